This design comes from an exercise in tuning for small area and a short achievable clock period on the open sky130 flow, not from production work.
At most, simulation tests tie the RTL to the original design; equivalence was not proved.
The runs stand in the order in which they began. Some may have run side by side, so a run need not build on the results above it, and the first need not be the original design.
The series may have gaps, and a smaller design here may also do less where the tests do not look.
Function not checked in runs 2, 8 to 18, 24 to 26, 28 to 32, 36 and 37: the RTL went through the layout flow alone.
No driver is modelled on the clock port, so clock power and skew are understated where the tree is cut down; a real chip needs a root buffer or a tree.
Power is estimated from default activity; no workload was simulated.

### design/flow/run.sh
#!/bin/bash
# synth_recipe.tcl (not shown) runs the flow's synth.tcl, then flattens the netlist and writes it again
# the make line also repeats each setting of config.mk as NAME=value (left out here)
make -C /OpenROAD-flow-scripts/flow DESIGN_CONFIG=/design/flow/config.mk WORK_HOME=/design/flow/orfs CLKGATE_MAP_FILE= SYNTH_SCRIPT=/design/flow/synth_recipe.tcl finish
### design/flow/config.mk
export PLATFORM = sky130hd
export DESIGN_NAME = uart_circle_area
export DESIGN_NICKNAME = uart_circle_area
export VERILOG_FILES = /design/flow/design.v
export SDC_FILE = /design/flow/constraint.sdc
export NUM_CORES = 4
export LEC_CHECK = 0
export CAP_MARGIN = 20
export CORE_MARGIN = 2
export CORE_UTILIZATION = 40
export SLEW_MARGIN = 20
### design/flow/constraint.sdc
create_clock -name core_clock -period 24.0 [get_ports {clock}]
set_input_delay 4.8000 -clock core_clock [delete_from_list [all_inputs] [get_ports {clock}]]
set_output_delay 4.8000 -clock core_clock [all_outputs]
set_load 0.01 [all_outputs]
### design/flow/design.v
`timescale 1ns/1ns
module uart_circle_area (
clock         ,  
reset         ,  
rx_i          ,  
rx_data       ,  
area_o        ,  
rx_data_valid ,  
rx_error         
);
input  clock;
input  reset;
input  rx_i;
output [7:0] rx_data;
output reg   rx_data_valid;
output reg   rx_error;
output [31:0] area_o;
parameter IDLE = 2'b00, DATA = 2'b01, CHECK_STOP = 2'b10, ERROR = 2'b11;   
parameter PI = 16'd31416;  
reg [1:0] state      ;  
reg [1:0] next_state ;  
reg [2:0] counter    ;  
reg [7:0] shift	     ;  
reg [31:0] area;
always @ (*) begin
  case(state)
    IDLE : if (rx_i == 1'b1) begin  
             next_state = IDLE;
           end else begin
             next_state = DATA;
           end
    DATA : if (counter < 7) begin	 
             next_state = DATA;
           end else begin
             next_state = CHECK_STOP;
           end
    CHECK_STOP : if (rx_i == 1'b1) begin
                   next_state = IDLE;
                 end else begin
                   next_state = ERROR;
                 end
    ERROR : if (rx_i == 1'b1) begin
	      next_state = IDLE;
            end else begin
	      next_state = ERROR;
            end
    default : next_state = IDLE;
  endcase
end
always @ (posedge clock) begin   
  if (reset == 1'b1) begin
    state <= IDLE;
  end else begin
    state <= next_state;
  end
end
always @ (posedge clock) begin   
  if (reset == 1'b1) begin
    counter       <= 1'b0;
    shift         <= 8'b0;
    rx_error      <= 1'b0;
    rx_data_valid <= 1'b0;
    area          <= 16'b0;
  end else begin
    case(state)
      IDLE : begin
               counter       <= 1'b0;
               shift         <= shift;
	       rx_error      <= 1'b0;
               rx_data_valid <= rx_data_valid;
               area          <= area;
             end
      DATA : begin
               counter       <= counter + 1;	    
	       shift[7]      <= rx_i;
               shift[6:0]    <= shift[7:1];
               rx_error      <= 1'b0;
               rx_data_valid <= 1'b0;
	       area          <= 16'b0;
             end
      CHECK_STOP : begin
                     counter  <= 1'b0;
		     shift    <= shift;
                     rx_error <= 1'b0;
		     if (rx_i == 1'b1) begin
		       rx_data_valid <= 1'b1;
		       area <= (PI * (shift * shift)) / 10_000;  
                     end else begin
		       rx_data_valid <= 1'b0;
		     end
                   end
      ERROR : begin
                counter       <= 1'b0;
		shift         <= shift;
		rx_error      <= 1'b1;
                rx_data_valid <= 1'b0;
                area          <= 16'b0;
	      end
      default : begin
                  counter       <= 1'b0;
		  shift         <= 8'b0;
		  rx_error      <= 1'b0;
		  rx_data_valid <= 1'b0;
                  area          <= 16'b0;
                end
    endcase
  end
end
assign rx_data = shift;
assign area_o = area;
endmodule  
==> metrics.yaml, run 1 <==
hold_path:
  min_path_type: "flop to flop"
  whs_path_depth: 1
logic_synthesis:
  synth_edf_count: 0
  yosysSeqAreaShare_pct: 4.56
  yosys_most_used_dff: "dfxtp_1"
  synthDistinctLibCells: 125
  ys_ff_latch: 33
  yosysWarnings: 1
  synthesis.area_sq_um: 14500
  synth.avg_cell_area_sq_um: 7.60
  syn-instance-count: 1905
  synthArstFlopShare_pct: 0
final_layout:
  syn2layout_area_growth_pct: 24.4
  nFillCells: 3377
  multi_input_area_sq_um: 14000
  drive_above_1_share_pct: 24.4
  num_antenna_cells: 0
  final_nets: 2299
  seq_area_sq_um: 678
  final_core_util_pct: 50.5
timing:
  slew_viol_final: 0
  relSlewSlack_pct: 23.3
  hold_violations: 0
  min_period_over_period_pct: 95.4
  setup_violations: 0
  setup_ws_ns: 1.09
  tightestPinTransition_ns: 1.15
  fin_crit_ns: 22.91
  fin_setup_tns_ns: 0
  fmax_mhz: 43.7
  clock_skew_ns: 0.00601
worst_setup_path:
  cp_max_fo: 12
  worstPathArrival_ns: 23.10
  cp-end-kind: "flop"
  critPathSlowestCell: "fa_1"
  critPathMostFrequentCell: "inv_1"
  rr_worst_depth: 89
  path_class: "flop to flop"
  critPathMaxStageDelay_ns: 0.55
  reg2reg_slack_ns: 1.09
  start_kind: "flop"
  cp.required_ns: 24.19
clock_network:
  cts_inserted_buffers: 5
  root_buffer: "clkbuf_16"
  h-tree-depth: 2
  cts_tree: "yes"
  cts.sink_count: 33
  cts.reportedPaths.clkPinSlew_ns: 0.06
  postCtsHoldBufs: 0
  cts_buffer_depth: 2
  clock_latency_ns: 0.30
route:
  post_drt_wl_per_cell_microns: 17.3
  drc: 0
  drt_iter0_markers: 1035
  vias: 15100
  routed_wl_mm: 44.0
  ant_nets: 0
  firstDrtPassIters: 22
  routed_via_density: 5.93
global_routing:
  grt_pass1_wl_mm: 70.3
  first_global_vias: 14200
  grt_max_degree: 34
  globalRouteOverflowTotal: 0
  grt_use_total_pct: 21.8
  antenna_found_initial: 0
job:
  maxCapViolCount: 0
die:
  start_util_pct: 40.6
  die_height_microns: 194
  io_pins: 45
  die_w_microns: 194
  row_count: 69
  fp.coreArea_sq_um: 35700
  die_area_sq_um: 37700
run_status:
  status: "no timing/DRC/antenna violations"
placed_design:
  portBuffers: 30
  hpwl_mm: 34.1
  dp_slack_ns: -0.608
  routabilityCongestion: 0.912
repair_timing:
action | in CTS | in global routing
cloned | 0 | 2
setup buffers | 3 | 62
setup endpoints to repair | 1 | 2
resized for setup | 20 | 226
pin swaps | 4 | 65
layout by cell type (no fill, tap or decap), types with 12 or more instances in the layout:
cell | netlist | final
nand3_1 | 49 | 44
a21oi_2 | 6 | 28
ha_1 | 118 | 109
nand2_1 | 133 | 129
nor3_2 | 4 | 12
inv_1 | 192 | 191
buf_4 | 16 | 199
o21ai_0 | 61 | 55
or3_1 | 19 | 18
a31oi_1 | 28 | 26
nand4_1 | 18 | 18
and2_1 | 51 | 43
a21o_1 | 27 | 26
conb_1 | 2 | 18
clkdlybuf4s50_1 | 0 | 30
o21a_1 | 27 | 24
a22oi_1 | 19 | 16
xnor2_1 | 89 | 76
nor3_1 | 54 | 44
a211oi_1 | 21 | 18
a21oi_1 | 138 | 113
nor2_1 | 146 | 137
nand2b_1 | 19 | 19
o211ai_1 | 29 | 29
fa_1 | 93 | 93
o21ai_1 | 31 | 27
dfxtp_1 | 33 | 27
or2_2 | 16 | 16
xor2_1 | 34 | 28
xnor2_2 | 9 | 15
and3_1 | 19 | 16
per-layer routing:
layer | track usage [%] | wire (microns)
met1 | 30.3 | 20300
met2 | 37.7 | 21400
met3 | 1.51 | 1710
met4 | 3.45 | 545
met5 | 0 | 0
worst max-delay path: cells and delay by family, from the launching register on:
family                   cells  cell delay, ns
AO/OA/AOI/OAI               41            9.88
XOR/XNOR                     4            0.64
adder cells (fa/ha/maj)     11            4.94
buffers and inverters       14            1.58
flip-flops                   1            0.40
multiplexers                 1            0.35
AND/OR/NAND/NOR             18            4.95
logic make-up after synthesis:
family,Yosys count,share of synthesized area [%]
AOI/OAI and AO/OA,629,32.5
xor gates and xnor gates,134,8.67
adders and majority gates,222,23.8
buffers and inverters,271,7.74
DFF,33,4.56
muxes,25,1.87
other,2,0.0519
and+or+nand+nor,589,20.8
sequential cells by signal, summed over array words and instances, names as in the netlist:
| name | count |
|---|---|
| rx_data_valid | 1 |
| rx_error | 1 |
| shift | 8 |
| counter | 3 |
| area | 18 |
| state | 2 |
layout make-up:
| cell class | instances | share of cell area [%] |
|---|---|---|
| clock inverters | 3 | 0.0972 |
| multi-input cells | 1619 | 77.9 |
| flip-flops and latches | 33 | 3.76 |
| clock buffers | 5 | 0.694 |
| inverters | 192 | 4.00 |
| repair buffers | 234 | 10.4 |
| well taps | 461 | 3.20 |
Yosys cell counts (12+ instances only):
cell type / count / area share (%)
nor2_1: 146 / 3.8
dfxtp_1: 33 / 4.6
a21oi_1: 138 / 4.8
buf_2: 23 / 0.79
mux2i_1: 15 / 1.0
or2_2: 16 / 0.69
a31oi_1: 28 / 1.2
inv_1: 192 / 5.0
a21o_1: 27 / 1.4
o21ai_0: 61 / 2.1
o22ai_1: 14 / 0.60
or3_1: 19 / 0.82
a211oi_1: 21 / 1.1
clkbuf_1: 32 / 0.83
xor2_1: 34 / 2.1
xnor2_1: 89 / 5.4
and3_1: 19 / 0.82
o211ai_1: 29 / 1.5
o21a_1: 27 / 1.4
nand4_1: 18 / 0.78
buf_4: 16 / 0.83
o21bai_1: 12 / 0.62
o21ai_1: 31 / 1.1
ha_1: 118 / 10
nor3_1: 54 / 1.9
o31ai_1: 12 / 0.62
and2_1: 51 / 2.2
nand2_1: 133 / 3.4
fa_1: 93 / 13
a22oi_1: 19 / 0.98
nand3_1: 49 / 1.7
nand2b_1: 19 / 0.82
path summary, 6_finish.rpt:
check | from | end
max | shift[3] | area[0]
min | counter[0] | counter[0]
max reg2reg | shift[3] | area[0]
min reg2reg | counter[0] | counter[0]
per-stage QoR:
stage	cells	instance area [sq um]	hold slack (ns)
global route	2547	18000	0.479
floorplan	1921	14500	0.428
CTS	2483	16300	0.460
global placement	2472	16100	0.437
finish	2547	18000	0.460
detailed placement	2472	16100	0.450
Power of run 1 is left out: the tool's default activity adds up to more than one toggle a clock period on the data nets, which glitch-free logic cannot reach.
==> run 2, diff against run 1 <==
==> design/flow/design.v (replaced) <==
module uart_circle_area (
  input         clock,
  input         reset,
  input         rx_i,
  output [7:0]  rx_data,
  output [31:0] area_o,
  output reg    rx_data_valid,
  output reg    rx_error
);
  localparam IDLE = 4'd0, CHECK_STOP = 4'd9, ERROR = 4'd10;
  reg [3:0]  state;
  reg [7:0]  shift;
  reg [17:0] area_q;
  wire       in_data = (state >= 4'd1) && (state <= 4'd8);
  wire [17:0] f;
  always @(posedge clock) begin
    if (reset) begin
      state <= IDLE;
      shift <= 8'd0;
      rx_data_valid <= 1'b0;
      rx_error <= 1'b0;
    end else begin
      rx_error <= (state == ERROR);
      case (state)
        IDLE:       if (!rx_i) state <= 4'd1;
        CHECK_STOP: begin state <= rx_i ? IDLE : ERROR; rx_data_valid <= rx_i; end
        ERROR:      begin if (rx_i) state <= IDLE; rx_data_valid <= 1'b0; end
        default:    begin state <= state + 4'd1; shift <= {rx_i, shift[7:1]}; rx_data_valid <= 1'b0; end
      endcase
    end
  end
  always @(posedge clock) area_q <= f;
  assign rx_data = shift;
  assign area_o  = {14'd0, area_q & {18{rx_data_valid}}};
  fcomb u_f(.r(shift), .a(f));
endmodule
module fcomb(r, a);
  input [7:0] r;
  wire [7:0] r;
  output [17:0] a;
  wire [17:0] a;
  wire _0_;
  wire _100_;
  wire _101_;
  wire _102_;
  wire _103_;
  wire _104_;
  wire _105_;
  wire _106_;
  wire _107_;
  wire _108_;
  wire _109_;
  wire _10_;
  wire _110_;
  wire _111_;
  wire _112_;
  wire _113_;
  wire _114_;
  wire _115_;
  wire _116_;
  wire _117_;
  wire _118_;
  wire _119_;
  wire _11_;
  wire _120_;
  wire _121_;
  wire _122_;
  wire _123_;
  wire _124_;
  wire _125_;
  wire _126_;
  wire _127_;
  wire _128_;
  wire _129_;
  wire _12_;
  wire _130_;
  wire _131_;
  wire _132_;
  wire _133_;
  wire _134_;
  wire _135_;
  wire _136_;
  wire _137_;
  wire _138_;
  wire _139_;
  wire _13_;
  wire _140_;
  wire _141_;
  wire _142_;
  wire _143_;
  wire _144_;
  wire _145_;
  wire _146_;
  wire _147_;
  wire _148_;
  wire _149_;
  wire _14_;
  wire _150_;
  wire _151_;
  wire _152_;
  wire _153_;
  wire _154_;
  wire _155_;
  wire _156_;
  wire _157_;
  wire _158_;
  wire _159_;
  wire _15_;
  wire _160_;
  wire _161_;
  wire _162_;
  wire _163_;
  wire _164_;
  wire _165_;
  wire _166_;
  wire _167_;
  wire _168_;
  wire _169_;
  wire _16_;
  wire _170_;
  wire _171_;
  wire _172_;
  wire _173_;
  wire _174_;
  wire _175_;
  wire _176_;
  wire _177_;
  wire _178_;
  wire _179_;
  wire _17_;
  wire _180_;
  wire _181_;
  wire _182_;
  wire _183_;
  wire _184_;
  wire _185_;
  wire _186_;
  wire _187_;
  wire _188_;
  wire _189_;
  wire _18_;
  wire _190_;
  wire _191_;
  wire _192_;
  wire _193_;
  wire _194_;
  wire _195_;
  wire _196_;
  wire _197_;
  wire _198_;
  wire _199_;
  wire _19_;
  wire _1_;
  wire _200_;
  wire _201_;
  wire _202_;
  wire _203_;
  wire _204_;
  wire _205_;
  wire _206_;
  wire _207_;
  wire _208_;
  wire _209_;
  wire _20_;
  wire _210_;
  wire _211_;
  wire _212_;
  wire _213_;
  wire _214_;
  wire _215_;
  wire _216_;
  wire _217_;
  wire _218_;
  wire _219_;
  wire _21_;
  wire _220_;
  wire _221_;
  wire _222_;
  wire _223_;
  wire _224_;
  wire _225_;
  wire _226_;
  wire _227_;
  wire _228_;
  wire _229_;
  wire _22_;
  wire _230_;
  wire _231_;
  wire _232_;
  wire _233_;
  wire _234_;
  wire _235_;
  wire _236_;
  wire _237_;
  wire _238_;
  wire _239_;
  wire _23_;
  wire _240_;
  wire _241_;
  wire _242_;
  wire _243_;
  wire _244_;
  wire _245_;
  wire _246_;
  wire _247_;
  wire _248_;
  wire _249_;
  wire _24_;
  wire _250_;
  wire _251_;
  wire _252_;
  wire _253_;
  wire _254_;
  wire _255_;
  wire _256_;
  wire _257_;
  wire _258_;
  wire _259_;
  wire _25_;
  wire _260_;
  wire _261_;
  wire _262_;
  wire _263_;
  wire _264_;
  wire _265_;
  wire _266_;
  wire _267_;
  wire _268_;
  wire _269_;
  wire _26_;
  wire _270_;
  wire _271_;
  wire _272_;
  wire _273_;
  wire _274_;
  wire _275_;
  wire _276_;
  wire _277_;
  wire _278_;
  wire _279_;
  wire _27_;
  wire _280_;
  wire _281_;
  wire _282_;
  wire _283_;
  wire _284_;
  wire _285_;
  wire _286_;
  wire _287_;
  wire _288_;
  wire _289_;
  wire _28_;
  wire _290_;
  wire _291_;
  wire _292_;
  wire _293_;
  wire _294_;
  wire _295_;
  wire _296_;
  wire _297_;
  wire _298_;
  wire _299_;
  wire _29_;
  wire _2_;
  wire _300_;
  wire _301_;
  wire _302_;
  wire _303_;
  wire _304_;
  wire _305_;
  wire _306_;
  wire _307_;
  wire _308_;
  wire _309_;
  wire _30_;
  wire _310_;
  wire _311_;
  wire _312_;
  wire _313_;
  wire _314_;
  wire _315_;
  wire _316_;
  wire _317_;
  wire _318_;
  wire _319_;
  wire _31_;
  wire _320_;
  wire _321_;
  wire _322_;
  wire _323_;
  wire _324_;
  wire _325_;
  wire _326_;
  wire _327_;
  wire _328_;
  wire _329_;
  wire _32_;
  wire _330_;
  wire _331_;
  wire _332_;
  wire _333_;
  wire _334_;
  wire _335_;
  wire _336_;
  wire _337_;
  wire _338_;
  wire _339_;
  wire _33_;
  wire _340_;
  wire _341_;
  wire _342_;
  wire _343_;
  wire _344_;
  wire _345_;
  wire _346_;
  wire _347_;
  wire _348_;
  wire _349_;
  wire _34_;
  wire _350_;
  wire _351_;
  wire _352_;
  wire _353_;
  wire _354_;
  wire _355_;
  wire _356_;
  wire _357_;
  wire _358_;
  wire _359_;
  wire _35_;
  wire _360_;
  wire _361_;
  wire _362_;
  wire _363_;
  wire _364_;
  wire _365_;
  wire _366_;
  wire _367_;
  wire _368_;
  wire _369_;
  wire _36_;
  wire _370_;
  wire _371_;
  wire _372_;
  wire _373_;
  wire _374_;
  wire _375_;
  wire _376_;
  wire _377_;
  wire _378_;
  wire _379_;
  wire _37_;
  wire _380_;
  wire _381_;
  wire _382_;
  wire _383_;
  wire _384_;
  wire _385_;
  wire _386_;
  wire _387_;
  wire _388_;
  wire _389_;
  wire _38_;
  wire _390_;
  wire _391_;
  wire _392_;
  wire _393_;
  wire _394_;
  wire _395_;
  wire _396_;
  wire _397_;
  wire _398_;
  wire _399_;
  wire _39_;
  wire _3_;
  wire _400_;
  wire _401_;
  wire _402_;
  wire _403_;
  wire _404_;
  wire _405_;
  wire _406_;
  wire _407_;
  wire _408_;
  wire _409_;
  wire _40_;
  wire _410_;
  wire _411_;
  wire _412_;
  wire _413_;
  wire _414_;
  wire _415_;
  wire _416_;
  wire _417_;
  wire _418_;
  wire _419_;
  wire _41_;
  wire _420_;
  wire _421_;
  wire _422_;
  wire _423_;
  wire _424_;
  wire _425_;
  wire _426_;
  wire _427_;
  wire _428_;
  wire _429_;
  wire _42_;
  wire _430_;
  wire _431_;
  wire _432_;
  wire _433_;
  wire _434_;
  wire _435_;
  wire _436_;
  wire _437_;
  wire _438_;
  wire _439_;
  wire _43_;
  wire _440_;
  wire _441_;
  wire _442_;
  wire _443_;
  wire _444_;
  wire _445_;
  wire _446_;
  wire _447_;
  wire _448_;
  wire _449_;
  wire _44_;
  wire _450_;
  wire _451_;
  wire _452_;
  wire _453_;
  wire _454_;
  wire _455_;
  wire _456_;
  wire _457_;
  wire _458_;
  wire _459_;
  wire _45_;
  wire _460_;
  wire _461_;
  wire _462_;
  wire _463_;
  wire _464_;
  wire _465_;
  wire _466_;
  wire _467_;
  wire _468_;
  wire _469_;
  wire _46_;
  wire _470_;
  wire _471_;
  wire _472_;
  wire _473_;
  wire _474_;
  wire _475_;
  wire _476_;
  wire _477_;
  wire _478_;
  wire _479_;
  wire _47_;
  wire _480_;
  wire _481_;
  wire _482_;
  wire _483_;
  wire _484_;
  wire _485_;
  wire _486_;
  wire _487_;
  wire _488_;
  wire _489_;
  wire _48_;
  wire _490_;
  wire _491_;
  wire _492_;
  wire _493_;
  wire _494_;
  wire _495_;
  wire _496_;
  wire _497_;
  wire _498_;
  wire _499_;
  wire _49_;
  wire _4_;
  wire _500_;
  wire _501_;
  wire _502_;
  wire _503_;
  wire _504_;
  wire _505_;
  wire _506_;
  wire _507_;
  wire _508_;
  wire _509_;
  wire _50_;
  wire _510_;
  wire _511_;
  wire _512_;
  wire _513_;
  wire _514_;
  wire _515_;
  wire _516_;
  wire _517_;
  wire _518_;
  wire _519_;
  wire _51_;
  wire _520_;
  wire _521_;
  wire _522_;
  wire _523_;
  wire _524_;
  wire _525_;
  wire _526_;
  wire _527_;
  wire _528_;
  wire _529_;
  wire _52_;
  wire _530_;
  wire _531_;
  wire _532_;
  wire _533_;
  wire _534_;
  wire _535_;
  wire _536_;
  wire _537_;
  wire _538_;
  wire _539_;
  wire _53_;
  wire _540_;
  wire _541_;
  wire _542_;
  wire _543_;
  wire _544_;
  wire _545_;
  wire _546_;
  wire _547_;
  wire _548_;
  wire _549_;
  wire _54_;
  wire _550_;
  wire _551_;
  wire _552_;
  wire _553_;
  wire _554_;
  wire _555_;
  wire _556_;
  wire _557_;
  wire _558_;
  wire _559_;
  wire _55_;
  wire _560_;
  wire _561_;
  wire _562_;
  wire _563_;
  wire _564_;
  wire _565_;
  wire _566_;
  wire _567_;
  wire _568_;
  wire _569_;
  wire _56_;
  wire _570_;
  wire _571_;
  wire _572_;
  wire _573_;
  wire _574_;
  wire _575_;
  wire _576_;
  wire _577_;
  wire _578_;
  wire _579_;
  wire _57_;
  wire _580_;
  wire _581_;
  wire _582_;
  wire _583_;
  wire _584_;
  wire _585_;
  wire _586_;
  wire _587_;
  wire _588_;
  wire _589_;
  wire _58_;
  wire _590_;
  wire _591_;
  wire _592_;
  wire _593_;
  wire _594_;
  wire _595_;
  wire _596_;
  wire _597_;
  wire _598_;
  wire _599_;
  wire _59_;
  wire _5_;
  wire _600_;
  wire _601_;
  wire _602_;
  wire _603_;
  wire _604_;
  wire _605_;
  wire _606_;
  wire _607_;
  wire _608_;
  wire _609_;
  wire _60_;
  wire _610_;
  wire _611_;
  wire _612_;
  wire _613_;
  wire _614_;
  wire _615_;
  wire _616_;
  wire _617_;
  wire _618_;
  wire _619_;
  wire _61_;
  wire _620_;
  wire _621_;
  wire _622_;
  wire _623_;
  wire _624_;
  wire _625_;
  wire _626_;
  wire _627_;
  wire _628_;
  wire _629_;
  wire _62_;
  wire _630_;
  wire _631_;
  wire _632_;
  wire _633_;
  wire _634_;
  wire _635_;
  wire _636_;
  wire _637_;
  wire _638_;
  wire _639_;
  wire _63_;
  wire _640_;
  wire _641_;
  wire _642_;
  wire _643_;
  wire _644_;
  wire _645_;
  wire _646_;
  wire _647_;
  wire _648_;
  wire _649_;
  wire _64_;
  wire _650_;
  wire _651_;
  wire _652_;
  wire _653_;
  wire _65_;
  wire _66_;
  wire _67_;
  wire _68_;
  wire _69_;
  wire _6_;
  wire _70_;
  wire _71_;
  wire _72_;
  wire _73_;
  wire _74_;
  wire _75_;
  wire _76_;
  wire _77_;
  wire _78_;
  wire _79_;
  wire _7_;
  wire _80_;
  wire _81_;
  wire _82_;
  wire _83_;
  wire _84_;
  wire _85_;
  wire _86_;
  wire _87_;
  wire _88_;
  wire _89_;
  wire _8_;
  wire _90_;
  wire _91_;
  wire _92_;
  wire _93_;
  wire _94_;
  wire _95_;
  wire _96_;
  wire _97_;
  wire _98_;
  wire _99_;
  wire _9_;
  assign _289_ = ~((_292_ & _291_) | _290_);
  assign _288_ = ~((_623_ | _342_) & _409_);
  assign _287_ = _562_ & ~(_604_);
  assign _286_ = _299_ | ~(_287_);
  assign _285_ = ~(_488_ & _445_);
  assign _284_ = _603_ & _285_;
  assign _283_ = ~((_617_ | _581_) & _621_);
  assign _282_ = ~((_497_ & _284_) | _283_);
  assign _281_ = _288_ & _282_;
  assign _280_ = ~((_295_ & _289_) | (_286_ & _281_));
  assign a[8] = r[7] ? _280_ : _300_;
  assign _279_ = _570_ & _502_;
  assign _278_ = _390_ & ~(_307_);
  assign _277_ = ~(_606_ | _581_);
  assign _276_ = ~((_602_ | _294_) & (_279_ | _561_));
  assign _275_ = ~((_292_ & _276_) | _277_);
  assign _274_ = ~((_619_ | _278_) & _275_);
  assign _273_ = _621_ & ~(_274_);
  assign _272_ = ~(_586_ & _517_);
  assign _271_ = ~((_372_ & _272_) | _561_);
  assign _270_ = ~((_607_ & _531_) | _581_);
  assign _269_ = _270_ & ~(_411_);
  assign _268_ = ~((_619_ | _299_) & r[6]);
  assign _267_ = _269_ | _268_;
  assign _266_ = _271_ | _267_;
  assign _265_ = ~((_495_ | _266_) & r[7]);
  assign _264_ = ~(_493_ & _435_);
  assign _263_ = ~((_493_ & _435_) | _399_);
  assign _262_ = ~(_517_ & _407_);
  assign _261_ = ~((_530_ & _262_) | _581_);
  assign _260_ = _586_ | _493_;
  assign _259_ = _585_ & ~(_493_);
  assign _258_ = ~((_605_ & _418_) | _619_);
  assign _257_ = ~((_624_ | _623_) & (_614_ | _507_));
  assign _256_ = ~((_259_ & _258_) | (_257_ & _603_));
  assign _255_ = ~((_561_ | _263_) & _256_);
  assign _254_ = ~((_261_ | _255_) & _328_);
  assign _253_ = r[2] ? _444_ : r[0];
  assign _252_ = ~(_607_ & _406_);
  assign _251_ = ~((_515_ & _252_) | _619_);
  assign _250_ = _608_ | ~(_600_);
  assign _249_ = ~((_624_ & _492_) | (_336_ & r[3]));
  assign _248_ = r[0] | _521_;
  assign _247_ = ~(_531_ & _248_);
  assign _246_ = ~((_603_ & _491_) | (_247_ & _562_));
  assign _245_ = ~((_581_ | _249_) & _246_);
  assign _244_ = ~((_251_ | _245_) & _593_);
  assign _243_ = _254_ & _244_;
  assign a[7] = ~((_273_ | _265_) & _243_);
  assign _242_ = ~(_582_ & _259_);
  assign _241_ = ~(_516_ & _408_);
  assign _240_ = ~((_618_ & _493_) | _561_);
  assign _239_ = ~((_241_ & _240_) | r[6]);
  assign _238_ = ~((_386_ | _242_) & _239_);
  assign _237_ = _482_ & _250_;
  assign _236_ = _584_ & _431_;
  assign _235_ = ~(r[3] & _512_);
  assign _234_ = ~(_603_ & _235_);
  assign _233_ = ~((_619_ | _237_) & (_236_ | _234_));
  assign _232_ = _562_ & _447_;
  assign _231_ = _604_ & _418_;
  assign _230_ = _602_ | _492_;
  assign _229_ = r[4] & _507_;
  assign _228_ = ~((_519_ & _317_) | _619_);
  assign _227_ = ~((_535_ | _444_) & _582_);
  assign _226_ = r[6] & ~(_228_);
  assign _225_ = ~((_231_ | _230_) & (_227_ | _371_));
  assign _224_ = ~((_264_ & _232_) | _225_);
  assign _223_ = ~((_238_ | _233_) & r[7]);
  assign _222_ = ~((_226_ & _224_) | _223_);
  assign _221_ = _607_ & _586_;
  assign _220_ = ~(_613_ & _221_);
  assign _219_ = ~((_376_ & _262_) | (_220_ & _474_));
  assign _218_ = ~((_623_ & _614_) | (_607_ & _550_));
  assign _217_ = ~((_553_ & _218_) | _619_);
  assign _216_ = _615_ & ~(_386_);
  assign _215_ = ~((_622_ | _219_) & (_216_ | _561_));
  assign _214_ = _217_ | _215_;
  assign _213_ = ~((_535_ | _444_) & _627_);
  assign _212_ = r[5] | _608_;
  assign _211_ = ~((r[3] & _490_) | _212_);
  assign _210_ = ~((_423_ | _213_) & (_211_ | _620_));
  assign _209_ = ~(_623_ & _293_);
  assign _208_ = r[2] & _531_;
  assign _207_ = _221_ | _208_;
  assign _206_ = ~((_579_ & _209_) | (_207_ & _582_));
  assign _205_ = ~(_210_ & _206_);
  assign _204_ = ~((_593_ & _214_) | (_205_ & _328_));
  assign a[6] = _222_ | ~(_204_);
  assign _203_ = ~((r[3] | _393_) & _562_);
  assign _202_ = r[1] ? _489_ : _607_;
  assign _201_ = ~(_623_ & _202_);
  assign _200_ = ~(_617_ & _376_);
  assign _199_ = r[5] & ~(_200_);
  assign _198_ = ~((_607_ & _533_) | (_431_ & _260_));
  assign _197_ = ~((_623_ | _445_) & _397_);
  assign _196_ = ~((_620_ & _198_) | r[6]);
  assign _195_ = ~((_201_ & _199_) | (_197_ & _603_));
  assign _194_ = ~((_373_ | _203_) & _195_);
  assign _193_ = _196_ & ~(_194_);
  assign _192_ = ~(_607_ & _523_);
  assign _191_ = r[3] & _192_;
  assign _190_ = r[3] ? _192_ : _444_;
  assign _189_ = _620_ & _190_;
  assign _188_ = _623_ ? _490_ : _512_;
  assign _187_ = _624_ & _562_;
  assign _186_ = _535_ & _187_;
  assign _185_ = ~((_582_ & _188_) | (_186_ & _519_));
  assign _184_ = ~(_404_ & _185_);
  assign _183_ = ~((_189_ | _184_) & r[7]);
  assign _182_ = ~((_609_ & _492_) | r[4]);
  assign _181_ = _353_ & _182_;
  assign _180_ = r[3] ? _445_ : _614_;
  assign _179_ = r[0] ? _508_ : _616_;
  assign _178_ = ~((_627_ | _179_) & r[5]);
  assign _177_ = ~((_561_ | _180_) & _178_);
  assign _176_ = _607_ & _582_;
  assign _175_ = ~((_582_ & _309_) | (_176_ & _407_));
  assign _174_ = ~((_181_ | _177_) & _175_);
  assign _173_ = ~((_584_ & _569_) | (_431_ & r[3]));
  assign _172_ = ~((_373_ | _333_) & _582_);
  assign _171_ = r[3] ? _433_ : _489_;
  assign _170_ = ~(_402_ & _171_);
  assign _169_ = ~(_586_ & _518_);
  assign _168_ = _562_ & ~(_516_);
  assign _167_ = r[4] & ~(_516_);
  assign _166_ = ~((_620_ & _170_) | (_169_ & _168_));
  assign _165_ = _172_ & _166_;
  assign _164_ = ~((_602_ | _173_) & _165_);
  assign _163_ = ~((_593_ & _174_) | (_164_ & _328_));
  assign a[5] = ~((_193_ | _183_) & _163_);
  assign _162_ = _515_ | ~(_418_);
  assign _161_ = _582_ & ~(_319_);
  assign _160_ = ~(r[3] & _393_);
  assign _159_ = _603_ & ~(_411_);
  assign _158_ = ~((_520_ & _480_) | _236_);
  assign _157_ = ~((_607_ & _550_) | _522_);
  assign _156_ = ~((_561_ | _157_) & r[6]);
  assign _155_ = ~((_160_ & _159_) | _156_);
  assign _154_ = ~((_162_ & _161_) | (_158_ & _620_));
  assign _153_ = _155_ & _154_;
  assign _152_ = ~((_418_ & _352_) | (_248_ & _604_));
  assign _151_ = _607_ & _260_;
  assign _150_ = ~((r[3] & _248_) | _151_);
  assign _149_ = _627_ ? _150_ : _152_;
  assign _148_ = ~((_584_ & _435_) | (_433_ & _520_));
  assign _147_ = _507_ & ~(_451_);
  assign _146_ = ~((_623_ & _512_) | (_433_ & _516_));
  assign _145_ = ~((_581_ | _148_) & (_146_ | _602_));
  assign _144_ = _621_ & ~(_145_);
  assign _143_ = ~((r[5] | _149_) & _144_);
  assign _142_ = ~(r[7] & _143_);
  assign _141_ = ~((_522_ | _253_) & _623_);
  assign _140_ = ~((_513_ & _448_) | r[4]);
  assign _139_ = _402_ & _248_;
  assign _138_ = ~((_141_ & _140_) | (_139_ & r[4]));
  assign _137_ = _622_ & _138_;
  assign _136_ = ~(_536_ & _444_);
  assign _135_ = ~(_553_ & _136_);
  assign _134_ = ~((_523_ & _448_) | _135_);
  assign _133_ = ~((_516_ & _480_) | _319_);
  assign _132_ = ~((_581_ | _134_) & (_133_ | _602_));
  assign _131_ = _137_ | _132_;
  assign _130_ = ~(_549_ & _431_);
  assign _129_ = ~((_517_ & _508_) | _627_);
  assign _128_ = ~((_618_ & _549_) | r[4]);
  assign _127_ = r[0] ? _507_ : _535_;
  assign _126_ = ~((_130_ & _129_) | (_128_ & _127_));
  assign _125_ = _622_ & _126_;
  assign _124_ = ~((_521_ & _299_) | (_248_ & _604_));
  assign _123_ = ~((_520_ & _433_) | _407_);
  assign _122_ = _602_ | _600_;
  assign _121_ = ~((_581_ | _124_) & (_123_ | _122_));
  assign _120_ = _125_ | _121_;
  assign _119_ = ~((_593_ & _131_) | (_120_ & _328_));
  assign a[4] = ~((_153_ | _142_) & _119_);
  assign _118_ = ~((_488_ & _445_) | (_392_ & _623_));
  assign _117_ = ~((r[5] | _118_) & _627_);
  assign _116_ = ~(_452_ & _248_);
  assign _115_ = ~((_493_ & _433_) | _561_);
  assign _114_ = ~((_520_ & _435_) | _622_);
  assign _113_ = ~((_116_ & _115_) | (_114_ & _272_));
  assign _112_ = _613_ & _446_;
  assign _111_ = _581_ | _406_;
  assign _110_ = ~((_112_ | _111_) & r[6]);
  assign _109_ = ~((_117_ & _113_) | _110_);
  assign _108_ = r[3] ? _392_ : _430_;
  assign _107_ = _623_ ? _294_ : _609_;
  assign _106_ = _582_ & _107_;
  assign _105_ = _440_ & ~(_571_);
  assign _104_ = ~((_534_ & _433_) | _561_);
  assign _103_ = ~((_607_ & _520_) | _555_);
  assign _102_ = ~((_426_ & _104_) | (_103_ & r[5]));
  assign _101_ = _102_ & ~(_106_);
  assign _100_ = ~((_619_ | _108_) & _101_);
  assign _99_ = ~((r[6] | _100_) & r[7]);
  assign _98_ = ~((_488_ & _435_) | _203_);
  assign _97_ = _623_ & ~(_521_);
  assign _96_ = ~((_452_ & _248_) | _600_);
  assign _95_ = _96_ & ~(_97_);
  assign _94_ = _498_ & ~(_221_);
  assign _93_ = ~((r[0] | _519_) & _94_);
  assign _92_ = ~((r[0] | _508_) & _603_);
  assign _91_ = ~((_558_ | _92_) & r[6]);
  assign _90_ = ~((_620_ & _93_) | _91_);
  assign _89_ = ~((_581_ | _95_) & _90_);
  assign _88_ = ~(_600_ & _523_);
  assign _87_ = ~((_160_ & _88_) | _627_);
  assign _86_ = ~((_492_ & _489_) | _315_);
  assign _85_ = r[5] | _86_;
  assign _84_ = ~((_531_ | _492_) & _603_);
  assign _83_ = ~((_624_ & _507_) | _581_);
  assign _82_ = _83_ & ~(_551_);
  assign _81_ = _621_ & _84_;
  assign _80_ = ~((_87_ | _85_) & _81_);
  assign _79_ = ~((_98_ | _89_) & (_82_ | _80_));
  assign a[3] = ~((_109_ | _99_) & (_79_ | r[7]));
  assign _78_ = ~((r[0] | _521_) & (_444_ | r[2]));
  assign _77_ = ~((_502_ & _464_) | (_78_ & r[3]));
  assign _76_ = ~((_524_ & _516_) | _411_);
  assign _75_ = ~((_627_ | _76_) & r[5]);
  assign _74_ = ~((_147_ & _105_) | (_77_ & _627_));
  assign _73_ = ~(_75_ & _74_);
  assign _72_ = r[1] ? r[0] : r[3];
  assign _71_ = _582_ & _72_;
  assign _70_ = ~((_613_ & _71_) | r[6]);
  assign _69_ = _623_ & _78_;
  assign _68_ = ~(_608_ | _424_);
  assign _67_ = ~((_69_ | _68_) & _620_);
  assign _66_ = ~((_626_ & _531_) | (_431_ & _260_));
  assign _65_ = ~((_602_ | _66_) & r[6]);
  assign _64_ = ~((r[3] & _502_) | _406_);
  assign _63_ = ~((_618_ & _352_) | (_192_ & r[3]));
  assign _62_ = ~((_561_ | _64_) & (_63_ | _581_));
  assign _61_ = ~(_65_ | _62_);
  assign _60_ = ~((_73_ & _70_) | (_67_ & _61_));
  assign _59_ = r[7] & ~(_60_);
  assign _58_ = _569_ & _534_;
  assign _57_ = _69_ | _58_;
  assign _56_ = ~((_520_ & _433_) | (_432_ & _492_));
  assign _55_ = ~_56_;
  assign _54_ = _627_ ? _55_ : _57_;
  assign _53_ = ~(_486_ & _367_);
  assign _52_ = ~(_603_ & _53_);
  assign _51_ = ~((_599_ | _445_) & _176_);
  assign _50_ = ~(_593_ & _51_);
  assign _49_ = ~((_622_ & _54_) | _50_);
  assign _48_ = ~((_584_ & _435_) | (_434_ & r[3]));
  assign _47_ = ~(_423_ | _135_);
  assign _46_ = ~((r[1] | _613_) & _407_);
  assign _45_ = ~(_620_ & _46_);
  assign _44_ = ~(_562_ & _444_);
  assign _43_ = _520_ | _44_;
  assign _42_ = ~((_487_ | _45_) & (_43_ | _97_));
  assign _41_ = ~((_581_ | _48_) & (_47_ | _602_));
  assign _40_ = ~(_42_ | _41_);
  assign _39_ = ~((_52_ & _49_) | (_40_ & _328_));
  assign a[2] = _39_ & ~(_59_);
  assign _38_ = r[3] & _293_;
  assign _37_ = ~((r[0] & _520_) | (_431_ & _623_));
  assign _36_ = ~((_570_ | _221_) & _603_);
  assign _35_ = ~((_582_ & _399_) | (_176_ & _501_));
  assign _34_ = ~((_203_ | _38_) & _36_);
  assign _33_ = r[6] & _35_;
  assign _32_ = ~((_619_ | _37_) & _33_);
  assign _31_ = ~(_34_ | _32_);
  assign _30_ = _600_ | _558_;
  assign _29_ = ~((_112_ | _30_) & _603_);
  assign _28_ = _520_ & _517_;
  assign _27_ = ~(_498_ & _229_);
  assign _26_ = ~((_407_ | _200_) & (_28_ | _27_));
  assign _25_ = ~(_520_ & _176_);
  assign _24_ = ~((_383_ & _97_) | r[6]);
  assign _23_ = _25_ & _24_;
  assign _22_ = ~((r[5] | _26_) & _23_);
  assign _21_ = _22_ | ~(_29_);
  assign _20_ = ~(r[7] & _21_);
  assign _19_ = ~((_487_ | _411_) & _603_);
  assign _18_ = ~((_618_ & _584_) | (_516_ & _408_));
  assign _17_ = ~((_581_ | _18_) & _19_);
  assign _16_ = ~((_623_ & _431_) | _458_);
  assign _15_ = ~((r[1] | _517_) & _488_);
  assign _14_ = _441_ & _15_;
  assign _13_ = ~((_561_ | _16_) & (_14_ | _619_));
  assign _12_ = _17_ | _13_;
  assign _11_ = ~((_408_ & _167_) | (_128_ & _292_));
  assign _10_ = ~((_279_ | _221_) & _620_);
  assign _9_ = ~((_605_ | _518_) & _562_);
  assign _8_ = _10_ & _9_;
  assign _7_ = ~((_622_ | _11_) & _8_);
  assign _6_ = ~((_593_ & _12_) | (_7_ & _328_));
  assign a[1] = ~((_31_ | _20_) & _6_);
  assign _5_ = ~(r[4] & _94_);
  assign _4_ = ~((_618_ & _452_) | _5_);
  assign _3_ = ~((_410_ | _401_) & r[5]);
  assign _2_ = r[3] ? r[0] : r[1];
  assign _1_ = ~((_522_ | _2_) & _627_);
  assign _0_ = ~(r[4] & _136_);
  assign _653_ = ~((_351_ | _1_) & (_0_ | _550_));
  assign _628_ = ~((_4_ | _3_) & (_653_ | r[5]));
  assign _629_ = ~((_606_ | _513_) & (_192_ | r[3]));
  assign _630_ = _493_ | ~(_285_);
  assign _631_ = ~((_623_ & _518_) | (_513_ & _448_));
  assign _632_ = _561_ | _388_;
  assign _633_ = ~((_581_ | _631_) & (_632_ | _523_));
  assign _634_ = ~((_603_ & _629_) | (_630_ & _620_));
  assign _635_ = _633_ | ~(_634_);
  assign _636_ = r[6] & ~(_635_);
  assign _637_ = ~((r[6] | _628_) & r[7]);
  assign _638_ = r[4] | _58_;
  assign _639_ = ~((_428_ | _231_) & (_638_ | _325_));
  assign _640_ = _191_ | _151_;
  assign _641_ = _582_ & _402_;
  assign _642_ = ~((_603_ & _640_) | (_641_ & _441_));
  assign _643_ = ~((r[5] | _639_) & _642_);
  assign _644_ = ~((_279_ | _69_) & _582_);
  assign _645_ = ~((r[0] | _519_) & (_192_ | r[3]));
  assign _646_ = ~(_585_ & _400_);
  assign _647_ = ~(_571_ & _524_);
  assign _648_ = ~((_493_ & _431_) | _561_);
  assign _649_ = ~((_620_ & _645_) | (_647_ & _648_));
  assign _650_ = _644_ & _649_;
  assign _651_ = ~((_602_ | _646_) & _650_);
  assign _652_ = ~((_593_ & _643_) | (_651_ & _328_));
  assign a[0] = ~((_636_ | _637_) & _652_);
  assign a[17] = r[7] & _610_;
  assign _627_ = ~r[4];
  assign _626_ = ~r[2];
  assign _625_ = ~r[1];
  assign _624_ = ~r[0];
  assign _623_ = ~r[3];
  assign _622_ = ~r[5];
  assign _621_ = ~r[6];
  assign _620_ = ~(r[4] | r[5]);
  assign _619_ = r[4] | r[5];
  assign _618_ = r[1] | r[0];
  assign _617_ = ~(r[2] & r[3]);
  assign _616_ = r[2] & r[1];
  assign _615_ = ~_616_;
  assign _614_ = r[2] & r[0];
  assign _613_ = ~(r[2] & r[0]);
  assign _612_ = _618_ & ~(_617_);
  assign _611_ = _619_ | _612_;
  assign _610_ = r[6] & _611_;
  assign _609_ = ~(r[1] & r[0]);
  assign _608_ = ~(r[2] | r[1]);
  assign _607_ = r[2] | r[0];
  assign _606_ = ~(r[1] & r[3]);
  assign _605_ = r[3] & ~(_608_);
  assign _604_ = ~((_626_ & _609_) | _623_);
  assign _603_ = r[4] & r[5];
  assign _602_ = ~(r[4] & r[5]);
  assign _601_ = ~(_604_ & _603_);
  assign _600_ = ~(r[0] | r[3]);
  assign _599_ = ~(r[2] | r[3]);
  assign _598_ = r[2] | r[3];
  assign _597_ = ~(_608_ & _600_);
  assign _596_ = ~(r[4] & _597_);
  assign _595_ = ~(_622_ & _596_);
  assign _594_ = ~((r[6] | _595_) & r[7]);
  assign a[16] = ~((_610_ & _601_) | _594_);
  assign _593_ = r[6] & ~(r[7]);
  assign _592_ = r[4] | r[3];
  assign _591_ = ~(r[5] & _592_);
  assign _590_ = ~(r[0] & _616_);
  assign _589_ = _590_ & ~(_592_);
  assign _588_ = _622_ | _589_;
  assign _587_ = _588_ | ~(_593_);
  assign _586_ = ~(r[1] | r[3]);
  assign _585_ = r[1] | r[3];
  assign _584_ = ~((r[2] & r[1]) | r[3]);
  assign _583_ = ~(_613_ & _584_);
  assign _582_ = r[5] & ~(r[4]);
  assign _581_ = r[4] | ~(r[5]);
  assign _580_ = ~(_627_ & _583_);
  assign _579_ = _603_ & ~(_604_);
  assign _578_ = _579_ | ~(_610_);
  assign _577_ = ~((_583_ & _582_) | _578_);
  assign _576_ = ~((_603_ & _597_) | r[6]);
  assign _575_ = ~(_595_ & _576_);
  assign _574_ = ~(r[7] & _575_);
  assign a[15] = ~((_577_ | _574_) & _587_);
  assign _573_ = r[1] & ~(_617_);
  assign _572_ = r[4] & _573_;
  assign _571_ = r[0] & r[3];
  assign _570_ = r[3] & _618_;
  assign _569_ = r[1] | _607_;
  assign _568_ = r[3] & _569_;
  assign _567_ = _627_ & ~(_568_);
  assign _566_ = _622_ & _567_;
  assign _565_ = ~((_588_ | _572_) & _593_);
  assign _564_ = r[5] & ~(_604_);
  assign _563_ = ~(_580_ & _564_);
  assign _562_ = r[4] & ~(r[5]);
  assign _561_ = r[5] | ~(r[4]);
  assign _560_ = ~(_610_ & _563_);
  assign _559_ = ~((_568_ & _562_) | _560_);
  assign _558_ = _623_ & _608_;
  assign _557_ = ~((r[4] & _597_) | (_582_ & _558_));
  assign _556_ = ~((r[6] | _557_) & r[7]);
  assign a[14] = ~((_566_ | _565_) & (_559_ | _556_));
  assign _555_ = ~(r[4] & _598_);
  assign _554_ = r[6] | ~(r[5]);
  assign _553_ = ~(_609_ & _599_);
  assign _552_ = ~(r[4] & _553_);
  assign _551_ = r[3] & ~(r[2]);
  assign _550_ = r[3] & ~(r[1]);
  assign _549_ = r[3] & ~(_616_);
  assign _548_ = ~(_573_ | _552_);
  assign _547_ = r[5] | _567_;
  assign _546_ = ~((r[4] & _568_) | _547_);
  assign _545_ = ~((_588_ | _548_) & r[6]);
  assign _544_ = ~((_555_ | _554_) & (_546_ | _545_));
  assign _543_ = ~(_605_ | _596_);
  assign _542_ = _543_ & ~(_571_);
  assign _541_ = ~((_605_ | _558_) & r[5]);
  assign _540_ = _602_ & _541_;
  assign _539_ = ~(_622_ & _592_);
  assign _538_ = ~((_542_ | _540_) & (_539_ | _543_));
  assign _537_ = ~((_613_ & _584_) | _604_);
  assign _536_ = r[2] & ~(r[3]);
  assign _535_ = r[3] | ~(r[2]);
  assign _534_ = r[3] & _613_;
  assign _533_ = _613_ & _549_;
  assign _532_ = ~((_611_ | _584_) & (_581_ | _537_));
  assign _531_ = r[3] & _609_;
  assign _530_ = ~(r[3] & _590_);
  assign _529_ = ~(_590_ & _568_);
  assign _528_ = _562_ & _553_;
  assign _527_ = ~((_583_ & _579_) | (_529_ & _528_));
  assign _526_ = _532_ | ~(_527_);
  assign _525_ = r[6] ? _526_ : _538_;
  assign a[13] = r[7] ? _525_ : _544_;
  assign _524_ = ~(_616_ | _608_);
  assign _523_ = ~(r[2] ^ r[1]);
  assign _522_ = r[1] & ~(r[2]);
  assign _521_ = r[1] | ~(r[2]);
  assign _520_ = r[3] & _521_;
  assign _519_ = ~(r[3] & _523_);
  assign _518_ = r[0] & ~(r[2]);
  assign _517_ = r[2] | ~(r[0]);
  assign _516_ = r[3] & _517_;
  assign _515_ = _522_ | ~(_516_);
  assign _514_ = r[5] ? _515_ : _519_;
  assign _513_ = ~(r[2] ^ r[0]);
  assign _512_ = ~(_625_ & _513_);
  assign _511_ = _625_ ? _513_ : r[2];
  assign _510_ = ~(_623_ & _511_);
  assign _509_ = ~(_514_ & _510_);
  assign _508_ = r[1] & ~(r[3]);
  assign _507_ = r[3] | ~(r[1]);
  assign _506_ = r[3] | _609_;
  assign _505_ = ~(r[2] | r[5]);
  assign _504_ = ~((r[5] & _524_) | (_506_ & _505_));
  assign _503_ = _627_ ? _504_ : _509_;
  assign _502_ = ~(r[0] & _522_);
  assign _501_ = _623_ & _521_;
  assign _500_ = ~((r[0] & _522_) | (_507_ & _598_));
  assign _499_ = ~(_502_ & _501_);
  assign _498_ = ~(_623_ & _614_);
  assign _497_ = _499_ & _498_;
  assign _496_ = _615_ & _604_;
  assign _495_ = ~((_613_ & _496_) | _602_);
  assign _494_ = _497_ & _495_;
  assign _493_ = ~((r[2] & r[0]) | r[3]);
  assign _492_ = _623_ & ~(_608_);
  assign _491_ = _523_ | ~(_493_);
  assign _490_ = r[2] & ~(r[0]);
  assign _489_ = r[0] | ~(r[2]);
  assign _488_ = r[3] & _489_;
  assign _487_ = r[3] & _513_;
  assign _486_ = _519_ & ~(_487_);
  assign _485_ = ~((_491_ & _486_) | _581_);
  assign _484_ = r[0] & ~(r[1]);
  assign _483_ = r[1] | ~(r[0]);
  assign _482_ = ~((_523_ | _484_) & r[3]);
  assign _481_ = _620_ & _482_;
  assign _480_ = ~(r[1] & _489_);
  assign _479_ = ~((_516_ & _480_) | _500_);
  assign _478_ = ~((_561_ | _479_) & r[6]);
  assign _477_ = ~((_499_ & _481_) | _478_);
  assign _476_ = _485_ | ~(_477_);
  assign _475_ = ~((r[6] | _503_) & (_494_ | _476_));
  assign _474_ = r[4] & ~(_549_);
  assign _473_ = ~((r[4] | _612_) & (_552_ | _549_));
  assign _472_ = _588_ | ~(_473_);
  assign _471_ = ~((_547_ | _542_) & r[6]);
  assign _470_ = _471_ | ~(_472_);
  assign _469_ = r[4] & _535_;
  assign _468_ = ~(_530_ & _469_);
  assign _467_ = ~((_580_ & _468_) | _554_);
  assign _466_ = ~(r[7] | _467_);
  assign a[12] = ~((r[7] & _475_) | (_470_ & _466_));
  assign _465_ = _592_ ? _511_ : r[2];
  assign _464_ = ~((r[2] & _609_) | r[3]);
  assign _463_ = ~(_502_ & _464_);
  assign _462_ = ~(_482_ & _463_);
  assign _461_ = ~((_500_ | _496_) & _603_);
  assign _460_ = ~((_581_ | _462_) & _461_);
  assign _459_ = ~((_622_ & _465_) | _460_);
  assign _458_ = _605_ & _590_;
  assign _457_ = _555_ | _458_;
  assign _456_ = _612_ | _580_;
  assign _455_ = r[5] & _457_;
  assign _454_ = ~((_605_ & _562_) | (_456_ & _455_));
  assign _453_ = _621_ ? _454_ : _459_;
  assign _452_ = r[3] & _480_;
  assign _451_ = _623_ & ~(_513_);
  assign _450_ = ~((_524_ & _451_) | _452_);
  assign _449_ = _627_ & ~(_450_);
  assign _448_ = r[3] & _483_;
  assign _447_ = ~(_551_ & _483_);
  assign _446_ = ~(_606_ & _447_);
  assign _445_ = r[1] ^ r[0];
  assign _444_ = ~(r[1] ^ r[0]);
  assign _443_ = ~(_623_ & _444_);
  assign _442_ = ~(r[5] & _443_);
  assign _441_ = ~(_493_ & _444_);
  assign _440_ = _562_ & ~(_550_);
  assign _439_ = ~((_441_ & _440_) | _582_);
  assign _438_ = ~((_446_ | _442_) & _439_);
  assign _437_ = ~((_625_ & _582_) | r[6]);
  assign _436_ = ~((_449_ | _438_) & _437_);
  assign _435_ = ~(_626_ & _444_);
  assign _434_ = r[1] & ~(r[0]);
  assign _433_ = r[0] | ~(r[1]);
  assign _432_ = ~(r[2] & _434_);
  assign _431_ = ~(_626_ & _445_);
  assign _430_ = r[2] ? _433_ : _445_;
  assign _429_ = r[3] & _430_;
  assign _428_ = ~((r[0] | _535_) & r[4]);
  assign _427_ = _428_ | ~(_443_);
  assign _426_ = ~(_584_ & _445_);
  assign _425_ = ~(_626_ & _434_);
  assign _424_ = ~((r[1] | _613_) & r[3]);
  assign _423_ = _425_ & ~(_424_);
  assign _422_ = _426_ & ~(_423_);
  assign _421_ = ~((_429_ | _427_) & (_422_ | r[4]));
  assign _420_ = ~((_615_ & _513_) | r[3]);
  assign _419_ = _582_ & _420_;
  assign _418_ = ~(r[2] & _444_);
  assign _417_ = _431_ & _418_;
  assign _416_ = ~((_591_ | _417_) & r[6]);
  assign _415_ = _419_ | _416_;
  assign _414_ = ~((_622_ & _421_) | _415_);
  assign _413_ = ~(r[7] & _436_);
  assign a[11] = ~((r[7] | _453_) & (_414_ | _413_));
  assign _412_ = ~(r[3] & _417_);
  assign _411_ = ~((_598_ & _507_) | _513_);
  assign _410_ = r[4] | _411_;
  assign _409_ = _620_ & ~(_411_);
  assign _408_ = ~(r[2] & _445_);
  assign _407_ = _623_ & ~(_522_);
  assign _406_ = ~((_585_ & _535_) | (_445_ & r[2]));
  assign _405_ = ~((_446_ | _406_) & _582_);
  assign _404_ = ~((r[1] & _603_) | _621_);
  assign _403_ = ~(_405_ & _404_);
  assign _402_ = ~(_626_ & _571_);
  assign _401_ = _607_ & ~(_424_);
  assign _400_ = ~(_624_ & _521_);
  assign _399_ = _400_ & ~(_424_);
  assign _398_ = _399_ & ~(_522_);
  assign _397_ = ~(_501_ & _425_);
  assign _396_ = ~((_614_ | _397_) & _562_);
  assign _395_ = _398_ | _396_;
  assign _394_ = ~((_412_ & _409_) | _403_);
  assign _393_ = _626_ ? _444_ : _484_;
  assign _392_ = _626_ ? _445_ : _483_;
  assign _391_ = ~(_623_ & _393_);
  assign _390_ = ~(_516_ & _432_);
  assign _389_ = _620_ & _390_;
  assign _388_ = _600_ | _571_;
  assign _387_ = ~((_623_ & _616_) | _388_);
  assign _386_ = _624_ & _605_;
  assign _385_ = ~((_624_ | r[3]) & _603_);
  assign _384_ = _386_ | _385_;
  assign _383_ = r[0] & _582_;
  assign _382_ = _621_ & ~(_383_);
  assign _381_ = ~((_561_ | _387_) & _382_);
  assign _380_ = ~((_391_ & _389_) | _381_);
  assign _379_ = ~((_395_ & _394_) | (_384_ & _380_));
  assign _378_ = ~((_448_ & _425_) | _627_);
  assign _377_ = ~(_443_ & _378_);
  assign _376_ = ~((r[3] & _444_) | r[4]);
  assign _375_ = ~((_507_ & _376_) | r[5]);
  assign _374_ = ~(_377_ & _375_);
  assign _373_ = ~((r[2] & _433_) | _623_);
  assign _372_ = ~(_534_ & _425_);
  assign _371_ = _425_ & _373_;
  assign _370_ = ~((r[3] | _430_) & _603_);
  assign _369_ = ~((_371_ | _370_) & r[6]);
  assign _368_ = _492_ & _445_;
  assign _367_ = ~(_492_ & _445_);
  assign _366_ = ~((_423_ | _368_) & _582_);
  assign _365_ = _366_ & ~(_369_);
  assign _364_ = ~(_583_ & _511_);
  assign _363_ = _582_ & _364_;
  assign _362_ = _528_ & ~(_605_);
  assign _361_ = ~((_464_ | _452_) & _603_);
  assign _360_ = _363_ | _362_;
  assign _359_ = _361_ & ~(_360_);
  assign _358_ = ~((_374_ & _365_) | (_359_ & _621_));
  assign a[10] = r[7] ? _379_ : _358_;
  assign _357_ = ~((r[3] | _480_) & _481_);
  assign _356_ = _590_ & _562_;
  assign _355_ = ~((_603_ & _364_) | (_356_ & _492_));
  assign _354_ = ~((_357_ & _355_) | r[6]);
  assign _353_ = ~(_534_ & _435_);
  assign _352_ = _623_ & _517_;
  assign _351_ = _623_ & _513_;
  assign _350_ = ~(_623_ & _513_);
  assign _349_ = ~((_353_ & _350_) | _581_);
  assign _348_ = ~((_524_ & _451_) | _550_);
  assign _347_ = _562_ & _372_;
  assign _346_ = ~((r[0] | _602_) & r[6]);
  assign _345_ = ~((_426_ & _347_) | _346_);
  assign _344_ = ~((_619_ | _348_) & _345_);
  assign _343_ = ~((_349_ | _344_) & r[7]);
  assign _342_ = r[2] ? _445_ : r[1];
  assign _341_ = _492_ & _418_;
  assign _340_ = _618_ & _531_;
  assign _339_ = ~(_618_ & _531_);
  assign _338_ = ~((_341_ | _340_) & _603_);
  assign _337_ = _600_ | ~(_390_);
  assign _336_ = ~(r[2] ^ _484_);
  assign _335_ = ~((_617_ | _433_) & _582_);
  assign _334_ = _517_ & _483_;
  assign _333_ = _492_ & _334_;
  assign _332_ = _619_ | _571_;
  assign _331_ = ~((_336_ | _335_) & (_333_ | _332_));
  assign _330_ = ~((_562_ & _337_) | _331_);
  assign _329_ = ~(_338_ & _330_);
  assign _328_ = ~(r[6] | r[7]);
  assign _327_ = ~(_562_ & _462_);
  assign _326_ = ~((_371_ | _341_) & _603_);
  assign _325_ = _418_ & _407_;
  assign _324_ = ~((_418_ & _407_) | _581_);
  assign _323_ = ~((_620_ & _612_) | (_339_ & _324_));
  assign _322_ = _326_ & _323_;
  assign _321_ = ~(_327_ & _322_);
  assign _320_ = ~((_593_ & _329_) | (_328_ & _321_));
  assign a[9] = ~((_354_ | _343_) & _320_);
  assign _319_ = ~((_483_ & _400_) | r[3]);
  assign _318_ = ~((_429_ | _319_) & _582_);
  assign _317_ = ~(_432_ & _352_);
  assign _316_ = _571_ | ~(_317_);
  assign _315_ = r[4] | _551_;
  assign _314_ = ~((_517_ & _480_) | r[3]);
  assign _313_ = ~((_627_ | _533_) & (_315_ | _314_));
  assign _312_ = ~((r[5] | _313_) & r[6]);
  assign _311_ = ~((_603_ & _316_) | _312_);
  assign _310_ = ~((_420_ | _340_) & _603_);
  assign _309_ = _516_ & _483_;
  assign _308_ = ~((_451_ | _309_) & _582_);
  assign _307_ = _492_ & _444_;
  assign _306_ = ~(_570_ & _524_);
  assign _305_ = ~(_562_ & _306_);
  assign _304_ = _620_ & ~(_523_);
  assign _303_ = ~((_448_ & _304_) | r[6]);
  assign _302_ = ~((_307_ | _305_) & _303_);
  assign _301_ = _308_ & ~(_302_);
  assign _300_ = ~((_318_ & _311_) | (_310_ & _301_));
  assign _299_ = _623_ & _480_;
  assign _298_ = _458_ | _299_;
  assign _297_ = _623_ ? _392_ : r[0];
  assign _296_ = _622_ ? _297_ : _298_;
  assign _295_ = ~(_627_ & _296_);
  assign _294_ = _626_ ? _433_ : _445_;
  assign _293_ = _626_ ? _434_ : _444_;
  assign _292_ = ~(_623_ & _294_);
  assign _291_ = ~((_520_ & _431_) | _561_);
  assign _290_ = ~(r[6] & _601_);
endmodule
--- a/design/flow/config.mk
+++ b/design/flow/config.mk
@@ -7,2 +7,3 @@
 export LEC_CHECK = 0
+export ABC_AREA = 1
 export CAP_MARGIN = 20
==> metrics.yaml, run 2 <==
run_status:
  status: "no timing/DRC/antenna violations"
global_routing:
  antenna_found_initial: 0
  first_global_vias: 6578
  globalRouteOverflowTotal: 0
  grt_use_total_pct: 43.1
  grt_max_degree: 57
  grt_pass1_wl_mm: 42.4
worst_setup_path:
  rr_worst_depth: 10
  crit_cells: 1
  path_class: "flop to primary output"
  crit_buf_inv: 1
  worstPathArrival_ns: 2.11
  path_cells: "clkdlybuf4s50_1"
  cp_top_family: "flip-flops"
  cp.required_ns: 19.20
  cp_max_fo: 24
  critPathMaxStageDelay_ns: 1.10
  start_kind: "flop"
  critPathSlowestCell: "dfxtp_1"
  cp-end-kind: "primary output"
placed_design:
  place_area_sq_um: 5390
  hpwl_mm: 20.4
  routabilityCongestion: 1.08
  portBuffers: 30
  dp.cells: 1124
route:
  drc: 0
  vias: 7383
  ant_nets: 0
  routed_wl_mm: 29.2
  post_drt_wl_per_cell_microns: 25.8
  drt_iter0_markers: 1688
  firstDrtPassIters: 9
  routed_via_density: 6.52
die:
  die_area_sq_um: 13600
  die_w_microns: 117
  io_pins: 45
  row_count: 41
  fp.coreArea_sq_um: 12500
  start_util_pct: 40.7
  die_height_microns: 117
hold_path:
  whs_path_depth: 2
  min_path_type: "flop to flop"
power:
  total_leakage_power_nw: 2.77
  ir_worst_vdd_uv: 75.1
  total_power_uw: 671
  p_per_area_nw_per_um2: 121
timing:
  fin_setup_tns_ns: 0
  fin_crit_ns: 6.91
  relSlewSlack_pct: 21.8
  tightestPinTransition_ns: 1.17
  fmax_mhz: 145
  rsz0062_at_grt: "false"
  min_period_over_period_pct: 28.8
  slew_viol_final: 0
  clock_skew_ns: 0.0126
  hold_violations: 0
  setup_violations: 0
clock_network:
  postCtsSetupBuffers: 0
  cts_buffer_depth: 2
  clock_latency_ns: 0.31
  h-tree-depth: 2
  cts.reportedPaths.clkPinSlew_ns: 0.06
  cts.sink_count: 32
  post_cts_resized: 0
  postCtsHoldBufs: 0
  root_buffer: "clkbuf_16"
  cts_tree: "yes"
  cts_inserted_buffers: 5
logic_synthesis:
  synth_area_leaders: "nand2_1 22%, dfxtp_1 13%, nand3_1 12%"
  yosysTopAreaCell: "nand2_1"
  yosys_most_used_dff: "dfxtp_1"
  synth.avg_cell_area_sq_um: 5.29
  synthTopCellsByCount: "296 x nand2_1, 120 x nand3_1, 91 x nor2_1, 85 x inv_1, 67 x o21ai_0"
  yosysSeqAreaShare_pct: 12.6
  synth-compound-area-share_pct: 20.4
  synth_top_family_by_area: "simple AND/OR/NAND/NOR gates"
  synthMuxAreaShare_pct: 0
  ys_ff_latch: 32
  synth.most_common_cell: "nand2_1"
  synth_edf_count: 0
  synth_fa_ha_area_share_pct: 8.50
  synthesis.area_sq_um: 5090
  synthDistinctLibCells: 33
  syn-instance-count: 962
  yosysWarnings: 1
  synthArstFlopShare_pct: 0
  synthXorXnorAreaFrac_pct: 0.344
  synthSimpleGateAreaFrac_pct: 44.2
  synth_top_cell_area_share_pct: 21.8
final_layout:
  top_register: "area_q"
  num_antenna_cells: 0
  syn2layout_area_growth_pct: 8.85
  layout.cells.non_filler: 1132
  final_cell_mix: "296 x nand2_1, 120 x nand3_1, 91 x nor2_1"
  final_core_util_pct: 44.3
  top_regs: "area_q: 18 flops, shift: 8 flops, state: 4 flops"
  largest_register_ffs: 18
  final_nets: 996
  postLayoutCellArea_sq_um: 5540
  drive_above_1_share_pct: 3.65
  mostFrequentLayoutCell: "nand2_1"
job:
  maxCapViolCount: 0
==> run 2: changes by cell type after synthesis, moves of 25 or more <==
| cell | change |
|---|---|
| nand2_1 | +163 |
| xnor2_1 | -89 |
| ha_1 | -85 |
| inv_1 | -107 |
| a21o_1 | -27 |
| o21a_1 | -25 |
| xor2_1 | -32 |
| fa_1 | -92 |
| nor2_1 | -55 |
| a21oi_1 | -76 |
| nand3_1 | +71 |
| and2_1 | -51 |
| nor3_1 | -43 |
==> run 2: kinds of logic (layout without fill, tap and decap cells) <==
family,after synthesis,in the layout
compound gates,193,193
other cells,1,14
flops,32,32
buf+inv,160,145
simple gates,540,540
fa+ha+maj,34,34
xor+xnor,2,2
==> run 2: routing by layer <==
metal / up-vias / track usage, % / routed length [microns]
met4: 0 / 30.0 / 2810
met2: 774 / 60.5 / 11400
met3: 209 / 16.9 / 4700
met1: 3277 / 53.8 / 10300
li1: 3123 / - / -
met5: - / 0 / 0
==> run 2: worst paths after layout <==
kind,endpoint,start,slack [ns]
max,rx_data[4],shift[4],17.09
min,state[2],state[2],0.57
max reg2reg,area_q[9],shift[2],19.74
min reg2reg,state[2],state[2],0.57
==> run 2: worst reg2reg max path, delay by kind of cell, from the launching register on <==
family                     cells  cell delay [ns]
AOI/OAI and AO/OA              2             0.57
buffers and inverters          4             1.29
DFF                            1             1.04
adders and majority gates      2             0.57
and+or+nand+nor                2             0.62
==> run 2: final cells by class <==
class	instances	area (sq um)
Tap cell	172	215
Timing Repair Buffer	39	368
Sequential cell	32	642
Inverter	98	368
Clock inverter	3	23.8
Clock buffer	5	125
Multi-Input combinational cell	783	3800
Fill cell	1441	6970
==> run 2: where the power goes <==
part / switching (mW) / internal, mW / total [mW]
clock network: 0.0310 / 0.0387 / 0.0697
registers: 0.0198 / 0.0707 / 0.0905
logic: 0.383 / 0.128 / 0.511
==> run 2: per-stage QoR <==
stage / setup WS (ns) / hold slack, ns
2_1_floorplan: 18.12 / 0.513
3_3_place_gp: 17.55 / 0.538
3_5_place_dp: 17.53 / 0.548
4_1_cts: 17.21 / 0.559
5_1_grt: 17.12 / 0.608
6_report: 17.09 / 0.570
==> run 3, diff against run 2 <==
==> design/flow/design.v (replaced) <==
module uart_circle_area (
  input         clock,
  input         reset,
  input         rx_i,
  output [7:0]  rx_data,
  output [31:0] area_o,
  output reg    rx_data_valid,
  output reg    rx_error
);
  localparam IDLE = 2'd0, DATA = 2'd1, CHECK_STOP = 2'd2, ERROR = 2'd3;
  reg [1:0]  state;
  reg [2:0]  cnt;
  reg [7:0]  shift;
  reg [17:0] acc;
  always @(posedge clock) begin
    if (reset) begin
      state <= IDLE;
      cnt <= 3'd0;
      shift <= 8'd0;
      rx_data_valid <= 1'b0;
      rx_error <= 1'b0;
    end else begin
      rx_error <= (state == ERROR);
      case (state)
        IDLE: begin
          cnt <= 3'd0;
          if (!rx_i) state <= DATA;
        end
        DATA: begin
          cnt <= cnt + 3'd1;
          shift <= {rx_i, shift[7:1]};
          rx_data_valid <= 1'b0;
          if (cnt == 3'd7) state <= CHECK_STOP;
        end
        CHECK_STOP: begin
          rx_data_valid <= rx_i;
          state <= rx_i ? IDLE : ERROR;
        end
        default: begin
          rx_data_valid <= 1'b0;
          if (rx_i) state <= IDLE;
        end
      endcase
    end
  end
  wire [7:0] mask = {cnt != 3'd0, cnt > 3'd1, cnt > 3'd2, cnt > 3'd3,
                     cnt > 3'd4, cnt > 3'd5, cnt > 3'd6, 1'b0};
  wire [7:0] sp   = shift & mask;
  wire [6:0] ahi  = (cnt == 3'd0) ? 7'd0 : acc[17:11];
  wire [8:0] sum  = {2'b00, ahi} + {1'b0, sp} + 9'd128;
  wire [17:0] area;
  kmul u_kmul (.s(acc[17:2]), .a(area));
  wire        in_data = (state == DATA);
  wire [17:0] keep = (state == CHECK_STOP) ? area : acc;
  wire [8:0]  hi0  = in_data ? {2'b00, ahi} : keep[17:9];
  wire [8:0]  lo   = in_data ? acc[10:2] : keep[8:0];
  wire        take = in_data & rx_i;
  always @(posedge clock)
    acc <= {take ? sum : hi0, lo};
  assign rx_data = shift;
  assign area_o  = {14'd0, acc & {18{rx_data_valid}}};
endmodule
module kmul(input [15:0] s, output [17:0] a);
  wire n1 = ~s[8];
  wire n2 = ~s[9];
  wire n3 = ~s[10];
  wire n4 = ~s[11];
  wire n5 = ~s[12];
  wire n6 = ~s[13];
  wire n7 = ~s[14];
  wire n8 = ~s[15];
  wire n9 = ~s[0];
  wire n10 = ~s[2];
  wire n11 = ~s[3];
  wire n12 = ~s[4];
  wire n13 = ~s[5];
  wire n14 = ~s[6];
  wire n15 = ~s[7];
  wire s16 = s[12] ^ s[8];
  wire c17 = s[12] & s[8];
  wire s18 = s[13] ^ s[9];
  wire c19 = s[13] & s[9];
  wire s20 = s[14] ^ s[10] ^ s[7];
  wire c21 = (s[14] & s[10]) | (s[14] & s[7]) | (s[10] & s[7]);
  wire s22 = s[15] ^ s[11] ^ s[8];
  wire c23 = (s[15] & s[11]) | (s[15] & s[8]) | (s[11] & s[8]);
  wire s24 = s[12] ^ s[9];
  wire c25 = s[12] & s[9];
  wire s26 = s[13] ^ s[10];
  wire c27 = s[13] & s[10];
  wire s28 = s[14] ^ s[11];
  wire c29 = s[14] & s[11];
  wire s30 = s[15] ^ s[12];
  wire c31 = s[15] & s[12];
  wire s32 = s[15] ^ n6;
  wire c33 = s[15] & n6;
  wire s34 = s[7] ^ s[3];
  wire c35 = s[7] & s[3];
  wire s36 = s[8] ^ s[4];
  wire c37 = s[8] & s[4];
  wire s38 = s[9] ^ s[5] ^ s[2];
  wire c39 = (s[9] & s[5]) | (s[9] & s[2]) | (s[5] & s[2]);
  wire s40 = s[10] ^ s[6] ^ s[3];
  wire c41 = (s[10] & s[6]) | (s[10] & s[3]) | (s[6] & s[3]);
  wire s42 = s[11] ^ s[7] ^ s[4];
  wire c43 = (s[11] & s[7]) | (s[11] & s[4]) | (s[7] & s[4]);
  wire s44 = s[5] ^ n10 ^ s[0];
  wire c45 = (s[5] & n10) | (s[5] & s[0]) | (n10 & s[0]);
  wire s46 = s[6] ^ n11 ^ s18;
  wire c47 = (s[6] & n11) | (s[6] & s18) | (n11 & s18);
  wire s48 = n12 ^ s[2] ^ s20;
  wire c49 = (n12 & s[2]) | (n12 & s20) | (s[2] & s20);
  wire s50 = n13 ^ s[3] ^ s22;
  wire c51 = (n13 & s[3]) | (n13 & s22) | (s[3] & s22);
  wire s52 = n14 ^ s[4] ^ s24;
  wire c53 = (n14 & s[4]) | (n14 & s24) | (s[4] & s24);
  wire s54 = n15 ^ s[5] ^ s26;
  wire c55 = (n15 & s[5]) | (n15 & s26) | (s[5] & s26);
  wire s56 = n1 ^ s[6] ^ s28;
  wire c57 = (n1 & s[6]) | (n1 & s28) | (s[6] & s28);
  wire s58 = n2 ^ s[7] ^ s30;
  wire c59 = (n2 & s[7]) | (n2 & s30) | (s[7] & s30);
  wire s60 = s[13] ^ n3 ^ s[8];
  wire c61 = (s[13] & n3) | (s[13] & s[8]) | (n3 & s[8]);
  wire s62 = s[14] ^ n4;
  wire c63 = s[14] & n4;
  wire s64 = s[15] ^ n5;
  wire c65 = s[15] & n5;
  wire s66 = s[10] ^ n1;
  wire c67 = s[10] & n1;
  wire s68 = s[11] ^ n2 ^ s[0];
  wire c69 = (s[11] & n2) | (s[11] & s[0]) | (n2 & s[0]);
  wire s70 = s[12] ^ n3;
  wire c71 = s[12] & n3;
  wire s72 = s[13] ^ n4 ^ s[2];
  wire c73 = (s[13] & n4) | (s[13] & s[2]) | (n4 & s[2]);
  wire s74 = s[14] ^ n5 ^ s[3];
  wire c75 = (s[14] & n5) | (s[14] & s[3]) | (n5 & s[3]);
  wire s76 = s[4] ^ s[0] ^ s32;
  wire c77 = (s[4] & s[0]) | (s[4] & s32) | (s[0] & s32);
  wire s78 = n7 ^ s[5] ^ c33;
  wire c79 = (n7 & s[5]) | (n7 & c33) | (s[5] & c33);
  wire s80 = n8 ^ s[6] ^ s[2];
  wire c81 = (n8 & s[6]) | (n8 & s[2]) | (s[6] & s[2]);
  wire s82 = s[0] ^ 1'b1 ^ s34;
  wire c83 = (s[0] & 1'b1) | (s[0] & s34) | (1'b1 & s34);
  wire s84 = 1'b1 ^ s36 ^ c35;
  wire c85 = (1'b1 & s36) | (1'b1 & c35) | (s36 & c35);
  wire s86 = 1'b1 ^ s38 ^ c37;
  wire c87 = (1'b1 & s38) | (1'b1 & c37) | (s38 & c37);
  wire s88 = n9 ^ s40 ^ c39;
  wire c89 = (n9 & s40) | (n9 & c39) | (s40 & c39);
  wire s90 = 1'b1 ^ s42 ^ c41;
  wire c91 = (1'b1 & s42) | (1'b1 & c41) | (s42 & c41);
  wire s92 = s16 ^ s44 ^ c43;
  wire c93 = (s16 & s44) | (s16 & c43) | (s44 & c43);
  wire s94 = c17 ^ s46 ^ c45;
  wire c95 = (c17 & s46) | (c17 & c45) | (s46 & c45);
  wire s96 = c19 ^ s48 ^ c47;
  wire c97 = (c19 & s48) | (c19 & c47) | (s48 & c47);
  wire s98 = c21 ^ s50 ^ c49;
  wire c99 = (c21 & s50) | (c21 & c49) | (s50 & c49);
  wire s100 = c23 ^ s52 ^ c51;
  wire c101 = (c23 & s52) | (c23 & c51) | (s52 & c51);
  wire s102 = c25 ^ s54 ^ c53;
  wire c103 = (c25 & s54) | (c25 & c53) | (s54 & c53);
  wire s104 = c27 ^ s56 ^ c55;
  wire c105 = (c27 & s56) | (c27 & c55) | (s56 & c55);
  wire s106 = c29 ^ s58 ^ c57;
  wire c107 = (c29 & s58) | (c29 & c57) | (s58 & c57);
  wire s108 = c31 ^ s60 ^ c59;
  wire c109 = (c31 & s60) | (c31 & c59) | (s60 & c59);
  wire s110 = s[9] ^ s62 ^ c61;
  wire c111 = (s[9] & s62) | (s[9] & c61) | (s62 & c61);
  wire s112 = s[10] ^ s64 ^ c63;
  wire c113 = (s[10] & s64) | (s[10] & c63) | (s64 & c63);
  wire s114 = n6 ^ s[11] ^ c65;
  wire c115 = (n6 & s[11]) | (n6 & c65) | (s[11] & c65);
  wire s116 = n7 ^ s[12];
  wire c117 = n7 & s[12];
  wire s118 = n8 ^ s[13];
  wire c119 = n8 & s[13];
  wire s120 = s[14] ^ 1'b1;
  wire c121 = s[14] & 1'b1;
  wire s122 = s[15] ^ 1'b1;
  wire c123 = s[15] & 1'b1;
  wire s124 = 1'b1 ^ s66;
  wire c125 = 1'b1 & s66;
  wire s126 = s68 ^ c67 ^ c125;
  wire c127 = (s68 & c67) | (s68 & c125) | (c67 & c125);
  wire s128 = s70 ^ c69 ^ c127;
  wire c129 = (s70 & c69) | (s70 & c127) | (c69 & c127);
  wire s130 = s72 ^ c71 ^ c129;
  wire c131 = (s72 & c71) | (s72 & c129) | (c71 & c129);
  wire s132 = s74 ^ c73 ^ c131;
  wire c133 = (s74 & c73) | (s74 & c131) | (c73 & c131);
  wire s134 = s76 ^ c75 ^ c133;
  wire c135 = (s76 & c75) | (s76 & c133) | (c75 & c133);
  wire s136 = s78 ^ c77 ^ c135;
  wire c137 = (s78 & c77) | (s78 & c135) | (c77 & c135);
  wire s138 = s80 ^ c79 ^ c137;
  wire c139 = (s80 & c79) | (s80 & c137) | (c79 & c137);
  wire s140 = s82 ^ c81 ^ c139;
  wire c141 = (s82 & c81) | (s82 & c139) | (c81 & c139);
  wire s142 = s84 ^ c83 ^ c141;
  wire c143 = (s84 & c83) | (s84 & c141) | (c83 & c141);
  wire s144 = s86 ^ c85 ^ c143;
  wire c145 = (s86 & c85) | (s86 & c143) | (c85 & c143);
  wire s146 = s88 ^ c87 ^ c145;
  wire c147 = (s88 & c87) | (s88 & c145) | (c87 & c145);
  wire s148 = s90 ^ c89 ^ c147;
  wire c149 = (s90 & c89) | (s90 & c147) | (c89 & c147);
  wire s150 = s92 ^ c91 ^ c149;
  wire c151 = (s92 & c91) | (s92 & c149) | (c91 & c149);
  wire s152 = s94 ^ c93 ^ c151;
  wire c153 = (s94 & c93) | (s94 & c151) | (c93 & c151);
  wire s154 = s96 ^ c95 ^ c153;
  wire c155 = (s96 & c95) | (s96 & c153) | (c95 & c153);
  wire s156 = s98 ^ c97 ^ c155;
  wire c157 = (s98 & c97) | (s98 & c155) | (c97 & c155);
  wire s158 = s100 ^ c99 ^ c157;
  wire c159 = (s100 & c99) | (s100 & c157) | (c99 & c157);
  wire s160 = s102 ^ c101 ^ c159;
  wire c161 = (s102 & c101) | (s102 & c159) | (c101 & c159);
  wire s162 = s104 ^ c103 ^ c161;
  wire c163 = (s104 & c103) | (s104 & c161) | (c103 & c161);
  wire s164 = s106 ^ c105 ^ c163;
  wire c165 = (s106 & c105) | (s106 & c163) | (c105 & c163);
  wire s166 = s108 ^ c107 ^ c165;
  wire c167 = (s108 & c107) | (s108 & c165) | (c107 & c165);
  wire s168 = s110 ^ c109 ^ c167;
  wire c169 = (s110 & c109) | (s110 & c167) | (c109 & c167);
  wire s170 = s112 ^ c111 ^ c169;
  wire c171 = (s112 & c111) | (s112 & c169) | (c111 & c169);
  wire s172 = s114 ^ c113 ^ c171;
  wire c173 = (s114 & c113) | (s114 & c171) | (c113 & c171);
  wire s174 = s116 ^ c115 ^ c173;
  wire c175 = (s116 & c115) | (s116 & c173) | (c115 & c173);
  wire s176 = s118 ^ c117 ^ c175;
  wire c177 = (s118 & c117) | (s118 & c175) | (c117 & c175);
  wire s178 = s120 ^ c119 ^ c177;
  wire c179 = (s120 & c119) | (s120 & c177) | (c119 & c177);
  wire s180 = s122 ^ c121 ^ c179;
  wire c181 = (s122 & c121) | (s122 & c179) | (c121 & c179);
  assign a = {s180, s178, s176, s174, s172, s170, s168, s166, s164, s162, s160, s158, s156, s154, s152, s150, s148, s146};
endmodule
==> metrics.yaml, run 3 <==
run_status:
  status: "no timing/DRC/antenna violations"
worst_setup_path:
  r2r_end: "acc[17]"
  reg2reg_slack_ns: 14.75
  r2r_start: "acc[15]"
  rr_worst_depth: 35
  critPathMostFrequentCell: "fa_1"
  worstPathArrival_ns: 9.30
  critPathSlowestCell: "edfxtp_1"
  path_class: "flop to flop"
  crit_start: "acc[15]"
  cp_max_fo: 7
  cp-endpoint: "acc[17]"
  start_kind: "flop"
  critPathMaxStageDelay_ns: 0.51
  cp-end-kind: "flop"
  cp.required_ns: 24.05
die:
  fp.coreArea_sq_um: 9150
  die_w_microns: 101
  die_area_sq_um: 10100
  row_count: 35
  start_util_pct: 40.8
  io_pins: 45
  die_height_microns: 101
timing:
  fmax_mhz: 108
  slew_viol_final: 0
  fin_setup_tns_ns: 0
  hold_violations: 0
  setup_violations: 0
  fin_crit_ns: 9.25
  relSlewSlack_pct: 44.5
  clock_skew_ns: 0.00302
  min_period_over_period_pct: 38.6
  rsz0062_at_grt: "false"
  tightestPinTransition_ns: 0.833
final_layout:
  final_nets: 566
  drive_above_1_share_pct: 2.53
  syn2layout_area_growth_pct: 11.9
  nFillCells: 893
  top_regs: "acc: 18 flops, shift: 8 flops, cnt: 3 flops"
  postLayoutCellArea_sq_um: 4180
  largest_register_ffs: 18
  final_cell_mix: "116 x inv_1, 88 x nand2_1, 51 x fa_1"
  num_antenna_cells: 0
  mostFrequentLayoutCell: "inv_1"
  top_register: "acc"
logic_synthesis:
  yosys_most_used_dff: "edfxtp_1"
  synthSimpleGateAreaFrac_pct: 13.8
  ys_ff_latch: 33
  synthTopCellsByCount: "116 x inv_1, 88 x nand2_1, 51 x fa_1, 38 x ha_1, 28 x nor2_1"
  synthMuxAreaShare_pct: 0
  synth_area_leaders: "fa_1 27%, edfxtp_1 14%, ha_1 13%"
  yosysSeqAreaShare_pct: 22.5
  synth-compound-area-share_pct: 7.80
  synth_edf_count: 18
  yosysWarnings: 1
  synth.most_common_cell: "inv_1"
  synth_fa_ha_area_share_pct: 40.1
  synthDistinctLibCells: 27
  syn-instance-count: 444
  synth_top_cell_area_share_pct: 27.3
  synth.avg_cell_area_sq_um: 8.41
  yosysTopAreaCell: "fa_1"
  synthesis.area_sq_um: 3740
  synthArstFlopShare_pct: 0
  synth_top_family_by_area: "adder cells"
  synthXorXnorAreaFrac_pct: 0.234
clock_network:
  postCtsSetupBuffers: 0
  cts.sink_count: 33
  cts.reportedPaths.clkPinSlew_ns: 0.07
  root_buffer: "clkbuf_8"
  clock_latency_ns: 0.28
  postCtsHoldBufs: 0
  post_cts_resized: 0
  h-tree-depth: 2
  cts_tree: "yes"
  cts_inserted_buffers: 5
  cts_buffer_depth: 2
job:
  maxCapViolCount: 0
global_routing:
  first_global_vias: 2780
  grt_pass1_wl_mm: 13.8
  grt_use_total_pct: 17.5
  antenna_found_initial: 0
  globalRouteOverflowTotal: 0
  grt_max_degree: 38
route:
  firstDrtPassIters: 4
  ant_nets: 0
  vias: 2724
  routed_wl_mm: 8.04
  routed_via_density: 4.65
  post_drt_wl_per_cell_microns: 13.7
  drt_iter0_markers: 135
  drc: 0
hold_path:
  worstHoldStart: "shift[5]"
  min_path_type: "flop to flop"
placed_design:
  place_area_sq_um: 4090
  routabilityCongestion: 0.896
  hpwl_mm: 6.66
  portBuffers: 30
[run 3: cell types whose count changed in the layout (fill, tap and decap cells not counted), moves of 48 or more]
cell | before | now
o21ai_0 | 67 | 19
nor2_1 | 91 | 28
nand2_1 | 296 | 88
fa_1 | 1 | 51
nand3_1 | 120 | 10
a21oi_1 | 62 | 14
[run 3: worst min path at each step]
| stage | depth (start not counted) | slack [ns] | endpoint |
|---|---|---|---|
| finish | 2 | 0.51 | shift[5] |
| global route | 2 | 0.55 | shift[6] |
| CTS | 2 | 0.51 | shift[5] |
| detailed placement | 2 | 0.50 | shift[5] |
| global placement | 2 | 0.49 | shift[4] |
| floorplan | 2 | 0.49 | cnt[2] |
[run 3: metrics by stage]
stage	worst slack (ns)	std cells	hold WS, ns	utilization (%)
2_1_floorplan	15.19	457	0.491	-
3_3_place_gp	14.92	578	0.491	44.7
3_5_place_dp	14.69	578	0.498	44.7
4_1_cts	14.72	586	0.507	45.7
5_1_grt	14.29	586	0.551	45.7
6_report	14.75	586	0.509	45.7
[run 3: final cells by class]
class / count / area (sq um) / area share (%)
Tap cell: 111 / 139 / 3.32
Multi-Input combinational cell: 286 / 2370 / 56.6
Timing Repair Buffer: 30 / 300 / 7.19
Clock buffer: 8 / 90.1 / 2.16
Sequential cell: 33 / 841 / 20.1
Inverter: 118 / 443 / 10.6
[run 3: worst max-delay path: cells and delay by family, from the launching register on]
family	cells	cell delay, ns
fa+ha+maj	19	7.12
buf+inv	5	0.44
compound gates	1	0.13
flops	1	0.51
simple gates	10	0.81
[run 3: routing by layer]
layer  share of wire, %  wire (microns)  GRT usage (%)
met5                  0               0              0
met4                1.9             155           4.74
met3                3.1             252           2.64
met2                 51            4090           30.8
met1                 44            3540           22.6
[run 3: cell families after synthesis]
group | Yosys count
buffers and inverters | 138
flip-flops | 33
other | 1
AND/OR/NAND/NOR | 131
adder cells (fa/ha/maj) | 89
AO/OA/AOI/OAI | 51
XOR/XNOR | 1
Power of run 3 is left out: the tool's default activity adds up to more than one toggle a clock period on the data nets, which glitch-free logic cannot reach.
==> run 4, diff against run 3 <==
--- a/design/flow/design.v
+++ b/design/flow/design.v
@@ -186,61 +186,149 @@
   wire c123 = s[15] & 1'b1;
-  wire s124 = 1'b1 ^ s66;
-  wire c125 = 1'b1 & s66;
-  wire s126 = s68 ^ c67 ^ c125;
-  wire c127 = (s68 & c67) | (s68 & c125) | (c67 & c125);
-  wire s128 = s70 ^ c69 ^ c127;
-  wire c129 = (s70 & c69) | (s70 & c127) | (c69 & c127);
-  wire s130 = s72 ^ c71 ^ c129;
-  wire c131 = (s72 & c71) | (s72 & c129) | (c71 & c129);
-  wire s132 = s74 ^ c73 ^ c131;
-  wire c133 = (s74 & c73) | (s74 & c131) | (c73 & c131);
-  wire s134 = s76 ^ c75 ^ c133;
-  wire c135 = (s76 & c75) | (s76 & c133) | (c75 & c133);
-  wire s136 = s78 ^ c77 ^ c135;
-  wire c137 = (s78 & c77) | (s78 & c135) | (c77 & c135);
-  wire s138 = s80 ^ c79 ^ c137;
-  wire c139 = (s80 & c79) | (s80 & c137) | (c79 & c137);
-  wire s140 = s82 ^ c81 ^ c139;
-  wire c141 = (s82 & c81) | (s82 & c139) | (c81 & c139);
-  wire s142 = s84 ^ c83 ^ c141;
-  wire c143 = (s84 & c83) | (s84 & c141) | (c83 & c141);
-  wire s144 = s86 ^ c85 ^ c143;
-  wire c145 = (s86 & c85) | (s86 & c143) | (c85 & c143);
-  wire s146 = s88 ^ c87 ^ c145;
-  wire c147 = (s88 & c87) | (s88 & c145) | (c87 & c145);
-  wire s148 = s90 ^ c89 ^ c147;
-  wire c149 = (s90 & c89) | (s90 & c147) | (c89 & c147);
-  wire s150 = s92 ^ c91 ^ c149;
-  wire c151 = (s92 & c91) | (s92 & c149) | (c91 & c149);
-  wire s152 = s94 ^ c93 ^ c151;
-  wire c153 = (s94 & c93) | (s94 & c151) | (c93 & c151);
-  wire s154 = s96 ^ c95 ^ c153;
-  wire c155 = (s96 & c95) | (s96 & c153) | (c95 & c153);
-  wire s156 = s98 ^ c97 ^ c155;
-  wire c157 = (s98 & c97) | (s98 & c155) | (c97 & c155);
-  wire s158 = s100 ^ c99 ^ c157;
-  wire c159 = (s100 & c99) | (s100 & c157) | (c99 & c157);
-  wire s160 = s102 ^ c101 ^ c159;
-  wire c161 = (s102 & c101) | (s102 & c159) | (c101 & c159);
-  wire s162 = s104 ^ c103 ^ c161;
-  wire c163 = (s104 & c103) | (s104 & c161) | (c103 & c161);
-  wire s164 = s106 ^ c105 ^ c163;
-  wire c165 = (s106 & c105) | (s106 & c163) | (c105 & c163);
-  wire s166 = s108 ^ c107 ^ c165;
-  wire c167 = (s108 & c107) | (s108 & c165) | (c107 & c165);
-  wire s168 = s110 ^ c109 ^ c167;
-  wire c169 = (s110 & c109) | (s110 & c167) | (c109 & c167);
-  wire s170 = s112 ^ c111 ^ c169;
-  wire c171 = (s112 & c111) | (s112 & c169) | (c111 & c169);
-  wire s172 = s114 ^ c113 ^ c171;
-  wire c173 = (s114 & c113) | (s114 & c171) | (c113 & c171);
-  wire s174 = s116 ^ c115 ^ c173;
-  wire c175 = (s116 & c115) | (s116 & c173) | (c115 & c173);
-  wire s176 = s118 ^ c117 ^ c175;
-  wire c177 = (s118 & c117) | (s118 & c175) | (c117 & c175);
-  wire s178 = s120 ^ c119 ^ c177;
-  wire c179 = (s120 & c119) | (s120 & c177) | (c119 & c177);
-  wire s180 = s122 ^ c121 ^ c179;
-  wire c181 = (s122 & c121) | (s122 & c179) | (c121 & c179);
-  assign a = {s180, s178, s176, s174, s172, s170, s168, s166, s164, s162, s160, s158, s156, s154, s152, s150, s148, s146};
+  wire g124 = 1'b1 & s66;
+  wire p125 = 1'b1 ^ s66;
+  wire g126 = s68 & c67;
+  wire p127 = s68 ^ c67;
+  wire g128 = s70 & c69;
+  wire p129 = s70 ^ c69;
+  wire g130 = s72 & c71;
+  wire p131 = s72 ^ c71;
+  wire g132 = s74 & c73;
+  wire p133 = s74 ^ c73;
+  wire g134 = s76 & c75;
+  wire p135 = s76 ^ c75;
+  wire g136 = s78 & c77;
+  wire p137 = s78 ^ c77;
+  wire g138 = s80 & c79;
+  wire p139 = s80 ^ c79;
+  wire g140 = s82 & c81;
+  wire p141 = s82 ^ c81;
+  wire g142 = s84 & c83;
+  wire p143 = s84 ^ c83;
+  wire g144 = s86 & c85;
+  wire p145 = s86 ^ c85;
+  wire g146 = s88 & c87;
+  wire p147 = s88 ^ c87;
+  wire g148 = s90 & c89;
+  wire p149 = s90 ^ c89;
+  wire g150 = s92 & c91;
+  wire p151 = s92 ^ c91;
+  wire g152 = s94 & c93;
+  wire p153 = s94 ^ c93;
+  wire g154 = s96 & c95;
+  wire p155 = s96 ^ c95;
+  wire g156 = s98 & c97;
+  wire p157 = s98 ^ c97;
+  wire g158 = s100 & c99;
+  wire p159 = s100 ^ c99;
+  wire g160 = s102 & c101;
+  wire p161 = s102 ^ c101;
+  wire g162 = s104 & c103;
+  wire p163 = s104 ^ c103;
+  wire g164 = s106 & c105;
+  wire p165 = s106 ^ c105;
+  wire g166 = s108 & c107;
+  wire p167 = s108 ^ c107;
+  wire g168 = s110 & c109;
+  wire p169 = s110 ^ c109;
+  wire g170 = s112 & c111;
+  wire p171 = s112 ^ c111;
+  wire g172 = s114 & c113;
+  wire p173 = s114 ^ c113;
+  wire g174 = s116 & c115;
+  wire p175 = s116 ^ c115;
+  wire g176 = s118 & c117;
+  wire p177 = s118 ^ c117;
+  wire g178 = s120 & c119;
+  wire p179 = s120 ^ c119;
+  wire g180 = s122 & c121;
+  wire p181 = s122 ^ c121;
+  wire G182 = g126 | (p127 & g124);
+  wire G183 = g130 | (p131 & g128);
+  wire P184 = p131 & p129;
+  wire G185 = g134 | (p135 & g132);
+  wire P186 = p135 & p133;
+  wire G187 = g138 | (p139 & g136);
+  wire P188 = p139 & p137;
+  wire G189 = g142 | (p143 & g140);
+  wire P190 = p143 & p141;
+  wire G191 = g146 | (p147 & g144);
+  wire P192 = p147 & p145;
+  wire G193 = g150 | (p151 & g148);
+  wire P194 = p151 & p149;
+  wire G195 = g154 | (p155 & g152);
+  wire P196 = p155 & p153;
+  wire G197 = g158 | (p159 & g156);
+  wire P198 = p159 & p157;
+  wire G199 = g162 | (p163 & g160);
+  wire P200 = p163 & p161;
+  wire G201 = g166 | (p167 & g164);
+  wire P202 = p167 & p165;
+  wire G203 = g170 | (p171 & g168);
+  wire P204 = p171 & p169;
+  wire G205 = g174 | (p175 & g172);
+  wire P206 = p175 & p173;
+  wire G207 = g178 | (p179 & g176);
+  wire P208 = p179 & p177;
+  wire G209 = G183 | (P184 & G182);
+  wire G210 = G187 | (P188 & G185);
+  wire P211 = P188 & P186;
+  wire G212 = G191 | (P192 & G189);
+  wire P213 = P192 & P190;
+  wire G214 = G195 | (P196 & G193);
+  wire P215 = P196 & P194;
+  wire G216 = G199 | (P200 & G197);
+  wire P217 = P200 & P198;
+  wire G218 = G203 | (P204 & G201);
+  wire P219 = P204 & P202;
+  wire G220 = G207 | (P208 & G205);
+  wire P221 = P208 & P206;
+  wire G222 = G210 | (P211 & G209);
+  wire G223 = G214 | (P215 & G212);
+  wire P224 = P215 & P213;
+  wire G225 = G218 | (P219 & G216);
+  wire P226 = P219 & P217;
+  wire G227 = G223 | (P224 & G222);
+  wire G228 = G225 | (P226 & G227);
+  wire G229 = G212 | (P213 & G222);
+  wire G230 = G216 | (P217 & G227);
+  wire G231 = G220 | (P221 & G228);
+  wire G232 = G185 | (P186 & G209);
+  wire G233 = G189 | (P190 & G222);
+  wire G234 = G193 | (P194 & G229);
+  wire G235 = G197 | (P198 & G227);
+  wire G236 = G201 | (P202 & G230);
+  wire G237 = G205 | (P206 & G228);
+  wire G238 = g128 | (p129 & G182);
+  wire G239 = g132 | (p133 & G209);
+  wire G240 = g136 | (p137 & G232);
+  wire G241 = g140 | (p141 & G222);
+  wire G242 = g144 | (p145 & G233);
+  wire G243 = g148 | (p149 & G229);
+  wire G244 = g152 | (p153 & G234);
+  wire G245 = g156 | (p157 & G227);
+  wire G246 = g160 | (p161 & G235);
+  wire G247 = g164 | (p165 & G230);
+  wire G248 = g168 | (p169 & G236);
+  wire G249 = g172 | (p173 & G228);
+  wire G250 = g176 | (p177 & G237);
+  wire G251 = g180 | (p181 & G231);
+  wire x252 = p147 ^ G242;
+  wire x253 = p149 ^ G229;
+  wire x254 = p151 ^ G243;
+  wire x255 = p153 ^ G234;
+  wire x256 = p155 ^ G244;
+  wire x257 = p157 ^ G227;
+  wire x258 = p159 ^ G245;
+  wire x259 = p161 ^ G235;
+  wire x260 = p163 ^ G246;
+  wire x261 = p165 ^ G230;
+  wire x262 = p167 ^ G247;
+  wire x263 = p169 ^ G236;
+  wire x264 = p171 ^ G248;
+  wire x265 = p173 ^ G228;
+  wire x266 = p175 ^ G249;
+  wire x267 = p177 ^ G237;
+  wire x268 = p179 ^ G250;
+  wire x269 = p181 ^ G231;
+  assign a = {x269, x268, x267, x266, x265, x264, x263, x262, x261, x260, x259, x258, x257, x256, x255, x254, x253, x252};
 endmodule
==> metrics.yaml, run 4 <==
clock_network:
  cts.reportedPaths.clkPinSlew_ns: 0.07
  cts.sink_count: 33
  postCtsHoldBufs: 0
  clock_latency_ns: 0.30
  h-tree-depth: 2
  root_buffer: "clkbuf_8"
  postCtsSetupBuffers: 0
  post_cts_resized: 0
  cts_buffer_depth: 2
  cts_inserted_buffers: 5
  cts_tree: "yes"
logic_synthesis:
  synth_top_cell_area_share_pct: 20.1
  synthArstFlopShare_pct: 0
  yosysSeqAreaShare_pct: 20.1
  synthDistinctLibCells: 35
  yosysTopAreaCell: "fa_1"
  yosys_most_used_dff: "edfxtp_1"
  yosysWarnings: 1
  synthesis.area_sq_um: 4170
  ys_ff_latch: 33
  syn-instance-count: 504
  synth_area_leaders: "fa_1 20%, ha_1 19%, edfxtp_1 13%"
  synth.avg_cell_area_sq_um: 8.28
  synth.most_common_cell: "inv_1"
  synth_edf_count: 18
  synthTopCellsByCount: "116 x inv_1, 81 x nand2_1, 65 x ha_1, 42 x fa_1, 34 x nor2_1"
global_routing:
  grt_use_total_pct: 17.9
  grt_max_degree: 34
  antenna_found_initial: 0
  grt_pass1_wl_mm: 15.9
  globalRouteOverflowTotal: 0
  first_global_vias: 3370
final_layout:
  largest_register_ffs: 18
  mostFrequentLayoutCell: "inv_1"
  syn2layout_area_growth_pct: 11.5
  final_nets: 645
  nFillCells: 1011
  top_register: "acc"
  top_regs: "acc: 18 flops, shift: 8 flops, cnt: 3 flops"
  num_antenna_cells: 0
  drive_above_1_share_pct: 4.10
  final_cell_mix: "116 x inv_1, 81 x nand2_1, 65 x ha_1"
timing:
  clock_skew_ns: 0.0113
  rsz0062_at_grt: "false"
  whs_ns: 0.518
  setup_ws_ns: 17.35
  relSlewSlack_pct: 42.7
  setup_violations: 0
  fin_crit_ns: 6.65
  min_period_over_period_pct: 27.7
  fin_setup_tns_ns: 0
  slew_viol_final: 0
  tightestPinTransition_ns: 0.859
  fmax_mhz: 150
  hold_violations: 0
worst_setup_path:
  r2r_end: "acc[10]"
  r2r_start: "acc[16]"
  cp_max_fo: 20
  worstPathArrival_ns: 1.85
  path_cells: "nand2_1 > inv_1 > clkdlybuf4s50_1"
  cp-endpoint: "area_o[13]"
  crit_start: "rx_data_valid"
  start_kind: "flop"
  cp-end-kind: "primary output"
  reg2reg_slack_ns: 19.44
  critPathMaxStageDelay_ns: 0.84
  cp.required_ns: 19.20
  rr_worst_depth: 16
  path_class: "flop to primary output"
  critPathSlowestCell: "dfxtp_1"
  cp_top_family: "flip-flops"
  crit_cells: 3
  crit_buf_inv: 2
die:
  row_count: 37
  io_pins: 45
  die_w_microns: 106
  fp.coreArea_sq_um: 10200
  die_area_sq_um: 11300
  start_util_pct: 40.8
  die_height_microns: 106
route:
  drt_iter0_markers: 107
  post_drt_wl_per_cell_microns: 13.3
  vias: 3175
  routed_wl_mm: 8.92
  drc: 0
  firstDrtPassIters: 4
  ant_nets: 0
  routed_via_density: 4.72
run_status:
  status: "no timing/DRC/antenna violations"
placed_design:
  portBuffers: 30
  dp_slack_ns: 17.64
  routabilityCongestion: 0.861
  hpwl_mm: 7.25
job:
  maxCapViolCount: 0
hold_path:
  min_path_type: "flop to flop"
## run 4: cell count changes after synthesis, sizes merged, moves of 4 or more
| cell | before | now |
|---|---|---|
| clkbuf | 0 | 5 |
| xnor2 | 1 | 6 |
| xor2 | 0 | 4 |
| fa | 51 | 42 |
| nor2 | 29 | 36 |
| a21oi | 14 | 26 |
| o21ai | 23 | 27 |
| buf | 20 | 15 |
| ha | 38 | 65 |
## run 4: final cells by class
class                   count  area, sq um  share of cell area [%]
multi-input cells         345         2800                    60.1
flip-flops and latches     33          841                    18.1
inverters                 119          447                    9.60
repair buffers             31          308                    6.61
well taps                 136          170                    3.66
clock buffers               7         86.3                    1.85
clock inverters             1         6.26                   0.134
## run 4: logic make-up after synthesis
| logic type | count (synthesis) | share of synthesized area, % |
|---|---|---|
| buffers and inverters | 139 | 14.0 |
| XOR/XNOR | 10 | 2.10 |
| AO/OA/AOI/OAI | 72 | 9.71 |
| flip-flops | 33 | 20.1 |
| other | 1 | 0.0898 |
| adder cells (fa/ha/maj) | 107 | 39.6 |
| multiplexers | 1 | 0.270 |
| AND/OR/NAND/NOR | 141 | 14.0 |
## run 4: tightest hold or removal path: cells and delay by family, from the launching register on
family | cells | cell delay [ns]
AOI/OAI and AO/OA | 1 | 0.07
buffers and inverters | 1 | 0.09
DFF | 1 | 0.32
## run 4: through the flow
| stage | cells | area (sq um) | utilization (%) |
|---|---|---|---|
| 3_5_place_dp | 664 | 4560 | 44.6 |
| 6_report | 672 | 4650 | 45.5 |
| 3_3_place_gp | 664 | 4560 | 44.6 |
| 2_1_floorplan | 517 | 4220 | - |
| 4_1_cts | 672 | 4650 | 45.5 |
| 5_1_grt | 672 | 4650 | 45.5 |
## run 4: worst min path at each step
| stage | start | to | depth (start not counted) | slack, ns |
|---|---|---|---|---|
| final | shift[3] | shift[3] | 2 | 0.52 |
| after global routing | shift[3] | shift[2] | 2 | 0.54 |
| after CTS | shift[3] | shift[2] | 2 | 0.52 |
| after detailed placement | shift[0] | shift[0] | 2 | 0.50 |
| after global placement | shift[0] | shift[0] | 2 | 0.49 |
| after floorplan | cnt[1] | cnt[1] | 2 | 0.49 |
## run 4: metal layers
layer | up-vias | track usage (%) | routed length [microns]
met5 | - | 0 | 0
met4 | 0 | 5.83 | 180
met3 | 15 | 2.82 | 289
met2 | 59 | 32.2 | 4590
met1 | 1492 | 21.8 | 3860
li1 | 1609 | - | -
Power of run 4 is left out for the same reason.
==> run 5, diff against run 4 <==
--- a/design/flow/design.v
+++ b/design/flow/design.v
@@ -9,7 +9,11 @@
 );
-  localparam IDLE = 2'd0, DATA = 2'd1, CHECK_STOP = 2'd2, ERROR = 2'd3;
-  reg [1:0]  state;
-  reg [2:0]  cnt;
+  localparam IDLE = 4'b0000, CHECK_STOP = 4'b0001, ERROR = 4'b0010;
+  reg [3:0]  state;
   reg [7:0]  shift;
   reg [17:0] acc;
+  reg [2:0]  vg;
+  wire       in_data = state[3];
+  wire [2:0] cnt     = state[2:0];
+  wire       in_cs   = (state == CHECK_STOP);
+  wire       in_idle = (state == IDLE);
   always @(posedge clock) begin
@@ -17,5 +21,5 @@
       state <= IDLE;
-      cnt <= 3'd0;
       shift <= 8'd0;
       rx_data_valid <= 1'b0;
+      vg <= 3'b000;
       rx_error <= 1'b0;
@@ -23,22 +27,16 @@
       rx_error <= (state == ERROR);
-      case (state)
-        IDLE: begin
-          cnt <= 3'd0;
-          if (!rx_i) state <= DATA;
-        end
-        DATA: begin
-          cnt <= cnt + 3'd1;
-          shift <= {rx_i, shift[7:1]};
-          rx_data_valid <= 1'b0;
-          if (cnt == 3'd7) state <= CHECK_STOP;
-        end
-        CHECK_STOP: begin
-          rx_data_valid <= rx_i;
-          state <= rx_i ? IDLE : ERROR;
-        end
-        default: begin
-          rx_data_valid <= 1'b0;
-          if (rx_i) state <= IDLE;
-        end
-      endcase
+      rx_data_valid <= in_cs ? rx_i : (in_idle & rx_data_valid);
+      vg[0] <= in_cs ? rx_i : (in_idle & vg[0]);
+      vg[1] <= in_cs ? rx_i : (in_idle & vg[1]);
+      vg[2] <= in_cs ? rx_i : (in_idle & vg[2]);
+      if (in_data) begin
+        shift <= {rx_i, shift[7:1]};
+        state <= (cnt == 3'd7) ? CHECK_STOP : state + 4'd1;
+      end else if (in_cs) begin
+        state <= rx_i ? IDLE : ERROR;
+      end else if (in_idle) begin
+        if (!rx_i) state <= 4'b1000;
+      end else begin
+        if (rx_i) state <= IDLE;
+      end
     end
@@ -52,4 +50,3 @@
   kmul u_kmul (.s(acc[17:2]), .a(area));
-  wire        in_data = (state == DATA);
-  wire [17:0] keep = (state == CHECK_STOP) ? area : acc;
+  wire [17:0] keep = in_cs ? area : acc;
   wire [8:0]  hi0  = in_data ? {2'b00, ahi} : keep[17:9];
@@ -60,3 +57,3 @@
   assign rx_data = shift;
-  assign area_o  = {14'd0, acc & {18{rx_data_valid}}};
+  assign area_o  = {14'd0, acc & {{6{vg[2]}}, {6{vg[1]}}, {6{vg[0]}}}};
 endmodule
@@ -245,90 +242,76 @@
   wire G182 = g126 | (p127 & g124);
-  wire G183 = g130 | (p131 & g128);
-  wire P184 = p131 & p129;
-  wire G185 = g134 | (p135 & g132);
-  wire P186 = p135 & p133;
-  wire G187 = g138 | (p139 & g136);
-  wire P188 = p139 & p137;
-  wire G189 = g142 | (p143 & g140);
-  wire P190 = p143 & p141;
-  wire G191 = g146 | (p147 & g144);
-  wire P192 = p147 & p145;
-  wire G193 = g150 | (p151 & g148);
-  wire P194 = p151 & p149;
-  wire G195 = g154 | (p155 & g152);
-  wire P196 = p155 & p153;
-  wire G197 = g158 | (p159 & g156);
-  wire P198 = p159 & p157;
-  wire G199 = g162 | (p163 & g160);
-  wire P200 = p163 & p161;
-  wire G201 = g166 | (p167 & g164);
-  wire P202 = p167 & p165;
-  wire G203 = g170 | (p171 & g168);
-  wire P204 = p171 & p169;
-  wire G205 = g174 | (p175 & g172);
-  wire P206 = p175 & p173;
-  wire G207 = g178 | (p179 & g176);
-  wire P208 = p179 & p177;
-  wire G209 = G183 | (P184 & G182);
-  wire G210 = G187 | (P188 & G185);
-  wire P211 = P188 & P186;
-  wire G212 = G191 | (P192 & G189);
-  wire P213 = P192 & P190;
-  wire G214 = G195 | (P196 & G193);
-  wire P215 = P196 & P194;
-  wire G216 = G199 | (P200 & G197);
-  wire P217 = P200 & P198;
-  wire G218 = G203 | (P204 & G201);
-  wire P219 = P204 & P202;
-  wire G220 = G207 | (P208 & G205);
-  wire P221 = P208 & P206;
-  wire G222 = G210 | (P211 & G209);
-  wire G223 = G214 | (P215 & G212);
-  wire P224 = P215 & P213;
-  wire G225 = G218 | (P219 & G216);
-  wire P226 = P219 & P217;
-  wire G227 = G223 | (P224 & G222);
-  wire G228 = G225 | (P226 & G227);
-  wire G229 = G212 | (P213 & G222);
-  wire G230 = G216 | (P217 & G227);
-  wire G231 = G220 | (P221 & G228);
-  wire G232 = G185 | (P186 & G209);
-  wire G233 = G189 | (P190 & G222);
-  wire G234 = G193 | (P194 & G229);
-  wire G235 = G197 | (P198 & G227);
-  wire G236 = G201 | (P202 & G230);
-  wire G237 = G205 | (P206 & G228);
-  wire G238 = g128 | (p129 & G182);
-  wire G239 = g132 | (p133 & G209);
-  wire G240 = g136 | (p137 & G232);
-  wire G241 = g140 | (p141 & G222);
-  wire G242 = g144 | (p145 & G233);
-  wire G243 = g148 | (p149 & G229);
-  wire G244 = g152 | (p153 & G234);
-  wire G245 = g156 | (p157 & G227);
-  wire G246 = g160 | (p161 & G235);
-  wire G247 = g164 | (p165 & G230);
-  wire G248 = g168 | (p169 & G236);
-  wire G249 = g172 | (p173 & G228);
-  wire G250 = g176 | (p177 & G237);
-  wire G251 = g180 | (p181 & G231);
-  wire x252 = p147 ^ G242;
-  wire x253 = p149 ^ G229;
-  wire x254 = p151 ^ G243;
-  wire x255 = p153 ^ G234;
-  wire x256 = p155 ^ G244;
-  wire x257 = p157 ^ G227;
-  wire x258 = p159 ^ G245;
-  wire x259 = p161 ^ G235;
-  wire x260 = p163 ^ G246;
-  wire x261 = p165 ^ G230;
-  wire x262 = p167 ^ G247;
-  wire x263 = p169 ^ G236;
-  wire x264 = p171 ^ G248;
-  wire x265 = p173 ^ G228;
-  wire x266 = p175 ^ G249;
-  wire x267 = p177 ^ G237;
-  wire x268 = p179 ^ G250;
-  wire x269 = p181 ^ G231;
-  assign a = {x269, x268, x267, x266, x265, x264, x263, x262, x261, x260, x259, x258, x257, x256, x255, x254, x253, x252};
+  wire G183 = g128 | (p129 & G182);
+  wire G184 = g130 | (p131 & G183);
+  wire G185 = g132 | (p133 & G184);
+  wire G186 = g134 | (p135 & G185);
+  wire G187 = g136 | (p137 & G186);
+  wire G188 = g138 | (p139 & G187);
+  wire G189 = g140 | (p141 & G188);
+  wire G190 = g142 | (p143 & G189);
+  wire G191 = g144 | (p145 & G190);
+  wire G192 = g148 | (p149 & g146);
+  wire P193 = p149 & p147;
+  wire G194 = g152 | (p153 & g150);
+  wire P195 = p153 & p151;
+  wire G196 = g156 | (p157 & g154);
+  wire P197 = p157 & p155;
+  wire G198 = g160 | (p161 & g158);
+  wire P199 = p161 & p159;
+  wire G200 = g164 | (p165 & g162);
+  wire P201 = p165 & p163;
+  wire G202 = g168 | (p169 & g166);
+  wire P203 = p169 & p167;
+  wire G204 = g172 | (p173 & g170);
+  wire P205 = p173 & p171;
+  wire G206 = g176 | (p177 & g174);
+  wire P207 = p177 & p175;
+  wire G208 = g180 | (p181 & g178);
+  wire P209 = p181 & p179;
+  wire G210 = G192 | (P193 & G191);
+  wire G211 = G196 | (P197 & G194);
+  wire P212 = P197 & P195;
+  wire G213 = G200 | (P201 & G198);
+  wire P214 = P201 & P199;
+  wire G215 = G204 | (P205 & G202);
+  wire P216 = P205 & P203;
+  wire G217 = G208 | (P209 & G206);
+  wire P218 = P209 & P207;
+  wire G219 = G211 | (P212 & G210);
+  wire G220 = G215 | (P216 & G213);
+  wire P221 = P216 & P214;
+  wire G222 = G220 | (P221 & G219);
+  wire G223 = G213 | (P214 & G219);
+  wire G224 = G217 | (P218 & G222);
+  wire G225 = G194 | (P195 & G210);
+  wire G226 = G198 | (P199 & G219);
+  wire G227 = G202 | (P203 & G223);
+  wire G228 = G206 | (P207 & G222);
+  wire G229 = g146 | (p147 & G191);
+  wire G230 = g150 | (p151 & G210);
+  wire G231 = g154 | (p155 & G225);
+  wire G232 = g158 | (p159 & G219);
+  wire G233 = g162 | (p163 & G226);
+  wire G234 = g166 | (p167 & G223);
+  wire G235 = g170 | (p171 & G227);
+  wire G236 = g174 | (p175 & G222);
+  wire G237 = g178 | (p179 & G228);
+  wire x238 = p147 ^ G191;
+  wire x239 = p149 ^ G229;
+  wire x240 = p151 ^ G210;
+  wire x241 = p153 ^ G230;
+  wire x242 = p155 ^ G225;
+  wire x243 = p157 ^ G231;
+  wire x244 = p159 ^ G219;
+  wire x245 = p161 ^ G232;
+  wire x246 = p163 ^ G226;
+  wire x247 = p165 ^ G233;
+  wire x248 = p167 ^ G223;
+  wire x249 = p169 ^ G234;
+  wire x250 = p171 ^ G227;
+  wire x251 = p173 ^ G235;
+  wire x252 = p175 ^ G222;
+  wire x253 = p177 ^ G236;
+  wire x254 = p179 ^ G228;
+  wire x255 = p181 ^ G237;
+  assign a = {x255, x254, x253, x252, x251, x250, x249, x248, x247, x246, x245, x244, x243, x242, x241, x240, x239, x238};
 endmodule
==> metrics.yaml, run 5 <==
clock_network:
  cts_tree: "yes"
  h-tree-depth: 2
  clock_latency_ns: 0.29
  postCtsSetupBuffers: 0
  cts.reportedPaths.clkPinSlew_ns: 0.08
  cts_inserted_buffers: 5
  post_cts_resized: 0
  cts.sink_count: 35
  postCtsHoldBufs: 0
  root_buffer: "clkbuf_8"
  cts_buffer_depth: 2
placed_design:
  hpwl_mm: 7.44
  portBuffers: 30
  routabilityCongestion: 0.894
job:
  maxCapViolCount: 0
final_layout:
  largest_register_ffs: 18
  drive_above_1_share_pct: 6.04
  final_nets: 634
  nFillCells: 1043
  top_regs: "acc: 18 flops, shift: 8 flops, state: 4 flops"
  top_register: "acc"
  syn2layout_area_growth_pct: 11.9
  num_antenna_cells: 0
  final_cell_mix: "109 x inv_1, 84 x nand2_1, 59 x ha_1"
  mostFrequentLayoutCell: "inv_1"
logic_synthesis:
  synth.most_common_cell: "inv_1"
  yosys_most_used_dff: "edfxtp_1"
  synthTopCellsByCount: "109 x inv_1, 84 x nand2_1, 59 x ha_1, 43 x fa_1, 32 x nor2_1"
  yosysWarnings: 1
  ys_ff_latch: 35
  syn-instance-count: 500
  yosysTopAreaCell: "fa_1"
  synth.avg_cell_area_sq_um: 8.32
  synth_edf_count: 18
  synth_area_leaders: "fa_1 21%, ha_1 18%, edfxtp_1 13%"
  synthArstFlopShare_pct: 0
  yosysSeqAreaShare_pct: 21.2
  synthDistinctLibCells: 32
  synth_top_cell_area_share_pct: 20.7
  synthesis.area_sq_um: 4160
die:
  fp.coreArea_sq_um: 10200
  io_pins: 45
  die_area_sq_um: 11200
  die_height_microns: 106
  die_w_microns: 106
  start_util_pct: 40.8
  row_count: 37
timing:
  min_period_over_period_pct: 26.7
  rsz0062_at_grt: "false"
  slew_viol_final: 0
  tightestPinTransition_ns: 0.993
  fmax_mhz: 156
  clock_skew_ns: 0.00889
  fin_setup_tns_ns: 0
  relSlewSlack_pct: 33.7
  setup_violations: 0
  hold_violations: 0
  fin_crit_ns: 6.42
worst_setup_path:
  crit_buf_inv: 2
  cp_max_fo: 8
  start_kind: "flop"
  critPathMaxStageDelay_ns: 0.61
  rr_worst_depth: 19
  worstPathArrival_ns: 1.62
  reg2reg_slack_ns: 19.47
  path_cells: "nand2_1 > inv_1 > clkdlybuf4s50_1"
  critPathSlowestCell: "edfxtp_1"
  cp-end-kind: "primary output"
  cp.required_ns: 19.20
  cp_top_family: "flip-flops"
  r2r_start: "acc[17]"
  path_class: "flop to primary output"
  r2r_end: "acc[13]"
route:
  routed_wl_mm: 9.12
  routed_via_density: 4.66
  ant_nets: 0
  wl_met3_microns: 244
  post_drt_wl_per_cell_microns: 13.7
  vias: 3102
  drc: 0
  dr_wl_met2_mm: 4.48
  highest_layer: "met4"
  drt_iter0_markers: 114
  firstDrtPassIters: 4
  m1WireLength_mm: 4.21
hold_path:
  min_path_type: "flop to flop"
  worstHoldStart: "rx_data_valid"
  min_to: "rx_data_valid"
  whs_path_depth: 2
run_status:
  status: "no timing/DRC/antenna violations"
global_routing:
  first_global_vias: 3273
  grt_pass1_wl_mm: 15.8
  globalRouteOverflowTotal: 0
  antenna_found_initial: 0
  grt_max_degree: 30
  grt_use_total_pct: 17.8
-- run 5: changes by cell type after synthesis, sizes merged, moves of 3 or more --
cell / delta
xnor2: +5
a211oi: -3
xor2: -3
nor2: -4
nand2: +9
ha: -6
nand3: -3
o21ai: +3
a31oi: -3
nor4: +3
a21o: -3
-- run 5: layout make-up --
type	instances	area [sq um]	area share, %
multi-input cells	337	2740	59.0
flip-flops and latches	35	881	18.9
inverters	120	450	9.68
repair buffers	30	300	6.45
well taps	136	170	3.66
clock buffers	5	68.8	1.48
clock inverters	3	38.8	0.834
-- run 5: cell families after synthesis --
group                      share of synthesized area (%)
xor gates and xnor gates                            2.53
AOI/OAI and AO/OA                                   8.43
other                                             0.0902
and+or+nand+nor                                     15.0
DFF                                                 21.2
adders and majority gates                           38.5
muxes                                              0.271
buffers and inverters                               14.0
-- run 5: routing by layer --
metal | up-vias | track usage (%)
met5 | - | 0
met4 | 0 | 5.36
met3 | 17 | 2.70
met2 | 49 | 30.4
met1 | 1463 | 23.4
li1 | 1573 | -
-- run 5: per-stage QoR --
step / instances / utilization (%) / setup WS, ns / instance area (sq um) / hold slack [ns]
after floorplan: 513 / - / 18.38 / 4210 / 0.483
after global placement: 658 / 44.6 / 17.63 / 4550 / 0.457
after detailed placement: 658 / 44.6 / 17.61 / 4550 / 0.462
after CTS: 666 / 45.7 / 17.56 / 4650 / 0.474
after global routing: 666 / 45.7 / 17.46 / 4650 / 0.505
final: 666 / 45.7 / 17.58 / 4650 / 0.469
-- run 5: tightest hold or removal path: stages, from the launching register on --
cell and delay [ns]:
dfxtp_1 0.31, nand2_1 0.06, a21oi_1 0.05
-- run 5: worst max-delay path by stage --
| stage | endpoint | from | depth (start not counted) | slack [ns] |
|---|---|---|---|---|
| final | area_o[14] | acc[14] | 3 | 17.58 |
| after global routing | area_o[14] | acc[14] | 3 | 17.46 |
| after CTS | area_o[4] | acc[4] | 3 | 17.56 |
| after detailed placement | acc[11] | rx_i | 4 | 17.61 |
| after global placement | acc[11] | rx_i | 4 | 17.63 |
| after floorplan | acc[11] | rx_i | 3 | 18.38 |
Power of run 5 is left out for the same reason.
==> run 6, diff against run 5 <==
==> design/flow/flow/run.sh (new file) <==
#!/bin/bash
# The standard layout (standard.sh, unchanged synthesis and steps).
# Only difference: the port buffers that global placement inserts on every
# input and output use sky130_fd_sc_hd__buf_2 instead of the resizer's pick.
cp standard.sh standard.sh.txt
export BUFFER_PORTS_ARGS="-buffer_cell sky130_fd_sc_hd__buf_2"
bash standard.sh > standard.log 2>&1
==> design/flow/standard.sh (new file) <==
#!/bin/bash
# synth_recipe.tcl (not shown) runs the flow's synth.tcl, then flattens the netlist and writes it again
# the make line also repeats each setting of config.mk as NAME=value (left out here)
make -C /OpenROAD-flow-scripts/flow DESIGN_CONFIG=/design/flow/config.mk WORK_HOME=/design/flow/orfs CLKGATE_MAP_FILE= SYNTH_SCRIPT=/design/flow/synth_recipe.tcl "${@:-finish}"
removed: design/flow/run.sh
==> metrics.yaml, run 6 <==
run_status:
  status: "no timing/DRC/antenna violations"
logic_synthesis:
  synthArstFlopShare_pct: 0
  yosysSeqAreaShare_pct: 21.2
  synth_edf_count: 18
  ys_ff_latch: 35
  synth_top_cell_area_share_pct: 20.7
  synthTopCellsByCount: "109 x inv_1, 84 x nand2_1, 59 x ha_1, 43 x fa_1, 32 x nor2_1"
  yosys_most_used_dff: "edfxtp_1"
  yosysTopAreaCell: "fa_1"
  synth_area_leaders: "fa_1 21%, ha_1 18%, edfxtp_1 13%"
  synth.most_common_cell: "inv_1"
  syn-instance-count: 500
  synth.avg_cell_area_sq_um: 8.32
  yosysWarnings: 1
  synthDistinctLibCells: 32
  synthesis.area_sq_um: 4160
clock_network:
  cts.reportedPaths.clkPinSlew_ns: 0.08
  post_cts_resized: 0
  cts.sink_count: 35
  cts_tree: "yes"
  postCtsHoldBufs: 0
  cts_buffer_depth: 2
  h-tree-depth: 2
  postCtsSetupBuffers: 0
  clock_latency_ns: 0.29
  cts_inserted_buffers: 5
  root_buffer: "clkbuf_8"
route:
  firstDrtPassIters: 4
  drt_iter0_markers: 84
  vias: 3113
  routed_via_density: 4.67
  routed_wl_mm: 8.93
  ant_nets: 0
  post_drt_wl_per_cell_microns: 13.4
  drc: 0
worst_setup_path:
  cp-end-kind: "primary output"
  path_cells: "nand2_1 > inv_1 > buf_2"
  start_kind: "flop"
  critPathMaxStageDelay_ns: 0.59
  cp_max_fo: 8
  worstPathArrival_ns: 1.20
  critPathSlowestCell: "edfxtp_1"
  path_class: "flop to primary output"
  cp.required_ns: 19.20
global_routing:
  antenna_found_initial: 0
  grt_util_met2_pct: 31.4
  grt_use_total_pct: 17.7
  grt_max_degree: 30
  first_global_vias: 3245
  grt_use_met3_pct: 2.21
  grt_pass1_wl_mm: 15.8
  top_usage_layer: "met2"
  grtUsageMet1_pct: 23.0
  globalRouteOverflowTotal: 0
timing:
  fin_setup_tns_ns: 0
  relSlewSlack_pct: 62.6
  hold_violations: 0
  min_period_over_period_pct: 25.0
  slew_viol_final: 0
  rsz0062_at_grt: "false"
  fin_crit_ns: 6.00
  setup_violations: 0
  clock_skew_ns: 0.00985
  tightestPinTransition_ns: 0.560
  fmax_mhz: 167
final_layout:
  seq_area_sq_um: 882
  multi_input_area_sq_um: 2740
  top_register: "acc"
  final_nets: 634
  final_core_util_pct: 44.0
  largest_register_ffs: 18
  top_regs: "acc: 18 flops, shift: 8 flops, state: 4 flops"
  syn2layout_area_growth_pct: 7.88
  mostFrequentLayoutCell: "inv_1"
  nFillCells: 1052
  num_antenna_cells: 0
  drive_above_1_share_pct: 11.9
  final_cell_mix: "109 x inv_1, 84 x nand2_1, 59 x ha_1"
die:
  die_w_microns: 106
  die_area_sq_um: 11200
  start_util_pct: 40.8
  fp.coreArea_sq_um: 10200
  io_pins: 45
  row_count: 37
  die_height_microns: 106
placed_design:
  routabilityCongestion: 0.895
  portBuffers: 30
  hpwl_mm: 7.33
hold_path:
  min_path_type: "flop to flop"
job:
  maxCapViolCount: 0
## run 6: logic make-up (layout without fill, tap and decap cells)
logic type / count (synthesis) / count (layout) / synth area share [%]
flops: 35 / 35 / 21.2
fa+ha+maj: 102 / 102 / 38.5
mux: 1 / 1 / 0.271
compound gates: 62 / 62 / 8.43
other cells: 1 / 14 / 0.0902
xor+xnor: 12 / 12 / 2.53
simple gates: 146 / 146 / 15.0
buf+inv: 141 / 158 / 14.0
## run 6: area by class of cell
| cell class | count | area share, % |
|---|---|---|
| flip-flops and latches | 35 | 19.7 |
| repair buffers | 30 | 3.35 |
| well taps | 136 | 3.79 |
| inverters | 120 | 10.0 |
| clock inverters | 3 | 0.446 |
| clock buffers | 5 | 1.53 |
| multi-input cells | 337 | 61.2 |
## run 6: path summary, 6_finish.rpt
check                 from             to  slack (ns)  cells past startpoint
max                acc[14]     area_o[14]       18.00                      3
min          rx_data_valid  rx_data_valid        0.47                      2
max reg2reg        acc[13]        acc[13]       19.51                     19
min reg2reg  rx_data_valid  rx_data_valid        0.47                      2
## run 6: worst max-delay path: cells and delay by family, from the launching register on
family / cells / cell delay [ns]
buf+inv: 2 / 0.18
simple gates: 1 / 0.14
flops: 1 / 0.59
## run 6: through the flow
stage          hold slack [ns]  std cells  instance area, sq um  setup WS [ns]
5_1_grt                  0.515        666                  4490          17.88
3_5_place_dp             0.456        658                  4400          18.07
6_report                 0.466        666                  4490          18.00
2_1_floorplan            0.483        513                  4210          18.38
4_1_cts                  0.468        666                  4480          17.98
3_3_place_gp             0.451        658                  4400          18.08
## run 6: layer usage
layer  vias up  part of all wire, %
li1       1567                    -
met1      1487                   45
met2        50                   50
met3         9                  3.4
met4         0                  1.4
met5         -                    0
Power of run 6 is left out for the same reason.
==> run 7, diff against run 6 <==
==> design/flow/design.v (replaced) <==
module uart_circle_area (
  input         clock,
  input         reset,
  input         rx_i,
  output [7:0]  rx_data,
  output [31:0] area_o,
  output reg    rx_data_valid,
  output reg    rx_error
);
  localparam IDLE = 4'b0000, CHECK_STOP = 4'b0001, ERROR = 4'b0010;
  reg [3:0]  state;
  reg [7:0]  shift;
  reg [17:0] acc;
  reg [2:0]  vg;
  wire       in_data = state[3];
  wire [2:0] cnt     = state[2:0];
  wire       in_cs   = (state == CHECK_STOP);
  wire       in_idle = (state == IDLE);
  always @(posedge clock) begin
    if (reset) begin
      state <= IDLE;
      shift <= 8'd0;
      rx_data_valid <= 1'b0;
      vg <= 3'b000;
      rx_error <= 1'b0;
    end else begin
      rx_error <= (state == ERROR);
      rx_data_valid <= in_cs ? rx_i : (in_idle & rx_data_valid);
      vg[0] <= in_cs ? rx_i : (in_idle & vg[0]);
      vg[1] <= in_cs ? rx_i : (in_idle & vg[1]);
      vg[2] <= in_cs ? rx_i : (in_idle & vg[2]);
      if (in_data) begin
        shift <= {rx_i, shift[7:1]};
        state <= (cnt == 3'd7) ? CHECK_STOP : state + 4'd1;
      end else if (in_cs) begin
        state <= rx_i ? IDLE : ERROR;
      end else if (in_idle) begin
        if (!rx_i) state <= 4'b1000;
      end else begin
        if (rx_i) state <= IDLE;
      end
    end
  end
  wire [7:0] mask = {cnt != 3'd0, cnt > 3'd1, cnt > 3'd2, cnt > 3'd3,
                     cnt > 3'd4, cnt > 3'd5, cnt > 3'd6, 1'b0};
  wire [7:0] sp   = shift & mask;
  wire [6:0] ahi  = (cnt == 3'd0) ? 7'd0 : acc[17:11];
  wire [8:0] sum  = {2'b00, ahi} + {1'b0, sp} + 9'd128;
  wire [17:0] area;
  wire [15:0] s = acc[17:2];
  wire s1 = s[12] ^ s[8];
  wire c2 = s[12] & s[8];
  wire s3 = s[13] ^ s[9];
  wire c4 = s[13] & s[9];
  wire s5, c6;
  kmul_fa u_s5 (.a(s[14]), .b(s[10]), .ci(s[7]), .s(s5), .co(c6));
  wire s7, c8;
  kmul_fa u_s7 (.a(s[15]), .b(s[11]), .ci(s[8]), .s(s7), .co(c8));
  wire s9 = s[12] ^ s[9];
  wire c10 = s[12] & s[9];
  wire s11 = s[13] ^ s[10];
  wire c12 = s[13] & s[10];
  wire s13 = s[14] ^ s[11];
  wire c14 = s[14] & s[11];
  wire s15 = s[15] ^ s[12];
  wire c16 = s[15] & s[12];
  wire s17 = s[15] ^ s[4];
  wire c18 = s[15] & s[4];
  wire s19 = s[7] ^ s[3];
  wire c20 = s[7] & s[3];
  wire s21 = s[8] ^ s[4];
  wire c22 = s[8] & s[4];
  wire s23, c24;
  kmul_fa u_s23 (.a(s[9]), .b(s[5]), .ci(s[2]), .s(s23), .co(c24));
  wire s25, c26;
  kmul_fa u_s25 (.a(s[10]), .b(s[6]), .ci(s[3]), .s(s25), .co(c26));
  wire s27, c28;
  kmul_fa u_s27 (.a(s[11]), .b(s[7]), .ci(s[4]), .s(s27), .co(c28));
  wire s29, c30;
  kmul_fa u_s29 (.a(s[5]), .b(s[0]), .ci(s1), .s(s29), .co(c30));
  wire s31, c32;
  kmul_fa u_s31 (.a(s[6]), .b(s3), .ci(c2), .s(s31), .co(c32));
  wire s33, c34;
  kmul_fa u_s33 (.a(s[2]), .b(s5), .ci(c4), .s(s33), .co(c34));
  wire s35, c36;
  kmul_fa u_s35 (.a(s[3]), .b(s7), .ci(c6), .s(s35), .co(c36));
  wire s37, c38;
  kmul_fa u_s37 (.a(s[4]), .b(s9), .ci(c8), .s(s37), .co(c38));
  wire s39, c40;
  kmul_fa u_s39 (.a(s[5]), .b(s11), .ci(c10), .s(s39), .co(c40));
  wire s41, c42;
  kmul_fa u_s41 (.a(s[6]), .b(s13), .ci(c12), .s(s41), .co(c42));
  wire s43, c44;
  kmul_fa u_s43 (.a(s[7]), .b(s15), .ci(c14), .s(s43), .co(c44));
  wire s45, c46;
  kmul_fa u_s45 (.a(s[13]), .b(s[8]), .ci(c16), .s(s45), .co(c46));
  wire s47 = s[14] ^ s[9];
  wire c48 = s[14] & s[9];
  wire s49 = s[15] ^ s[10];
  wire c50 = s[15] & s[10];
  wire s51, c52;
  kmul_fa u_s51 (.a(~s[9]), .b(s[11]), .ci(s[0]), .s(s51), .co(c52));
  wire s53 = s[10] ^ s[12];
  wire c54 = ~s[10] & s[12];
  wire s55, c56;
  kmul_fa u_s55 (.a(~s[11]), .b(s[13]), .ci(s[2]), .s(s55), .co(c56));
  wire s57, c58;
  kmul_fa u_s57 (.a(~s[12]), .b(s[14]), .ci(s[3]), .s(s57), .co(c58));
  wire s59, c60;
  kmul_fa u_s59 (.a(~s[13]), .b(s[0]), .ci(s17), .s(s59), .co(c60));
  wire s61, c62;
  kmul_fa u_s61 (.a(~s[14]), .b(s[5]), .ci(c18), .s(s61), .co(c62));
  wire s63, c64;
  kmul_fa u_s63 (.a(~s[15]), .b(s[6]), .ci(s[2]), .s(s63), .co(c64));
  wire s65, c66;
  kmul_fa u_s65 (.a(1'b1), .b(s[0]), .ci(s19), .s(s65), .co(c66));
  wire s67, c68;
  kmul_fa u_s67 (.a(1'b1), .b(s21), .ci(c20), .s(s67), .co(c68));
  wire s69, c70;
  kmul_fa u_s69 (.a(1'b1), .b(s23), .ci(c22), .s(s69), .co(c70));
  wire s71, c72;
  kmul_fa u_s71 (.a(~s[0]), .b(s25), .ci(c24), .s(s71), .co(c72));
  wire s73, c74;
  kmul_fa u_s73 (.a(1'b1), .b(s27), .ci(c26), .s(s73), .co(c74));
  wire s75, c76;
  kmul_fa u_s75 (.a(~s[2]), .b(s29), .ci(c28), .s(s75), .co(c76));
  wire s77, c78;
  kmul_fa u_s77 (.a(~s[3]), .b(s31), .ci(c30), .s(s77), .co(c78));
  wire s79, c80;
  kmul_fa u_s79 (.a(~s[4]), .b(s33), .ci(c32), .s(s79), .co(c80));
  wire s81, c82;
  kmul_fa u_s81 (.a(~s[5]), .b(s35), .ci(c34), .s(s81), .co(c82));
  wire s83, c84;
  kmul_fa u_s83 (.a(~s[6]), .b(s37), .ci(c36), .s(s83), .co(c84));
  wire s85, c86;
  kmul_fa u_s85 (.a(~s[7]), .b(s39), .ci(c38), .s(s85), .co(c86));
  wire s87, c88;
  kmul_fa u_s87 (.a(~s[8]), .b(s41), .ci(c40), .s(s87), .co(c88));
  wire s89, c90;
  kmul_fa u_s89 (.a(~s[9]), .b(s43), .ci(c42), .s(s89), .co(c90));
  wire s91, c92;
  kmul_fa u_s91 (.a(~s[10]), .b(s45), .ci(c44), .s(s91), .co(c92));
  wire s93, c94;
  kmul_fa u_s93 (.a(~s[11]), .b(s47), .ci(c46), .s(s93), .co(c94));
  wire s95, c96;
  kmul_fa u_s95 (.a(~s[12]), .b(s49), .ci(c48), .s(s95), .co(c96));
  wire s97, c98;
  kmul_fa u_s97 (.a(~s[13]), .b(s[11]), .ci(c50), .s(s97), .co(c98));
  wire s99 = s[14] ^ s[12];
  wire c100 = ~s[14] & s[12];
  wire s101 = s[15] ^ s[13];
  wire c102 = ~s[15] & s[13];
  wire p103 = s[10] ^ s[8];
  wire g104 = s[10] & s[8];
  wire p105 = s51 ^ s[8];
  wire g106 = s51 & ~s[8];
  wire p107 = s53 ^ c52;
  wire g108 = ~s53 & c52;
  wire p109 = s55 ^ c54;
  wire g110 = s55 & c54;
  wire p111 = s57 ^ c56;
  wire g112 = s57 & c56;
  wire p113 = s59 ^ c58;
  wire g114 = s59 & c58;
  wire p115 = s61 ^ c60;
  wire g116 = s61 & c60;
  wire p117 = s63 ^ c62;
  wire g118 = s63 & c62;
  wire p119 = s65 ^ c64;
  wire g120 = s65 & c64;
  wire p121 = s67 ^ c66;
  wire g122 = s67 & c66;
  wire p123 = s69 ^ c68;
  wire g124 = s69 & c68;
  wire p125 = s71 ^ c70;
  wire g126 = s71 & c70;
  wire p127 = s73 ^ c72;
  wire g128 = s73 & c72;
  wire p129 = s75 ^ c74;
  wire g130 = s75 & c74;
  wire p131 = s77 ^ c76;
  wire g132 = s77 & c76;
  wire p133 = s79 ^ c78;
  wire g134 = s79 & c78;
  wire p135 = s81 ^ c80;
  wire g136 = s81 & c80;
  wire p137 = s83 ^ c82;
  wire g138 = s83 & c82;
  wire p139 = s85 ^ c84;
  wire g140 = s85 & c84;
  wire p141 = s87 ^ c86;
  wire g142 = s87 & c86;
  wire p143 = s89 ^ c88;
  wire g144 = s89 & c88;
  wire p145 = s91 ^ c90;
  wire g146 = s91 & c90;
  wire p147 = s93 ^ c92;
  wire g148 = s93 & c92;
  wire p149 = s95 ^ c94;
  wire g150 = s95 & c94;
  wire p151 = s97 ^ c96;
  wire g152 = s97 & c96;
  wire p153 = s99 ^ c98;
  wire g154 = ~s99 & c98;
  wire p155 = s101 ^ c100;
  wire g156 = ~s101 & c100;
  wire p157 = s[14] ^ c102;
  wire g158 = ~s[14] & c102;
  wire p159 = s[15] ^ s[14];
  wire g160 = ~s[15] & s[14];
  wire G161 = g106 | (~p105 & g104);
  wire P162 = ~p105 & p103;
  wire G163 = g108 | (~p107 & G161);
  wire P164 = ~p107 & P162;
  wire G165 = g110 | (p109 & G163);
  wire P166 = p109 & P164;
  wire G167 = g112 | (p111 & G165);
  wire P168 = p111 & P166;
  wire G169 = g114 | (p113 & G167);
  wire P170 = p113 & P168;
  wire G171 = g116 | (p115 & G169);
  wire P172 = p115 & P170;
  wire G173 = g118 | (p117 & G171);
  wire P174 = p117 & P172;
  wire G175 = g120 | (p119 & G173);
  wire P176 = p119 & P174;
  wire G177 = g122 | (p121 & G175);
  wire P178 = p121 & P176;
  wire G179 = g124 | (p123 & G177);
  wire P180 = p123 & P178;
  wire G181 = g126 | (p125 & G179);
  wire P182 = p125 & P180;
  wire G183 = g128 | (p127 & G181);
  wire P184 = p127 & P182;
  wire G185 = g132 | (p131 & g130);
  wire P186 = p131 & p129;
  wire G187 = g136 | (p135 & g134);
  wire P188 = p135 & p133;
  wire G189 = g140 | (p139 & g138);
  wire P190 = p139 & p137;
  wire G191 = g144 | (p143 & g142);
  wire P192 = p143 & p141;
  wire G193 = g148 | (p147 & g146);
  wire P194 = p147 & p145;
  wire G195 = g152 | (p151 & g150);
  wire P196 = p151 & p149;
  wire G197 = g156 | (~p155 & g154);
  wire P198 = ~p155 & ~p153;
  wire G199 = g160 | (~p159 & g158);
  wire P200 = ~p159 & ~p157;
  wire G201 = G185 | (P186 & G183);
  wire P202 = P186 & P184;
  wire G203 = G189 | (P190 & G187);
  wire P204 = P190 & P188;
  wire G205 = G193 | (P194 & G191);
  wire P206 = P194 & P192;
  wire G207 = G197 | (P198 & G195);
  wire P208 = P198 & P196;
  wire G209 = G203 | (P204 & G201);
  wire P210 = P204 & P202;
  wire G211 = G207 | (P208 & G205);
  wire P212 = P208 & P206;
  wire G213 = G211 | (P212 & G209);
  wire P214 = P212 & P210;
  wire G215 = G205 | (P206 & G209);
  wire P216 = P206 & P210;
  wire G217 = G187 | (P188 & G201);
  wire P218 = P188 & P202;
  wire G219 = G191 | (P192 & G209);
  wire P220 = P192 & P210;
  wire G221 = G195 | (P196 & G215);
  wire P222 = P196 & P216;
  wire G223 = G199 | (P200 & G213);
  wire P224 = P200 & P214;
  wire G225 = g130 | (p129 & G183);
  wire P226 = p129 & P184;
  wire G227 = g134 | (p133 & G201);
  wire P228 = p133 & P202;
  wire G229 = g138 | (p137 & G217);
  wire P230 = p137 & P218;
  wire G231 = g142 | (p141 & G209);
  wire P232 = p141 & P210;
  wire G233 = g146 | (p145 & G219);
  wire P234 = p145 & P220;
  wire G235 = g150 | (p149 & G215);
  wire P236 = p149 & P216;
  wire G237 = g154 | (~p153 & G221);
  wire P238 = ~p153 & P222;
  wire G239 = g158 | (~p157 & G213);
  wire P240 = ~p157 & P214;
  wire x241 = p125 ^ G179;
  wire x242 = p127 ^ G181;
  wire x243 = p129 ^ G183;
  wire x244 = p131 ^ G225;
  wire x245 = p133 ^ G201;
  wire x246 = p135 ^ G227;
  wire x247 = p137 ^ G217;
  wire x248 = p139 ^ G229;
  wire x249 = p141 ^ G209;
  wire x250 = p143 ^ G231;
  wire x251 = p145 ^ G219;
  wire x252 = p147 ^ G233;
  wire x253 = p149 ^ G215;
  wire x254 = p151 ^ G235;
  wire x255 = ~p153 ^ G221;
  wire x256 = ~p155 ^ G237;
  wire x257 = ~p157 ^ G213;
  wire x258 = ~p159 ^ G239;
  assign area = {x258, x257, x256, x255, x254, x253, x252, x251, x250, x249, x248, x247, x246, x245, x244, x243, x242, x241};
  wire [17:0] keep = in_cs ? area : acc;
  wire [8:0]  hi0  = in_data ? {2'b00, ahi} : keep[17:9];
  wire [8:0]  lo   = in_data ? acc[10:2] : keep[8:0];
  wire        take = in_data & rx_i;
  always @(posedge clock)
    acc <= {take ? sum : hi0, lo};
  assign rx_data = shift;
  assign area_o  = {14'd0, acc & {{6{vg[2]}}, {6{vg[1]}}, {6{vg[0]}}}};
endmodule
module kmul_fa(input a, input b, input ci, output s, output co);
  assign s  = a ^ b ^ ci;
  assign co = (a & b) | (a & ci) | (b & ci);
endmodule
--- a/design/flow/config.mk
+++ b/design/flow/config.mk
@@ -12 +12,2 @@
 export SLEW_MARGIN = 20
+export SYNTH_HIERARCHICAL = 1
==> metrics.yaml, run 7 <==
worst_setup_path:
  cp.required_ns: 19.20
  r2r_start: "acc[11]"
  cp-end-kind: "primary output"
  reg2reg_slack_ns: 18.75
  path_class: "flop to primary output"
  start_kind: "flop"
  r2r_end: "acc[16]"
  rr_worst_depth: 39
  cp_max_fo: 7
  worstPathArrival_ns: 1.23
logic_synthesis:
  ys_ff_latch: 35
  yosysTopAreaCell: "fa_1"
  synth_fa_ha_area_share_pct: 41.2
  synth_edf_count: 18
  synth-compound-area-share_pct: 9.64
  synth_top_cell_area_share_pct: 24.9
  synth_area_leaders: "fa_1 25%, ha_1 16%, edfxtp_1 14%"
  synthMuxAreaShare_pct: 0.292
  syn-instance-count: 422
  synthTopCellsByCount: "83 x nand2_1, 64 x inv_1, 50 x ha_1, 48 x fa_1"
  synth.avg_cell_area_sq_um: 9.13
  synthDistinctLibCells: 36
  yosysSeqAreaShare_pct: 22.8
  synthSimpleGateAreaFrac_pct: 14.1
  synthesis.area_sq_um: 3850
  synth_top_family_by_area: "adder cells"
  synthArstFlopShare_pct: 0
  yosysWarnings: 7
  synthXorXnorAreaFrac_pct: 2.04
  yosys_most_used_dff: "edfxtp_1"
  synth.most_common_cell: "nand2_1"
hold_path:
  min_path_type: "flop to flop"
  worstHoldStart: "shift[0]"
  min_to: "shift[0]"
  whs_path_depth: 2
route:
  drc: 0
  drt_iter0_markers: 101
  routed_via_density: 4.76
  routed_wl_mm: 8.26
  firstDrtPassIters: 6
  ant_nets: 0
  post_drt_wl_per_cell_microns: 14.1
  vias: 2796
clock_network:
  cts_inserted_buffers: 5
  cts_tree: "yes"
  post_cts_resized: 0
  clock_latency_ns: 0.29
  cts.sink_count: 35
  cts.reportedPaths.clkPinSlew_ns: 0.08
  h-tree-depth: 2
  postCtsHoldBufs: 0
  postCtsSetupBuffers: 0
  root_buffer: "clkbuf_8"
  cts_buffer_depth: 2
global_routing:
  grt_max_degree: 31
  grt_use_total_pct: 17.2
  first_global_vias: 2849
  globalRouteOverflowTotal: 0
  antenna_found_initial: 0
  grt_pass1_wl_mm: 14.0
die:
  fp.coreArea_sq_um: 9280
  die_area_sq_um: 10400
  io_pins: 45
  row_count: 35
  start_util_pct: 41.5
  die_height_microns: 102
  die_w_microns: 102
final_layout:
  num_antenna_cells: 0
  final_cell_mix: "83 x nand2_1, 64 x inv_1, 50 x ha_1"
  mostFrequentLayoutCell: "nand2_1"
  largest_register_ffs: 18
  syn2layout_area_growth_pct: 8.89
  final_nets: 558
  top_register: "acc"
  top_regs: "acc: 18 flops, shift: 8 flops, state: 4 flops"
  drive_above_1_share_pct: 11.6
timing:
  clock_skew_ns: 0.00822
  fin_crit_ns: 6.03
  fmax_mhz: 166
  slew_viol_final: 0
  setup_violations: 0
  rsz0062_at_grt: "false"
  relSlewSlack_pct: 49.4
  tightestPinTransition_ns: 0.755
  min_period_over_period_pct: 25.1
  hold_violations: 0
  fin_setup_tns_ns: 0
placed_design:
  hpwl_mm: 6.66
  routabilityCongestion: 0.855
  portBuffers: 30
job:
  maxCapViolCount: 0
run_status:
  status: "no timing/DRC/antenna violations"
run 7: critical path, stage by stage, from the launching register on:
cell and delay, ns:
edfxtp_1 0.64, nand2_1 0.11, inv_1 0.06, buf_2 0.12
run 7: Yosys stat by module, one instance, submodules excluded:
module	cells inside	copies in the design
kmul_fa	1	37
uart_circle_area	385	1
run 7: area by class of cell:
cell class / count / area (sq um)
clock inverters: 2 / 8.76
clock buffers: 6 / 72.6
well taps: 129 / 161
inverters: 65 / 244
fillers: 923 / 5090
flip-flops and latches: 35 / 881
multi-input cells: 317 / 2660
repair buffers: 33 / 173
run 7: stage by stage:
stage	setup WS [ns]	util (%)	hold slack [ns]	area, sq um	cells
2_1_floorplan	18.40	-	0.484	3920	438
3_3_place_gp	18.16	44.3	0.447	4120	579
3_5_place_dp	18.13	44.3	0.456	4120	579
4_1_cts	17.94	45.2	0.466	4200	587
5_1_grt	17.80	45.2	0.503	4200	587
6_report	17.97	45.2	0.463	4200	587
run 7: logic make-up (layout without fill, tap and decap cells):
family                     Yosys count  in the layout
buffers and inverters               86            106
muxes                                1              1
other                                2             18
xor gates and xnor gates             9              9
AOI/OAI and AO/OA                   63             63
and+or+nand+nor                    128            128
adders and majority gates           98             98
DFF                                 35             35
run 7: metal layers:
| metal | part of all wire, % | track usage [%] |
|---|---|---|
| met2 | 48 | 28.9 |
| met3 | 3.2 | 2.67 |
| met1 | 48 | 23.9 |
| met4 | 0.76 | 3.08 |
| met5 | 0 | 0 |
run 7: worst max-delay path by stage:
stage | from | cells after the start | slack [ns] | to
after floorplan | rx_i | 3 | 18.40 | acc[11]
after global placement | rx_i | 4 | 18.16 | acc[11]
after detailed placement | rx_i | 4 | 18.13 | acc[11]
after CTS | acc[13] | 3 | 17.94 | area_o[13]
after global routing | acc[13] | 3 | 17.80 | area_o[13]
final | acc[13] | 3 | 17.97 | area_o[13]
Power of run 7 is left out for the same reason.
==> run 8, diff against run 7 <==
==> design/flow/design.v (replaced) <==
module uart_circle_area (
  input         clock,
  input         reset,
  input         rx_i,
  output [7:0]  rx_data,
  output [31:0] area_o,
  output reg    rx_data_valid,
  output reg    rx_error
);
  localparam IDLE = 4'b0000, CHECK_STOP = 4'b0001, ERROR = 4'b0010;
  reg [3:0]  state;
  reg [7:0]  shift;
  reg [17:0] acc;
  reg [2:0]  vg;
  wire       in_data = state[3];
  wire [2:0] cnt     = state[2:0];
  wire       in_cs   = (state == CHECK_STOP);
  wire       in_idle = (state == IDLE);
  always @(posedge clock) begin
    if (reset) begin
      state <= IDLE;
      shift <= 8'd0;
      rx_data_valid <= 1'b0;
      vg <= 3'b000;
      rx_error <= 1'b0;
    end else begin
      rx_error <= (state == ERROR);
      rx_data_valid <= in_cs ? rx_i : (in_idle & rx_data_valid);
      vg[0] <= in_cs ? rx_i : (in_idle & vg[0]);
      vg[1] <= in_cs ? rx_i : (in_idle & vg[1]);
      vg[2] <= in_cs ? rx_i : (in_idle & vg[2]);
      if (in_data) begin
        shift <= {rx_i, shift[7:1]};
        state <= (cnt == 3'd7) ? CHECK_STOP : state + 4'd1;
      end else if (in_cs) begin
        state <= rx_i ? IDLE : ERROR;
      end else if (in_idle) begin
        if (!rx_i) state <= 4'b1000;
      end else begin
        if (rx_i) state <= IDLE;
      end
    end
  end
  wire [7:0] mask = {cnt != 3'd0, cnt > 3'd1, cnt > 3'd2, cnt > 3'd3,
                     cnt > 3'd4, cnt > 3'd5, cnt > 3'd6, 1'b0};
  wire [7:0] sp   = shift & mask;
  wire [6:0] ahi  = (cnt == 3'd0) ? 7'd0 : acc[17:11];
  wire [8:0] sum;
  wire [8:2] sc;
  assign sum[0] = ahi[0];
  assign sum[1] = ahi[1] ^ sp[1];
  assign sc[2]  = ahi[1] & sp[1];
  genvar gi;
  generate
    for (gi = 2; gi < 7; gi = gi + 1) begin : g_sadd
      kmul_fa u_fa (.a(ahi[gi]), .b(sp[gi]), .ci(sc[gi]), .s(sum[gi]), .co(sc[gi+1]));
    end
  endgenerate
  assign sum[7] = ~(sp[7] ^ sc[7]);
  assign sum[8] = sp[7] | sc[7];
  wire [17:0] area;
  wire [15:0] s = acc[17:2];
  wire s1 = s[12] ^ s[8];
  wire c2 = s[12] & s[8];
  wire s3 = s[13] ^ s[9];
  wire c4 = s[13] & s[9];
  wire s5, c6;
  kmul_fa u_s5 (.a(s[14]), .b(s[10]), .ci(s[7]), .s(s5), .co(c6));
  wire s7, c8;
  kmul_fa u_s7 (.a(s[15]), .b(s[11]), .ci(s[8]), .s(s7), .co(c8));
  wire s9 = s[12] ^ s[9];
  wire c10 = s[12] & s[9];
  wire s11 = s[13] ^ s[10];
  wire c12 = s[13] & s[10];
  wire s13 = s[14] ^ s[11];
  wire c14 = s[14] & s[11];
  wire s15 = s[15] ^ s[12];
  wire c16 = s[15] & s[12];
  wire s17 = s[15] ^ s[4];
  wire c18 = s[15] & s[4];
  wire s19 = s[7] ^ s[3];
  wire c20 = s[7] & s[3];
  wire s21 = s[8] ^ s[4];
  wire c22 = s[8] & s[4];
  wire s23, c24;
  kmul_fa u_s23 (.a(s[9]), .b(s[5]), .ci(s[2]), .s(s23), .co(c24));
  wire s25, c26;
  kmul_fa u_s25 (.a(s[10]), .b(s[6]), .ci(s[3]), .s(s25), .co(c26));
  wire s27, c28;
  kmul_fa u_s27 (.a(s[11]), .b(s[7]), .ci(s[4]), .s(s27), .co(c28));
  wire s29, c30;
  kmul_fa u_s29 (.a(s[5]), .b(s[0]), .ci(s1), .s(s29), .co(c30));
  wire s31, c32;
  kmul_fa u_s31 (.a(s[6]), .b(s3), .ci(c2), .s(s31), .co(c32));
  wire s33, c34;
  kmul_fa u_s33 (.a(s[2]), .b(s5), .ci(c4), .s(s33), .co(c34));
  wire s35, c36;
  kmul_fa u_s35 (.a(s[3]), .b(s7), .ci(c6), .s(s35), .co(c36));
  wire s37, c38;
  kmul_fa u_s37 (.a(s[4]), .b(s9), .ci(c8), .s(s37), .co(c38));
  wire s39, c40;
  kmul_fa u_s39 (.a(s[5]), .b(s11), .ci(c10), .s(s39), .co(c40));
  wire s41, c42;
  kmul_fa u_s41 (.a(s[6]), .b(s13), .ci(c12), .s(s41), .co(c42));
  wire s43, c44;
  kmul_fa u_s43 (.a(s[7]), .b(s15), .ci(c14), .s(s43), .co(c44));
  wire s45, c46;
  kmul_fa u_s45 (.a(s[13]), .b(s[8]), .ci(c16), .s(s45), .co(c46));
  wire s47 = s[14] ^ s[9];
  wire c48 = s[14] & s[9];
  wire s49 = s[15] ^ s[10];
  wire c50 = s[15] & s[10];
  wire s51 = s[13] ^ s[2];
  wire c52 = s[13] & s[2];
  wire s53 = s[12] ^ s[14];
  wire c54 = ~s[12] & s[14];
  wire s55, c56;
  kmul_fa u_s55 (.a(~s[13]), .b(s[0]), .ci(s17), .s(s55), .co(c56));
  wire s57, c58;
  kmul_fa u_s57 (.a(~s[14]), .b(s[5]), .ci(c18), .s(s57), .co(c58));
  wire s59, c60;
  kmul_fa u_s59 (.a(~s[15]), .b(s[6]), .ci(s[2]), .s(s59), .co(c60));
  wire s61, c62;
  kmul_fa u_s61 (.a(1'b1), .b(s[0]), .ci(s19), .s(s61), .co(c62));
  wire s63, c64;
  kmul_fa u_s63 (.a(1'b1), .b(s21), .ci(c20), .s(s63), .co(c64));
  wire s65, c66;
  kmul_fa u_s65 (.a(1'b1), .b(s23), .ci(c22), .s(s65), .co(c66));
  wire s67, c68;
  kmul_fa u_s67 (.a(~s[0]), .b(s25), .ci(c24), .s(s67), .co(c68));
  wire s69, c70;
  kmul_fa u_s69 (.a(1'b1), .b(s27), .ci(c26), .s(s69), .co(c70));
  wire s71, c72;
  kmul_fa u_s71 (.a(~s[2]), .b(s29), .ci(c28), .s(s71), .co(c72));
  wire s73, c74;
  kmul_fa u_s73 (.a(~s[3]), .b(s31), .ci(c30), .s(s73), .co(c74));
  wire s75, c76;
  kmul_fa u_s75 (.a(~s[4]), .b(s33), .ci(c32), .s(s75), .co(c76));
  wire s77, c78;
  kmul_fa u_s77 (.a(~s[5]), .b(s35), .ci(c34), .s(s77), .co(c78));
  wire s79, c80;
  kmul_fa u_s79 (.a(~s[6]), .b(s37), .ci(c36), .s(s79), .co(c80));
  wire s81, c82;
  kmul_fa u_s81 (.a(~s[7]), .b(s39), .ci(c38), .s(s81), .co(c82));
  wire s83, c84;
  kmul_fa u_s83 (.a(~s[8]), .b(s41), .ci(c40), .s(s83), .co(c84));
  wire s85, c86;
  kmul_fa u_s85 (.a(~s[9]), .b(s43), .ci(c42), .s(s85), .co(c86));
  wire s87, c88;
  kmul_fa u_s87 (.a(~s[10]), .b(s45), .ci(c44), .s(s87), .co(c88));
  wire s89, c90;
  kmul_fa u_s89 (.a(~s[11]), .b(s47), .ci(c46), .s(s89), .co(c90));
  wire s91, c92;
  kmul_fa u_s91 (.a(~s[12]), .b(s49), .ci(c48), .s(s91), .co(c92));
  wire s93, c94;
  kmul_fa u_s93 (.a(~s[13]), .b(s[11]), .ci(c50), .s(s93), .co(c94));
  wire s95 = s[14] ^ s[12];
  wire c96 = ~s[14] & s[12];
  wire s97 = s[15] ^ s[13];
  wire c98 = ~s[15] & s[13];
  wire p99 = s[9] ^ s[11];
  wire g100 = ~s[9] & s[11];
  wire p101 = s53 ^ c52;
  wire g102 = ~s53 & c52;
  wire p103 = s55 ^ c54;
  wire g104 = s55 & c54;
  wire p105 = s57 ^ c56;
  wire g106 = s57 & c56;
  wire p107 = s59 ^ c58;
  wire g108 = s59 & c58;
  wire p109 = s61 ^ c60;
  wire g110 = s61 & c60;
  wire p111 = s63 ^ c62;
  wire g112 = s63 & c62;
  wire p113 = s65 ^ c64;
  wire g114 = s65 & c64;
  wire p115 = s67 ^ c66;
  wire g116 = s67 & c66;
  wire p117 = s69 ^ c68;
  wire g118 = s69 & c68;
  wire p119 = s71 ^ c70;
  wire g120 = s71 & c70;
  wire p121 = s73 ^ c72;
  wire g122 = s73 & c72;
  wire p123 = s75 ^ c74;
  wire g124 = s75 & c74;
  wire p125 = s77 ^ c76;
  wire g126 = s77 & c76;
  wire p127 = s79 ^ c78;
  wire g128 = s79 & c78;
  wire p129 = s81 ^ c80;
  wire g130 = s81 & c80;
  wire p131 = s83 ^ c82;
  wire g132 = s83 & c82;
  wire p133 = s85 ^ c84;
  wire g134 = s85 & c84;
  wire p135 = s87 ^ c86;
  wire g136 = s87 & c86;
  wire p137 = s89 ^ c88;
  wire g138 = s89 & c88;
  wire p139 = s91 ^ c90;
  wire g140 = s91 & c90;
  wire p141 = s93 ^ c92;
  wire g142 = s93 & c92;
  wire p143 = s95 ^ c94;
  wire g144 = ~s95 & c94;
  wire p145 = s97 ^ c96;
  wire g146 = ~s97 & c96;
  wire p147 = s[14] ^ c98;
  wire g148 = ~s[14] & c98;
  wire p149 = s[15] ^ s[14];
  wire g150 = ~s[15] & s[14];
  wire G151 = g100 | (~p99 & ~s[8]);
  wire P152 = ~p99 & s[8];
  wire G153 = ~s[10] & G151;
  wire P154 = ~s[10] & P152;
  wire G155 = s51 | (~s51 & G153);
  wire P156 = ~s51 & P154;
  wire G157 = g102 | (~p101 & G155);
  wire P158 = ~p101 & P156;
  wire G159 = g104 | (p103 & G157);
  wire P160 = p103 & P158;
  wire G161 = g106 | (p105 & G159);
  wire P162 = p105 & P160;
  wire G163 = g108 | (p107 & G161);
  wire P164 = p107 & P162;
  wire G165 = g110 | (p109 & G163);
  wire P166 = p109 & P164;
  wire G167 = g112 | (p111 & G165);
  wire P168 = p111 & P166;
  wire G169 = g114 | (p113 & G167);
  wire P170 = p113 & P168;
  wire G171 = g116 | (p115 & G169);
  wire P172 = p115 & P170;
  wire G173 = g118 | (p117 & G171);
  wire P174 = p117 & P172;
  wire G175 = g122 | (p121 & g120);
  wire P176 = p121 & p119;
  wire G177 = g126 | (p125 & g124);
  wire P178 = p125 & p123;
  wire G179 = g130 | (p129 & g128);
  wire P180 = p129 & p127;
  wire G181 = g134 | (p133 & g132);
  wire P182 = p133 & p131;
  wire G183 = g138 | (p137 & g136);
  wire P184 = p137 & p135;
  wire G185 = g142 | (p141 & g140);
  wire P186 = p141 & p139;
  wire G187 = g146 | (~p145 & g144);
  wire P188 = ~p145 & ~p143;
  wire G189 = g150 | (~p149 & g148);
  wire P190 = ~p149 & ~p147;
  wire G191 = G175 | (P176 & G173);
  wire P192 = P176 & P174;
  wire G193 = G179 | (P180 & G177);
  wire P194 = P180 & P178;
  wire G195 = G183 | (P184 & G181);
  wire P196 = P184 & P182;
  wire G197 = G187 | (P188 & G185);
  wire P198 = P188 & P186;
  wire G199 = G193 | (P194 & G191);
  wire P200 = P194 & P192;
  wire G201 = G197 | (P198 & G195);
  wire P202 = P198 & P196;
  wire G203 = G201 | (P202 & G199);
  wire P204 = P202 & P200;
  wire G205 = G195 | (P196 & G199);
  wire P206 = P196 & P200;
  wire G207 = G177 | (P178 & G191);
  wire P208 = P178 & P192;
  wire G209 = G181 | (P182 & G199);
  wire P210 = P182 & P200;
  wire G211 = G185 | (P186 & G205);
  wire P212 = P186 & P206;
  wire G213 = G189 | (P190 & G203);
  wire P214 = P190 & P204;
  wire G215 = g120 | (p119 & G173);
  wire P216 = p119 & P174;
  wire G217 = g124 | (p123 & G191);
  wire P218 = p123 & P192;
  wire G219 = g128 | (p127 & G207);
  wire P220 = p127 & P208;
  wire G221 = g132 | (p131 & G199);
  wire P222 = p131 & P200;
  wire G223 = g136 | (p135 & G209);
  wire P224 = p135 & P210;
  wire G225 = g140 | (p139 & G205);
  wire P226 = p139 & P206;
  wire G227 = g144 | (~p143 & G211);
  wire P228 = ~p143 & P212;
  wire G229 = g148 | (~p147 & G203);
  wire P230 = ~p147 & P204;
  wire x231 = p115 ^ G169;
  wire x232 = p117 ^ G171;
  wire x233 = p119 ^ G173;
  wire x234 = p121 ^ G215;
  wire x235 = p123 ^ G191;
  wire x236 = p125 ^ G217;
  wire x237 = p127 ^ G207;
  wire x238 = p129 ^ G219;
  wire x239 = p131 ^ G199;
  wire x240 = p133 ^ G221;
  wire x241 = p135 ^ G209;
  wire x242 = p137 ^ G223;
  wire x243 = p139 ^ G205;
  wire x244 = p141 ^ G225;
  wire x245 = ~p143 ^ G211;
  wire x246 = ~p145 ^ G227;
  wire x247 = ~p147 ^ G203;
  wire x248 = ~p149 ^ G229;
  assign area = {x248, x247, x246, x245, x244, x243, x242, x241, x240, x239, x238, x237, x236, x235, x234, x233, x232, x231};
  wire [17:0] keep = in_cs ? area : acc;
  wire [8:0]  hi0  = in_data ? {2'b00, ahi} : keep[17:9];
  wire [8:0]  lo   = in_data ? acc[10:2] : keep[8:0];
  wire        take = in_data & rx_i;
  always @(posedge clock)
    acc <= {take ? sum : hi0, lo};
  assign rx_data = shift;
  assign area_o  = {14'd0, acc & {{6{vg[2]}}, {6{vg[1]}}, {6{vg[0]}}}};
endmodule
module kmul_fa(input a, input b, input ci, output s, output co);
  assign s  = a ^ b ^ ci;
  assign co = (a & b) | (a & ci) | (b & ci);
endmodule
--- a/design/flow/config.mk
+++ b/design/flow/config.mk
@@ -11,2 +11,4 @@
 export CORE_UTILIZATION = 40
+export CTS_CLUSTER_DIAMETER = 150
+export CTS_CLUSTER_SIZE = 40
 export SLEW_MARGIN = 20
==> metrics.yaml, run 8 <==
worst_setup_path:
  critPathMaxStageDelay_ns: 0.59
  crit_buf_inv: 2
  path_class: "flop to primary output"
  crit_cells: 3
  r2r_end: "acc[17]"
  cp-endpoint: "area_o[7]"
  start_kind: "flop"
  crit_start: "acc[7]"
  cp_top_family: "flip-flops"
  worstPathArrival_ns: 1.19
  path_cells: "nand2_1 > inv_1 > buf_2"
  reg2reg_slack_ns: 19.08
  rr_worst_depth: 31
  cp_max_fo: 7
  critPathSlowestCell: "edfxtp_1"
  cp-end-kind: "primary output"
  r2r_start: "acc[6]"
  cp.required_ns: 19.20
clock_network:
  root_buffer: "clkbuf_8"
  h-tree-depth: 2
  cts_buffer_depth: 2
  post_cts_resized: 0
  cts_tree: "yes"
  postCtsSetupBuffers: 0
  clock_latency_ns: 0.29
  cts_inserted_buffers: 5
  cts.reportedPaths.clkPinSlew_ns: 0.08
  postCtsHoldBufs: 0
  cts.sink_count: 35
run_status:
  status: "no timing/DRC/antenna violations"
final_layout:
  syn2layout_area_growth_pct: 9.03
  top_regs: "acc: 18 flops, shift: 8 flops, state: 4 flops"
  final_cell_mix: "87 x nand2_1, 49 x inv_1, 49 x fa_1"
  num_antenna_cells: 0
  drive_above_1_share_pct: 14.5
  mostFrequentLayoutCell: "nand2_1"
  largest_register_ffs: 18
  top_register: "acc"
  final_nets: 529
  layout.cells.non_filler: 544
logic_synthesis:
  synthTopCellsByCount: "87 x nand2_1, 49 x fa_1, 49 x inv_1, 45 x ha_1, 25 x nor2_1"
  syn-instance-count: 399
  synthesis.area_sq_um: 3710
  yosysTopAreaCell: "fa_1"
  synthArstFlopShare_pct: 0
  synthDistinctLibCells: 37
  synth.most_common_cell: "nand2_1"
  synth_edf_count: 18
  yosys_most_used_dff: "edfxtp_1"
  yosysSeqAreaShare_pct: 23.7
  synth_top_cell_area_share_pct: 26.4
  synth_area_leaders: "fa_1 26%, ha_1 15%, edfxtp_1 15%"
  yosysWarnings: 7
  ys_ff_latch: 35
  synth.avg_cell_area_sq_um: 9.30
timing:
  clock_skew_ns: 0.00757
  tightestPinTransition_ns: 0.524
  whs_ns: 0.459
  fin_setup_tns_ns: 0
  relSlewSlack_pct: 65.0
  hold_violations: 0
  fmax_mhz: 167
  setup_violations: 0
  fin_crit_ns: 5.99
  rsz0062_at_grt: "false"
  slew_viol_final: 0
  min_period_over_period_pct: 25.0
die:
  die_w_microns: 100
  die_height_microns: 100
  io_pins: 45
  start_util_pct: 40.8
  fp.coreArea_sq_um: 9110
  row_count: 35
  die_area_sq_um: 10100
placed_design:
  portBuffers: 30
  routabilityCongestion: 0.890
  dp.cells: 536
  hpwl_mm: 6.31
route:
  routed_wl_mm: 7.78
  post_drt_wl_per_cell_microns: 14.3
  firstDrtPassIters: 4
  ant_nets: 0
  drc: 0
  vias: 2660
  routed_via_density: 4.89
  drt_iter0_markers: 97
global_routing:
  grt_max_degree: 29
  antenna_found_initial: 0
  first_global_vias: 2769
  grt_pass1_wl_mm: 13.7
  grt_use_total_pct: 17.1
  globalRouteOverflowTotal: 0
job:
  maxCapViolCount: 0
hold_path:
  min_path_type: "flop to flop"
-- run 8: cell count changes in the layout (fill, tap and decap cells not counted), moves of 3 or more --
| cell | change |
|---|---|
| o21ai_0 | -18 |
| inv_1 | -15 |
| o21ai_1 | +12 |
| inv_2 | +10 |
| a21oi_1 | -7 |
| ha_1 | -5 |
| nand2_1 | +4 |
| nor2_1 | +3 |
| nor3_1 | -3 |
-- run 8: metrics by stage --
step	instance area, sq um	setup WS [ns]	utilization, %
detailed placement	3940	18.18	43.2
global route	4050	17.93	44.4
CTS	4050	17.99	44.4
global placement	3940	18.22	43.2
finish	4050	18.01	44.4
floorplan	3770	18.42	-
-- run 8: per-module statistics from Yosys, one instance, submodules excluded --
module / copies in the design / cells / cell area (sq um)
uart_circle_area: 1 / 360 / 2930
kmul_fa: 39 / 1 / 20.0
-- run 8: cell type report --
cell class              count  area, sq um
inverters                  59          221
flip-flops and latches     35          881
fillers                   896         5060
clock inverters             2         17.5
multi-input cells         300         2540
clock buffers               6         93.8
repair buffers             31          158
well taps                 111          139
-- run 8: worst min-delay path, delay by kind of cell, from the launching register on --
kind,cells,cell delay [ns]
compound gates,1,0.05
flops,1,0.31
simple gates,1,0.06
-- run 8: worst min-delay path by stage --
stage	start	end	slack (ns)	depth (start not counted)
floorplan	rx_data_valid	rx_data_valid	0.48	2
global placement	shift[0]	shift[0]	0.45	2
detailed placement	shift[0]	shift[0]	0.45	2
CTS	shift[0]	shift[0]	0.46	2
global route	rx_data_valid	rx_data_valid	0.51	2
finish	shift[0]	shift[0]	0.46	2
-- run 8: layer usage --
metal,up-vias,part of all wire [%],track usage [%]
li1,1309,-,-
met1,1300,44,22.0
met2,44,52,30.6
met3,7,2.8,2.86
met4,0,0.63,2.85
met5,-,0,0
-- run 8: logic make-up after synthesis --
| kind of cell | after synthesis | share of synthesized area [%] |
|---|---|---|
| simple gates | 135 | 15.7 |
| flops | 35 | 23.7 |
| buf+inv | 80 | 9.54 |
| mux | 1 | 0.303 |
| other cells | 2 | 0.202 |
| compound gates | 44 | 7.08 |
| xor+xnor | 8 | 1.89 |
| fa+ha+maj | 94 | 41.6 |
Power of run 8 is left out for the same reason.
==> run 9, diff against run 8 <==
--- a/design/flow/config.mk
+++ b/design/flow/config.mk
@@ -11,4 +11,2 @@
 export CORE_UTILIZATION = 40
-export CTS_CLUSTER_DIAMETER = 150
-export CTS_CLUSTER_SIZE = 40
 export SLEW_MARGIN = 20
==> metrics.yaml, run 9 <==
run_status:
  status: "no timing/DRC/antenna violations"
die:
  row_count: 35
  die_area_sq_um: 10100
  die_w_microns: 100
  fp.coreArea_sq_um: 9110
  io_pins: 45
  die_height_microns: 100
  start_util_pct: 40.8
logic_synthesis:
  synthDistinctLibCells: 37
  synth.avg_cell_area_sq_um: 9.30
  synth_edf_count: 18
  yosysSeqAreaShare_pct: 23.7
  ys_ff_latch: 35
  yosysTopAreaCell: "fa_1"
  synth.most_common_cell: "nand2_1"
  synthArstFlopShare_pct: 0
  synthesis.area_sq_um: 3710
  yosys_most_used_dff: "edfxtp_1"
  syn-instance-count: 399
  synth_area_leaders: "fa_1 26%, ha_1 15%, edfxtp_1 15%"
  yosysWarnings: 7
  synthTopCellsByCount: "87 x nand2_1, 49 x fa_1, 49 x inv_1, 45 x ha_1, 25 x nor2_1"
  synth_top_cell_area_share_pct: 26.4
clock_network:
  cts_inserted_buffers: 5
  post_cts_resized: 0
  cts.reportedPaths.clkPinSlew_ns: 0.08
  clock_latency_ns: 0.29
  cts.sink_count: 35
  h-tree-depth: 2
  postCtsSetupBuffers: 0
  root_buffer: "clkbuf_8"
  cts_buffer_depth: 2
  postCtsHoldBufs: 0
  cts_tree: "yes"
worst_setup_path:
  cp_max_fo: 7
  cp-end-kind: "primary output"
  cp.required_ns: 19.20
  worstPathArrival_ns: 1.19
  path_cells: "nand2_1 > inv_1 > buf_2"
  critPathMaxStageDelay_ns: 0.59
  start_kind: "flop"
  critPathSlowestCell: "edfxtp_1"
  path_class: "flop to primary output"
  crit_buf_inv: 2
  cp_top_family: "flip-flops"
final_layout:
  largest_register_ffs: 18
  nFillCells: 896
  final_nets: 529
  drive_above_1_share_pct: 14.5
  multi_input_area_sq_um: 2540
  mostFrequentLayoutCell: "nand2_1"
  num_antenna_cells: 0
  seq_area_sq_um: 881
  top_regs: "acc: 18 flops, shift: 8 flops, state: 4 flops"
  syn2layout_area_growth_pct: 9.03
  top_register: "acc"
  final_cell_mix: "87 x nand2_1, 49 x inv_1, 49 x fa_1"
  layout.cells.non_filler: 544
  final_core_util_pct: 44.4
timing:
  min_period_over_period_pct: 25.0
  rsz0062_at_grt: "false"
  whs_ns: 0.459
  tightestPinTransition_ns: 0.524
  fmax_mhz: 167
  slew_viol_final: 0
  clock_skew_ns: 0.00757
  hold_violations: 0
  fin_crit_ns: 5.99
  fin_setup_tns_ns: 0
  setup_violations: 0
  relSlewSlack_pct: 65.0
placed_design:
  portBuffers: 30
  hpwl_mm: 6.31
  routabilityCongestion: 0.890
  dp.cells: 536
route:
  drc: 0
  routed_wl_mm: 7.78
  post_drt_wl_per_cell_microns: 14.3
  routed_via_density: 4.89
  ant_nets: 0
  vias: 2660
  drt_iter0_markers: 97
  firstDrtPassIters: 4
global_routing:
  grt_pass1_wl_mm: 13.7
  globalRouteOverflowTotal: 0
  grt_max_degree: 29
  first_global_vias: 2769
  antenna_found_initial: 0
  grt_use_total_pct: 17.1
hold_path:
  min_path_type: "flop to flop"
job:
  maxCapViolCount: 0
==> run 9: cell counts after synthesis <==
Identical to the previous run, type by type.
==> run 9: per-module statistics from Yosys, one instance, submodules excluded <==
module | cells | copies in the design | flip-flops and latches
kmul_fa | 1 | 39 | 0
uart_circle_area | 360 | 1 | 35
==> run 9: worst paths after layout <==
kind                               start  slack (ns)         to  depth (start not counted)
worst max-delay path              acc[7]       18.01  area_o[7]                          3
worst max register to register    acc[6]       19.08    acc[17]                         31
worst min-delay path            shift[0]        0.46   shift[0]                          2
worst min register to register  shift[0]        0.46   shift[0]                          2
==> run 9: worst register-to-register path, delay by kind of cell (launching register included) <==
kind,cells,cell delay [ns]
flip-flops,1,0.55
AO/OA/AOI/OAI,1,0.08
AND/OR/NAND/NOR,24,1.76
adder cells (fa/ha/maj),6,2.31
==> run 9: cell families after synthesis <==
group	count (synthesis)	share of synthesized area, %
adder cells (fa/ha/maj)	94	41.6
AO/OA/AOI/OAI	44	7.08
AND/OR/NAND/NOR	135	15.7
XOR/XNOR	8	1.89
flip-flops	35	23.7
multiplexers	1	0.303
buffers and inverters	80	9.54
other	2	0.202
==> run 9: layout make-up <==
type | count | area share [%]
repair buffers | 31 | 3.89
inverters | 59 | 5.47
clock inverters | 2 | 0.433
clock buffers | 6 | 2.32
well taps | 111 | 3.43
flip-flops and latches | 35 | 21.8
multi-input cells | 300 | 62.7
==> run 9: routing by layer <==
layer  global-route usage [%]  wire (microns)  vias to the layer above
li1                         -               -                     1309
met1                     22.0            3460                     1300
met2                     30.6            4060                       44
met3                     2.86             217                        7
met4                     2.85              49                        0
met5                        0               0                        -
==> run 9: stage by stage <==
stage	setup slack, ns	cell area [sq um]
2_1_floorplan	18.42	3770
3_3_place_gp	18.22	3940
3_5_place_dp	18.18	3940
4_1_cts	17.99	4050
5_1_grt	17.93	4050
6_report	18.01	4050
Power of run 9 is left out for the same reason.
==> run 10, diff against run 9 <==
==> design/flow/flow/run.sh (replaced) <==
#!/bin/bash
# The standard layout (standard.sh: unchanged synthesis and steps) with
# two differences:
# - the port buffers that global placement puts on every input and output are
#   sky130_fd_sc_hd__buf_2 instead of the resizer's pick;
# - the resizer's setup repair (floorplan, CTS, global route) aims for 18 ns of
#   slack at the design's 24 ns clock, so it also shortens paths that already
#   meet 24 ns. The SDC and the clock period are the standard flow's, unchanged.
cp standard.sh standard.sh.txt
export BUFFER_PORTS_ARGS="-buffer_cell sky130_fd_sc_hd__buf_2"
export SETUP_SLACK_MARGIN=18
bash standard.sh > standard.log 2>&1
==> metrics.yaml, run 10 <==
run_status:
  status: "no timing/DRC/antenna violations"
worst_setup_path:
  cp_max_fo: 6
  path_class: "flop to primary output"
  start_kind: "flop"
  cp-end-kind: "primary output"
  worstPathArrival_ns: 1.14
  cp.required_ns: 19.20
final_layout:
  mostFrequentLayoutCell: "nand2_1"
  top_register: "acc"
  final_cell_mix: "87 x nand2_1, 49 x inv_1, 49 x fa_1"
  syn2layout_area_growth_pct: 13.9
  largest_register_ffs: 18
  layout.cells.non_filler: 568
  postLayoutCellArea_sq_um: 4230
  top_regs: "acc: 18 flops, shift: 8 flops, state: 4 flops"
  num_antenna_cells: 0
  final_nets: 553
  drive_above_1_share_pct: 19.0
timing:
  tightestPinTransition_ns: 0.525
  fmax_mhz: 168
  hold_violations: 0
  clock_skew_ns: 0.00768
  fin_crit_ns: 5.94
  rsz0062_at_grt: "false"
  slew_viol_final: 0
  fin_setup_tns_ns: 0
  setup_violations: 0
  whs_ns: 0.459
  min_period_over_period_pct: 24.8
  relSlewSlack_pct: 65.0
logic_synthesis:
  yosysWarnings: 7
  synth_top_cell_area_share_pct: 26.4
  ys_ff_latch: 35
  yosys_most_used_dff: "edfxtp_1"
  synth_edf_count: 18
  yosysSeqAreaShare_pct: 23.7
  synthArstFlopShare_pct: 0
  synthesis.area_sq_um: 3710
  synthDistinctLibCells: 37
  synth_area_leaders: "fa_1 26%, ha_1 15%, edfxtp_1 15%"
  synth.avg_cell_area_sq_um: 9.30
  synth.most_common_cell: "nand2_1"
  syn-instance-count: 399
  yosysTopAreaCell: "fa_1"
  synthTopCellsByCount: "87 x nand2_1, 49 x fa_1, 49 x inv_1, 45 x ha_1, 25 x nor2_1"
route:
  routed_via_density: 4.83
  ant_nets: 0
  post_drt_wl_per_cell_microns: 14.0
  vias: 2743
  firstDrtPassIters: 4
  drt_iter0_markers: 118
  drc: 0
  routed_wl_mm: 7.96
global_routing:
  grt_pass1_wl_mm: 13.7
  first_global_vias: 2771
  globalRouteOverflowTotal: 0
  antenna_found_initial: 0
  grt_use_total_pct: 17.1
  grt_max_degree: 29
clock_network:
  h-tree-depth: 2
  postCtsHoldBufs: 0
  clock_latency_ns: 0.30
  cts.sink_count: 35
  root_buffer: "clkbuf_8"
  post_cts_resized: 0
  cts_inserted_buffers: 5
  cts_tree: "yes"
  cts.reportedPaths.clkPinSlew_ns: 0.08
  postCtsSetupBuffers: 1
  cts_buffer_depth: 2
job:
  maxCapViolCount: 0
hold_path:
  min_path_type: "flop to flop"
die:
  fp.coreArea_sq_um: 9110
  io_pins: 45
  die_height_microns: 100
  die_w_microns: 100
  start_util_pct: 40.8
  row_count: 35
  die_area_sq_um: 10100
placed_design:
  place_area_sq_um: 3940
  portBuffers: 30
  routabilityCongestion: 0.890
  hpwl_mm: 6.31
  dp.cells: 536
## run 10: cell count changes in the layout (fill, tap and decap cells not counted), sizes merged
cell	delta
buf	+24
## run 10: final cells by class
| class | count | area, sq um |
|---|---|---|
| tap | 111 | 139 |
| sequential | 35 | 881 |
| timing repair buffer | 55 | 338 |
| fill | 887 | 4880 |
| clock buffer | 6 | 93.8 |
| inverter | 59 | 221 |
| clock inverter | 2 | 17.5 |
| multi-input combinational | 300 | 2540 |
## run 10: final timing paths
| path | from | to | slack (ns) | cells after the start |
|---|---|---|---|---|
| worst min-delay path | shift[0] | shift[0] | 0.46 | 2 |
| worst max-delay path | acc[10] | area_o[10] | 18.06 | 3 |
| worst max register to register | acc[17] | acc[17] | 19.00 | 32 |
| worst min register to register | shift[0] | shift[0] | 0.46 | 2 |
## run 10: layer usage
layer  global-route usage (%)  up-vias  routed length [microns]
li1                         -     1355                        -
met3                     2.86        5                      243
met1                     22.0     1344                     3480
met4                     2.85        0                       36
met5                        0        -                        0
met2                     30.6       39                     4200
## run 10: cells by family (layout without fill, tap and decap cells)
| family | Yosys count | count (layout) | share of synthesized area, % |
|---|---|---|---|
| and+or+nand+nor | 135 | 135 | 15.7 |
| adders and majority gates | 94 | 94 | 41.6 |
| muxes | 1 | 1 | 0.303 |
| other | 2 | 18 | 0.202 |
| buffers and inverters | 80 | 122 | 9.54 |
| xor gates and xnor gates | 8 | 8 | 1.89 |
| AOI/OAI and AO/OA | 44 | 44 | 7.08 |
| DFF | 35 | 35 | 23.7 |
## run 10: modules after synthesis, one instance, submodules excluded
module / times used / cells
uart_circle_area: 1 / 360
kmul_fa: 39 / 1
## run 10: stage by stage
step | util, % | setup WS, ns
after floorplan | - | 18.42
after global placement | 43.2 | 18.22
after detailed placement | 43.2 | 18.18
after CTS | 44.5 | 18.00
after global routing | 46.4 | 18.00
final | 46.4 | 18.06
## run 10: critical path: stages (launching register included)
cell and delay [ns]:
edfxtp_1 0.56, nand2_1 0.13, inv_1 0.04, buf_2 0.13
Power of run 10 is left out for the same reason.
==> run 11, diff against run 10 <==
--- a/design/flow/flow/run.sh
+++ b/design/flow/flow/run.sh
@@ -5,3 +5,3 @@
 #   sky130_fd_sc_hd__buf_2 instead of the resizer's pick;
-# - the resizer's setup repair (floorplan, CTS, global route) aims for 18 ns of
+# - the resizer's setup repair (floorplan, CTS, global route) aims for 18.4 ns of
 #   slack at the design's 24 ns clock, so it also shortens paths that already
@@ -10,3 +10,3 @@
 export BUFFER_PORTS_ARGS="-buffer_cell sky130_fd_sc_hd__buf_2"
-export SETUP_SLACK_MARGIN=18
+export SETUP_SLACK_MARGIN=18.4
 bash standard.sh > standard.log 2>&1
==> metrics.yaml, run 11 <==
timing:
  relSlewSlack_pct: 64.7
  tightestPinTransition_ns: 0.529
  setup_violations: 0
  hold_violations: 0
  fin_crit_ns: 5.81
  min_period_over_period_pct: 24.2
  slew_viol_final: 0
  fmax_mhz: 172
  clock_skew_ns: 0.00828
  rsz0062_at_grt: "true"
  fin_setup_tns_ns: 0
logic_synthesis:
  yosys_most_used_dff: "edfxtp_1"
  syn-instance-count: 399
  synthTopCellsByCount: "87 x nand2_1, 49 x fa_1, 49 x inv_1, 45 x ha_1, 25 x nor2_1"
  yosysTopAreaCell: "fa_1"
  synth_edf_count: 18
  synthDistinctLibCells: 37
  synth_area_leaders: "fa_1 26%, ha_1 15%, edfxtp_1 15%"
  synthesis.area_sq_um: 3710
  synth.avg_cell_area_sq_um: 9.30
  synth.most_common_cell: "nand2_1"
  synthArstFlopShare_pct: 0
  yosysSeqAreaShare_pct: 23.7
  synth_top_cell_area_share_pct: 26.4
  yosysWarnings: 7
  ys_ff_latch: 35
placed_design:
  routabilityCongestion: 0.890
  hpwl_mm: 6.31
  portBuffers: 30
global_routing:
  grt_pass1_wl_mm: 14.1
  grt_use_total_pct: 17.8
  globalRouteOverflowTotal: 0
  first_global_vias: 2869
  antenna_found_initial: 0
  grt_max_degree: 29
route:
  vias: 2751
  post_drt_wl_per_cell_microns: 14.4
  routed_wl_mm: 8.19
  routed_via_density: 4.85
  drt_iter0_markers: 140
  ant_nets: 0
  firstDrtPassIters: 5
  drc: 0
final_layout:
  largest_register_ffs: 18
  drive_above_1_share_pct: 20.6
  top_regs: "acc: 18 flops, shift: 8 flops, state: 4 flops"
  top_register: "acc"
  syn2layout_area_growth_pct: 14.4
  final_cell_mix: "87 x nand2_1, 49 x inv_1, 49 x fa_1"
  num_antenna_cells: 0
  mostFrequentLayoutCell: "nand2_1"
  final_nets: 552
worst_setup_path:
  cp-end-kind: "primary output"
  r2r_end: "acc[17]"
  path_class: "flop to primary output"
  rr_worst_depth: 33
  critPathMaxStageDelay_ns: 0.46
  path_cells: "nand2_1 > inv_1 > buf_2"
  reg2reg_slack_ns: 18.94
  worstPathArrival_ns: 1.01
  cp.required_ns: 19.20
  start_kind: "flop"
  cp_max_fo: 2
  critPathSlowestCell: "edfxtp_1"
  r2r_start: "acc[17]"
die:
  die_height_microns: 100
  fp.coreArea_sq_um: 9110
  start_util_pct: 40.8
  die_w_microns: 100
  die_area_sq_um: 10100
  row_count: 35
  io_pins: 45
hold_path:
  min_to: "shift[0]"
  worstHoldStart: "shift[0]"
  whs_path_depth: 2
  min_path_type: "flop to flop"
clock_network:
  cts_tree: "yes"
  cts.reportedPaths.clkPinSlew_ns: 0.09
  cts_inserted_buffers: 5
  root_buffer: "clkbuf_8"
  h-tree-depth: 2
  cts_buffer_depth: 2
  cts.sink_count: 35
  clock_latency_ns: 0.29
job:
  maxCapViolCount: 0
run_status:
  status: "no timing/DRC/antenna violations"
## run 11: cell counts after synthesis
Identical to the previous run, type by type.
## run 11: kinds of logic (layout without fill, tap and decap cells)
| family | after synthesis | after routing | share of synthesized area [%] |
|---|---|---|---|
| DFF | 35 | 35 | 23.7 |
| other | 2 | 18 | 0.202 |
| xor gates and xnor gates | 8 | 8 | 1.89 |
| buffers and inverters | 80 | 121 | 9.54 |
| and+or+nand+nor | 135 | 135 | 15.7 |
| adders and majority gates | 94 | 94 | 41.6 |
| muxes | 1 | 1 | 0.303 |
| AOI/OAI and AO/OA | 44 | 44 | 7.08 |
## run 11: cell type report
cell class / instances / area, sq um
Tap cell: 111 / 139
Clock inverter: 2 / 17.5
Fill cell: 886 / 4860
Timing Repair Buffer: 54 / 343
Multi-Input combinational cell: 300 / 2540
Clock buffer: 6 / 93.8
Inverter: 59 / 221
Sequential cell: 35 / 896
## run 11: routing by layer
metal  track usage, %  vias to the layer above  wire [microns]
li1                 -                     1352               -
met1             22.1                     1337            3560
met2             32.3                       51            4280
met3             2.92                       11             216
met4             4.00                        0             129
met5                0                        -               0
## run 11: worst max path at each step
stage / from / endpoint / slack, ns / cells past startpoint
2_1_floorplan: rx_i / acc[11] / 18.42 / 3
3_3_place_gp: rx_i / acc[11] / 18.22 / 4
3_5_place_dp: rx_i / acc[11] / 18.18 / 4
4_1_cts: acc[14] / area_o[14] / 18.18 / 3
5_1_grt: acc[14] / area_o[14] / 18.13 / 3
6_report: acc[14] / area_o[14] / 18.19 / 3
## run 11: worst max-delay path: cells and delay by family, from the launching register on
family,cells,cell delay (ns)
flip-flops,1,0.46
AND/OR/NAND/NOR,1,0.10
buffers and inverters,2,0.17
## run 11: timing repair
| action | in CTS | in global routing |
|---|---|---|
| setup endpoints to repair | 23 | 23 |
| pin swaps | 17 | 4 |
| hold buffers | 0 | 0 |
| gates cloned | 0 | 0 |
| gates resized for setup | 10 | 2 |
| buffers inserted | 18 | 5 |
## run 11: stage by stage
step                      instance area, sq um  instances  hold WS, ns  worst slack, ns  util, %
after global routing                      4250        567        0.509            18.13     46.6
final                                     4250        567        0.459            18.19     46.6
after detailed placement                  3940        536        0.450            18.18     43.2
after global placement                    3940        536        0.450            18.22     43.2
after CTS                                 4200        562        0.462            18.18     46.1
after floorplan                           3770        415        0.483            18.42        -
## run 11: modules after synthesis (local to each module, per instance)
| module | flip-flops and latches | cell area, sq um | cells |
|---|---|---|---|
| kmul_fa | 0 | 20.0 | 1 |
| uart_circle_area | 35 | 2930 | 360 |
Power of run 11 is left out for the same reason.
==> run 12, diff against run 11 <==
==> design/flow/flow/run.sh (replaced) <==
#!/bin/bash
# The standard layout (standard.sh, unchanged synthesis and steps).
# Only difference: the port buffers that global placement inserts on every
# input and output use sky130_fd_sc_hd__buf_2 instead of the resizer's pick.
cp standard.sh standard.sh.txt
export BUFFER_PORTS_ARGS="-buffer_cell sky130_fd_sc_hd__buf_2"
bash standard.sh > standard.log 2>&1
--- a/design/flow/config.mk
+++ b/design/flow/config.mk
@@ -10,3 +10,4 @@
 export CORE_MARGIN = 2
-export CORE_UTILIZATION = 40
+export CORE_UTILIZATION = 80
+export PLACE_DENSITY = 0.9
 export SLEW_MARGIN = 20
==> metrics.yaml, run 12 <==
die:
  row_count: 24
  start_util_pct: 84.1
  fp.coreArea_sq_um: 4410
  die_area_sq_um: 5200
  die_w_microns: 72.1
  io_pins: 45
  die_height_microns: 72.1
clock_network:
  cts.reportedPaths.clkPinSlew_ns: 0.08
  cts_buffer_depth: 2
  cts_inserted_buffers: 5
  postCtsHoldBufs: 0
  root_buffer: "clkbuf_8"
  post_cts_resized: 0
  postCtsSetupBuffers: 0
  h-tree-depth: 2
  cts_tree: "yes"
  cts.sink_count: 35
  clock_latency_ns: 0.30
final_layout:
  mostFrequentLayoutCell: "nand2_1"
  final_nets: 528
  postLayoutCellArea_sq_um: 3960
  final_cell_mix: "87 x nand2_1, 49 x inv_1, 49 x fa_1"
  top_regs: "acc: 18 flops, shift: 8 flops, state: 4 flops"
  drive_above_1_share_pct: 14.4
  top_register: "acc"
  num_antenna_cells: 0
  largest_register_ffs: 18
  syn2layout_area_growth_pct: 6.74
  nFillCells: 205
logic_synthesis:
  synth.avg_cell_area_sq_um: 9.30
  yosys_most_used_dff: "edfxtp_1"
  synthTopCellsByCount: "87 x nand2_1, 49 x fa_1, 49 x inv_1, 45 x ha_1, 25 x nor2_1"
  syn-instance-count: 399
  synthArstFlopShare_pct: 0
  synth_top_cell_area_share_pct: 26.4
  synthesis.area_sq_um: 3710
  synthMuxAreaShare_pct: 0.303
  ys_ff_latch: 35
  yosysWarnings: 7
  synthSimpleGateAreaFrac_pct: 15.7
  synthDistinctLibCells: 37
  synth_fa_ha_area_share_pct: 41.6
  synth_area_leaders: "fa_1 26%, ha_1 15%, edfxtp_1 15%"
  yosysTopAreaCell: "fa_1"
  synth_edf_count: 18
  synthXorXnorAreaFrac_pct: 1.89
  synth-compound-area-share_pct: 7.08
  synth_top_family_by_area: "adder cells"
  synth.most_common_cell: "nand2_1"
  yosysSeqAreaShare_pct: 23.7
job:
  maxCapViolCount: 0
route:
  routed_via_density: 6.05
  ant_nets: 0
  routed_wl_mm: 8.65
  vias: 2928
  drt_iter0_markers: 293
  post_drt_wl_per_cell_microns: 17.9
  firstDrtPassIters: 6
  drc: 0
hold_path:
  min_to: "shift[0]"
  worstHoldStart: "shift[0]"
  whs_path_depth: 2
  min_path_type: "flop to flop"
timing:
  rsz0062_at_grt: "false"
  min_period_over_period_pct: 25.0
  tightestPinTransition_ns: 1.05
  setup_violations: 0
  fin_setup_tns_ns: 0
  fmax_mhz: 167
  fin_crit_ns: 5.99
  clock_skew_ns: 0.00846
  slew_viol_final: 0
  relSlewSlack_pct: 29.8
  hold_violations: 0
global_routing:
  grt_pass1_wl_mm: 14.4
  grt_use_total_pct: 37.0
  grt_max_degree: 29
  globalRouteOverflowTotal: 0
  first_global_vias: 3111
  antenna_found_initial: 0
placed_design:
  routabilityCongestion: 0.890
  hpwl_mm: 6.41
  place_area_sq_um: 3850
  portBuffers: 30
worst_setup_path:
  worstPathArrival_ns: 1.19
  cp.required_ns: 19.20
  r2r_end: "acc[17]"
  r2r_start: "acc[6]"
  path_class: "flop to primary output"
  start_kind: "flop"
  rr_worst_depth: 31
  path_cells: "nand2_1 > inv_1 > buf_2"
  reg2reg_slack_ns: 18.83
  critPathSlowestCell: "edfxtp_1"
  critPathMaxStageDelay_ns: 0.59
  crit_start: "acc[7]"
  cp_max_fo: 7
  cp-end-kind: "primary output"
run_status:
  status: "no timing/DRC/antenna violations"
## run 12: changes by cell type in the layout (fill, tap and decap cells not counted)
cell and delta:
buf_6 -2, dfxtp_1 +8, buf_2 +2, inv_6 -1
dfxtp_2 -6, buf_4 -24, clkinv_2 +1, dfxtp_4 -2
## run 12: logic make-up after synthesis
kind of cell,after synthesis
flip-flops,35
multiplexers,1
adder cells (fa/ha/maj),94
other,2
buffers and inverters,80
AO/OA/AOI/OAI,44
XOR/XNOR,8
AND/OR/NAND/NOR,135
## run 12: worst max path at each step
stage	end	slack, ns	depth (start not counted)
detailed placement	acc[11]	18.12	4
global route	area_o[7]	17.93	3
finish	area_o[7]	18.01	3
global placement	acc[11]	18.18	4
floorplan	acc[11]	18.42	3
CTS	area_o[7]	18.00	3
## run 12: through the flow
| stage | hold slack [ns] | cells | setup slack, ns | utilization [%] |
|---|---|---|---|---|
| after detailed placement | 0.455 | 476 | 18.12 | 87.3 |
| after floorplan | 0.483 | 415 | 18.42 | - |
| final | 0.460 | 484 | 18.01 | 89.8 |
| after global routing | 0.494 | 484 | 17.93 | 89.8 |
| after global placement | 0.445 | 476 | 18.18 | 87.3 |
| after CTS | 0.467 | 484 | 18.00 | 89.8 |
## run 12: per-layer routing
metal  routed length (microns)  vias up  track usage (%)
met3                       742       42             7.36
li1                          -     1300                -
met5                         0        -                0
met2                      4320      182             61.5
met1                      3290     1404             46.9
met4                       301        0             17.6
## run 12: per-module statistics from Yosys (local to each module, per instance)
module	flip-flops and latches	cells inside	copies in the design
uart_circle_area	35	360	1
kmul_fa	0	1	39
## run 12: layout make-up
cell class,count,area (sq um),area share (%)
multi-input combinational,300,2540,64.0
sequential,35,881,22.2
inverter,59,221,5.59
timing repair buffer,30,150,3.79
clock buffer,6,93.8,2.37
tap,52,65.1,1.64
clock inverter,2,13.8,0.347
## run 12: worst max-delay path, delay by kind of cell (launching register included)
family	cells	cell delay, ns
and+or+nand+nor	1	0.14
DFF	1	0.59
buffers and inverters	2	0.17
Power of run 12 is left out for the same reason.
==> run 13, diff against run 12 <==
--- a/design/flow/config.mk
+++ b/design/flow/config.mk
@@ -10,4 +10,4 @@
 export CORE_MARGIN = 2
-export CORE_UTILIZATION = 80
-export PLACE_DENSITY = 0.9
+export CORE_UTILIZATION = 65
+export PLACE_DENSITY = 0.75
 export SLEW_MARGIN = 20
==> metrics.yaml, run 13 <==
global_routing:
  first_global_vias: 2765
  antenna_found_initial: 0
  grt_use_total_pct: 27.8
  grt_max_degree: 29
  globalRouteOverflowTotal: 0
  grt_pass1_wl_mm: 13.1
clock_network:
  h-tree-depth: 2
  cts_buffer_depth: 2
  cts_inserted_buffers: 5
  postCtsSetupBuffers: 0
  clock_latency_ns: 0.30
  postCtsHoldBufs: 0
  root_buffer: "clkbuf_8"
  cts.sink_count: 35
  cts_tree: "yes"
  cts.reportedPaths.clkPinSlew_ns: 0.07
  post_cts_resized: 0
final_layout:
  largest_register_ffs: 18
  drive_above_1_share_pct: 14.5
  syn2layout_area_growth_pct: 7.75
  top_register: "acc"
  mostFrequentLayoutCell: "nand2_1"
  top_regs: "acc: 18 flops, shift: 8 flops, state: 4 flops"
  final_nets: 529
  final_cell_mix: "87 x nand2_1, 49 x inv_1, 49 x fa_1"
  num_antenna_cells: 0
  final_core_util_pct: 72.6
  seq_area_sq_um: 881
  multi_input_area_sq_um: 2540
  nFillCells: 434
timing:
  setup_violations: 0
  clock_skew_ns: 0.00377
  fin_crit_ns: 6.00
  fmax_mhz: 167
  tightestPinTransition_ns: 0.517
  min_period_over_period_pct: 25.0
  relSlewSlack_pct: 65.5
  hold_violations: 0
  fin_setup_tns_ns: 0
  slew_viol_final: 0
  rsz0062_at_grt: "false"
worst_setup_path:
  worstPathArrival_ns: 1.20
  path_class: "flop to primary output"
  cp-end-kind: "primary output"
  start_kind: "flop"
  cp_max_fo: 7
  cp.required_ns: 19.20
die:
  io_pins: 45
  row_count: 27
  fp.coreArea_sq_um: 5510
  die_w_microns: 79.6
  die_height_microns: 79.6
  die_area_sq_um: 6330
  start_util_pct: 67.4
logic_synthesis:
  synth_fa_ha_area_share_pct: 41.6
  synth_edf_count: 18
  synthArstFlopShare_pct: 0
  yosysSeqAreaShare_pct: 23.7
  synth-compound-area-share_pct: 7.08
  synth_area_leaders: "fa_1 26%, ha_1 15%, edfxtp_1 15%"
  synth_top_cell_area_share_pct: 26.4
  ys_ff_latch: 35
  synthSimpleGateAreaFrac_pct: 15.7
  yosysTopAreaCell: "fa_1"
  synthTopCellsByCount: "87 x nand2_1, 49 x fa_1, 49 x inv_1, 45 x ha_1, 25 x nor2_1"
  synthXorXnorAreaFrac_pct: 1.89
  yosys_most_used_dff: "edfxtp_1"
  synthesis.area_sq_um: 3710
  syn-instance-count: 399
  synth_top_family_by_area: "adder cells"
  synth.most_common_cell: "nand2_1"
  yosysWarnings: 7
  synthDistinctLibCells: 37
  synthMuxAreaShare_pct: 0.303
  synth.avg_cell_area_sq_um: 9.30
job:
  maxCapViolCount: 0
route:
  drc: 0
  firstDrtPassIters: 4
  m1WireLength_mm: 3.35
  ant_nets: 0
  highest_layer: "met4"
  drt_iter0_markers: 122
  routed_via_density: 5.34
  wl_met3_microns: 334
  routed_wl_mm: 7.66
  post_drt_wl_per_cell_microns: 15.2
  dr_wl_met2_mm: 3.81
  vias: 2699
placed_design:
  routabilityCongestion: 0.838
  portBuffers: 30
  hpwl_mm: 6.13
run_status:
  status: "no timing/DRC/antenna violations"
hold_path:
  min_path_type: "flop to flop"
-- run 13: cell counts after synthesis --
Identical to the previous run, type by type.
-- run 13: metal layers --
metal  global-route usage [%]  vias to the layer above
met5                        0                        -
met4                     11.0                        0
met3                     4.86                       15
met2                     46.8                       68
met1                     35.7                     1312
li1                         -                     1304
-- run 13: cell families (layout without fill, tap and decap cells) --
| kind of cell | after synthesis | after routing |
|---|---|---|
| AO/OA/AOI/OAI | 44 | 44 |
| XOR/XNOR | 8 | 8 |
| flip-flops | 35 | 35 |
| buffers and inverters | 80 | 98 |
| multiplexers | 1 | 1 |
| adder cells (fa/ha/maj) | 94 | 94 |
| AND/OR/NAND/NOR | 135 | 135 |
| other | 2 | 18 |
-- run 13: Yosys stat by module (local to each module, per instance) --
module / times used / cell area (sq um) / cells
kmul_fa: 39 / 20.0 / 1
uart_circle_area: 1 / 2930 / 360
-- run 13: critical path, stage by stage, from the launching register on --
cell	delay (ns)
edfxtp_1	0.59
nand2_1	0.14
inv_1	0.04
buf_2	0.13
-- run 13: path summary, 6_finish.rpt --
kind,startpoint,endpoint,slack [ns],cells after the start
min,shift[0],shift[0],0.47,2
max,acc[13],area_o[13],18.00,3
max reg2reg,acc[17],acc[17],19.01,31
min reg2reg,shift[0],shift[0],0.47,2
-- run 13: layout make-up --
class,instances,share of cell area [%]
Timing Repair Buffer,31,3.94
Sequential cell,35,22.0
Inverter,59,5.54
Clock inverter,1,0.125
Tap cell,72,2.25
Clock buffer,7,2.69
Multi-Input combinational cell,300,63.4
-- run 13: stage by stage --
| stage | hold slack [ns] | cell area (sq um) | cells | setup slack, ns |
|---|---|---|---|---|
| 2_1_floorplan | 0.483 | 3770 | 415 | 18.42 |
| 3_3_place_gp | 0.447 | 3890 | 497 | 18.21 |
| 3_5_place_dp | 0.457 | 3890 | 497 | 18.15 |
| 4_1_cts | 0.466 | 4000 | 505 | 17.99 |
| 5_1_grt | 0.481 | 4000 | 505 | 17.91 |
| 6_report | 0.472 | 4000 | 505 | 18.00 |
Power of run 13 is left out for the same reason.
==> run 14, diff against run 13 <==
==> design/flow/flow/run.sh (replaced) <==
#!/bin/bash
# The standard layout (standard.sh: unchanged synthesis and steps) with
# two differences:
# - the port buffers that global placement puts on every input and output are
#   sky130_fd_sc_hd__buf_2 instead of the resizer's pick;
# - clock tree synthesis may put all 35 flip-flops in one sink cluster, uses
#   clkbuf_16 buffers and no dummy loads, so the tree is shallow.
cp standard.sh standard.sh.txt
export BUFFER_PORTS_ARGS="-buffer_cell sky130_fd_sc_hd__buf_2"
export CTS_ARGS="-sink_clustering_enable -repair_clock_nets -sink_clustering_size 64 -sink_clustering_max_diameter 400 -buf_list sky130_fd_sc_hd__clkbuf_16 -root_buf sky130_fd_sc_hd__clkbuf_16 -dont_use_dummy_load"
bash standard.sh > standard.log 2>&1
--- a/design/flow/config.mk
+++ b/design/flow/config.mk
@@ -10,4 +10,3 @@
 export CORE_MARGIN = 2
-export CORE_UTILIZATION = 65
-export PLACE_DENSITY = 0.75
+export CORE_UTILIZATION = 40
 export SLEW_MARGIN = 20
==> metrics.yaml, run 14 <==
final_layout:
  num_antenna_cells: 0
  largest_register_ffs: 18
  top_register: "acc"
  drive_above_1_share_pct: 14.0
  final_nets: 529
  syn2layout_area_growth_pct: 9.40
  top_regs: "acc: 18 flops, shift: 8 flops, state: 4 flops"
  mostFrequentLayoutCell: "nand2_1"
  nFillCells: 897
  final_cell_mix: "87 x nand2_1, 49 x inv_1, 49 x fa_1"
global_routing:
  antenna_found_initial: 0
  grt_use_total_pct: 17.2
  grt_pass1_wl_mm: 13.7
  globalRouteOverflowTotal: 0
  grt_max_degree: 29
  first_global_vias: 2751
logic_synthesis:
  yosys_most_used_dff: "edfxtp_1"
  synth_area_leaders: "fa_1 26%, ha_1 15%, edfxtp_1 15%"
  syn-instance-count: 399
  synth_edf_count: 18
  yosysWarnings: 7
  yosysSeqAreaShare_pct: 23.7
  synthTopCellsByCount: "87 x nand2_1, 49 x fa_1, 49 x inv_1, 45 x ha_1, 25 x nor2_1"
  yosysTopAreaCell: "fa_1"
  synthArstFlopShare_pct: 0
  ys_ff_latch: 35
  synth.avg_cell_area_sq_um: 9.30
  synthesis.area_sq_um: 3710
  synth_top_cell_area_share_pct: 26.4
  synth.most_common_cell: "nand2_1"
  synthDistinctLibCells: 37
route:
  drt_iter0_markers: 95
  routed_wl_mm: 7.82
  post_drt_wl_per_cell_microns: 14.5
  routed_via_density: 4.87
  vias: 2636
  drc: 0
  firstDrtPassIters: 4
  ant_nets: 0
worst_setup_path:
  cp-end-kind: "primary output"
  cp_max_fo: 7
  cp_top_family: "flip-flops"
  path_class: "flop to primary output"
  worstPathArrival_ns: 1.15
  path_cells: "nand2_1 > inv_1 > buf_2"
  cp.required_ns: 19.20
  start_kind: "flop"
  crit_start: "acc[7]"
  crit_buf_inv: 2
  r2r_start: "acc[6]"
  critPathMaxStageDelay_ns: 0.58
  critPathSlowestCell: "edfxtp_1"
die:
  fp.coreArea_sq_um: 9110
  die_area_sq_um: 10100
  io_pins: 45
  die_height_microns: 100
  row_count: 35
  start_util_pct: 40.8
  die_w_microns: 100
clock_network:
  postCtsHoldBufs: 0
  cts.sink_count: 35
  root_buffer: "clkbuf_16"
  h-tree-depth: 2
  cts_buffer_depth: 2
  cts.reportedPaths.clkPinSlew_ns: 0.06
  cts_inserted_buffers: 5
  postCtsSetupBuffers: 0
  post_cts_resized: 0
  cts_tree: "yes"
  clock_latency_ns: 0.28
hold_path:
  min_path_type: "flop to flop"
  worstHoldStart: "shift[0]"
timing:
  fmax_mhz: 168
  relSlewSlack_pct: 64.4
  setup_violations: 0
  tightestPinTransition_ns: 0.533
  rsz0062_at_grt: "false"
  fin_crit_ns: 5.95
  fin_setup_tns_ns: 0
  min_period_over_period_pct: 24.8
  clock_skew_ns: 0.0106
  slew_viol_final: 0
  hold_violations: 0
job:
  maxCapViolCount: 0
placed_design:
  routabilityCongestion: 0.890
  portBuffers: 30
  hpwl_mm: 6.31
run_status:
  status: "no timing/DRC/antenna violations"
==> run 14: cell counts after synthesis <==
Identical to the previous run, type by type.
==> run 14: final cells by class <==
type,instances,area [sq um],area share (%)
flip-flops and latches,35,881,21.7
inverters,59,221,5.45
multi-input cells,300,2540,62.5
well taps,111,139,3.42
clock buffers,5,125,3.08
repair buffers,31,158,3.88
==> run 14: through the flow <==
stage | cell area [sq um] | hold WS [ns] | setup WS (ns) | util, % | cells
6_report | 4060 | 0.456 | 18.05 | 44.6 | 541
5_1_grt | 4060 | 0.505 | 17.97 | 44.6 | 541
4_1_cts | 4060 | 0.459 | 18.02 | 44.6 | 541
3_5_place_dp | 3940 | 0.450 | 18.18 | 43.2 | 536
3_3_place_gp | 3940 | 0.450 | 18.22 | 43.2 | 536
2_1_floorplan | 3770 | 0.483 | 18.42 | - | 415
==> run 14: worst paths after layout <==
check | to | slack (ns) | cells after the start
setup / recovery | area_o[7] | 18.05 | 3
hold reg to reg | shift[0] | 0.46 | 2
hold / removal | shift[0] | 0.46 | 2
setup reg to reg | acc[17] | 19.05 | 31
==> run 14: per-layer routing <==
metal	vias up	global-route usage, %	wire, microns
li1	1306	-	-
met1	1293	22.2	3470
met2	33	30.6	4090
met3	4	3.06	231
met4	0	2.85	36
met5	-	0	0
==> run 14: per-module statistics from Yosys (local to each module, per instance) <==
| module | flops+latches | area, sq um | copies in the design | cells |
|---|---|---|---|---|
| kmul_fa | 0 | 20.0 | 39 | 1 |
| uart_circle_area | 35 | 2930 | 1 | 360 |
==> run 14: kinds of logic after synthesis <==
| logic type | Yosys count | synth area share, % |
|---|---|---|
| and+or+nand+nor | 135 | 15.7 |
| adders and majority gates | 94 | 41.6 |
| buffers and inverters | 80 | 9.54 |
| AOI/OAI and AO/OA | 44 | 7.08 |
| DFF | 35 | 23.7 |
| xor gates and xnor gates | 8 | 1.89 |
| other | 2 | 0.202 |
| muxes | 1 | 0.303 |
==> run 14: worst register-to-register path: cells and delay by family (launching register included) <==
kind | cells | cell delay, ns
adders and majority gates | 6 | 2.33
DFF | 1 | 0.56
and+or+nand+nor | 24 | 1.76
AOI/OAI and AO/OA | 1 | 0.08
Power of run 14 is left out for the same reason.
==> run 15, diff against run 14 <==
==> design/flow/flow/run.sh (replaced) <==
#!/bin/bash
# The standard layout (standard.sh: unchanged synthesis and steps) with
# two differences:
# - the port buffers that global placement puts on every input and output are
#   sky130_fd_sc_hd__buf_2 instead of the resizer's pick;
# - clock tree synthesis may put all 35 flip-flops in one sink cluster, uses
#   clkbuf_8 buffers and no dummy loads, so the tree is shallow.
cp standard.sh standard.sh.txt
export BUFFER_PORTS_ARGS="-buffer_cell sky130_fd_sc_hd__buf_2"
export CTS_ARGS="-sink_clustering_enable -repair_clock_nets -sink_clustering_size 64 -sink_clustering_max_diameter 400 -buf_list sky130_fd_sc_hd__clkbuf_8 -root_buf sky130_fd_sc_hd__clkbuf_8 -dont_use_dummy_load"
bash standard.sh > standard.log 2>&1
==> metrics.yaml, run 15 <==
logic_synthesis:
  synthesis.area_sq_um: 3710
  synth_edf_count: 18
  synth.most_common_cell: "nand2_1"
  synth_top_cell_area_share_pct: 26.4
  yosysTopAreaCell: "fa_1"
  yosysSeqAreaShare_pct: 23.7
  yosysWarnings: 7
  synth.avg_cell_area_sq_um: 9.30
  synthTopCellsByCount: "87 x nand2_1, 49 x fa_1, 49 x inv_1, 45 x ha_1, 25 x nor2_1"
  synthArstFlopShare_pct: 0
  syn-instance-count: 399
  yosys_most_used_dff: "edfxtp_1"
  synth_area_leaders: "fa_1 26%, ha_1 15%, edfxtp_1 15%"
  synthDistinctLibCells: 37
  ys_ff_latch: 35
hold_path:
  worstHoldStart: "shift[0]"
  min_path_type: "flop to flop"
  whs_path_depth: 2
  min_to: "shift[0]"
worst_setup_path:
  cp.required_ns: 19.20
  start_kind: "flop"
  path_class: "flop to primary output"
  critPathMaxStageDelay_ns: 0.58
  worstPathArrival_ns: 1.17
  path_cells: "nand2_1 > inv_1 > buf_2"
  r2r_end: "acc[17]"
  critPathSlowestCell: "edfxtp_1"
  cp_max_fo: 7
  reg2reg_slack_ns: 19.07
  crit_start: "acc[9]"
  cp-end-kind: "primary output"
  r2r_start: "acc[6]"
  rr_worst_depth: 31
final_layout:
  top_register: "acc"
  mostFrequentLayoutCell: "nand2_1"
  top_regs: "acc: 18 flops, shift: 8 flops, state: 4 flops"
  postLayoutCellArea_sq_um: 4010
  num_antenna_cells: 0
  drive_above_1_share_pct: 14.0
  nFillCells: 902
  final_cell_mix: "87 x nand2_1, 49 x inv_1, 49 x fa_1"
  syn2layout_area_growth_pct: 7.89
  largest_register_ffs: 18
  final_nets: 529
timing:
  fmax_mhz: 168
  min_period_over_period_pct: 24.9
  clock_skew_ns: 0.0175
  relSlewSlack_pct: 64.9
  fin_crit_ns: 5.97
  tightestPinTransition_ns: 0.526
  rsz0062_at_grt: "false"
  hold_violations: 0
  setup_violations: 0
  slew_viol_final: 0
  fin_setup_tns_ns: 0
global_routing:
  grt_pass1_wl_mm: 13.6
  globalRouteOverflowTotal: 0
  grt_max_degree: 29
  grt_use_total_pct: 17.0
  first_global_vias: 2744
  antenna_found_initial: 0
die:
  start_util_pct: 40.8
  die_area_sq_um: 10100
  die_height_microns: 100
  fp.coreArea_sq_um: 9110
  die_w_microns: 100
  row_count: 35
  io_pins: 45
placed_design:
  routabilityCongestion: 0.890
  portBuffers: 30
  hpwl_mm: 6.31
  place_area_sq_um: 3940
clock_network:
  postCtsSetupBuffers: 0
  h-tree-depth: 2
  post_cts_resized: 0
  cts.reportedPaths.clkPinSlew_ns: 0.08
  cts_tree: "yes"
  root_buffer: "clkbuf_8"
  cts.sink_count: 35
  cts_inserted_buffers: 5
  cts_buffer_depth: 2
  postCtsHoldBufs: 0
  clock_latency_ns: 0.29
route:
  post_drt_wl_per_cell_microns: 14.4
  firstDrtPassIters: 4
  drt_iter0_markers: 99
  routed_wl_mm: 7.80
  routed_via_density: 4.90
  ant_nets: 0
  drc: 0
  vias: 2649
run_status:
  status: "no timing/DRC/antenna violations"
job:
  maxCapViolCount: 0
run 15: cell families after synthesis:
group	after synthesis	share of synthesized area, %
DFF	35	23.7
muxes	1	0.303
xor gates and xnor gates	8	1.89
adders and majority gates	94	41.6
and+or+nand+nor	135	15.7
other	2	0.202
buffers and inverters	80	9.54
AOI/OAI and AO/OA	44	7.08
run 15: worst max-delay path by stage:
stage	cells after the start	slack (ns)	endpoint
2_1_floorplan	3	18.42	acc[11]
3_5_place_dp	4	18.18	acc[11]
3_3_place_gp	4	18.22	acc[11]
4_1_cts	3	18.01	area_o[7]
5_1_grt	3	17.95	area_o[7]
6_report	3	18.03	area_o[9]
run 15: cell type report:
type	count	area (sq um)	share of cell area [%]
flip-flops and latches	35	881	22.0
well taps	111	139	3.47
clock buffers	5	68.8	1.72
multi-input cells	300	2540	63.4
repair buffers	31	158	3.94
inverters	59	221	5.53
run 15: critical path: cells and delay by family, from the launching register on:
kind	cells	cell delay, ns
flops	1	0.58
buf+inv	2	0.17
simple gates	1	0.13
run 15: layer usage:
metal	global-route usage, %	part of all wire (%)	vias up
met3	2.86	3.0	7
met2	30.4	52	43
li1	-	-	1301
met4	2.53	0.44	0
met5	0	0	-
met1	22.0	44	1298
run 15: per-stage QoR:
step                cells  setup WS, ns  utilization, %  hold WS, ns
floorplan             415         18.42               -        0.483
global placement      536         18.22            43.2        0.450
detailed placement    536         18.18            43.2        0.450
CTS                   541         18.01            44.0        0.463
global route          541         17.95            44.0        0.509
finish                541         18.03            44.0        0.459
run 15: Yosys stat by module, one instance, submodules excluded:
module	cells	copies in the design	flip-flops and latches	area (sq um)
kmul_fa	1	39	0	20.0
uart_circle_area	360	1	35	2930
Power of run 15 is left out for the same reason.
==> run 16, diff against run 15 <==
--- a/design/flow/config.mk
+++ b/design/flow/config.mk
@@ -7,3 +7,3 @@
 export LEC_CHECK = 0
-export ABC_AREA = 1
+export ABC_AREA = 0
 export CAP_MARGIN = 20
==> metrics.yaml, run 16 <==
run_status:
  status: "no timing/DRC/antenna violations"
final_layout:
  final_cell_mix: "49 x fa_1, 45 x ha_1, 30 x buf_2"
  final_nets: 475
  nFillCells: 892
  largest_register_ffs: 18
  num_antenna_cells: 0
  mostFrequentLayoutCell: "fa_1"
  syn2layout_area_growth_pct: 6.91
  drive_above_1_share_pct: 13.0
  top_register: "acc"
  top_regs: "acc: 18 flops, shift: 8 flops, state: 4 flops"
global_routing:
  globalRouteOverflowTotal: 0
  first_global_vias: 2605
  antenna_found_initial: 0
  grt_pass1_wl_mm: 13.5
  grt_use_total_pct: 16.9
  grt_max_degree: 50
logic_synthesis:
  synth_edf_count: 18
  synth_top_cell_area_share_pct: 26.1
  ys_ff_latch: 35
  yosysTopAreaCell: "fa_1"
  synth.most_common_cell: "fa_1"
  synth.avg_cell_area_sq_um: 10.7
  synthTopCellsByCount: "49 x fa_1, 45 x ha_1, 25 x a21oi_1, 23 x nor2_1, 21 x inv_1"
  synthArstFlopShare_pct: 0
  yosysWarnings: 7
  synthDistinctLibCells: 44
  yosys_most_used_dff: "edfxtp_1"
  synthesis.area_sq_um: 3760
  syn-instance-count: 351
  yosysSeqAreaShare_pct: 23.4
  synth_area_leaders: "fa_1 26%, ha_1 15%, edfxtp_1 14%"
route:
  firstDrtPassIters: 4
  drc: 0
  drt_iter0_markers: 140
  ant_nets: 0
  routed_via_density: 5.17
  vias: 2517
  routed_wl_mm: 7.84
  post_drt_wl_per_cell_microns: 16.1
die:
  start_util_pct: 40.9
  die_w_microns: 101
  die_height_microns: 101
  row_count: 35
  die_area_sq_um: 10200
  fp.coreArea_sq_um: 9200
  io_pins: 45
clock_network:
  postCtsHoldBufs: 0
  postCtsSetupBuffers: 0
  cts_tree: "yes"
  post_cts_resized: 0
  cts_inserted_buffers: 5
  root_buffer: "clkbuf_8"
  clock_latency_ns: 0.29
  cts.sink_count: 35
  cts_buffer_depth: 2
  h-tree-depth: 2
  cts.reportedPaths.clkPinSlew_ns: 0.08
hold_path:
  min_path_type: "flop to flop"
worst_setup_path:
  critPathSlowestCell: "edfxtp_1"
  path_class: "flop to primary output"
  critPathMaxStageDelay_ns: 0.60
  worstPathArrival_ns: 1.28
  start_kind: "flop"
  path_cells: "and2_1 > buf_2"
  cp-end-kind: "primary output"
  cp_max_fo: 7
  cp.required_ns: 19.20
timing:
  whs_ns: 0.497
  fin_setup_tns_ns: 0
  fin_crit_ns: 6.08
  slew_viol_final: 0
  relSlewSlack_pct: 29.2
  setup_violations: 0
  tightestPinTransition_ns: 1.06
  clock_skew_ns: 0.00743
  rsz0062_at_grt: "false"
  min_period_over_period_pct: 25.3
  fmax_mhz: 164
  hold_violations: 0
placed_design:
  portBuffers: 30
  routabilityCongestion: 0.812
  hpwl_mm: 6.05
job:
  maxCapViolCount: 0
==> run 16: cell types whose count changed after synthesis, moves of 6 or more <==
cell / before / now
a21o_1: 1 / 8
mux2i_1: 0 / 10
inv_1: 49 / 21
inv_2: 10 / 1
buf_2: 1 / 7
a21oi_1: 15 / 25
o21ai_1: 12 / 2
mux2_2: 1 / 9
o21ai_0: 4 / 12
and2_1: 0 / 18
nand2_1: 87 / 17
==> run 16: cell families after synthesis <==
| group | Yosys count | share of synthesized area, % |
|---|---|---|
| adders and majority gates | 94 | 41.0 |
| muxes | 19 | 5.35 |
| AOI/OAI and AO/OA | 63 | 10.2 |
| DFF | 35 | 23.4 |
| and+or+nand+nor | 81 | 11.3 |
| other | 2 | 0.200 |
| buffers and inverters | 48 | 6.42 |
| xor gates and xnor gates | 9 | 2.09 |
==> run 16: per-module statistics from Yosys (local to each module, per instance) <==
module	cells inside	flops+latches	times used
kmul_fa	1	0	39
uart_circle_area	312	35	1
==> run 16: layout make-up <==
cell class                      count  area (sq um)  area share [%]
Tap cell                          111           139            3.45
Timing Repair Buffer               30           150            3.73
Inverter                           22          82.6            2.05
Multi-Input combinational cell    284          2700            67.1
Sequential cell                    35           882            21.9
Clock buffer                        5          68.8            1.71
==> run 16: per-layer routing <==
layer  global-route usage [%]  routed length (microns)  vias to the layer above
met5                        0                        0                        -
met4                     4.37                       76                        0
met3                     2.15                      210                        4
met2                     26.4                     3610                       50
met1                     24.9                     3940                     1237
li1                         -                        -                     1226
==> run 16: per-stage QoR <==
| stage | instance area [sq um] | util [%] | setup slack [ns] | std cells |
|---|---|---|---|---|
| floorplan | 3820 | - | 18.30 | 367 |
| global placement | 3960 | 43.0 | 18.12 | 482 |
| detailed placement | 3960 | 43.0 | 18.09 | 482 |
| CTS | 4020 | 43.8 | 17.91 | 487 |
| global route | 4020 | 43.8 | 17.83 | 487 |
| finish | 4020 | 43.8 | 17.92 | 487 |
==> run 16: path summary, 6_finish.rpt <==
path | start | to | slack [ns] | cells after the start
worst max-delay path | acc[8] | area_o[8] | 17.92 | 2
worst min-delay path | shift[0] | shift[0] | 0.50 | 2
worst max register to register | acc[9] | acc[17] | 18.32 | 18
worst min register to register | shift[0] | shift[0] | 0.50 | 2
==> run 16: critical path: cells and delay by family (launching register included) <==
kind,cells,cell delay (ns)
buf+inv,1,0.13
flops,1,0.60
simple gates,1,0.26
Power of run 16 is left out for the same reason.
==> run 17, diff against run 16 <==
==> design/flow/flow/run.sh (replaced) <==
#!/bin/bash
# The standard layout (standard.sh: unchanged synthesis and steps) with
# these differences:
# - the port buffers that global placement puts on every input and output are
#   sky130_fd_sc_hd__buf_2 instead of the resizer's pick;
# - clock tree synthesis uses clkbuf_8 buffers and no dummy loads;
# - the tie-low cell that synthesis makes is not split into one cell per load
#   (SKIP_REPAIR_TIE_FANOUT), so the constant outputs share it.
cp standard.sh standard.sh.txt
export BUFFER_PORTS_ARGS="-buffer_cell sky130_fd_sc_hd__buf_2"
export CTS_ARGS="-sink_clustering_enable -repair_clock_nets -sink_clustering_size 64 -sink_clustering_max_diameter 400 -buf_list sky130_fd_sc_hd__clkbuf_8 -root_buf sky130_fd_sc_hd__clkbuf_8 -dont_use_dummy_load"
export SKIP_REPAIR_TIE_FANOUT=1
bash standard.sh > standard.log 2>&1
--- a/design/flow/config.mk
+++ b/design/flow/config.mk
@@ -7,3 +7,3 @@
 export LEC_CHECK = 0
-export ABC_AREA = 0
+export ABC_AREA = 1
 export CAP_MARGIN = 20
==> metrics.yaml, run 17 <==
run_status:
  status: "no timing/DRC/antenna violations"
job:
  maxCapViolCount: 0
timing:
  rsz0062_at_grt: "false"
  slew_viol_final: 0
  relSlewSlack_pct: 63.5
  clock_skew_ns: 0.0167
  fmax_mhz: 167
  fin_crit_ns: 5.99
  hold_violations: 0
  whs_ns: 0.464
  tightestPinTransition_ns: 0.547
  min_period_over_period_pct: 25.0
  setup_violations: 0
  fin_setup_tns_ns: 0
clock_network:
  cts_tree: "yes"
  cts.sink_count: 35
  clock_latency_ns: 0.30
  postCtsSetupBuffers: 0
  root_buffer: "clkbuf_8"
  postCtsHoldBufs: 0
  post_cts_resized: 0
  cts_inserted_buffers: 5
  cts.reportedPaths.clkPinSlew_ns: 0.08
  h-tree-depth: 2
  cts_buffer_depth: 2
logic_synthesis:
  synth_top_family_by_area: "adder cells"
  synthSimpleGateAreaFrac_pct: 15.7
  yosysSeqAreaShare_pct: 23.7
  synthTopCellsByCount: "87 x nand2_1, 49 x fa_1, 49 x inv_1, 45 x ha_1, 25 x nor2_1"
  synth_edf_count: 18
  synthMuxAreaShare_pct: 0.303
  synth_area_leaders: "fa_1 26%, ha_1 15%, edfxtp_1 15%"
  yosysWarnings: 7
  synth_top_cell_area_share_pct: 26.4
  synthDistinctLibCells: 37
  ys_ff_latch: 35
  synthArstFlopShare_pct: 0
  synth_fa_ha_area_share_pct: 41.6
  yosys_most_used_dff: "edfxtp_1"
  synth.avg_cell_area_sq_um: 9.30
  synthXorXnorAreaFrac_pct: 1.89
  synth.most_common_cell: "nand2_1"
  synthesis.area_sq_um: 3710
  yosysTopAreaCell: "fa_1"
  syn-instance-count: 399
  synth-compound-area-share_pct: 7.08
die:
  row_count: 35
  fp.coreArea_sq_um: 9110
  start_util_pct: 40.8
  die_w_microns: 100
  io_pins: 45
  die_area_sq_um: 10100
  die_height_microns: 100
worst_setup_path:
  start_kind: "flop"
  rr_worst_depth: 31
  crit_buf_inv: 2
  path_class: "flop to primary output"
  reg2reg_slack_ns: 19.02
  worstPathArrival_ns: 1.19
  cp_max_fo: 7
  critPathSlowestCell: "edfxtp_1"
  critPathMaxStageDelay_ns: 0.58
  path_cells: "nand2_1 > inv_1 > buf_2"
  cp.required_ns: 19.20
  cp_top_family: "flip-flops"
  cp-end-kind: "primary output"
  r2r_end: "acc[17]"
  r2r_start: "acc[6]"
placed_design:
  place_area_sq_um: 3880
  routabilityCongestion: 0.897
  portBuffers: 30
  hpwl_mm: 6.29
final_layout:
  mostFrequentLayoutCell: "nand2_1"
  final_cell_mix: "87 x nand2_1, 49 x inv_1, 49 x fa_1"
  final_core_util_pct: 43.3
  final_nets: 513
  postLayoutCellArea_sq_um: 3950
  syn2layout_area_growth_pct: 6.27
  num_antenna_cells: 0
  top_register: "acc"
  largest_register_ffs: 18
  nFillCells: 907
  top_regs: "acc: 18 flops, shift: 8 flops, state: 4 flops"
  drive_above_1_share_pct: 14.5
global_routing:
  antenna_found_initial: 0
  grt_pass1_wl_mm: 13.1
  grt_max_degree: 29
  globalRouteOverflowTotal: 0
  grt_use_total_pct: 16.9
  first_global_vias: 2677
hold_path:
  min_path_type: "flop to flop"
  whs_path_depth: 2
  worstHoldStart: "shift[0]"
  min_to: "shift[0]"
route:
  post_drt_wl_per_cell_microns: 14.7
  drc: 0
  routed_wl_mm: 7.71
  ant_nets: 0
  routed_via_density: 4.93
  firstDrtPassIters: 4
  vias: 2588
  drt_iter0_markers: 105
run 17: cell types whose count changed in the layout (fill, tap and decap cells not counted), sizes merged, moves of 8 or more:
cell | before | now
a21oi | 25 | 15
and2 | 18 | 0
conb | 18 | 2
inv | 22 | 59
mux2 | 9 | 1
mux2i | 10 | 0
nand2 | 17 | 92
nand3 | 2 | 10
run 17: modules after synthesis, one instance, submodules excluded:
module            cells  area [sq um]
uart_circle_area    360          2930
kmul_fa               1          20.0
run 17: cell type report:
type | count | area, sq um | share of cell area (%)
multi-input combinational | 284 | 2480 | 62.8
sequential | 35 | 881 | 22.3
timing repair buffer | 31 | 158 | 4.00
clock buffer | 5 | 68.8 | 1.74
inverter | 59 | 221 | 5.61
tap | 111 | 139 | 3.52
run 17: cell families (layout without fill, tap and decap cells):
logic type      Yosys count  count (layout)
compound gates           44              44
xor+xnor                  8               8
fa+ha+maj                94              94
buf+inv                  80              95
flops                    35              35
mux                       1               1
other cells               2               2
simple gates            135             135
run 17: how the worst max path moves through the flow:
stage,start,end,slack (ns),depth (start not counted)
2_1_floorplan,rx_i,acc[11],18.42,3
4_1_cts,acc[13],area_o[13],17.98,3
3_3_place_gp,rx_i,acc[11],18.21,4
3_5_place_dp,rx_i,acc[11],18.20,4
5_1_grt,acc[13],area_o[13],17.91,3
6_report,acc[13],area_o[13],18.01,3
run 17: metrics by stage:
stage	setup WS [ns]	cells
after floorplan	18.42	399
after global placement	18.21	520
after detailed placement	18.20	520
after CTS	17.98	525
after global routing	17.91	525
final	18.01	525
run 17: per-layer routing:
layer	wire length (microns)	global-route usage (%)	up-vias
met1	3490	22.0	1256
met5	0	0	-
met4	89	3.58	0
met2	3940	29.7	42
li1	-	-	1281
met3	189	2.58	9
run 17: worst register-to-register path, delay by kind of cell, from the launching register on:
family          cells  cell delay, ns
compound gates      1            0.08
fa+ha+maj           6            2.28
flops               1            0.55
simple gates       24            1.83
Power of run 17 is left out for the same reason.
==> run 18, diff against run 17 <==
--- a/design/flow/design.v
+++ b/design/flow/design.v
@@ -13,3 +13,3 @@
   reg [17:0] acc;
-  reg [2:0]  vg;
+  reg [1:0]  vg;
   wire       in_data = state[3];
@@ -23,3 +23,3 @@
       rx_data_valid <= 1'b0;
-      vg <= 3'b000;
+      vg <= 2'b00;
       rx_error <= 1'b0;
@@ -30,3 +30,2 @@
       vg[1] <= in_cs ? rx_i : (in_idle & vg[1]);
-      vg[2] <= in_cs ? rx_i : (in_idle & vg[2]);
       if (in_data) begin
@@ -236,26 +235,26 @@
   wire P174 = p117 & P172;
-  wire G175 = g122 | (p121 & g120);
-  wire P176 = p121 & p119;
-  wire G177 = g126 | (p125 & g124);
-  wire P178 = p125 & p123;
-  wire G179 = g130 | (p129 & g128);
-  wire P180 = p129 & p127;
-  wire G181 = g134 | (p133 & g132);
-  wire P182 = p133 & p131;
-  wire G183 = g138 | (p137 & g136);
-  wire P184 = p137 & p135;
-  wire G185 = g142 | (p141 & g140);
-  wire P186 = p141 & p139;
-  wire G187 = g146 | (~p145 & g144);
-  wire P188 = ~p145 & ~p143;
-  wire G189 = g150 | (~p149 & g148);
-  wire P190 = ~p149 & ~p147;
-  wire G191 = G175 | (P176 & G173);
-  wire P192 = P176 & P174;
-  wire G193 = G179 | (P180 & G177);
-  wire P194 = P180 & P178;
-  wire G195 = G183 | (P184 & G181);
-  wire P196 = P184 & P182;
-  wire G197 = G187 | (P188 & G185);
-  wire P198 = P188 & P186;
+  wire G175 = g120 | (p119 & G173);
+  wire P176 = p119 & P174;
+  wire G177 = g124 | (p123 & g122);
+  wire P178 = p123 & p121;
+  wire G179 = g128 | (p127 & g126);
+  wire P180 = p127 & p125;
+  wire G181 = g132 | (p131 & g130);
+  wire P182 = p131 & p129;
+  wire G183 = g136 | (p135 & g134);
+  wire P184 = p135 & p133;
+  wire G185 = g140 | (p139 & g138);
+  wire P186 = p139 & p137;
+  wire G187 = g144 | (~p143 & g142);
+  wire P188 = ~p143 & p141;
+  wire G189 = g148 | (~p147 & g146);
+  wire P190 = ~p147 & ~p145;
+  wire G191 = G177 | (P178 & G175);
+  wire P192 = P178 & P176;
+  wire G193 = G181 | (P182 & G179);
+  wire P194 = P182 & P180;
+  wire G195 = G185 | (P186 & G183);
+  wire P196 = P186 & P184;
+  wire G197 = G189 | (P190 & G187);
+  wire P198 = P190 & P188;
   wire G199 = G193 | (P194 & G191);
@@ -268,45 +267,43 @@
   wire P206 = P196 & P200;
-  wire G207 = G177 | (P178 & G191);
-  wire P208 = P178 & P192;
-  wire G209 = G181 | (P182 & G199);
-  wire P210 = P182 & P200;
-  wire G211 = G185 | (P186 & G205);
-  wire P212 = P186 & P206;
-  wire G213 = G189 | (P190 & G203);
-  wire P214 = P190 & P204;
-  wire G215 = g120 | (p119 & G173);
-  wire P216 = p119 & P174;
-  wire G217 = g124 | (p123 & G191);
-  wire P218 = p123 & P192;
-  wire G219 = g128 | (p127 & G207);
-  wire P220 = p127 & P208;
-  wire G221 = g132 | (p131 & G199);
-  wire P222 = p131 & P200;
-  wire G223 = g136 | (p135 & G209);
-  wire P224 = p135 & P210;
-  wire G225 = g140 | (p139 & G205);
-  wire P226 = p139 & P206;
-  wire G227 = g144 | (~p143 & G211);
-  wire P228 = ~p143 & P212;
-  wire G229 = g148 | (~p147 & G203);
-  wire P230 = ~p147 & P204;
-  wire x231 = p115 ^ G169;
-  wire x232 = p117 ^ G171;
-  wire x233 = p119 ^ G173;
-  wire x234 = p121 ^ G215;
-  wire x235 = p123 ^ G191;
-  wire x236 = p125 ^ G217;
-  wire x237 = p127 ^ G207;
-  wire x238 = p129 ^ G219;
-  wire x239 = p131 ^ G199;
-  wire x240 = p133 ^ G221;
-  wire x241 = p135 ^ G209;
-  wire x242 = p137 ^ G223;
-  wire x243 = p139 ^ G205;
-  wire x244 = p141 ^ G225;
-  wire x245 = ~p143 ^ G211;
-  wire x246 = ~p145 ^ G227;
-  wire x247 = ~p147 ^ G203;
-  wire x248 = ~p149 ^ G229;
-  assign area = {x248, x247, x246, x245, x244, x243, x242, x241, x240, x239, x238, x237, x236, x235, x234, x233, x232, x231};
+  wire G207 = G179 | (P180 & G191);
+  wire P208 = P180 & P192;
+  wire G209 = G183 | (P184 & G199);
+  wire P210 = P184 & P200;
+  wire G211 = G187 | (P188 & G205);
+  wire P212 = P188 & P206;
+  wire G213 = g122 | (p121 & G175);
+  wire P214 = p121 & P176;
+  wire G215 = g126 | (p125 & G191);
+  wire P216 = p125 & P192;
+  wire G217 = g130 | (p129 & G207);
+  wire P218 = p129 & P208;
+  wire G219 = g134 | (p133 & G199);
+  wire P220 = p133 & P200;
+  wire G221 = g138 | (p137 & G209);
+  wire P222 = p137 & P210;
+  wire G223 = g142 | (p141 & G205);
+  wire P224 = p141 & P206;
+  wire G225 = g146 | (~p145 & G211);
+  wire P226 = ~p145 & P212;
+  wire G227 = g150 | (~p149 & G203);
+  wire P228 = ~p149 & P204;
+  wire x229 = p115 ^ G169;
+  wire x230 = p117 ^ G171;
+  wire x231 = p119 ^ G173;
+  wire x232 = p121 ^ G175;
+  wire x233 = p123 ^ G213;
+  wire x234 = p125 ^ G191;
+  wire x235 = p127 ^ G215;
+  wire x236 = p129 ^ G207;
+  wire x237 = p131 ^ G217;
+  wire x238 = p133 ^ G199;
+  wire x239 = p135 ^ G219;
+  wire x240 = p137 ^ G209;
+  wire x241 = p139 ^ G221;
+  wire x242 = p141 ^ G205;
+  wire x243 = ~p143 ^ G223;
+  wire x244 = ~p145 ^ G211;
+  wire x245 = ~p147 ^ G225;
+  wire x246 = ~p149 ^ G203;
+  assign area = {x246, x245, x244, x243, x242, x241, x240, x239, x238, x237, x236, x235, x234, x233, x232, x231, x230, x229};
   wire [17:0] keep = in_cs ? area : acc;
@@ -318,3 +315,3 @@
   assign rx_data = shift;
-  assign area_o  = {14'd0, acc & {{6{vg[2]}}, {6{vg[1]}}, {6{vg[0]}}}};
+  assign area_o  = {14'd0, acc & {{6{rx_data_valid}}, {6{vg[1]}}, {6{vg[0]}}}};
 endmodule
==> metrics.yaml, run 18 <==
run_status:
  status: "no timing/DRC/antenna violations"
route:
  routed_wl_mm: 7.49
  drt_iter0_markers: 70
  firstDrtPassIters: 4
  vias: 2610
  post_drt_wl_per_cell_microns: 14.1
  ant_nets: 0
  drc: 0
  routed_via_density: 4.92
logic_synthesis:
  synth_top_family_by_area: "adder cells"
  synthSimpleGateAreaFrac_pct: 15.2
  synthMuxAreaShare_pct: 0
  yosysSeqAreaShare_pct: 23.2
  synth_area_leaders: "fa_1 26%, ha_1 15%, edfxtp_1 15%"
  synth_fa_ha_area_share_pct: 41.5
  syn-instance-count: 407
  synth.most_common_cell: "nand2_1"
  synth_top_cell_area_share_pct: 26.4
  yosysTopAreaCell: "fa_1"
  synthTopCellsByCount: "89 x nand2_1, 65 x inv_1, 49 x fa_1, 45 x ha_1, 26 x nor2_1"
  synthArstFlopShare_pct: 0
  yosys_most_used_dff: "edfxtp_1"
  synthXorXnorAreaFrac_pct: 1.41
  synthesis.area_sq_um: 3720
  synthDistinctLibCells: 39
  ys_ff_latch: 34
  yosysWarnings: 7
  synth.avg_cell_area_sq_um: 9.13
  synth_edf_count: 18
  synth-compound-area-share_pct: 7.91
clock_network:
  cts.reportedPaths.clkPinSlew_ns: 0.08
  postCtsSetupBuffers: 0
  root_buffer: "clkbuf_8"
  cts_tree: "yes"
  clock_latency_ns: 0.29
  postCtsHoldBufs: 0
  cts_inserted_buffers: 5
  h-tree-depth: 2
  cts_buffer_depth: 2
  cts.sink_count: 34
  post_cts_resized: 0
worst_setup_path:
  path_class: "flop to primary output"
  cp-end-kind: "primary output"
  path_cells: "nand2_1 > inv_1 > buf_2"
  r2r_start: "acc[17]"
  cp.required_ns: 19.20
  cp_max_fo: 7
  r2r_end: "acc[16]"
  cp-endpoint: "area_o[15]"
  crit_cells: 3
  start_kind: "flop"
  reg2reg_slack_ns: 18.78
  critPathMaxStageDelay_ns: 0.58
  worstPathArrival_ns: 1.17
  cp_top_family: "flip-flops"
  crit_start: "acc[15]"
  crit_buf_inv: 2
  critPathSlowestCell: "edfxtp_1"
  rr_worst_depth: 29
timing:
  tightestPinTransition_ns: 0.910
  relSlewSlack_pct: 39.3
  slew_viol_final: 0
  setup_violations: 0
  fin_crit_ns: 5.97
  min_period_over_period_pct: 24.9
  fin_setup_tns_ns: 0
  clock_skew_ns: 0.0148
  hold_violations: 0
  fmax_mhz: 168
  rsz0062_at_grt: "false"
hold_path:
  min_path_type: "flop to flop"
  whs_path_depth: 2
final_layout:
  final_nets: 518
  top_regs: "acc: 18 flops, shift: 8 flops, state: 4 flops"
  mostFrequentLayoutCell: "nand2_1"
  largest_register_ffs: 18
  syn2layout_area_growth_pct: 5.59
  top_register: "acc"
  drive_above_1_share_pct: 11.5
  final_cell_mix: "89 x nand2_1, 65 x inv_1, 49 x fa_1"
  num_antenna_cells: 0
  nFillCells: 933
global_routing:
  first_global_vias: 2687
  globalRouteOverflowTotal: 0
  grt_max_degree: 30
  grt_pass1_wl_mm: 12.8
  antenna_found_initial: 0
  grt_use_total_pct: 16.3
job:
  maxCapViolCount: 0
die:
  die_area_sq_um: 10100
  die_w_microns: 100
  die_height_microns: 100
  start_util_pct: 40.8
  io_pins: 45
  row_count: 35
  fp.coreArea_sq_um: 9110
placed_design:
  routabilityCongestion: 0.892
  portBuffers: 30
  hpwl_mm: 6.18
run 18: stage by stage:
step,instances,util (%),worst slack (ns),hold slack [ns],area (sq um)
after floorplan,407,-,18.50,0.484,3720
after global placement,525,42.3,18.28,0.449,3860
after detailed placement,525,42.3,18.26,0.464,3860
after CTS,530,43.1,18.00,0.477,3930
after global routing,530,43.1,17.92,0.507,3930
final,530,43.1,18.03,0.476,3930
run 18: cell families (layout without fill, tap and decap cells):
group                    after synthesis  count (layout)
AO/OA/AOI/OAI                         50              50
other                                  2               2
AND/OR/NAND/NOR                      133             133
flip-flops                            34              34
XOR/XNOR                               6               6
adder cells (fa/ha/maj)               94              94
buffers and inverters                 88             100
run 18: per-layer routing:
layer	GRT usage, %	vias to the layer above	routed length (microns)
met2	29.2	44	3870
met4	3.90	0	140
li1	-	1299	-
met1	20.3	1257	3270
met5	0	-	0
met3	2.92	10	208
run 18: worst min path at each step:
stage                     to  slack [ns]      from
CTS                 shift[0]        0.48  shift[0]
global route        shift[0]        0.51  shift[0]
detailed placement  shift[0]        0.46  shift[0]
finish              shift[0]        0.48  shift[0]
global placement    shift[0]        0.45  shift[0]
floorplan           shift[0]        0.48  shift[0]
run 18: tightest hold or removal path, delay by kind of cell, from the launching register on:
family / cells / cell delay [ns]
flip-flops: 1 / 0.32
AND/OR/NAND/NOR: 1 / 0.06
AO/OA/AOI/OAI: 1 / 0.05
run 18: layout make-up:
| class | instances | area [sq um] | area share (%) |
|---|---|---|---|
| timing repair buffer | 30 | 150 | 3.83 |
| sequential | 34 | 861 | 21.9 |
| clock buffer | 5 | 68.8 | 1.75 |
| tap | 111 | 139 | 3.54 |
| multi-input combinational | 285 | 2460 | 62.7 |
| inverter | 65 | 244 | 6.22 |
run 18: per-module statistics from Yosys (local to each module, per instance):
module	cell area [sq um]	copies in the design	cells inside	flip-flops and latches
kmul_fa	20.0	39	1	0
uart_circle_area	2940	1	368	34
Power of run 18 is left out for the same reason.
==> run 19, diff against run 18 <==
--- a/design/flow/design.v
+++ b/design/flow/design.v
@@ -237,54 +237,54 @@
   wire P176 = p119 & P174;
-  wire G177 = g124 | (p123 & g122);
-  wire P178 = p123 & p121;
-  wire G179 = g128 | (p127 & g126);
-  wire P180 = p127 & p125;
-  wire G181 = g132 | (p131 & g130);
-  wire P182 = p131 & p129;
-  wire G183 = g136 | (p135 & g134);
-  wire P184 = p135 & p133;
-  wire G185 = g140 | (p139 & g138);
-  wire P186 = p139 & p137;
-  wire G187 = g144 | (~p143 & g142);
-  wire P188 = ~p143 & p141;
-  wire G189 = g148 | (~p147 & g146);
-  wire P190 = ~p147 & ~p145;
-  wire G191 = G177 | (P178 & G175);
-  wire P192 = P178 & P176;
-  wire G193 = G181 | (P182 & G179);
-  wire P194 = P182 & P180;
-  wire G195 = G185 | (P186 & G183);
-  wire P196 = P186 & P184;
-  wire G197 = G189 | (P190 & G187);
-  wire P198 = P190 & P188;
-  wire G199 = G193 | (P194 & G191);
-  wire P200 = P194 & P192;
-  wire G201 = G197 | (P198 & G195);
-  wire P202 = P198 & P196;
-  wire G203 = G201 | (P202 & G199);
-  wire P204 = P202 & P200;
-  wire G205 = G195 | (P196 & G199);
-  wire P206 = P196 & P200;
-  wire G207 = G179 | (P180 & G191);
-  wire P208 = P180 & P192;
-  wire G209 = G183 | (P184 & G199);
-  wire P210 = P184 & P200;
-  wire G211 = G187 | (P188 & G205);
-  wire P212 = P188 & P206;
-  wire G213 = g122 | (p121 & G175);
-  wire P214 = p121 & P176;
-  wire G215 = g126 | (p125 & G191);
-  wire P216 = p125 & P192;
-  wire G217 = g130 | (p129 & G207);
-  wire P218 = p129 & P208;
-  wire G219 = g134 | (p133 & G199);
-  wire P220 = p133 & P200;
-  wire G221 = g138 | (p137 & G209);
-  wire P222 = p137 & P210;
-  wire G223 = g142 | (p141 & G205);
-  wire P224 = p141 & P206;
-  wire G225 = g146 | (~p145 & G211);
-  wire P226 = ~p145 & P212;
-  wire G227 = g150 | (~p149 & G203);
-  wire P228 = ~p149 & P204;
+  wire G177 = g122 | (p121 & G175);
+  wire P178 = p121 & P176;
+  wire G179 = g126 | (p125 & g124);
+  wire P180 = p125 & p123;
+  wire G181 = g130 | (p129 & g128);
+  wire P182 = p129 & p127;
+  wire G183 = g134 | (p133 & g132);
+  wire P184 = p133 & p131;
+  wire G185 = g138 | (p137 & g136);
+  wire P186 = p137 & p135;
+  wire G187 = g142 | (p141 & g140);
+  wire P188 = p141 & p139;
+  wire G189 = g146 | (~p145 & g144);
+  wire P190 = ~p145 & ~p143;
+  wire G191 = g150 | (~p149 & g148);
+  wire P192 = ~p149 & ~p147;
+  wire G193 = G179 | (P180 & G177);
+  wire P194 = P180 & P178;
+  wire G195 = G183 | (P184 & G181);
+  wire P196 = P184 & P182;
+  wire G197 = G187 | (P188 & G185);
+  wire P198 = P188 & P186;
+  wire G199 = G191 | (P192 & G189);
+  wire P200 = P192 & P190;
+  wire G201 = G195 | (P196 & G193);
+  wire P202 = P196 & P194;
+  wire G203 = G199 | (P200 & G197);
+  wire P204 = P200 & P198;
+  wire G205 = G203 | (P204 & G201);
+  wire P206 = P204 & P202;
+  wire G207 = G197 | (P198 & G201);
+  wire P208 = P198 & P202;
+  wire G209 = G181 | (P182 & G193);
+  wire P210 = P182 & P194;
+  wire G211 = G185 | (P186 & G201);
+  wire P212 = P186 & P202;
+  wire G213 = G189 | (P190 & G207);
+  wire P214 = P190 & P208;
+  wire G215 = g124 | (p123 & G177);
+  wire P216 = p123 & P178;
+  wire G217 = g128 | (p127 & G193);
+  wire P218 = p127 & P194;
+  wire G219 = g132 | (p131 & G209);
+  wire P220 = p131 & P210;
+  wire G221 = g136 | (p135 & G201);
+  wire P222 = p135 & P202;
+  wire G223 = g140 | (p139 & G211);
+  wire P224 = p139 & P212;
+  wire G225 = g144 | (~p143 & G207);
+  wire P226 = ~p143 & P208;
+  wire G227 = g148 | (~p147 & G213);
+  wire P228 = ~p147 & P214;
   wire x229 = p115 ^ G169;
@@ -293,16 +293,16 @@
   wire x232 = p121 ^ G175;
-  wire x233 = p123 ^ G213;
-  wire x234 = p125 ^ G191;
-  wire x235 = p127 ^ G215;
-  wire x236 = p129 ^ G207;
-  wire x237 = p131 ^ G217;
-  wire x238 = p133 ^ G199;
-  wire x239 = p135 ^ G219;
-  wire x240 = p137 ^ G209;
-  wire x241 = p139 ^ G221;
-  wire x242 = p141 ^ G205;
-  wire x243 = ~p143 ^ G223;
-  wire x244 = ~p145 ^ G211;
-  wire x245 = ~p147 ^ G225;
-  wire x246 = ~p149 ^ G203;
+  wire x233 = p123 ^ G177;
+  wire x234 = p125 ^ G215;
+  wire x235 = p127 ^ G193;
+  wire x236 = p129 ^ G217;
+  wire x237 = p131 ^ G209;
+  wire x238 = p133 ^ G219;
+  wire x239 = p135 ^ G201;
+  wire x240 = p137 ^ G221;
+  wire x241 = p139 ^ G211;
+  wire x242 = p141 ^ G223;
+  wire x243 = ~p143 ^ G207;
+  wire x244 = ~p145 ^ G225;
+  wire x245 = ~p147 ^ G213;
+  wire x246 = ~p149 ^ G227;
   assign area = {x246, x245, x244, x243, x242, x241, x240, x239, x238, x237, x236, x235, x234, x233, x232, x231, x230, x229};
==> metrics.yaml, run 19 <==
run_status:
  status: "no timing/DRC/antenna violations"
global_routing:
  grt_max_degree: 32
  grt_pass1_wl_mm: 13.4
  grt_use_total_pct: 17.2
  first_global_vias: 2667
  globalRouteOverflowTotal: 0
  antenna_found_initial: 0
clock_network:
  clock_latency_ns: 0.30
  cts.sink_count: 34
  cts.reportedPaths.clkPinSlew_ns: 0.07
  cts_buffer_depth: 2
  postCtsHoldBufs: 0
  post_cts_resized: 0
  h-tree-depth: 2
  cts_inserted_buffers: 5
  cts_tree: "yes"
  postCtsSetupBuffers: 0
  root_buffer: "clkbuf_8"
worst_setup_path:
  path_class: "flop to primary output"
  cp.required_ns: 19.20
  cp-end-kind: "primary output"
  start_kind: "flop"
  cp_max_fo: 7
  worstPathArrival_ns: 1.22
timing:
  fmax_mhz: 166
  hold_violations: 0
  whs_ns: 0.461
  clock_skew_ns: 0.0161
  rsz0062_at_grt: "false"
  relSlewSlack_pct: 63.3
  tightestPinTransition_ns: 0.550
  slew_viol_final: 0
  setup_violations: 0
  min_period_over_period_pct: 25.1
  fin_setup_tns_ns: 0
  fin_crit_ns: 6.02
placed_design:
  dp.cells: 507
  portBuffers: 30
  routabilityCongestion: 0.934
  hpwl_mm: 6.18
final_layout:
  num_antenna_cells: 0
  drive_above_1_share_pct: 12.6
  final_nets: 502
  syn2layout_area_growth_pct: 6.50
  layout.cells.non_filler: 512
  largest_register_ffs: 18
  top_register: "acc"
  nFillCells: 856
  mostFrequentLayoutCell: "nand2_1"
  top_regs: "acc: 18 flops, shift: 8 flops, state: 4 flops"
  final_cell_mix: "87 x nand2_1, 57 x inv_1, 50 x fa_1"
die:
  start_util_pct: 41.3
  row_count: 34
  die_height_microns: 99.1
  die_area_sq_um: 9830
  die_w_microns: 99.1
  io_pins: 45
  fp.coreArea_sq_um: 8760
route:
  drc: 0
  post_drt_wl_per_cell_microns: 15.2
  ant_nets: 0
  drt_iter0_markers: 98
  routed_via_density: 4.97
  firstDrtPassIters: 4
  vias: 2543
  routed_wl_mm: 7.80
logic_synthesis:
  yosysSeqAreaShare_pct: 23.8
  yosysWarnings: 7
  synthTopCellsByCount: "87 x nand2_1, 57 x inv_1, 50 x fa_1, 43 x ha_1, 24 x nor2_1"
  synth_area_leaders: "fa_1 28%, edfxtp_1 15%, ha_1 15%"
  syn-instance-count: 388
  synthArstFlopShare_pct: 0
  synth.most_common_cell: "nand2_1"
  synth_top_cell_area_share_pct: 27.7
  synth.avg_cell_area_sq_um: 9.33
  synthDistinctLibCells: 31
  synthesis.area_sq_um: 3620
  ys_ff_latch: 34
  yosys_most_used_dff: "edfxtp_1"
  yosysTopAreaCell: "fa_1"
  synth_edf_count: 18
hold_path:
  min_path_type: "flop to flop"
job:
  maxCapViolCount: 0
## run 19: cell count changes in the layout (fill, tap and decap cells not counted), sizes merged, moves of 3 or more
cell | before | now
o22ai | 3 | 0
o21ai | 11 | 15
o31ai | 3 | 0
a21oi | 24 | 15
inv | 65 | 58
## run 19: worst paths after layout
check	slack [ns]	startpoint	end	cells after the start
min reg2reg	0.46	shift[0]	shift[0]	2
min	0.46	shift[0]	shift[0]	2
max	17.98	acc[13]	area_o[13]	3
max reg2reg	18.30	acc[17]	acc[17]	33
## run 19: logic make-up after synthesis
family                   synth area share, %
AND/OR/NAND/NOR                         15.2
adder cells (fa/ha/maj)                 42.5
buffers and inverters                   9.71
AO/OA/AOI/OAI                           6.91
flip-flops                              23.8
XOR/XNOR                                1.69
other                                  0.207
## run 19: through the flow
stage,util (%),worst slack [ns],cell area (sq um)
2_1_floorplan,-,18.51,3620
3_3_place_gp,43.2,18.28,3790
3_5_place_dp,43.2,18.29,3790
4_1_cts,44.0,17.98,3850
5_1_grt,44.0,17.88,3850
6_report,44.0,17.98,3850
## run 19: layout make-up
class | count | area, sq um | share of cell area (%)
Tap cell | 108 | 135 | 3.51
Clock buffer | 5 | 68.8 | 1.79
Inverter | 58 | 218 | 5.65
Multi-Input combinational cell | 275 | 2410 | 62.4
Sequential cell | 34 | 861 | 22.3
Timing Repair Buffer | 32 | 165 | 4.28
## run 19: layer usage
layer  share of wire (%)  track usage, %
met2                  46            28.4
met4                 1.4            4.21
met1                  48            23.9
met3                 4.2            2.67
met5                   0               0
## run 19: per-module statistics from Yosys (local to each module, per instance)
| module | flip-flops and latches | cells inside | copies in the design |
|---|---|---|---|
| kmul_fa | 0 | 1 | 39 |
| uart_circle_area | 34 | 349 | 1 |
## run 19: critical path: stages, from the launching register on
cell and delay, ns:
edfxtp_1 0.64, nand2_1 0.10, inv_1 0.06, buf_2 0.13
Power of run 19 is left out for the same reason.
==> run 20, diff against run 19 <==
--- a/design/flow/flow/run.sh
+++ b/design/flow/flow/run.sh
@@ -4,3 +4,3 @@
 # - the port buffers that global placement puts on every input and output are
-#   sky130_fd_sc_hd__buf_2 instead of the resizer's pick;
+#   sky130_fd_sc_hd__buf_1 instead of the resizer's pick;
 # - clock tree synthesis uses clkbuf_8 buffers and no dummy loads;
@@ -9,3 +9,3 @@
 cp standard.sh standard.sh.txt
-export BUFFER_PORTS_ARGS="-buffer_cell sky130_fd_sc_hd__buf_2"
+export BUFFER_PORTS_ARGS="-buffer_cell sky130_fd_sc_hd__buf_1"
 export CTS_ARGS="-sink_clustering_enable -repair_clock_nets -sink_clustering_size 64 -sink_clustering_max_diameter 400 -buf_list sky130_fd_sc_hd__clkbuf_8 -root_buf sky130_fd_sc_hd__clkbuf_8 -dont_use_dummy_load"
==> metrics.yaml, run 20 <==
timing:
  rsz0062_at_grt: "false"
  fin_crit_ns: 6.07
  setup_violations: 0
  min_period_over_period_pct: 25.3
  whs_ns: 0.464
  clock_skew_ns: 0.0102
  fin_setup_tns_ns: 0
  hold_violations: 0
  fmax_mhz: 165
  slew_viol_final: 0
  relSlewSlack_pct: 32.2
  tightestPinTransition_ns: 1.02
logic_synthesis:
  synthDistinctLibCells: 31
  synth.most_common_cell: "nand2_1"
  syn-instance-count: 388
  yosysSeqAreaShare_pct: 23.8
  synth_edf_count: 18
  yosysTopAreaCell: "fa_1"
  synth_top_cell_area_share_pct: 27.7
  yosysWarnings: 7
  synthesis.area_sq_um: 3620
  synth_area_leaders: "fa_1 28%, edfxtp_1 15%, ha_1 15%"
  ys_ff_latch: 34
  synth.avg_cell_area_sq_um: 9.33
  synthArstFlopShare_pct: 0
  synthTopCellsByCount: "87 x nand2_1, 57 x inv_1, 50 x fa_1, 43 x ha_1, 24 x nor2_1"
  yosys_most_used_dff: "edfxtp_1"
die:
  die_w_microns: 99.1
  fp.coreArea_sq_um: 8760
  row_count: 34
  die_area_sq_um: 9830
  start_util_pct: 41.3
  io_pins: 45
  die_height_microns: 99.1
global_routing:
  first_global_vias: 2709
  grt_use_total_pct: 17.8
  grt_max_degree: 32
  grt_pass1_wl_mm: 13.7
  globalRouteOverflowTotal: 0
  antenna_found_initial: 0
placed_design:
  place_area_sq_um: 3730
  portBuffers: 30
  hpwl_mm: 6.32
  routabilityCongestion: 0.848
  dp.cells: 505
clock_network:
  h-tree-depth: 2
  cts_buffer_depth: 2
  cts.sink_count: 34
  post_cts_resized: 0
  clock_latency_ns: 0.29
  cts.reportedPaths.clkPinSlew_ns: 0.06
  postCtsSetupBuffers: 0
  cts_tree: "yes"
  root_buffer: "clkbuf_8"
  cts_inserted_buffers: 5
  postCtsHoldBufs: 0
route:
  ant_nets: 0
  firstDrtPassIters: 4
  drt_iter0_markers: 101
  routed_via_density: 4.97
  routed_wl_mm: 7.97
  post_drt_wl_per_cell_microns: 15.6
  drc: 0
  vias: 2533
final_layout:
  mostFrequentLayoutCell: "nand2_1"
  top_regs: "acc: 18 flops, shift: 8 flops, state: 4 flops"
  layout.cells.non_filler: 510
  postLayoutCellArea_sq_um: 3800
  num_antenna_cells: 0
  final_cell_mix: "87 x nand2_1, 57 x inv_1, 50 x fa_1"
  final_nets: 500
  drive_above_1_share_pct: 4.73
  syn2layout_area_growth_pct: 5.05
  largest_register_ffs: 18
  top_register: "acc"
hold_path:
  worstHoldStart: "shift[0]"
  min_path_type: "flop to flop"
  whs_path_depth: 2
  min_to: "shift[0]"
worst_setup_path:
  cp.required_ns: 19.20
  path_class: "flop to primary output"
  cp-end-kind: "primary output"
  reg2reg_slack_ns: 18.29
  start_kind: "flop"
  crit_start: "acc[13]"
  rr_worst_depth: 33
  r2r_start: "acc[17]"
  worstPathArrival_ns: 1.27
  cp_max_fo: 7
  r2r_end: "acc[17]"
run_status:
  status: "no timing/DRC/antenna violations"
job:
  maxCapViolCount: 0
==> run 20: cell counts after synthesis <==
No cell type changed its count.
==> run 20: how the worst max path moves through the flow <==
stage	depth (start not counted)	to
floorplan	2	area_o[7]
global route	3	area_o[13]
CTS	3	area_o[13]
finish	3	area_o[13]
global placement	5	acc[11]
detailed placement	6	state[1]
==> run 20: critical path: stages (launching register included) <==
cell,delay [ns]
edfxtp_1,0.67
nand2_1,0.11
inv_1,0.07
buf_1,0.14
==> run 20: layout make-up <==
class | instances | area (sq um)
clock buffer | 5 | 68.8
fill | 875 | 4960
timing repair buffer | 30 | 113
sequential | 34 | 861
multi-input combinational | 275 | 2410
tap | 108 | 135
inverter | 58 | 218
==> run 20: cell families (layout without fill, tap and decap cells) <==
group | Yosys count | after routing | share of synthesized area, %
and+or+nand+nor | 131 | 131 | 15.2
DFF | 34 | 34 | 23.8
other | 2 | 2 | 0.207
buffers and inverters | 79 | 93 | 9.71
AOI/OAI and AO/OA | 42 | 42 | 6.91
xor gates and xnor gates | 7 | 7 | 1.69
adders and majority gates | 93 | 93 | 42.5
==> run 20: metal layers <==
metal	vias to the layer above	track usage, %	wire [microns]
met4	0	5.90	214
li1	1241	-	-
met5	-	0	0
met1	1199	24.1	3580
met3	16	2.88	409
met2	77	29.3	3760
==> run 20: through the flow <==
stage / util, % / setup WS [ns]
2_1_floorplan: - / 18.51
3_3_place_gp: 42.6 / 18.25
3_5_place_dp: 42.6 / 18.19
4_1_cts: 43.4 / 17.92
5_1_grt: 43.4 / 17.84
6_report: 43.4 / 17.93
==> run 20: Yosys stat by module, one instance, submodules excluded <==
module,flip-flops and latches,cell area (sq um),cells inside
kmul_fa,0,20.0,1
uart_circle_area,34,2840,349
Power of run 20 is left out for the same reason.
==> run 21, diff against run 20 <==
--- a/design/flow/design.v
+++ b/design/flow/design.v
@@ -159,151 +159,120 @@
   wire c98 = ~s[15] & s[13];
-  wire p99 = s[9] ^ s[11];
-  wire g100 = ~s[9] & s[11];
-  wire p101 = s53 ^ c52;
-  wire g102 = ~s53 & c52;
-  wire p103 = s55 ^ c54;
-  wire g104 = s55 & c54;
-  wire p105 = s57 ^ c56;
-  wire g106 = s57 & c56;
-  wire p107 = s59 ^ c58;
-  wire g108 = s59 & c58;
-  wire p109 = s61 ^ c60;
-  wire g110 = s61 & c60;
-  wire p111 = s63 ^ c62;
-  wire g112 = s63 & c62;
-  wire p113 = s65 ^ c64;
-  wire g114 = s65 & c64;
-  wire p115 = s67 ^ c66;
-  wire g116 = s67 & c66;
-  wire p117 = s69 ^ c68;
-  wire g118 = s69 & c68;
-  wire p119 = s71 ^ c70;
-  wire g120 = s71 & c70;
-  wire p121 = s73 ^ c72;
-  wire g122 = s73 & c72;
-  wire p123 = s75 ^ c74;
-  wire g124 = s75 & c74;
-  wire p125 = s77 ^ c76;
-  wire g126 = s77 & c76;
-  wire p127 = s79 ^ c78;
-  wire g128 = s79 & c78;
-  wire p129 = s81 ^ c80;
-  wire g130 = s81 & c80;
-  wire p131 = s83 ^ c82;
-  wire g132 = s83 & c82;
-  wire p133 = s85 ^ c84;
-  wire g134 = s85 & c84;
-  wire p135 = s87 ^ c86;
-  wire g136 = s87 & c86;
-  wire p137 = s89 ^ c88;
-  wire g138 = s89 & c88;
-  wire p139 = s91 ^ c90;
-  wire g140 = s91 & c90;
-  wire p141 = s93 ^ c92;
-  wire g142 = s93 & c92;
-  wire p143 = s95 ^ c94;
-  wire g144 = ~s95 & c94;
-  wire p145 = s97 ^ c96;
-  wire g146 = ~s97 & c96;
-  wire p147 = s[14] ^ c98;
-  wire g148 = ~s[14] & c98;
-  wire p149 = s[15] ^ s[14];
-  wire g150 = ~s[15] & s[14];
-  wire G151 = g100 | (~p99 & ~s[8]);
-  wire P152 = ~p99 & s[8];
-  wire G153 = ~s[10] & G151;
-  wire P154 = ~s[10] & P152;
-  wire G155 = s51 | (~s51 & G153);
-  wire P156 = ~s51 & P154;
-  wire G157 = g102 | (~p101 & G155);
-  wire P158 = ~p101 & P156;
-  wire G159 = g104 | (p103 & G157);
-  wire P160 = p103 & P158;
-  wire G161 = g106 | (p105 & G159);
-  wire P162 = p105 & P160;
-  wire G163 = g108 | (p107 & G161);
-  wire P164 = p107 & P162;
-  wire G165 = g110 | (p109 & G163);
-  wire P166 = p109 & P164;
-  wire G167 = g112 | (p111 & G165);
-  wire P168 = p111 & P166;
-  wire G169 = g114 | (p113 & G167);
-  wire P170 = p113 & P168;
-  wire G171 = g116 | (p115 & G169);
-  wire P172 = p115 & P170;
-  wire G173 = g118 | (p117 & G171);
-  wire P174 = p117 & P172;
-  wire G175 = g120 | (p119 & G173);
-  wire P176 = p119 & P174;
-  wire G177 = g122 | (p121 & G175);
-  wire P178 = p121 & P176;
-  wire G179 = g126 | (p125 & g124);
-  wire P180 = p125 & p123;
-  wire G181 = g130 | (p129 & g128);
-  wire P182 = p129 & p127;
-  wire G183 = g134 | (p133 & g132);
-  wire P184 = p133 & p131;
-  wire G185 = g138 | (p137 & g136);
-  wire P186 = p137 & p135;
-  wire G187 = g142 | (p141 & g140);
-  wire P188 = p141 & p139;
-  wire G189 = g146 | (~p145 & g144);
-  wire P190 = ~p145 & ~p143;
-  wire G191 = g150 | (~p149 & g148);
-  wire P192 = ~p149 & ~p147;
-  wire G193 = G179 | (P180 & G177);
-  wire P194 = P180 & P178;
-  wire G195 = G183 | (P184 & G181);
-  wire P196 = P184 & P182;
-  wire G197 = G187 | (P188 & G185);
-  wire P198 = P188 & P186;
-  wire G199 = G191 | (P192 & G189);
-  wire P200 = P192 & P190;
-  wire G201 = G195 | (P196 & G193);
-  wire P202 = P196 & P194;
-  wire G203 = G199 | (P200 & G197);
-  wire P204 = P200 & P198;
-  wire G205 = G203 | (P204 & G201);
-  wire P206 = P204 & P202;
-  wire G207 = G197 | (P198 & G201);
-  wire P208 = P198 & P202;
-  wire G209 = G181 | (P182 & G193);
-  wire P210 = P182 & P194;
-  wire G211 = G185 | (P186 & G201);
-  wire P212 = P186 & P202;
-  wire G213 = G189 | (P190 & G207);
-  wire P214 = P190 & P208;
-  wire G215 = g124 | (p123 & G177);
-  wire P216 = p123 & P178;
-  wire G217 = g128 | (p127 & G193);
-  wire P218 = p127 & P194;
-  wire G219 = g132 | (p131 & G209);
-  wire P220 = p131 & P210;
-  wire G221 = g136 | (p135 & G201);
-  wire P222 = p135 & P202;
-  wire G223 = g140 | (p139 & G211);
-  wire P224 = p139 & P212;
-  wire G225 = g144 | (~p143 & G207);
-  wire P226 = ~p143 & P208;
-  wire G227 = g148 | (~p147 & G213);
-  wire P228 = ~p147 & P214;
-  wire x229 = p115 ^ G169;
-  wire x230 = p117 ^ G171;
-  wire x231 = p119 ^ G173;
-  wire x232 = p121 ^ G175;
-  wire x233 = p123 ^ G177;
-  wire x234 = p125 ^ G215;
-  wire x235 = p127 ^ G193;
-  wire x236 = p129 ^ G217;
-  wire x237 = p131 ^ G209;
-  wire x238 = p133 ^ G219;
-  wire x239 = p135 ^ G201;
-  wire x240 = p137 ^ G221;
-  wire x241 = p139 ^ G211;
-  wire x242 = p141 ^ G223;
-  wire x243 = ~p143 ^ G207;
-  wire x244 = ~p145 ^ G225;
-  wire x245 = ~p147 ^ G213;
-  wire x246 = ~p149 ^ G227;
-  assign area = {x246, x245, x244, x243, x242, x241, x240, x239, x238, x237, x236, x235, x234, x233, x232, x231, x230, x229};
+  wire p99 = s53 ^ c52;
+  wire g100 = ~s53 & c52;
+  wire p101 = s55 ^ c54;
+  wire g102 = s55 & c54;
+  wire p103 = s57 ^ c56;
+  wire g104 = s57 & c56;
+  wire p105 = s59 ^ c58;
+  wire g106 = s59 & c58;
+  wire p107 = s61 ^ c60;
+  wire g108 = s61 & c60;
+  wire p109 = s63 ^ c62;
+  wire g110 = s63 & c62;
+  wire p111 = s65 ^ c64;
+  wire g112 = s65 & c64;
+  wire p113 = s67 ^ c66;
+  wire g114 = s67 & c66;
+  wire p115 = s69 ^ c68;
+  wire g116 = s69 & c68;
+  wire p117 = s71 ^ c70;
+  wire g118 = s71 & c70;
+  wire p119 = s73 ^ c72;
+  wire g120 = s73 & c72;
+  wire p121 = s75 ^ c74;
+  wire g122 = s75 & c74;
+  wire p123 = s77 ^ c76;
+  wire g124 = s77 & c76;
+  wire p125 = s79 ^ c78;
+  wire g126 = s79 & c78;
+  wire p127 = s81 ^ c80;
+  wire g128 = s81 & c80;
+  wire p129 = s83 ^ c82;
+  wire g130 = s83 & c82;
+  wire p131 = s85 ^ c84;
+  wire g132 = s85 & c84;
+  wire p133 = s87 ^ c86;
+  wire g134 = s87 & c86;
+  wire p135 = s89 ^ c88;
+  wire g136 = s89 & c88;
+  wire p137 = s91 ^ c90;
+  wire g138 = s91 & c90;
+  wire p139 = s93 ^ c92;
+  wire g140 = s93 & c92;
+  wire p141 = s95 ^ c94;
+  wire g142 = ~s95 & c94;
+  wire p143 = s97 ^ c96;
+  wire g144 = ~s97 & c96;
+  wire p145 = s[14] ^ c98;
+  wire g146 = ~s[14] & c98;
+  wire p147 = s[15] ^ s[14];
+  wire g148 = ~s[15] & s[14];
+  wire G149 = ~s[10] & ~s[9];
+  wire G150 = s51 | (~s51 & G149);
+  wire G151 = g100 | (~p99 & G150);
+  wire G152 = g102 | (p101 & G151);
+  wire G153 = g104 | (p103 & G152);
+  wire G154 = g106 | (p105 & G153);
+  wire G155 = g108 | (p107 & G154);
+  wire G156 = g110 | (p109 & G155);
+  wire G157 = g112 | (p111 & G156);
+  wire G158 = g114 | (p113 & G157);
+  wire G159 = g116 | (p115 & G158);
+  wire G160 = g118 | (p117 & G159);
+  wire G161 = g120 | (p119 & G160);
+  wire G162 = g124 | (p123 & g122);
+  wire P163 = p123 & p121;
+  wire G164 = g128 | (p127 & g126);
+  wire P165 = p127 & p125;
+  wire G166 = g132 | (p131 & g130);
+  wire P167 = p131 & p129;
+  wire G168 = g136 | (p135 & g134);
+  wire P169 = p135 & p133;
+  wire G170 = g140 | (p139 & g138);
+  wire P171 = p139 & p137;
+  wire G172 = g144 | (~p143 & g142);
+  wire P173 = ~p143 & ~p141;
+  wire G174 = g148 | (~p147 & g146);
+  wire P175 = ~p147 & ~p145;
+  wire G176 = G162 | (P163 & G161);
+  wire G177 = G166 | (P167 & G164);
+  wire P178 = P167 & P165;
+  wire G179 = G170 | (P171 & G168);
+  wire P180 = P171 & P169;
+  wire G181 = G174 | (P175 & G172);
+  wire P182 = P175 & P173;
+  wire G183 = G177 | (P178 & G176);
+  wire G184 = G181 | (P182 & G179);
+  wire P185 = P182 & P180;
+  wire G186 = G184 | (P185 & G183);
+  wire G187 = G179 | (P180 & G183);
+  wire G188 = G164 | (P165 & G176);
+  wire G189 = G168 | (P169 & G183);
+  wire G190 = G172 | (P173 & G187);
+  wire G191 = g122 | (p121 & G161);
+  wire G192 = g126 | (p125 & G176);
+  wire G193 = g130 | (p129 & G188);
+  wire G194 = g134 | (p133 & G183);
+  wire G195 = g138 | (p137 & G189);
+  wire G196 = g142 | (~p141 & G187);
+  wire G197 = g146 | (~p145 & G190);
+  wire x198 = p113 ^ G157;
+  wire x199 = p115 ^ G158;
+  wire x200 = p117 ^ G159;
+  wire x201 = p119 ^ G160;
+  wire x202 = p121 ^ G161;
+  wire x203 = p123 ^ G191;
+  wire x204 = p125 ^ G176;
+  wire x205 = p127 ^ G192;
+  wire x206 = p129 ^ G188;
+  wire x207 = p131 ^ G193;
+  wire x208 = p133 ^ G183;
+  wire x209 = p135 ^ G194;
+  wire x210 = p137 ^ G189;
+  wire x211 = p139 ^ G195;
+  wire x212 = ~p141 ^ G187;
+  wire x213 = ~p143 ^ G196;
+  wire x214 = ~p145 ^ G190;
+  wire x215 = ~p147 ^ G197;
+  assign area = {x215, x214, x213, x212, x211, x210, x209, x208, x207, x206, x205, x204, x203, x202, x201, x200, x199, x198};
   wire [17:0] keep = in_cs ? area : acc;
==> design/flow/flow/run.sh (replaced) <==
#!/bin/bash
# The standard layout (standard.sh: unchanged synthesis and steps) with
# these differences:
# - the port buffers that global placement puts on every input and output are
#   sky130_fd_sc_hd__buf_1 instead of the resizer's pick;
# - the tie-low cell that synthesis makes is not split into one cell per load
#   (SKIP_REPAIR_TIE_FANOUT), so the constant outputs share it;
# - after CTS, nbuf.tcl replaces the clock tree by 2 clkbuf_16 buffers, each fed
#   by the clock port and driving one placement cluster of the 34 flip-flops;
#   then the standard steps go on from global routing. The buffers are alike
#   and so are their loads, so all flip-flops see about the same clock arrival.
cp standard.sh standard.sh.txt
export BUFFER_PORTS_ARGS="-buffer_cell sky130_fd_sc_hd__buf_1"
export CTS_ARGS="-sink_clustering_enable -repair_clock_nets -buf_list sky130_fd_sc_hd__clkbuf_8 -root_buf sky130_fd_sc_hd__clkbuf_8 -dont_use_dummy_load"
export SKIP_REPAIR_TIE_FANOUT=1
bash standard.sh cts > standard_cts.log 2>&1
RES_DIR=orfs/results/sky130hd/uart_circle_area/base CLK_NET=clock NBUF=2 CLKBUF=sky130_fd_sc_hd__clkbuf_16 \
  openroad -no_init -exit flow/nbuf.tcl > nbuf.log 2>&1
bash standard.sh > standard.log 2>&1
==> design/flow/flow/nbuf.tcl (new file) <==
# Replace the clock tree that CTS built by NBUF clock buffers (CLKBUF), each
# driven straight from the clock port and driving one cluster of flip-flop
# clock pins (k-means on the pin positions). Reads and rewrites the CTS result.
set res $::env(RES_DIR)
set nbuf $::env(NBUF)
read_db $res/4_1_cts.odb
set db [ord::get_db]
set block [ord::get_db_block]
set clk [$block findNet $::env(CLK_NET)]
set bufs {}
set nets {}
set sinks {}
proc walk {net} {
  global bufs nets sinks
  foreach it [$net getITerms] {
    if {[$it getIoType] != "INPUT"} { continue }
    set inst [$it getInst]
    set m [[$inst getMaster] getName]
    if {[string match "sky130_fd_sc_hd__clkbuf_*" $m]} {
      lappend bufs $inst
      set on [[$inst findITerm X] getNet]
      if {$on ne "NULL"} { lappend nets $on; walk $on }
    } else {
      lappend sinks $it
    }
  }
}
walk $clk
puts "nbuf: [llength $bufs] tree buffers, [llength $sinks] sinks"
set px {}; set py {}
foreach it $sinks {
  set b [[$it getInst] getBBox]
  lappend px [expr {([$b xMin] + [$b xMax]) / 2}]
  lappend py [expr {([$b yMin] + [$b yMax]) / 2}]
}
set n [llength $sinks]
# k-means, seeded by sinks spread along x
set order [lsort -integer -indices $px]
set cx {}; set cy {}
for {set k 0} {$k < $nbuf} {incr k} {
  set i [lindex $order [expr {int(($k + 0.5) * $n / $nbuf)}]]
  lappend cx [lindex $px $i]; lappend cy [lindex $py $i]
}
for {set iter 0} {$iter < 20} {incr iter} {
  set asg {}
  for {set i 0} {$i < $n} {incr i} {
    set best 0; set bd -1
    for {set k 0} {$k < $nbuf} {incr k} {
      set d [expr {abs([lindex $px $i] - [lindex $cx $k]) + abs([lindex $py $i] - [lindex $cy $k])}]
      if {$bd < 0 || $d < $bd} { set bd $d; set best $k }
    }
    lappend asg $best
  }
  for {set k 0} {$k < $nbuf} {incr k} {
    set sx 0; set sy 0; set c 0
    for {set i 0} {$i < $n} {incr i} {
      if {[lindex $asg $i] == $k} { incr sx [lindex $px $i]; incr sy [lindex $py $i]; incr c }
    }
    if {$c > 0} { lset cx $k [expr {$sx / $c}]; lset cy $k [expr {$sy / $c}] }
  }
}
foreach it $sinks { $it disconnect }
foreach b $bufs {
  foreach it [$b getITerms] { $it disconnect }
  odb::dbInst_destroy $b
}
foreach nn $nets { odb::dbNet_destroy $nn }
set master [$db findMaster $::env(CLKBUF)]
for {set k 0} {$k < $nbuf} {incr k} {
  set inst [odb::dbInst_create $block $master clkbuf_${k}_clock]
  set onet [odb::dbNet_create $block clknet_${k}_clock]
  $onet setSigType CLOCK
  [$inst findITerm A] connect $clk
  [$inst findITerm X] connect $onet
  set c 0
  for {set i 0} {$i < $n} {incr i} {
    if {[lindex $asg $i] == $k} { [lindex $sinks $i] connect $onet; incr c }
  }
  $inst setLocation [lindex $cx $k] [lindex $cy $k]
  $inst setPlacementStatus PLACED
  $inst setSourceType TIMING
  puts "nbuf: buffer $k at [lindex $cx $k] [lindex $cy $k] drives $c flip-flops"
}
detailed_placement
check_placement
write_db $res/4_1_cts.odb
write_db $res/4_cts.odb
==> metrics.yaml, run 21 <==
logic_synthesis:
  synthTopCellsByCount: "76 x nand2_1, 61 x inv_1, 50 x fa_1, 42 x ha_1, 24 x nor2_1"
  yosysWarnings: 7
  synth_top_cell_area_share_pct: 27.8
  synth_top_family_by_area: "adder cells"
  synthesis.area_sq_um: 3600
  synth-compound-area-share_pct: 7.19
  synth_area_leaders: "fa_1 28%, edfxtp_1 15%, ha_1 15%"
  synth.avg_cell_area_sq_um: 9.33
  synth.most_common_cell: "nand2_1"
  synth_edf_count: 18
  synthMuxAreaShare_pct: 0
  yosys_most_used_dff: "edfxtp_1"
  syn-instance-count: 386
  ys_ff_latch: 34
  synthDistinctLibCells: 29
  synth_fa_ha_area_share_pct: 42.4
  yosysTopAreaCell: "fa_1"
  synthArstFlopShare_pct: 0
  synthXorXnorAreaFrac_pct: 1.22
  yosysSeqAreaShare_pct: 23.9
  synthSimpleGateAreaFrac_pct: 14.8
route:
  drc: 0
  drt_iter0_markers: 100
  routed_via_density: 4.90
  vias: 2472
  ant_nets: 0
  firstDrtPassIters: 4
  post_drt_wl_per_cell_microns: 14.3
  routed_wl_mm: 7.25
clock_network:
  postCtsSetupBuffers: 0
  post_cts_resized: 0
  postCtsHoldBufs: 0
  clock_latency_ns: 0.16
  cts.sink_count: 34
  cts.reportedPaths.clkPinSlew_ns: 0.10
final_layout:
  final_cell_mix: "76 x nand2_1, 61 x inv_1, 50 x fa_1"
  drive_above_1_share_pct: 4.28
  top_register: "acc"
  final_nets: 494
  nFillCells: 851
  final_core_util_pct: 43.1
  syn2layout_area_growth_pct: 4.41
  mostFrequentLayoutCell: "nand2_1"
  top_regs: "acc: 18 flops, shift: 8 flops, state: 4 flops"
  largest_register_ffs: 18
  num_antenna_cells: 0
die:
  die_area_sq_um: 9780
  die_height_microns: 98.9
  io_pins: 45
  fp.coreArea_sq_um: 8720
  die_w_microns: 98.9
  row_count: 34
  start_util_pct: 41.3
placed_design:
  routabilityCongestion: 0.830
  dp_slack_ns: 18.10
  portBuffers: 30
  hpwl_mm: 5.97
timing:
  fin_setup_tns_ns: 0
  setup_ws_ns: 18.09
  setup_violations: 0
  min_period_over_period_pct: 24.6
  slew_viol_final: 0
  fin_crit_ns: 5.91
  relSlewSlack_pct: 33.6
  fmax_mhz: 169
  rsz0062_at_grt: "false"
  tightestPinTransition_ns: 0.995
  hold_violations: 0
  clock_skew_ns: 0.0371
worst_setup_path:
  cp-end-kind: "primary output"
  reg2reg_slack_ns: 18.18
  cp_max_fo: 8
  worstPathArrival_ns: 1.11
  start_kind: "flop"
  path_class: "flop to primary output"
  cp.required_ns: 19.20
job:
  maxCapViolCount: 0
global_routing:
  first_global_vias: 2505
  grt_pass1_wl_mm: 12.4
  grt_use_total_pct: 15.8
  antenna_found_initial: 0
  grt_max_degree: 30
  globalRouteOverflowTotal: 0
hold_path:
  min_path_type: "flop to flop"
run_status:
  status: "no timing/DRC/antenna violations"
[run 21: changes by cell type in the layout (fill, tap and decap cells not counted), moves of 2 or more]
cell       before  now
a211oi_1        4    6
clkbuf_8        5    0
xnor2_1         7    5
clkbuf_16       0    2
a21oi_1        15   18
o22ai_1         0    2
nand2_1        87   76
inv_1          57   61
[run 21: final timing paths]
kind                            startpoint    endpoint  cells past startpoint
worst max register to register     acc[17]     acc[17]                     35
worst max-delay path               acc[11]  area_o[11]                      3
worst min register to register    shift[0]    shift[0]                      2
worst min-delay path              shift[0]    shift[0]                      2
[run 21: stage by stage]
| stage | hold slack [ns] | cell area, sq um | cells |
|---|---|---|---|
| final | 0.473 | 3760 | 505 |
| after global routing | 0.508 | 3760 | 505 |
| after CTS | 0.471 | 3780 | 508 |
| after detailed placement | 0.459 | 3710 | 503 |
| after global placement | 0.452 | 3710 | 503 |
| after floorplan | 0.484 | 3600 | 386 |
[run 21: final cells by class]
| class | count | area [sq um] | area share (%) |
|---|---|---|---|
| Inverter | 62 | 233 | 6.19 |
| Timing Repair Buffer | 30 | 113 | 3.00 |
| Sequential cell | 34 | 861 | 22.9 |
| Tap cell | 108 | 135 | 3.59 |
| Multi-Input combinational cell | 269 | 2370 | 63.0 |
| Clock buffer | 2 | 50.0 | 1.33 |
[run 21: layer usage]
metal	up-vias	track usage, %	part of all wire, %
met5	-	0	0
met3	4	2.20	3.9
met1	1205	21.7	45
met4	0	2.74	0.70
met2	33	27.1	50
li1	1230	-	-
[run 21: per-module statistics from Yosys (local to each module, per instance)]
module	flops+latches	times used
kmul_fa	0	39
uart_circle_area	34	1
[run 21: critical path: stages (launching register included)]
cell and delay, ns:
edfxtp_1 0.60, nand2_1 0.12, inv_1 0.08, buf_1 0.15
[run 21: logic make-up after synthesis]
logic type      Yosys count
other cells               2
fa+ha+maj                92
buf+inv                  83
compound gates           46
simple gates            124
xor+xnor                  5
flops                    34
Power of run 21 is left out for the same reason.
==> run 22, diff against run 21 <==
--- a/design/flow/flow/run.sh
+++ b/design/flow/flow/run.sh
@@ -7,3 +7,3 @@
 #   (SKIP_REPAIR_TIE_FANOUT), so the constant outputs share it;
-# - after CTS, nbuf.tcl replaces the clock tree by 2 clkbuf_16 buffers, each fed
+# - after CTS, nbuf.tcl replaces the clock tree by 4 clkbuf_4 buffers, each fed
 #   by the clock port and driving one placement cluster of the 34 flip-flops;
@@ -16,3 +16,3 @@
 bash standard.sh cts > standard_cts.log 2>&1
-RES_DIR=orfs/results/sky130hd/uart_circle_area/base CLK_NET=clock NBUF=2 CLKBUF=sky130_fd_sc_hd__clkbuf_16 \
+RES_DIR=orfs/results/sky130hd/uart_circle_area/base CLK_NET=clock NBUF=4 CLKBUF=sky130_fd_sc_hd__clkbuf_4 \
   openroad -no_init -exit flow/nbuf.tcl > nbuf.log 2>&1
==> metrics.yaml, run 22 <==
run_status:
  status: "no timing/DRC/antenna violations"
clock_network:
  postCtsHoldBufs: 0
  postCtsSetupBuffers: 0
  post_cts_resized: 0
  clock_latency_ns: 0.18
  cts.sink_count: 34
  cts.reportedPaths.clkPinSlew_ns: 0.12
timing:
  rsz0062_at_grt: "false"
  tightestPinTransition_ns: 0.988
  setup_violations: 0
  clock_skew_ns: 0.0333
  fmax_mhz: 168
  min_period_over_period_pct: 24.8
  fin_crit_ns: 5.95
  fin_setup_tns_ns: 0
  hold_violations: 0
  setup_ws_ns: 18.05
  relSlewSlack_pct: 34.0
  slew_viol_final: 0
final_layout:
  top_register: "acc"
  top_regs: "acc: 18 flops, shift: 8 flops, state: 4 flops"
  final_nets: 496
  mostFrequentLayoutCell: "nand2_1"
  seq_area_sq_um: 861
  multi_input_area_sq_um: 2370
  largest_register_ffs: 18
  nFillCells: 859
  final_cell_mix: "76 x nand2_1, 61 x inv_1, 50 x fa_1"
  postLayoutCellArea_sq_um: 3740
  syn2layout_area_growth_pct: 3.93
  drive_above_1_share_pct: 4.76
logic_synthesis:
  yosysWarnings: 7
  synth_top_cell_area_share_pct: 27.8
  synth_edf_count: 18
  synthTopCellsByCount: "76 x nand2_1, 61 x inv_1, 50 x fa_1, 42 x ha_1, 24 x nor2_1"
  yosysTopAreaCell: "fa_1"
  synth.avg_cell_area_sq_um: 9.33
  ys_ff_latch: 34
  synthesis.area_sq_um: 3600
  yosys_most_used_dff: "edfxtp_1"
  synth.most_common_cell: "nand2_1"
  synthArstFlopShare_pct: 0
  yosysSeqAreaShare_pct: 23.9
  synth_area_leaders: "fa_1 28%, edfxtp_1 15%, ha_1 15%"
  synthDistinctLibCells: 29
  syn-instance-count: 386
placed_design:
  place_area_sq_um: 3710
  portBuffers: 30
  routabilityCongestion: 0.830
  dp_slack_ns: 18.10
  hpwl_mm: 5.97
route:
  ant_nets: 0
  drt_iter0_markers: 84
  routed_wl_mm: 7.26
  post_drt_wl_per_cell_microns: 14.3
  firstDrtPassIters: 4
  drc: 0
  routed_via_density: 4.91
  vias: 2496
die:
  die_w_microns: 98.9
  fp.coreArea_sq_um: 8720
  io_pins: 45
  start_util_pct: 41.3
  row_count: 34
  die_area_sq_um: 9780
  die_height_microns: 98.9
job:
  maxCapViolCount: 0
global_routing:
  antenna_found_initial: 1
  first_global_vias: 2524
  grt_use_total_pct: 16.0
  grt_max_degree: 30
  grt_pass1_wl_mm: 12.4
  globalRouteOverflowTotal: 0
worst_setup_path:
  cp-endpoint: "area_o[7]"
  path_cells: "nand2_1 > inv_1 > buf_1"
  cp.required_ns: 19.20
  cp-end-kind: "primary output"
  r2r_end: "acc[17]"
  rr_worst_depth: 35
  crit_buf_inv: 2
  r2r_start: "acc[6]"
  cp_top_family: "flip-flops"
  start_kind: "flop"
  crit_start: "acc[7]"
  reg2reg_slack_ns: 18.16
  critPathSlowestCell: "edfxtp_1"
  crit_cells: 3
  path_class: "flop to primary output"
  cp_max_fo: 7
  critPathMaxStageDelay_ns: 0.64
  worstPathArrival_ns: 1.15
hold_path:
  min_path_type: "flop to flop"
run 22: cell counts after synthesis:
No cell type changed its count.
run 22: per-stage QoR:
step / cells / utilization, % / hold slack, ns
6_report: 508 / 42.9 / 0.472
5_1_grt: 508 / 42.9 / 0.507
4_1_cts: 508 / 43.3 / 0.471
3_5_place_dp: 503 / 42.5 / 0.459
3_3_place_gp: 503 / 42.5 / 0.452
2_1_floorplan: 386 / - / 0.484
run 22: per-module statistics from Yosys, one instance, submodules excluded:
module	cells inside	flops+latches	area, sq um	times used
kmul_fa	1	0	20.0	39
uart_circle_area	347	34	2820	1
run 22: worst register-to-register path: cells and delay by family, from the launching register on:
family / cells / cell delay (ns)
AO/OA/AOI/OAI: 1 / 0.10
AND/OR/NAND/NOR: 26 / 1.82
flip-flops: 1 / 0.57
adder cells (fa/ha/maj): 8 / 3.09
run 22: worst min path at each step:
| stage | from | end | slack, ns | depth (start not counted) |
|---|---|---|---|---|
| after floorplan | shift[0] | shift[0] | 0.48 | 2 |
| after global placement | shift[0] | shift[0] | 0.45 | 2 |
| after detailed placement | shift[0] | shift[0] | 0.46 | 2 |
| after CTS | shift[0] | shift[0] | 0.47 | 2 |
| after global routing | shift[0] | shift[0] | 0.51 | 2 |
| final | shift[0] | shift[0] | 0.47 | 2 |
run 22: cells by family (layout without fill, tap and decap cells):
logic type | count (synthesis) | count (layout) | share of synthesized area [%]
compound gates | 46 | 46 | 7.19
xor+xnor | 5 | 5 | 1.22
fa+ha+maj | 92 | 92 | 42.4
buf+inv | 83 | 96 | 10.3
flops | 34 | 34 | 23.9
other cells | 2 | 3 | 0.209
simple gates | 124 | 124 | 14.8
run 22: layout make-up:
class / instances / area share (%)
Multi-Input combinational cell: 269 / 63.3
Inverter: 62 / 6.22
Sequential cell: 34 / 23.0
Antenna cell: 1 / 0.0669
Timing Repair Buffer: 30 / 3.01
Clock buffer: 4 / 0.802
Tap cell: 108 / 3.61
run 22: layer usage:
metal  global-route usage, %  share of wire, %  wire length (microns)  vias up
li1                        -                 -                      -     1234
met2                    27.2                50                   3630       32
met3                    3.05               3.2                    230        5
met1                    21.4                46                   3330     1225
met4                    3.69              0.98                     71        0
met5                       0                 0                      0        -
Power of run 22 is left out for the same reason.
==> run 23, diff against run 22 <==
--- a/design/flow/flow/run.sh
+++ b/design/flow/flow/run.sh
@@ -7,3 +7,3 @@
 #   (SKIP_REPAIR_TIE_FANOUT), so the constant outputs share it;
-# - after CTS, nbuf.tcl replaces the clock tree by 4 clkbuf_4 buffers, each fed
+# - after CTS, nbuf.tcl replaces the clock tree by 3 clkbuf_8 buffers, each fed
 #   by the clock port and driving one placement cluster of the 34 flip-flops;
@@ -16,3 +16,3 @@
 bash standard.sh cts > standard_cts.log 2>&1
-RES_DIR=orfs/results/sky130hd/uart_circle_area/base CLK_NET=clock NBUF=4 CLKBUF=sky130_fd_sc_hd__clkbuf_4 \
+RES_DIR=orfs/results/sky130hd/uart_circle_area/base CLK_NET=clock NBUF=3 CLKBUF=sky130_fd_sc_hd__clkbuf_8 \
   openroad -no_init -exit flow/nbuf.tcl > nbuf.log 2>&1
==> metrics.yaml, run 23 <==
run_status:
  status: "no timing/DRC/antenna violations"
die:
  io_pins: 45
  die_area_sq_um: 9780
  row_count: 34
  die_w_microns: 98.9
  die_height_microns: 98.9
  start_util_pct: 41.3
  fp.coreArea_sq_um: 8720
timing:
  tightestPinTransition_ns: 0.984
  clock_skew_ns: 0.0376
  relSlewSlack_pct: 34.3
  rsz0062_at_grt: "false"
  fin_crit_ns: 5.91
  slew_viol_final: 0
  setup_ws_ns: 18.09
  setup_violations: 0
  hold_violations: 0
  fin_setup_tns_ns: 0
  min_period_over_period_pct: 24.6
  fmax_mhz: 169
worst_setup_path:
  cp-end-kind: "primary output"
  path_class: "flop to primary output"
  r2r_end: "acc[17]"
  reg2reg_slack_ns: 18.18
  rr_worst_depth: 35
  start_kind: "flop"
  critPathMaxStageDelay_ns: 0.61
  cp.required_ns: 19.20
  r2r_start: "acc[17]"
  cp_max_fo: 8
  path_cells: "nand2_1 > inv_1 > buf_1"
  critPathSlowestCell: "edfxtp_1"
  worstPathArrival_ns: 1.11
clock_network:
  clock_latency_ns: 0.16
  cts.reportedPaths.clkPinSlew_ns: 0.10
  postCtsSetupBuffers: 0
  cts.sink_count: 34
  post_cts_resized: 0
  postCtsHoldBufs: 0
placed_design:
  routabilityCongestion: 0.830
  portBuffers: 30
  dp_slack_ns: 18.10
  hpwl_mm: 5.97
global_routing:
  top_usage_layer: "met2"
  first_global_vias: 2510
  grt_util_met2_pct: 27.2
  globalRouteOverflowTotal: 0
  grtUsageMet1_pct: 21.3
  grt_use_met3_pct: 2.62
  grt_use_total_pct: 15.8
  antenna_found_initial: 0
  grt_pass1_wl_mm: 12.3
  grt_max_degree: 30
logic_synthesis:
  synthesis.area_sq_um: 3600
  synthArstFlopShare_pct: 0
  yosysSeqAreaShare_pct: 23.9
  synthTopCellsByCount: "76 x nand2_1, 61 x inv_1, 50 x fa_1, 42 x ha_1, 24 x nor2_1"
  synth_edf_count: 18
  ys_ff_latch: 34
  syn-instance-count: 386
  synth_top_cell_area_share_pct: 27.8
  synth.avg_cell_area_sq_um: 9.33
  yosys_most_used_dff: "edfxtp_1"
  synth.most_common_cell: "nand2_1"
  synth_area_leaders: "fa_1 28%, edfxtp_1 15%, ha_1 15%"
  yosysWarnings: 7
  synthDistinctLibCells: 29
  yosysTopAreaCell: "fa_1"
route:
  ant_nets: 0
  firstDrtPassIters: 4
  drc: 0
  routed_wl_mm: 7.21
  drt_iter0_markers: 72
  routed_via_density: 4.93
  post_drt_wl_per_cell_microns: 14.3
  vias: 2493
final_layout:
  top_register: "acc"
  final_core_util_pct: 43.0
  num_antenna_cells: 0
  final_nets: 495
  final_cell_mix: "76 x nand2_1, 61 x inv_1, 50 x fa_1"
  nFillCells: 854
  top_regs: "acc: 18 flops, shift: 8 flops, state: 4 flops"
  mostFrequentLayoutCell: "nand2_1"
  largest_register_ffs: 18
  syn2layout_area_growth_pct: 4.17
  drive_above_1_share_pct: 4.52
job:
  maxCapViolCount: 0
hold_path:
  whs_path_depth: 2
  worstHoldStart: "shift[0]"
  min_to: "shift[0]"
  min_path_type: "flop to flop"
==> run 23: cell count changes in the layout (fill, tap and decap cells not counted) <==
cell,before,now
clkbuf_4,4,0
clkbuf_8,0,3
diode_2,1,0
==> run 23: worst max path at each step <==
stage,end,startpoint,cells after the start
finish,area_o[11],acc[11],3
global route,acc[17],acc[17],35
CTS,area_o[7],acc[7],3
detailed placement,acc[15],rx_i,5
global placement,acc[15],rx_i,5
floorplan,state[1],rx_i,4
==> run 23: cells by family after synthesis <==
family / share of synthesized area (%)
buffers and inverters: 10.3
DFF: 23.9
other: 0.209
and+or+nand+nor: 14.8
adders and majority gates: 42.4
AOI/OAI and AO/OA: 7.19
xor gates and xnor gates: 1.22
==> run 23: metal layers <==
layer / routed length, microns / vias up
li1: - / 1230
met1: 3340 / 1223
met2: 3600 / 36
met3: 218 / 4
met4: 56 / 0
met5: 0 / -
==> run 23: critical path: cells and delay by family, from the launching register on <==
kind,cells,cell delay (ns)
flip-flops,1,0.61
buffers and inverters,2,0.23
AND/OR/NAND/NOR,1,0.12
==> run 23: per-stage QoR <==
| step | hold WS [ns] | cell area, sq um | instances |
|---|---|---|---|
| 2_1_floorplan | 0.484 | 3600 | 386 |
| 3_3_place_gp | 0.452 | 3710 | 503 |
| 3_5_place_dp | 0.459 | 3710 | 503 |
| 4_1_cts | 0.471 | 3780 | 508 |
| 5_1_grt | 0.507 | 3750 | 506 |
| 6_report | 0.473 | 3750 | 506 |
==> run 23: modules after synthesis, one instance, submodules excluded <==
module	cells inside	area [sq um]	copies in the design
uart_circle_area	347	2820	1
kmul_fa	1	20.0	39
==> run 23: area by class of cell <==
cell class | instances | area [sq um] | share of cell area (%)
Clock buffer | 3 | 41.3 | 1.10
Inverter | 62 | 233 | 6.20
Multi-Input combinational cell | 269 | 2370 | 63.1
Sequential cell | 34 | 861 | 22.9
Tap cell | 108 | 135 | 3.60
Timing Repair Buffer | 30 | 113 | 3.00
Power of run 23 is left out for the same reason.
==> run 24, diff against run 23 <==
--- a/design/flow/design.v
+++ b/design/flow/design.v
@@ -13,3 +13,3 @@
   reg [17:0] acc;
-  reg [1:0]  vg;
+  reg [1:0]  vgn;
   wire       in_data = state[3];
@@ -23,3 +23,3 @@
       rx_data_valid <= 1'b0;
-      vg <= 2'b00;
+      vgn <= 2'b11;
       rx_error <= 1'b0;
@@ -28,4 +28,4 @@
       rx_data_valid <= in_cs ? rx_i : (in_idle & rx_data_valid);
-      vg[0] <= in_cs ? rx_i : (in_idle & vg[0]);
-      vg[1] <= in_cs ? rx_i : (in_idle & vg[1]);
+      vgn[0] <= in_cs ? ~rx_i : (~in_idle | vgn[0]);
+      vgn[1] <= in_cs ? ~rx_i : (~in_idle | vgn[1]);
       if (in_data) begin
@@ -159,15 +159,15 @@
   wire c98 = ~s[15] & s[13];
-  wire p99 = s53 ^ c52;
+  wire p99 = ~s53 | c52;
   wire g100 = ~s53 & c52;
-  wire p101 = s55 ^ c54;
+  wire p101 = s55 | c54;
   wire g102 = s55 & c54;
-  wire p103 = s57 ^ c56;
+  wire p103 = s57 | c56;
   wire g104 = s57 & c56;
-  wire p105 = s59 ^ c58;
+  wire p105 = s59 | c58;
   wire g106 = s59 & c58;
-  wire p107 = s61 ^ c60;
+  wire p107 = s61 | c60;
   wire g108 = s61 & c60;
-  wire p109 = s63 ^ c62;
+  wire p109 = s63 | c62;
   wire g110 = s63 & c62;
-  wire p111 = s65 ^ c64;
+  wire p111 = s65 | c64;
   wire g112 = s65 & c64;
@@ -211,3 +211,3 @@
   wire G150 = s51 | (~s51 & G149);
-  wire G151 = g100 | (~p99 & G150);
+  wire G151 = g100 | (p99 & G150);
   wire G152 = g102 | (p101 & G151);
@@ -277,3 +277,3 @@
   assign area = {x215, x214, x213, x212, x211, x210, x209, x208, x207, x206, x205, x204, x203, x202, x201, x200, x199, x198};
-  wire [17:0] keep = in_cs ? area : acc;
+  wire [17:0] keep = in_cs ? ~area : acc;
   wire [8:0]  hi0  = in_data ? {2'b00, ahi} : keep[17:9];
@@ -284,3 +284,3 @@
   assign rx_data = shift;
-  assign area_o  = {14'd0, acc & {{6{rx_data_valid}}, {6{vg[1]}}, {6{vg[0]}}}};
+  assign area_o  = {14'd0, ~(acc | {{6{~rx_data_valid}}, {6{vgn[1]}}, {6{vgn[0]}}})};
 endmodule
==> metrics.yaml, run 24 <==
timing:
  clock_skew_ns: 0.0588
  min_period_over_period_pct: 24.7
  fin_crit_ns: 5.93
  slew_viol_final: 0
  fmax_mhz: 169
  hold_violations: 0
  rsz0062_at_grt: "false"
  setup_violations: 0
  fin_setup_tns_ns: 0
logic_synthesis:
  synthArstFlopShare_pct: 0
  synth_area_leaders: "fa_1 28%, edfxtp_1 15%, ha_1 12%"
  yosysTopAreaCell: "fa_1"
  synthDistinctLibCells: 35
  yosys_most_used_dff: "edfxtp_1"
  yosysSeqAreaShare_pct: 24.2
  yosysWarnings: 7
  synth.most_common_cell: "inv_1"
  ys_ff_latch: 34
  synthesis.area_sq_um: 3560
  synthTopCellsByCount: "60 x inv_1, 58 x nand2_1, 50 x fa_1, 41 x nor2_1, 35 x ha_1"
  synth.avg_cell_area_sq_um: 9.14
  synth_top_cell_area_share_pct: 28.1
  syn-instance-count: 389
  synth_edf_count: 18
global_routing:
  grt_max_degree: 31
  antenna_found_initial: 0
  globalRouteOverflowTotal: 0
  first_global_vias: 2741
  grt_use_total_pct: 17.2
  grt_pass1_wl_mm: 13.3
worst_setup_path:
  crit_start: "acc[16]"
  start_kind: "flop"
  cp_top_family: "flip-flops"
  cp-end-kind: "primary output"
  path_cells: "nor2_1 > buf_1"
  worstPathArrival_ns: 1.13
  critPathMaxStageDelay_ns: 0.59
  crit_buf_inv: 1
  cp.required_ns: 19.20
  critPathSlowestCell: "edfxtp_1"
  r2r_start: "acc[11]"
  cp_max_fo: 8
  path_class: "flop to primary output"
final_layout:
  nFillCells: 887
  drive_above_1_share_pct: 3.23
  syn2layout_area_growth_pct: 4.68
  final_cell_mix: "60 x inv_1, 58 x nand2_1, 50 x fa_1"
  multi_input_area_sq_um: 2330
  mostFrequentLayoutCell: "inv_1"
  top_register: "acc"
  top_regs: "acc: 18 flops, shift: 8 flops, state: 4 flops"
  final_nets: 493
  largest_register_ffs: 18
  layout.cells.non_filler: 511
  num_antenna_cells: 0
  seq_area_sq_um: 861
placed_design:
  hpwl_mm: 6.36
  portBuffers: 30
  dp.cells: 508
  routabilityCongestion: 0.851
clock_network:
  post_cts_resized: 0
  postCtsSetupBuffers: 0
  cts.sink_count: 34
  clock_latency_ns: 0.17
  cts.reportedPaths.clkPinSlew_ns: 0.12
  postCtsHoldBufs: 0
hold_path:
  min_path_type: "flop to flop"
  worstHoldStart: "shift[0]"
die:
  start_util_pct: 41.0
  die_height_microns: 98.3
  die_w_microns: 98.3
  io_pins: 45
  die_area_sq_um: 9660
  row_count: 34
  fp.coreArea_sq_um: 8680
job:
  maxCapViolCount: 0
route:
  post_drt_wl_per_cell_microns: 15.2
  routed_via_density: 5.12
  firstDrtPassIters: 5
  drt_iter0_markers: 66
  vias: 2617
  ant_nets: 0
  routed_wl_mm: 7.78
  drc: 0
run_status:
  status: "no timing/DRC/antenna violations"
==> run 24: changes by cell type in the layout (fill, tap and decap cells not counted), moves of 5 or more <==
cell,delta
o21ai_0,+7
ha_1,-7
nor2_1,+17
a211oi_1,-5
nand2_2,-6
nand2_1,-18
==> run 24: modules after synthesis, one instance, submodules excluded <==
| module | cells | flip-flops and latches | cell area (sq um) | copies in the design |
|---|---|---|---|---|
| uart_circle_area | 350 | 34 | 2780 | 1 |
| kmul_fa | 1 | 0 | 20.0 | 39 |
==> run 24: worst min-delay path, cell delays in order, from the launching register on <==
cell	delay, ns
dfxtp_1	0.33
o21ai_0	0.07
nor2_1	0.08
==> run 24: through the flow <==
stage | util (%) | cell area, sq um | setup slack (ns) | hold slack [ns]
finish | 42.9 | 3720 | 18.07 | 0.520
global route | 42.9 | 3720 | 18.00 | 0.539
CTS | 43.2 | 3750 | 17.94 | 0.514
detailed placement | 42.4 | 3680 | 18.13 | 0.502
global placement | 42.4 | 3680 | 18.17 | 0.482
floorplan | - | 3560 | 18.46 | 0.501
==> run 24: cell type report <==
class	instances	area share, %
Sequential cell	34	23.1
Clock buffer	3	1.11
Tap cell	108	3.63
Multi-Input combinational cell	272	62.6
Inverter	63	6.35
Timing Repair Buffer	31	3.23
==> run 24: final timing paths <==
check,endpoint,slack (ns),cells after the start
setup / recovery,area_o[16],18.07,2
hold / removal,shift[0],0.52,2
setup reg to reg,acc[17],18.69,22
hold reg to reg,shift[0],0.52,2
==> run 24: cells by family (layout without fill, tap and decap cells) <==
| family | Yosys count | in the layout | share of synthesized area (%) |
|---|---|---|---|
| simple gates | 119 | 119 | 13.8 |
| fa+ha+maj | 85 | 85 | 40.5 |
| buf+inv | 83 | 97 | 10.3 |
| compound gates | 60 | 60 | 9.39 |
| flops | 34 | 34 | 24.2 |
| xor+xnor | 6 | 6 | 1.69 |
| other cells | 2 | 2 | 0.211 |
==> run 24: routing by layer <==
layer / part of all wire [%] / vias to the layer above / wire length (microns) / GRT usage (%)
li1: - / 1248 / - / -
met1: 45 / 1293 / 3540 / 23.0
met2: 49 / 67 / 3800 / 29.6
met3: 4.2 / 9 / 324 / 2.22
met4: 1.4 / 0 / 112 / 4.53
met5: 0 / - / 0 / 0
Power of run 24 is left out for the same reason.
==> run 25, diff against run 24 <==
--- a/design/flow/design.v
+++ b/design/flow/design.v
@@ -13,3 +13,2 @@
   reg [17:0] acc;
-  reg [1:0]  vgn;
   wire       in_data = state[3];
@@ -23,3 +22,2 @@
       rx_data_valid <= 1'b0;
-      vgn <= 2'b11;
       rx_error <= 1'b0;
@@ -28,4 +26,2 @@
       rx_data_valid <= in_cs ? rx_i : (in_idle & rx_data_valid);
-      vgn[0] <= in_cs ? ~rx_i : (~in_idle | vgn[0]);
-      vgn[1] <= in_cs ? ~rx_i : (~in_idle | vgn[1]);
       if (in_data) begin
@@ -284,3 +280,3 @@
   assign rx_data = shift;
-  assign area_o  = {14'd0, ~(acc | {{6{~rx_data_valid}}, {6{vgn[1]}}, {6{vgn[0]}}})};
+  assign area_o  = {14'd0, ~(acc | {18{~rx_data_valid}})};
 endmodule
==> metrics.yaml, run 25 <==
run_status:
  status: "no timing/DRC/antenna violations"
worst_setup_path:
  path_class: "flop to primary output"
  worstPathArrival_ns: 1.28
  cp_max_fo: 19
  crit_start: "rx_data_valid"
  cp.required_ns: 19.20
  start_kind: "flop"
  r2r_start: "acc[11]"
  cp-end-kind: "primary output"
logic_synthesis:
  yosysSeqAreaShare_pct: 23.3
  synthTopCellsByCount: "56 x inv_1, 55 x nand2_1, 50 x fa_1, 44 x nor2_1, 35 x ha_1"
  synth_top_cell_area_share_pct: 28.4
  ys_ff_latch: 32
  synthesis.area_sq_um: 3520
  yosysWarnings: 7
  yosys_most_used_dff: "edfxtp_1"
  synthDistinctLibCells: 36
  synthArstFlopShare_pct: 0
  syn-instance-count: 381
  synth_area_leaders: "fa_1 28%, edfxtp_1 15%, ha_1 12%"
  synth.avg_cell_area_sq_um: 9.25
  yosysTopAreaCell: "fa_1"
  synth_edf_count: 18
  synth.most_common_cell: "inv_1"
final_layout:
  postLayoutCellArea_sq_um: 3660
  top_regs: "acc: 18 flops, shift: 8 flops, state: 4 flops"
  syn2layout_area_growth_pct: 3.87
  num_antenna_cells: 0
  drive_above_1_share_pct: 3.32
  seq_area_sq_um: 821
  top_register: "acc"
  mostFrequentLayoutCell: "inv_1"
  final_nets: 482
  nFillCells: 875
  final_cell_mix: "56 x inv_1, 55 x nand2_1, 50 x fa_1"
  multi_input_area_sq_um: 2320
  largest_register_ffs: 18
timing:
  rsz0062_at_grt: "false"
  fin_setup_tns_ns: 0
  slew_viol_final: 0
  relSlewSlack_pct: 33.6
  fmax_mhz: 165
  clock_skew_ns: 0.0172
  hold_violations: 0
  min_period_over_period_pct: 25.3
  setup_violations: 0
  whs_ns: 0.512
  tightestPinTransition_ns: 0.995
  fin_crit_ns: 6.08
hold_path:
  min_path_type: "flop to flop"
  worstHoldStart: "shift[7]"
global_routing:
  antenna_found_initial: 0
  first_global_vias: 2612
  grt_use_total_pct: 17.5
  grt_pass1_wl_mm: 13.3
  grt_max_degree: 31
  globalRouteOverflowTotal: 0
route:
  drc: 0
  routed_wl_mm: 7.61
  drt_iter0_markers: 106
  vias: 2507
  post_drt_wl_per_cell_microns: 15.2
  ant_nets: 0
  firstDrtPassIters: 4
  routed_via_density: 5.01
job:
  maxCapViolCount: 0
placed_design:
  routabilityCongestion: 0.811
  portBuffers: 30
  hpwl_mm: 6.21
  place_area_sq_um: 3620
die:
  io_pins: 45
  die_height_microns: 97.9
  row_count: 34
  die_w_microns: 97.9
  start_util_pct: 40.8
  fp.coreArea_sq_um: 8640
  die_area_sq_um: 9580
clock_network:
  postCtsSetupBuffers: 0
  clock_latency_ns: 0.15
  cts.reportedPaths.clkPinSlew_ns: 0.08
  post_cts_resized: 0
  cts.sink_count: 32
  postCtsHoldBufs: 0
[run 25: changes by cell type after synthesis, sizes merged, moves of 2 or more]
cell    previous run  this run
dfxtp             16        14
o211ai             2         4
nand2             59        57
clkbuf             4         1
o22ai              6         3
and3               0         2
o21ai             23        21
a21oi             20        16
inv               63        57
buf               16        21
clkinv             0         2
nand4              1         3
[run 25: through the flow]
step | std cells | setup slack, ns | util, %
4_1_cts | 502 | 17.77 | 42.7
6_report | 500 | 17.92 | 42.4
2_1_floorplan | 381 | 18.23 | -
3_5_place_dp | 497 | 18.09 | 41.9
3_3_place_gp | 497 | 18.22 | 41.9
5_1_grt | 500 | 17.77 | 42.4
[run 25: cell type report]
cell class,instances,share of cell area (%)
multi-input combinational,268,63.3
sequential,32,22.4
inverter,59,6.39
tap,108,3.69
timing repair buffer,30,3.08
clock buffer,3,1.13
[run 25: per-layer routing]
layer  part of all wire (%)  global-route usage (%)  vias up  wire length [microns]
met4                    1.5                    3.53        0                    117
met2                     47                    29.2       68                   3590
met5                      0                       0        -                      0
met1                     46                    24.3     1213                   3530
li1                       -                       -     1218                      -
met3                    5.0                    2.65        8                    380
[run 25: final timing paths]
| kind | cells after the start | slack, ns | to |
|---|---|---|---|
| setup / recovery | 3 | 17.92 | area_o[11] |
| hold / removal | 2 | 0.51 | shift[7] |
| setup reg to reg | 22 | 18.57 | acc[17] |
| hold reg to reg | 2 | 0.51 | shift[7] |
[run 25: modules after synthesis, one instance, submodules excluded]
module	cells	copies in the design	area, sq um	flops+latches
uart_circle_area	342	1	2740	32
kmul_fa	1	39	20.0	0
[run 25: kinds of logic (layout without fill, tap and decap cells)]
kind of cell / Yosys count / in the layout / share of synthesized area (%)
buffers and inverters: 81 / 92 / 11.0
xor gates and xnor gates: 7 / 7 / 1.74
DFF: 32 / 32 / 23.3
adders and majority gates: 85 / 85 / 40.8
other: 2 / 2 / 0.213
and+or+nand+nor: 122 / 122 / 14.6
AOI/OAI and AO/OA: 52 / 52 / 8.38
[run 25: critical path, cell delays in order (launching register included)]
cell and delay, ns:
dfxtp_1 0.34, clkinv_1 0.37, nor2_1 0.25, buf_1 0.17
Power of run 25 is left out for the same reason.
==> run 26, diff against run 25 <==
--- a/design/flow/design.v
+++ b/design/flow/design.v
@@ -13,2 +13,3 @@
   reg [17:0] acc;
+  reg        vgn;
   wire       in_data = state[3];
@@ -22,2 +23,3 @@
       rx_data_valid <= 1'b0;
+      vgn <= 1'b1;
       rx_error <= 1'b0;
@@ -26,2 +28,3 @@
       rx_data_valid <= in_cs ? rx_i : (in_idle & rx_data_valid);
+      vgn <= in_cs ? ~rx_i : (~in_idle | vgn);
       if (in_data) begin
@@ -280,3 +283,3 @@
   assign rx_data = shift;
-  assign area_o  = {14'd0, ~(acc | {18{~rx_data_valid}})};
+  assign area_o  = {14'd0, ~(acc | {18{vgn}})};
 endmodule
==> metrics.yaml, run 26 <==
run_status:
  status: "no timing/DRC/antenna violations"
global_routing:
  antenna_found_initial: 0
  first_global_vias: 2739
  globalRouteOverflowTotal: 0
  grt_pass1_wl_mm: 13.6
  grt_use_total_pct: 17.5
  grt_max_degree: 33
clock_network:
  postCtsHoldBufs: 0
  post_cts_resized: 0
  cts.sink_count: 33
  cts.reportedPaths.clkPinSlew_ns: 0.10
  clock_latency_ns: 0.15
  postCtsSetupBuffers: 0
worst_setup_path:
  start_kind: "flop"
  r2r_start: "acc[11]"
  reg2reg_slack_ns: 18.69
  cp-endpoint: "area_o[13]"
  cp.required_ns: 19.20
  path_class: "flop to primary output"
  rr_worst_depth: 22
  worstPathArrival_ns: 1.21
  r2r_end: "acc[17]"
  cp-end-kind: "primary output"
  cp_max_fo: 19
  crit_start: "vgn"
route:
  drt_iter0_markers: 122
  routed_via_density: 5.09
  vias: 2603
  firstDrtPassIters: 4
  ant_nets: 0
  drc: 0
  post_drt_wl_per_cell_microns: 15.5
  routed_wl_mm: 7.90
final_layout:
  final_core_util_pct: 42.8
  mostFrequentLayoutCell: "nand2_1"
  top_regs: "acc: 18 flops, shift: 8 flops, state: 4 flops"
  syn2layout_area_growth_pct: 3.53
  top_register: "acc"
  final_nets: 493
  largest_register_ffs: 18
  drive_above_1_share_pct: 5.21
  final_cell_mix: "64 x nand2_1, 57 x inv_1, 50 x fa_1"
  num_antenna_cells: 0
logic_synthesis:
  synthesis.area_sq_um: 3620
  synth.avg_cell_area_sq_um: 9.23
  synthTopCellsByCount: "64 x nand2_1, 57 x inv_1, 50 x fa_1, 44 x nor2_1, 35 x ha_1"
  yosys_most_used_dff: "edfxtp_1"
  yosysTopAreaCell: "fa_1"
  synth_edf_count: 18
  synth.most_common_cell: "nand2_1"
  synthDistinctLibCells: 39
  synth_area_leaders: "fa_1 28%, edfxtp_1 15%, ha_1 12%"
  yosysSeqAreaShare_pct: 23.2
  synthArstFlopShare_pct: 0
  ys_ff_latch: 33
  synth_top_cell_area_share_pct: 27.7
  yosysWarnings: 7
  syn-instance-count: 392
hold_path:
  worstHoldStart: "rx_data_valid"
  min_path_type: "flop to flop"
  whs_path_depth: 2
die:
  start_util_pct: 41.3
  die_w_microns: 99.1
  row_count: 34
  io_pins: 45
  die_area_sq_um: 9830
  fp.coreArea_sq_um: 8760
  die_height_microns: 99.1
job:
  maxCapViolCount: 0
timing:
  fmax_mhz: 166
  fin_crit_ns: 6.01
  setup_ws_ns: 17.99
  hold_violations: 0
  clock_skew_ns: 0.0262
  min_period_over_period_pct: 25.1
  rsz0062_at_grt: "false"
  setup_violations: 0
  fin_setup_tns_ns: 0
  tightestPinTransition_ns: 0.683
  relSlewSlack_pct: 54.4
  slew_viol_final: 0
placed_design:
  hpwl_mm: 6.32
  routabilityCongestion: 0.803
  portBuffers: 30
  dp_slack_ns: 18.14
run 26: logic make-up after synthesis:
family                     count (synthesis)  synth area share, %
other                                      2                0.207
AOI/OAI and AO/OA                         51                 8.30
xor gates and xnor gates                   8                 2.14
DFF                                       33                 23.2
adders and majority gates                 85                 39.8
and+or+nand+nor                          128                 15.1
buffers and inverters                     85                 11.2
run 26: critical path, stage by stage, from the launching register on:
cell and delay (ns):
dfxtp_1 0.77, nor2_1 0.13, buf_1 0.16
run 26: per-stage QoR:
stage	instance area [sq um]	instances	hold slack (ns)
floorplan	3620	392	0.483
finish	3750	511	0.466
detailed placement	3710	508	0.455
global placement	3710	508	0.449
CTS	3770	513	0.464
global route	3750	511	0.512
run 26: area by class of cell:
| class | instances | area, sq um |
|---|---|---|
| inverter | 62 | 238 |
| fill | 870 | 5020 |
| sequential | 33 | 841 |
| clock buffer | 3 | 41.3 |
| multi-input combinational | 274 | 2370 |
| timing repair buffer | 31 | 120 |
| tap | 108 | 135 |
run 26: how the worst min path moves through the flow:
stage / end
2_1_floorplan: rx_data_valid
3_3_place_gp: rx_data_valid
3_5_place_dp: rx_data_valid
4_1_cts: rx_data_valid
5_1_grt: rx_data_valid
6_report: rx_data_valid
run 26: metal layers:
metal  up-vias  part of all wire [%]  global-route usage (%)
met5         -                     0                       0
met4         0                   1.4                    4.21
met3        10                   4.4                    2.67
met2        68                    49                    30.2
met1      1278                    45                    23.3
li1       1247                     -                       -
run 26: modules after synthesis (local to each module, per instance):
module	copies in the design	area (sq um)	flip-flops and latches
kmul_fa	39	20.0	0
uart_circle_area	1	2840	33
Power of run 26 is left out for the same reason.
==> run 27, diff against run 26 <==
--- a/design/flow/design.v
+++ b/design/flow/design.v
@@ -13,3 +13,3 @@
   reg [17:0] acc;
-  reg        vgn;
+  reg [1:0]  vgn;
   wire       in_data = state[3];
@@ -23,3 +23,3 @@
       rx_data_valid <= 1'b0;
-      vgn <= 1'b1;
+      vgn <= 2'b11;
       rx_error <= 1'b0;
@@ -28,3 +28,4 @@
       rx_data_valid <= in_cs ? rx_i : (in_idle & rx_data_valid);
-      vgn <= in_cs ? ~rx_i : (~in_idle | vgn);
+      vgn[0] <= in_cs ? ~rx_i : (~in_idle | vgn[0]);
+      vgn[1] <= in_cs ? ~rx_i : (~in_idle | vgn[1]);
       if (in_data) begin
@@ -158,15 +159,15 @@
   wire c98 = ~s[15] & s[13];
-  wire p99 = ~s53 | c52;
+  wire p99 = s53 ^ c52;
   wire g100 = ~s53 & c52;
-  wire p101 = s55 | c54;
+  wire p101 = s55 ^ c54;
   wire g102 = s55 & c54;
-  wire p103 = s57 | c56;
+  wire p103 = s57 ^ c56;
   wire g104 = s57 & c56;
-  wire p105 = s59 | c58;
+  wire p105 = s59 ^ c58;
   wire g106 = s59 & c58;
-  wire p107 = s61 | c60;
+  wire p107 = s61 ^ c60;
   wire g108 = s61 & c60;
-  wire p109 = s63 | c62;
+  wire p109 = s63 ^ c62;
   wire g110 = s63 & c62;
-  wire p111 = s65 | c64;
+  wire p111 = s65 ^ c64;
   wire g112 = s65 & c64;
@@ -210,3 +211,3 @@
   wire G150 = s51 | (~s51 & G149);
-  wire G151 = g100 | (p99 & G150);
+  wire G151 = g100 | (~p99 & G150);
   wire G152 = g102 | (p101 & G151);
@@ -283,3 +284,3 @@
   assign rx_data = shift;
-  assign area_o  = {14'd0, ~(acc | {18{vgn}})};
+  assign area_o  = {14'd0, ~(acc | {{6{~rx_data_valid}}, {6{vgn[1]}}, {6{vgn[0]}}})};
 endmodule
==> metrics.yaml, run 27 <==
run_status:
  status: "no timing/DRC/antenna violations"
clock_network:
  post_cts_resized: 0
  cts.sink_count: 34
  postCtsHoldBufs: 0
  cts.reportedPaths.clkPinSlew_ns: 0.09
  clock_latency_ns: 0.15
  postCtsSetupBuffers: 0
timing:
  rsz0062_at_grt: "false"
  slew_viol_final: 0
  fin_setup_tns_ns: 0
  setup_violations: 0
  fmax_mhz: 170
  clock_skew_ns: 0.0193
  relSlewSlack_pct: 50.4
  fin_crit_ns: 5.89
  tightestPinTransition_ns: 0.743
  hold_violations: 0
  min_period_over_period_pct: 24.5
final_layout:
  final_nets: 493
  mostFrequentLayoutCell: "inv_1"
  top_regs: "acc: 18 flops, shift: 8 flops, state: 4 flops"
  num_antenna_cells: 0
  largest_register_ffs: 18
  final_cell_mix: "64 x inv_1, 57 x nand2_1, 50 x fa_1"
  top_register: "acc"
  layout.cells.non_filler: 504
  syn2layout_area_growth_pct: 4.69
  drive_above_1_share_pct: 3.28
logic_synthesis:
  yosysSeqAreaShare_pct: 24.1
  synthDistinctLibCells: 31
  synthesis.area_sq_um: 3580
  synthTopCellsByCount: "64 x inv_1, 57 x nand2_1, 50 x fa_1, 42 x ha_1, 38 x nor2_1"
  synthArstFlopShare_pct: 0
  yosysWarnings: 7
  synth_top_cell_area_share_pct: 28.0
  ys_ff_latch: 34
  synth.most_common_cell: "inv_1"
  syn-instance-count: 382
  synth.avg_cell_area_sq_um: 9.36
  yosysTopAreaCell: "fa_1"
  synth_edf_count: 18
  yosys_most_used_dff: "edfxtp_1"
  synth_area_leaders: "fa_1 28%, edfxtp_1 15%, ha_1 15%"
die:
  die_height_microns: 98.6
  start_util_pct: 41.2
  die_w_microns: 98.6
  row_count: 34
  io_pins: 45
  fp.coreArea_sq_um: 8680
  die_area_sq_um: 9720
route:
  drt_iter0_markers: 91
  post_drt_wl_per_cell_microns: 15.2
  routed_via_density: 4.96
  ant_nets: 0
  drc: 0
  firstDrtPassIters: 4
  routed_wl_mm: 7.67
  vias: 2499
global_routing:
  first_global_vias: 2735
  globalRouteOverflowTotal: 0
  antenna_found_initial: 0
  grt_use_total_pct: 17.1
  grt_max_degree: 32
  grt_pass1_wl_mm: 13.3
hold_path:
  min_path_type: "flop to flop"
  whs_path_depth: 2
  worstHoldStart: "rx_data_valid"
  min_to: "rx_data_valid"
placed_design:
  dp.cells: 501
  portBuffers: 30
  hpwl_mm: 6.19
  routabilityCongestion: 0.843
job:
  maxCapViolCount: 0
worst_setup_path:
  cp_max_fo: 8
  start_kind: "flop"
  path_class: "flop to primary output"
  reg2reg_slack_ns: 18.26
  r2r_start: "acc[17]"
  r2r_end: "acc[17]"
  worstPathArrival_ns: 1.09
  cp-end-kind: "primary output"
  rr_worst_depth: 29
  cp.required_ns: 19.20
-- run 27: worst max-delay path, stage by stage (launching register included) --
cell	delay, ns
edfxtp_1	0.60
nor2_1	0.17
buf_1	0.17
-- run 27: per-layer routing --
| metal | up-vias | wire length (microns) | track usage [%] |
|---|---|---|---|
| li1 | 1221 | - | - |
| met1 | 1219 | 3390 | 22.5 |
| met2 | 54 | 3910 | 30.8 |
| met3 | 5 | 312 | 2.77 |
| met4 | 0 | 60 | 2.32 |
| met5 | - | 0 | 0 |
-- run 27: how the worst max path moves through the flow --
stage	from	to	cells past startpoint
global placement	rx_i	acc[11]	5
global route	acc[6]	acc[17]	29
finish	acc[16]	area_o[16]	2
floorplan	rx_i	acc[11]	4
detailed placement	rx_i	acc[13]	5
CTS	acc[16]	area_o[16]	2
-- run 27: layout make-up --
type,instances,area [sq um]
well taps,108,135
multi-input cells,264,2350
fillers,882,4930
flip-flops and latches,34,861
inverters,64,240
repair buffers,31,120
clock buffers,3,41.3
-- run 27: logic make-up after synthesis --
group	count (synthesis)	synth area share [%]
adder cells (fa/ha/maj)	92	42.7
buffers and inverters	84	10.3
other	2	0.210
flip-flops	34	24.1
AND/OR/NAND/NOR	106	11.7
AO/OA/AOI/OAI	57	9.34
XOR/XNOR	7	1.71
-- run 27: per-module statistics from Yosys (local to each module, per instance) --
module | copies in the design | cells inside | area (sq um)
uart_circle_area | 1 | 343 | 2800
kmul_fa | 39 | 1 | 20.0
-- run 27: metrics by stage --
step / util (%) / hold WS (ns) / setup slack (ns) / instance area, sq um
after floorplan: - / 0.495 / 18.46 / 3580
after global placement: 42.7 / 0.471 / 18.18 / 3700
after detailed placement: 42.7 / 0.476 / 18.12 / 3700
after CTS: 43.5 / 0.486 / 17.92 / 3770
after global routing: 43.2 / 0.517 / 17.91 / 3740
final: 43.2 / 0.495 / 18.11 / 3740
Power of run 27 is left out for the same reason.
==> run 28, diff against run 27 <==
--- a/design/flow/design.v
+++ b/design/flow/design.v
@@ -159,15 +159,15 @@
   wire c98 = ~s[15] & s[13];
-  wire p99 = s53 ^ c52;
+  wire p99 = ~s53 | c52;
   wire g100 = ~s53 & c52;
-  wire p101 = s55 ^ c54;
+  wire p101 = s55 | c54;
   wire g102 = s55 & c54;
-  wire p103 = s57 ^ c56;
+  wire p103 = s57 | c56;
   wire g104 = s57 & c56;
-  wire p105 = s59 ^ c58;
+  wire p105 = s59 | c58;
   wire g106 = s59 & c58;
-  wire p107 = s61 ^ c60;
+  wire p107 = s61 | c60;
   wire g108 = s61 & c60;
-  wire p109 = s63 ^ c62;
+  wire p109 = s63 | c62;
   wire g110 = s63 & c62;
-  wire p111 = s65 ^ c64;
+  wire p111 = s65 | c64;
   wire g112 = s65 & c64;
@@ -211,3 +211,3 @@
   wire G150 = s51 | (~s51 & G149);
-  wire G151 = g100 | (~p99 & G150);
+  wire G151 = g100 | (p99 & G150);
   wire G152 = g102 | (p101 & G151);
--- a/design/flow/config.mk
+++ b/design/flow/config.mk
@@ -8,6 +8,6 @@
 export ABC_AREA = 1
-export CAP_MARGIN = 20
+export CAP_MARGIN = 0
 export CORE_MARGIN = 2
 export CORE_UTILIZATION = 40
-export SLEW_MARGIN = 20
+export SLEW_MARGIN = 0
 export SYNTH_HIERARCHICAL = 1
==> metrics.yaml, run 28 <==
global_routing:
  first_global_vias: 2741
  grt_use_met3_pct: 2.22
  grt_util_met2_pct: 29.6
  grt_use_total_pct: 17.2
  top_usage_layer: "met2"
  globalRouteOverflowTotal: 0
  grt_pass1_wl_mm: 13.3
  grt_max_degree: 31
  grtUsageMet1_pct: 23.0
  antenna_found_initial: 0
logic_synthesis:
  synth.most_common_cell: "inv_1"
  synth_top_cell_area_share_pct: 28.1
  ys_ff_latch: 34
  syn-instance-count: 389
  synthXorXnorAreaFrac_pct: 1.69
  synthSimpleGateAreaFrac_pct: 13.8
  synth.avg_cell_area_sq_um: 9.14
  synth_fa_ha_area_share_pct: 40.5
  yosysSeqAreaShare_pct: 24.2
  synth_top_family_by_area: "adder cells"
  yosys_most_used_dff: "edfxtp_1"
  synthMuxAreaShare_pct: 0
  synthTopCellsByCount: "60 x inv_1, 58 x nand2_1, 50 x fa_1, 41 x nor2_1, 35 x ha_1"
  synth_edf_count: 18
  synthArstFlopShare_pct: 0
  yosysWarnings: 7
  synthDistinctLibCells: 35
  synthesis.area_sq_um: 3560
  synth_area_leaders: "fa_1 28%, edfxtp_1 15%, ha_1 12%"
  synth-compound-area-share_pct: 9.39
  yosysTopAreaCell: "fa_1"
clock_network:
  postCtsHoldBufs: 0
  post_cts_resized: 0
  cts.sink_count: 34
  clock_latency_ns: 0.17
  postCtsSetupBuffers: 0
  cts.reportedPaths.clkPinSlew_ns: 0.12
route:
  post_drt_wl_per_cell_microns: 15.2
  routed_wl_mm: 7.78
  drc: 0
  ant_nets: 0
  routed_via_density: 5.12
  firstDrtPassIters: 5
  vias: 2617
  drt_iter0_markers: 66
final_layout:
  multi_input_area_sq_um: 2330
  largest_register_ffs: 18
  final_nets: 493
  mostFrequentLayoutCell: "inv_1"
  final_cell_mix: "60 x inv_1, 58 x nand2_1, 50 x fa_1"
  syn2layout_area_growth_pct: 4.68
  seq_area_sq_um: 861
  drive_above_1_share_pct: 3.23
  final_core_util_pct: 42.9
  nFillCells: 887
  num_antenna_cells: 0
  top_regs: "acc: 18 flops, shift: 8 flops, state: 4 flops"
  top_register: "acc"
timing:
  fin_crit_ns: 5.93
  clock_skew_ns: 0.0588
  fmax_mhz: 169
  setup_violations: 0
  rsz0062_at_grt: "false"
  fin_setup_tns_ns: 0
  min_period_over_period_pct: 24.7
  slew_viol_final: 0
  hold_violations: 0
die:
  die_height_microns: 98.3
  die_area_sq_um: 9660
  start_util_pct: 41.0
  row_count: 34
  fp.coreArea_sq_um: 8680
  io_pins: 45
  die_w_microns: 98.3
hold_path:
  min_path_type: "flop to flop"
worst_setup_path:
  start_kind: "flop"
  path_class: "flop to primary output"
  crit_buf_inv: 1
  cp.required_ns: 19.20
  critPathMaxStageDelay_ns: 0.59
  worstPathArrival_ns: 1.13
  cp_max_fo: 8
  cp_top_family: "flip-flops"
  path_cells: "nor2_1 > buf_1"
  cp-end-kind: "primary output"
  critPathSlowestCell: "edfxtp_1"
placed_design:
  hpwl_mm: 6.36
  routabilityCongestion: 0.851
  portBuffers: 30
run_status:
  status: "no timing/DRC/antenna violations"
job:
  maxCapViolCount: 0
[run 28: changes by cell type after synthesis, moves of 3 or more]
| cell | delta |
|---|---|
| inv_1 | -4 |
| inv_2 | +3 |
| nor2_1 | +3 |
| ha_1 | -7 |
| nand3_1 | +4 |
| o22ai_1 | +3 |
[run 28: cell families (layout without fill, tap and decap cells)]
logic type,after synthesis,count (layout)
XOR/XNOR,6,6
buffers and inverters,83,97
AND/OR/NAND/NOR,119,119
adder cells (fa/ha/maj),85,85
other,2,2
AO/OA/AOI/OAI,60,60
flip-flops,34,34
[run 28: per-stage QoR]
stage	area (sq um)	setup slack (ns)	cells	hold slack [ns]
after global placement	3680	18.17	508	0.482
after global routing	3720	18.00	511	0.539
after CTS	3750	17.94	513	0.514
final	3720	18.07	511	0.520
after detailed placement	3680	18.13	508	0.502
after floorplan	3560	18.46	389	0.501
[run 28: worst min-delay path, cell delays in order (launching register included)]
cell     delay, ns
dfxtp_1       0.33
o21ai_0       0.07
nor2_1        0.08
[run 28: final timing paths]
check	start	endpoint	slack, ns	cells past startpoint
min	shift[0]	shift[0]	0.52	2
max reg2reg	acc[11]	acc[17]	18.69	22
min reg2reg	shift[0]	shift[0]	0.52	2
max	acc[16]	area_o[16]	18.07	2
[run 28: Yosys stat by module, one instance, submodules excluded]
| module | cells inside | flip-flops and latches | copies in the design | cell area, sq um |
|---|---|---|---|---|
| kmul_fa | 1 | 0 | 39 | 20.0 |
| uart_circle_area | 350 | 34 | 1 | 2780 |
[run 28: final cells by class]
type / instances / area share (%)
Tap cell: 108 / 3.63
Clock buffer: 3 / 1.11
Multi-Input combinational cell: 272 / 62.6
Sequential cell: 34 / 23.1
Timing Repair Buffer: 31 / 3.23
Inverter: 63 / 6.35
[run 28: metal layers]
| layer | share of wire [%] | wire length, microns |
|---|---|---|
| met2 | 49 | 3800 |
| met4 | 1.4 | 112 |
| met3 | 4.2 | 324 |
| met1 | 45 | 3540 |
| met5 | 0 | 0 |
Power of run 28 is left out for the same reason.
==> run 29, diff against run 28 <==
--- a/design/flow/design.v
+++ b/design/flow/design.v
@@ -7,5 +7,6 @@
   output reg    rx_data_valid,
-  output reg    rx_error
+  output        rx_error
 );
-  localparam IDLE = 4'b0000, CHECK_STOP = 4'b0001, ERROR = 4'b0010;
+  localparam IDLE = 4'b0000, IDLE_E = 4'b0100, CHECK_STOP = 4'b0001,
+             ERROR = 4'b0010, ERROR_E = 4'b0011;
   reg [3:0]  state;
@@ -13,3 +14,3 @@
   reg [17:0] acc;
-  reg [1:0]  vgn;
+  reg        vgn;
   wire       in_data = state[3];
@@ -17,3 +18,3 @@
   wire       in_cs   = (state == CHECK_STOP);
-  wire       in_idle = (state == IDLE);
+  wire       in_idle = (state == IDLE) | (state == IDLE_E);
   always @(posedge clock) begin
@@ -23,9 +24,6 @@
       rx_data_valid <= 1'b0;
-      vgn <= 2'b11;
-      rx_error <= 1'b0;
+      vgn <= 1'b1;
     end else begin
-      rx_error <= (state == ERROR);
       rx_data_valid <= in_cs ? rx_i : (in_idle & rx_data_valid);
-      vgn[0] <= in_cs ? ~rx_i : (~in_idle | vgn[0]);
-      vgn[1] <= in_cs ? ~rx_i : (~in_idle | vgn[1]);
+      vgn <= in_cs ? ~rx_i : (~in_idle | vgn);
       if (in_data) begin
@@ -36,5 +34,5 @@
       end else if (in_idle) begin
-        if (!rx_i) state <= 4'b1000;
+        state <= rx_i ? IDLE : 4'b1000;
       end else begin
-        if (rx_i) state <= IDLE;
+        state <= rx_i ? IDLE_E : ERROR_E;
       end
@@ -284,3 +282,4 @@
   assign rx_data = shift;
-  assign area_o  = {14'd0, ~(acc | {{6{~rx_data_valid}}, {6{vgn[1]}}, {6{vgn[0]}}})};
+  assign rx_error = (state == ERROR_E) | (state == IDLE_E);
+  assign area_o  = {14'd0, ~(acc | {18{vgn}})};
 endmodule
--- a/design/flow/config.mk
+++ b/design/flow/config.mk
@@ -8,6 +8,6 @@
 export ABC_AREA = 1
-export CAP_MARGIN = 0
+export CAP_MARGIN = 20
 export CORE_MARGIN = 2
 export CORE_UTILIZATION = 40
-export SLEW_MARGIN = 0
+export SLEW_MARGIN = 20
 export SYNTH_HIERARCHICAL = 1
==> metrics.yaml, run 29 <==
run_status:
  status: "no timing/DRC/antenna violations"
route:
  drt_iter0_markers: 109
  wl_met3_microns: 286
  highest_layer: "met4"
  ant_nets: 0
  vias: 2517
  routed_via_density: 4.94
  firstDrtPassIters: 4
  post_drt_wl_per_cell_microns: 15.0
  m1WireLength_mm: 3.54
  routed_wl_mm: 7.65
  dr_wl_met2_mm: 3.80
  drc: 0
global_routing:
  first_global_vias: 2567
  grt_pass1_wl_mm: 13.1
  globalRouteOverflowTotal: 0
  grt_use_total_pct: 17.0
  grt_max_degree: 29
  antenna_found_initial: 0
die:
  fp.coreArea_sq_um: 8680
  start_util_pct: 40.9
  io_pins: 45
  die_w_microns: 98.2
  die_area_sq_um: 9640
  row_count: 34
  die_height_microns: 98.2
timing:
  setup_violations: 0
  rsz0062_at_grt: "false"
  fin_crit_ns: 6.58
  clock_skew_ns: 0.00824
  slew_viol_final: 0
  min_period_over_period_pct: 27.4
  relSlewSlack_pct: 32.4
  tightestPinTransition_ns: 1.01
  fmax_mhz: 152
  hold_violations: 0
  fin_setup_tns_ns: 0
logic_synthesis:
  synthTopCellsByCount: "68 x inv_1, 50 x fa_1, 49 x nand2_1, 45 x nor2_1, 35 x ha_1"
  ys_ff_latch: 32
  yosysSeqAreaShare_pct: 23.1
  synth_top_cell_area_share_pct: 28.2
  synthesis.area_sq_um: 3550
  synth.most_common_cell: "inv_1"
  synth.avg_cell_area_sq_um: 9.12
  synthDistinctLibCells: 36
  synth_area_leaders: "fa_1 28%, edfxtp_1 15%, ha_1 12%"
  yosys_most_used_dff: "edfxtp_1"
  yosysWarnings: 7
  syn-instance-count: 389
  synth_edf_count: 18
  yosysTopAreaCell: "fa_1"
  synthArstFlopShare_pct: 0
clock_network:
  cts.sink_count: 32
  post_cts_resized: 0
  postCtsHoldBufs: 0
  postCtsSetupBuffers: 0
  cts.reportedPaths.clkPinSlew_ns: 0.08
  clock_latency_ns: 0.14
final_layout:
  syn2layout_area_growth_pct: 4.09
  num_antenna_cells: 0
  seq_area_sq_um: 821
  final_nets: 491
  top_register: "acc"
  final_cell_mix: "68 x inv_1, 50 x fa_1, 49 x nand2_1"
  largest_register_ffs: 18
  mostFrequentLayoutCell: "inv_1"
  drive_above_1_share_pct: 3.74
  top_regs: "acc: 18 flops, shift: 8 flops, state: 4 flops"
  nFillCells: 880
  multi_input_area_sq_um: 2320
worst_setup_path:
  rr_worst_depth: 21
  path_cells: "inv_4 > nand3_1 > o21ai_0 > buf_1"
  start_kind: "flop"
  r2r_start: "acc[7]"
  crit_buf_inv: 2
  reg2reg_slack_ns: 18.59
  critPathSlowestCell: "dfxtp_1"
  cp_top_family: "flip-flops"
  r2r_end: "acc[17]"
  cp-end-kind: "primary output"
  critPathMaxStageDelay_ns: 0.99
  worstPathArrival_ns: 1.78
  cp_max_fo: 28
  cp.required_ns: 19.20
  path_class: "flop to primary output"
hold_path:
  worstHoldStart: "rx_data_valid"
  min_path_type: "flop to flop"
  min_to: "rx_data_valid"
  whs_path_depth: 2
placed_design:
  portBuffers: 30
  hpwl_mm: 6.26
  routabilityCongestion: 0.866
job:
  maxCapViolCount: 0
run 29: cell count changes after synthesis, moves of 3 or more:
cell / delta
or2_2: +3
inv_1: +8
a21oi_1: -3
nor2_1: +4
clkbuf_1: -3
nand2_1: -9
run 29: Yosys stat by module, one instance, submodules excluded:
module | times used | flip-flops and latches | cells inside | area (sq um)
kmul_fa | 39 | 0 | 1 | 20.0
uart_circle_area | 1 | 32 | 350 | 2770
run 29: tightest hold or removal path, delay by kind of cell, from the launching register on:
kind	cells	cell delay (ns)
flops	1	0.32
simple gates	1	0.06
compound gates	1	0.06
run 29: worst max-delay path by stage:
stage | from | end | slack, ns | depth (start not counted)
CTS | state[3] | rx_error | 17.27 | 4
finish | state[3] | rx_error | 17.42 | 4
global route | state[3] | rx_error | 17.17 | 4
floorplan | state[0] | rx_error | 18.09 | 6
detailed placement | state[3] | rx_error | 17.57 | 4
global placement | state[3] | rx_error | 17.63 | 4
run 29: layer usage:
layer,up-vias,global-route usage [%]
li1,1238,-
met1,1228,24.5
met2,48,28.8
met3,3,2.15
met4,0,1.90
met5,-,0
run 29: cells by family (layout without fill, tap and decap cells):
logic type               after synthesis  in the layout  synth area share, %
AO/OA/AOI/OAI                         56             56                 8.89
AND/OR/NAND/NOR                      118            118                 14.5
XOR/XNOR                               5              5                 1.23
other                                  2              2                0.212
adder cells (fa/ha/maj)               85             85                 40.6
buffers and inverters                 91            103                 11.5
flip-flops                            32             32                 23.1
run 29: area by class of cell:
type                            count  share of cell area (%)
Clock buffer                        3                    1.12
Inverter                           70                    7.18
Multi-Input combinational cell    266                    62.8
Sequential cell                    32                    22.2
Tap cell                          108                    3.66
Timing Repair Buffer               30                    3.05
run 29: through the flow:
stage | setup slack (ns) | area, sq um | hold slack (ns) | util [%] | instances
after global routing | 17.17 | 3690 | 0.497 | 42.6 | 509
after floorplan | 18.09 | 3550 | 0.483 | - | 389
final | 17.42 | 3690 | 0.472 | 42.6 | 509
after CTS | 17.27 | 3720 | 0.475 | 42.9 | 511
after global placement | 17.63 | 3650 | 0.463 | 42.1 | 506
after detailed placement | 17.57 | 3650 | 0.464 | 42.1 | 506
Power of run 29 is left out for the same reason.
==> run 30, diff against run 29 <==
--- a/design/flow/design.v
+++ b/design/flow/design.v
@@ -14,3 +14,3 @@
   reg [17:0] acc;
-  reg        vgn;
+  reg [1:0]  vgn;
   wire       in_data = state[3];
@@ -24,6 +24,7 @@
       rx_data_valid <= 1'b0;
-      vgn <= 1'b1;
+      vgn <= 2'b11;
     end else begin
       rx_data_valid <= in_cs ? rx_i : (in_idle & rx_data_valid);
-      vgn <= in_cs ? ~rx_i : (~in_idle | vgn);
+      vgn[0] <= in_cs ? ~rx_i : (~in_idle | vgn[0]);
+      vgn[1] <= in_cs ? ~rx_i : (~in_idle | vgn[1]);
       if (in_data) begin
@@ -283,3 +284,3 @@
   assign rx_error = (state == ERROR_E) | (state == IDLE_E);
-  assign area_o  = {14'd0, ~(acc | {18{vgn}})};
+  assign area_o  = {14'd0, ~(acc | {{6{~rx_data_valid}}, {6{vgn[1]}}, {6{vgn[0]}}})};
 endmodule
==> metrics.yaml, run 30 <==
logic_synthesis:
  syn-instance-count: 390
  yosysTopAreaCell: "fa_1"
  yosysWarnings: 7
  synthDistinctLibCells: 38
  synth.most_common_cell: "inv_1"
  synth_area_leaders: "fa_1 28%, edfxtp_1 15%, ha_1 12%"
  ys_ff_latch: 33
  synthesis.area_sq_um: 3570
  yosys_most_used_dff: "edfxtp_1"
  synth_edf_count: 18
  yosysSeqAreaShare_pct: 23.6
  synth_top_cell_area_share_pct: 28.1
  synthTopCellsByCount: "65 x inv_1, 53 x nand2_1, 50 x fa_1, 50 x nor2_1, 35 x ha_1"
  synthArstFlopShare_pct: 0
  synth.avg_cell_area_sq_um: 9.14
final_layout:
  multi_input_area_sq_um: 2320
  postLayoutCellArea_sq_um: 3730
  nFillCells: 861
  syn2layout_area_growth_pct: 4.53
  top_register: "acc"
  largest_register_ffs: 18
  top_regs: "acc: 18 flops, shift: 8 flops, state: 4 flops"
  num_antenna_cells: 0
  mostFrequentLayoutCell: "inv_1"
  drive_above_1_share_pct: 3.95
  final_cell_mix: "65 x inv_1, 53 x nand2_1, 50 x nor2_1, 50 x fa_1, 35 x ha_1"
  final_nets: 495
  seq_area_sq_um: 841
  layout.cells.non_filler: 513
clock_network:
  cts.sink_count: 33
  postCtsHoldBufs: 0
  postCtsSetupBuffers: 0
  clock_latency_ns: 0.14
  cts.reportedPaths.clkPinSlew_ns: 0.08
  post_cts_resized: 0
global_routing:
  grtUsageMet1_pct: 22.1
  top_usage_layer: "met2"
  antenna_found_initial: 0
  first_global_vias: 2567
  globalRouteOverflowTotal: 0
  grt_pass1_wl_mm: 12.7
  grt_use_total_pct: 16.4
  grt_max_degree: 29
  grt_use_met3_pct: 2.62
  grt_util_met2_pct: 28.2
die:
  io_pins: 45
  start_util_pct: 41.1
  die_w_microns: 98.4
  row_count: 34
  die_area_sq_um: 9690
  fp.coreArea_sq_um: 8680
  die_height_microns: 98.4
worst_setup_path:
  cp_max_fo: 6
  cp.required_ns: 19.20
  crit_start: "state[0]"
  r2r_start: "acc[7]"
  cp-end-kind: "primary output"
  worstPathArrival_ns: 1.49
  start_kind: "flop"
  path_class: "flop to primary output"
timing:
  hold_violations: 0
  fmax_mhz: 159
  fin_setup_tns_ns: 0
  fin_crit_ns: 6.29
  setup_violations: 0
  setup_ws_ns: 17.71
  rsz0062_at_grt: "false"
  clock_skew_ns: 0.0208
  min_period_over_period_pct: 26.2
  slew_viol_final: 0
route:
  routed_wl_mm: 7.45
  drc: 0
  routed_via_density: 4.90
  ant_nets: 0
  drt_iter0_markers: 88
  firstDrtPassIters: 4
  vias: 2512
  post_drt_wl_per_cell_microns: 14.5
run_status:
  status: "no timing/DRC/antenna violations"
placed_design:
  dp.cells: 510
  hpwl_mm: 6.11
  dp_slack_ns: 17.90
  place_area_sq_um: 3690
  portBuffers: 30
  routabilityCongestion: 0.866
job:
  maxCapViolCount: 0
hold_path:
  min_path_type: "flop to flop"
  worstHoldStart: "rx_data_valid"
run 30: logic make-up (layout without fill, tap and decap cells):
family,after synthesis,in the layout,synth area share [%]
simple gates,119,119,13.8
buf+inv,87,102,11.2
compound gates,58,58,9.33
flops,33,33,23.6
fa+ha+maj,85,85,40.4
other cells,2,2,0.211
xor+xnor,6,6,1.47
run 30: through the flow:
| stage | utilization [%] | hold WS, ns |
|---|---|---|
| after floorplan | - | 0.496 |
| after global placement | 42.5 | 0.478 |
| after detailed placement | 42.5 | 0.476 |
| after CTS | 43.3 | 0.487 |
| after global routing | 42.9 | 0.503 |
| final | 42.9 | 0.490 |
run 30: critical path, cell delays in order (launching register included):
cell and delay (ns):
dfxtp_1 0.37, inv_1 0.12, ha_1 0.19, inv_1 0.06, nor2_1 0.18, inv_1 0.11, o21ai_0 0.15, buf_1 0.16
run 30: path summary, 6_finish.rpt:
path                    to  slack, ns  depth (start not counted)
max               rx_error      17.71                          7
min reg2reg  rx_data_valid       0.49                          2
max reg2reg        acc[14]      18.81                         19
min          rx_data_valid       0.49                          2
run 30: layout make-up:
| type | instances | share of cell area, % |
|---|---|---|
| clock buffers | 3 | 1.11 |
| well taps | 108 | 3.63 |
| repair buffers | 31 | 3.22 |
| multi-input cells | 270 | 62.4 |
| flip-flops and latches | 33 | 22.6 |
| inverters | 68 | 7.12 |
run 30: modules after synthesis (local to each module, per instance):
module            flip-flops and latches  copies in the design  cells
kmul_fa                                0                    39      1
uart_circle_area                      33                     1    351
run 30: routing by layer:
metal,part of all wire [%],up-vias
li1,-,1244
met3,3.0,8
met4,1.2,0
met5,0,-
met2,50,37
met1,46,1223
Power of run 30 is left out for the same reason.
==> run 31, diff against run 30 <==
--- a/design/flow/design.v
+++ b/design/flow/design.v
@@ -7,6 +7,5 @@
   output reg    rx_data_valid,
-  output        rx_error
+  output reg    rx_error
 );
-  localparam IDLE = 4'b0000, IDLE_E = 4'b0100, CHECK_STOP = 4'b0001,
-             ERROR = 4'b0010, ERROR_E = 4'b0011;
+  localparam IDLE = 4'b0000, CHECK_STOP = 4'b0001, ERROR = 4'b0010;
   reg [3:0]  state;
@@ -18,3 +17,3 @@
   wire       in_cs   = (state == CHECK_STOP);
-  wire       in_idle = (state == IDLE) | (state == IDLE_E);
+  wire       in_idle = (state == IDLE);
   always @(posedge clock) begin
@@ -25,3 +24,5 @@
       vgn <= 2'b11;
+      rx_error <= 1'b0;
     end else begin
+      rx_error <= (state == ERROR);
       rx_data_valid <= in_cs ? rx_i : (in_idle & rx_data_valid);
@@ -35,5 +36,5 @@
       end else if (in_idle) begin
-        state <= rx_i ? IDLE : 4'b1000;
+        if (!rx_i) state <= 4'b1000;
       end else begin
-        state <= rx_i ? IDLE_E : ERROR_E;
+        if (rx_i) state <= IDLE;
       end
@@ -283,3 +284,2 @@
   assign rx_data = shift;
-  assign rx_error = (state == ERROR_E) | (state == IDLE_E);
   assign area_o  = {14'd0, ~(acc | {{6{~rx_data_valid}}, {6{vgn[1]}}, {6{vgn[0]}}})};
--- a/design/flow/config.mk
+++ b/design/flow/config.mk
@@ -10,3 +10,4 @@
 export CORE_MARGIN = 2
-export CORE_UTILIZATION = 40
+export CORE_UTILIZATION = 70
+export PLACE_DENSITY = 0.85
 export SLEW_MARGIN = 20
==> metrics.yaml, run 31 <==
run_status:
  status: "no timing/DRC/antenna violations"
route:
  routed_via_density: 5.69
  routed_wl_mm: 7.70
  drc: 0
  firstDrtPassIters: 5
  ant_nets: 0
  post_drt_wl_per_cell_microns: 16.4
  drt_iter0_markers: 226
  vias: 2675
worst_setup_path:
  start_kind: "flop"
  critPathSlowestCell: "edfxtp_1"
  rr_worst_depth: 26
  cp.required_ns: 19.20
  r2r_start: "acc[17]"
  path_class: "flop to primary output"
  cp_max_fo: 6
  critPathMaxStageDelay_ns: 0.56
  cp-end-kind: "primary output"
  crit_start: "acc[13]"
  reg2reg_slack_ns: 18.64
  worstPathArrival_ns: 1.11
  path_cells: "nor2_1 > buf_1"
timing:
  clock_skew_ns: 0.0446
  slew_viol_final: 0
  min_period_over_period_pct: 24.6
  fmax_mhz: 169
  setup_violations: 0
  hold_violations: 0
  fin_setup_tns_ns: 0
  setup_ws_ns: 18.09
  rsz0062_at_grt: "false"
  fin_crit_ns: 5.91
final_layout:
  final_core_util_pct: 76.2
  mostFrequentLayoutCell: "inv_1"
  final_nets: 493
  final_cell_mix: "60 x inv_1, 58 x nand2_1, 50 x fa_1"
  drive_above_1_share_pct: 3.23
  layout.cells.non_filler: 470
  syn2layout_area_growth_pct: 3.24
  num_antenna_cells: 0
  top_regs: "acc: 18 flops, shift: 8 flops, state: 4 flops"
  top_register: "acc"
  nFillCells: 327
  largest_register_ffs: 18
die:
  die_height_microns: 75.3
  fp.coreArea_sq_um: 4820
  die_w_microns: 75.3
  io_pins: 45
  start_util_pct: 73.8
  die_area_sq_um: 5670
  row_count: 25
logic_synthesis:
  synthesis.area_sq_um: 3560
  yosysTopAreaCell: "fa_1"
  syn-instance-count: 389
  synthDistinctLibCells: 35
  synth_area_leaders: "fa_1 28%, edfxtp_1 15%, ha_1 12%"
  synth.most_common_cell: "inv_1"
  synth.avg_cell_area_sq_um: 9.14
  synthTopCellsByCount: "60 x inv_1, 58 x nand2_1, 50 x fa_1, 41 x nor2_1, 35 x ha_1"
  synth_edf_count: 18
  yosysWarnings: 7
  yosysSeqAreaShare_pct: 24.2
  yosys_most_used_dff: "edfxtp_1"
  synthArstFlopShare_pct: 0
  synth_top_cell_area_share_pct: 28.1
  ys_ff_latch: 34
clock_network:
  clock_latency_ns: 0.16
  cts.sink_count: 34
  cts.reportedPaths.clkPinSlew_ns: 0.11
  postCtsSetupBuffers: 0
  post_cts_resized: 0
  postCtsHoldBufs: 0
hold_path:
  worstHoldStart: "shift[0]"
  min_path_type: "flop to flop"
  whs_path_depth: 2
placed_design:
  dp.cells: 467
  routabilityCongestion: 0.940
  portBuffers: 30
  dp_slack_ns: 18.10
  hpwl_mm: 5.95
global_routing:
  globalRouteOverflowTotal: 0
  first_global_vias: 2684
  grt_pass1_wl_mm: 12.7
  antenna_found_initial: 0
  grt_use_total_pct: 30.4
  grt_max_degree: 31
job:
  maxCapViolCount: 0
[run 31: cell types whose count changed after synthesis, sizes merged, moves of 3 or more]
| cell | change |
|---|---|
| inv | -5 |
| nor2 | -8 |
| nand2 | +4 |
| nand3 | +4 |
| a21oi | +3 |
| clkbuf | +3 |
[run 31: area by class of cell]
cell class	count	area [sq um]	share of cell area, %
Clock buffer	3	41.3	1.12
Multi-Input combinational cell	272	2330	63.4
Inverter	63	236	6.44
Timing Repair Buffer	31	120	3.27
Sequential cell	34	861	23.4
Tap cell	67	83.8	2.28
[run 31: modules after synthesis, one instance, submodules excluded]
module            copies in the design  cell area, sq um
uart_circle_area                     1              2780
kmul_fa                             39              20.0
[run 31: final timing paths]
| kind | endpoint |
|---|---|
| setup reg to reg | acc[15] |
| hold reg to reg | shift[0] |
| setup / recovery | area_o[13] |
| hold / removal | shift[0] |
[run 31: worst max-delay path: cells and delay by family, from the launching register on]
| family | cells | cell delay (ns) |
|---|---|---|
| and+or+nand+nor | 1 | 0.22 |
| buffers and inverters | 1 | 0.17 |
| DFF | 1 | 0.56 |
[run 31: cells by family after synthesis]
group	Yosys count	share of synthesized area (%)
AO/OA/AOI/OAI	60	9.39
XOR/XNOR	6	1.69
adder cells (fa/ha/maj)	85	40.5
buffers and inverters	83	10.3
flip-flops	34	24.2
other	2	0.211
AND/OR/NAND/NOR	119	13.8
[run 31: stage by stage]
stage | hold WS (ns) | area, sq um
2_1_floorplan | 0.501 | 3560
3_3_place_gp | 0.478 | 3630
3_5_place_dp | 0.483 | 3630
4_1_cts | 0.498 | 3700
5_1_grt | 0.537 | 3670
6_report | 0.504 | 3670
[run 31: per-layer routing]
metal	routed length (microns)	global-route usage, %
met3	515	5.35
met4	221	10.9
met1	3080	39.3
met2	3880	51.8
met5	0	0
Power of run 31 is left out for the same reason.
==> run 32, diff against run 31 <==
--- a/design/flow/config.mk
+++ b/design/flow/config.mk
@@ -10,4 +10,4 @@
 export CORE_MARGIN = 2
-export CORE_UTILIZATION = 70
-export PLACE_DENSITY = 0.85
+export CORE_UTILIZATION = 85
+export PLACE_DENSITY = 0.92
 export SLEW_MARGIN = 20
==> metrics.yaml, run 32 <==
die:
  die_area_sq_um: 4720
  row_count: 23
  start_util_pct: 88.9
  die_height_microns: 68.7
  die_w_microns: 68.7
  fp.coreArea_sq_um: 4000
  io_pins: 45
timing:
  setup_violations: 0
  hold_violations: 0
  slew_viol_final: 0
  fin_setup_tns_ns: 0
  fmax_mhz: 169
  rsz0062_at_grt: "false"
  min_period_over_period_pct: 24.7
  clock_skew_ns: 0.0208
  fin_crit_ns: 5.93
clock_network:
  cts.sink_count: 34
  clock_latency_ns: 0.15
  postCtsHoldBufs: 0
  cts.reportedPaths.clkPinSlew_ns: 0.09
  postCtsSetupBuffers: 0
  post_cts_resized: 0
worst_setup_path:
  worstPathArrival_ns: 1.13
  critPathSlowestCell: "edfxtp_1"
  cp_top_family: "flip-flops"
  cp-end-kind: "primary output"
  cp.required_ns: 19.20
  start_kind: "flop"
  path_class: "flop to primary output"
  critPathMaxStageDelay_ns: 0.59
  cp_max_fo: 6
  path_cells: "nor2_1 > buf_1"
  crit_buf_inv: 1
placed_design:
  routabilityCongestion: 0.908
  dp.cells: 450
  hpwl_mm: 6.44
  portBuffers: 30
final_layout:
  nFillCells: 168
  top_register: "acc"
  final_cell_mix: "60 x inv_1, 58 x nand2_1, 50 x fa_1"
  mostFrequentLayoutCell: "inv_1"
  final_core_util_pct: 91.3
  largest_register_ffs: 18
  top_regs: "acc: 18 flops, shift: 8 flops, state: 4 flops"
  num_antenna_cells: 0
  layout.cells.non_filler: 453
  syn2layout_area_growth_pct: 2.64
  final_nets: 493
  drive_above_1_share_pct: 3.23
job:
  maxCapViolCount: 0
run_status:
  status: "no timing/DRC/antenna violations"
logic_synthesis:
  synthSimpleGateAreaFrac_pct: 13.8
  synth-compound-area-share_pct: 9.39
  yosysTopAreaCell: "fa_1"
  synthMuxAreaShare_pct: 0
  ys_ff_latch: 34
  yosys_most_used_dff: "edfxtp_1"
  synth_edf_count: 18
  synthesis.area_sq_um: 3560
  synth_area_leaders: "fa_1 28%, edfxtp_1 15%, ha_1 12%"
  synth.most_common_cell: "inv_1"
  synthTopCellsByCount: "60 x inv_1, 58 x nand2_1, 50 x fa_1, 41 x nor2_1, 35 x ha_1"
  synth.avg_cell_area_sq_um: 9.14
  synthDistinctLibCells: 35
  syn-instance-count: 389
  synth_fa_ha_area_share_pct: 40.5
  synth_top_cell_area_share_pct: 28.1
  synth_top_family_by_area: "adder cells"
  synthArstFlopShare_pct: 0
  synthXorXnorAreaFrac_pct: 1.69
  yosysSeqAreaShare_pct: 24.2
  yosysWarnings: 7
global_routing:
  grt_use_total_pct: 42.0
  first_global_vias: 2961
  antenna_found_initial: 0
  grt_pass1_wl_mm: 13.9
  grt_max_degree: 31
  globalRouteOverflowTotal: 0
route:
  ant_nets: 0
  routed_via_density: 6.42
  post_drt_wl_per_cell_microns: 19.8
  firstDrtPassIters: 5
  wl_met3_microns: 997
  highest_layer: "met4"
  dr_wl_met2_mm: 4.38
  drt_iter0_markers: 357
  routed_wl_mm: 8.98
  m1WireLength_mm: 3.19
  drc: 0
  vias: 2906
hold_path:
  min_path_type: "flop to flop"
## run 32: cell counts in the layout (fill, tap and decap cells not counted)
No cell type changed its count.
## run 32: worst paths after layout
check	startpoint	endpoint	slack (ns)	depth (start not counted)
setup / recovery	acc[13]	area_o[13]	18.07	2
hold / removal	shift[5]	shift[4]	0.52	2
setup reg to reg	acc[11]	acc[17]	18.53	22
hold reg to reg	shift[5]	shift[4]	0.52	2
## run 32: cells by family (layout without fill, tap and decap cells)
family,after synthesis,after routing
and+or+nand+nor,119,119
adders and majority gates,85,85
DFF,34,34
xor gates and xnor gates,6,6
AOI/OAI and AO/OA,60,60
buffers and inverters,83,97
other,2,2
## run 32: final cells by class
type,instances,area (sq um),area share (%)
repair buffers,31,120,3.29
inverters,63,236,6.48
multi-input cells,272,2330,63.8
clock buffers,3,41.3,1.13
well taps,50,62.6,1.71
flip-flops and latches,34,861,23.6
## run 32: stage by stage
step | setup slack, ns | hold slack (ns) | instance area [sq um]
after global routing | 18.04 | 0.554 | 3650
after detailed placement | 18.13 | 0.494 | 3610
final | 18.07 | 0.516 | 3650
after CTS | 17.97 | 0.510 | 3680
after floorplan | 18.46 | 0.501 | 3560
after global placement | 18.18 | 0.476 | 3610
## run 32: per-module statistics from Yosys, one instance, submodules excluded
module | flops+latches | copies in the design | cells | cell area (sq um)
kmul_fa | 0 | 39 | 1 | 20.0
uart_circle_area | 34 | 1 | 350 | 2780
## run 32: tightest hold or removal path: cells and delay by family, from the launching register on
kind,cells,cell delay [ns]
buffers and inverters,1,0.09
flip-flops,1,0.32
AO/OA/AOI/OAI,1,0.07
## run 32: routing by layer
metal	vias to the layer above	track usage (%)
met3	43	11.0
li1	1247	-
met1	1386	50.3
met2	230	70.0
met5	-	0
met4	0	21.8
Power of run 32 is left out for the same reason.
==> run 33, diff against run 32 <==
--- a/design/flow/design.v
+++ b/design/flow/design.v
@@ -159,15 +159,15 @@
   wire c98 = ~s[15] & s[13];
-  wire p99 = ~s53 | c52;
+  wire p99 = s53 ^ c52;
   wire g100 = ~s53 & c52;
-  wire p101 = s55 | c54;
+  wire p101 = s55 ^ c54;
   wire g102 = s55 & c54;
-  wire p103 = s57 | c56;
+  wire p103 = s57 ^ c56;
   wire g104 = s57 & c56;
-  wire p105 = s59 | c58;
+  wire p105 = s59 ^ c58;
   wire g106 = s59 & c58;
-  wire p107 = s61 | c60;
+  wire p107 = s61 ^ c60;
   wire g108 = s61 & c60;
-  wire p109 = s63 | c62;
+  wire p109 = s63 ^ c62;
   wire g110 = s63 & c62;
-  wire p111 = s65 | c64;
+  wire p111 = s65 ^ c64;
   wire g112 = s65 & c64;
@@ -211,3 +211,3 @@
   wire G150 = s51 | (~s51 & G149);
-  wire G151 = g100 | (p99 & G150);
+  wire G151 = g100 | (~p99 & G150);
   wire G152 = g102 | (p101 & G151);
--- a/design/flow/config.mk
+++ b/design/flow/config.mk
@@ -10,4 +10,4 @@
 export CORE_MARGIN = 2
-export CORE_UTILIZATION = 85
-export PLACE_DENSITY = 0.92
+export CORE_UTILIZATION = 70
+export PLACE_DENSITY = 0.85
 export SLEW_MARGIN = 20
==> metrics.yaml, run 33 <==
timing:
  setup_violations: 0
  clock_skew_ns: 0.0181
  min_period_over_period_pct: 24.4
  fmax_mhz: 171
  rsz0062_at_grt: "false"
  fin_crit_ns: 5.86
  slew_viol_final: 0
  hold_violations: 0
  fin_setup_tns_ns: 0
  setup_ws_ns: 18.14
  tightestPinTransition_ns: 0.717
  relSlewSlack_pct: 52.1
global_routing:
  antenna_found_initial: 0
  globalRouteOverflowTotal: 0
  first_global_vias: 2629
  grt_use_total_pct: 28.4
  grt_pass1_wl_mm: 12.0
  grt_max_degree: 31
logic_synthesis:
  yosysSeqAreaShare_pct: 24.1
  synth_edf_count: 18
  synth.most_common_cell: "inv_1"
  yosysTopAreaCell: "fa_1"
  synth_area_leaders: "fa_1 28%, edfxtp_1 15%, ha_1 15%"
  synth_top_cell_area_share_pct: 28.0
  yosys_most_used_dff: "edfxtp_1"
  synthesis.area_sq_um: 3580
  synthArstFlopShare_pct: 0
  synthTopCellsByCount: "64 x inv_1, 57 x nand2_1, 50 x fa_1, 42 x ha_1, 38 x nor2_1"
  ys_ff_latch: 34
  yosysWarnings: 7
  syn-instance-count: 382
  synth.avg_cell_area_sq_um: 9.36
  synthDistinctLibCells: 31
die:
  fp.coreArea_sq_um: 5010
  start_util_pct: 71.4
  die_w_microns: 75.5
  die_height_microns: 75.5
  die_area_sq_um: 5700
  row_count: 26
  io_pins: 45
final_layout:
  top_regs: "acc: 18 flops, shift: 8 flops, state: 4 flops"
  final_cell_mix: "64 x inv_1, 57 x nand2_1, 50 x fa_1"
  seq_area_sq_um: 861
  largest_register_ffs: 18
  mostFrequentLayoutCell: "inv_1"
  multi_input_area_sq_um: 2350
  drive_above_1_share_pct: 3.28
  syn2layout_area_growth_pct: 3.36
  num_antenna_cells: 0
  final_nets: 493
  top_register: "acc"
  final_core_util_pct: 73.8
  nFillCells: 372
worst_setup_path:
  cp_max_fo: 8
  cp.required_ns: 19.20
  critPathSlowestCell: "edfxtp_1"
  critPathMaxStageDelay_ns: 0.59
  path_class: "flop to primary output"
  path_cells: "nor2_1 > buf_1"
  worstPathArrival_ns: 1.06
  start_kind: "flop"
  cp-end-kind: "primary output"
clock_network:
  cts.reportedPaths.clkPinSlew_ns: 0.09
  cts.sink_count: 34
  postCtsHoldBufs: 0
  postCtsSetupBuffers: 0
  clock_latency_ns: 0.15
  post_cts_resized: 0
hold_path:
  min_path_type: "flop to flop"
route:
  firstDrtPassIters: 4
  vias: 2603
  post_drt_wl_per_cell_microns: 16.2
  routed_via_density: 5.59
  drc: 0
  drt_iter0_markers: 155
  routed_wl_mm: 7.55
  ant_nets: 0
placed_design:
  routabilityCongestion: 0.854
  hpwl_mm: 6.07
  portBuffers: 30
  dp_slack_ns: 18.17
run_status:
  status: "no timing/DRC/antenna violations"
job:
  maxCapViolCount: 0
run 33: cell types whose count changed in the layout (fill, tap and decap cells not counted), moves of 2 or more:
| cell | change |
|---|---|
| o21ai_2 | +2 |
| nor2_2 | -2 |
| a21oi_2 | +2 |
| inv_2 | -3 |
| nand3_1 | -4 |
| inv_1 | +4 |
| o22ai_1 | -3 |
| nor2_1 | -3 |
| a21oi_1 | -2 |
| ha_1 | +7 |
run 33: stage by stage:
| stage | area [sq um] | std cells | hold slack (ns) |
|---|---|---|---|
| after floorplan | 3580 | 382 | 0.495 |
| after global placement | 3660 | 463 | 0.475 |
| after detailed placement | 3660 | 463 | 0.476 |
| after CTS | 3720 | 468 | 0.485 |
| after global routing | 3700 | 466 | 0.517 |
| final | 3700 | 466 | 0.496 |
run 33: cell families after synthesis:
group | share of synthesized area, %
adders and majority gates | 42.7
other | 0.210
buffers and inverters | 10.3
DFF | 24.1
and+or+nand+nor | 11.7
xor gates and xnor gates | 1.71
AOI/OAI and AO/OA | 9.34
run 33: layout make-up:
class	instances	share of cell area, %
multi-input combinational	264	63.5
inverter	64	6.50
tap	70	2.37
clock buffer	3	1.12
sequential	34	23.3
timing repair buffer	31	3.25
run 33: worst paths after layout:
path / to / depth (start not counted) / startpoint / slack, ns
hold / removal: rx_data_valid / 2 / rx_data_valid / 0.50
hold reg to reg: rx_data_valid / 2 / rx_data_valid / 0.50
setup / recovery: area_o[16] / 2 / acc[16] / 18.14
setup reg to reg: acc[15] / 29 / acc[17] / 18.32
run 33: worst max-delay path, delay by kind of cell (launching register included):
family	cells	cell delay, ns
buf+inv	1	0.16
flops	1	0.59
simple gates	1	0.17
run 33: Yosys stat by module (local to each module, per instance):
module	flops+latches	area (sq um)	copies in the design	cells inside
uart_circle_area	34	2800	1	343
kmul_fa	0	20.0	39	1
run 33: layer usage:
metal,part of all wire [%],global-route usage [%],vias to the layer above
li1,-,-,1223
met1,39,34.7,1278
met2,54,51.5,87
met3,5.3,4.89,15
met4,1.6,8.38,0
met5,0,0,-
Power of run 33 is left out for the same reason.
==> run 34, diff against run 33 <==
--- a/design/flow/flow/run.sh
+++ b/design/flow/flow/run.sh
@@ -7,3 +7,3 @@
 #   (SKIP_REPAIR_TIE_FANOUT), so the constant outputs share it;
-# - after CTS, nbuf.tcl replaces the clock tree by 3 clkbuf_8 buffers, each fed
+# - after CTS, nbuf.tcl replaces the clock tree by 2 clkbuf_8 buffers, each fed
 #   by the clock port and driving one placement cluster of the 34 flip-flops;
@@ -16,3 +16,3 @@
 bash standard.sh cts > standard_cts.log 2>&1
-RES_DIR=orfs/results/sky130hd/uart_circle_area/base CLK_NET=clock NBUF=3 CLKBUF=sky130_fd_sc_hd__clkbuf_8 \
+RES_DIR=orfs/results/sky130hd/uart_circle_area/base CLK_NET=clock NBUF=2 CLKBUF=sky130_fd_sc_hd__clkbuf_8 \
   openroad -no_init -exit flow/nbuf.tcl > nbuf.log 2>&1
--- a/design/flow/flow/nbuf.tcl
+++ b/design/flow/flow/nbuf.tcl
@@ -2,3 +2,3 @@
 # driven straight from the clock port and driving one cluster of flip-flop
-# clock pins (k-means on the pin positions). Reads and rewrites the CTS result.
+# clock pins (k-means on the pin positions, clusters of equal size). Reads and rewrites the CTS result.
 set res $::env(RES_DIR)
@@ -43,11 +43,20 @@
 }
+# balanced k-means: each buffer gets at most ceil(n / nbuf) flip-flops
+set cap [expr {($n + $nbuf - 1) / $nbuf}]
 for {set iter 0} {$iter < 20} {incr iter} {
-  set asg {}
+  set pairs {}
   for {set i 0} {$i < $n} {incr i} {
-    set best 0; set bd -1
     for {set k 0} {$k < $nbuf} {incr k} {
       set d [expr {abs([lindex $px $i] - [lindex $cx $k]) + abs([lindex $py $i] - [lindex $cy $k])}]
-      if {$bd < 0 || $d < $bd} { set bd $d; set best $k }
+      lappend pairs [list $d $i $k]
     }
-    lappend asg $best
+  }
+  set pairs [lsort -integer -index 0 $pairs]
+  set asg [lrepeat $n -1]
+  set fill [lrepeat $nbuf 0]
+  foreach p $pairs {
+    lassign $p d i k
+    if {[lindex $asg $i] >= 0 || [lindex $fill $k] >= $cap} { continue }
+    lset asg $i $k
+    lset fill $k [expr {[lindex $fill $k] + 1}]
   }
==> metrics.yaml, run 34 <==
run_status:
  status: "no timing/DRC/antenna violations"
timing:
  fin_setup_tns_ns: 0
  min_period_over_period_pct: 24.5
  fin_crit_ns: 5.89
  tightestPinTransition_ns: 0.732
  relSlewSlack_pct: 51.1
  rsz0062_at_grt: "false"
  fmax_mhz: 170
  clock_skew_ns: 0.00484
  hold_violations: 0
  setup_violations: 0
  slew_viol_final: 0
die:
  die_area_sq_um: 5700
  row_count: 26
  fp.coreArea_sq_um: 5010
  die_height_microns: 75.5
  start_util_pct: 71.4
  io_pins: 45
  die_w_microns: 75.5
worst_setup_path:
  cp-end-kind: "primary output"
  critPathMaxStageDelay_ns: 0.60
  critPathSlowestCell: "edfxtp_1"
  cp_max_fo: 8
  cp.required_ns: 19.20
  worstPathArrival_ns: 1.09
  path_class: "flop to primary output"
  path_cells: "nor2_1 > buf_1"
  start_kind: "flop"
logic_synthesis:
  yosysSeqAreaShare_pct: 24.1
  ys_ff_latch: 34
  synth_edf_count: 18
  yosys_most_used_dff: "edfxtp_1"
  synthDistinctLibCells: 31
  syn-instance-count: 382
  yosysTopAreaCell: "fa_1"
  synthArstFlopShare_pct: 0
  synthesis.area_sq_um: 3580
  synth_area_leaders: "fa_1 28%, edfxtp_1 15%, ha_1 15%"
  yosysWarnings: 7
  synth.most_common_cell: "inv_1"
  synth_top_cell_area_share_pct: 28.0
  synthTopCellsByCount: "64 x inv_1, 57 x nand2_1, 50 x fa_1, 42 x ha_1, 38 x nor2_1"
  synth.avg_cell_area_sq_um: 9.36
final_layout:
  top_register: "acc"
  final_nets: 492
  mostFrequentLayoutCell: "inv_1"
  final_cell_mix: "64 x inv_1, 57 x nand2_1, 50 x fa_1"
  top_regs: "acc: 18 flops, shift: 8 flops, state: 4 flops"
  num_antenna_cells: 0
  syn2layout_area_growth_pct: 2.97
  drive_above_1_share_pct: 3.04
  largest_register_ffs: 18
route:
  firstDrtPassIters: 4
  ant_nets: 0
  routed_via_density: 5.50
  drt_iter0_markers: 194
  post_drt_wl_per_cell_microns: 16.2
  routed_wl_mm: 7.51
  drc: 0
  vias: 2558
clock_network:
  clock_latency_ns: 0.16
  cts.reportedPaths.clkPinSlew_ns: 0.11
  postCtsSetupBuffers: 0
  postCtsHoldBufs: 0
  post_cts_resized: 0
  cts.sink_count: 34
global_routing:
  grt_max_degree: 31
  globalRouteOverflowTotal: 0
  first_global_vias: 2596
  antenna_found_initial: 0
  grt_use_total_pct: 28.2
  grt_pass1_wl_mm: 12.0
placed_design:
  hpwl_mm: 6.07
  routabilityCongestion: 0.854
  portBuffers: 30
job:
  maxCapViolCount: 0
hold_path:
  min_path_type: "flop to flop"
-- run 34: cell counts after synthesis --
No cell type changed its count.
-- run 34: worst max-delay path, delay by kind of cell, from the launching register on --
kind	cells	cell delay, ns
buf+inv	1	0.16
flops	1	0.60
simple gates	1	0.17
-- run 34: worst paths after layout --
| path | to | slack [ns] | from | cells past startpoint |
|---|---|---|---|---|
| max reg2reg | acc[15] | 18.30 | acc[6] | 29 |
| min | rx_data_valid | 0.50 | rx_data_valid | 2 |
| min reg2reg | rx_data_valid | 0.50 | rx_data_valid | 2 |
| max | area_o[16] | 18.11 | acc[16] | 2 |
-- run 34: cells by family (layout without fill, tap and decap cells) --
kind of cell / Yosys count / in the layout / synth area share, %
AND/OR/NAND/NOR: 106 / 106 / 11.7
adder cells (fa/ha/maj): 92 / 92 / 42.7
buffers and inverters: 84 / 97 / 10.3
AO/OA/AOI/OAI: 57 / 57 / 9.34
flip-flops: 34 / 34 / 24.1
XOR/XNOR: 7 / 7 / 1.71
other: 2 / 2 / 0.210
-- run 34: layer usage --
layer / track usage, % / share of wire, % / vias up
met3: 3.57 / 5.0 / 13
li1: - / - / 1216
met1: 35.6 / 39 / 1256
met5: 0 / 0 / -
met4: 6.43 / 1.6 / 0
met2: 51.7 / 54 / 73
-- run 34: through the flow --
stage	utilization (%)	area (sq um)	hold WS, ns	setup slack, ns	std cells
after floorplan	-	3580	0.495	18.46	382
after global placement	73.0	3660	0.475	18.21	463
after detailed placement	73.0	3660	0.476	18.17	463
after CTS	74.4	3720	0.485	17.98	468
after global routing	73.5	3680	0.522	17.98	465
final	73.5	3680	0.496	18.11	465
-- run 34: modules after synthesis, one instance, submodules excluded --
module,flops+latches,cells inside,times used,area [sq um]
uart_circle_area,34,343,1,2800
kmul_fa,0,1,39,20.0
-- run 34: final cells by class --
| class | instances | area (sq um) |
|---|---|---|
| sequential | 34 | 861 |
| timing repair buffer | 31 | 120 |
| multi-input combinational | 264 | 2350 |
| tap | 70 | 87.6 |
| clock buffer | 2 | 27.5 |
| inverter | 64 | 240 |
| fill | 376 | 1330 |
Power of run 34 is left out for the same reason.
==> run 35, diff against run 34 <==
--- a/design/flow/flow/run.sh
+++ b/design/flow/flow/run.sh
@@ -7,3 +7,3 @@
 #   (SKIP_REPAIR_TIE_FANOUT), so the constant outputs share it;
-# - after CTS, nbuf.tcl replaces the clock tree by 2 clkbuf_8 buffers, each fed
+# - after CTS, nbuf.tcl replaces the clock tree by 3 clkbuf_8 buffers, each fed
 #   by the clock port and driving one placement cluster of the 34 flip-flops;
@@ -16,3 +16,3 @@
 bash standard.sh cts > standard_cts.log 2>&1
-RES_DIR=orfs/results/sky130hd/uart_circle_area/base CLK_NET=clock NBUF=2 CLKBUF=sky130_fd_sc_hd__clkbuf_8 \
+RES_DIR=orfs/results/sky130hd/uart_circle_area/base CLK_NET=clock NBUF=3 CLKBUF=sky130_fd_sc_hd__clkbuf_8 \
   openroad -no_init -exit flow/nbuf.tcl > nbuf.log 2>&1
==> metrics.yaml, run 35 <==
timing:
  whs_ns: 0.492
  fmax_mhz: 171
  setup_violations: 0
  min_period_over_period_pct: 24.4
  fin_setup_tns_ns: 0
  slew_viol_final: 0
  fin_crit_ns: 5.86
  relSlewSlack_pct: 51.8
  hold_violations: 0
  clock_skew_ns: 0.00383
  tightestPinTransition_ns: 0.723
  rsz0062_at_grt: "false"
route:
  drt_iter0_markers: 175
  routed_wl_mm: 7.58
  post_drt_wl_per_cell_microns: 16.3
  routed_via_density: 5.59
  vias: 2607
  drc: 0
  ant_nets: 0
  firstDrtPassIters: 5
die:
  io_pins: 45
  die_w_microns: 75.5
  fp.coreArea_sq_um: 5010
  row_count: 26
  start_util_pct: 71.4
  die_height_microns: 75.5
  die_area_sq_um: 5700
logic_synthesis:
  synth_edf_count: 18
  synthDistinctLibCells: 31
  synth.most_common_cell: "inv_1"
  synthTopCellsByCount: "64 x inv_1, 57 x nand2_1, 50 x fa_1, 42 x ha_1, 38 x nor2_1"
  ys_ff_latch: 34
  synth_top_cell_area_share_pct: 28.0
  yosysWarnings: 7
  synth_area_leaders: "fa_1 28%, edfxtp_1 15%, ha_1 15%"
  syn-instance-count: 382
  yosysTopAreaCell: "fa_1"
  synthArstFlopShare_pct: 0
  synth.avg_cell_area_sq_um: 9.36
  yosys_most_used_dff: "edfxtp_1"
  synthesis.area_sq_um: 3580
  yosysSeqAreaShare_pct: 24.1
clock_network:
  postCtsSetupBuffers: 0
  post_cts_resized: 0
  clock_latency_ns: 0.14
  cts.sink_count: 34
  postCtsHoldBufs: 0
  cts.reportedPaths.clkPinSlew_ns: 0.08
worst_setup_path:
  reg2reg_slack_ns: 18.31
  critPathSlowestCell: "edfxtp_1"
  worstPathArrival_ns: 1.06
  rr_worst_depth: 29
  r2r_end: "acc[15]"
  critPathMaxStageDelay_ns: 0.59
  cp-end-kind: "primary output"
  r2r_start: "acc[6]"
  cp.required_ns: 19.20
  path_cells: "nor2_1 > buf_1"
  cp_max_fo: 8
  path_class: "flop to primary output"
  start_kind: "flop"
hold_path:
  min_path_type: "flop to flop"
  min_to: "rx_data_valid"
  whs_path_depth: 2
  worstHoldStart: "rx_data_valid"
global_routing:
  globalRouteOverflowTotal: 0
  antenna_found_initial: 0
  grt_pass1_wl_mm: 12.0
  first_global_vias: 2636
  grt_use_total_pct: 28.3
  grt_max_degree: 31
final_layout:
  largest_register_ffs: 18
  nFillCells: 373
  final_nets: 493
  final_core_util_pct: 73.8
  num_antenna_cells: 0
  drive_above_1_share_pct: 3.28
  top_register: "acc"
  final_cell_mix: "64 x inv_1, 57 x nand2_1, 50 x fa_1"
  top_regs: "acc: 18 flops, shift: 8 flops, state: 4 flops"
  syn2layout_area_growth_pct: 3.36
  mostFrequentLayoutCell: "inv_1"
  postLayoutCellArea_sq_um: 3700
run_status:
  status: "no timing/DRC/antenna violations"
placed_design:
  routabilityCongestion: 0.854
  hpwl_mm: 6.07
  portBuffers: 30
  place_area_sq_um: 3660
job:
  maxCapViolCount: 0
[run 35: stage by stage]
stage	setup WS (ns)	instances
global placement	18.21	463
finish	18.14	466
floorplan	18.46	382
global route	17.99	466
detailed placement	18.17	463
CTS	17.98	468
[run 35: modules after synthesis, one instance, submodules excluded]
module / flops+latches / cell area [sq um]
uart_circle_area: 34 / 2800
kmul_fa: 0 / 20.0
[run 35: per-layer routing]
layer | vias up | global-route usage (%) | wire, microns
li1 | 1224 | - | -
met1 | 1272 | 35.2 | 3010
met2 | 92 | 51.5 | 4020
met3 | 19 | 3.97 | 378
met4 | 0 | 7.80 | 160
met5 | - | 0 | 0
[run 35: worst max-delay path, delay by kind of cell, from the launching register on]
| kind | cells | cell delay [ns] |
|---|---|---|
| DFF | 1 | 0.59 |
| and+or+nand+nor | 1 | 0.17 |
| buffers and inverters | 1 | 0.16 |
[run 35: worst max path at each step]
stage | from | to | slack, ns | cells after the start
2_1_floorplan | rx_i | acc[11] | 18.46 | 4
3_3_place_gp | rx_i | acc[11] | 18.21 | 5
3_5_place_dp | rx_i | acc[13] | 18.17 | 5
4_1_cts | acc[16] | area_o[16] | 17.98 | 2
5_1_grt | acc[15] | acc[17] | 17.99 | 29
6_report | acc[16] | area_o[16] | 18.14 | 2
[run 35: cell type report]
type                            instances  area [sq um]  share of cell area, %
Multi-Input combinational cell        264          2350                   63.5
Inverter                               64           240                   6.50
Clock buffer                            3          41.3                   1.12
Timing Repair Buffer                   31           120                   3.25
Sequential cell                        34           861                   23.3
Tap cell                               70          87.6                   2.37
[run 35: kinds of logic (layout without fill, tap and decap cells)]
kind of cell | Yosys count | after routing | synth area share, %
flip-flops | 34 | 34 | 24.1
buffers and inverters | 84 | 98 | 10.3
AO/OA/AOI/OAI | 57 | 57 | 9.34
AND/OR/NAND/NOR | 106 | 106 | 11.7
XOR/XNOR | 7 | 7 | 1.71
other | 2 | 2 | 0.210
adder cells (fa/ha/maj) | 92 | 92 | 42.7
Power of run 35 is left out for the same reason.
==> run 36, diff against run 35 <==
--- a/design/flow/design.v
+++ b/design/flow/design.v
@@ -222,4 +222,4 @@
   wire G161 = g120 | (p119 & G160);
-  wire G162 = g124 | (p123 & g122);
-  wire P163 = p123 & p121;
+  wire G162 = g122 | (p121 & G161);
+  wire G163 = g124 | (p123 & G162);
   wire G164 = g128 | (p127 & g126);
@@ -236,43 +236,37 @@
   wire P175 = ~p147 & ~p145;
-  wire G176 = G162 | (P163 & G161);
-  wire G177 = G166 | (P167 & G164);
-  wire P178 = P167 & P165;
-  wire G179 = G170 | (P171 & G168);
-  wire P180 = P171 & P169;
-  wire G181 = G174 | (P175 & G172);
-  wire P182 = P175 & P173;
-  wire G183 = G177 | (P178 & G176);
-  wire G184 = G181 | (P182 & G179);
-  wire P185 = P182 & P180;
-  wire G186 = G184 | (P185 & G183);
-  wire G187 = G179 | (P180 & G183);
-  wire G188 = G164 | (P165 & G176);
-  wire G189 = G168 | (P169 & G183);
-  wire G190 = G172 | (P173 & G187);
-  wire G191 = g122 | (p121 & G161);
-  wire G192 = g126 | (p125 & G176);
-  wire G193 = g130 | (p129 & G188);
-  wire G194 = g134 | (p133 & G183);
-  wire G195 = g138 | (p137 & G189);
-  wire G196 = g142 | (~p141 & G187);
-  wire G197 = g146 | (~p145 & G190);
-  wire x198 = p113 ^ G157;
-  wire x199 = p115 ^ G158;
-  wire x200 = p117 ^ G159;
-  wire x201 = p119 ^ G160;
-  wire x202 = p121 ^ G161;
-  wire x203 = p123 ^ G191;
-  wire x204 = p125 ^ G176;
-  wire x205 = p127 ^ G192;
-  wire x206 = p129 ^ G188;
-  wire x207 = p131 ^ G193;
-  wire x208 = p133 ^ G183;
-  wire x209 = p135 ^ G194;
-  wire x210 = p137 ^ G189;
-  wire x211 = p139 ^ G195;
-  wire x212 = ~p141 ^ G187;
-  wire x213 = ~p143 ^ G196;
-  wire x214 = ~p145 ^ G190;
-  wire x215 = ~p147 ^ G197;
-  assign area = {x215, x214, x213, x212, x211, x210, x209, x208, x207, x206, x205, x204, x203, x202, x201, x200, x199, x198};
+  wire G176 = G164 | (P165 & G163);
+  wire G177 = G168 | (P169 & G166);
+  wire P178 = P169 & P167;
+  wire G179 = G172 | (P173 & G170);
+  wire P180 = P173 & P171;
+  wire G181 = G177 | (P178 & G176);
+  wire G182 = G179 | (P180 & G181);
+  wire G183 = G166 | (P167 & G176);
+  wire G184 = G170 | (P171 & G181);
+  wire G185 = G174 | (P175 & G182);
+  wire G186 = g126 | (p125 & G163);
+  wire G187 = g130 | (p129 & G176);
+  wire G188 = g134 | (p133 & G183);
+  wire G189 = g138 | (p137 & G181);
+  wire G190 = g142 | (~p141 & G184);
+  wire G191 = g146 | (~p145 & G182);
+  wire x192 = p113 ^ G157;
+  wire x193 = p115 ^ G158;
+  wire x194 = p117 ^ G159;
+  wire x195 = p119 ^ G160;
+  wire x196 = p121 ^ G161;
+  wire x197 = p123 ^ G162;
+  wire x198 = p125 ^ G163;
+  wire x199 = p127 ^ G186;
+  wire x200 = p129 ^ G176;
+  wire x201 = p131 ^ G187;
+  wire x202 = p133 ^ G183;
+  wire x203 = p135 ^ G188;
+  wire x204 = p137 ^ G181;
+  wire x205 = p139 ^ G189;
+  wire x206 = ~p141 ^ G184;
+  wire x207 = ~p143 ^ G190;
+  wire x208 = ~p145 ^ G182;
+  wire x209 = ~p147 ^ G191;
+  assign area = {x209, x208, x207, x206, x205, x204, x203, x202, x201, x200, x199, x198, x197, x196, x195, x194, x193, x192};
   wire [17:0] keep = in_cs ? ~area : acc;
--- a/design/flow/flow/nbuf.tcl
+++ b/design/flow/flow/nbuf.tcl
@@ -2,3 +2,3 @@
 # driven straight from the clock port and driving one cluster of flip-flop
-# clock pins (k-means on the pin positions, clusters of equal size). Reads and rewrites the CTS result.
+# clock pins (k-means on the pin positions). Reads and rewrites the CTS result.
 set res $::env(RES_DIR)
@@ -43,20 +43,11 @@
 }
-# balanced k-means: each buffer gets at most ceil(n / nbuf) flip-flops
-set cap [expr {($n + $nbuf - 1) / $nbuf}]
 for {set iter 0} {$iter < 20} {incr iter} {
-  set pairs {}
+  set asg {}
   for {set i 0} {$i < $n} {incr i} {
+    set best 0; set bd -1
     for {set k 0} {$k < $nbuf} {incr k} {
       set d [expr {abs([lindex $px $i] - [lindex $cx $k]) + abs([lindex $py $i] - [lindex $cy $k])}]
-      lappend pairs [list $d $i $k]
+      if {$bd < 0 || $d < $bd} { set bd $d; set best $k }
     }
-  }
-  set pairs [lsort -integer -index 0 $pairs]
-  set asg [lrepeat $n -1]
-  set fill [lrepeat $nbuf 0]
-  foreach p $pairs {
-    lassign $p d i k
-    if {[lindex $asg $i] >= 0 || [lindex $fill $k] >= $cap} { continue }
-    lset asg $i $k
-    lset fill $k [expr {[lindex $fill $k] + 1}]
+    lappend asg $best
   }
==> metrics.yaml, run 36 <==
run_status:
  status: "no timing/DRC/antenna violations"
route:
  post_drt_wl_per_cell_microns: 16.7
  vias: 2585
  firstDrtPassIters: 5
  drc: 0
  ant_nets: 0
  routed_wl_mm: 7.60
  drt_iter0_markers: 129
  routed_via_density: 5.68
timing:
  fin_setup_tns_ns: 0
  rsz0062_at_grt: "false"
  setup_violations: 0
  min_period_over_period_pct: 25.8
  tightestPinTransition_ns: 0.790
  whs_ns: 0.509
  relSlewSlack_pct: 47.0
  fin_crit_ns: 6.19
  slew_viol_final: 0
  hold_violations: 0
  fmax_mhz: 162
  clock_skew_ns: 0.0712
die:
  die_height_microns: 75.4
  row_count: 25
  fp.coreArea_sq_um: 4820
  die_area_sq_um: 5690
  io_pins: 45
  start_util_pct: 74.1
  die_w_microns: 75.4
global_routing:
  grt_pass1_wl_mm: 12.8
  first_global_vias: 2718
  grt_max_degree: 28
  globalRouteOverflowTotal: 0
  antenna_found_initial: 0
  grt_use_total_pct: 30.8
clock_network:
  clock_latency_ns: 0.17
  cts.reportedPaths.clkPinSlew_ns: 0.11
  post_cts_resized: 0
  postCtsSetupBuffers: 0
  postCtsHoldBufs: 0
  cts.sink_count: 34
final_layout:
  nFillCells: 349
  top_regs: "acc: 18 flops, shift: 8 flops, state: 4 flops"
  syn2layout_area_growth_pct: 3.30
  layout.cells.non_filler: 455
  mostFrequentLayoutCell: "inv_1"
  seq_area_sq_um: 861
  multi_input_area_sq_um: 2350
  num_antenna_cells: 0
  drive_above_1_share_pct: 4.38
  final_nets: 484
  largest_register_ffs: 18
  final_cell_mix: "58 x inv_1, 56 x nand2_1, 51 x fa_1"
  top_register: "acc"
placed_design:
  routabilityCongestion: 0.845
  dp.cells: 452
  portBuffers: 30
  hpwl_mm: 6.10
logic_synthesis:
  yosysWarnings: 7
  yosysTopAreaCell: "fa_1"
  synthArstFlopShare_pct: 0
  synth_edf_count: 18
  yosysSeqAreaShare_pct: 24.1
  synth.most_common_cell: "inv_1"
  synth.avg_cell_area_sq_um: 9.57
  synth_area_leaders: "fa_1 29%, edfxtp_1 15%, ha_1 14%"
  synthTopCellsByCount: "58 x inv_1, 56 x nand2_1, 51 x fa_1, 40 x ha_1, 37 x nor2_1"
  yosys_most_used_dff: "edfxtp_1"
  synth_top_cell_area_share_pct: 28.6
  synthDistinctLibCells: 37
  ys_ff_latch: 34
  synthesis.area_sq_um: 3570
  syn-instance-count: 373
worst_setup_path:
  critPathMostFrequentCell: "nand2_1"
  r2r_start: "acc[17]"
  cp.required_ns: 23.92
  r2r_end: "acc[17]"
  cp-end-kind: "flop"
  reg2reg_slack_ns: 17.81
  start_kind: "flop"
  critPathMaxStageDelay_ns: 0.55
  cp_max_fo: 7
  worstPathArrival_ns: 6.11
  path_class: "flop to flop"
  critPathSlowestCell: "edfxtp_1"
  crit_buf_inv: 0
  cp_top_family: "adder cells"
  rr_worst_depth: 28
hold_path:
  min_to: "shift[6]"
  worstHoldStart: "shift[7]"
  min_path_type: "flop to flop"
  whs_path_depth: 2
job:
  maxCapViolCount: 0
run 36: cell types whose count changed in the layout (fill, tap and decap cells not counted), sizes merged, moves of 2 or more:
cell   before  now
ha         42   40
a21oi      20   13
inv        64   61
o22ai       3    1
nand3       6    4
run 36: area by class of cell:
| class | instances | area share, % |
|---|---|---|
| Multi-Input combinational cell | 258 | 63.7 |
| Sequential cell | 34 | 23.4 |
| Inverter | 62 | 6.31 |
| Timing Repair Buffer | 31 | 3.26 |
| Tap cell | 67 | 2.27 |
| Clock buffer | 3 | 1.12 |
run 36: worst register-to-register path, delay by kind of cell (launching register included):
family,cells,cell delay (ns)
AO/OA/AOI/OAI,5,0.66
XOR/XNOR,1,0.16
adder cells (fa/ha/maj),10,3.87
flip-flops,1,0.55
AND/OR/NAND/NOR,12,0.72
run 36: Yosys stat by module, one instance, submodules excluded:
| module | cells | flip-flops and latches | copies in the design |
|---|---|---|---|
| kmul_fa | 1 | 0 | 39 |
| uart_circle_area | 334 | 34 | 1 |
run 36: per-layer routing:
metal / vias to the layer above / part of all wire [%] / global-route usage (%)
li1: 1197 / - / -
met5: - / 0 / 0
met3: 21 / 3.9 / 3.84
met2: 85 / 54 / 54.8
met1: 1282 / 40 / 38.6
met4: 0 / 2.4 / 11.7
run 36: kinds of logic after synthesis:
family	Yosys count	synth area share, %
multiplexers	1	0.316
other	2	0.210
flip-flops	34	24.1
buffers and inverters	81	10.1
XOR/XNOR	7	1.72
adder cells (fa/ha/maj)	91	42.6
AO/OA/AOI/OAI	52	8.91
AND/OR/NAND/NOR	105	12.0
run 36: how the worst max path moves through the flow:
stage                         end  slack, ns    start  cells after the start
final                     acc[17]      17.81  acc[17]                     28
after global routing      acc[17]      17.44  acc[17]                     28
after CTS                 acc[17]      17.81  acc[17]                     28
after detailed placement  acc[17]      17.83  acc[17]                     28
after global placement    acc[17]      17.96  acc[17]                     28
after floorplan           acc[17]      18.16  acc[17]                     28
run 36: metrics by stage:
| stage | utilization, % | setup slack [ns] | cell area, sq um |
|---|---|---|---|
| 3_3_place_gp | 75.7 | 17.96 | 3640 |
| 5_1_grt | 76.5 | 17.44 | 3690 |
| 3_5_place_dp | 75.7 | 17.83 | 3640 |
| 4_1_cts | 77.1 | 17.81 | 3710 |
| 6_report | 76.5 | 17.81 | 3690 |
| 2_1_floorplan | - | 18.16 | 3570 |
Power of run 36 is left out for the same reason.
==> run 37, diff against run 36 <==
--- a/design/flow/design.v
+++ b/design/flow/design.v
@@ -223,31 +223,31 @@
   wire G162 = g122 | (p121 & G161);
-  wire G163 = g124 | (p123 & G162);
-  wire G164 = g128 | (p127 & g126);
-  wire P165 = p127 & p125;
-  wire G166 = g132 | (p131 & g130);
-  wire P167 = p131 & p129;
-  wire G168 = g136 | (p135 & g134);
-  wire P169 = p135 & p133;
-  wire G170 = g140 | (p139 & g138);
-  wire P171 = p139 & p137;
-  wire G172 = g144 | (~p143 & g142);
-  wire P173 = ~p143 & ~p141;
-  wire G174 = g148 | (~p147 & g146);
-  wire P175 = ~p147 & ~p145;
-  wire G176 = G164 | (P165 & G163);
-  wire G177 = G168 | (P169 & G166);
-  wire P178 = P169 & P167;
-  wire G179 = G172 | (P173 & G170);
-  wire P180 = P173 & P171;
-  wire G181 = G177 | (P178 & G176);
-  wire G182 = G179 | (P180 & G181);
-  wire G183 = G166 | (P167 & G176);
-  wire G184 = G170 | (P171 & G181);
-  wire G185 = G174 | (P175 & G182);
-  wire G186 = g126 | (p125 & G163);
-  wire G187 = g130 | (p129 & G176);
-  wire G188 = g134 | (p133 & G183);
-  wire G189 = g138 | (p137 & G181);
-  wire G190 = g142 | (~p141 & G184);
-  wire G191 = g146 | (~p145 & G182);
+  wire G163 = g126 | (p125 & g124);
+  wire P164 = p125 & p123;
+  wire G165 = g130 | (p129 & g128);
+  wire P166 = p129 & p127;
+  wire G167 = g134 | (p133 & g132);
+  wire P168 = p133 & p131;
+  wire G169 = g138 | (p137 & g136);
+  wire P170 = p137 & p135;
+  wire G171 = g142 | (~p141 & g140);
+  wire P172 = ~p141 & p139;
+  wire G173 = g146 | (~p145 & g144);
+  wire P174 = ~p145 & ~p143;
+  wire G175 = G163 | (P164 & G162);
+  wire G176 = G167 | (P168 & G165);
+  wire P177 = P168 & P166;
+  wire G178 = G171 | (P172 & G169);
+  wire P179 = P172 & P170;
+  wire G180 = G176 | (P177 & G175);
+  wire G181 = G178 | (P179 & G180);
+  wire G182 = G165 | (P166 & G175);
+  wire G183 = G169 | (P170 & G180);
+  wire G184 = G173 | (P174 & G181);
+  wire G185 = g124 | (p123 & G162);
+  wire G186 = g128 | (p127 & G175);
+  wire G187 = g132 | (p131 & G182);
+  wire G188 = g136 | (p135 & G180);
+  wire G189 = g140 | (p139 & G183);
+  wire G190 = g144 | (~p143 & G181);
+  wire G191 = g148 | (~p147 & G184);
   wire x192 = p113 ^ G157;
@@ -258,14 +258,14 @@
   wire x197 = p123 ^ G162;
-  wire x198 = p125 ^ G163;
-  wire x199 = p127 ^ G186;
-  wire x200 = p129 ^ G176;
-  wire x201 = p131 ^ G187;
-  wire x202 = p133 ^ G183;
-  wire x203 = p135 ^ G188;
-  wire x204 = p137 ^ G181;
-  wire x205 = p139 ^ G189;
-  wire x206 = ~p141 ^ G184;
-  wire x207 = ~p143 ^ G190;
-  wire x208 = ~p145 ^ G182;
-  wire x209 = ~p147 ^ G191;
+  wire x198 = p125 ^ G185;
+  wire x199 = p127 ^ G175;
+  wire x200 = p129 ^ G186;
+  wire x201 = p131 ^ G182;
+  wire x202 = p133 ^ G187;
+  wire x203 = p135 ^ G180;
+  wire x204 = p137 ^ G188;
+  wire x205 = p139 ^ G183;
+  wire x206 = ~p141 ^ G189;
+  wire x207 = ~p143 ^ G181;
+  wire x208 = ~p145 ^ G190;
+  wire x209 = ~p147 ^ G184;
   assign area = {x209, x208, x207, x206, x205, x204, x203, x202, x201, x200, x199, x198, x197, x196, x195, x194, x193, x192};
==> metrics.yaml, run 37 <==
placed_design:
  routabilityCongestion: 0.926
  hpwl_mm: 5.85
  dp.cells: 472
  portBuffers: 30
clock_network:
  postCtsHoldBufs: 0
  post_cts_resized: 0
  cts.reportedPaths.clkPinSlew_ns: 0.08
  clock_latency_ns: 0.14
  postCtsSetupBuffers: 0
  cts.sink_count: 34
final_layout:
  top_regs: "acc: 18 flops, shift: 8 flops, state: 4 flops"
  mostFrequentLayoutCell: "nand2_1"
  final_cell_mix: "59 x nand2_1, 57 x inv_1, 50 x fa_1"
  final_nets: 502
  num_antenna_cells: 0
  top_register: "acc"
  drive_above_1_share_pct: 5.43
  largest_register_ffs: 18
  layout.cells.non_filler: 475
  syn2layout_area_growth_pct: 3.01
timing:
  fmax_mhz: 171
  fin_setup_tns_ns: 0
  rsz0062_at_grt: "false"
  tightestPinTransition_ns: 0.925
  setup_violations: 0
  whs_ns: 0.505
  fin_crit_ns: 5.86
  hold_violations: 0
  min_period_over_period_pct: 24.4
  slew_viol_final: 0
  relSlewSlack_pct: 38.3
  clock_skew_ns: 0.00733
logic_synthesis:
  synth_area_leaders: "fa_1 28%, edfxtp_1 15%, ha_1 15%"
  synthXorXnorAreaFrac_pct: 1.21
  synth.most_common_cell: "nand2_1"
  yosys_most_used_dff: "edfxtp_1"
  synthDistinctLibCells: 34
  synthSimpleGateAreaFrac_pct: 13.3
  synthMuxAreaShare_pct: 0
  synth-compound-area-share_pct: 8.64
  synth_top_family_by_area: "adder cells"
  synthesis.area_sq_um: 3620
  synth_fa_ha_area_share_pct: 42.2
  syn-instance-count: 392
  synth_edf_count: 18
  yosysTopAreaCell: "fa_1"
  synthArstFlopShare_pct: 0
  yosysWarnings: 7
  ys_ff_latch: 34
  yosysSeqAreaShare_pct: 23.8
  synth_top_cell_area_share_pct: 27.7
  synth.avg_cell_area_sq_um: 9.23
  synthTopCellsByCount: "59 x nand2_1, 57 x inv_1, 50 x fa_1, 42 x ha_1, 39 x nor2_1"
die:
  start_util_pct: 71.8
  die_w_microns: 75.9
  die_area_sq_um: 5760
  die_height_microns: 75.9
  row_count: 26
  fp.coreArea_sq_um: 5040
  io_pins: 45
job:
  maxCapViolCount: 0
route:
  vias: 2595
  highest_layer: "met4"
  wl_met3_microns: 346
  firstDrtPassIters: 5
  dr_wl_met2_mm: 3.76
  post_drt_wl_per_cell_microns: 15.2
  drc: 0
  ant_nets: 0
  routed_wl_mm: 7.23
  m1WireLength_mm: 3.03
  drt_iter0_markers: 124
  routed_via_density: 5.46
worst_setup_path:
  rr_worst_depth: 28
  cp-end-kind: "flop"
  start_kind: "flop"
  worstPathArrival_ns: 5.71
  reg2reg_slack_ns: 18.14
  critPathSlowestCell: "edfxtp_1"
  path_class: "flop to flop"
  cp.required_ns: 23.86
  cp_max_fo: 6
  r2r_start: "acc[6]"
  critPathMostFrequentCell: "nand2_1"
  r2r_end: "acc[16]"
  critPathMaxStageDelay_ns: 0.55
global_routing:
  grt_pass1_wl_mm: 12.0
  antenna_found_initial: 0
  grt_max_degree: 29
  grt_use_total_pct: 28.2
  globalRouteOverflowTotal: 0
  first_global_vias: 2627
hold_path:
  whs_path_depth: 2
  min_path_type: "flop to flop"
  min_to: "shift[4]"
  worstHoldStart: "shift[5]"
run_status:
  status: "no timing/DRC/antenna violations"
==> run 37: critical path, delay by kind of cell (launching register included) <==
family / cells / cell delay, ns
fa+ha+maj: 9 / 3.50
xor+xnor: 1 / 0.19
compound gates: 3 / 0.40
simple gates: 14 / 0.89
buf+inv: 1 / 0.05
flops: 1 / 0.55
==> run 37: metal layers <==
metal	vias up	global-route usage [%]
met1	1241	36.9
li1	1260	-
met5	-	0
met2	82	48.9
met3	12	3.44
met4	0	8.77
==> run 37: final cells by class <==
class / count / area (sq um)
flip-flops and latches: 34 / 861
clock buffers: 3 / 41.3
fillers: 356 / 1320
multi-input cells: 271 / 2370
well taps: 70 / 87.6
repair buffers: 30 / 113
inverters: 67 / 251
==> run 37: kinds of logic after synthesis <==
group	after synthesis
AOI/OAI and AO/OA	57
xor gates and xnor gates	5
adders and majority gates	92
buffers and inverters	87
DFF	34
other	2
and+or+nand+nor	115
==> run 37: how the worst max path moves through the flow <==
stage	from	to	slack [ns]	depth (start not counted)
after global placement	rx_i	acc[14]	18.21	5
final	acc[6]	acc[16]	18.14	28
after CTS	acc[8]	area_o[8]	18.00	2
after floorplan	acc[8]	area_o[8]	18.47	1
after detailed placement	rx_i	acc[14]	18.13	5
after global routing	acc[17]	acc[16]	17.78	28
==> run 37: modules after synthesis, one instance, submodules excluded <==
| module | times used | cells |
|---|---|---|
| uart_circle_area | 1 | 353 |
| kmul_fa | 39 | 1 |
==> run 37: metrics by stage <==
stage	setup WS [ns]	util (%)	cell area, sq um
floorplan	18.47	-	3620
global placement	18.21	73.1	3690
detailed placement	18.13	73.1	3690
CTS	18.00	74.5	3750
global route	17.78	73.9	3730
finish	18.14	73.9	3730
Power of run 37 is left out for the same reason.

-- afterwards: timing with drivers on the ports --
How much do the figures lean on ideal ports? The routed layouts below were timed once more, with nothing changed but the port constraints. Step 1 assumes that a clkbuf_16 drives the clock port and a buf_2 every other input. Step 2 moves the port delays by t, midway between the first and last clock arrival at a register: inputs arrive t later, outputs are due t later. That takes back most of the time a late clock gives input paths. Three values: ideal ports, drivers, drivers and shift; two values: the first two.
| run | shift t [ns] | setup slack, ns | cell pins on the clock port's net |
|---|---|---|---|
| run 1 | 0.331 | 1.092 / 1.092 / 1.092 | 1 |
| run 2 | 0.343 | 17.094 / 17.052 / 17.395 | 1 |
| run 3 | 0.309 | 14.746 / 14.746 / 14.746 | 1 |
| run 4 | 0.320 | 17.348 / 17.318 / 17.638 | 1 |
| run 5 | 0.318 | 17.585 / 17.556 / 17.602 | 1 |
| run 6 | 0.321 | 18.002 / 17.970 / 18.101 | 1 |
| run 7 | 0.312 | 17.969 / 17.941 / 18.115 | 1 |
| run 8 | 0.321 | 18.005 / 17.975 / 18.166 | 1 |
| run 9 | 0.321 | 18.005 / 17.975 / 18.166 | 1 |
| run 10 | 0.322 | 18.057 / 18.027 / 18.167 | 1 |
| run 11 | 0.321 | 18.187 / 18.157 / 18.165 | 1 |
| run 12 | 0.327 | 18.006 / 17.976 / 18.070 | 1 |
| run 13 | 0.328 | 18.002 / 17.973 / 18.152 | 1 |
| run 14 | 0.304 | 18.047 / 18.014 / 18.155 | 1 |
| run 15 | 0.312 | 18.033 / 18.002 / 18.156 | 1 |
| run 16 | 0.320 | 17.921 / 17.888 / 18.075 | 1 |
| run 17 | 0.321 | 18.009 / 17.979 / 18.192 | 1 |
| run 18 | 0.310 | 18.033 / 18.005 / 18.241 | 1 |
| run 19 | 0.322 | 17.977 / 17.943 / 18.265 | 1 |
| run 20 | 0.313 | 17.925 / 17.895 / 18.195 | 1 |
| run 21 | 0.196 | 18.088 / 18.034 / 18.111 | 2 |
| run 22 | 0.217 | 18.052 / 17.996 / 18.086 | 4 |
| run 23 | 0.191 | 18.093 / 18.039 / 18.115 | 3 |
| run 24 | 0.195 | 18.068 / 18.016 / 18.169 | 3 |
| run 25 | 0.189 | 17.922 / 17.870 / 18.059 | 3 |
| run 26 | 0.194 | 17.986 / 17.933 / 18.127 | 3 |
| run 27 | 0.193 | 18.110 / 18.057 / 18.119 | 3 |
| run 28 | 0.195 | 18.068 / 18.016 / 18.169 | 3 |
| run 29 | 0.183 | 17.418 / 17.372 / 17.555 | 3 |
| run 30 | 0.185 | 17.710 / 17.659 / 17.844 | 3 |
| run 31 | 0.194 | 18.085 / 18.033 / 18.099 | 3 |
| run 32 | 0.197 | 18.072 / 18.016 / 17.990 | 3 |
| run 33 | 0.185 | 18.144 / 18.096 / 18.114 | 3 |
| run 34 | 0.199 | 18.108 / 18.072 / 18.118 | 2 |
| run 35 | 0.178 | 18.142 / 18.100 / 18.118 | 3 |
| run 36 | 0.177 | 17.810 / 17.810 / 17.810 | 3 |
| run 37 | 0.186 | 18.143 / 18.118 / 18.119 | 3 |
After both steps setup and hold are still met in every run listed. For run 32, which loses most, drivers alone change the setup slack by -0.056 ns; drivers and shift together by -0.082 ns.
